What follows belongs to an exercise in optimizing a design on an open flow for small area; a production flow would make more cautious choices. Where RTL was checked, it was by simulation tests only, not by an equivalence proof against the original. Runs are listed by start time; runs that overlapped did not see each other's results, and the first one shown may already differ from the original design. The series may have gaps, and a smaller design here may also do less where the tests do not look. Function not checked in runs 4, 10 to 12, 15, 17 and 18: the RTL went through the layout flow alone.

--- flow/design.v ---
module bmp280_spi_uart_v2005
#(
  parameter CLK_HZ = 50000,
  parameter BAUD   = 5000,
  parameter SCK_HZ = 12500
)(
  input  wire clk,
  input  wire rst_n,
  output wire spi_csn,
  output wire spi_sck,
  output wire spi_mosi,
  input  wire spi_miso,
  output wire uart_tx
);
  reg [6:0] g;                  
  wire [5:0] t = g[5:0];
  wire eow = (t == 6'd63);
  reg [6:0] pc;
  reg [7:0] j;
  reg first;
  reg [1:0] sp;
  reg [5:0] c;
  reg [1:0] cls; reg [4:0] xs; reg [3:0] ys; reg [1:0] kys; reg [2:0] kms; reg [2:0] msrc;
  reg [2:0] mnx; reg [2:0] kmn; reg [7:0] jsn;
  reg mmul, clr, mdiv, mdve, md10, conv, isT; reg [1:0] subm;
  reg dA, dB, dC, dD, dT, ltsign, lnz, ldsign, nzg, j12;
  reg [7:0] chr; reg [1:0] ctype; reg pre_en, pre_hex; reg [3:0] pre_idx; reg [2:0] spit; reg lastpc;
  reg cbit;
  always @* begin
    cls=2'd1; xs=5'd0; ys=4'd0; kys=2'd0; kms=3'd0; msrc=3'd0; mnx=3'd0; kmn=3'd0; jsn=8'd0;
    mmul=1'b0; clr=1'b0; mdiv=1'b0; mdve=1'b0; md10=1'b0; conv=1'b0; isT=1'b0; subm=2'd0;
    dA=1'b0; dB=1'b0; dC=1'b0; dD=1'b0; dT=1'b0; ltsign=1'b0; lnz=1'b0; ldsign=1'b0; nzg=1'b0; j12=1'b0;
    chr=8'd0; ctype=2'd0; pre_en=1'b0; pre_hex=1'b0; pre_idx=4'd0; spit=3'd0; lastpc=1'b0;
    case (pc)
      7'd0: begin cls=2'd1; jsn=8'd0; end
      7'd1: begin cls=2'd2; jsn=8'd0; chr=8'h42; ctype=2'd0; end
      7'd2: begin cls=2'd2; jsn=8'd0; chr=8'h4d; ctype=2'd0; end
      7'd3: begin cls=2'd2; jsn=8'd0; chr=8'h50; ctype=2'd0; end
      7'd4: begin cls=2'd2; jsn=8'd0; chr=8'h32; ctype=2'd0; end
      7'd5: begin cls=2'd2; jsn=8'd0; chr=8'h38; ctype=2'd0; end
      7'd6: begin cls=2'd2; jsn=8'd0; chr=8'h30; ctype=2'd0; end
      7'd7: begin cls=2'd2; jsn=8'd0; chr=8'h20; ctype=2'd0; end
      7'd8: begin cls=2'd2; jsn=8'd0; chr=8'h53; ctype=2'd0; end
      7'd9: begin cls=2'd2; jsn=8'd0; chr=8'h50; ctype=2'd0; end
      7'd10: begin cls=2'd2; jsn=8'd0; chr=8'h49; ctype=2'd0; end
      7'd11: begin cls=2'd2; jsn=8'd0; chr=8'h20; ctype=2'd0; end
      7'd12: begin cls=2'd2; jsn=8'd0; chr=8'h76; ctype=2'd0; end
      7'd13: begin cls=2'd2; jsn=8'd0; chr=8'h32; ctype=2'd0; end
      7'd14: begin cls=2'd2; jsn=8'd0; chr=8'h30; ctype=2'd0; end
      7'd15: begin cls=2'd2; jsn=8'd0; chr=8'h30; ctype=2'd0; end
      7'd16: begin cls=2'd2; jsn=8'd0; chr=8'h35; ctype=2'd0; end
      7'd17: begin cls=2'd2; jsn=8'd15; chr=8'h0a; ctype=2'd0; end
      7'd18: begin cls=2'd3; jsn=8'd0; spit=3'd0; ys=4'd7; end
      7'd19: begin cls=2'd2; jsn=8'd0; chr=8'h49; ctype=2'd0; end
      7'd20: begin cls=2'd2; jsn=8'd0; chr=8'h44; ctype=2'd0; end
      7'd21: begin cls=2'd2; jsn=8'd0; chr=8'h3d; ctype=2'd0; end
      7'd22: begin cls=2'd2; jsn=8'd0; chr=8'h30; ctype=2'd0; end
      7'd23: begin cls=2'd2; jsn=8'd0; chr=8'h78; ctype=2'd0; pre_en=1'b1; pre_idx=4'd13; pre_hex=1'b1; end
      7'd24: begin cls=2'd2; jsn=8'd0; chr=8'h00; ctype=2'd2; pre_en=1'b1; pre_idx=4'd12; pre_hex=1'b1; end
      7'd25: begin cls=2'd2; jsn=8'd0; chr=8'h00; ctype=2'd2; end
      7'd26: begin cls=2'd2; jsn=8'd15; chr=8'h0a; ctype=2'd0; end
      7'd27: begin cls=2'd3; jsn=8'd6; spit=3'd1; ys=4'd7; end
      7'd28: begin cls=2'd1; jsn=8'd199; end
      7'd29: begin cls=2'd3; jsn=8'd15; spit=3'd2; ys=4'd7; end
      7'd30: begin cls=2'd3; jsn=8'd15; spit=3'd3; ys=4'd7; end
      7'd31: begin cls=2'd3; jsn=8'd75; spit=3'd4; ys=4'd7; end
      7'd32: begin cls=2'd1; jsn=8'd0; end
      7'd33: begin cls=2'd0; jsn=8'd55; xs=5'd0; ys=4'd0; dA=1'b1; dD=1'b1; end
      7'd34: begin cls=2'd3; jsn=8'd0; spit=3'd5; ys=4'd7; end
      7'd35: begin cls=2'd0; jsn=8'd0; xs=5'd6; ys=4'd5; kys=2'd0; subm=2'd1; dB=1'b1; end
      7'd36: begin cls=2'd0; jsn=8'd0; xs=5'd5; ys=4'd5; kys=2'd0; subm=2'd1; dA=1'b1; end
      7'd37: begin cls=2'd0; jsn=8'd15; mnx=3'd3; kmn=3'd0; xs=5'd1; ys=4'd5; kys=2'd0; subm=2'd1; dC=1'b1; end
      7'd38: begin cls=2'd0; jsn=8'd0; xs=5'd0; ys=4'd2; msrc=3'd3; kms=3'd0; mmul=1'b1; subm=2'd1; clr=1'b1; dA=1'b1; end
      7'd39: begin cls=2'd0; jsn=8'd16; mnx=3'd0; xs=5'd6; ys=4'd0; dC=1'b1; end
      7'd40: begin cls=2'd0; jsn=8'd0; xs=5'd0; ys=4'd1; msrc=3'd0; mmul=1'b1; subm=2'd1; clr=1'b1; dA=1'b1; end
      7'd41: begin cls=2'd0; jsn=8'd32; mnx=3'd0; xs=5'd1; ys=4'd0; dB=1'b1; end
      7'd42: begin cls=2'd0; jsn=8'd0; xs=5'd0; ys=4'd5; kys=2'd1; msrc=3'd0; mmul=1'b1; subm=2'd1; clr=1'b1; dA=1'b1; j12=1'b1; end
      7'd43: begin cls=2'd0; jsn=8'd0; xs=5'd8; ys=4'd2; dA=1'b1; end
      7'd44: begin cls=2'd0; jsn=8'd0; xs=5'd16; ys=4'd8; subm=2'd1; dB=1'b1; end
      7'd45: begin cls=2'd0; jsn=8'd0; xs=5'd14; ys=4'd4; dC=1'b1; end
      7'd46: begin cls=2'd0; jsn=8'd0; xs=5'd15; ys=4'd2; dA=1'b1; end
      7'd47: begin cls=2'd0; jsn=8'd32; mnx=3'd0; xs=5'd4; ys=4'd0; dT=1'b1; ltsign=1'b1; end
      7'd48: begin cls=2'd0; jsn=8'd0; xs=5'd0; ys=4'd1; msrc=3'd0; mmul=1'b1; subm=2'd1; clr=1'b1; dA=1'b1; end
      7'd49: begin cls=2'd0; jsn=8'd0; xs=5'd1; ys=4'd0; dC=1'b1; end
      7'd50: begin cls=2'd0; jsn=8'd17; mnx=3'd3; kmn=3'd4; xs=5'd0; ys=4'd5; kys=2'd2; dA=1'b1; end
      7'd51: begin cls=2'd0; jsn=8'd16; mnx=3'd3; kmn=3'd5; xs=5'd0; ys=4'd1; msrc=3'd3; kms=3'd4; mmul=1'b1; subm=2'd1; dA=1'b1; end
      7'd52: begin cls=2'd0; jsn=8'd0; xs=5'd0; ys=4'd2; msrc=3'd3; kms=3'd5; mmul=1'b1; subm=2'd1; dA=1'b1; end
      7'd53: begin cls=2'd0; jsn=8'd0; xs=5'd1; ys=4'd3; dA=1'b1; end
      7'd54: begin cls=2'd0; jsn=8'd12; mnx=3'd4; xs=5'd15; ys=4'd4; subm=2'd1; dD=1'b1; end
      7'd55: begin cls=2'd0; jsn=8'd0; xs=5'd0; ys=4'd3; msrc=3'd4; mmul=1'b1; subm=2'd1; clr=1'b1; dA=1'b1; end
      7'd56: begin cls=2'd0; jsn=8'd15; mnx=3'd3; kmn=3'd3; xs=5'd0; ys=4'd4; subm=2'd2; dD=1'b1; ldsign=1'b1; end
      7'd57: begin cls=2'd0; jsn=8'd0; xs=5'd0; ys=4'd2; msrc=3'd3; kms=3'd3; mmul=1'b1; subm=2'd1; clr=1'b1; dA=1'b1; end
      7'd58: begin cls=2'd0; jsn=8'd15; mnx=3'd3; kmn=3'd2; xs=5'd4; ys=4'd8; dC=1'b1; end
      7'd59: begin cls=2'd0; jsn=8'd0; xs=5'd0; ys=4'd1; msrc=3'd3; kms=3'd2; mmul=1'b1; subm=2'd1; clr=1'b1; dA=1'b1; end
      7'd60: begin cls=2'd0; jsn=8'd16; mnx=3'd3; kmn=3'd1; xs=5'd13; ys=4'd2; dB=1'b1; end
      7'd61: begin cls=2'd0; jsn=8'd0; xs=5'd0; ys=4'd1; msrc=3'd3; kms=3'd1; mmul=1'b1; subm=2'd1; clr=1'b1; dA=1'b1; end
      7'd62: begin cls=2'd0; jsn=8'd63; mnx=3'd2; xs=5'd12; ys=4'd0; dC=1'b1; lnz=1'b1; end
      7'd63: begin cls=2'd0; jsn=8'd0; xs=5'd0; ys=4'd2; msrc=3'd2; mdiv=1'b1; clr=1'b1; dA=1'b1; end
      7'd64: begin cls=2'd0; jsn=8'd0; xs=5'd0; ys=4'd0; mdve=1'b1; dA=1'b1; end
      7'd65: begin cls=2'd0; jsn=8'd0; xs=5'd0; ys=4'd3; subm=2'd3; dD=1'b1; end
      7'd66: begin cls=2'd0; jsn=8'd0; xs=5'd0; ys=4'd3; dA=1'b1; end
      7'd67: begin cls=2'd0; jsn=8'd51; mnx=3'd0; xs=5'd7; ys=4'd0; dB=1'b1; end
      7'd68: begin cls=2'd0; jsn=8'd0; xs=5'd0; ys=4'd1; msrc=3'd0; mmul=1'b1; subm=2'd1; clr=1'b1; dA=1'b1; end
      7'd69: begin cls=2'd0; jsn=8'd15; mnx=3'd3; kmn=3'd7; xs=5'd1; ys=4'd0; dC=1'b1; end
      7'd70: begin cls=2'd0; jsn=8'd0; xs=5'd0; ys=4'd2; msrc=3'd3; kms=3'd7; mmul=1'b1; subm=2'd1; clr=1'b1; dA=1'b1; end
      7'd71: begin cls=2'd0; jsn=8'd0; xs=5'd11; ys=4'd0; dC=1'b1; end
      7'd72: begin cls=2'd0; jsn=8'd0; xs=5'd0; ys=4'd5; kys=2'd3; dA=1'b1; end
      7'd73: begin cls=2'd0; jsn=8'd15; mnx=3'd3; kmn=3'd6; xs=5'd13; ys=4'd0; dB=1'b1; end
      7'd74: begin cls=2'd0; jsn=8'd0; xs=5'd0; ys=4'd3; msrc=3'd3; kms=3'd6; mmul=1'b1; subm=2'd1; clr=1'b1; dA=1'b1; end
      7'd75: begin cls=2'd0; jsn=8'd0; xs=5'd10; ys=4'd2; dA=1'b1; end
      7'd76: begin cls=2'd0; jsn=8'd0; xs=5'd1; ys=4'd3; dA=1'b1; end
      7'd77: begin cls=2'd0; jsn=8'd0; xs=5'd1; ys=4'd1; dA=1'b1; end
      7'd78: begin cls=2'd0; jsn=8'd5; xs=5'd9; ys=4'd0; dA=1'b1; nzg=1'b1; conv=1'b1; end
      7'd79: begin cls=2'd0; jsn=8'd0; xs=5'd3; ys=4'd8; md10=1'b1; subm=2'd1; dA=1'b1; conv=1'b1; end
      7'd80: begin cls=2'd0; jsn=8'd3; xs=5'd0; ys=4'd6; dA=1'b1; conv=1'b1; end
      7'd81: begin cls=2'd0; jsn=8'd0; xs=5'd3; ys=4'd8; md10=1'b1; subm=2'd1; dA=1'b1; conv=1'b1; isT=1'b1; end
      7'd82: begin cls=2'd0; jsn=8'd0; xs=5'd0; ys=4'd0; end
      7'd83: begin cls=2'd2; jsn=8'd0; chr=8'h54; ctype=2'd0; end
      7'd84: begin cls=2'd2; jsn=8'd0; chr=8'h3d; ctype=2'd0; end
      7'd85: begin cls=2'd2; jsn=8'd0; chr=8'h2d; ctype=2'd3; pre_en=1'b1; pre_idx=4'd8; end
      7'd86: begin cls=2'd2; jsn=8'd0; chr=8'h00; ctype=2'd1; pre_en=1'b1; pre_idx=4'd9; end
      7'd87: begin cls=2'd2; jsn=8'd0; chr=8'h00; ctype=2'd1; pre_en=1'b1; pre_idx=4'd10; end
      7'd88: begin cls=2'd2; jsn=8'd0; chr=8'h00; ctype=2'd1; end
      7'd89: begin cls=2'd2; jsn=8'd0; chr=8'h2e; ctype=2'd0; pre_en=1'b1; pre_idx=4'd11; end
      7'd90: begin cls=2'd2; jsn=8'd0; chr=8'h00; ctype=2'd1; end
      7'd91: begin cls=2'd2; jsn=8'd0; chr=8'h20; ctype=2'd0; end
      7'd92: begin cls=2'd2; jsn=8'd0; chr=8'h50; ctype=2'd0; end
      7'd93: begin cls=2'd2; jsn=8'd0; chr=8'h3d; ctype=2'd0; pre_en=1'b1; pre_idx=4'd0; end
      7'd94: begin cls=2'd2; jsn=8'd0; chr=8'h00; ctype=2'd1; pre_en=1'b1; pre_idx=4'd1; end
      7'd95: begin cls=2'd2; jsn=8'd0; chr=8'h00; ctype=2'd1; pre_en=1'b1; pre_idx=4'd2; end
      7'd96: begin cls=2'd2; jsn=8'd0; chr=8'h00; ctype=2'd1; pre_en=1'b1; pre_idx=4'd3; end
      7'd97: begin cls=2'd2; jsn=8'd0; chr=8'h00; ctype=2'd1; pre_en=1'b1; pre_idx=4'd4; end
      7'd98: begin cls=2'd2; jsn=8'd0; chr=8'h00; ctype=2'd1; pre_en=1'b1; pre_idx=4'd5; end
      7'd99: begin cls=2'd2; jsn=8'd0; chr=8'h00; ctype=2'd1; end
      7'd100: begin cls=2'd2; jsn=8'd0; chr=8'h50; ctype=2'd0; end
      7'd101: begin cls=2'd2; jsn=8'd0; chr=8'h0d; ctype=2'd0; end
      7'd102: begin cls=2'd2; jsn=8'd75; chr=8'h0a; ctype=2'd0; lastpc=1'b1; end
      default: ;
    endcase
  end
  always @* begin
    cbit=1'b0;
    case (pc)
      7'd44: cbit = (t==6'd10) | (t==6'd12) | (t==6'd13) | (t==6'd14) | (t==6'd15) | (t==6'd16);
      7'd46: cbit = (t==6'd7);
      7'd54: cbit = (t==6'd51);
      7'd58: cbit = (t==6'd47);
      default: cbit = 1'b0;
    endcase
  end
  reg [63:0] A, B, C, D;
  reg [31:0] TC;
  reg [191:0] KR;               
  reg Aprev, s32, ksY, ksM, mcap, m, cy, q1, q2, c5, rsign, dsign, tsign, nz, z0;
  reg [2:0] r5;
  reg [3:0] dg;
  wire isALU  = (cls == 2'd0);
  wire isCHAR = (cls == 2'd2);
  wire isSPI  = (cls == 2'd3);
  wire raw    = (spit == 3'd5);
  wire bitend = raw ? (c == 6'd62) : (c == 6'd14);
  wire sckhi  = raw ? (c >= 6'd31) : (c >= 6'd7);
  wire sbits  = isSPI & (sp == 2'd1);
  wire sample = sbits & bitend;
  assign spi_csn = ~sbits;
  assign spi_sck = sbits & sckhi;
  reg [7:0] cmdb, datb; reg [4:0] cmdpos;
  always @* begin
    case (spit)
      3'd0: begin cmdb = 8'hD0; datb = 8'h00; cmdpos = 5'd1;  end
      3'd1: begin cmdb = 8'h60; datb = 8'hB6; cmdpos = 5'd1;  end
      3'd2: begin cmdb = 8'h88; datb = 8'h00; cmdpos = 5'd24; end
      3'd3: begin cmdb = 8'h74; datb = 8'h27; cmdpos = 5'd1;  end
      3'd4: begin cmdb = 8'h75; datb = 8'h00; cmdpos = 5'd1;  end
      default: begin cmdb = 8'hF7; datb = 8'h00; cmdpos = 5'd6; end
    endcase
  end
  assign spi_mosi = (j[7:3] == cmdpos) ? cmdb[j[2:0]] : ((j[7:3] == 5'd0) ? datb[j[2:0]] : 1'b0);
  wire calw = sample & ((spit == 3'd0) | (spit == 3'd2)) & ~(j[7] & j[6]);
  wire rawA = sample & raw & (j[7:3] < 5'd3);
  wire rawD = sample & raw & ((j[7:3] == 5'd5) | (j[7:3] == 5'd4) | ((j[7:3] == 5'd3) & j[2]));
  wire start_ok = raw ? (t == 6'd59) : (t[3:0] == 4'd0);
  wire last = (j == (j12 ? 8'd12 : 8'd0));
  always @(posedge clk or negedge rst_n) begin
    if (!rst_n) begin
      g <= 7'd0; pc <= 7'd0; j <= 8'd15; first <= 1'b1; sp <= 2'd0; c <= 6'd0;
    end else begin : seq
      reg adv;
      adv = 1'b0;
      g <= g + 7'd1;
      case (cls)
        2'd0, 2'd1: if (eow) begin if (last) adv = 1'b1; else j <= j - 8'd1; end
        2'd2: if (g == 7'd127) adv = 1'b1;
        default: begin
          case (sp)
            2'd0: if (start_ok) begin sp <= 2'd1; c <= 6'd0; end
            2'd1: if (bitend) begin c <= 6'd0; if (j == 8'd0) sp <= 2'd2; else j <= j - 8'd1; end
                  else c <= c + 6'd1;
            default: if (g == 7'd127) begin sp <= 2'd0; adv = 1'b1; end
          endcase
        end
      endcase
      if (adv) begin
        pc <= lastpc ? 7'd32 : pc + 7'd1;
        j <= jsn; first <= 1'b1;
      end else if (eow) first <= 1'b0;
    end
  end
  wire [11:0] kout;
  genvar gi;
  generate for (gi = 0; gi < 12; gi = gi + 1) begin : kr
    assign kout[gi] = KR[16*gi+15];
    wire we = calw & (j[7:4] == (4'd11 - gi));
    always @(posedge clk) KR[16*gi +: 16] <= {KR[16*gi +: 15], we ? spi_miso : KR[16*gi+15]};
  end endgenerate
  reg kyo, kmo; wire kysg = (kys != 2'd0);
  always @* case (kys) 2'd0: kyo = kout[0]; 2'd1: kyo = kout[2]; 2'd2: kyo = kout[6]; default: kyo = kout[9]; endcase
  wire [2:0] kmsel = last ? kmn : kms;
  always @* case (kmsel)
    3'd0: kmo = kout[1]; 3'd1: kmo = kout[3]; 3'd2: kmo = kout[4]; 3'd3: kmo = kout[5];
    3'd4: kmo = kout[7]; 3'd5: kmo = kout[8]; 3'd6: kmo = kout[10]; default: kmo = kout[11];
  endcase
  wire kmsg = (kmsel != 3'd1);
  wire lo16 = (t[5:4] == 2'b00);
  wire kys_s = lo16 ? kyo : (kysg & ksY);
  wire kms_s = lo16 ? kmo : (kmsg & ksM);
  wire muldiv = mmul | mdiv;
  wire [4:0] xe = muldiv ? ((first & clr) ? 5'd0 : 5'd2) : xs;
  reg xr, xm;
  always @* begin
    case (xe)
      5'd1:  xr = A[63];
      5'd2:  xr = (t == 6'd0) ? (mdiv & m) : Aprev;
      5'd3:  xr = A[62];
      5'd4:  xr = A[55];
      5'd5:  xr = A[53];
      5'd6:  xr = A[52];
      5'd7:  xr = A[50];
      5'd8:  xr = A[49];
      5'd9:  xr = A[47];
      5'd10: xr = A[44];
      5'd11: xr = A[38];
      5'd12: xr = A[30];
      5'd13: xr = A[11];
      5'd14: xr = A[1];
      5'd15: xr = cbit;
      5'd16: xr = (t[5] == 1'b0) ? A[63] : s32;
      default: xr = 1'b0;
    endcase
    case (xe)
      5'd3:  xm = (t == 6'd63);
      5'd4:  xm = (t >= 6'd56);
      5'd7:  xm = (t >= 6'd51);
      5'd9:  xm = t[5] | ~nz;
      5'd10: xm = (t >= 6'd45);
      5'd11: xm = (t >= 6'd39);
      5'd12: xm = (t >= 6'd31);
      5'd13: xm = (t < 6'd12);
      5'd14: xm = (t < 6'd2);
      default: xm = 1'b0;
    endcase
  end
  wire X = xr & ~xm;
  wire dgs = (t == 6'd0) ? dg[1] : (t == 6'd1) ? dg[2] : (t == 6'd2) ? dg[3] : 1'b0;
  reg yr;
  always @* case (ys)
    4'd1: yr = B[63];
    4'd2: yr = C[63];
    4'd3: yr = D[63];
    4'd4: yr = A[63];
    4'd5: yr = kys_s;
    4'd6: yr = ~t[5] & (TC[31] ^ tsign);
    4'd7: yr = spi_miso;
    4'd8: yr = md10 ? dgs : cbit;
    default: yr = 1'b0;
  endcase
  reg sub;
  always @* begin
    if (mmul) sub = first;
    else if (mdiv) sub = first | ~rsign;
    else case (subm) 2'd1: sub = 1'b1; 2'd2: sub = rsign; 2'd3: sub = dsign; default: sub = 1'b0; endcase
  end
  wire yg  = mmul ? (yr & m) : yr;
  wire Y   = yg ^ sub;
  wire cin = (t == 6'd0) ? (sub | ((ys == 4'd6) & tsign)) : cy;
  wire Z   = X ^ Y ^ cin;
  wire q   = Z ^ q2 ^ c5;
  wire W   = md10 ? q : Z;
  wire [2:0] msel = last ? mnx : msrc;
  wire [7:0] jn = last ? jsn : (j - 8'd1);
  reg mbit;
  wire c3125 = (t == 6'd0) | (t == 6'd2) | (t == 6'd4) | (t == 6'd5) | (t == 6'd10) | (t == 6'd11);
  always @* case (msel)
    3'd0: mbit = (isALU & dB) ? W : B[63]; 3'd1: mbit = C[63]; 3'd2: mbit = D[63]; 3'd3: mbit = kms_s; default: mbit = c3125;
  endcase
  wire capt = (t == jn[5:0]);
  wire digst = isALU & md10 & (t[5:2] == {isT, j[2:0]});
  wire qwr   = isALU & ((mdiv & ~first & (t == j[5:0] + 6'd1)) | (mdve & (t == 6'd0)));
  wire weA = (isALU & dA) | rawA;
  wire weB = (isALU & dB) | digst;
  wire weC = isALU & dC;
  wire weD = (isALU & dD) | rawD | qwr;
  wire weT = isALU & dT & ~t[5];
  always @(posedge clk) begin
    A  <= {A[62:0], weA ? W : A[63]};
    B  <= {B[62:0], weB ? (digst ? dg[t[1:0]] : W) : B[63]};
    C  <= {C[62:0], weC ? W : C[63]};
    D  <= {D[62:0], weD ? (qwr ? ~rsign : W) : D[63]};
    TC <= {TC[30:0], weT ? W : TC[31]};
  end
  reg [2:0] r5n; reg [2:0] wt;
  wire [3:0] r5s = {1'b0, r5} + {1'b0, wt};
  always @* begin
    case (t[1:0]) 2'd0: wt = 3'd1; 2'd1: wt = 3'd2; 2'd2: wt = 3'd4; default: wt = 3'd3; endcase
    if (t == 6'd0) r5n = {2'b00, W};
    else if (!W) r5n = r5;
    else r5n = r5s[3:0] >= 4'd5 ? r5s - 4'd5 : r5s[2:0];
  end
  wire [3:0] crt = (r5[0] == z0) ? {1'b0, r5} : ({1'b0, r5} + 4'd5);
  always @(posedge clk) begin
    Aprev <= A[63];
    cy <= (X & Y) | (X & cin) | (Y & cin);
    if (eow) begin q1 <= 1'b0; q2 <= 1'b0; c5 <= 1'b0; end
    else begin q1 <= q; q2 <= q1; c5 <= (q & q2) | (q & c5) | (q2 & c5); end
    if (t == 6'd31) s32 <= A[63];
    if (t == 6'd15) begin ksY <= kyo; ksM <= kmo; end
    if (capt) mcap <= mbit;
    if (eow) m <= (jn[5:0] == 6'd63) ? mbit : mcap;
    if (eow) rsign <= W;
    if (isALU & ldsign & (t == 6'd0)) dsign <= rsign;
    if (isALU & ltsign & (t == 6'd31)) tsign <= W;
    if (isALU & lnz) nz <= (t == 6'd0) ? W : (nz | W);
    r5 <= r5n;
    if (t == 6'd0) z0 <= W;
    if (isALU & conv & eow) dg <= crt;
    else if (isCHAR & pre_en & g[6] & (t[5:2] == pre_idx)) dg <= {pre_hex ? kout[11] : B[63], dg[3:1]};
  end
  reg [2:0] bidx;
  always @* begin
    if (g < 7'd24) bidx = 3'd0;
    else if (g < 7'd35) bidx = 3'd1;
    else if (g < 7'd46) bidx = 3'd2;
    else if (g < 7'd57) bidx = 3'd3;
    else if (g < 7'd68) bidx = 3'd4;
    else if (g < 7'd79) bidx = 3'd5;
    else if (g < 7'd90) bidx = 3'd6;
    else bidx = 3'd7;
  end
  wire hexa = dg[3] & (dg[2] | dg[1]);
  wire [7:0] chv = (ctype == 2'd1 || (ctype == 2'd2 && !hexa)) ? {4'h3, dg} :
                   (ctype == 2'd2) ? {4'h4, dg + 4'd7} : chr;
  wire emit = isCHAR & ~((ctype == 2'd3) & ~tsign);
  wire ustart = (g < 7'd13);
  wire ustop  = (g >= 7'd101);
  assign uart_tx = ~emit | (~ustart & (ustop | chv[bidx]));
endmodule
--- flow/run.sh ---
#!/bin/bash
# synth_recipe.tcl (not shown) runs the flow's synth.tcl, then flattens the netlist and writes it again
# the make line also repeats each setting of config.mk as NAME=value (left out here)
make -C /OpenROAD-flow-scripts/flow DESIGN_CONFIG=/design/flow/config.mk WORK_HOME=/design/flow/orfs CLKGATE_MAP_FILE= SYNTH_SCRIPT=/design/flow/synth_recipe.tcl finish
--- flow/config.mk ---
export PLATFORM = sky130hd
export DESIGN_NAME = bmp280_spi_uart_v2005
export DESIGN_NICKNAME = bmp280_spi_uart_v2005
export VERILOG_FILES = /design/flow/design.v
export SDC_FILE = /design/flow/constraint.sdc
export NUM_CORES = 8
export LEC_CHECK = 0
export ABC_AREA = 1
export CAP_MARGIN = 20
export CORE_MARGIN = 2
export CORE_UTILIZATION = 33
export GPL_TIMING_DRIVEN = 0
export PLACE_DENSITY = 0.5
export SLEW_MARGIN = 20
--- flow/constraint.sdc ---
create_clock -name core_clock -period 1000.0 [get_ports {clk}]
set_input_delay 200.0000 -clock core_clock [delete_from_list [all_inputs] [get_ports {clk}]]
set_output_delay 200.0000 -clock core_clock [all_outputs]
set_load 0.01 [all_outputs]
==> flow_summary_export.csv, run 1 <==
group,metric,value,unit
outcome,status,"aborted with a tool error",
outcome,stop_stage,"1_2_yosys",
outcome,tool.error,"ERROR: TCL interpreter returned an error: Source files actually used in the design:",
logic_synthesis,synth_warnings,1,
==> inputs of run 2 (changes only) <==
--- a/flow/config.mk
+++ b/flow/config.mk
@@ -12,3 +12,4 @@
 export GPL_TIMING_DRIVEN = 0
 export PLACE_DENSITY = 0.5
 export SLEW_MARGIN = 20
+export SYNTH_MEMORY_MAX_BITS = 16384
==> flow_summary_export.csv, run 2 <==
group,metric,value,unit
outcome,status,"complete, no violations",
finish,layout_commonest_cell,"dfxtp_1",
setup_path,critPathMaxStageDelay,0.58,ns
timing,finalSetupViolations,0,
logic_synthesis,synth_cells,1842,
die,dieArea,54800,sq um
global_routing,gr-total-overflow,0,
finish,finalNetCount,1940,
setup_path,crit_cells,18,
timing,fmax,0.00488,GHz
finish,fillerInstances,5223,
finish,largest_register_ffs,192,
logic_synthesis,netlist_area,17500,sq um
cts,cts_resized,0,
setup_path,start_kind,"flip-flop",
global_routing,grt_max_degree,22,
cts,cts_sinks,533,
die,ios,7,
logic_synthesis,synth_largest_area_cell,"dfxtp_1",
detailed_routing,via_per_inst,4.91,
die,rows,84,
detailed_routing,via_count,12900,
setup_path,cp.required,800.00,ns
die,die_h,234,um
setup_path,cpMostUsedCell,"nand2_1",
detailed_routing,wire_per_inst,20.1,um
detailed_routing,dr.pass1.iters,7,
logic_synthesis,synth_warnings,1,
setup_path,crit_start,"pc[1]$_DFFE_PN0N_",
global_routing,grt_antenna_before_repair,1,
logic_synthesis,yosysSeqAreaShare,0.628,
logic_synthesis,synth-edff-count,15,
logic_synthesis,synth_top_area_frac,0.558,
cts,clk_pin_slew,0.06,ns
cts,post_cts_buffers,0,
cts,cts_buffers,50,
die,start_util,0.333,
cts,postCtsHoldBufs,0,
cts,root_buffer,"clkbuf_16",
setup_path,critPathCapture,"uart_tx",
finish,most-common-layout-cells,"487 x dfxtp_1, 353 x nand2_1, 170 x nor2_1",
logic_synthesis,syn_avg_cell_area,9.49,sq um
timing,fin_skew,0.0395,ns
setup_path,crit_type,"flip-flop to output port",
finish,diodes,0,
setup_path,reg2reg_from,"pc[1]$_DFFE_PN0N_",
setup_path,path_cells,"inv_1 -> ha_1 -> nand2_1 -> nor2_1 -> nand2_1 -> o21ai_1 -> nand2_1 -> o21ai_0 -> nand2_1 -> nand2_1 -> nand2_1 -> nand2_1 -> nand2_1 -> nand2_1 -> nand3_1 -> nand2_1 -> nand2_1 -> clkdlybuf4s50_1",
logic_synthesis,synthArstFlopShare,0.0582,
setup_path,crit_slowest_cell,"dfrtp_1",
setup_path,ff2ff_path_depth,29,
die,core-area,52400,sq um
timing,slew-limit-headroom,0.355,
setup_path,crit_buf_inv,2,
detailed_routing,met1Wirelength,23900,um
finish,regMostFlops,"KR",
cts,clock_path_buffers,3,
logic_synthesis,synth_common_cells,"487 x dfxtp_1, 353 x nand2_1, 170 x nor2_1",
worst_hold_path,hold_class,"flip-flop to flip-flop",
logic_synthesis,ys_types,58,
timing,timing.final.crit_period,204.96,ns
cts,h-tree-depth,2,
global_routing,grtUsageTotal,0.195,
timing,rsz0062_at_grt,"no",
flow_run,max_cap_viol_count,0,
timing,tightest_slew,0.961,ns
placement,place_hpwl,39200,um
timing,post-route-period-util,0.205,
detailed_routing,met2_length,23000,um
cts,insertion_delay,0.61,ns
logic_synthesis,synth_seq_cells,533,
detailed_routing,drtAntennaViolNets,0,
setup_path,r2r_setup_slack,993.14,ns
logic_synthesis,dominantRegCellSynth,"dfxtp_1",
setup_path,worstPathArrival,4.96,ns
timing,hold_viol,0,
die,fp.dieW,234,um
placement,gp_congestion,0.975,
global_routing,grt_pass1_wl,78600,um
global_routing,grt_pass1_vias,12400,
detailed_routing,wl_met3,3700,um
setup_path,path_delay_family,"simple AND/OR/NAND/NOR gates",
timing,setup_tns,0,ns
cts,tritoncts,"yes",
detailed_routing,drc_errors,0,
timing,drv_slew,0,
setup_path,cp_max_fo,11,
finish,drive_above_1_share,0.0948,
finish,syn_to_final_growth,15.6,%
placement,port-buffer-count,6,
detailed_routing,wl,52700,um
detailed_routing,drtIter0Drc,1134,
setup_path,worstSetupEndpointType,"output port",
logic_synthesis,synth_fp_nets,1881,
setup_path,worstReg2RegEnd,"m$_DFFE_PP_",
detailed_routing,highest_layer,"met4",
logic_synthesis,synth_area_leaders,"dfxtp_1 56%, nand2_1 7.6%, nand3_1 3.8%",
logic_synthesis,synth_most_common_cell,"dfxtp_1",
[run 2: cells by family (layout without fill, tap and decap cells)]
logic type	after synthesis	after routing	synth area share
XOR/XNOR	36	36	0.0180
buffers and inverters	213	312	0.0495
adder cells (fa/ha/maj)	36	36	0.0266
AO/OA/AOI/OAI	277	277	0.0908
flip-flops	533	533	0.628
multiplexers	2	2	0.00150
AND/OR/NAND/NOR	745	745	0.186
[run 2: layout make-up]
| class | instances | area, sq um | area share |
|---|---|---|---|
| buffer | 44 | 229 | 0.0113 |
| clock buffer | 68 | 1430 | 0.0708 |
| clock inverter | 24 | 360 | 0.0178 |
| inverter | 169 | 637 | 0.0315 |
| multi-input combinational | 1096 | 5640 | 0.279 |
| sequential | 533 | 11000 | 0.543 |
| tap | 688 | 861 | 0.0426 |
| timing repair buffer | 7 | 75.1 | 0.00371 |
[run 2: worst min-delay path by stage]
stage,cells after the start,to,startpoint
after floorplan,0,A[10]$_DFF_P_,A[9]$_DFF_P_
after global placement,0,KR[105]$_DFF_P_,KR[104]$_DFF_P_
after detailed placement,0,KR[133]$_DFF_P_,KR[132]$_DFF_P_
after CTS,0,B[5]$_DFF_P_,B[4]$_DFF_P_
after global routing,0,KR[183]$_DFF_P_,KR[182]$_DFF_P_
final,0,D[58]$_DFF_P_,D[57]$_DFF_P_
[run 2: through the flow]
stage	hold slack (ns)	utilization	setup WS [ns]	std cells	cell area, sq um
2_1_floorplan	0.310	-	797.61	1842	17500
3_3_place_gp	0.310	0.351	795.62	2536	18400
3_5_place_dp	0.312	0.351	795.68	2537	18400
4_1_cts	0.322	0.385	795.04	2629	20200
5_1_grt	0.326	0.385	794.74	2629	20200
6_report	0.312	0.385	795.04	2629	20200
[run 2: worst register-to-register path: cells and delay by family (launching register included)]
family          cells  cell delay (ns)
simple gates       16             2.46
compound gates      5             1.43
fa+ha+maj           2             1.02
buf+inv             4             0.77
flops               1             0.68
xor+xnor            2             0.37
[run 2: metal layers]
layer | GRT usage | vias up
met5 | 0 | -
met4 | 0.0850 | 0
met3 | 0.0401 | 114
met2 | 0.300 | 502
met1 | 0.265 | 6147
li1 | - | 6133
Power of run 2 is not shown: the default activity estimate is doubtful for this run.
==> inputs of run 3 (changes only) <==
==> flow/design.v (replaced) <==
module bmp280_spi_uart_v2005
#(
  parameter CLK_HZ = 50000,
  parameter BAUD   = 5000,
  parameter SCK_HZ = 12500
)(
  input  wire clk,
  input  wire rst_n,
  output wire spi_csn,
  output wire spi_sck,
  output wire spi_mosi,
  input  wire spi_miso,
  output wire uart_tx
);
  reg [6:0] g;                  
  wire [5:0] t = g[5:0];
  wire eow = (t == 6'd63);
  reg [6:0] pc;
  reg [7:0] j;
  reg first;
  reg sp;
  wire [1:0] cls;
  wire [4:0] xs;
  wire [3:0] ys;
  wire [1:0] kys;
  wire [2:0] kms;
  wire [2:0] msrc;
  wire [2:0] mnx;
  wire [2:0] kmn;
  wire [7:0] jsn;
  wire [1:0] jend;
  wire mmul;
  wire fsub;
  wire clr;
  wire mdiv;
  wire mdve;
  wire md10;
  wire conv;
  wire isT;
  wire [1:0] subm;
  wire dA;
  wire dB;
  wire dC;
  wire dD;
  wire dT;
  wire ltsign;
  wire lnz;
  wire ldsign;
  wire nzg;
  wire [7:0] chr;
  wire [1:0] ctype;
  wire pre_en;
  wire pre_hex;
  wire [3:0] pre_idx;
  wire [2:0] spit;
  wire lastpc;
  assign cls[0] = (pc == 7'd0) | (pc == 7'd18) | (pc == 7'd27) | (pc == 7'd28) | (pc == 7'd29) | (pc == 7'd30) | (pc == 7'd31) | (pc == 7'd32) | (pc == 7'd34) | (pc == 7'd104);
  assign cls[1] = (pc == 7'd1) | (pc == 7'd2) | (pc == 7'd3) | (pc == 7'd4) | (pc == 7'd5) | (pc == 7'd6) | (pc == 7'd7) | (pc == 7'd8) | (pc == 7'd9) | (pc == 7'd10) | (pc == 7'd11) | (pc == 7'd12) | (pc == 7'd13) | (pc == 7'd14) | (pc == 7'd15) | (pc == 7'd16) | (pc == 7'd17) | (pc == 7'd18) | (pc == 7'd19) | (pc == 7'd20) | (pc == 7'd21) | (pc == 7'd22) | (pc == 7'd23) | (pc == 7'd24) | (pc == 7'd25) | (pc == 7'd26) | (pc == 7'd27) | (pc == 7'd29) | (pc == 7'd30) | (pc == 7'd31) | (pc == 7'd34) | (pc == 7'd84) | (pc == 7'd85) | (pc == 7'd86) | (pc == 7'd87) | (pc == 7'd88) | (pc == 7'd89) | (pc == 7'd90) | (pc == 7'd91) | (pc == 7'd92) | (pc == 7'd93) | (pc == 7'd94) | (pc == 7'd95) | (pc == 7'd96) | (pc == 7'd97) | (pc == 7'd98) | (pc == 7'd99) | (pc == 7'd100) | (pc == 7'd101) | (pc == 7'd102) | (pc == 7'd103);
  assign xs[0] = (pc == 7'd36) | (pc == 7'd37) | (pc == 7'd41) | (pc == 7'd46) | (pc == 7'd49) | (pc == 7'd53) | (pc == 7'd55) | (pc == 7'd61) | (pc == 7'd68) | (pc == 7'd70) | (pc == 7'd72) | (pc == 7'd74) | (pc == 7'd77) | (pc == 7'd78) | (pc == 7'd79) | (pc == 7'd80) | (pc == 7'd82);
  assign xs[1] = (pc == 7'd39) | (pc == 7'd45) | (pc == 7'd46) | (pc == 7'd55) | (pc == 7'd68) | (pc == 7'd72) | (pc == 7'd76) | (pc == 7'd80) | (pc == 7'd82);
  assign xs[2] = (pc == 7'd35) | (pc == 7'd36) | (pc == 7'd39) | (pc == 7'd45) | (pc == 7'd46) | (pc == 7'd47) | (pc == 7'd55) | (pc == 7'd59) | (pc == 7'd61) | (pc == 7'd63) | (pc == 7'd68) | (pc == 7'd74);
  assign xs[3] = (pc == 7'd43) | (pc == 7'd45) | (pc == 7'd46) | (pc == 7'd55) | (pc == 7'd61) | (pc == 7'd63) | (pc == 7'd72) | (pc == 7'd74) | (pc == 7'd76) | (pc == 7'd79);
  assign xs[4] = (pc == 7'd44);
  assign ys[0] = (pc == 7'd18) | (pc == 7'd27) | (pc == 7'd29) | (pc == 7'd30) | (pc == 7'd31) | (pc == 7'd34) | (pc == 7'd35) | (pc == 7'd36) | (pc == 7'd37) | (pc == 7'd40) | (pc == 7'd42) | (pc == 7'd48) | (pc == 7'd50) | (pc == 7'd51) | (pc == 7'd53) | (pc == 7'd56) | (pc == 7'd60) | (pc == 7'd62) | (pc == 7'd66) | (pc == 7'd67) | (pc == 7'd69) | (pc == 7'd73) | (pc == 7'd75) | (pc == 7'd77) | (pc == 7'd78);
  assign ys[1] = (pc == 7'd18) | (pc == 7'd27) | (pc == 7'd29) | (pc == 7'd30) | (pc == 7'd31) | (pc == 7'd34) | (pc == 7'd38) | (pc == 7'd43) | (pc == 7'd46) | (pc == 7'd52) | (pc == 7'd53) | (pc == 7'd54) | (pc == 7'd56) | (pc == 7'd58) | (pc == 7'd61) | (pc == 7'd64) | (pc == 7'd66) | (pc == 7'd67) | (pc == 7'd71) | (pc == 7'd75) | (pc == 7'd76) | (pc == 7'd77) | (pc == 7'd81);
  assign ys[2] = (pc == 7'd18) | (pc == 7'd27) | (pc == 7'd29) | (pc == 7'd30) | (pc == 7'd31) | (pc == 7'd34) | (pc == 7'd35) | (pc == 7'd36) | (pc == 7'd37) | (pc == 7'd42) | (pc == 7'd45) | (pc == 7'd50) | (pc == 7'd55) | (pc == 7'd57) | (pc == 7'd73) | (pc == 7'd81);
  assign ys[3] = (pc == 7'd44) | (pc == 7'd59) | (pc == 7'd80) | (pc == 7'd82);
  assign kys[0] = (pc == 7'd42) | (pc == 7'd73);
  assign kys[1] = (pc == 7'd50) | (pc == 7'd73);
  assign kms[0] = (pc == 7'd52) | (pc == 7'd54) | (pc == 7'd58) | (pc == 7'd62) | (pc == 7'd71);
  assign kms[1] = (pc == 7'd58) | (pc == 7'd60) | (pc == 7'd71) | (pc == 7'd75);
  assign kms[2] = (pc == 7'd51) | (pc == 7'd52) | (pc == 7'd54) | (pc == 7'd71) | (pc == 7'd75);
  assign msrc[0] = (pc == 7'd38) | (pc == 7'd51) | (pc == 7'd52) | (pc == 7'd54) | (pc == 7'd58) | (pc == 7'd60) | (pc == 7'd62) | (pc == 7'd71) | (pc == 7'd75);
  assign msrc[1] = (pc == 7'd38) | (pc == 7'd51) | (pc == 7'd52) | (pc == 7'd54) | (pc == 7'd58) | (pc == 7'd60) | (pc == 7'd62) | (pc == 7'd64) | (pc == 7'd71) | (pc == 7'd75);
  assign msrc[2] = (pc == 7'd56);
  assign mnx[0] = (pc == 7'd37) | (pc == 7'd50) | (pc == 7'd51) | (pc == 7'd53) | (pc == 7'd57) | (pc == 7'd59) | (pc == 7'd61) | (pc == 7'd70) | (pc == 7'd74);
  assign mnx[1] = (pc == 7'd37) | (pc == 7'd50) | (pc == 7'd51) | (pc == 7'd53) | (pc == 7'd57) | (pc == 7'd59) | (pc == 7'd61) | (pc == 7'd63) | (pc == 7'd70) | (pc == 7'd74);
  assign mnx[2] = (pc == 7'd55);
  assign kmn[0] = (pc == 7'd51) | (pc == 7'd53) | (pc == 7'd57) | (pc == 7'd61) | (pc == 7'd70);
  assign kmn[1] = (pc == 7'd57) | (pc == 7'd59) | (pc == 7'd70) | (pc == 7'd74);
  assign kmn[2] = (pc == 7'd50) | (pc == 7'd51) | (pc == 7'd53) | (pc == 7'd70) | (pc == 7'd74);
  assign jsn[0] = (pc == 7'd17) | (pc == 7'd26) | (pc == 7'd28) | (pc == 7'd29) | (pc == 7'd30) | (pc == 7'd33) | (pc == 7'd37) | (pc == 7'd50) | (pc == 7'd57) | (pc == 7'd59) | (pc == 7'd63) | (pc == 7'd68) | (pc == 7'd70) | (pc == 7'd74) | (pc == 7'd79) | (pc == 7'd81) | (pc == 7'd103);
  assign jsn[1] = (pc == 7'd17) | (pc == 7'd26) | (pc == 7'd27) | (pc == 7'd28) | (pc == 7'd29) | (pc == 7'd30) | (pc == 7'd33) | (pc == 7'd37) | (pc == 7'd53) | (pc == 7'd57) | (pc == 7'd59) | (pc == 7'd63) | (pc == 7'd68) | (pc == 7'd70) | (pc == 7'd74) | (pc == 7'd81) | (pc == 7'd103);
  assign jsn[2] = (pc == 7'd17) | (pc == 7'd26) | (pc == 7'd27) | (pc == 7'd28) | (pc == 7'd29) | (pc == 7'd30) | (pc == 7'd31) | (pc == 7'd33) | (pc == 7'd37) | (pc == 7'd55) | (pc == 7'd57) | (pc == 7'd59) | (pc == 7'd63) | (pc == 7'd70) | (pc == 7'd74) | (pc == 7'd79);
  assign jsn[3] = (pc == 7'd17) | (pc == 7'd26) | (pc == 7'd29) | (pc == 7'd30) | (pc == 7'd31) | (pc == 7'd37) | (pc == 7'd55) | (pc == 7'd57) | (pc == 7'd59) | (pc == 7'd63) | (pc == 7'd70) | (pc == 7'd74) | (pc == 7'd103);
  assign jsn[4] = (pc == 7'd33) | (pc == 7'd39) | (pc == 7'd50) | (pc == 7'd51) | (pc == 7'd61) | (pc == 7'd63) | (pc == 7'd68);
  assign jsn[5] = (pc == 7'd33) | (pc == 7'd41) | (pc == 7'd47) | (pc == 7'd63) | (pc == 7'd68);
  assign jsn[6] = (pc == 7'd28) | (pc == 7'd103);
  assign jsn[7] = (pc == 7'd28);
  assign jend[0] = (pc == 7'd52);
  assign jend[1] = (pc == 7'd42);
  assign mmul = (pc == 7'd38) | (pc == 7'd40) | (pc == 7'd42) | (pc == 7'd48) | (pc == 7'd51) | (pc == 7'd52) | (pc == 7'd54) | (pc == 7'd56) | (pc == 7'd58) | (pc == 7'd60) | (pc == 7'd62) | (pc == 7'd69) | (pc == 7'd71) | (pc == 7'd75);
  assign fsub = (pc == 7'd38) | (pc == 7'd40) | (pc == 7'd42) | (pc == 7'd48) | (pc == 7'd51) | (pc == 7'd52) | (pc == 7'd56) | (pc == 7'd58) | (pc == 7'd60) | (pc == 7'd62) | (pc == 7'd69) | (pc == 7'd71) | (pc == 7'd75);
  assign clr = (pc == 7'd38) | (pc == 7'd40) | (pc == 7'd42) | (pc == 7'd48) | (pc == 7'd56) | (pc == 7'd58) | (pc == 7'd60) | (pc == 7'd62) | (pc == 7'd64) | (pc == 7'd69) | (pc == 7'd71) | (pc == 7'd75);
  assign mdiv = (pc == 7'd64);
  assign mdve = (pc == 7'd65);
  assign md10 = (pc == 7'd80) | (pc == 7'd82);
  assign conv = (pc == 7'd79) | (pc == 7'd80) | (pc == 7'd81) | (pc == 7'd82);
  assign isT = (pc == 7'd82);
  assign subm[0] = (pc == 7'd35) | (pc == 7'd36) | (pc == 7'd37) | (pc == 7'd44) | (pc == 7'd55) | (pc == 7'd66) | (pc == 7'd80) | (pc == 7'd82);
  assign subm[1] = (pc == 7'd57) | (pc == 7'd66);
  assign dA = (pc == 7'd33) | (pc == 7'd36) | (pc == 7'd38) | (pc == 7'd40) | (pc == 7'd42) | (pc == 7'd43) | (pc == 7'd46) | (pc == 7'd48) | (pc == 7'd50) | (pc == 7'd51) | (pc == 7'd52) | (pc == 7'd53) | (pc == 7'd54) | (pc == 7'd56) | (pc == 7'd58) | (pc == 7'd60) | (pc == 7'd62) | (pc == 7'd64) | (pc == 7'd67) | (pc == 7'd69) | (pc == 7'd71) | (pc == 7'd73) | (pc == 7'd75) | (pc == 7'd76) | (pc == 7'd77) | (pc == 7'd78) | (pc == 7'd79) | (pc == 7'd80) | (pc == 7'd81) | (pc == 7'd82);
  assign dB = (pc == 7'd35) | (pc == 7'd41) | (pc == 7'd44) | (pc == 7'd61) | (pc == 7'd68) | (pc == 7'd74);
  assign dC = (pc == 7'd37) | (pc == 7'd39) | (pc == 7'd45) | (pc == 7'd49) | (pc == 7'd59) | (pc == 7'd63) | (pc == 7'd70) | (pc == 7'd72);
  assign dD = (pc == 7'd33) | (pc == 7'd55) | (pc == 7'd57) | (pc == 7'd66);
  assign dT = (pc == 7'd47);
  assign ltsign = (pc == 7'd47);
  assign lnz = (pc == 7'd63);
  assign ldsign = (pc == 7'd57);
  assign nzg = (pc == 7'd79);
  assign chr[0] = (pc == 7'd2) | (pc == 7'd8) | (pc == 7'd10) | (pc == 7'd16) | (pc == 7'd19) | (pc == 7'd21) | (pc == 7'd85) | (pc == 7'd86) | (pc == 7'd94) | (pc == 7'd102);
  assign chr[1] = (pc == 7'd1) | (pc == 7'd4) | (pc == 7'd8) | (pc == 7'd12) | (pc == 7'd13) | (pc == 7'd17) | (pc == 7'd26) | (pc == 7'd90) | (pc == 7'd103);
  assign chr[2] = (pc == 7'd2) | (pc == 7'd12) | (pc == 7'd16) | (pc == 7'd20) | (pc == 7'd21) | (pc == 7'd84) | (pc == 7'd85) | (pc == 7'd86) | (pc == 7'd90) | (pc == 7'd94) | (pc == 7'd102);
  assign chr[3] = (pc == 7'd2) | (pc == 7'd5) | (pc == 7'd10) | (pc == 7'd17) | (pc == 7'd19) | (pc == 7'd21) | (pc == 7'd23) | (pc == 7'd26) | (pc == 7'd85) | (pc == 7'd86) | (pc == 7'd90) | (pc == 7'd94) | (pc == 7'd102) | (pc == 7'd103);
  assign chr[4] = (pc == 7'd3) | (pc == 7'd4) | (pc == 7'd5) | (pc == 7'd6) | (pc == 7'd8) | (pc == 7'd9) | (pc == 7'd12) | (pc == 7'd13) | (pc == 7'd14) | (pc == 7'd15) | (pc == 7'd16) | (pc == 7'd21) | (pc == 7'd22) | (pc == 7'd23) | (pc == 7'd84) | (pc == 7'd85) | (pc == 7'd93) | (pc == 7'd94) | (pc == 7'd101);
  assign chr[5] = (pc == 7'd4) | (pc == 7'd5) | (pc == 7'd6) | (pc == 7'd7) | (pc == 7'd11) | (pc == 7'd12) | (pc == 7'd13) | (pc == 7'd14) | (pc == 7'd15) | (pc == 7'd16) | (pc == 7'd21) | (pc == 7'd22) | (pc == 7'd23) | (pc == 7'd85) | (pc == 7'd86) | (pc == 7'd90) | (pc == 7'd92) | (pc == 7'd94);
  assign chr[6] = (pc == 7'd1) | (pc == 7'd2) | (pc == 7'd3) | (pc == 7'd8) | (pc == 7'd9) | (pc == 7'd10) | (pc == 7'd12) | (pc == 7'd19) | (pc == 7'd20) | (pc == 7'd23) | (pc == 7'd84) | (pc == 7'd93) | (pc == 7'd101);
  assign chr[7] = 1'b0;
  assign ctype[0] = (pc == 7'd86) | (pc == 7'd87) | (pc == 7'd88) | (pc == 7'd89) | (pc == 7'd91) | (pc == 7'd95) | (pc == 7'd96) | (pc == 7'd97) | (pc == 7'd98) | (pc == 7'd99) | (pc == 7'd100);
  assign ctype[1] = (pc == 7'd24) | (pc == 7'd25) | (pc == 7'd86);
  assign pre_en = (pc == 7'd23) | (pc == 7'd24) | (pc == 7'd86) | (pc == 7'd87) | (pc == 7'd88) | (pc == 7'd90) | (pc == 7'd94) | (pc == 7'd95) | (pc == 7'd96) | (pc == 7'd97) | (pc == 7'd98) | (pc == 7'd99);
  assign pre_hex = (pc == 7'd23) | (pc == 7'd24);
  assign pre_idx[0] = (pc == 7'd23) | (pc == 7'd87) | (pc == 7'd90) | (pc == 7'd95) | (pc == 7'd97) | (pc == 7'd99);
  assign pre_idx[1] = (pc == 7'd23) | (pc == 7'd24) | (pc == 7'd88) | (pc == 7'd90) | (pc == 7'd96) | (pc == 7'd97);
  assign pre_idx[2] = (pc == 7'd23) | (pc == 7'd24) | (pc == 7'd98) | (pc == 7'd99);
  assign pre_idx[3] = (pc == 7'd23) | (pc == 7'd24) | (pc == 7'd86) | (pc == 7'd87) | (pc == 7'd88) | (pc == 7'd90);
  assign spit[0] = (pc == 7'd27) | (pc == 7'd30) | (pc == 7'd34);
  assign spit[1] = (pc == 7'd29) | (pc == 7'd30);
  assign spit[2] = (pc == 7'd31) | (pc == 7'd34);
  assign lastpc = (pc == 7'd104);
  wire cbit = ((pc == 7'd44) & ((t == 6'd10) | (t == 6'd12) | (t == 6'd13) | (t == 6'd14) | (t == 6'd15) | (t == 6'd16))) | ((pc == 7'd46) & ((t == 6'd7))) | ((pc == 7'd55) & ((t == 6'd51))) | ((pc == 7'd59) & ((t == 6'd47)));
  reg [63:0] A, B, C, D;
  reg [31:0] TC;
  reg [191:0] KR;               
  reg Aprev, s32, ksY, ksM, mcap, m, cy, q1, q2, c5, rsign, dsign, tsign, nz, z0;
  reg [2:0] r5;
  reg [3:0] dg;
  wire isALU  = (cls == 2'd0);
  wire isCHAR = (cls == 2'd2);
  wire isSPI  = (cls == 2'd3);
  wire raw    = (spit == 3'd5);
  wire bitend = raw ? eow : (t[4:0] == 5'd31);
  wire sbits  = isSPI & ~sp;
  assign spi_csn = ~sbits;
  assign spi_sck = sbits & (raw ? t[5] : t[4]);
  reg [7:0] cmdb, datb; reg [4:0] cmdpos;
  always @* begin
    case (spit)
      3'd0: begin cmdb = 8'hD0; datb = 8'h00; cmdpos = 5'd1;  end
      3'd1: begin cmdb = 8'h60; datb = 8'hB6; cmdpos = 5'd1;  end
      3'd2: begin cmdb = 8'h88; datb = 8'h00; cmdpos = 5'd24; end
      3'd3: begin cmdb = 8'h74; datb = 8'h27; cmdpos = 5'd1;  end
      3'd4: begin cmdb = 8'h75; datb = 8'h00; cmdpos = 5'd1;  end
      default: begin cmdb = 8'hF7; datb = 8'h00; cmdpos = 5'd6; end
    endcase
  end
  assign spi_mosi = (j[7:3] == cmdpos) ? cmdb[j[2:0]] : ((j[7:3] == 5'd0) ? datb[j[2:0]] : 1'b0);
  wire calw = sbits & ((spit == 3'd0) | (spit == 3'd2)) & ~(j[7] & j[6]) & t[4] & (t[3:0] == {~j[3], j[2:0]});
  wire rawt = sbits & raw & (t == j[5:0]);
  wire rawA = rawt & (j[7:3] < 5'd3);
  wire rawD = rawt & ((j[7:3] == 5'd5) | (j[7:3] == 5'd4) | ((j[7:3] == 5'd3) & j[2]));
  wire last = (j == ((jend == 2'd1) ? 8'd3 : (jend == 2'd2) ? 8'd12 : 8'd0));
  always @(posedge clk or negedge rst_n) begin
    if (!rst_n) begin
      g <= 7'd0; pc <= 7'd0; j <= 8'd15; first <= 1'b1; sp <= 1'b0;
    end else begin : seq
      reg adv;
      adv = 1'b0;
      g <= g + 7'd1;
      case (cls)
        2'd0, 2'd1: if (eow) begin if (last) adv = 1'b1; else j <= j - 8'd1; end
        2'd2: if (g == 7'd127) adv = 1'b1;
        default:
          if (!sp) begin
            if (bitend) begin if (j == 8'd0) sp <= 1'b1; else j <= j - 8'd1; end
          end else if (g == 7'd127) begin sp <= 1'b0; adv = 1'b1; end
      endcase
      if (adv) begin
        pc <= lastpc ? 7'd33 : pc + 7'd1;
        j <= jsn; first <= 1'b1;
      end else if (eow) first <= 1'b0;
    end
  end
  wire [11:0] kout;
  genvar gi;
  generate for (gi = 0; gi < 12; gi = gi + 1) begin : kr
    assign kout[gi] = KR[16*gi+15];
    wire we = calw & (j[7:4] == (4'd11 - gi));
    always @(posedge clk) KR[16*gi +: 16] <= {KR[16*gi +: 15], we ? spi_miso : KR[16*gi+15]};
  end endgenerate
  reg kyo, kmo; wire kysg = (kys != 2'd0);
  always @* case (kys) 2'd0: kyo = kout[0]; 2'd1: kyo = kout[2]; 2'd2: kyo = kout[6]; default: kyo = kout[9]; endcase
  wire [2:0] kmsel = last ? kmn : kms;
  always @* case (kmsel)
    3'd0: kmo = kout[1]; 3'd1: kmo = kout[3]; 3'd2: kmo = kout[4]; 3'd3: kmo = kout[5];
    3'd4: kmo = kout[7]; 3'd5: kmo = kout[8]; 3'd6: kmo = kout[10]; default: kmo = kout[11];
  endcase
  wire kmsg = (kmsel != 3'd1);
  wire lo16 = (t[5:4] == 2'b00);
  wire kys_s = lo16 ? kyo : (kysg & ksY);
  wire kms_s = lo16 ? kmo : (kmsg & ksM);
  wire muldiv = mmul | mdiv;
  wire [4:0] xe = muldiv ? ((first & clr) ? 5'd0 : 5'd2) : xs;
  reg xr, xm;
  always @* begin
    case (xe)
      5'd1:  xr = A[63];
      5'd2:  xr = (t == 6'd0) ? (mdiv & m) : Aprev;
      5'd3:  xr = A[62];
      5'd4:  xr = A[55];
      5'd5:  xr = A[56];
      5'd6:  xr = A[52];
      5'd7:  xr = A[50];
      5'd8:  xr = A[49];
      5'd9:  xr = A[47];
      5'd10: xr = A[44];
      5'd11: xr = A[38];
      5'd12: xr = A[30];
      5'd13: xr = A[11];
      5'd14: xr = A[1];
      5'd15: xr = cbit;
      5'd16: xr = (t[5] == 1'b0) ? A[63] : s32;
      default: xr = 1'b0;
    endcase
    case (xe)
      5'd3:  xm = (t == 6'd63);
      5'd4:  xm = (t >= 6'd56);
      5'd7:  xm = (t >= 6'd51);
      5'd9:  xm = t[5] | ~nz;
      5'd10: xm = (t >= 6'd45);
      5'd11: xm = (t >= 6'd39);
      5'd12: xm = (t >= 6'd31);
      5'd13: xm = (t < 6'd12);
      5'd14: xm = (t < 6'd2);
      default: xm = 1'b0;
    endcase
  end
  wire X = xr & ~xm;
  wire dgs = (t == 6'd0) ? dg[1] : (t == 6'd1) ? dg[2] : (t == 6'd2) ? dg[3] : 1'b0;
  reg yr;
  always @* case (ys)
    4'd1: yr = B[63];
    4'd2: yr = C[63];
    4'd3: yr = D[63];
    4'd4: yr = A[63];
    4'd5: yr = kys_s;
    4'd6: yr = ~t[5] & (TC[31] ^ tsign);
    4'd7: yr = spi_miso;
    4'd8: yr = md10 ? dgs : cbit;
    default: yr = 1'b0;
  endcase
  reg sub;
  always @* begin
    if (mmul) sub = first & fsub;
    else if (mdiv) sub = first | ~rsign;
    else case (subm) 2'd1: sub = 1'b1; 2'd2: sub = rsign; 2'd3: sub = dsign; default: sub = 1'b0; endcase
  end
  wire yg  = mmul ? (yr & m) : yr;
  wire Y   = yg ^ sub;
  wire cin = (t == 6'd0) ? (sub | ((ys == 4'd6) & tsign)) : cy;
  wire Z   = X ^ Y ^ cin;
  wire q   = Z ^ q2 ^ c5;
  wire W   = md10 ? q : Z;
  wire [2:0] msel = last ? mnx : msrc;
  wire [7:0] jn = last ? jsn : (j - 8'd1);
  reg mbit;
  wire c3125 = (t == 6'd0) | (t == 6'd2) | (t == 6'd4) | (t == 6'd5) | (t == 6'd10) | (t == 6'd11);
  always @* case (msel)
    3'd0: mbit = (isALU & dB) ? W : B[63]; 3'd1: mbit = C[63]; 3'd2: mbit = D[63]; 3'd3: mbit = kms_s; default: mbit = c3125;
  endcase
  wire capt = (t == jn[5:0]);
  wire digst = isALU & md10 & (t[5:2] == {isT, j[2:0]});
  wire qwr   = isALU & ((mdiv & ~first & (t == j[5:0] + 6'd1)) | (mdve & (t == 6'd0)));
  wire weA = (isALU & dA) | rawA;
  wire weB = (isALU & dB) | digst;
  wire weC = isALU & dC;
  wire weD = (isALU & dD) | rawD | qwr;
  wire weT = isALU & dT & ~t[5];
  always @(posedge clk) begin
    A  <= {A[62:0], weA ? W : A[63]};
    B  <= {B[62:0], weB ? (digst ? dg[t[1:0]] : W) : B[63]};
    C  <= {C[62:0], weC ? W : C[63]};
    D  <= {D[62:0], weD ? (qwr ? ~rsign : W) : D[63]};
    TC <= {TC[30:0], weT ? W : TC[31]};
  end
  reg [2:0] r5n; reg [2:0] wt;
  wire [3:0] r5s = {1'b0, r5} + {1'b0, wt};
  always @* begin
    case (t[1:0]) 2'd0: wt = 3'd1; 2'd1: wt = 3'd2; 2'd2: wt = 3'd4; default: wt = 3'd3; endcase
    if (t == 6'd0) r5n = {2'b00, W};
    else if (!W) r5n = r5;
    else r5n = r5s[3:0] >= 4'd5 ? r5s - 4'd5 : r5s[2:0];
  end
  wire [3:0] crt = (r5[0] == z0) ? {1'b0, r5} : ({1'b0, r5} + 4'd5);
  always @(posedge clk) begin
    Aprev <= A[63];
    cy <= (X & Y) | (X & cin) | (Y & cin);
    if (eow) begin q1 <= 1'b0; q2 <= 1'b0; c5 <= 1'b0; end
    else begin q1 <= q; q2 <= q1; c5 <= (q & q2) | (q & c5) | (q2 & c5); end
    if (t == 6'd31) s32 <= A[63];
    if (t == 6'd15) begin ksY <= kyo; ksM <= kmo; end
    if (capt) mcap <= mbit;
    if (eow) m <= (jn[5:0] == 6'd63) ? mbit : mcap;
    if (eow) rsign <= W;
    if (isALU & ldsign & (t == 6'd0)) dsign <= rsign;
    if (isALU & ltsign & (t == 6'd31)) tsign <= W;
    if (isALU & lnz) nz <= (t == 6'd0) ? W : (nz | W);
    r5 <= r5n;
    if (t == 6'd0) z0 <= W;
    if (isALU & conv & eow) dg <= crt;
    else if (isCHAR & pre_en & g[6] & (t[5:2] == pre_idx)) dg <= {pre_hex ? kout[11] : B[63], dg[3:1]};
  end
  reg [2:0] bidx;
  always @* begin
    if (g < 7'd24) bidx = 3'd0;
    else if (g < 7'd35) bidx = 3'd1;
    else if (g < 7'd46) bidx = 3'd2;
    else if (g < 7'd57) bidx = 3'd3;
    else if (g < 7'd68) bidx = 3'd4;
    else if (g < 7'd79) bidx = 3'd5;
    else if (g < 7'd90) bidx = 3'd6;
    else bidx = 3'd7;
  end
  wire hexa = dg[3] & (dg[2] | dg[1]);
  wire [7:0] chv = (ctype == 2'd1 || (ctype == 2'd2 && !hexa)) ? {4'h3, dg} :
                   (ctype == 2'd2) ? {4'h4, dg + 4'd7} : chr;
  wire emit = isCHAR & ~((ctype == 2'd3) & ~tsign);
  wire ustart = (g < 7'd13);
  wire ustop  = (g >= 7'd101);
  assign uart_tx = ~emit | (~ustart & (ustop | chv[bidx]));
endmodule
==> flow_summary_export.csv, run 3 <==
group,metric,value,unit
detailed_routing,via_per_inst,4.68,
setup_path,cpMostUsedCell,"inv_1",
setup_path,crit_buf_inv,6,
cts,cts_buffers,50,
setup_path,start_kind,"flip-flop",
detailed_routing,via_count,11400,
setup_path,critPathMaxStageDelay,0.66,ns
timing,timing.final.crit_period,204.77,ns
timing,tightest_slew,0.963,ns
logic_synthesis,synth_warnings,1,
setup_path,reg2reg_from,"pc[0]$_DFFE_PN0P_",
detailed_routing,drtAntennaViolNets,0,
finish,layout_commonest_cell,"dfxtp_1",
cts,postCtsHoldBufs,0,
placement,place_hpwl,30800,um
logic_synthesis,synth_top_area_frac,0.591,
logic_synthesis,synth_top_family_by_area,"simple AND/OR/NAND/NOR gates",
setup_path,critPathCapture,"spi_sck",
logic_synthesis,syn_avg_cell_area,9.86,sq um
global_routing,grt_max_degree,18,
die,fp.dieW,228,um
worst_hold_path,hold_class,"flip-flop to flip-flop",
cts,root_buffer,"clkbuf_16",
setup_path,worstPathArrival,4.77,ns
setup_path,crit_type,"flip-flop to output port",
setup_path,path_cells,"inv_1 -> ha_1 -> inv_1 -> nor2_1 -> nor2_2 -> inv_2 -> nand2_2 -> nand2_2 -> nor2_4 -> inv_2 -> nor3_2 -> nand4_2 -> nand2_1 -> nor2_1 -> inv_1 -> a211oi_1 -> clkdlybuf4s50_1",
setup_path,crit_start,"pc[0]$_DFFE_PN0P_",
cts,cts_resized,0,
finish,most-common-layout-cells,"487 x dfxtp_1, 320 x nand2_1, 180 x nor2_1",
global_routing,grt_pass1_wl,64600,um
cts,post_cts_buffers,0,
logic_synthesis,synth-edff-count,15,
logic_synthesis,yosysSeqAreaShare,0.655,
timing,post-route-period-util,0.205,
worst_hold_path,min_from,"KR[189]$_DFF_P_",
logic_synthesis,synth_largest_area_cell,"dfxtp_1",
die,dieArea,51800,sq um
finish,fillerInstances,4896,
logic_synthesis,synth_area_leaders,"dfxtp_1 59%, nand2_1 7.3%, nor2_1 4.1%",
timing,fin_skew,0.0123,ns
setup_path,r2r_setup_slack,993.50,ns
logic_synthesis,dominantRegCellSynth,"dfxtp_1",
logic_synthesis,yosys.area_share.simple,0.189,
logic_synthesis,muxShareOfSynthArea,0,
logic_synthesis,synth_seq_cells,526,
setup_path,path_delay_family,"simple AND/OR/NAND/NOR gates",
die,start_util,0.336,
logic_synthesis,synth_most_common_cell,"dfxtp_1",
finish,diodes,0,
die,rows,81,
setup_path,cp_max_fo,6,
detailed_routing,drtIter0Drc,821,
logic_synthesis,synth_cells,1674,
flow_run,max_cap_viol_count,0,
placement,gp_congestion,0.948,
setup_path,crit_slowest_cell,"nor2_1",
detailed_routing,wl,42300,um
die,ios,7,
logic_synthesis,synth_common_cells,"487 x dfxtp_1, 320 x nand2_1, 180 x nor2_1",
logic_synthesis,synth_compound_area_frac,0.0713,
setup_path,worstSetupEndpointType,"output port",
finish,largest_register_ffs,192,
finish,finalNetCount,1758,
global_routing,grt_antenna_before_repair,1,
logic_synthesis,synth-xor-area-share,0.0196,
setup_path,ff2ff_path_depth,29,
finish,syn_to_final_growth,15.9,%
outcome,status,"complete, no violations",
logic_synthesis,ys_types,66,
cts,clock_path_buffers,3,
setup_path,crit_cells,17,
logic_synthesis,netlist_area,16500,sq um
finish,drive_above_1_share,0.0998,
cts,insertion_delay,0.58,ns
logic_synthesis,synth_fp_nets,1699,
setup_path,worstReg2RegEnd,"B[0]$_DFF_P_",
timing,slew-limit-headroom,0.354,
cts,cts_sinks,526,
timing,rsz0062_at_grt,"no",
timing,fmax,0.00488,GHz
cts,tritoncts,"yes",
placement,port-buffer-count,6,
setup_path,cp.required,800.00,ns
logic_synthesis,synthArstFlopShare,0.0456,
finish,utilization,0.389,
detailed_routing,drc_errors,0,
timing,setup_tns,0,ns
die,core-area,49200,sq um
finish,regMostFlops,"KR",
cts,clk_pin_slew,0.06,ns
global_routing,grt_pass1_vias,11000,
detailed_routing,dr.pass1.iters,5,
die,die_h,228,um
detailed_routing,wire_per_inst,17.3,um
global_routing,gr-total-overflow,0,
timing,finalSetupViolations,0,
logic_synthesis,synth_fa_ha_area_frac,0.0176,
timing,drv_slew,0,
cts,h-tree-depth,2,
timing,hold_viol,0,
global_routing,grtUsageTotal,0.167,
[run 3: cell types whose count changed after synthesis, sizes merged, moves of 9 or more]
cell,before,now
a21oi,65,46
buf,30,17
ha,34,20
nand2,364,331
nand3,139,98
nand4,19,30
nor2,187,198
nor4,3,12
o21ai,139,89
[run 3: cells by family (layout without fill, tap and decap cells)]
family,after synthesis,after routing
buffers and inverters,189,289
flip-flops,526,526
adder cells (fa/ha/maj),22,22
XOR/XNOR,37,37
AND/OR/NAND/NOR,705,705
AO/OA/AOI/OAI,195,195
[run 3: final cells by class]
| class | count | area, sq um | area share |
|---|---|---|---|
| clock inverters | 29 | 337 | 0.0176 |
| multi-input cells | 959 | 4920 | 0.257 |
| clock buffers | 64 | 1370 | 0.0718 |
| plain buffers | 24 | 156 | 0.00818 |
| flip-flops and latches | 526 | 10800 | 0.565 |
| repair buffers | 7 | 82.6 | 0.00432 |
| inverters | 165 | 627 | 0.0328 |
| well taps | 664 | 831 | 0.0434 |
[run 3: routing by layer]
metal | GRT usage | wire (um) | up-vias
met1 | 0.225 | 19700 | 5390
met5 | 0 | 0 | -
li1 | - | - | 5564
met3 | 0.0314 | 2480 | 95
met2 | 0.264 | 18500 | 352
met4 | 0.0681 | 1520 | 0
[run 3: worst min-delay path by stage]
stage                                  to  slack (ns)  cells past startpoint
final                     KR[190]$_DFF_P_        0.32                      0
after global routing         D[1]$_DFF_P_        0.32                      0
after CTS                 KR[190]$_DFF_P_        0.32                      0
after detailed placement    B[14]$_DFF_P_        0.31                      0
after global placement      C[60]$_DFF_P_        0.31                      0
after floorplan             A[10]$_DFF_P_        0.31                      0
[run 3: worst register-to-register path: cells and delay by family (launching register included)]
kind | cells | cell delay, ns
fa+ha+maj | 2 | 0.83
buf+inv | 6 | 1.14
compound gates | 2 | 0.91
xor+xnor | 1 | 0.18
simple gates | 18 | 2.94
flops | 1 | 0.40
[run 3: through the flow]
stage | hold slack (ns) | instance area, sq um | setup WS (ns) | cells
after CTS | 0.316 | 19100 | 795.13 | 2438
after detailed placement | 0.312 | 17400 | 795.81 | 2345
after floorplan | 0.310 | 16500 | 797.56 | 1674
after global routing | 0.322 | 19100 | 794.95 | 2438
after global placement | 0.310 | 17400 | 795.76 | 2344
final | 0.315 | 19100 | 795.23 | 2438
Power of run 3 is not shown: the default activity estimate is doubtful for this run.
==> inputs of run 4 (changes only) <==
--- a/flow/design.v
+++ b/flow/design.v
@@ -17,7 +17,7 @@
   wire eow = (t == 6'd63);
   reg [6:0] pc;
   reg [7:0] j;
-  reg first;
+  reg first, f2;
   reg sp;
   wire [1:0] cls;
   wire [4:0] xs;
@@ -25,9 +25,7 @@
   wire [1:0] kys;
   wire [2:0] kms;
   wire [2:0] msrc;
-  wire [2:0] mnx;
-  wire [2:0] kmn;
-  wire [7:0] jsn;
+  wire [3:0] jc;
   wire [1:0] jend;
   wire mmul;
   wire fsub;
@@ -54,8 +52,8 @@
   wire [3:0] pre_idx;
   wire [2:0] spit;
   wire lastpc;
-  assign cls[0] = (pc == 7'd0) | (pc == 7'd18) | (pc == 7'd27) | (pc == 7'd28) | (pc == 7'd29) | (pc == 7'd30) | (pc == 7'd31) | (pc == 7'd32) | (pc == 7'd34) | (pc == 7'd104);
-  assign cls[1] = (pc == 7'd1) | (pc == 7'd2) | (pc == 7'd3) | (pc == 7'd4) | (pc == 7'd5) | (pc == 7'd6) | (pc == 7'd7) | (pc == 7'd8) | (pc == 7'd9) | (pc == 7'd10) | (pc == 7'd11) | (pc == 7'd12) | (pc == 7'd13) | (pc == 7'd14) | (pc == 7'd15) | (pc == 7'd16) | (pc == 7'd17) | (pc == 7'd18) | (pc == 7'd19) | (pc == 7'd20) | (pc == 7'd21) | (pc == 7'd22) | (pc == 7'd23) | (pc == 7'd24) | (pc == 7'd25) | (pc == 7'd26) | (pc == 7'd27) | (pc == 7'd29) | (pc == 7'd30) | (pc == 7'd31) | (pc == 7'd34) | (pc == 7'd84) | (pc == 7'd85) | (pc == 7'd86) | (pc == 7'd87) | (pc == 7'd88) | (pc == 7'd89) | (pc == 7'd90) | (pc == 7'd91) | (pc == 7'd92) | (pc == 7'd93) | (pc == 7'd94) | (pc == 7'd95) | (pc == 7'd96) | (pc == 7'd97) | (pc == 7'd98) | (pc == 7'd99) | (pc == 7'd100) | (pc == 7'd101) | (pc == 7'd102) | (pc == 7'd103);
+  assign cls[0] = (pc == 7'd0) | (pc == 7'd18) | (pc == 7'd27) | (pc == 7'd28) | (pc == 7'd29) | (pc == 7'd30) | (pc == 7'd31) | (pc == 7'd32) | (pc == 7'd34) | (pc == 7'd103);
+  assign cls[1] = (pc == 7'd1) | (pc == 7'd2) | (pc == 7'd3) | (pc == 7'd4) | (pc == 7'd5) | (pc == 7'd6) | (pc == 7'd7) | (pc == 7'd8) | (pc == 7'd9) | (pc == 7'd10) | (pc == 7'd11) | (pc == 7'd12) | (pc == 7'd13) | (pc == 7'd14) | (pc == 7'd15) | (pc == 7'd16) | (pc == 7'd17) | (pc == 7'd18) | (pc == 7'd19) | (pc == 7'd20) | (pc == 7'd21) | (pc == 7'd22) | (pc == 7'd23) | (pc == 7'd24) | (pc == 7'd25) | (pc == 7'd26) | (pc == 7'd27) | (pc == 7'd29) | (pc == 7'd30) | (pc == 7'd31) | (pc == 7'd34) | (pc == 7'd83) | (pc == 7'd84) | (pc == 7'd85) | (pc == 7'd86) | (pc == 7'd87) | (pc == 7'd88) | (pc == 7'd89) | (pc == 7'd90) | (pc == 7'd91) | (pc == 7'd92) | (pc == 7'd93) | (pc == 7'd94) | (pc == 7'd95) | (pc == 7'd96) | (pc == 7'd97) | (pc == 7'd98) | (pc == 7'd99) | (pc == 7'd100) | (pc == 7'd101) | (pc == 7'd102);
   assign xs[0] = (pc == 7'd36) | (pc == 7'd37) | (pc == 7'd41) | (pc == 7'd46) | (pc == 7'd49) | (pc == 7'd53) | (pc == 7'd55) | (pc == 7'd61) | (pc == 7'd68) | (pc == 7'd70) | (pc == 7'd72) | (pc == 7'd74) | (pc == 7'd77) | (pc == 7'd78) | (pc == 7'd79) | (pc == 7'd80) | (pc == 7'd82);
   assign xs[1] = (pc == 7'd39) | (pc == 7'd45) | (pc == 7'd46) | (pc == 7'd55) | (pc == 7'd68) | (pc == 7'd72) | (pc == 7'd76) | (pc == 7'd80) | (pc == 7'd82);
   assign xs[2] = (pc == 7'd35) | (pc == 7'd36) | (pc == 7'd39) | (pc == 7'd45) | (pc == 7'd46) | (pc == 7'd47) | (pc == 7'd55) | (pc == 7'd59) | (pc == 7'd61) | (pc == 7'd63) | (pc == 7'd68) | (pc == 7'd74);
@@ -73,20 +71,10 @@
   assign msrc[0] = (pc == 7'd38) | (pc == 7'd51) | (pc == 7'd52) | (pc == 7'd54) | (pc == 7'd58) | (pc == 7'd60) | (pc == 7'd62) | (pc == 7'd71) | (pc == 7'd75);
   assign msrc[1] = (pc == 7'd38) | (pc == 7'd51) | (pc == 7'd52) | (pc == 7'd54) | (pc == 7'd58) | (pc == 7'd60) | (pc == 7'd62) | (pc == 7'd64) | (pc == 7'd71) | (pc == 7'd75);
   assign msrc[2] = (pc == 7'd56);
-  assign mnx[0] = (pc == 7'd37) | (pc == 7'd50) | (pc == 7'd51) | (pc == 7'd53) | (pc == 7'd57) | (pc == 7'd59) | (pc == 7'd61) | (pc == 7'd70) | (pc == 7'd74);
-  assign mnx[1] = (pc == 7'd37) | (pc == 7'd50) | (pc == 7'd51) | (pc == 7'd53) | (pc == 7'd57) | (pc == 7'd59) | (pc == 7'd61) | (pc == 7'd63) | (pc == 7'd70) | (pc == 7'd74);
-  assign mnx[2] = (pc == 7'd55);
-  assign kmn[0] = (pc == 7'd51) | (pc == 7'd53) | (pc == 7'd57) | (pc == 7'd61) | (pc == 7'd70);
-  assign kmn[1] = (pc == 7'd57) | (pc == 7'd59) | (pc == 7'd70) | (pc == 7'd74);
-  assign kmn[2] = (pc == 7'd50) | (pc == 7'd51) | (pc == 7'd53) | (pc == 7'd70) | (pc == 7'd74);
-  assign jsn[0] = (pc == 7'd17) | (pc == 7'd26) | (pc == 7'd28) | (pc == 7'd29) | (pc == 7'd30) | (pc == 7'd33) | (pc == 7'd37) | (pc == 7'd50) | (pc == 7'd57) | (pc == 7'd59) | (pc == 7'd63) | (pc == 7'd68) | (pc == 7'd70) | (pc == 7'd74) | (pc == 7'd79) | (pc == 7'd81) | (pc == 7'd103);
-  assign jsn[1] = (pc == 7'd17) | (pc == 7'd26) | (pc == 7'd27) | (pc == 7'd28) | (pc == 7'd29) | (pc == 7'd30) | (pc == 7'd33) | (pc == 7'd37) | (pc == 7'd53) | (pc == 7'd57) | (pc == 7'd59) | (pc == 7'd63) | (pc == 7'd68) | (pc == 7'd70) | (pc == 7'd74) | (pc == 7'd81) | (pc == 7'd103);
-  assign jsn[2] = (pc == 7'd17) | (pc == 7'd26) | (pc == 7'd27) | (pc == 7'd28) | (pc == 7'd29) | (pc == 7'd30) | (pc == 7'd31) | (pc == 7'd33) | (pc == 7'd37) | (pc == 7'd55) | (pc == 7'd57) | (pc == 7'd59) | (pc == 7'd63) | (pc == 7'd70) | (pc == 7'd74) | (pc == 7'd79);
-  assign jsn[3] = (pc == 7'd17) | (pc == 7'd26) | (pc == 7'd29) | (pc == 7'd30) | (pc == 7'd31) | (pc == 7'd37) | (pc == 7'd55) | (pc == 7'd57) | (pc == 7'd59) | (pc == 7'd63) | (pc == 7'd70) | (pc == 7'd74) | (pc == 7'd103);
-  assign jsn[4] = (pc == 7'd33) | (pc == 7'd39) | (pc == 7'd50) | (pc == 7'd51) | (pc == 7'd61) | (pc == 7'd63) | (pc == 7'd68);
-  assign jsn[5] = (pc == 7'd33) | (pc == 7'd41) | (pc == 7'd47) | (pc == 7'd63) | (pc == 7'd68);
-  assign jsn[6] = (pc == 7'd28) | (pc == 7'd103);
-  assign jsn[7] = (pc == 7'd28);
+  assign jc[0] = (pc == 7'd27) | (pc == 7'd28) | (pc == 7'd37) | (pc == 7'd50) | (pc == 7'd53) | (pc == 7'd55) | (pc == 7'd57) | (pc == 7'd59) | (pc == 7'd63) | (pc == 7'd68) | (pc == 7'd70) | (pc == 7'd74) | (pc == 7'd81);
+  assign jc[1] = (pc == 7'd17) | (pc == 7'd26) | (pc == 7'd27) | (pc == 7'd28) | (pc == 7'd29) | (pc == 7'd30) | (pc == 7'd37) | (pc == 7'd41) | (pc == 7'd47) | (pc == 7'd57) | (pc == 7'd59) | (pc == 7'd68) | (pc == 7'd70) | (pc == 7'd74) | (pc == 7'd79) | (pc == 7'd102);
+  assign jc[2] = (pc == 7'd17) | (pc == 7'd26) | (pc == 7'd28) | (pc == 7'd29) | (pc == 7'd30) | (pc == 7'd31) | (pc == 7'd33) | (pc == 7'd37) | (pc == 7'd55) | (pc == 7'd57) | (pc == 7'd59) | (pc == 7'd63) | (pc == 7'd70) | (pc == 7'd74) | (pc == 7'd102);
+  assign jc[3] = (pc == 7'd28) | (pc == 7'd33) | (pc == 7'd39) | (pc == 7'd41) | (pc == 7'd47) | (pc == 7'd50) | (pc == 7'd51) | (pc == 7'd61) | (pc == 7'd63) | (pc == 7'd68) | (pc == 7'd102);
   assign jend[0] = (pc == 7'd52);
   assign jend[1] = (pc == 7'd42);
   assign mmul = (pc == 7'd38) | (pc == 7'd40) | (pc == 7'd42) | (pc == 7'd48) | (pc == 7'd51) | (pc == 7'd52) | (pc == 7'd54) | (pc == 7'd56) | (pc == 7'd58) | (pc == 7'd60) | (pc == 7'd62) | (pc == 7'd69) | (pc == 7'd71) | (pc == 7'd75);
@@ -108,27 +96,47 @@
   assign lnz = (pc == 7'd63);
   assign ldsign = (pc == 7'd57);
   assign nzg = (pc == 7'd79);
-  assign chr[0] = (pc == 7'd2) | (pc == 7'd8) | (pc == 7'd10) | (pc == 7'd16) | (pc == 7'd19) | (pc == 7'd21) | (pc == 7'd85) | (pc == 7'd86) | (pc == 7'd94) | (pc == 7'd102);
-  assign chr[1] = (pc == 7'd1) | (pc == 7'd4) | (pc == 7'd8) | (pc == 7'd12) | (pc == 7'd13) | (pc == 7'd17) | (pc == 7'd26) | (pc == 7'd90) | (pc == 7'd103);
-  assign chr[2] = (pc == 7'd2) | (pc == 7'd12) | (pc == 7'd16) | (pc == 7'd20) | (pc == 7'd21) | (pc == 7'd84) | (pc == 7'd85) | (pc == 7'd86) | (pc == 7'd90) | (pc == 7'd94) | (pc == 7'd102);
-  assign chr[3] = (pc == 7'd2) | (pc == 7'd5) | (pc == 7'd10) | (pc == 7'd17) | (pc == 7'd19) | (pc == 7'd21) | (pc == 7'd23) | (pc == 7'd26) | (pc == 7'd85) | (pc == 7'd86) | (pc == 7'd90) | (pc == 7'd94) | (pc == 7'd102) | (pc == 7'd103);
-  assign chr[4] = (pc == 7'd3) | (pc == 7'd4) | (pc == 7'd5) | (pc == 7'd6) | (pc == 7'd8) | (pc == 7'd9) | (pc == 7'd12) | (pc == 7'd13) | (pc == 7'd14) | (pc == 7'd15) | (pc == 7'd16) | (pc == 7'd21) | (pc == 7'd22) | (pc == 7'd23) | (pc == 7'd84) | (pc == 7'd85) | (pc == 7'd93) | (pc == 7'd94) | (pc == 7'd101);
-  assign chr[5] = (pc == 7'd4) | (pc == 7'd5) | (pc == 7'd6) | (pc == 7'd7) | (pc == 7'd11) | (pc == 7'd12) | (pc == 7'd13) | (pc == 7'd14) | (pc == 7'd15) | (pc == 7'd16) | (pc == 7'd21) | (pc == 7'd22) | (pc == 7'd23) | (pc == 7'd85) | (pc == 7'd86) | (pc == 7'd90) | (pc == 7'd92) | (pc == 7'd94);
-  assign chr[6] = (pc == 7'd1) | (pc == 7'd2) | (pc == 7'd3) | (pc == 7'd8) | (pc == 7'd9) | (pc == 7'd10) | (pc == 7'd12) | (pc == 7'd19) | (pc == 7'd20) | (pc == 7'd23) | (pc == 7'd84) | (pc == 7'd93) | (pc == 7'd101);
+  assign chr[0] = (pc == 7'd2) | (pc == 7'd8) | (pc == 7'd10) | (pc == 7'd16) | (pc == 7'd19) | (pc == 7'd21) | (pc == 7'd84) | (pc == 7'd85) | (pc == 7'd93) | (pc == 7'd101);
+  assign chr[1] = (pc == 7'd1) | (pc == 7'd4) | (pc == 7'd8) | (pc == 7'd12) | (pc == 7'd13) | (pc == 7'd17) | (pc == 7'd26) | (pc == 7'd89) | (pc == 7'd102);
+  assign chr[2] = (pc == 7'd2) | (pc == 7'd12) | (pc == 7'd16) | (pc == 7'd20) | (pc == 7'd21) | (pc == 7'd83) | (pc == 7'd84) | (pc == 7'd85) | (pc == 7'd89) | (pc == 7'd93) | (pc == 7'd101);
+  assign chr[3] = (pc == 7'd2) | (pc == 7'd5) | (pc == 7'd10) | (pc == 7'd17) | (pc == 7'd19) | (pc == 7'd21) | (pc == 7'd23) | (pc == 7'd26) | (pc == 7'd84) | (pc == 7'd85) | (pc == 7'd89) | (pc == 7'd93) | (pc == 7'd101) | (pc == 7'd102);
+  assign chr[4] = (pc == 7'd3) | (pc == 7'd4) | (pc == 7'd5) | (pc == 7'd6) | (pc == 7'd8) | (pc == 7'd9) | (pc == 7'd12) | (pc == 7'd13) | (pc == 7'd14) | (pc == 7'd15) | (pc == 7'd16) | (pc == 7'd21) | (pc == 7'd22) | (pc == 7'd23) | (pc == 7'd83) | (pc == 7'd84) | (pc == 7'd92) | (pc == 7'd93) | (pc == 7'd100);
+  assign chr[5] = (pc == 7'd4) | (pc == 7'd5) | (pc == 7'd6) | (pc == 7'd7) | (pc == 7'd11) | (pc == 7'd12) | (pc == 7'd13) | (pc == 7'd14) | (pc == 7'd15) | (pc == 7'd16) | (pc == 7'd21) | (pc == 7'd22) | (pc == 7'd23) | (pc == 7'd84) | (pc == 7'd85) | (pc == 7'd89) | (pc == 7'd91) | (pc == 7'd93);
+  assign chr[6] = (pc == 7'd1) | (pc == 7'd2) | (pc == 7'd3) | (pc == 7'd8) | (pc == 7'd9) | (pc == 7'd10) | (pc == 7'd12) | (pc == 7'd19) | (pc == 7'd20) | (pc == 7'd23) | (pc == 7'd83) | (pc == 7'd92) | (pc == 7'd100);
   assign chr[7] = 1'b0;
-  assign ctype[0] = (pc == 7'd86) | (pc == 7'd87) | (pc == 7'd88) | (pc == 7'd89) | (pc == 7'd91) | (pc == 7'd95) | (pc == 7'd96) | (pc == 7'd97) | (pc == 7'd98) | (pc == 7'd99) | (pc == 7'd100);
-  assign ctype[1] = (pc == 7'd24) | (pc == 7'd25) | (pc == 7'd86);
-  assign pre_en = (pc == 7'd23) | (pc == 7'd24) | (pc == 7'd86) | (pc == 7'd87) | (pc == 7'd88) | (pc == 7'd90) | (pc == 7'd94) | (pc == 7'd95) | (pc == 7'd96) | (pc == 7'd97) | (pc == 7'd98) | (pc == 7'd99);
+  assign ctype[0] = (pc == 7'd85) | (pc == 7'd86) | (pc == 7'd87) | (pc == 7'd88) | (pc == 7'd90) | (pc == 7'd94) | (pc == 7'd95) | (pc == 7'd96) | (pc == 7'd97) | (pc == 7'd98) | (pc == 7'd99);
+  assign ctype[1] = (pc == 7'd24) | (pc == 7'd25) | (pc == 7'd85);
+  assign pre_en = (pc == 7'd23) | (pc == 7'd24) | (pc == 7'd85) | (pc == 7'd86) | (pc == 7'd87) | (pc == 7'd89) | (pc == 7'd93) | (pc == 7'd94) | (pc == 7'd95) | (pc == 7'd96) | (pc == 7'd97) | (pc == 7'd98);
   assign pre_hex = (pc == 7'd23) | (pc == 7'd24);
-  assign pre_idx[0] = (pc == 7'd23) | (pc == 7'd87) | (pc == 7'd90) | (pc == 7'd95) | (pc == 7'd97) | (pc == 7'd99);
-  assign pre_idx[1] = (pc == 7'd23) | (pc == 7'd24) | (pc == 7'd88) | (pc == 7'd90) | (pc == 7'd96) | (pc == 7'd97);
-  assign pre_idx[2] = (pc == 7'd23) | (pc == 7'd24) | (pc == 7'd98) | (pc == 7'd99);
-  assign pre_idx[3] = (pc == 7'd23) | (pc == 7'd24) | (pc == 7'd86) | (pc == 7'd87) | (pc == 7'd88) | (pc == 7'd90);
+  assign pre_idx[0] = (pc == 7'd23) | (pc == 7'd86) | (pc == 7'd89) | (pc == 7'd94) | (pc == 7'd96) | (pc == 7'd98);
+  assign pre_idx[1] = (pc == 7'd23) | (pc == 7'd24) | (pc == 7'd87) | (pc == 7'd89) | (pc == 7'd95) | (pc == 7'd96);
+  assign pre_idx[2] = (pc == 7'd23) | (pc == 7'd24) | (pc == 7'd97) | (pc == 7'd98);
+  assign pre_idx[3] = (pc == 7'd23) | (pc == 7'd24) | (pc == 7'd85) | (pc == 7'd86) | (pc == 7'd87) | (pc == 7'd89);
   assign spit[0] = (pc == 7'd27) | (pc == 7'd30) | (pc == 7'd34);
   assign spit[1] = (pc == 7'd29) | (pc == 7'd30);
   assign spit[2] = (pc == 7'd31) | (pc == 7'd34);
-  assign lastpc = (pc == 7'd104);
+  assign lastpc = (pc == 7'd103);
   wire cbit = ((pc == 7'd44) & ((t == 6'd10) | (t == 6'd12) | (t == 6'd13) | (t == 6'd14) | (t == 6'd15) | (t == 6'd16))) | ((pc == 7'd46) & ((t == 6'd7))) | ((pc == 7'd55) & ((t == 6'd51))) | ((pc == 7'd59) & ((t == 6'd47)));
+  reg [7:0] jsn;
+  always @* case (jc)
+    4'd0: jsn = 8'd0;
+    4'd1: jsn = 8'd3;
+    4'd2: jsn = 8'd5;
+    4'd3: jsn = 8'd6;
+    4'd4: jsn = 8'd12;
+    4'd5: jsn = 8'd13;
+    4'd6: jsn = 8'd15;
+    4'd7: jsn = 8'd16;
+    4'd8: jsn = 8'd17;
+    4'd9: jsn = 8'd18;
+    4'd10: jsn = 8'd33;
+    4'd11: jsn = 8'd52;
+    4'd12: jsn = 8'd55;
+    4'd13: jsn = 8'd64;
+    4'd14: jsn = 8'd75;
+    4'd15: jsn = 8'd199;
+    default: jsn = 8'd0;
+  endcase
   reg [63:0] A, B, C, D;
   reg [31:0] TC;
   reg [191:0] KR;               
@@ -162,7 +170,7 @@
   wire last = (j == ((jend == 2'd1) ? 8'd3 : (jend == 2'd2) ? 8'd12 : 8'd0));
   always @(posedge clk or negedge rst_n) begin
     if (!rst_n) begin
-      g <= 7'd0; pc <= 7'd0; j <= 8'd15; first <= 1'b1; sp <= 1'b0;
+      g <= 7'd0; pc <= 7'd0; j <= 8'd15; first <= 1'b1; f2 <= 1'b0; sp <= 1'b0;
     end else begin : seq
       reg adv;
       adv = 1'b0;
@@ -177,8 +185,8 @@
       endcase
       if (adv) begin
         pc <= lastpc ? 7'd33 : pc + 7'd1;
-        j <= jsn; first <= 1'b1;
-      end else if (eow) first <= 1'b0;
+        j <= jsn; first <= 1'b1; f2 <= 1'b0;
+      end else if (eow) begin first <= 1'b0; f2 <= first; end
     end
   end
   wire [11:0] kout;
@@ -190,7 +198,7 @@
   end endgenerate
   reg kyo, kmo; wire kysg = (kys != 2'd0);
   always @* case (kys) 2'd0: kyo = kout[0]; 2'd1: kyo = kout[2]; 2'd2: kyo = kout[6]; default: kyo = kout[9]; endcase
-  wire [2:0] kmsel = last ? kmn : kms;
+  wire [2:0] kmsel = kms;
   always @* case (kmsel)
     3'd0: kmo = kout[1]; 3'd1: kmo = kout[3]; 3'd2: kmo = kout[4]; 3'd3: kmo = kout[5];
     3'd4: kmo = kout[7]; 3'd5: kmo = kout[8]; 3'd6: kmo = kout[10]; default: kmo = kout[11];
@@ -200,7 +208,8 @@
   wire kys_s = lo16 ? kyo : (kysg & ksY);
   wire kms_s = lo16 ? kmo : (kmsg & ksM);
   wire muldiv = mmul | mdiv;
-  wire [4:0] xe = muldiv ? ((first & clr) ? 5'd0 : 5'd2) : xs;
+  wire [4:0] xe = muldiv ? ((f2 & clr) ? 5'd0 : 5'd2) : xs;
+  wire setup = muldiv & first;           
   reg xr, xm;
   always @* begin
     case (xe)
@@ -251,8 +260,8 @@
   endcase
   reg sub;
   always @* begin
-    if (mmul) sub = first & fsub;
-    else if (mdiv) sub = first | ~rsign;
+    if (mmul) sub = f2 & fsub;
+    else if (mdiv) sub = f2 | ~rsign;
     else case (subm) 2'd1: sub = 1'b1; 2'd2: sub = rsign; 2'd3: sub = dsign; default: sub = 1'b0; endcase
   end
   wire yg  = mmul ? (yr & m) : yr;
@@ -261,8 +270,8 @@
   wire Z   = X ^ Y ^ cin;
   wire q   = Z ^ q2 ^ c5;
   wire W   = md10 ? q : Z;
-  wire [2:0] msel = last ? mnx : msrc;
-  wire [7:0] jn = last ? jsn : (j - 8'd1);
+  wire [2:0] msel = msrc;
+  wire [7:0] jn = j - 8'd1;
   reg mbit;
   wire c3125 = (t == 6'd0) | (t == 6'd2) | (t == 6'd4) | (t == 6'd5) | (t == 6'd10) | (t == 6'd11);
   always @* case (msel)
@@ -270,8 +279,8 @@
   endcase
   wire capt = (t == jn[5:0]);
   wire digst = isALU & md10 & (t[5:2] == {isT, j[2:0]});
-  wire qwr   = isALU & ((mdiv & ~first & (t == j[5:0] + 6'd1)) | (mdve & (t == 6'd0)));
-  wire weA = (isALU & dA) | rawA;
+  wire qwr   = isALU & ((mdiv & ~first & ~f2 & (t == j[5:0] + 6'd1)) | (mdve & (t == 6'd0)));
+  wire weA = (isALU & dA & ~setup) | rawA;
   wire weB = (isALU & dB) | digst;
   wire weC = isALU & dC;
   wire weD = (isALU & dD) | rawD | qwr;
--- a/flow/config.mk
+++ b/flow/config.mk
@@ -9,6 +9,8 @@
 export CAP_MARGIN = 20
 export CORE_MARGIN = 2
 export CORE_UTILIZATION = 33
+export CTS_BUF_LIST = sky130_fd_sc_hd__clkbuf_4
+export CTS_CLUSTER_SIZE = 20
 export GPL_TIMING_DRIVEN = 0
 export PLACE_DENSITY = 0.5
 export SLEW_MARGIN = 20
==> flow_summary_export.csv, run 4 <==
group,metric,value,unit
global_routing,grt_antenna_before_repair,2,
die,ios,7,
setup_path,start_kind,"flip-flop",
setup_path,cp.required,800.00,ns
timing,fin_skew,0.0933,ns
worst_hold_path,hold-path-cell-count,0,
placement,post-place-ws,796.38,ns
finish,regMostFlops,"KR",
detailed_routing,drtAntennaViolNets,0,
logic_synthesis,synth_seq_cells,527,
setup_path,crit_type,"flip-flop to output port",
cts,tritoncts,"yes",
detailed_routing,drc_errors,0,
die,rows,81,
global_routing,grtUsageTotal,0.177,
worst_hold_path,hold_class,"flip-flop to flip-flop",
die,core-area,49200,sq um
cts,clk_pin_slew,0.06,ns
logic_synthesis,dominantRegCellSynth,"dfxtp_1",
detailed_routing,dr.pass1.iters,7,
logic_synthesis,synth_top_area_frac,0.591,
detailed_routing,wire_per_inst,16.8,um
finish,syn_to_final_growth,16.1,%
global_routing,grt_pass1_wl,67900,um
setup_path,cp_max_fo,8,
cts,h-tree-depth,4,
outcome,status,"complete, no violations",
timing,drv_slew,0,
logic_synthesis,syn_avg_cell_area,9.69,sq um
setup_path,worstPathArrival,4.63,ns
timing,slew-limit-headroom,0.369,
cts,cts_buffers,132,
global_routing,grt_pass1_vias,12100,
timing,setup_tns,0,ns
cts,root_buffer,"clkbuf_4",
setup_path,ff2ff_path_depth,28,
cts,clock_path_buffers,3,
placement,place_hpwl,31500,um
cts,cts_sinks,527,
placement,port-buffer-count,6,
finish,finalNetCount,1874,
cts,postCtsHoldBufs,0,
logic_synthesis,synth_area_leaders,"dfxtp_1 59%, nand2_1 6.9%, nor2_1 5.2%",
timing,fmax,0.00489,GHz
cts,insertion_delay,0.94,ns
finish,most-common-layout-cells,"487 x dfxtp_1, 302 x nand2_1, 230 x nor2_1",
logic_synthesis,synth-edff-count,15,
die,start_util,0.336,
finish,largest_register_ffs,192,
flow_run,max_cap_viol_count,0,
die,dieArea,51800,sq um
logic_synthesis,ys_types,56,
cts,cts_resized,0,
placement,gp_congestion,0.939,
timing,tightest_slew,0.946,ns
timing,rsz0062_at_grt,"no",
timing,finalSetupViolations,0,
cts,post_cts_buffers,0,
finish,ff_latch_area,10800,sq um
finish,utilization,0.390,
die,die_h,228,um
finish,layout_commonest_cell,"dfxtp_1",
timing,post-route-period-util,0.205,
die,fp.dieW,228,um
logic_synthesis,synthArstFlopShare,0.0474,
global_routing,gr-total-overflow,0,
detailed_routing,via_count,12100,
finish,drive_above_1_share,0.137,
logic_synthesis,netlist_area,16500,sq um
finish,multi_input_area,4940,sq um
logic_synthesis,synth_fp_nets,1733,
detailed_routing,drtIter0Drc,862,
logic_synthesis,synth_most_common_cell,"dfxtp_1",
logic_synthesis,synth_warnings,1,
timing,hold_viol,0,
finish,fillerInstances,4991,
detailed_routing,wl,43700,um
logic_synthesis,synth_common_cells,"487 x dfxtp_1, 302 x nand2_1, 230 x nor2_1",
global_routing,grt_max_degree,17,
setup_path,worstSetupEndpointType,"output port",
timing,timing.final.crit_period,204.63,ns
logic_synthesis,synth_largest_area_cell,"dfxtp_1",
detailed_routing,via_per_inst,4.64,
timing,worst_slack,795.37,ns
logic_synthesis,yosysSeqAreaShare,0.657,
logic_synthesis,synth_cells,1702,
==> run 4: changes by cell type after synthesis, sizes merged, moves of 6 or more <==
cell,previous run,this run
nand2,331,307
xor2,31,23
nor2,198,238
nand3,98,123
nand4,30,36
ha,20,26
o21ai,89,81
nor3,23,35
o211ai,12,6
inv,161,146
a21oi,46,56
==> run 4: path summary, 6_finish.rpt <==
kind,startpoint,to,slack (ns)
worst min-delay path,B[58]$_DFF_P_,B[59]$_DFF_P_,0.25
max in group asynchronous,rst_n,g[0]$_DFF_PN0_,800.53
worst max register to register,pc[0]$_DFFE_PN0P_,m$_DFFE_PP_,994.22
min in group asynchronous,rst_n,sp$_DFFE_PN0N_,199.03
worst max-delay path,pc[0]$_DFFE_PN0P_,spi_mosi,795.37
worst min register to register,B[58]$_DFF_P_,B[59]$_DFF_P_,0.25
==> run 4: routing by layer <==
layer | up-vias | global-route usage | routed length (um)
li1 | 5910 | - | -
met1 | 5736 | 0.233 | 20800
met2 | 359 | 0.264 | 18900
met3 | 75 | 0.0472 | 2490
met4 | 0 | 0.100 | 1530
met5 | - | 0 | 0
==> run 4: cell families (layout without fill, tap and decap cells) <==
kind of cell	count (synthesis)	after routing	share of synthesized area
muxes	1	1	0.000683
AOI/OAI and AO/OA	181	181	0.0633
xor gates and xnor gates	29	29	0.0154
other	0	2	0
and+or+nand+nor	755	755	0.198
DFF	527	527	0.657
buffers and inverters	181	415	0.0443
adders and majority gates	28	28	0.0221
==> run 4: final cells by class <==
| type | count | area share |
|---|---|---|
| Clock buffer | 183 | 0.0717 |
| Tap cell | 664 | 0.0434 |
| Antenna cell | 2 | 0.000261 |
| Sequential cell | 527 | 0.566 |
| Timing Repair Buffer | 7 | 0.00431 |
| Inverter | 150 | 0.0294 |
| Buffer | 31 | 0.00875 |
| Multi-Input combinational cell | 994 | 0.258 |
| Clock inverter | 44 | 0.0186 |
==> run 4: stage by stage <==
stage               hold slack [ns]  instance area (sq um)  instances
floorplan                     0.310                  16500       1702
global placement              0.310                  17400       2372
detailed placement            0.312                  17400       2373
CTS                           0.248                  19100       2600
global route                  0.281                  19200       2602
finish                        0.252                  19200       2602
==> run 4: worst max-delay path, stage by stage (launching register included) <==
cell,delay [ns]
dfrtp_1,0.40
inv_1,0.11
ha_1,0.29
nand3_1,0.43
inv_1,0.27
nand2_1,0.23
nand2_1,0.14
nor2_1,0.21
nand2_1,0.18
o31ai_1,0.23
o2111ai_1,0.16
nor2_1,0.14
nand2_1,0.06
o21ai_0,0.23
clkdlybuf4s50_1,0.59
Power of run 4 is not shown: the default activity estimate is doubtful for this run.
==> inputs of run 5 (changes only) <==
--- a/flow/design.v
+++ b/flow/design.v
@@ -40,7 +40,9 @@
   wire dB;
   wire dC;
   wire dD;
-  wire dT;
+  wire whi;
+  wire bsx;
+  wire xinv;
   wire ltsign;
   wire lnz;
   wire ldsign;
@@ -54,48 +56,50 @@
   wire lastpc;
   assign cls[0] = (pc == 7'd0) | (pc == 7'd18) | (pc == 7'd27) | (pc == 7'd28) | (pc == 7'd29) | (pc == 7'd30) | (pc == 7'd31) | (pc == 7'd32) | (pc == 7'd34) | (pc == 7'd103);
   assign cls[1] = (pc == 7'd1) | (pc == 7'd2) | (pc == 7'd3) | (pc == 7'd4) | (pc == 7'd5) | (pc == 7'd6) | (pc == 7'd7) | (pc == 7'd8) | (pc == 7'd9) | (pc == 7'd10) | (pc == 7'd11) | (pc == 7'd12) | (pc == 7'd13) | (pc == 7'd14) | (pc == 7'd15) | (pc == 7'd16) | (pc == 7'd17) | (pc == 7'd18) | (pc == 7'd19) | (pc == 7'd20) | (pc == 7'd21) | (pc == 7'd22) | (pc == 7'd23) | (pc == 7'd24) | (pc == 7'd25) | (pc == 7'd26) | (pc == 7'd27) | (pc == 7'd29) | (pc == 7'd30) | (pc == 7'd31) | (pc == 7'd34) | (pc == 7'd83) | (pc == 7'd84) | (pc == 7'd85) | (pc == 7'd86) | (pc == 7'd87) | (pc == 7'd88) | (pc == 7'd89) | (pc == 7'd90) | (pc == 7'd91) | (pc == 7'd92) | (pc == 7'd93) | (pc == 7'd94) | (pc == 7'd95) | (pc == 7'd96) | (pc == 7'd97) | (pc == 7'd98) | (pc == 7'd99) | (pc == 7'd100) | (pc == 7'd101) | (pc == 7'd102);
-  assign xs[0] = (pc == 7'd36) | (pc == 7'd37) | (pc == 7'd41) | (pc == 7'd46) | (pc == 7'd49) | (pc == 7'd53) | (pc == 7'd55) | (pc == 7'd61) | (pc == 7'd68) | (pc == 7'd70) | (pc == 7'd72) | (pc == 7'd74) | (pc == 7'd77) | (pc == 7'd78) | (pc == 7'd79) | (pc == 7'd80) | (pc == 7'd82);
-  assign xs[1] = (pc == 7'd39) | (pc == 7'd45) | (pc == 7'd46) | (pc == 7'd55) | (pc == 7'd68) | (pc == 7'd72) | (pc == 7'd76) | (pc == 7'd80) | (pc == 7'd82);
-  assign xs[2] = (pc == 7'd35) | (pc == 7'd36) | (pc == 7'd39) | (pc == 7'd45) | (pc == 7'd46) | (pc == 7'd47) | (pc == 7'd55) | (pc == 7'd59) | (pc == 7'd61) | (pc == 7'd63) | (pc == 7'd68) | (pc == 7'd74);
-  assign xs[3] = (pc == 7'd43) | (pc == 7'd45) | (pc == 7'd46) | (pc == 7'd55) | (pc == 7'd61) | (pc == 7'd63) | (pc == 7'd72) | (pc == 7'd74) | (pc == 7'd76) | (pc == 7'd79);
-  assign xs[4] = (pc == 7'd44);
-  assign ys[0] = (pc == 7'd18) | (pc == 7'd27) | (pc == 7'd29) | (pc == 7'd30) | (pc == 7'd31) | (pc == 7'd34) | (pc == 7'd35) | (pc == 7'd36) | (pc == 7'd37) | (pc == 7'd40) | (pc == 7'd42) | (pc == 7'd48) | (pc == 7'd50) | (pc == 7'd51) | (pc == 7'd53) | (pc == 7'd56) | (pc == 7'd60) | (pc == 7'd62) | (pc == 7'd66) | (pc == 7'd67) | (pc == 7'd69) | (pc == 7'd73) | (pc == 7'd75) | (pc == 7'd77) | (pc == 7'd78);
-  assign ys[1] = (pc == 7'd18) | (pc == 7'd27) | (pc == 7'd29) | (pc == 7'd30) | (pc == 7'd31) | (pc == 7'd34) | (pc == 7'd38) | (pc == 7'd43) | (pc == 7'd46) | (pc == 7'd52) | (pc == 7'd53) | (pc == 7'd54) | (pc == 7'd56) | (pc == 7'd58) | (pc == 7'd61) | (pc == 7'd64) | (pc == 7'd66) | (pc == 7'd67) | (pc == 7'd71) | (pc == 7'd75) | (pc == 7'd76) | (pc == 7'd77) | (pc == 7'd81);
-  assign ys[2] = (pc == 7'd18) | (pc == 7'd27) | (pc == 7'd29) | (pc == 7'd30) | (pc == 7'd31) | (pc == 7'd34) | (pc == 7'd35) | (pc == 7'd36) | (pc == 7'd37) | (pc == 7'd42) | (pc == 7'd45) | (pc == 7'd50) | (pc == 7'd55) | (pc == 7'd57) | (pc == 7'd73) | (pc == 7'd81);
-  assign ys[3] = (pc == 7'd44) | (pc == 7'd59) | (pc == 7'd80) | (pc == 7'd82);
-  assign kys[0] = (pc == 7'd42) | (pc == 7'd73);
-  assign kys[1] = (pc == 7'd50) | (pc == 7'd73);
+  assign xs[0] = (pc == 7'd36) | (pc == 7'd37) | (pc == 7'd41) | (pc == 7'd46) | (pc == 7'd47) | (pc == 7'd49) | (pc == 7'd53) | (pc == 7'd55) | (pc == 7'd61) | (pc == 7'd68) | (pc == 7'd70) | (pc == 7'd72) | (pc == 7'd75) | (pc == 7'd76) | (pc == 7'd77) | (pc == 7'd78) | (pc == 7'd81);
+  assign xs[1] = (pc == 7'd39) | (pc == 7'd45) | (pc == 7'd46) | (pc == 7'd55) | (pc == 7'd68) | (pc == 7'd72) | (pc == 7'd74) | (pc == 7'd78) | (pc == 7'd81);
+  assign xs[2] = (pc == 7'd35) | (pc == 7'd36) | (pc == 7'd39) | (pc == 7'd45) | (pc == 7'd46) | (pc == 7'd55) | (pc == 7'd59) | (pc == 7'd61) | (pc == 7'd63) | (pc == 7'd68) | (pc == 7'd80);
+  assign xs[3] = (pc == 7'd43) | (pc == 7'd45) | (pc == 7'd46) | (pc == 7'd55) | (pc == 7'd61) | (pc == 7'd63) | (pc == 7'd72) | (pc == 7'd74) | (pc == 7'd77) | (pc == 7'd80);
+  assign xs[4] = (pc == 7'd44) | (pc == 7'd47);
+  assign ys[0] = (pc == 7'd18) | (pc == 7'd27) | (pc == 7'd29) | (pc == 7'd30) | (pc == 7'd31) | (pc == 7'd34) | (pc == 7'd35) | (pc == 7'd36) | (pc == 7'd37) | (pc == 7'd40) | (pc == 7'd42) | (pc == 7'd48) | (pc == 7'd50) | (pc == 7'd51) | (pc == 7'd53) | (pc == 7'd56) | (pc == 7'd60) | (pc == 7'd66) | (pc == 7'd67) | (pc == 7'd73) | (pc == 7'd75) | (pc == 7'd79);
+  assign ys[1] = (pc == 7'd18) | (pc == 7'd27) | (pc == 7'd29) | (pc == 7'd30) | (pc == 7'd31) | (pc == 7'd34) | (pc == 7'd38) | (pc == 7'd43) | (pc == 7'd46) | (pc == 7'd52) | (pc == 7'd53) | (pc == 7'd54) | (pc == 7'd56) | (pc == 7'd58) | (pc == 7'd61) | (pc == 7'd62) | (pc == 7'd64) | (pc == 7'd66) | (pc == 7'd67) | (pc == 7'd69) | (pc == 7'd71) | (pc == 7'd73) | (pc == 7'd74) | (pc == 7'd75) | (pc == 7'd76);
+  assign ys[2] = (pc == 7'd18) | (pc == 7'd27) | (pc == 7'd29) | (pc == 7'd30) | (pc == 7'd31) | (pc == 7'd34) | (pc == 7'd35) | (pc == 7'd36) | (pc == 7'd37) | (pc == 7'd42) | (pc == 7'd45) | (pc == 7'd50) | (pc == 7'd55) | (pc == 7'd57) | (pc == 7'd76);
+  assign ys[3] = (pc == 7'd44) | (pc == 7'd59) | (pc == 7'd78) | (pc == 7'd81);
+  assign kys[0] = (pc == 7'd42) | (pc == 7'd76);
+  assign kys[1] = (pc == 7'd50) | (pc == 7'd76);
   assign kms[0] = (pc == 7'd52) | (pc == 7'd54) | (pc == 7'd58) | (pc == 7'd62) | (pc == 7'd71);
-  assign kms[1] = (pc == 7'd58) | (pc == 7'd60) | (pc == 7'd71) | (pc == 7'd75);
-  assign kms[2] = (pc == 7'd51) | (pc == 7'd52) | (pc == 7'd54) | (pc == 7'd71) | (pc == 7'd75);
-  assign msrc[0] = (pc == 7'd38) | (pc == 7'd51) | (pc == 7'd52) | (pc == 7'd54) | (pc == 7'd58) | (pc == 7'd60) | (pc == 7'd62) | (pc == 7'd71) | (pc == 7'd75);
-  assign msrc[1] = (pc == 7'd38) | (pc == 7'd51) | (pc == 7'd52) | (pc == 7'd54) | (pc == 7'd58) | (pc == 7'd60) | (pc == 7'd62) | (pc == 7'd64) | (pc == 7'd71) | (pc == 7'd75);
+  assign kms[1] = (pc == 7'd58) | (pc == 7'd60) | (pc == 7'd71) | (pc == 7'd73);
+  assign kms[2] = (pc == 7'd51) | (pc == 7'd52) | (pc == 7'd54) | (pc == 7'd71) | (pc == 7'd73);
+  assign msrc[0] = (pc == 7'd38) | (pc == 7'd51) | (pc == 7'd52) | (pc == 7'd54) | (pc == 7'd58) | (pc == 7'd60) | (pc == 7'd62) | (pc == 7'd69) | (pc == 7'd71) | (pc == 7'd73);
+  assign msrc[1] = (pc == 7'd38) | (pc == 7'd51) | (pc == 7'd52) | (pc == 7'd54) | (pc == 7'd58) | (pc == 7'd60) | (pc == 7'd62) | (pc == 7'd64) | (pc == 7'd71) | (pc == 7'd73);
   assign msrc[2] = (pc == 7'd56);
-  assign jc[0] = (pc == 7'd27) | (pc == 7'd28) | (pc == 7'd37) | (pc == 7'd50) | (pc == 7'd53) | (pc == 7'd55) | (pc == 7'd57) | (pc == 7'd59) | (pc == 7'd63) | (pc == 7'd68) | (pc == 7'd70) | (pc == 7'd74) | (pc == 7'd81);
-  assign jc[1] = (pc == 7'd17) | (pc == 7'd26) | (pc == 7'd27) | (pc == 7'd28) | (pc == 7'd29) | (pc == 7'd30) | (pc == 7'd37) | (pc == 7'd41) | (pc == 7'd47) | (pc == 7'd57) | (pc == 7'd59) | (pc == 7'd68) | (pc == 7'd70) | (pc == 7'd74) | (pc == 7'd79) | (pc == 7'd102);
-  assign jc[2] = (pc == 7'd17) | (pc == 7'd26) | (pc == 7'd28) | (pc == 7'd29) | (pc == 7'd30) | (pc == 7'd31) | (pc == 7'd33) | (pc == 7'd37) | (pc == 7'd55) | (pc == 7'd57) | (pc == 7'd59) | (pc == 7'd63) | (pc == 7'd70) | (pc == 7'd74) | (pc == 7'd102);
+  assign jc[0] = (pc == 7'd27) | (pc == 7'd28) | (pc == 7'd37) | (pc == 7'd50) | (pc == 7'd53) | (pc == 7'd55) | (pc == 7'd57) | (pc == 7'd59) | (pc == 7'd63) | (pc == 7'd68) | (pc == 7'd70) | (pc == 7'd72) | (pc == 7'd80);
+  assign jc[1] = (pc == 7'd17) | (pc == 7'd26) | (pc == 7'd27) | (pc == 7'd28) | (pc == 7'd29) | (pc == 7'd30) | (pc == 7'd37) | (pc == 7'd41) | (pc == 7'd47) | (pc == 7'd57) | (pc == 7'd59) | (pc == 7'd68) | (pc == 7'd70) | (pc == 7'd72) | (pc == 7'd77) | (pc == 7'd102);
+  assign jc[2] = (pc == 7'd17) | (pc == 7'd26) | (pc == 7'd28) | (pc == 7'd29) | (pc == 7'd30) | (pc == 7'd31) | (pc == 7'd33) | (pc == 7'd37) | (pc == 7'd55) | (pc == 7'd57) | (pc == 7'd59) | (pc == 7'd63) | (pc == 7'd70) | (pc == 7'd72) | (pc == 7'd102);
   assign jc[3] = (pc == 7'd28) | (pc == 7'd33) | (pc == 7'd39) | (pc == 7'd41) | (pc == 7'd47) | (pc == 7'd50) | (pc == 7'd51) | (pc == 7'd61) | (pc == 7'd63) | (pc == 7'd68) | (pc == 7'd102);
   assign jend[0] = (pc == 7'd52);
   assign jend[1] = (pc == 7'd42);
-  assign mmul = (pc == 7'd38) | (pc == 7'd40) | (pc == 7'd42) | (pc == 7'd48) | (pc == 7'd51) | (pc == 7'd52) | (pc == 7'd54) | (pc == 7'd56) | (pc == 7'd58) | (pc == 7'd60) | (pc == 7'd62) | (pc == 7'd69) | (pc == 7'd71) | (pc == 7'd75);
-  assign fsub = (pc == 7'd38) | (pc == 7'd40) | (pc == 7'd42) | (pc == 7'd48) | (pc == 7'd51) | (pc == 7'd52) | (pc == 7'd56) | (pc == 7'd58) | (pc == 7'd60) | (pc == 7'd62) | (pc == 7'd69) | (pc == 7'd71) | (pc == 7'd75);
-  assign clr = (pc == 7'd38) | (pc == 7'd40) | (pc == 7'd42) | (pc == 7'd48) | (pc == 7'd56) | (pc == 7'd58) | (pc == 7'd60) | (pc == 7'd62) | (pc == 7'd64) | (pc == 7'd69) | (pc == 7'd71) | (pc == 7'd75);
+  assign mmul = (pc == 7'd38) | (pc == 7'd40) | (pc == 7'd42) | (pc == 7'd48) | (pc == 7'd51) | (pc == 7'd52) | (pc == 7'd54) | (pc == 7'd56) | (pc == 7'd58) | (pc == 7'd60) | (pc == 7'd62) | (pc == 7'd69) | (pc == 7'd71) | (pc == 7'd73);
+  assign fsub = (pc == 7'd38) | (pc == 7'd40) | (pc == 7'd42) | (pc == 7'd48) | (pc == 7'd51) | (pc == 7'd52) | (pc == 7'd56) | (pc == 7'd58) | (pc == 7'd60) | (pc == 7'd62) | (pc == 7'd69) | (pc == 7'd71) | (pc == 7'd73);
+  assign clr = (pc == 7'd38) | (pc == 7'd40) | (pc == 7'd42) | (pc == 7'd48) | (pc == 7'd56) | (pc == 7'd58) | (pc == 7'd60) | (pc == 7'd62) | (pc == 7'd64) | (pc == 7'd69) | (pc == 7'd71) | (pc == 7'd73);
   assign mdiv = (pc == 7'd64);
   assign mdve = (pc == 7'd65);
-  assign md10 = (pc == 7'd80) | (pc == 7'd82);
-  assign conv = (pc == 7'd79) | (pc == 7'd80) | (pc == 7'd81) | (pc == 7'd82);
-  assign isT = (pc == 7'd82);
-  assign subm[0] = (pc == 7'd35) | (pc == 7'd36) | (pc == 7'd37) | (pc == 7'd44) | (pc == 7'd55) | (pc == 7'd66) | (pc == 7'd80) | (pc == 7'd82);
+  assign md10 = (pc == 7'd78) | (pc == 7'd81);
+  assign conv = (pc == 7'd77) | (pc == 7'd78) | (pc == 7'd80) | (pc == 7'd81);
+  assign isT = (pc == 7'd81);
+  assign subm[0] = (pc == 7'd35) | (pc == 7'd36) | (pc == 7'd37) | (pc == 7'd44) | (pc == 7'd55) | (pc == 7'd66) | (pc == 7'd78) | (pc == 7'd81);
   assign subm[1] = (pc == 7'd57) | (pc == 7'd66);
-  assign dA = (pc == 7'd33) | (pc == 7'd36) | (pc == 7'd38) | (pc == 7'd40) | (pc == 7'd42) | (pc == 7'd43) | (pc == 7'd46) | (pc == 7'd48) | (pc == 7'd50) | (pc == 7'd51) | (pc == 7'd52) | (pc == 7'd53) | (pc == 7'd54) | (pc == 7'd56) | (pc == 7'd58) | (pc == 7'd60) | (pc == 7'd62) | (pc == 7'd64) | (pc == 7'd67) | (pc == 7'd69) | (pc == 7'd71) | (pc == 7'd73) | (pc == 7'd75) | (pc == 7'd76) | (pc == 7'd77) | (pc == 7'd78) | (pc == 7'd79) | (pc == 7'd80) | (pc == 7'd81) | (pc == 7'd82);
-  assign dB = (pc == 7'd35) | (pc == 7'd41) | (pc == 7'd44) | (pc == 7'd61) | (pc == 7'd68) | (pc == 7'd74);
-  assign dC = (pc == 7'd37) | (pc == 7'd39) | (pc == 7'd45) | (pc == 7'd49) | (pc == 7'd59) | (pc == 7'd63) | (pc == 7'd70) | (pc == 7'd72);
+  assign dA = (pc == 7'd33) | (pc == 7'd36) | (pc == 7'd38) | (pc == 7'd40) | (pc == 7'd42) | (pc == 7'd43) | (pc == 7'd46) | (pc == 7'd48) | (pc == 7'd50) | (pc == 7'd51) | (pc == 7'd52) | (pc == 7'd53) | (pc == 7'd54) | (pc == 7'd56) | (pc == 7'd58) | (pc == 7'd60) | (pc == 7'd62) | (pc == 7'd64) | (pc == 7'd67) | (pc == 7'd69) | (pc == 7'd71) | (pc == 7'd73) | (pc == 7'd74) | (pc == 7'd75) | (pc == 7'd76) | (pc == 7'd77) | (pc == 7'd78) | (pc == 7'd79) | (pc == 7'd80) | (pc == 7'd81);
+  assign dB = (pc == 7'd35) | (pc == 7'd41) | (pc == 7'd44) | (pc == 7'd47);
+  assign dC = (pc == 7'd37) | (pc == 7'd39) | (pc == 7'd45) | (pc == 7'd49) | (pc == 7'd59) | (pc == 7'd61) | (pc == 7'd63) | (pc == 7'd68) | (pc == 7'd70) | (pc == 7'd72);
   assign dD = (pc == 7'd33) | (pc == 7'd55) | (pc == 7'd57) | (pc == 7'd66);
-  assign dT = (pc == 7'd47);
-  assign ltsign = (pc == 7'd47);
+  assign whi = (pc == 7'd47);
+  assign bsx = (pc == 7'd48) | (pc == 7'd51) | (pc == 7'd60);
+  assign xinv = (pc == 7'd80);
+  assign ltsign = (pc == 7'd46);
   assign lnz = (pc == 7'd63);
   assign ldsign = (pc == 7'd57);
-  assign nzg = (pc == 7'd79);
+  assign nzg = (pc == 7'd77);
   assign chr[0] = (pc == 7'd2) | (pc == 7'd8) | (pc == 7'd10) | (pc == 7'd16) | (pc == 7'd19) | (pc == 7'd21) | (pc == 7'd84) | (pc == 7'd85) | (pc == 7'd93) | (pc == 7'd101);
   assign chr[1] = (pc == 7'd1) | (pc == 7'd4) | (pc == 7'd8) | (pc == 7'd12) | (pc == 7'd13) | (pc == 7'd17) | (pc == 7'd26) | (pc == 7'd89) | (pc == 7'd102);
   assign chr[2] = (pc == 7'd2) | (pc == 7'd12) | (pc == 7'd16) | (pc == 7'd20) | (pc == 7'd21) | (pc == 7'd83) | (pc == 7'd84) | (pc == 7'd85) | (pc == 7'd89) | (pc == 7'd93) | (pc == 7'd101);
@@ -138,9 +142,8 @@
     default: jsn = 8'd0;
   endcase
   reg [63:0] A, B, C, D;
-  reg [31:0] TC;
   reg [191:0] KR;               
-  reg Aprev, s32, ksY, ksM, mcap, m, cy, q1, q2, c5, rsign, dsign, tsign, nz, z0;
+  reg Aprev, s32, b32, ksY, ksM, mcap, m, cy, q1, q2, c5, rsign, dsign, tsign, nz, z0;
   reg [2:0] r5;
   reg [3:0] dg;
   wire isALU  = (cls == 2'd0);
@@ -229,6 +232,7 @@
       5'd14: xr = A[1];
       5'd15: xr = cbit;
       5'd16: xr = (t[5] == 1'b0) ? A[63] : s32;
+      5'd17: xr = A[24];
       default: xr = 1'b0;
     endcase
     case (xe)
@@ -244,16 +248,17 @@
       default: xm = 1'b0;
     endcase
   end
-  wire X = xr & ~xm;
+  wire xiv = xinv & tsign;
+  wire X = (xr ^ xiv) & ~xm;
   wire dgs = (t == 6'd0) ? dg[1] : (t == 6'd1) ? dg[2] : (t == 6'd2) ? dg[3] : 1'b0;
   reg yr;
   always @* case (ys)
-    4'd1: yr = B[63];
+    4'd1: yr = (bsx & (t > 6'd32)) ? b32 : B[63];
     4'd2: yr = C[63];
     4'd3: yr = D[63];
     4'd4: yr = A[63];
     4'd5: yr = kys_s;
-    4'd6: yr = ~t[5] & (TC[31] ^ tsign);
+    4'd6: yr = (t < 6'd12) ? 1'b0 : (t < 6'd28) ? KR[16*9+11] : ksY;
     4'd7: yr = spi_miso;
     4'd8: yr = md10 ? dgs : cbit;
     default: yr = 1'b0;
@@ -266,7 +271,7 @@
   end
   wire yg  = mmul ? (yr & m) : yr;
   wire Y   = yg ^ sub;
-  wire cin = (t == 6'd0) ? (sub | ((ys == 4'd6) & tsign)) : cy;
+  wire cin = (t == 6'd0) ? (sub | xiv) : cy;
   wire Z   = X ^ Y ^ cin;
   wire q   = Z ^ q2 ^ c5;
   wire W   = md10 ? q : Z;
@@ -275,22 +280,20 @@
   reg mbit;
   wire c3125 = (t == 6'd0) | (t == 6'd2) | (t == 6'd4) | (t == 6'd5) | (t == 6'd10) | (t == 6'd11);
   always @* case (msel)
-    3'd0: mbit = (isALU & dB) ? W : B[63]; 3'd1: mbit = C[63]; 3'd2: mbit = D[63]; 3'd3: mbit = kms_s; default: mbit = c3125;
+    3'd0: mbit = B[63]; 3'd1: mbit = C[63]; 3'd2: mbit = D[63]; 3'd3: mbit = kms_s; default: mbit = c3125;
   endcase
   wire capt = (t == jn[5:0]);
   wire digst = isALU & md10 & (t[5:2] == {isT, j[2:0]});
   wire qwr   = isALU & ((mdiv & ~first & ~f2 & (t == j[5:0] + 6'd1)) | (mdve & (t == 6'd0)));
   wire weA = (isALU & dA & ~setup) | rawA;
-  wire weB = (isALU & dB) | digst;
+  wire weB = (isALU & dB & (~whi | (t > 6'd32))) | digst;
   wire weC = isALU & dC;
   wire weD = (isALU & dD) | rawD | qwr;
-  wire weT = isALU & dT & ~t[5];
   always @(posedge clk) begin
     A  <= {A[62:0], weA ? W : A[63]};
     B  <= {B[62:0], weB ? (digst ? dg[t[1:0]] : W) : B[63]};
     C  <= {C[62:0], weC ? W : C[63]};
     D  <= {D[62:0], weD ? (qwr ? ~rsign : W) : D[63]};
-    TC <= {TC[30:0], weT ? W : TC[31]};
   end
   reg [2:0] r5n; reg [2:0] wt;
   wire [3:0] r5s = {1'b0, r5} + {1'b0, wt};
@@ -307,12 +310,13 @@
     if (eow) begin q1 <= 1'b0; q2 <= 1'b0; c5 <= 1'b0; end
     else begin q1 <= q; q2 <= q1; c5 <= (q & q2) | (q & c5) | (q2 & c5); end
     if (t == 6'd31) s32 <= A[63];
+    if (t == 6'd32) b32 <= B[63];
     if (t == 6'd15) begin ksY <= kyo; ksM <= kmo; end
     if (capt) mcap <= mbit;
     if (eow) m <= (jn[5:0] == 6'd63) ? mbit : mcap;
     if (eow) rsign <= W;
     if (isALU & ldsign & (t == 6'd0)) dsign <= rsign;
-    if (isALU & ltsign & (t == 6'd31)) tsign <= W;
+    if (isALU & ltsign & (t == 6'd39)) tsign <= W;
     if (isALU & lnz) nz <= (t == 6'd0) ? W : (nz | W);
     r5 <= r5n;
     if (t == 6'd0) z0 <= W;
==> flow/flow/run.sh (new file) <==
#!/bin/bash
# Standard layout, with clock tree synthesis told not to add dummy loads.
set -euo pipefail
bash standard.sh "CTS_ARGS=-sink_clustering_enable -repair_clock_nets -dont_use_dummy_load" finish > flow_make.log 2>&1
==> flow/standard.sh (new file) <==
#!/bin/bash
# synth_recipe.tcl (not shown) runs the flow's synth.tcl, then flattens the netlist and writes it again
# the make line also repeats each setting of config.mk as NAME=value (left out here)
make -C /OpenROAD-flow-scripts/flow DESIGN_CONFIG=/design/flow/config.mk WORK_HOME=/design/flow/orfs CLKGATE_MAP_FILE= SYNTH_SCRIPT=/design/flow/synth_recipe.tcl "${@:-finish}"
--- a/flow/config.mk
+++ b/flow/config.mk
@@ -9,8 +9,6 @@
 export CAP_MARGIN = 20
 export CORE_MARGIN = 2
 export CORE_UTILIZATION = 33
-export CTS_BUF_LIST = sky130_fd_sc_hd__clkbuf_4
-export CTS_CLUSTER_SIZE = 20
 export GPL_TIMING_DRIVEN = 0
 export PLACE_DENSITY = 0.5
 export SLEW_MARGIN = 20
removed: flow/run.sh
==> flow_summary_export.csv, run 5 <==
group,metric,value,unit
die,ios,7,
placement,gp_congestion,0.960,
logic_synthesis,syn_avg_cell_area,9.92,sq um
setup_path,ff2ff_path_depth,26,
die,rows,81,
logic_synthesis,synthArstFlopShare,0.0504,
cts,root_buffer,"clkbuf_16",
setup_path,start_kind,"flip-flop",
outcome,status,"complete, no violations",
logic_synthesis,synth_fa_ha_area_frac,0.0226,
timing,hold_viol,0,
logic_synthesis,synth_most_common_cell,"dfxtp_1",
setup_path,worstPathArrival,3.92,ns
finish,diodes,0,
logic_synthesis,synth_cells,1629,
logic_synthesis,synth-xor-area-share,0.0190,
timing,rsz0062_at_grt,"no",
die,fp.dieW,225,um
detailed_routing,wl,41200,um
cts,cts_resized,0,
finish,finalNetCount,1716,
setup_path,critPathCapture,"spi_sck",
setup_path,reg2reg_from,"g[1]$_DFF_PN0_",
timing,slew-limit-headroom,0.344,
placement,place_hpwl,31000,um
logic_synthesis,muxShareOfSynthArea,0.00201,
setup_path,crit_type,"flip-flop to output port",
setup_path,cp.required,800.00,ns
setup_path,cp_max_fo,7,
logic_synthesis,synth_top_family_by_area,"simple AND/OR/NAND/NOR gates",
global_routing,grtUsageTotal,0.165,
finish,syn_to_final_growth,12.6,%
finish,regMostFlops,"KR",
logic_synthesis,synth_common_cells,"455 x dfxtp_1, 268 x nand2_1, 168 x nor2_1",
die,core-area,48600,sq um
cts,insertion_delay,0.57,ns
setup_path,r2r_setup_slack,994.46,ns
worst_hold_path,min_from,"KR[82]$_DFF_P_",
logic_synthesis,synth_fp_nets,1660,
cts,h-tree-depth,2,
timing,timing.final.crit_period,203.92,ns
cts,tritoncts,"yes",
timing,post-route-period-util,0.204,
cts,postCtsHoldBufs,0,
detailed_routing,wire_per_inst,17.9,um
timing,fin_skew,0.0517,ns
cts,clk_pin_slew,0.06,ns
timing,tightest_slew,0.974,ns
logic_synthesis,synth_area_leaders,"dfxtp_1 56%, nand2_1 6.2%, nor2_1 3.9%",
global_routing,gr-total-overflow,0,
placement,port-buffer-count,6,
detailed_routing,drc_errors,0,
logic_synthesis,synth-edff-count,16,
finish,most-common-layout-cells,"455 x dfxtp_1, 268 x nand2_1, 168 x nor2_1",
global_routing,grt_max_degree,22,
global_routing,grt_antenna_before_repair,0,
flow_run,max_cap_viol_count,0,
cts,post_cts_buffers,0,
setup_path,worstReg2RegEnd,"C[0]$_DFF_P_",
detailed_routing,met1Wirelength,19600,um
global_routing,grt_pass1_vias,10600,
finish,layout_commonest_cell,"dfxtp_1",
cts,clock_path_buffers,3,
detailed_routing,met2_length,17800,um
logic_synthesis,dominantRegCellSynth,"dfxtp_1",
detailed_routing,drtIter0Drc,842,
die,die_h,225,um
logic_synthesis,netlist_area,16200,sq um
setup_path,worstSetupEndpointType,"output port",
logic_synthesis,synth_warnings,1,
logic_synthesis,synth_compound_area_frac,0.0708,
logic_synthesis,synth_top_area_frac,0.564,
detailed_routing,drtAntennaViolNets,0,
finish,largest_register_ffs,192,
logic_synthesis,yosys.area_share.simple,0.205,
detailed_routing,via_per_inst,4.83,
detailed_routing,wl_met3,2190,um
timing,fmax,0.00490,GHz
detailed_routing,highest_layer,"met4",
cts,cts_sinks,496,
die,dieArea,50800,sq um
global_routing,grt_pass1_wl,63000,um
logic_synthesis,yosysSeqAreaShare,0.632,
logic_synthesis,ys_types,68,
finish,drive_above_1_share,0.110,
detailed_routing,via_count,11100,
detailed_routing,dr.pass1.iters,6,
setup_path,crit_start,"pc[0]$_DFFE_PN0P_",
logic_synthesis,synth_seq_cells,496,
die,start_util,0.332,
timing,setup_tns,0,ns
timing,finalSetupViolations,0,
timing,drv_slew,0,
cts,cts_buffers,47,
worst_hold_path,hold_class,"flip-flop to flip-flop",
logic_synthesis,synth_largest_area_cell,"dfxtp_1",
[run 5: worst min path at each step]
stage | slack, ns | end | cells past startpoint
after global placement | 0.31 | C[26]$_DFF_P_ | 0
after detailed placement | 0.31 | A[11]$_DFF_P_ | 0
after CTS | 0.31 | B[62]$_DFF_P_ | 0
after floorplan | 0.31 | A[10]$_DFF_P_ | 0
final | 0.31 | KR[83]$_DFF_P_ | 0
after global routing | 0.31 | KR[83]$_DFF_P_ | 0
[run 5: worst max-delay path, cell delays in order (launching register included)]
cell and delay, ns:
dfrtp_1 0.39, inv_1 0.15, ha_1 0.32, nand3_2 0.29
nor2_1 0.42, nor2_4 0.14, nand3_1 0.12, nor3_1 0.04
nor3b_2 0.16, nand2_4 0.12, clkinv_4 0.09, nor2_4 0.16
inv_1 0.10, a211oi_1 0.27, clkdlybuf4s50_1 0.60
[run 5: final cells by class]
type,instances,area [sq um]
Fill cell,4919,30500
Sequential cell,496,10200
Multi-Input combinational cell,944,5160
Clock buffer,47,1180
Tap cell,622,778
Inverter,160,611
Buffer,29,176
Timing Repair Buffer,7,75.1
[run 5: per-stage QoR]
stage	utilization	worst slack, ns	instance area [sq um]	instances	hold WS (ns)
floorplan	-	797.77	16200	1629	0.310
global placement	0.349	796.10	17000	2257	0.310
detailed placement	0.350	796.10	17000	2258	0.312
CTS	0.374	795.99	18200	2305	0.308
global route	0.374	795.85	18200	2305	0.309
finish	0.374	796.08	18200	2305	0.306
[run 5: kinds of logic (layout without fill, tap and decap cells)]
group | Yosys count | after routing
simple gates | 691 | 691
flops | 496 | 496
buf+inv | 189 | 243
compound gates | 187 | 187
fa+ha+maj | 28 | 28
mux | 3 | 3
xor+xnor | 35 | 35
[run 5: metal layers]
metal / vias to the layer above / track usage
met5: - / 0
met4: 0 / 0.0722
met3: 89 / 0.0269
met2: 323 / 0.255
met1: 5307 / 0.229
li1: 5410 / -
Power of run 5 is not shown: the default activity estimate is doubtful for this run.
==> inputs of run 6 (changes only) <==
==> flow/run.sh (new file) <==
#!/bin/bash
# synth_recipe.tcl (not shown) runs the flow's synth.tcl, then flattens the netlist and writes it again
# the make line also repeats each setting of config.mk as NAME=value (left out here)
make -C /OpenROAD-flow-scripts/flow DESIGN_CONFIG=/design/flow/config.mk WORK_HOME=/design/flow/orfs CLKGATE_MAP_FILE= SYNTH_SCRIPT=/design/flow/synth_recipe.tcl finish
--- a/flow/config.mk
+++ b/flow/config.mk
@@ -9,6 +9,9 @@
 export CAP_MARGIN = 20
 export CORE_MARGIN = 2
 export CORE_UTILIZATION = 33
+export CTS_BUF_LIST = sky130_fd_sc_hd__clkbuf_8
+export CTS_CLUSTER_DIAMETER = 60
+export CTS_CLUSTER_SIZE = 18
 export GPL_TIMING_DRIVEN = 0
 export PLACE_DENSITY = 0.5
 export SLEW_MARGIN = 20
removed: flow/flow/run.sh
removed: flow/standard.sh
==> flow_summary_export.csv, run 6 <==
group,metric,value,unit
detailed_routing,via_count,11100,
die,rows,81,
timing,fmax,0.00490,GHz
timing,fin_skew,0.0336,ns
logic_synthesis,synth_cells,1629,
logic_synthesis,synth_compound_area_frac,0.0708,
finish,regMostFlops,"KR",
outcome,status,"complete, no violations",
timing,slew-limit-headroom,0.340,
cts,clk_pin_slew,0.08,ns
die,start_util,0.332,
logic_synthesis,synth_most_common_cell,"dfxtp_1",
logic_synthesis,muxShareOfSynthArea,0.00201,
setup_path,worstPathArrival,4.03,ns
global_routing,grtUsageTotal,0.165,
setup_path,worstSetupEndpointType,"output port",
global_routing,grt_max_degree,22,
detailed_routing,dr.pass1.iters,5,
finish,largest_register_ffs,192,
finish,drive_above_1_share,0.111,
logic_synthesis,dominantRegCellSynth,"dfxtp_1",
detailed_routing,drtAntennaViolNets,0,
flow_run,max_cap_viol_count,0,
finish,final_cell_area,17700,sq um
timing,timing.final.crit_period,204.03,ns
global_routing,gr-total-overflow,0,
placement,port-buffer-count,6,
finish,most-common-layout-cells,"455 x dfxtp_1, 268 x nand2_1, 168 x nor2_1",
die,ios,7,
placement,place_hpwl,31000,um
cts,cts_resized,0,
setup_path,start_kind,"flip-flop",
cts,clock_path_buffers,3,
detailed_routing,via_per_inst,4.80,
logic_synthesis,synth_seq_cells,496,
setup_path,crit_type,"flip-flop to output port",
timing,setup_tns,0,ns
logic_synthesis,synthArstFlopShare,0.0504,
logic_synthesis,synth_top_family_by_area,"simple AND/OR/NAND/NOR gates",
cts,h-tree-depth,2,
die,fp.dieW,225,um
logic_synthesis,syn_avg_cell_area,9.92,sq um
die,dieArea,50800,sq um
timing,rsz0062_at_grt,"no",
setup_path,cp.required,800.00,ns
cts,post_cts_buffers,0,
cts,tritoncts,"yes",
logic_synthesis,synth_fp_nets,1660,
finish,finalNetCount,1708,
detailed_routing,wire_per_inst,17.8,um
logic_synthesis,netlist_area,16200,sq um
global_routing,grt_antenna_before_repair,2,
logic_synthesis,synth_area_leaders,"dfxtp_1 56%, nand2_1 6.2%, nor2_1 3.9%",
worst_hold_path,hold_class,"flip-flop to flip-flop",
placement,gp_congestion,0.960,
logic_synthesis,synth_fa_ha_area_frac,0.0226,
detailed_routing,drc_errors,0,
timing,hold_slack,0.306,ns
setup_path,cp_max_fo,7,
logic_synthesis,ys_types,68,
die,core-area,48600,sq um
cts,insertion_delay,0.62,ns
timing,finalSetupViolations,0,
finish,layout_commonest_cell,"dfxtp_1",
logic_synthesis,synth-xor-area-share,0.0190,
timing,tightest_slew,0.980,ns
logic_synthesis,synth-edff-count,16,
die,die_h,225,um
logic_synthesis,yosysSeqAreaShare,0.632,
detailed_routing,drtIter0Drc,953,
logic_synthesis,synth_common_cells,"455 x dfxtp_1, 268 x nand2_1, 168 x nor2_1",
timing,hold_viol,0,
logic_synthesis,synth_largest_area_cell,"dfxtp_1",
cts,cts_sinks,496,
global_routing,grt_pass1_vias,10600,
cts,root_buffer,"clkbuf_8",
cts,cts_buffers,39,
global_routing,grt_pass1_wl,62800,um
logic_synthesis,yosys.area_share.simple,0.205,
timing,drv_slew,0,
finish,utilization,0.364,
detailed_routing,wl,41100,um
finish,syn_to_final_growth,9.58,%
logic_synthesis,synth_top_area_frac,0.564,
cts,postCtsHoldBufs,0,
placement,placed_area,17000,sq um
logic_synthesis,synth_warnings,1,
timing,post-route-period-util,0.204,
run 6: changes by cell type in the layout (fill, tap and decap cells not counted), moves of 2 or more:
| cell | change |
|---|---|
| inv_6 | +2 |
| clkbuf_16 | -47 |
| inv_1 | +7 |
| inv_12 | +2 |
| inv_8 | +3 |
| clkinv_4 | +2 |
| clkbuf_8 | +39 |
run 6: critical path, cell delays in order (launching register included):
cell	delay [ns]
dfrtp_1	0.40
inv_1	0.15
ha_1	0.32
nand3_2	0.29
nor2_1	0.42
nor2_4	0.15
nand3_1	0.12
nor3_1	0.04
nor3b_2	0.16
nand2_4	0.12
clkinv_4	0.09
nor2_4	0.16
inv_1	0.10
a211oi_1	0.28
clkdlybuf4s50_1	0.60
run 6: layer usage:
metal  track usage  vias to the layer above  share of wire
li1              -                     5413              -
met2         0.253                      320           0.43
met4        0.0692                        0          0.036
met1         0.230                     5301           0.48
met3        0.0272                       88          0.053
met5             0                        -              0
run 6: kinds of logic (layout without fill, tap and decap cells):
logic type               Yosys count  after routing
XOR/XNOR                          35             35
other                              0              1
AND/OR/NAND/NOR                  691            691
adder cells (fa/ha/maj)           28             28
AO/OA/AOI/OAI                    187            187
multiplexers                       3              3
flip-flops                       496            496
buffers and inverters            189            253
run 6: final cells by class:
type / instances / area [sq um]
multi-input cells: 944 / 5160
clock inverters: 18 / 151
inverters: 160 / 611
well taps: 622 / 778
clock buffers: 39 / 537
flip-flops and latches: 496 / 10200
plain buffers: 29 / 176
fillers: 4979 / 30900
diodes: 1 / 2.50
repair buffers: 7 / 75.1
run 6: worst paths after layout:
check,start,to,slack [ns],cells past startpoint
max reg2reg,g[1]$_DFF_PN0_,C[0]$_DFF_P_,994.44,26
min,B[59]$_DFF_P_,B[60]$_DFF_P_,0.31,0
max in group asynchronous,rst_n,first$_DFFE_PN1P_,800.35,2
max,pc[0]$_DFFE_PN0P_,spi_sck,795.97,14
min reg2reg,B[59]$_DFF_P_,B[60]$_DFF_P_,0.31,0
min in group asynchronous,rst_n,j[6]$_DFFE_PN0P_,199.19,1
run 6: through the flow:
| stage | worst slack, ns | cells |
|---|---|---|
| floorplan | 797.77 | 1629 |
| global placement | 796.10 | 2257 |
| detailed placement | 796.10 | 2258 |
| CTS | 795.88 | 2315 |
| global route | 795.74 | 2316 |
| finish | 795.97 | 2316 |
Power of run 6 is not shown: the default activity estimate is doubtful for this run.
==> inputs of run 7 (changes only) <==
--- a/flow/config.mk
+++ b/flow/config.mk
@@ -9,9 +9,9 @@
 export CAP_MARGIN = 20
 export CORE_MARGIN = 2
 export CORE_UTILIZATION = 33
-export CTS_BUF_LIST = sky130_fd_sc_hd__clkbuf_8
+export CTS_BUF_LIST = sky130_fd_sc_hd__clkbuf_16
 export CTS_CLUSTER_DIAMETER = 60
-export CTS_CLUSTER_SIZE = 18
+export CTS_CLUSTER_SIZE = 30
 export GPL_TIMING_DRIVEN = 0
 export PLACE_DENSITY = 0.5
 export SLEW_MARGIN = 20
==> flow_summary_export.csv, run 7 <==
group,metric,value,unit
outcome,status,"complete, no violations",
timing,tightest_slew,0.886,ns
flow_run,max_cap_viol_count,0,
setup_path,r2r_setup_slack,994.51,ns
setup_path,critPathCapture,"spi_sck",
setup_path,cp_max_fo,7,
die,rows,81,
timing,worst_slack,796.02,ns
timing,fin_skew,0.0251,ns
logic_synthesis,yosysSeqAreaShare,0.632,
logic_synthesis,synth_fp_nets,1660,
finish,syn_to_final_growth,12.0,%
cts,cts_resized,0,
detailed_routing,wl,40600,um
cts,root_buffer,"clkbuf_16",
logic_synthesis,synth_warnings,1,
cts,clk_pin_slew,0.09,ns
detailed_routing,highest_layer,"met4",
logic_synthesis,synthArstFlopShare,0.0504,
die,ios,7,
die,dieArea,50800,sq um
die,start_util,0.332,
placement,place_hpwl,31000,um
worst_hold_path,hold-path-cell-count,0,
finish,final_cell_area,18100,sq um
logic_synthesis,synth_seq_cells,496,
logic_synthesis,dominantRegCellSynth,"dfxtp_1",
timing,hold_viol,0,
timing,drv_slew,0,
detailed_routing,drtIter0Drc,848,
detailed_routing,dr.pass1.iters,6,
finish,drive_above_1_share,0.110,
placement,port-buffer-count,6,
global_routing,grtUsageTotal,0.162,
finish,multi_input_area,5160,sq um
placement,placed_area,17000,sq um
finish,fillerInstances,4937,
die,core-area,48600,sq um
timing,post-route-period-util,0.204,
cts,h-tree-depth,1,
finish,ff_latch_area,10200,sq um
logic_synthesis,synth_top_area_frac,0.564,
timing,fmax,0.00490,GHz
detailed_routing,met1Wirelength,19200,um
timing,rsz0062_at_grt,"no",
timing,finalSetupViolations,0,
setup_path,cp.required,800.00,ns
setup_path,worstSetupEndpointType,"output port",
finish,layout_commonest_cell,"dfxtp_1",
logic_synthesis,synth_common_cells,"455 x dfxtp_1, 268 x nand2_1, 168 x nor2_1",
global_routing,grt_pass1_wl,62400,um
die,die_h,225,um
global_routing,grt_pass1_vias,10400,
logic_synthesis,syn_avg_cell_area,9.92,sq um
detailed_routing,wl_met3,2460,um
logic_synthesis,ys_types,68,
timing,slew-limit-headroom,0.403,
finish,diodes,0,
logic_synthesis,synth-edff-count,16,
setup_path,crit_type,"flip-flop to output port",
timing,setup_tns,0,ns
cts,cts_buffers,28,
die,fp.dieW,225,um
cts,insertion_delay,0.60,ns
cts,clock_path_buffers,3,
finish,most-common-layout-cells,"455 x dfxtp_1, 268 x nand2_1, 168 x nor2_1",
cts,cts_sinks,496,
cts,post_cts_buffers,0,
setup_path,ff2ff_path_depth,26,
finish,finalNetCount,1697,
logic_synthesis,synth_cells,1629,
placement,post-place-ws,796.10,ns
setup_path,worstPathArrival,3.98,ns
detailed_routing,drtAntennaViolNets,0,
cts,postCtsHoldBufs,0,
logic_synthesis,netlist_area,16200,sq um
global_routing,grt_antenna_before_repair,1,
logic_synthesis,synth_area_leaders,"dfxtp_1 56%, nand2_1 6.2%, nor2_1 3.9%",
detailed_routing,via_count,11100,
placement,gp_congestion,0.960,
finish,regMostFlops,"KR",
setup_path,start_kind,"flip-flop",
cts,tritoncts,"yes",
global_routing,gr-total-overflow,0,
detailed_routing,wire_per_inst,17.6,um
logic_synthesis,synth_largest_area_cell,"dfxtp_1",
global_routing,grt_max_degree,31,
detailed_routing,met2_length,17600,um
timing,hold_slack,0.310,ns
setup_path,worstReg2RegEnd,"C[0]$_DFF_P_",
logic_synthesis,synth_most_common_cell,"dfxtp_1",
finish,largest_register_ffs,192,
timing,timing.final.crit_period,203.98,ns
worst_hold_path,hold_class,"flip-flop to flip-flop",
detailed_routing,via_per_inst,4.81,
setup_path,reg2reg_from,"g[1]$_DFF_PN0_",
setup_path,crit_start,"pc[0]$_DFFE_PN0P_",
detailed_routing,drc_errors,0,
run 7: worst min path at each step:
stage	startpoint	to	slack, ns
2_1_floorplan	A[9]$_DFF_P_	A[10]$_DFF_P_	0.31
3_3_place_gp	C[25]$_DFF_P_	C[26]$_DFF_P_	0.31
3_5_place_dp	A[10]$_DFF_P_	A[11]$_DFF_P_	0.31
4_1_cts	B[59]$_DFF_P_	B[60]$_DFF_P_	0.31
5_1_grt	B[59]$_DFF_P_	B[60]$_DFF_P_	0.32
6_report	B[59]$_DFF_P_	B[60]$_DFF_P_	0.31
run 7: logic make-up (layout without fill, tap and decap cells):
family                     Yosys count  count (layout)  share of synthesized area
and+or+nand+nor                    691             691                      0.205
DFF                                496             496                      0.632
buffers and inverters              189             245                     0.0487
AOI/OAI and AO/OA                  187             187                     0.0708
xor gates and xnor gates            35              35                     0.0190
adders and majority gates           28              28                     0.0226
muxes                                3               3                    0.00201
run 7: per-layer routing:
layer | up-vias | global-route usage
li1 | 5395 | -
met1 | 5277 | 0.230
met2 | 340 | 0.252
met3 | 76 | 0.0252
met4 | 0 | 0.0551
met5 | - | 0
run 7: area by class of cell:
class / count / share of cell area
clock buffer: 28 / 0.0387
sequential: 496 / 0.565
multi-input combinational: 944 / 0.285
inverter: 160 / 0.0337
timing repair buffer: 7 / 0.00415
buffer: 29 / 0.00975
tap: 622 / 0.0430
clock inverter: 21 / 0.0210
run 7: critical path, cell delays in order (launching register included):
cell             delay, ns
dfrtp_1               0.41
inv_1                 0.15
ha_1                  0.31
nand3_2               0.28
nor2_1                0.40
nor2_4                0.15
nand3_1               0.12
nor3_1                0.04
nor3b_2               0.16
nand2_4               0.12
clkinv_4              0.09
nor2_4                0.16
inv_1                 0.10
a211oi_1              0.28
clkdlybuf4s50_1       0.60
run 7: stage by stage:
step,util,cells
global route,0.372,2307
finish,0.372,2307
floorplan,-,1629
detailed placement,0.350,2258
global placement,0.349,2257
CTS,0.372,2307
Power of run 7 is not shown: the default activity estimate is doubtful for this run.
==> inputs of run 8 (changes only) <==
--- a/flow/config.mk
+++ b/flow/config.mk
@@ -6,12 +6,10 @@
 export NUM_CORES = 8
 export LEC_CHECK = 0
 export ABC_AREA = 1
+export ABC_CLOCK_PERIOD_IN_PS = 1000000
 export CAP_MARGIN = 20
 export CORE_MARGIN = 2
 export CORE_UTILIZATION = 33
-export CTS_BUF_LIST = sky130_fd_sc_hd__clkbuf_16
-export CTS_CLUSTER_DIAMETER = 60
-export CTS_CLUSTER_SIZE = 30
 export GPL_TIMING_DRIVEN = 0
 export PLACE_DENSITY = 0.5
 export SLEW_MARGIN = 20
==> flow_summary_export.csv, run 8 <==
group,metric,value,unit
global_routing,grt_antenna_before_repair,0,
die,start_util,0.332,
detailed_routing,wl,41400,um
setup_path,worstPathArrival,4.00,ns
logic_synthesis,dominantRegCellSynth,"dfxtp_1",
logic_synthesis,yosysSeqAreaShare,0.632,
global_routing,grtUsageTotal,0.166,
logic_synthesis,synthArstFlopShare,0.0504,
finish,most-common-layout-cells,"455 x dfxtp_1, 268 x nand2_1, 168 x nor2_1",
die,fp.dieW,225,um
timing,setup_tns,0,ns
die,core-area,48600,sq um
timing,hold_viol,0,
cts,clk_pin_slew,0.06,ns
finish,syn_to_final_growth,14.5,%
cts,clock_path_buffers,3,
logic_synthesis,synth_common_cells,"455 x dfxtp_1, 268 x nand2_1, 168 x nor2_1",
placement,gp_congestion,0.960,
global_routing,grt_max_degree,22,
setup_path,cp.required,800.00,ns
detailed_routing,via_count,11200,
timing,drv_slew,0,
cts,tritoncts,"yes",
timing,tightest_slew,0.990,ns
die,dieArea,50800,sq um
logic_synthesis,synth_largest_area_cell,"dfxtp_1",
finish,layout_commonest_cell,"dfxtp_1",
setup_path,crit_buf_inv,4,
logic_synthesis,synth-edff-count,16,
detailed_routing,dr.pass1.iters,6,
logic_synthesis,ys_types,68,
timing,fin_skew,0.0274,ns
logic_synthesis,synth_top_area_frac,0.564,
timing,slew-limit-headroom,0.333,
setup_path,path_cells,"inv_1 -> ha_1 -> nand3_2 -> nor2_1 -> nor2_4 -> nand3_1 -> nor3_1 -> nor3b_2 -> nand2_4 -> clkinv_4 -> nor2_4 -> inv_1 -> a211oi_1 -> clkdlybuf4s50_1",
setup_path,crit_type,"flip-flop to output port",
finish,regMostFlops,"KR",
die,die_h,225,um
detailed_routing,wire_per_inst,17.7,um
finish,drive_above_1_share,0.121,
cts,postCtsHoldBufs,0,
flow_run,max_cap_viol_count,0,
logic_synthesis,synth_fp_nets,1660,
global_routing,gr-total-overflow,0,
logic_synthesis,synth_warnings,1,
finish,diodes,0,
setup_path,cp_max_fo,7,
finish,largest_register_ffs,192,
timing,post-route-period-util,0.204,
placement,place_hpwl,31000,um
timing,rsz0062_at_grt,"no",
timing,fmax,0.00490,GHz
cts,cts_sinks,496,
die,ios,7,
logic_synthesis,synth_seq_cells,496,
detailed_routing,via_per_inst,4.78,
cts,post_cts_buffers,0,
setup_path,crit_slowest_cell,"clkdlybuf4s50_1",
outcome,status,"complete, no violations",
timing,finalSetupViolations,0,
cts,cts_resized,0,
logic_synthesis,netlist_area,16200,sq um
logic_synthesis,synth_area_leaders,"dfxtp_1 56%, nand2_1 6.2%, nor2_1 3.9%",
cts,cts_buffers,47,
placement,port-buffer-count,6,
cts,insertion_delay,0.58,ns
setup_path,worstSetupEndpointType,"output port",
logic_synthesis,synth_most_common_cell,"dfxtp_1",
cts,h-tree-depth,2,
finish,finalNetCount,1716,
logic_synthesis,synth_cells,1629,
global_routing,grt_pass1_wl,63300,um
setup_path,critPathMaxStageDelay,0.60,ns
timing,timing.final.crit_period,204.00,ns
setup_path,start_kind,"flip-flop",
global_routing,grt_pass1_vias,10700,
detailed_routing,drc_errors,0,
logic_synthesis,syn_avg_cell_area,9.92,sq um
finish,utilization,0.380,
die,rows,81,
detailed_routing,drtAntennaViolNets,0,
detailed_routing,drtIter0Drc,952,
worst_hold_path,hold_class,"flip-flop to flip-flop",
cts,root_buffer,"clkbuf_16",
setup_path,path_delay_family,"simple AND/OR/NAND/NOR gates",
[run 8: changes by cell type in the layout (fill, tap and decap cells not counted), moves of 2 or more]
cell | previous run | this run
clkbuf_1 | 12 | 21
clkbuf_16 | 28 | 48
clkbuf_8 | 0 | 7
clkinv_16 | 6 | 1
clkinv_2 | 1 | 5
clkinvlp_4 | 1 | 3
inv_16 | 3 | 0
inv_8 | 3 | 1
[run 8: through the flow]
step / instance area [sq um] / hold slack [ns] / setup WS (ns) / std cells
floorplan: 16200 / 0.310 / 797.77 / 1629
global placement: 17000 / 0.310 / 796.10 / 2257
detailed placement: 17000 / 0.312 / 796.10 / 2258
CTS: 18500 / 0.308 / 795.94 / 2336
global route: 18500 / 0.321 / 795.80 / 2336
finish: 18500 / 0.302 / 796.00 / 2336
[run 8: path summary, 6_finish.rpt]
kind / startpoint / endpoint / slack, ns / cells past startpoint
worst max-delay path: pc[0]$_DFFE_PN0P_ / spi_sck / 796.00 / 14
worst max register to register: g[1]$_DFF_PN0_ / C[0]$_DFF_P_ / 994.45 / 26
max in group asynchronous: rst_n / first$_DFFE_PN1P_ / 800.30 / 2
worst min-delay path: A[60]$_DFF_P_ / A[61]$_DFF_P_ / 0.30 / 0
worst min register to register: A[60]$_DFF_P_ / A[61]$_DFF_P_ / 0.30 / 0
min in group asynchronous: rst_n / j[4]$_DFFE_PN0P_ / 199.24 / 1
[run 8: per-layer routing]
| layer | track usage | wire length (um) |
|---|---|---|
| met1 | 0.230 | 19800 |
| met2 | 0.255 | 18100 |
| met3 | 0.0271 | 2120 |
| met4 | 0.0728 | 1430 |
| met5 | 0 | 0 |
[run 8: final cells by class]
class	instances	area [sq um]
clock inverter	14	153
buffer	29	176
fill	4902	30100
clock buffer	64	1330
multi-input combinational	944	5160
inverter	160	611
timing repair buffer	7	75.1
tap	622	778
sequential	496	10200
[run 8: logic make-up (layout without fill, tap and decap cells)]
| kind of cell | Yosys count | count (layout) | synth area share |
|---|---|---|---|
| adders and majority gates | 28 | 28 | 0.0226 |
| DFF | 496 | 496 | 0.632 |
| buffers and inverters | 189 | 274 | 0.0487 |
| muxes | 3 | 3 | 0.00201 |
| AOI/OAI and AO/OA | 187 | 187 | 0.0708 |
| xor gates and xnor gates | 35 | 35 | 0.0190 |
| and+or+nand+nor | 691 | 691 | 0.205 |
[run 8: worst register-to-register path, stage by stage (launching register included)]
cell and delay [ns]:
dfrtp_1 0.42, clkbuf_1 0.31, inv_1 0.41, ha_1 0.26, inv_1 0.08, nor2_2 0.41
inv_1 0.33, nand2_1 0.12, o21ai_0 0.09, nand2_1 0.08, nand2_1 0.07, nand2_1 0.06
nand2_1 0.05, clkinv_1 0.04, nand2_1 0.04, nor2_1 0.11, nand3_1 0.08, nand2_1 0.07
nand2_1 0.11, fa_1 0.58, xor2_1 0.18, or2_2 0.29, nand2_1 0.07, nand2_1 0.06
o21ai_2 0.25, inv_1 0.28, mux2i_1 0.51
Power of run 8 is not shown: the default activity estimate is doubtful for this run.
==> inputs of run 9 (changes only) <==
==> flow/flow/run.sh (new file) <==
#!/bin/bash
# Own layout flow:
#  1. the standard synthesis (standard.sh synth), unchanged;
#  2. its combinational logic re-mapped for area with a stronger ABC script
#     (resynth.ys, opt.abc); every register instance is kept as it is, same
#     name and cell;
#  3. the standard layout from that netlist, with clock tree synthesis
#     using clkbuf_8 clusters and no dummy loads.
# Each tool's output goes to a log file of its own in this folder.
set -euo pipefail
W=$PWD
R=$W/orfs/results/$FLOW_PLATFORM/bmp280_spi_uart_v2005/base
L=$W/orfs/logs/$FLOW_PLATFORM/bmp280_spi_uart_v2005/base
bash standard.sh synth > log_1_standard_synth.txt 2>&1
cp "$R/1_2_yosys.v" "$W/synth_standard.v"
LIB=$FLOW_HOME/platforms/$FLOW_PLATFORM/lib/sky130_fd_sc_hd__tt_025C_1v80.lib
DU=$(grep -o -- '-dont_use [A-Za-z0-9_]*' "$L/1_2_yosys.log" | sort -u | tr '\n' ' ')
YOSYS=$FLOW_HOME/../tools/install/yosys/bin/yosys
[ -x "$YOSYS" ] || YOSYS=yosys
sed -e "s|@LIB@|$LIB|g" -e "s|@DU@|$DU|g" -e "s|@IN@|$W/synth_standard.v|g" \
    -e "s|@OUT@|$W/synth_resynth.v|g" -e "s|@ABC@|$W/flow/opt.abc|g" -e "s|@TOP@|$FLOW_TOP|g" \
    flow/resynth.ys > "$W/resynth_run.ys"
"$YOSYS" -s "$W/resynth_run.ys" > log_2_resynth.txt 2>&1
cp "$W/synth_resynth.v" "$R/1_2_yosys.v"
rm -f "$R/1_synth.odb" "$R/1_synth.sdc"
bash standard.sh "CTS_ARGS=-sink_clustering_enable -repair_clock_nets -dont_use_dummy_load -buf_list sky130_fd_sc_hd__clkbuf_8 -sink_clustering_size 18 -sink_clustering_max_diameter 60" finish > log_3_standard_layout.txt 2>&1
==> flow/flow/opt.abc (new file) <==
&get -n
&deepsyn -T 60
&put
dch -f
amap
strash
dch -f
amap
topo
==> flow/flow/resynth.ys (new file) <==
# Re-map the combinational logic of the standard synthesis netlist for area.
# Register cells are kept as hierarchy (not flattened), so every register
# instance keeps its name and cell type.
read_liberty -ignore_miss_func @LIB@
read_verilog @IN@
hierarchy -top @TOP@
setattr -mod -set keep_hierarchy 1 sky130_fd_sc_hd__df* sky130_fd_sc_hd__edf* sky130_fd_sc_hd__sdf* sky130_fd_sc_hd__dl* sky130_fd_sc_hd__conb*
flatten
opt_clean
abc -liberty @LIB@ @DU@ -script @ABC@
opt_clean -purge
splitnets
opt_clean -purge
hilomap -singleton -hicell sky130_fd_sc_hd__conb_1 HI -locell sky130_fd_sc_hd__conb_1 LO
select @TOP@
stat -liberty @LIB@
write_verilog -noattr -nohex -nodec -selected @OUT@
==> flow/standard.sh (new file) <==
#!/bin/bash
# synth_recipe.tcl (not shown) runs the flow's synth.tcl, then flattens the netlist and writes it again
# the make line also repeats each setting of config.mk as NAME=value (left out here)
make -C /OpenROAD-flow-scripts/flow DESIGN_CONFIG=/design/flow/config.mk WORK_HOME=/design/flow/orfs CLKGATE_MAP_FILE= SYNTH_SCRIPT=/design/flow/synth_recipe.tcl "${@:-finish}"
--- a/flow/config.mk
+++ b/flow/config.mk
@@ -6,7 +6,6 @@
 export NUM_CORES = 8
 export LEC_CHECK = 0
 export ABC_AREA = 1
-export ABC_CLOCK_PERIOD_IN_PS = 1000000
 export CAP_MARGIN = 20
 export CORE_MARGIN = 2
 export CORE_UTILIZATION = 33
removed: flow/run.sh
==> flow_summary_export.csv, run 9 <==
group,metric,value,unit
worst_hold_path,hold-path-cell-count,0,
cts,cts_sinks,496,
timing,tightest_slew,1.12,ns
timing,post-route-period-util,0.206,
timing,rsz0062_at_grt,"no",
setup_path,ff2ff_path_depth,25,
finish,largest_register_ffs,192,
setup_path,crit_type,"flip-flop to output port",
finish,finalNetCount,1321,
setup_path,cp_max_fo,16,
outcome,status,"complete, no violations",
finish,regMostFlops,"KR",
placement,placed_area,14800,sq um
finish,utilization,0.364,
global_routing,grt_antenna_before_repair,0,
timing,slew-limit-headroom,0.249,
logic_synthesis,syn_avg_cell_area,11.0,sq um
finish,syn_to_final_growth,9.18,%
die,die_h,210,um
global_routing,grt_pass1_vias,9107,
timing,setup_tns,0,ns
worst_hold_path,hold_class,"flip-flop to flip-flop",
global_routing,grtUsageTotal,0.177,
finish,drive_above_1_share,0.0350,
global_routing,gr-total-overflow,0,
detailed_routing,drtAntennaViolNets,0,
detailed_routing,via_per_inst,4.99,
cts,root_buffer,"clkbuf_8",
global_routing,grt_max_degree,19,
timing,fin_skew,0.0824,ns
logic_synthesis,synth_cells,1271,
cts,insertion_delay,0.60,ns
cts,tritoncts,"yes",
die,core-area,41900,sq um
cts,h-tree-depth,2,
setup_path,crit_slowest_cell,"clkinv_1",
setup_path,critPathMaxStageDelay,0.83,ns
setup_path,path_cells,"clkinv_1 -> nor2_1 -> clkinv_1 -> o21ai_0 -> nor2_1 -> a221o_1 -> a221oi_1 -> a21o_1 -> nand2b_1 -> a31oi_1 -> o21ai_0 -> clkdlybuf4s50_1",
detailed_routing,dr.pass1.iters,6,
worst_hold_path,min_from,"A[0]$_DFF_P_",
timing,fmax,0.00486,GHz
setup_path,worstSetupEndpointType,"output port",
setup_path,r2r_setup_slack,991.72,ns
flow_run,max_cap_viol_count,0,
cts,clock_path_buffers,3,
setup_path,crit_start,"pc[2]$_DFFE_PN0P_",
die,fp.dieW,210,um
die,rows,75,
finish,fillerInstances,4179,
timing,hold_slack,0.275,ns
die,start_util,0.334,
placement,gp_congestion,0.923,
setup_path,start_kind,"flip-flop",
detailed_routing,wl,38200,um
die,ios,7,
detailed_routing,drc_errors,0,
cts,postCtsHoldBufs,0,
finish,most-common-layout-cells,"455 x dfxtp_1, 230 x nor2_1, 120 x clkinv_1",
timing,hold_viol,0,
finish,final_cell_area,15300,sq um
cts,post_cts_buffers,0,
placement,port-buffer-count,6,
timing,timing.final.crit_period,205.81,ns
cts,cts_resized,0,
cts,clk_pin_slew,0.10,ns
logic_synthesis,synth_warnings,1,
placement,place_hpwl,28000,um
logic_synthesis,netlist_area,14000,sq um
detailed_routing,wire_per_inst,20.6,um
setup_path,reg2reg_from,"pc[2]$_DFFE_PN0P_",
cts,cts_buffers,37,
timing,finalSetupViolations,0,
finish,layout_commonest_cell,"dfxtp_1",
detailed_routing,via_count,9256,
setup_path,cp.required,800.00,ns
global_routing,grt_pass1_wl,57500,um
setup_path,worstReg2RegEnd,"r5[1]$_SDFFE_PP0P_",
logic_synthesis,synth_fp_nets,1274,
setup_path,worstPathArrival,5.81,ns
timing,drv_slew,0,
worst_hold_path,min_to,"A[1]$_DFF_P_",
detailed_routing,drtIter0Drc,796,
die,dieArea,44100,sq um
## run 9: worst max path at each step
stage                     cells after the start  slack, ns       to
after CTS                                    12     794.28  uart_tx
final                                        12     794.19  uart_tx
after detailed placement                     12     794.97  uart_tx
after global routing                         18     794.03  uart_tx
after floorplan                              16     797.15  uart_tx
after global placement                       12     794.85  uart_tx
## run 9: layout make-up
type | instances | area, sq um | share of cell area
repair buffers | 8 | 86.3 | 0.00565
clock buffers | 37 | 509 | 0.0333
diodes | 1 | 2.50 | 0.000164
inverters | 120 | 450 | 0.0295
multi-input cells | 655 | 3340 | 0.219
well taps | 539 | 674 | 0.0441
flip-flops and latches | 496 | 10200 | 0.669
## run 9: worst max-delay path: cells and delay by family, from the launching register on
family	cells	cell delay, ns
AO/OA/AOI/OAI	6	1.76
buffers and inverters	3	1.81
flip-flops	1	0.82
AND/OR/NAND/NOR	3	0.83
## run 9: metal layers
metal | vias to the layer above | routed length, um | global-route usage
li1 | 4398 | - | -
met1 | 4502 | 18100 | 0.248
met2 | 278 | 16700 | 0.270
met3 | 78 | 1990 | 0.0280
met4 | 0 | 1450 | 0.0785
met5 | - | 0 | 0
## run 9: stage by stage
stage / worst slack (ns) / cells
floorplan: 797.15 / 1271
global placement: 794.85 / 1816
detailed placement: 794.97 / 1818
CTS: 794.28 / 1855
global route: 794.03 / 1855
finish: 794.19 / 1856
Power of run 9 is not shown: the default activity estimate is doubtful for this run.
==> inputs of run 10 (changes only) <==
==> flow/design.v (replaced) <==
module bmp280_spi_uart_v2005
#(
  parameter CLK_HZ = 50000,
  parameter BAUD   = 5000,
  parameter SCK_HZ = 12500
)(
  input  wire clk,
  input  wire rst_n,
  output wire spi_csn,
  output wire spi_sck,
  output wire spi_mosi,
  input  wire spi_miso,
  output wire uart_tx
);
  reg [6:0] g;                  
  wire [5:0] t = g[5:0];
  wire eow = (t == 6'd63);
  reg [6:0] pc;
  reg [7:0] j;
  reg first, f2;
  reg sp;
  wire [1:0] cls;
  wire [4:0] xs;
  wire [3:0] ys;
  wire [3:0] ki;
  wire [2:0] msrc;
  wire [3:0] jc;
  wire [1:0] jend;
  wire mmul;
  wire fsub;
  wire clr;
  wire mdiv;
  wire mdve;
  wire md10;
  wire conv;
  wire isT;
  wire [1:0] subm;
  wire dA;
  wire dB;
  wire dC;
  wire dD;
  wire whi;
  wire bsx;
  wire xinv;
  wire ltsign;
  wire lnz;
  wire ldsign;
  wire nzg;
  wire [7:0] chr;
  wire [1:0] ctype;
  wire pre_en;
  wire pre_hex;
  wire [3:0] pre_idx;
  wire [2:0] spit;
  wire lastpc;
  assign cls[0] = (pc == 7'd1) | (pc == 7'd19) | (pc == 7'd28) | (pc == 7'd29) | (pc == 7'd30) | (pc == 7'd31) | (pc == 7'd32) | (pc == 7'd33) | (pc == 7'd35) | (pc == 7'd104);
  assign cls[1] = (pc == 7'd0) | (pc == 7'd2) | (pc == 7'd3) | (pc == 7'd4) | (pc == 7'd5) | (pc == 7'd6) | (pc == 7'd7) | (pc == 7'd8) | (pc == 7'd9) | (pc == 7'd10) | (pc == 7'd11) | (pc == 7'd12) | (pc == 7'd13) | (pc == 7'd14) | (pc == 7'd15) | (pc == 7'd16) | (pc == 7'd17) | (pc == 7'd18) | (pc == 7'd19) | (pc == 7'd20) | (pc == 7'd21) | (pc == 7'd22) | (pc == 7'd23) | (pc == 7'd24) | (pc == 7'd25) | (pc == 7'd26) | (pc == 7'd27) | (pc == 7'd28) | (pc == 7'd30) | (pc == 7'd31) | (pc == 7'd32) | (pc == 7'd35) | (pc == 7'd84) | (pc == 7'd85) | (pc == 7'd86) | (pc == 7'd87) | (pc == 7'd88) | (pc == 7'd89) | (pc == 7'd90) | (pc == 7'd91) | (pc == 7'd92) | (pc == 7'd93) | (pc == 7'd94) | (pc == 7'd95) | (pc == 7'd96) | (pc == 7'd97) | (pc == 7'd98) | (pc == 7'd99) | (pc == 7'd100) | (pc == 7'd101) | (pc == 7'd102) | (pc == 7'd103);
  assign xs[0] = (pc == 7'd37) | (pc == 7'd38) | (pc == 7'd42) | (pc == 7'd47) | (pc == 7'd48) | (pc == 7'd50) | (pc == 7'd54) | (pc == 7'd56) | (pc == 7'd62) | (pc == 7'd69) | (pc == 7'd71) | (pc == 7'd73) | (pc == 7'd76) | (pc == 7'd77) | (pc == 7'd78) | (pc == 7'd79) | (pc == 7'd82);
  assign xs[1] = (pc == 7'd40) | (pc == 7'd46) | (pc == 7'd47) | (pc == 7'd56) | (pc == 7'd69) | (pc == 7'd73) | (pc == 7'd75) | (pc == 7'd79) | (pc == 7'd82);
  assign xs[2] = (pc == 7'd36) | (pc == 7'd37) | (pc == 7'd40) | (pc == 7'd46) | (pc == 7'd47) | (pc == 7'd56) | (pc == 7'd60) | (pc == 7'd62) | (pc == 7'd64) | (pc == 7'd69) | (pc == 7'd81);
  assign xs[3] = (pc == 7'd44) | (pc == 7'd46) | (pc == 7'd47) | (pc == 7'd56) | (pc == 7'd62) | (pc == 7'd64) | (pc == 7'd73) | (pc == 7'd75) | (pc == 7'd78) | (pc == 7'd81);
  assign xs[4] = (pc == 7'd45) | (pc == 7'd48);
  assign ys[0] = (pc == 7'd19) | (pc == 7'd28) | (pc == 7'd30) | (pc == 7'd31) | (pc == 7'd32) | (pc == 7'd35) | (pc == 7'd36) | (pc == 7'd37) | (pc == 7'd38) | (pc == 7'd41) | (pc == 7'd43) | (pc == 7'd49) | (pc == 7'd51) | (pc == 7'd52) | (pc == 7'd54) | (pc == 7'd57) | (pc == 7'd61) | (pc == 7'd67) | (pc == 7'd68) | (pc == 7'd74) | (pc == 7'd76) | (pc == 7'd80);
  assign ys[1] = (pc == 7'd19) | (pc == 7'd28) | (pc == 7'd30) | (pc == 7'd31) | (pc == 7'd32) | (pc == 7'd35) | (pc == 7'd39) | (pc == 7'd44) | (pc == 7'd47) | (pc == 7'd53) | (pc == 7'd54) | (pc == 7'd55) | (pc == 7'd57) | (pc == 7'd59) | (pc == 7'd62) | (pc == 7'd63) | (pc == 7'd65) | (pc == 7'd67) | (pc == 7'd68) | (pc == 7'd70) | (pc == 7'd72) | (pc == 7'd74) | (pc == 7'd75) | (pc == 7'd76) | (pc == 7'd77);
  assign ys[2] = (pc == 7'd19) | (pc == 7'd28) | (pc == 7'd30) | (pc == 7'd31) | (pc == 7'd32) | (pc == 7'd35) | (pc == 7'd36) | (pc == 7'd37) | (pc == 7'd38) | (pc == 7'd43) | (pc == 7'd46) | (pc == 7'd51) | (pc == 7'd56) | (pc == 7'd58) | (pc == 7'd77);
  assign ys[3] = (pc == 7'd45) | (pc == 7'd60) | (pc == 7'd79) | (pc == 7'd82);
  assign ki[0] = (pc == 7'd39) | (pc == 7'd52) | (pc == 7'd59) | (pc == 7'd63) | (pc == 7'd72) | (pc == 7'd77);
  assign ki[1] = (pc == 7'd43) | (pc == 7'd51) | (pc == 7'd52) | (pc == 7'd63) | (pc == 7'd72) | (pc == 7'd74);
  assign ki[2] = (pc == 7'd51) | (pc == 7'd52) | (pc == 7'd59) | (pc == 7'd61);
  assign ki[3] = (pc == 7'd53) | (pc == 7'd55) | (pc == 7'd72) | (pc == 7'd74) | (pc == 7'd77);
  assign msrc[0] = (pc == 7'd39) | (pc == 7'd52) | (pc == 7'd53) | (pc == 7'd55) | (pc == 7'd59) | (pc == 7'd61) | (pc == 7'd63) | (pc == 7'd70) | (pc == 7'd72) | (pc == 7'd74);
  assign msrc[1] = (pc == 7'd39) | (pc == 7'd52) | (pc == 7'd53) | (pc == 7'd55) | (pc == 7'd59) | (pc == 7'd61) | (pc == 7'd63) | (pc == 7'd65) | (pc == 7'd72) | (pc == 7'd74);
  assign msrc[2] = (pc == 7'd57);
  assign jc[0] = (pc == 7'd28) | (pc == 7'd29) | (pc == 7'd38) | (pc == 7'd51) | (pc == 7'd54) | (pc == 7'd56) | (pc == 7'd58) | (pc == 7'd60) | (pc == 7'd64) | (pc == 7'd69) | (pc == 7'd71) | (pc == 7'd73) | (pc == 7'd81);
  assign jc[1] = (pc == 7'd0) | (pc == 7'd18) | (pc == 7'd27) | (pc == 7'd28) | (pc == 7'd29) | (pc == 7'd30) | (pc == 7'd31) | (pc == 7'd38) | (pc == 7'd42) | (pc == 7'd48) | (pc == 7'd58) | (pc == 7'd60) | (pc == 7'd69) | (pc == 7'd71) | (pc == 7'd73) | (pc == 7'd78) | (pc == 7'd103);
  assign jc[2] = (pc == 7'd0) | (pc == 7'd18) | (pc == 7'd27) | (pc == 7'd29) | (pc == 7'd30) | (pc == 7'd31) | (pc == 7'd32) | (pc == 7'd34) | (pc == 7'd38) | (pc == 7'd56) | (pc == 7'd58) | (pc == 7'd60) | (pc == 7'd64) | (pc == 7'd71) | (pc == 7'd73) | (pc == 7'd103);
  assign jc[3] = (pc == 7'd29) | (pc == 7'd34) | (pc == 7'd40) | (pc == 7'd42) | (pc == 7'd48) | (pc == 7'd51) | (pc == 7'd52) | (pc == 7'd62) | (pc == 7'd64) | (pc == 7'd69) | (pc == 7'd103);
  assign jend[0] = (pc == 7'd53);
  assign jend[1] = (pc == 7'd43);
  assign mmul = (pc == 7'd39) | (pc == 7'd41) | (pc == 7'd43) | (pc == 7'd49) | (pc == 7'd52) | (pc == 7'd53) | (pc == 7'd55) | (pc == 7'd57) | (pc == 7'd59) | (pc == 7'd61) | (pc == 7'd63) | (pc == 7'd70) | (pc == 7'd72) | (pc == 7'd74);
  assign fsub = (pc == 7'd39) | (pc == 7'd41) | (pc == 7'd43) | (pc == 7'd49) | (pc == 7'd52) | (pc == 7'd53) | (pc == 7'd57) | (pc == 7'd59) | (pc == 7'd61) | (pc == 7'd63) | (pc == 7'd70) | (pc == 7'd72) | (pc == 7'd74);
  assign clr = (pc == 7'd39) | (pc == 7'd41) | (pc == 7'd43) | (pc == 7'd49) | (pc == 7'd57) | (pc == 7'd59) | (pc == 7'd61) | (pc == 7'd63) | (pc == 7'd65) | (pc == 7'd70) | (pc == 7'd72) | (pc == 7'd74);
  assign mdiv = (pc == 7'd65);
  assign mdve = (pc == 7'd66);
  assign md10 = (pc == 7'd79) | (pc == 7'd82);
  assign conv = (pc == 7'd78) | (pc == 7'd79) | (pc == 7'd81) | (pc == 7'd82);
  assign isT = (pc == 7'd82);
  assign subm[0] = (pc == 7'd36) | (pc == 7'd37) | (pc == 7'd38) | (pc == 7'd45) | (pc == 7'd56) | (pc == 7'd67) | (pc == 7'd79) | (pc == 7'd82);
  assign subm[1] = (pc == 7'd58) | (pc == 7'd67);
  assign dA = (pc == 7'd34) | (pc == 7'd37) | (pc == 7'd39) | (pc == 7'd41) | (pc == 7'd43) | (pc == 7'd44) | (pc == 7'd47) | (pc == 7'd49) | (pc == 7'd51) | (pc == 7'd52) | (pc == 7'd53) | (pc == 7'd54) | (pc == 7'd55) | (pc == 7'd57) | (pc == 7'd59) | (pc == 7'd61) | (pc == 7'd63) | (pc == 7'd65) | (pc == 7'd68) | (pc == 7'd70) | (pc == 7'd72) | (pc == 7'd74) | (pc == 7'd75) | (pc == 7'd76) | (pc == 7'd77) | (pc == 7'd78) | (pc == 7'd79) | (pc == 7'd80) | (pc == 7'd81) | (pc == 7'd82);
  assign dB = (pc == 7'd36) | (pc == 7'd42) | (pc == 7'd45) | (pc == 7'd48);
  assign dC = (pc == 7'd38) | (pc == 7'd40) | (pc == 7'd46) | (pc == 7'd50) | (pc == 7'd60) | (pc == 7'd62) | (pc == 7'd64) | (pc == 7'd69) | (pc == 7'd71) | (pc == 7'd73);
  assign dD = (pc == 7'd34) | (pc == 7'd56) | (pc == 7'd58) | (pc == 7'd67);
  assign whi = (pc == 7'd48);
  assign bsx = (pc == 7'd49) | (pc == 7'd52) | (pc == 7'd61);
  assign xinv = (pc == 7'd81);
  assign ltsign = (pc == 7'd47);
  assign lnz = (pc == 7'd64);
  assign ldsign = (pc == 7'd58);
  assign nzg = (pc == 7'd78);
  assign chr[0] = (pc == 7'd3) | (pc == 7'd9) | (pc == 7'd11) | (pc == 7'd17) | (pc == 7'd20) | (pc == 7'd22) | (pc == 7'd85) | (pc == 7'd86) | (pc == 7'd94) | (pc == 7'd102);
  assign chr[1] = (pc == 7'd2) | (pc == 7'd5) | (pc == 7'd9) | (pc == 7'd13) | (pc == 7'd14) | (pc == 7'd18) | (pc == 7'd27) | (pc == 7'd90) | (pc == 7'd103);
  assign chr[2] = (pc == 7'd3) | (pc == 7'd13) | (pc == 7'd17) | (pc == 7'd21) | (pc == 7'd22) | (pc == 7'd84) | (pc == 7'd85) | (pc == 7'd86) | (pc == 7'd90) | (pc == 7'd94) | (pc == 7'd102);
  assign chr[3] = (pc == 7'd3) | (pc == 7'd6) | (pc == 7'd11) | (pc == 7'd18) | (pc == 7'd20) | (pc == 7'd22) | (pc == 7'd24) | (pc == 7'd27) | (pc == 7'd85) | (pc == 7'd86) | (pc == 7'd90) | (pc == 7'd94) | (pc == 7'd102) | (pc == 7'd103);
  assign chr[4] = (pc == 7'd4) | (pc == 7'd5) | (pc == 7'd6) | (pc == 7'd7) | (pc == 7'd9) | (pc == 7'd10) | (pc == 7'd13) | (pc == 7'd14) | (pc == 7'd15) | (pc == 7'd16) | (pc == 7'd17) | (pc == 7'd22) | (pc == 7'd23) | (pc == 7'd24) | (pc == 7'd84) | (pc == 7'd85) | (pc == 7'd93) | (pc == 7'd94) | (pc == 7'd101);
  assign chr[5] = (pc == 7'd5) | (pc == 7'd6) | (pc == 7'd7) | (pc == 7'd8) | (pc == 7'd12) | (pc == 7'd13) | (pc == 7'd14) | (pc == 7'd15) | (pc == 7'd16) | (pc == 7'd17) | (pc == 7'd22) | (pc == 7'd23) | (pc == 7'd24) | (pc == 7'd85) | (pc == 7'd86) | (pc == 7'd90) | (pc == 7'd92) | (pc == 7'd94);
  assign chr[6] = (pc == 7'd2) | (pc == 7'd3) | (pc == 7'd4) | (pc == 7'd9) | (pc == 7'd10) | (pc == 7'd11) | (pc == 7'd13) | (pc == 7'd20) | (pc == 7'd21) | (pc == 7'd24) | (pc == 7'd84) | (pc == 7'd93) | (pc == 7'd101);
  assign chr[7] = 1'b0;
  assign ctype[0] = (pc == 7'd86) | (pc == 7'd87) | (pc == 7'd88) | (pc == 7'd89) | (pc == 7'd91) | (pc == 7'd95) | (pc == 7'd96) | (pc == 7'd97) | (pc == 7'd98) | (pc == 7'd99) | (pc == 7'd100);
  assign ctype[1] = (pc == 7'd25) | (pc == 7'd26) | (pc == 7'd86);
  assign pre_en = (pc == 7'd24) | (pc == 7'd25) | (pc == 7'd86) | (pc == 7'd87) | (pc == 7'd88) | (pc == 7'd90) | (pc == 7'd94) | (pc == 7'd95) | (pc == 7'd96) | (pc == 7'd97) | (pc == 7'd98) | (pc == 7'd99);
  assign pre_hex = (pc == 7'd24) | (pc == 7'd25);
  assign pre_idx[0] = (pc == 7'd24) | (pc == 7'd87) | (pc == 7'd90) | (pc == 7'd95) | (pc == 7'd97) | (pc == 7'd99);
  assign pre_idx[1] = (pc == 7'd24) | (pc == 7'd25) | (pc == 7'd88) | (pc == 7'd90) | (pc == 7'd96) | (pc == 7'd97);
  assign pre_idx[2] = (pc == 7'd24) | (pc == 7'd25) | (pc == 7'd98) | (pc == 7'd99);
  assign pre_idx[3] = (pc == 7'd24) | (pc == 7'd25) | (pc == 7'd86) | (pc == 7'd87) | (pc == 7'd88) | (pc == 7'd90);
  assign spit[0] = (pc == 7'd28) | (pc == 7'd31) | (pc == 7'd35);
  assign spit[1] = (pc == 7'd30) | (pc == 7'd31);
  assign spit[2] = (pc == 7'd32) | (pc == 7'd35);
  assign lastpc = (pc == 7'd104);
  wire cbit = ((pc == 7'd45) & ((t == 6'd10) | (t == 6'd12) | (t == 6'd13) | (t == 6'd14) | (t == 6'd15) | (t == 6'd16))) | ((pc == 7'd47) & ((t == 6'd7))) | ((pc == 7'd56) & ((t == 6'd51))) | ((pc == 7'd60) & ((t == 6'd47)));
  reg [7:0] jsn;
  always @* case (jc)
    4'd0: jsn = 8'd0;
    4'd1: jsn = 8'd3;
    4'd2: jsn = 8'd5;
    4'd3: jsn = 8'd6;
    4'd4: jsn = 8'd12;
    4'd5: jsn = 8'd13;
    4'd6: jsn = 8'd15;
    4'd7: jsn = 8'd16;
    4'd8: jsn = 8'd17;
    4'd9: jsn = 8'd18;
    4'd10: jsn = 8'd33;
    4'd11: jsn = 8'd52;
    4'd12: jsn = 8'd55;
    4'd13: jsn = 8'd64;
    4'd14: jsn = 8'd75;
    4'd15: jsn = 8'd199;
    default: jsn = 8'd0;
  endcase
  reg [63:0] A, B, C, D;
  reg [191:0] KR;               
  reg Aprev, sxf, ks, mcap, m, cy, q1, q2, c5, rsign, dsign, tsign, nz, z0;
  reg [2:0] r5;
  reg [3:0] dg;
  wire isALU  = (cls == 2'd0);
  wire isCHAR = (cls == 2'd2);
  wire isSPI  = (cls == 2'd3);
  wire raw    = (spit == 3'd5);
  wire bitend = raw ? eow : (t[4:0] == 5'd31);
  wire sbits  = isSPI & ~sp;
  assign spi_csn = ~sbits;
  assign spi_sck = sbits & (raw ? t[5] : t[4]);
  reg [7:0] cmdb, datb; reg [4:0] cmdpos;
  always @* begin
    case (spit)
      3'd0: begin cmdb = 8'hD0; datb = 8'h00; cmdpos = 5'd1;  end
      3'd1: begin cmdb = 8'h60; datb = 8'hB6; cmdpos = 5'd1;  end
      3'd2: begin cmdb = 8'h88; datb = 8'h00; cmdpos = 5'd24; end
      3'd3: begin cmdb = 8'h74; datb = 8'h27; cmdpos = 5'd1;  end
      3'd4: begin cmdb = 8'h75; datb = 8'h00; cmdpos = 5'd1;  end
      default: begin cmdb = 8'hF7; datb = 8'h00; cmdpos = 5'd6; end
    endcase
  end
  assign spi_mosi = (j[7:3] == cmdpos) ? cmdb[j[2:0]] : ((j[7:3] == 5'd0) ? datb[j[2:0]] : 1'b0);
  wire calw = sbits & ((spit == 3'd0) | (spit == 3'd2)) & ~(j[7] & j[6]) & t[4] & (t[3:0] == {~j[3], j[2:0]});
  wire rawt = sbits & raw & (t == j[5:0]);
  wire rawA = rawt & (j[7:3] < 5'd3);
  wire rawD = rawt & ((j[7:3] == 5'd5) | (j[7:3] == 5'd4) | ((j[7:3] == 5'd3) & j[2]));
  wire last = (j == ((jend == 2'd1) ? 8'd3 : (jend == 2'd2) ? 8'd12 : 8'd0));
  reg adv;
  always @* begin
    adv = 1'b0;
    case (cls)
      2'd0, 2'd1: adv = eow & last;
      2'd2: adv = (g == 7'd127);
      default: adv = sp & (g == 7'd127);
    endcase
  end
  always @(posedge clk or negedge rst_n) begin
    if (!rst_n) begin
      g <= 7'd0; pc <= 7'd0;
    end else begin
      g <= g + 7'd1;
      if (adv) pc <= lastpc ? 7'd34 : pc + 7'd1;
    end
  end
  always @(posedge clk) begin : seq
      case (cls)
        2'd0, 2'd1: if (eow & ~last) j <= j - 8'd1;
        2'd2: ;
        default:
          if (!sp) begin
            if (bitend) begin if (j == 8'd0) sp <= 1'b1; else j <= j - 8'd1; end
          end
      endcase
      if (adv) begin
        j <= jsn; first <= 1'b1; f2 <= 1'b0; sp <= 1'b0;
      end else if (eow) begin first <= 1'b0; f2 <= first; end
  end
  wire [11:0] kout;
  genvar gi;
  generate for (gi = 0; gi < 12; gi = gi + 1) begin : kr
    assign kout[gi] = KR[16*gi+15];
    wire we = calw & (j[7:4] == (4'd11 - gi));
    always @(posedge clk) KR[16*gi +: 16] <= {KR[16*gi +: 15], we ? spi_miso : KR[16*gi+15]};
  end endgenerate
  wire ko  = kout[ki];
  wire ksg = (ki != 4'd0) & (ki != 4'd3);      
  wire lo16 = (t[5:4] == 2'b00);
  wire kst = lo16 ? ko : (ksg & ks);
  wire muldiv = mmul | mdiv;
  wire [4:0] xe = muldiv ? ((f2 & clr) ? 5'd0 : 5'd2) : xs;
  wire setup = muldiv & first;           
  reg xr, xm;
  always @* begin
    case (xe)
      5'd1:  xr = A[63];
      5'd2:  xr = (t == 6'd0) ? (mdiv & m) : Aprev;
      5'd3:  xr = A[62];
      5'd4:  xr = A[55];
      5'd5:  xr = A[56];
      5'd6:  xr = A[52];
      5'd7:  xr = A[50];
      5'd8:  xr = A[49];
      5'd9:  xr = A[47];
      5'd10: xr = A[44];
      5'd11: xr = A[38];
      5'd12: xr = A[30];
      5'd13: xr = A[11];
      5'd14: xr = A[1];
      5'd15: xr = cbit;
      5'd16: xr = (t[5] == 1'b0) ? A[63] : sxf;
      5'd17: xr = A[24];
      default: xr = 1'b0;
    endcase
    case (xe)
      5'd3:  xm = (t == 6'd63);
      5'd4:  xm = (t >= 6'd56);
      5'd7:  xm = (t >= 6'd51);
      5'd9:  xm = t[5] | ~nz;
      5'd10: xm = (t >= 6'd45);
      5'd11: xm = (t >= 6'd39);
      5'd12: xm = (t >= 6'd31);
      5'd13: xm = (t < 6'd12);
      5'd14: xm = (t < 6'd2);
      default: xm = 1'b0;
    endcase
  end
  wire xiv = xinv & tsign;
  wire X = (xr ^ xiv) & ~xm;
  wire dgs = (t == 6'd0) ? dg[1] : (t == 6'd1) ? dg[2] : (t == 6'd2) ? dg[3] : 1'b0;
  reg yr;
  always @* case (ys)
    4'd1: yr = (bsx & (t > 6'd32)) ? sxf : B[63];
    4'd2: yr = C[63];
    4'd3: yr = D[63];
    4'd4: yr = A[63];
    4'd5: yr = kst;
    4'd6: yr = (t < 6'd12) ? 1'b0 : (t < 6'd28) ? KR[16*9+11] : ks;
    4'd7: yr = spi_miso;
    4'd8: yr = md10 ? dgs : cbit;
    default: yr = 1'b0;
  endcase
  reg sub;
  always @* begin
    if (mmul) sub = f2 & fsub;
    else if (mdiv) sub = f2 | ~rsign;
    else case (subm) 2'd1: sub = 1'b1; 2'd2: sub = rsign; 2'd3: sub = dsign; default: sub = 1'b0; endcase
  end
  wire yg  = mmul ? (yr & m) : yr;
  wire Y   = yg ^ sub;
  wire cin = (t == 6'd0) ? (sub | xiv) : cy;
  wire Z   = X ^ Y ^ cin;
  wire q   = Z ^ q2 ^ c5;
  wire W   = md10 ? q : Z;
  wire [2:0] msel = msrc;
  wire [7:0] jn = j - 8'd1;
  reg mbit;
  wire c3125 = (t == 6'd0) | (t == 6'd2) | (t == 6'd4) | (t == 6'd5) | (t == 6'd10) | (t == 6'd11);
  always @* case (msel)
    3'd0: mbit = B[63]; 3'd1: mbit = C[63]; 3'd2: mbit = D[63]; 3'd3: mbit = kst; default: mbit = c3125;
  endcase
  wire capt = (t == jn[5:0]);
  wire digst = isALU & md10 & (t[5:2] == {isT, j[2:0]});
  wire qwr   = isALU & ((mdiv & ~first & ~f2 & (t == j[5:0] + 6'd1)) | (mdve & (t == 6'd0)));
  wire weA = (isALU & dA & ~setup) | rawA;
  wire weB = (isALU & dB & (~whi | (t > 6'd32))) | digst;
  wire weC = isALU & dC;
  wire weD = (isALU & dD) | rawD | qwr;
  always @(posedge clk) begin
    A  <= {A[62:0], weA ? W : A[63]};
    B  <= {B[62:0], weB ? (digst ? dg[t[1:0]] : W) : B[63]};
    C  <= {C[62:0], weC ? W : C[63]};
    D  <= {D[62:0], weD ? (qwr ? ~rsign : W) : D[63]};
  end
  reg [2:0] r5n; reg [2:0] wt;
  wire [3:0] r5s = {1'b0, r5} + {1'b0, wt};
  always @* begin
    case (t[1:0]) 2'd0: wt = 3'd1; 2'd1: wt = 3'd2; 2'd2: wt = 3'd4; default: wt = 3'd3; endcase
    if (t == 6'd0) r5n = {2'b00, W};
    else if (!W) r5n = r5;
    else r5n = r5s[3:0] >= 4'd5 ? r5s - 4'd5 : r5s[2:0];
  end
  wire [3:0] crt = (r5[0] == z0) ? {1'b0, r5} : ({1'b0, r5} + 4'd5);
  always @(posedge clk) begin
    Aprev <= A[63];
    cy <= (X & Y) | (X & cin) | (Y & cin);
    if (eow) begin q1 <= 1'b0; q2 <= 1'b0; c5 <= 1'b0; end
    else begin q1 <= q; q2 <= q1; c5 <= (q & q2) | (q & c5) | (q2 & c5); end
    if (bsx ? (t == 6'd32) : (t == 6'd31)) sxf <= bsx ? B[63] : A[63];
    if (t == 6'd15) ks <= ko;
    if (capt) mcap <= mbit;
    if (eow) m <= (jn[5:0] == 6'd63) ? mbit : mcap;
    if (eow) rsign <= W;
    if (isALU & ldsign & (t == 6'd0)) dsign <= rsign;
    if (isALU & ltsign & (t == 6'd39)) tsign <= W;
    if (isALU & lnz) nz <= (t == 6'd0) ? W : (nz | W);
    r5 <= r5n;
    if (t == 6'd0) z0 <= W;
    if (isALU & conv & eow) dg <= crt;
    else if (isCHAR & pre_en & g[6] & (t[5:2] == pre_idx)) dg <= {pre_hex ? kout[11] : B[63], dg[3:1]};
  end
  reg [2:0] bidx;
  always @* begin
    if (g < 7'd24) bidx = 3'd0;
    else if (g < 7'd35) bidx = 3'd1;
    else if (g < 7'd46) bidx = 3'd2;
    else if (g < 7'd57) bidx = 3'd3;
    else if (g < 7'd68) bidx = 3'd4;
    else if (g < 7'd79) bidx = 3'd5;
    else if (g < 7'd90) bidx = 3'd6;
    else bidx = 3'd7;
  end
  wire hexa = dg[3] & (dg[2] | dg[1]);
  wire [7:0] chv = (ctype == 2'd1 || (ctype == 2'd2 && !hexa)) ? {4'h3, dg} :
                   (ctype == 2'd2) ? {4'h4, dg + 4'd7} : chr;
  wire emit = isCHAR & ~((ctype == 2'd3) & ~tsign) & (pc != 7'd0);
  wire ustart = (g < 7'd13);
  wire ustop  = (g >= 7'd101);
  assign uart_tx = ~emit | (~ustart & (ustop | chv[bidx]));
endmodule
==> flow_summary_export.csv, run 10 <==
group,metric,value,unit
detailed_routing,wire_per_inst,19.5,um
worst_hold_path,min_from,"KR[60]$_DFF_P_",
detailed_routing,dr.pass1.iters,5,
placement,gp_congestion,0.972,
setup_path,crit_slowest_cell,"nor2_1",
setup_path,ff2ff_path_depth,24,
finish,largest_register_ffs,192,
detailed_routing,drc_errors,0,
finish,drive_above_1_share,0.0322,
placement,dp.cells,1766,
detailed_routing,wl_met3,2530,um
logic_synthesis,synth_fp_nets,1229,
logic_synthesis,synth_warnings,1,
placement,port-buffer-count,6,
setup_path,cp.required,800.00,ns
cts,root_buffer,"clkbuf_8",
logic_synthesis,synth_cells,1226,
global_routing,grt_antenna_before_repair,2,
die,fp.dieW,209,um
cts,cts_resized,0,
setup_path,worstPathArrival,7.51,ns
detailed_routing,drtIter0Drc,818,
setup_path,worstSetupEndpointType,"output port",
die,dieArea,43500,sq um
outcome,status,"complete, no violations",
setup_path,reg2reg_from,"pc[1]$_DFFE_PN0N_",
finish,syn_to_final_growth,9.19,%
finish,most-common-layout-cells,"458 x dfxtp_1, 198 x nor2_1, 115 x clkinv_1",
timing,slew-limit-headroom,0.345,
detailed_routing,via_per_inst,4.94,
setup_path,path_delay_family,"compound AO/OA/AOI/OAI gates",
setup_path,crit_buf_inv,3,
die,start_util,0.336,
die,die_h,209,um
setup_path,cp_max_fo,19,
timing,fmax,0.00482,GHz
die,ios,7,
global_routing,grt_pass1_vias,8560,
global_routing,grt_max_degree,20,
cts,h-tree-depth,2,
setup_path,crit_type,"flip-flop to output port",
finish,finalNetCount,1277,
timing,tightest_slew,0.972,ns
timing,fin_skew,0.0976,ns
global_routing,gr-total-overflow,0,
worst_hold_path,hold-path-cell-count,0,
logic_synthesis,netlist_area,13800,sq um
setup_path,critPathMaxStageDelay,1.02,ns
setup_path,r2r_setup_slack,991.76,ns
logic_synthesis,syn_avg_cell_area,11.3,sq um
die,core-area,41100,sq um
detailed_routing,via_count,8921,
global_routing,grt_pass1_wl,53100,um
setup_path,start_kind,"flip-flop",
setup_path,worstReg2RegEnd,"B[0]$_DFF_P_",
placement,place_hpwl,25500,um
detailed_routing,met2_length,14700,um
cts,post_cts_buffers,0,
timing,setup_tns,0,ns
global_routing,grtUsageTotal,0.163,
worst_hold_path,min_to,"KR[61]$_DFF_P_",
detailed_routing,wl,35300,um
timing,post-route-period-util,0.208,
flow_run,max_cap_viol_count,0,
finish,stdcell_count,1805,
finish,layout_commonest_cell,"dfxtp_1",
setup_path,path_cells,"clkinv_1 -> nor2_1 -> clkinv_1 -> o21ai_0 -> nor2_1 -> a221oi_1 -> a311oi_1 -> o211ai_1 -> nor3_1 -> a32oi_1 -> o22a_1 -> nor3_1 -> nor2_1 -> nor2_1 -> a21o_1 -> nand4_1 -> clkdlybuf4s50_1",
timing,hold_slack,0.259,ns
cts,postCtsHoldBufs,0,
timing,rsz0062_at_grt,"no",
timing,hold_viol,0,
timing,finalSetupViolations,0,
detailed_routing,highest_layer,"met4",
timing,drv_slew,0,
cts,tritoncts,"yes",
detailed_routing,met1Wirelength,16500,um
worst_hold_path,hold_class,"flip-flop to flip-flop",
cts,cts_buffers,38,
timing,timing.final.crit_period,207.51,ns
die,rows,74,
detailed_routing,drtAntennaViolNets,0,
cts,cts_sinks,494,
cts,clock_path_buffers,3,
finish,regMostFlops,"KR",
cts,insertion_delay,0.61,ns
cts,clk_pin_slew,0.10,ns
setup_path,cpMostUsedCell,"nor2_1",
[run 10: layer usage]
metal	vias up	GRT usage
met5	-	0
met4	0	0.0882
met3	90	0.0346
met2	350	0.238
met1	4190	0.226
li1	4291	-
[run 10: layout make-up]
class / count / area, sq um
fillers: 4147 / 26000
well taps: 532 / 666
multi-input cells: 617 / 3220
diodes: 1 / 2.50
clock buffers: 38 / 523
flip-flops and latches: 494 / 10200
inverters: 115 / 432
repair buffers: 8 / 72.6
[run 10: through the flow]
stage / util / setup WS, ns / cell area (sq um)
2_1_floorplan: - / 796.61 / 13800
6_report: 0.367 / 792.49 / 15100
3_3_place_gp: 0.354 / 793.09 / 14500
4_1_cts: 0.367 / 792.72 / 15100
5_1_grt: 0.367 / 792.17 / 15100
3_5_place_dp: 0.354 / 793.42 / 14600
[run 10: worst max-delay path by stage]
stage	start	to	slack, ns	depth (start not counted)
floorplan	pc[0]$_DFFE_PN0N_	uart_tx	796.61	15
global placement	pc[1]$_DFFE_PN0N_	uart_tx	793.09	17
detailed placement	pc[1]$_DFFE_PN0N_	uart_tx	793.42	17
CTS	pc[1]$_DFFE_PN0N_	uart_tx	792.72	17
global route	pc[1]$_DFFE_PN0N_	uart_tx	792.17	17
finish	pc[1]$_DFFE_PN0N_	uart_tx	792.49	17
Power of run 10 is not shown: the default activity estimate is doubtful for this run.
==> inputs of run 11 (changes only) <==
--- a/flow/flow/run.sh
+++ b/flow/flow/run.sh
@@ -23,4 +23,4 @@
 "$YOSYS" -s "$W/resynth_run.ys" > log_2_resynth.txt 2>&1
 cp "$W/synth_resynth.v" "$R/1_2_yosys.v"
 rm -f "$R/1_synth.odb" "$R/1_synth.sdc"
-bash standard.sh "CTS_ARGS=-sink_clustering_enable -repair_clock_nets -dont_use_dummy_load -buf_list sky130_fd_sc_hd__clkbuf_8 -sink_clustering_size 18 -sink_clustering_max_diameter 60" finish > log_3_standard_layout.txt 2>&1
+bash standard.sh "CTS_ARGS=-sink_clustering_enable -repair_clock_nets -dont_use_dummy_load -buf_list sky130_fd_sc_hd__clkbuf_4 -sink_clustering_size 12 -sink_clustering_max_diameter 40" finish > log_3_standard_layout.txt 2>&1
==> flow_summary_export.csv, run 11 <==
group,metric,value,unit
outcome,status,"complete, no violations",
global_routing,grt_antenna_before_repair,3,
setup_path,r2r_setup_slack,991.69,ns
die,ios,7,
logic_synthesis,syn_avg_cell_area,11.3,sq um
cts,post_cts_buffers,0,
die,die_h,209,um
setup_path,path_cells,"clkinv_1 -> nor2_1 -> clkinv_1 -> o21ai_0 -> nor2_1 -> a221oi_1 -> a311oi_1 -> o211ai_1 -> nor3_1 -> a32oi_1 -> o22a_1 -> nor3_1 -> nor2_1 -> nor2_1 -> a21o_1 -> nand4_1 -> clkdlybuf4s50_1",
detailed_routing,via_count,9091,
setup_path,crit_type,"flip-flop to output port",
global_routing,gr-total-overflow,0,
timing,fmax,0.00482,GHz
die,rows,74,
detailed_routing,dr.pass1.iters,5,
timing,fin_skew,0.0847,ns
cts,h-tree-depth,2,
placement,gp_congestion,0.972,
global_routing,grt_max_degree,20,
die,start_util,0.336,
cts,postCtsHoldBufs,0,
setup_path,cpMostUsedCell,"nor2_1",
cts,root_buffer,"clkbuf_4",
finish,syn_to_final_growth,8.52,%
setup_path,cp_max_fo,19,
setup_path,crit_slowest_cell,"nor2_1",
setup_path,cp.required,800.00,ns
timing,slew-limit-headroom,0.322,
cts,cts_resized,0,
flow_run,max_cap_viol_count,0,
setup_path,worstSetupEndpointType,"output port",
finish,largest_register_ffs,192,
die,dieArea,43500,sq um
cts,cts_sinks,494,
finish,layout_commonest_cell,"dfxtp_1",
finish,regMostFlops,"KR",
placement,port-buffer-count,6,
cts,clock_path_buffers,3,
cts,cts_buffers,57,
setup_path,worstReg2RegEnd,"B[0]$_DFF_P_",
timing,finalSetupViolations,0,
worst_hold_path,hold_class,"flip-flop to flip-flop",
setup_path,critPathMaxStageDelay,1.03,ns
finish,drive_above_1_share,0.0465,
timing,rsz0062_at_grt,"no",
setup_path,worstPathArrival,7.67,ns
cts,clk_pin_slew,0.10,ns
timing,drv_slew,0,
timing,timing.final.crit_period,207.67,ns
detailed_routing,drtAntennaViolNets,0,
detailed_routing,wl,35400,um
global_routing,grt_pass1_vias,8676,
setup_path,crit_start,"pc[1]$_DFFE_PN0N_",
logic_synthesis,synth_fp_nets,1229,
timing,setup_tns,0,ns
die,core-area,41100,sq um
global_routing,grtUsageTotal,0.164,
detailed_routing,via_per_inst,4.98,
logic_synthesis,netlist_area,13800,sq um
cts,insertion_delay,0.77,ns
logic_synthesis,synth_warnings,1,
timing,hold_viol,0,
setup_path,ff2ff_path_depth,24,
timing,post-route-period-util,0.208,
die,fp.dieW,209,um
setup_path,critPathCapture,"uart_tx",
detailed_routing,drtIter0Drc,916,
detailed_routing,drc_errors,0,
finish,most-common-layout-cells,"458 x dfxtp_1, 198 x nor2_1, 115 x clkinv_1",
detailed_routing,wire_per_inst,19.4,um
setup_path,start_kind,"flip-flop",
setup_path,reg2reg_from,"pc[1]$_DFFE_PN0N_",
logic_synthesis,synth_cells,1226,
cts,tritoncts,"yes",
timing,tightest_slew,0.991,ns
finish,finalNetCount,1296,
placement,place_hpwl,25500,um
global_routing,grt_pass1_wl,53600,um
==> run 11: critical path, delay by kind of cell (launching register included) <==
family / cells / cell delay (ns)
flops: 1 / 0.82
buf+inv: 3 / 1.98
compound gates: 7 / 2.41
simple gates: 7 / 1.66
==> run 11: final cells by class <==
type,count,area [sq um]
antenna,2,5.00
clock buffer,57,428
multi-input combinational,617,3220
timing repair buffer,8,72.6
inverter,115,432
sequential,494,10200
fill,4178,26100
tap,532,666
==> run 11: worst min path at each step <==
stage                    start              end  slack [ns]  cells after the start
4_1_cts        KR[161]$_DFF_P_  KR[162]$_DFF_P_        0.26                      0
3_3_place_gp   KR[103]$_DFF_P_  KR[104]$_DFF_P_        0.31                      0
2_1_floorplan     A[9]$_DFF_P_    A[10]$_DFF_P_        0.31                      0
6_report       KR[158]$_DFF_P_  KR[159]$_DFF_P_        0.25                      0
3_5_place_dp     B[23]$_DFF_P_    B[24]$_DFF_P_        0.31                      0
5_1_grt          KR[3]$_DFF_P_    KR[4]$_DFF_P_        0.25                      0
==> run 11: stage by stage <==
stage / area (sq um) / std cells / util / hold slack [ns] / setup slack [ns]
floorplan: 13800 / 1226 / - / 0.310 / 796.61
global placement: 14500 / 1764 / 0.354 / 0.310 / 793.09
detailed placement: 14600 / 1766 / 0.354 / 0.312 / 793.42
CTS: 15000 / 1823 / 0.365 / 0.260 / 792.45
global route: 15000 / 1824 / 0.365 / 0.247 / 791.90
finish: 15000 / 1825 / 0.365 / 0.253 / 792.33
==> run 11: layer usage <==
metal	share of wire	track usage
met1	0.47	0.226
met2	0.41	0.239
met3	0.072	0.0383
met4	0.051	0.0901
met5	0	0
Power of run 11 is not shown: the default activity estimate is doubtful for this run.
==> inputs of run 12 (changes only) <==
--- a/flow/flow/run.sh
+++ b/flow/flow/run.sh
@@ -23,4 +23,4 @@
 "$YOSYS" -s "$W/resynth_run.ys" > log_2_resynth.txt 2>&1
 cp "$W/synth_resynth.v" "$R/1_2_yosys.v"
 rm -f "$R/1_synth.odb" "$R/1_synth.sdc"
-bash standard.sh "CTS_ARGS=-sink_clustering_enable -repair_clock_nets -dont_use_dummy_load -buf_list sky130_fd_sc_hd__clkbuf_4 -sink_clustering_size 12 -sink_clustering_max_diameter 40" finish > log_3_standard_layout.txt 2>&1
+bash standard.sh "CTS_ARGS=-sink_clustering_enable -repair_clock_nets -dont_use_dummy_load -buf_list sky130_fd_sc_hd__clkbuf_8 -sink_clustering_size 18 -sink_clustering_max_diameter 60" finish > log_3_standard_layout.txt 2>&1
--- a/flow/config.mk
+++ b/flow/config.mk
@@ -8,8 +8,8 @@
 export ABC_AREA = 1
 export CAP_MARGIN = 20
 export CORE_MARGIN = 2
-export CORE_UTILIZATION = 33
+export CORE_UTILIZATION = 55
 export GPL_TIMING_DRIVEN = 0
-export PLACE_DENSITY = 0.5
+export PLACE_DENSITY = 0.7
 export SLEW_MARGIN = 20
 export SYNTH_MEMORY_MAX_BITS = 16384
==> flow_summary_export.csv, run 12 <==
group,metric,value,unit
outcome,status,"complete, no violations",
timing,post-route-period-util,0.207,
setup_path,critPathMaxStageDelay,0.92,ns
cts,insertion_delay,0.57,ns
timing,timing.final.crit_period,207.40,ns
cts,postCtsHoldBufs,0,
setup_path,crit_type,"flip-flop to output port",
cts,root_buffer,"clkbuf_8",
die,dieArea,26400,sq um
timing,drv_slew,0,
finish,most-common-layout-cells,"458 x dfxtp_1, 198 x nor2_1, 115 x clkinv_1",
cts,cts_buffers,36,
finish,finalNetCount,1273,
detailed_routing,drtAntennaViolNets,0,
global_routing,met1_usage,0.371,
finish,regMostFlops,"KR",
die,ios,7,
timing,tightest_slew,1.11,ns
timing,setup_tns,0,ns
timing,slew-limit-headroom,0.259,
placement,gp_congestion,1.03,
detailed_routing,wire_per_inst,21.3,um
global_routing,grt_antenna_before_repair,1,
worst_hold_path,hold_class,"flip-flop to flip-flop",
logic_synthesis,synth_fp_nets,1229,
die,core-area,24900,sq um
finish,fillerInstances,2034,
finish,drive_above_1_share,0.0300,
finish,multi_input_area,3220,sq um
die,die_h,163,um
worst_hold_path,min_from,"A[13]$_DFF_P_",
detailed_routing,drtIter0Drc,925,
worst_hold_path,min_to,"A[14]$_DFF_P_",
global_routing,grt_max_degree,20,
detailed_routing,dr.pass1.iters,5,
setup_path,reg2reg_from,"pc[0]$_DFFE_PN0N_",
global_routing,met3_usage,0.0489,
setup_path,start_kind,"flip-flop",
detailed_routing,wl,34100,um
logic_synthesis,netlist_area,13800,sq um
cts,post_cts_buffers,0,
timing,hold_slack,0.287,ns
setup_path,path_cells,"clkinv_1 -> nor2_1 -> clkinv_1 -> nor2_1 -> a221oi_1 -> a311oi_1 -> o211ai_1 -> nor3_1 -> a32oi_1 -> o22a_1 -> nor3_1 -> nor2_1 -> nor2_1 -> a21o_1 -> nand4_1 -> clkdlybuf4s50_1",
placement,port-buffer-count,6,
cts,clk_pin_slew,0.10,ns
finish,syn_to_final_growth,7.10,%
cts,h-tree-depth,2,
timing,finalSetupViolations,0,
timing,hold_viol,0,
global_routing,grtUsageTotal,0.262,
timing,fin_skew,0.0957,ns
detailed_routing,drc_errors,0,
setup_path,path_delay_family,"simple AND/OR/NAND/NOR gates",
finish,ff_latch_area,10200,sq um
cts,cts_resized,0,
detailed_routing,via_per_inst,5.64,
global_routing,grt_pass1_vias,8680,
die,rows,58,
placement,dp.cells,1562,
cts,clock_path_buffers,3,
flow_run,max_cap_viol_count,0,
die,fp.dieW,163,um
placement,place_hpwl,24900,um
global_routing,grt_util_met2,0.397,
detailed_routing,via_count,9013,
global_routing,grt_pass1_wl,51800,um
setup_path,worstReg2RegEnd,"tsign$_DFFE_PP_",
logic_synthesis,syn_avg_cell_area,11.3,sq um
timing,fmax,0.00482,GHz
logic_synthesis,synth_warnings,1,
setup_path,ff2ff_path_depth,19,
setup_path,worstPathArrival,7.40,ns
setup_path,r2r_setup_slack,991.92,ns
cts,cts_sinks,494,
setup_path,crit_slowest_cell,"nor2_1",
finish,largest_register_ffs,192,
finish,stdcell_count,1598,
logic_synthesis,synth_cells,1226,
cts,tritoncts,"yes",
die,start_util,0.555,
setup_path,crit_start,"pc[0]$_DFFE_PN0N_",
finish,diodes,0,
setup_path,cp.required,800.00,ns
timing,rsz0062_at_grt,"no",
finish,layout_commonest_cell,"dfxtp_1",
worst_hold_path,hold-path-cell-count,0,
global_routing,grt.busiest_layer,"met2",
setup_path,cp_max_fo,18,
global_routing,gr-total-overflow,0,
setup_path,cpMostUsedCell,"nor2_1",
setup_path,crit_buf_inv,3,
setup_path,worstSetupEndpointType,"output port",
run 12: area by class of cell:
class / count / share of cell area
repair buffers: 6 / 0.00406
clock buffers: 36 / 0.0335
inverters: 115 / 0.0292
well taps: 330 / 0.0279
flip-flops and latches: 494 / 0.688
multi-input cells: 617 / 0.218
run 12: worst max path at each step:
stage | to | cells past startpoint
finish | uart_tx | 16
floorplan | uart_tx | 15
CTS | uart_tx | 16
detailed placement | uart_tx | 16
global route | uart_tx | 16
global placement | uart_tx | 16
run 12: routing by layer:
| metal | part of all wire | up-vias |
|---|---|---|
| li1 | - | 4263 |
| met1 | 0.45 | 4239 |
| met2 | 0.43 | 414 |
| met3 | 0.076 | 95 |
| met4 | 0.042 | 2 |
| met5 | 0.00032 | - |
run 12: per-stage QoR:
stage / instance area, sq um / setup slack [ns] / util
5_1_grt: 14800 / 792.44 / 0.595
4_1_cts: 14800 / 792.88 / 0.595
3_3_place_gp: 14300 / 793.23 / 0.574
2_1_floorplan: 13800 / 796.61 / -
6_report: 14800 / 792.60 / 0.595
3_5_place_dp: 14300 / 793.51 / 0.575
Power of run 12 is not shown: the default activity estimate is doubtful for this run.
==> inputs of run 13 (changes only) <==
--- a/flow/design.v
+++ b/flow/design.v
@@ -48,13 +48,10 @@
   wire nzg;
   wire [7:0] chr;
   wire [1:0] ctype;
-  wire pre_en;
-  wire pre_hex;
-  wire [3:0] pre_idx;
   wire [2:0] spit;
   wire lastpc;
-  assign cls[0] = (pc == 7'd1) | (pc == 7'd19) | (pc == 7'd28) | (pc == 7'd29) | (pc == 7'd30) | (pc == 7'd31) | (pc == 7'd32) | (pc == 7'd33) | (pc == 7'd35) | (pc == 7'd104);
-  assign cls[1] = (pc == 7'd0) | (pc == 7'd2) | (pc == 7'd3) | (pc == 7'd4) | (pc == 7'd5) | (pc == 7'd6) | (pc == 7'd7) | (pc == 7'd8) | (pc == 7'd9) | (pc == 7'd10) | (pc == 7'd11) | (pc == 7'd12) | (pc == 7'd13) | (pc == 7'd14) | (pc == 7'd15) | (pc == 7'd16) | (pc == 7'd17) | (pc == 7'd18) | (pc == 7'd19) | (pc == 7'd20) | (pc == 7'd21) | (pc == 7'd22) | (pc == 7'd23) | (pc == 7'd24) | (pc == 7'd25) | (pc == 7'd26) | (pc == 7'd27) | (pc == 7'd28) | (pc == 7'd30) | (pc == 7'd31) | (pc == 7'd32) | (pc == 7'd35) | (pc == 7'd84) | (pc == 7'd85) | (pc == 7'd86) | (pc == 7'd87) | (pc == 7'd88) | (pc == 7'd89) | (pc == 7'd90) | (pc == 7'd91) | (pc == 7'd92) | (pc == 7'd93) | (pc == 7'd94) | (pc == 7'd95) | (pc == 7'd96) | (pc == 7'd97) | (pc == 7'd98) | (pc == 7'd99) | (pc == 7'd100) | (pc == 7'd101) | (pc == 7'd102) | (pc == 7'd103);
+  assign cls[0] = (pc == 7'd1) | (pc == 7'd19) | (pc == 7'd28) | (pc == 7'd29) | (pc == 7'd30) | (pc == 7'd31) | (pc == 7'd32) | (pc == 7'd33) | (pc == 7'd35) | (pc == 7'd103);
+  assign cls[1] = (pc == 7'd0) | (pc == 7'd2) | (pc == 7'd3) | (pc == 7'd4) | (pc == 7'd5) | (pc == 7'd6) | (pc == 7'd7) | (pc == 7'd8) | (pc == 7'd9) | (pc == 7'd10) | (pc == 7'd11) | (pc == 7'd12) | (pc == 7'd13) | (pc == 7'd14) | (pc == 7'd15) | (pc == 7'd16) | (pc == 7'd17) | (pc == 7'd18) | (pc == 7'd19) | (pc == 7'd20) | (pc == 7'd21) | (pc == 7'd22) | (pc == 7'd23) | (pc == 7'd24) | (pc == 7'd25) | (pc == 7'd26) | (pc == 7'd27) | (pc == 7'd28) | (pc == 7'd30) | (pc == 7'd31) | (pc == 7'd32) | (pc == 7'd35) | (pc == 7'd83) | (pc == 7'd84) | (pc == 7'd85) | (pc == 7'd86) | (pc == 7'd87) | (pc == 7'd88) | (pc == 7'd89) | (pc == 7'd90) | (pc == 7'd91) | (pc == 7'd92) | (pc == 7'd93) | (pc == 7'd94) | (pc == 7'd95) | (pc == 7'd96) | (pc == 7'd97) | (pc == 7'd98) | (pc == 7'd99) | (pc == 7'd100) | (pc == 7'd101) | (pc == 7'd102);
   assign xs[0] = (pc == 7'd37) | (pc == 7'd38) | (pc == 7'd42) | (pc == 7'd47) | (pc == 7'd48) | (pc == 7'd50) | (pc == 7'd54) | (pc == 7'd56) | (pc == 7'd62) | (pc == 7'd69) | (pc == 7'd71) | (pc == 7'd73) | (pc == 7'd76) | (pc == 7'd77) | (pc == 7'd78) | (pc == 7'd79) | (pc == 7'd82);
   assign xs[1] = (pc == 7'd40) | (pc == 7'd46) | (pc == 7'd47) | (pc == 7'd56) | (pc == 7'd69) | (pc == 7'd73) | (pc == 7'd75) | (pc == 7'd79) | (pc == 7'd82);
   assign xs[2] = (pc == 7'd36) | (pc == 7'd37) | (pc == 7'd40) | (pc == 7'd46) | (pc == 7'd47) | (pc == 7'd56) | (pc == 7'd60) | (pc == 7'd62) | (pc == 7'd64) | (pc == 7'd69) | (pc == 7'd81);
@@ -71,10 +68,10 @@
   assign msrc[0] = (pc == 7'd39) | (pc == 7'd52) | (pc == 7'd53) | (pc == 7'd55) | (pc == 7'd59) | (pc == 7'd61) | (pc == 7'd63) | (pc == 7'd70) | (pc == 7'd72) | (pc == 7'd74);
   assign msrc[1] = (pc == 7'd39) | (pc == 7'd52) | (pc == 7'd53) | (pc == 7'd55) | (pc == 7'd59) | (pc == 7'd61) | (pc == 7'd63) | (pc == 7'd65) | (pc == 7'd72) | (pc == 7'd74);
   assign msrc[2] = (pc == 7'd57);
-  assign jc[0] = (pc == 7'd28) | (pc == 7'd29) | (pc == 7'd38) | (pc == 7'd51) | (pc == 7'd54) | (pc == 7'd56) | (pc == 7'd58) | (pc == 7'd60) | (pc == 7'd64) | (pc == 7'd69) | (pc == 7'd71) | (pc == 7'd73) | (pc == 7'd81);
-  assign jc[1] = (pc == 7'd0) | (pc == 7'd18) | (pc == 7'd27) | (pc == 7'd28) | (pc == 7'd29) | (pc == 7'd30) | (pc == 7'd31) | (pc == 7'd38) | (pc == 7'd42) | (pc == 7'd48) | (pc == 7'd58) | (pc == 7'd60) | (pc == 7'd69) | (pc == 7'd71) | (pc == 7'd73) | (pc == 7'd78) | (pc == 7'd103);
-  assign jc[2] = (pc == 7'd0) | (pc == 7'd18) | (pc == 7'd27) | (pc == 7'd29) | (pc == 7'd30) | (pc == 7'd31) | (pc == 7'd32) | (pc == 7'd34) | (pc == 7'd38) | (pc == 7'd56) | (pc == 7'd58) | (pc == 7'd60) | (pc == 7'd64) | (pc == 7'd71) | (pc == 7'd73) | (pc == 7'd103);
-  assign jc[3] = (pc == 7'd29) | (pc == 7'd34) | (pc == 7'd40) | (pc == 7'd42) | (pc == 7'd48) | (pc == 7'd51) | (pc == 7'd52) | (pc == 7'd62) | (pc == 7'd64) | (pc == 7'd69) | (pc == 7'd103);
+  assign jc[0] = (pc == 7'd0) | (pc == 7'd2) | (pc == 7'd3) | (pc == 7'd4) | (pc == 7'd5) | (pc == 7'd6) | (pc == 7'd7) | (pc == 7'd8) | (pc == 7'd9) | (pc == 7'd10) | (pc == 7'd11) | (pc == 7'd12) | (pc == 7'd13) | (pc == 7'd14) | (pc == 7'd15) | (pc == 7'd16) | (pc == 7'd17) | (pc == 7'd18) | (pc == 7'd19) | (pc == 7'd20) | (pc == 7'd21) | (pc == 7'd22) | (pc == 7'd23) | (pc == 7'd24) | (pc == 7'd25) | (pc == 7'd26) | (pc == 7'd27) | (pc == 7'd30) | (pc == 7'd31) | (pc == 7'd34) | (pc == 7'd40) | (pc == 7'd42) | (pc == 7'd48) | (pc == 7'd52) | (pc == 7'd54) | (pc == 7'd62) | (pc == 7'd81) | (pc == 7'd82) | (pc == 7'd83) | (pc == 7'd84) | (pc == 7'd85) | (pc == 7'd86) | (pc == 7'd87) | (pc == 7'd88) | (pc == 7'd89) | (pc == 7'd90) | (pc == 7'd91) | (pc == 7'd92) | (pc == 7'd93) | (pc == 7'd94) | (pc == 7'd95) | (pc == 7'd96) | (pc == 7'd97) | (pc == 7'd98) | (pc == 7'd99) | (pc == 7'd100) | (pc == 7'd101) | (pc == 7'd102);
+  assign jc[1] = (pc == 7'd2) | (pc == 7'd3) | (pc == 7'd4) | (pc == 7'd5) | (pc == 7'd6) | (pc == 7'd7) | (pc == 7'd8) | (pc == 7'd9) | (pc == 7'd10) | (pc == 7'd11) | (pc == 7'd12) | (pc == 7'd13) | (pc == 7'd14) | (pc == 7'd15) | (pc == 7'd16) | (pc == 7'd17) | (pc == 7'd20) | (pc == 7'd21) | (pc == 7'd22) | (pc == 7'd23) | (pc == 7'd24) | (pc == 7'd25) | (pc == 7'd26) | (pc == 7'd29) | (pc == 7'd34) | (pc == 7'd38) | (pc == 7'd40) | (pc == 7'd52) | (pc == 7'd56) | (pc == 7'd58) | (pc == 7'd60) | (pc == 7'd62) | (pc == 7'd69) | (pc == 7'd71) | (pc == 7'd73) | (pc == 7'd78) | (pc == 7'd82) | (pc == 7'd83) | (pc == 7'd84) | (pc == 7'd85) | (pc == 7'd86) | (pc == 7'd87) | (pc == 7'd88) | (pc == 7'd89) | (pc == 7'd90) | (pc == 7'd91) | (pc == 7'd92) | (pc == 7'd93) | (pc == 7'd94) | (pc == 7'd95) | (pc == 7'd96) | (pc == 7'd97) | (pc == 7'd98) | (pc == 7'd99) | (pc == 7'd100) | (pc == 7'd101);
+  assign jc[2] = (pc == 7'd0) | (pc == 7'd2) | (pc == 7'd3) | (pc == 7'd4) | (pc == 7'd5) | (pc == 7'd6) | (pc == 7'd7) | (pc == 7'd8) | (pc == 7'd9) | (pc == 7'd10) | (pc == 7'd11) | (pc == 7'd12) | (pc == 7'd13) | (pc == 7'd14) | (pc == 7'd15) | (pc == 7'd16) | (pc == 7'd17) | (pc == 7'd18) | (pc == 7'd19) | (pc == 7'd20) | (pc == 7'd21) | (pc == 7'd22) | (pc == 7'd23) | (pc == 7'd24) | (pc == 7'd25) | (pc == 7'd26) | (pc == 7'd27) | (pc == 7'd28) | (pc == 7'd29) | (pc == 7'd30) | (pc == 7'd31) | (pc == 7'd32) | (pc == 7'd38) | (pc == 7'd40) | (pc == 7'd52) | (pc == 7'd56) | (pc == 7'd58) | (pc == 7'd60) | (pc == 7'd62) | (pc == 7'd64) | (pc == 7'd71) | (pc == 7'd73) | (pc == 7'd83) | (pc == 7'd84) | (pc == 7'd85) | (pc == 7'd86) | (pc == 7'd87) | (pc == 7'd88) | (pc == 7'd89) | (pc == 7'd90) | (pc == 7'd91) | (pc == 7'd92) | (pc == 7'd93) | (pc == 7'd94) | (pc == 7'd95) | (pc == 7'd96) | (pc == 7'd97) | (pc == 7'd98) | (pc == 7'd99) | (pc == 7'd100) | (pc == 7'd101) | (pc == 7'd102);
+  assign jc[3] = (pc == 7'd2) | (pc == 7'd3) | (pc == 7'd4) | (pc == 7'd5) | (pc == 7'd6) | (pc == 7'd7) | (pc == 7'd8) | (pc == 7'd9) | (pc == 7'd10) | (pc == 7'd11) | (pc == 7'd12) | (pc == 7'd13) | (pc == 7'd14) | (pc == 7'd15) | (pc == 7'd16) | (pc == 7'd17) | (pc == 7'd20) | (pc == 7'd21) | (pc == 7'd22) | (pc == 7'd23) | (pc == 7'd24) | (pc == 7'd25) | (pc == 7'd26) | (pc == 7'd29) | (pc == 7'd34) | (pc == 7'd42) | (pc == 7'd48) | (pc == 7'd51) | (pc == 7'd64) | (pc == 7'd69) | (pc == 7'd83) | (pc == 7'd84) | (pc == 7'd85) | (pc == 7'd86) | (pc == 7'd87) | (pc == 7'd88) | (pc == 7'd89) | (pc == 7'd90) | (pc == 7'd91) | (pc == 7'd92) | (pc == 7'd93) | (pc == 7'd94) | (pc == 7'd95) | (pc == 7'd96) | (pc == 7'd97) | (pc == 7'd98) | (pc == 7'd99) | (pc == 7'd100) | (pc == 7'd101) | (pc == 7'd102);
   assign jend[0] = (pc == 7'd53);
   assign jend[1] = (pc == 7'd43);
   assign mmul = (pc == 7'd39) | (pc == 7'd41) | (pc == 7'd43) | (pc == 7'd49) | (pc == 7'd52) | (pc == 7'd53) | (pc == 7'd55) | (pc == 7'd57) | (pc == 7'd59) | (pc == 7'd61) | (pc == 7'd63) | (pc == 7'd70) | (pc == 7'd72) | (pc == 7'd74);
@@ -98,46 +95,39 @@
   assign lnz = (pc == 7'd64);
   assign ldsign = (pc == 7'd58);
   assign nzg = (pc == 7'd78);
-  assign chr[0] = (pc == 7'd3) | (pc == 7'd9) | (pc == 7'd11) | (pc == 7'd17) | (pc == 7'd20) | (pc == 7'd22) | (pc == 7'd85) | (pc == 7'd86) | (pc == 7'd94) | (pc == 7'd102);
-  assign chr[1] = (pc == 7'd2) | (pc == 7'd5) | (pc == 7'd9) | (pc == 7'd13) | (pc == 7'd14) | (pc == 7'd18) | (pc == 7'd27) | (pc == 7'd90) | (pc == 7'd103);
-  assign chr[2] = (pc == 7'd3) | (pc == 7'd13) | (pc == 7'd17) | (pc == 7'd21) | (pc == 7'd22) | (pc == 7'd84) | (pc == 7'd85) | (pc == 7'd86) | (pc == 7'd90) | (pc == 7'd94) | (pc == 7'd102);
-  assign chr[3] = (pc == 7'd3) | (pc == 7'd6) | (pc == 7'd11) | (pc == 7'd18) | (pc == 7'd20) | (pc == 7'd22) | (pc == 7'd24) | (pc == 7'd27) | (pc == 7'd85) | (pc == 7'd86) | (pc == 7'd90) | (pc == 7'd94) | (pc == 7'd102) | (pc == 7'd103);
-  assign chr[4] = (pc == 7'd4) | (pc == 7'd5) | (pc == 7'd6) | (pc == 7'd7) | (pc == 7'd9) | (pc == 7'd10) | (pc == 7'd13) | (pc == 7'd14) | (pc == 7'd15) | (pc == 7'd16) | (pc == 7'd17) | (pc == 7'd22) | (pc == 7'd23) | (pc == 7'd24) | (pc == 7'd84) | (pc == 7'd85) | (pc == 7'd93) | (pc == 7'd94) | (pc == 7'd101);
-  assign chr[5] = (pc == 7'd5) | (pc == 7'd6) | (pc == 7'd7) | (pc == 7'd8) | (pc == 7'd12) | (pc == 7'd13) | (pc == 7'd14) | (pc == 7'd15) | (pc == 7'd16) | (pc == 7'd17) | (pc == 7'd22) | (pc == 7'd23) | (pc == 7'd24) | (pc == 7'd85) | (pc == 7'd86) | (pc == 7'd90) | (pc == 7'd92) | (pc == 7'd94);
-  assign chr[6] = (pc == 7'd2) | (pc == 7'd3) | (pc == 7'd4) | (pc == 7'd9) | (pc == 7'd10) | (pc == 7'd11) | (pc == 7'd13) | (pc == 7'd20) | (pc == 7'd21) | (pc == 7'd24) | (pc == 7'd84) | (pc == 7'd93) | (pc == 7'd101);
+  assign chr[0] = (pc == 7'd3) | (pc == 7'd9) | (pc == 7'd11) | (pc == 7'd17) | (pc == 7'd20) | (pc == 7'd22) | (pc == 7'd84) | (pc == 7'd85) | (pc == 7'd93) | (pc == 7'd101);
+  assign chr[1] = (pc == 7'd2) | (pc == 7'd5) | (pc == 7'd9) | (pc == 7'd13) | (pc == 7'd14) | (pc == 7'd18) | (pc == 7'd27) | (pc == 7'd89) | (pc == 7'd102);
+  assign chr[2] = (pc == 7'd3) | (pc == 7'd13) | (pc == 7'd17) | (pc == 7'd21) | (pc == 7'd22) | (pc == 7'd83) | (pc == 7'd84) | (pc == 7'd85) | (pc == 7'd89) | (pc == 7'd93) | (pc == 7'd101);
+  assign chr[3] = (pc == 7'd3) | (pc == 7'd6) | (pc == 7'd11) | (pc == 7'd18) | (pc == 7'd20) | (pc == 7'd22) | (pc == 7'd24) | (pc == 7'd27) | (pc == 7'd84) | (pc == 7'd85) | (pc == 7'd89) | (pc == 7'd93) | (pc == 7'd101) | (pc == 7'd102);
+  assign chr[4] = (pc == 7'd4) | (pc == 7'd5) | (pc == 7'd6) | (pc == 7'd7) | (pc == 7'd9) | (pc == 7'd10) | (pc == 7'd13) | (pc == 7'd14) | (pc == 7'd15) | (pc == 7'd16) | (pc == 7'd17) | (pc == 7'd22) | (pc == 7'd23) | (pc == 7'd24) | (pc == 7'd83) | (pc == 7'd84) | (pc == 7'd92) | (pc == 7'd93) | (pc == 7'd100);
+  assign chr[5] = (pc == 7'd5) | (pc == 7'd6) | (pc == 7'd7) | (pc == 7'd8) | (pc == 7'd12) | (pc == 7'd13) | (pc == 7'd14) | (pc == 7'd15) | (pc == 7'd16) | (pc == 7'd17) | (pc == 7'd22) | (pc == 7'd23) | (pc == 7'd24) | (pc == 7'd84) | (pc == 7'd85) | (pc == 7'd89) | (pc == 7'd91) | (pc == 7'd93);
+  assign chr[6] = (pc == 7'd2) | (pc == 7'd3) | (pc == 7'd4) | (pc == 7'd9) | (pc == 7'd10) | (pc == 7'd11) | (pc == 7'd13) | (pc == 7'd20) | (pc == 7'd21) | (pc == 7'd24) | (pc == 7'd83) | (pc == 7'd92) | (pc == 7'd100);
   assign chr[7] = 1'b0;
-  assign ctype[0] = (pc == 7'd86) | (pc == 7'd87) | (pc == 7'd88) | (pc == 7'd89) | (pc == 7'd91) | (pc == 7'd95) | (pc == 7'd96) | (pc == 7'd97) | (pc == 7'd98) | (pc == 7'd99) | (pc == 7'd100);
-  assign ctype[1] = (pc == 7'd25) | (pc == 7'd26) | (pc == 7'd86);
-  assign pre_en = (pc == 7'd24) | (pc == 7'd25) | (pc == 7'd86) | (pc == 7'd87) | (pc == 7'd88) | (pc == 7'd90) | (pc == 7'd94) | (pc == 7'd95) | (pc == 7'd96) | (pc == 7'd97) | (pc == 7'd98) | (pc == 7'd99);
-  assign pre_hex = (pc == 7'd24) | (pc == 7'd25);
-  assign pre_idx[0] = (pc == 7'd24) | (pc == 7'd87) | (pc == 7'd90) | (pc == 7'd95) | (pc == 7'd97) | (pc == 7'd99);
-  assign pre_idx[1] = (pc == 7'd24) | (pc == 7'd25) | (pc == 7'd88) | (pc == 7'd90) | (pc == 7'd96) | (pc == 7'd97);
-  assign pre_idx[2] = (pc == 7'd24) | (pc == 7'd25) | (pc == 7'd98) | (pc == 7'd99);
-  assign pre_idx[3] = (pc == 7'd24) | (pc == 7'd25) | (pc == 7'd86) | (pc == 7'd87) | (pc == 7'd88) | (pc == 7'd90);
+  assign ctype[0] = (pc == 7'd85) | (pc == 7'd86) | (pc == 7'd87) | (pc == 7'd88) | (pc == 7'd90) | (pc == 7'd94) | (pc == 7'd95) | (pc == 7'd96) | (pc == 7'd97) | (pc == 7'd98) | (pc == 7'd99);
+  assign ctype[1] = (pc == 7'd25) | (pc == 7'd26) | (pc == 7'd85);
   assign spit[0] = (pc == 7'd28) | (pc == 7'd31) | (pc == 7'd35);
   assign spit[1] = (pc == 7'd30) | (pc == 7'd31);
   assign spit[2] = (pc == 7'd32) | (pc == 7'd35);
-  assign lastpc = (pc == 7'd104);
+  assign lastpc = (pc == 7'd103);
   wire cbit = ((pc == 7'd45) & ((t == 6'd10) | (t == 6'd12) | (t == 6'd13) | (t == 6'd14) | (t == 6'd15) | (t == 6'd16))) | ((pc == 7'd47) & ((t == 6'd7))) | ((pc == 7'd56) & ((t == 6'd51))) | ((pc == 7'd60) & ((t == 6'd47)));
   reg [7:0] jsn;
   always @* case (jc)
     4'd0: jsn = 8'd0;
     4'd1: jsn = 8'd3;
     4'd2: jsn = 8'd5;
-    4'd3: jsn = 8'd6;
+    4'd3: jsn = 8'd11;
     4'd4: jsn = 8'd12;
-    4'd5: jsn = 8'd13;
-    4'd6: jsn = 8'd15;
-    4'd7: jsn = 8'd16;
-    4'd8: jsn = 8'd17;
-    4'd9: jsn = 8'd18;
-    4'd10: jsn = 8'd33;
-    4'd11: jsn = 8'd52;
-    4'd12: jsn = 8'd55;
-    4'd13: jsn = 8'd64;
-    4'd14: jsn = 8'd75;
-    4'd15: jsn = 8'd199;
-    default: jsn = 8'd0;
+    4'd5: jsn = 8'd15;
+    4'd6: jsn = 8'd16;
+    4'd7: jsn = 8'd17;
+    4'd8: jsn = 8'd18;
+    4'd9: jsn = 8'd33;
+    4'd10: jsn = 8'd52;
+    4'd11: jsn = 8'd55;
+    4'd12: jsn = 8'd64;
+    4'd13: jsn = 8'd75;
+    4'd14: jsn = 8'd199;
+    default: jsn = j;    
   endcase
   reg [63:0] A, B, C, D;
   reg [191:0] KR;               
@@ -189,7 +179,7 @@
   always @(posedge clk) begin : seq
       case (cls)
         2'd0, 2'd1: if (eow & ~last) j <= j - 8'd1;
-        2'd2: ;
+        2'd2: if ((g == 7'd63) & (ctype[1] ^ ctype[0])) j <= j - 8'd1;    
         default:
           if (!sp) begin
             if (bitend) begin if (j == 8'd0) sp <= 1'b1; else j <= j - 8'd1; end
@@ -283,7 +273,7 @@
     3'd0: mbit = B[63]; 3'd1: mbit = C[63]; 3'd2: mbit = D[63]; 3'd3: mbit = kst; default: mbit = c3125;
   endcase
   wire capt = (t == jn[5:0]);
-  wire digst = isALU & md10 & (t[5:2] == {isT, j[2:0]});
+  wire digst = isALU & md10 & (t[5:2] == (isT ? {2'b10, ~j[1:0]} : {1'b0, ~j[2:0]}));
   wire qwr   = isALU & ((mdiv & ~first & ~f2 & (t == j[5:0] + 6'd1)) | (mdve & (t == 6'd0)));
   wire weA = (isALU & dA & ~setup) | rawA;
   wire weB = (isALU & dB & (~whi | (t > 6'd32))) | digst;
@@ -320,7 +310,7 @@
     r5 <= r5n;
     if (t == 6'd0) z0 <= W;
     if (isALU & conv & eow) dg <= crt;
-    else if (isCHAR & pre_en & g[6] & (t[5:2] == pre_idx)) dg <= {pre_hex ? kout[11] : B[63], dg[3:1]};
+    else if (isCHAR & g[6] & (t[5:2] == j[3:0])) dg <= {(j[3:2] == 2'b11) ? kout[11] : B[63], dg[3:1]};
   end
   reg [2:0] bidx;
   always @* begin
--- a/flow/flow/run.sh
+++ b/flow/flow/run.sh
@@ -5,7 +5,7 @@
 #     (resynth.ys, opt.abc); every register instance is kept as it is, same
 #     name and cell;
 #  3. the standard layout from that netlist, with clock tree synthesis
-#     using clkbuf_8 clusters and no dummy loads.
+#     using clkbuf_4 clusters and no dummy loads.
 # Each tool's output goes to a log file of its own in this folder.
 set -euo pipefail
 W=$PWD
@@ -23,4 +23,4 @@
 "$YOSYS" -s "$W/resynth_run.ys" > log_2_resynth.txt 2>&1
 cp "$W/synth_resynth.v" "$R/1_2_yosys.v"
 rm -f "$R/1_synth.odb" "$R/1_synth.sdc"
-bash standard.sh "CTS_ARGS=-sink_clustering_enable -repair_clock_nets -dont_use_dummy_load -buf_list sky130_fd_sc_hd__clkbuf_8 -sink_clustering_size 18 -sink_clustering_max_diameter 60" finish > log_3_standard_layout.txt 2>&1
+bash standard.sh "CTS_ARGS=-sink_clustering_enable -repair_clock_nets -dont_use_dummy_load -buf_list {sky130_fd_sc_hd__clkbuf_4 sky130_fd_sc_hd__clkbuf_8} -sink_clustering_size 16 -sink_clustering_max_diameter 50" finish > log_3_standard_layout.txt 2>&1
==> flow_summary_export.csv, run 13 <==
group,metric,value,unit
placement,dp.cells,1571,
die,core-area,24900,sq um
cts,h-tree-depth,2,
cts,clk_pin_slew,0.08,ns
worst_hold_path,hold_class,"flip-flop to flip-flop",
logic_synthesis,netlist_area,13800,sq um
setup_path,worstReg2RegEnd,"r5[2]$_SDFFE_PP0P_",
setup_path,reg2reg_from,"pc[1]$_DFFE_PN0N_",
cts,clock_path_buffers,3,
die,fp.dieW,163,um
flow_run,max_cap_viol_count,0,
setup_path,start_kind,"flip-flop",
placement,place_hpwl,24400,um
timing,drv_slew,0,
logic_synthesis,synth_fp_nets,1238,
finish,layout_commonest_cell,"dfxtp_1",
finish,diodes,0,
timing,fin_skew,0.0815,ns
outcome,status,"complete, no violations",
detailed_routing,drtIter0Drc,774,
detailed_routing,wire_per_inst,20.9,um
placement,placed_area,14300,sq um
cts,tritoncts,"yes",
detailed_routing,wl,33600,um
setup_path,worstPathArrival,6.86,ns
finish,syn_to_final_growth,7.45,%
setup_path,path_cells,"clkinv_1 -> nor2_1 -> clkinv_1 -> nor2_1 -> clkinv_1 -> nor2_1 -> clkinv_1 -> nor2_1 -> a21o_1 -> a311o_1 -> nand2b_1 -> o22ai_1 -> a2111o_1 -> a31oi_1 -> nor2_1 -> nor2_1 -> a31oi_1 -> o21ai_0 -> a31oi_1 -> nor2_1 -> o31ai_1 -> clkdlybuf4s50_1",
finish,drive_above_1_share,0.0320,
detailed_routing,drc_errors,0,
setup_path,ff2ff_path_depth,24,
timing,slew-limit-headroom,0.307,
cts,insertion_delay,0.58,ns
die,dieArea,26400,sq um
finish,finalNetCount,1286,
timing,rsz0062_at_grt,"no",
timing,post-route-period-util,0.207,
die,rows,58,
cts,root_buffer,"clkbuf_8",
global_routing,grt_pass1_vias,8851,
cts,cts_resized,0,
worst_hold_path,hold-path-cell-count,0,
finish,most-common-layout-cells,"458 x dfxtp_1, 203 x nor2_1, 108 x clkinv_1",
finish,final_cell_area,14900,sq um
timing,timing.final.crit_period,206.86,ns
setup_path,path_delay_family,"buffers and inverters",
cts,cts_buffers,40,
detailed_routing,via_count,9021,
logic_synthesis,synth_warnings,1,
setup_path,cpMostUsedCell,"nor2_1",
timing,finalSetupViolations,0,
cts,post_cts_buffers,0,
detailed_routing,via_per_inst,5.60,
placement,port-buffer-count,6,
finish,largest_register_ffs,192,
setup_path,crit_slowest_cell,"dfrtp_1",
detailed_routing,dr.pass1.iters,5,
die,start_util,0.555,
setup_path,cp.required,800.00,ns
global_routing,grtUsageTotal,0.261,
finish,regMostFlops,"KR",
setup_path,r2r_setup_slack,992.01,ns
timing,fmax,0.00483,GHz
placement,gp_congestion,0.990,
cts,postCtsHoldBufs,0,
setup_path,worstSetupEndpointType,"output port",
logic_synthesis,syn_avg_cell_area,11.2,sq um
global_routing,gr-total-overflow,0,
worst_hold_path,min_to,"A[38]$_DFF_P_",
logic_synthesis,synth_cells,1235,
cts,cts_sinks,494,
timing,hold_viol,0,
die,die_h,163,um
setup_path,crit_buf_inv,5,
setup_path,critPathMaxStageDelay,0.87,ns
global_routing,grt_antenna_before_repair,1,
worst_hold_path,min_from,"A[37]$_DFF_P_",
finish,stdcell_count,1611,
timing,setup_tns,0,ns
setup_path,cp_max_fo,17,
global_routing,grt_max_degree,20,
die,ios,7,
detailed_routing,drtAntennaViolNets,0,
setup_path,crit_type,"flip-flop to output port",
global_routing,grt_pass1_wl,51600,um
timing,tightest_slew,1.03,ns
run 13: cell count changes in the layout (fill, tap and decap cells not counted), sizes merged, moves of 5 or more:
cell,before,now
a211oi,8,2
nor2,198,203
a31oi,11,18
clkinv,115,108
o22a,10,2
a22oi,12,6
o21ai,55,80
run 13: cell type report:
cell class	count	area, sq um
Clock buffer	40	551
Fill cell	2076	10000
Inverter	108	405
Multi-Input combinational cell	633	3240
Sequential cell	494	10200
Tap cell	330	413
Timing Repair Buffer	6	60.1
run 13: through the flow:
step	worst slack (ns)	hold WS (ns)	util
floorplan	796.39	0.310	-
global placement	793.74	0.311	0.574
detailed placement	793.95	0.312	0.574
CTS	793.32	0.273	0.596
global route	792.71	0.270	0.597
finish	793.14	0.278	0.597
run 13: worst max-delay path by stage:
stage,from,endpoint,cells past startpoint
floorplan,pc[1]$_DFFE_PN0N_,uart_tx,21
global placement,pc[1]$_DFFE_PN0N_,uart_tx,22
detailed placement,pc[1]$_DFFE_PN0N_,uart_tx,22
CTS,pc[1]$_DFFE_PN0N_,uart_tx,22
global route,pc[1]$_DFFE_PN0N_,uart_tx,22
finish,pc[1]$_DFFE_PN0N_,uart_tx,22
run 13: worst register-to-register path, stage by stage (launching register included):
cell,delay (ns)
dfrtp_1,0.87
clkinv_1,0.77
nor2_1,0.64
clkinv_1,0.37
o21ai_0,0.38
clkinv_1,0.21
a41o_1,0.29
or2_0,0.29
or3_1,0.42
or2_0,0.25
nor2_1,0.15
nor2_1,0.06
a2111oi_0,0.70
nor2_1,0.12
a21oi_1,0.17
nand2_1,0.06
o21ai_0,0.12
clkinv_1,0.15
nor2b_1,0.18
nor2_1,0.11
a21oi_1,0.51
clkinv_1,0.52
nand2_1,0.24
nand2_1,0.07
a32o_1,0.21
run 13: per-layer routing:
metal / share of wire / wire [um] / up-vias / global-route usage
met5: 0.00030 / 10 / - / 0
met4: 0.045 / 1500 / 2 / 0.115
met3: 0.065 / 2180 / 98 / 0.0469
met2: 0.44 / 14900 / 382 / 0.414
met1: 0.45 / 15000 / 4251 / 0.352
li1: - / - / 4288 / -
Power of run 13 is not shown: the default activity estimate is doubtful for this run.
==> inputs of run 14 (changes only) <==
--- a/flow/flow/run.sh
+++ b/flow/flow/run.sh
@@ -23,4 +23,4 @@
 "$YOSYS" -s "$W/resynth_run.ys" > log_2_resynth.txt 2>&1
 cp "$W/synth_resynth.v" "$R/1_2_yosys.v"
 rm -f "$R/1_synth.odb" "$R/1_synth.sdc"
-bash standard.sh "CTS_ARGS=-sink_clustering_enable -repair_clock_nets -dont_use_dummy_load -buf_list {sky130_fd_sc_hd__clkbuf_4 sky130_fd_sc_hd__clkbuf_8} -sink_clustering_size 16 -sink_clustering_max_diameter 50" finish > log_3_standard_layout.txt 2>&1
+bash standard.sh "CTS_ARGS=-sink_clustering_enable -repair_clock_nets -dont_use_dummy_load -buf_list sky130_fd_sc_hd__clkbuf_4 -sink_clustering_size 10 -sink_clustering_max_diameter 35" finish > log_3_standard_layout.txt 2>&1
==> flow_summary_export.csv, run 14 <==
group,metric,value,unit
finish,largest_register_ffs,192,
cts,insertion_delay,0.71,ns
detailed_routing,wire_per_inst,20.5,um
cts,cts_resized,0,
detailed_routing,met1Wirelength,14700,um
logic_synthesis,netlist_area,13800,sq um
detailed_routing,dr.pass1.iters,5,
global_routing,grtUsageTotal,0.261,
timing,setup_tns,0,ns
finish,syn_to_final_growth,6.74,%
setup_path,start_kind,"flip-flop",
timing,rsz0062_at_grt,"no",
placement,post-place-ws,793.95,ns
setup_path,path_delay_family,"buffers and inverters",
detailed_routing,drtAntennaViolNets,0,
timing,hold_viol,0,
logic_synthesis,synth_fp_nets,1238,
timing,worst_slack,793.03,ns
finish,most-common-layout-cells,"458 x dfxtp_1, 203 x nor2_1, 108 x clkinv_1",
detailed_routing,wl,33500,um
worst_hold_path,hold_class,"flip-flop to flip-flop",
flow_run,max_cap_viol_count,0,
placement,dp.cells,1571,
cts,cts_buffers,59,
die,ios,7,
setup_path,path_cells,"clkinv_1 -> nor2_1 -> clkinv_1 -> nor2_1 -> clkinv_1 -> nor2_1 -> clkinv_1 -> nor2_1 -> a21o_1 -> a311o_1 -> nand2b_1 -> o22ai_1 -> a2111o_1 -> a31oi_1 -> nor2_1 -> nor2_1 -> a31oi_1 -> o21ai_0 -> a31oi_1 -> nor2_1 -> o31ai_1 -> clkdlybuf4s50_1",
die,fp.dieW,163,um
timing,fin_skew,0.0501,ns
cts,tritoncts,"yes",
setup_path,cpMostUsedCell,"nor2_1",
cts,h-tree-depth,2,
setup_path,r2r_setup_slack,992.14,ns
detailed_routing,drc_errors,0,
logic_synthesis,synth_warnings,1,
setup_path,crit_slowest_cell,"dfrtp_1",
setup_path,worstSetupEndpointType,"output port",
outcome,status,"complete, no violations",
setup_path,crit_buf_inv,5,
detailed_routing,via_per_inst,5.58,
die,dieArea,26400,sq um
global_routing,grt_max_degree,20,
setup_path,worstPathArrival,6.98,ns
placement,port-buffer-count,6,
global_routing,grt_pass1_wl,51700,um
timing,fmax,0.00483,GHz
timing,timing.final.crit_period,206.98,ns
detailed_routing,wl_met3,2260,um
finish,layout_commonest_cell,"dfxtp_1",
logic_synthesis,syn_avg_cell_area,11.2,sq um
placement,place_hpwl,24400,um
cts,cts_sinks,494,
detailed_routing,met2_length,14800,um
finish,regMostFlops,"KR",
timing,tightest_slew,1.03,ns
global_routing,gr-total-overflow,0,
timing,post-route-period-util,0.207,
cts,postCtsHoldBufs,0,
die,die_h,163,um
finish,stdcell_count,1634,
finish,finalNetCount,1305,
detailed_routing,highest_layer,"met4",
timing,drv_slew,0,
global_routing,grt_antenna_before_repair,1,
placement,gp_congestion,0.990,
finish,drive_above_1_share,0.0462,
setup_path,cp_max_fo,17,
setup_path,crit_type,"flip-flop to output port",
cts,clock_path_buffers,3,
detailed_routing,via_count,9123,
setup_path,critPathMaxStageDelay,0.87,ns
cts,post_cts_buffers,0,
setup_path,cp.required,800.00,ns
cts,root_buffer,"clkbuf_4",
timing,slew-limit-headroom,0.306,
die,rows,58,
detailed_routing,drtIter0Drc,762,
die,core-area,24900,sq um
logic_synthesis,synth_cells,1235,
timing,finalSetupViolations,0,
global_routing,grt_pass1_vias,9031,
cts,clk_pin_slew,0.09,ns
die,start_util,0.555,
-- run 14: final timing paths --
| path | startpoint | depth (start not counted) | end |
|---|---|---|---|
| setup / recovery | pc[1]$_DFFE_PN0N_ | 22 | uart_tx |
| min in group asynchronous | rst_n | 1 | g[0]$_DFF_PN0_ |
| setup reg to reg | pc[1]$_DFFE_PN0N_ | 24 | r5[2]$_SDFFE_PP0P_ |
| hold reg to reg | A[59]$_DFF_P_ | 0 | A[60]$_DFF_P_ |
| max in group asynchronous | rst_n | 1 | g[1]$_DFF_PN0_ |
| hold / removal | A[59]$_DFF_P_ | 0 | A[60]$_DFF_P_ |
-- run 14: per-layer routing --
metal | track usage | vias to the layer above
met5 | 0 | -
met4 | 0.134 | 0
met3 | 0.0507 | 96
met2 | 0.403 | 389
met1 | 0.351 | 4265
li1 | - | 4373
-- run 14: cell type report --
| type | count | area [sq um] |
|---|---|---|
| Antenna cell | 4 | 10.0 |
| Clock buffer | 59 | 443 |
| Fill cell | 2095 | 10100 |
| Inverter | 108 | 405 |
| Multi-Input combinational cell | 633 | 3240 |
| Sequential cell | 494 | 10200 |
| Tap cell | 330 | 413 |
| Timing Repair Buffer | 6 | 60.1 |
-- run 14: through the flow --
| step | instance area (sq um) | utilization | hold slack [ns] |
|---|---|---|---|
| final | 14800 | 0.593 | 0.291 |
| after global routing | 14800 | 0.593 | 0.278 |
| after CTS | 14700 | 0.592 | 0.285 |
| after detailed placement | 14300 | 0.574 | 0.312 |
| after global placement | 14300 | 0.574 | 0.311 |
| after floorplan | 13800 | - | 0.310 |
Power of run 14 is not shown: the default activity estimate is doubtful for this run.
==> run 15: too many edits to list; what changed since run 14 <==
flow/design.v: 333 -> 341 lines; modules unchanged: 0
  bmp280_spi_uart_v2005: edited, 333 -> 341 lines, shown in part
==> module bmp280_spi_uart_v2005 as of run 15, first 52 of 341 lines <==
module bmp280_spi_uart_v2005
#(
  parameter CLK_HZ = 50000,
  parameter BAUD   = 5000,
  parameter SCK_HZ = 12500
)(
  input  wire clk,
  input  wire rst_n,
  output wire spi_csn,
  output wire spi_sck,
  output wire spi_mosi,
  input  wire spi_miso,
  output wire uart_tx
);
  reg [6:0] g;                  
  wire [5:0] t = g[5:0];
  wire eow = (t == 6'd63);
  reg [6:0] pc;
  reg [7:0] j;
  reg first, f2;
  wire [1:0] cls;
  wire [4:0] xs;
  wire [3:0] ys;
  wire [3:0] ki;
  wire [2:0] msrc;
  wire [4:0] jc;
  wire [1:0] jend;
  wire mmul;
  wire fsub;
  wire clr;
  wire mdiv;
  wire mdve;
  wire md10;
  wire conv;
  wire isT;
  wire [1:0] subm;
  wire dA;
  wire dB;
  wire dC;
  wire dD;
  wire [1:0] bw;
  wire bsx;
  wire tinv;
  wire ltsign;
  wire lnz;
  wire ldsign;
  wire nzg;
  wire [7:0] chr;
  wire [1:0] ctype;
  wire [2:0] spit;
  wire lastpc;
  assign cls[0] = (pc == 7'd1) | (pc == 7'd19) | (pc == 7'd28) | (pc == 7'd29) | (pc == 7'd30) | (pc == 7'd32) | (pc == 7'd34) | (pc == 7'd35) | (pc == 7'd36) | (pc == 7'd104);
==> flow_summary_export.csv, run 15 <==
group,metric,value,unit
die,dieArea,25300,sq um
timing,slew-limit-headroom,0.143,
die,die_h,159,um
finish,largest_register_ffs,192,
detailed_routing,dr.pass1.iters,6,
cts,post_cts_buffers,0,
global_routing,grt_pass1_vias,8838,
setup_path,critPathCapture,"uart_tx",
cts,h-tree-depth,2,
timing,fin_skew,0.0900,ns
cts,clock_path_buffers,3,
timing,worst_slack,793.13,ns
timing,finalSetupViolations,0,
logic_synthesis,syn_avg_cell_area,10.9,sq um
cts,tritoncts,"yes",
global_routing,grt_antenna_before_repair,2,
setup_path,worstReg2RegEnd,"C[0]$_DFF_P_",
outcome,status,"complete, no violations",
placement,post-place-ws,794.29,ns
cts,insertion_delay,0.71,ns
setup_path,cp.required,800.00,ns
setup_path,worstPathArrival,6.87,ns
timing,rsz0062_at_grt,"no",
cts,clk_pin_slew,0.10,ns
cts,cts_sinks,461,
logic_synthesis,synth_fp_nets,1215,
timing,drv_slew,0,
setup_path,r2r_setup_slack,991.72,ns
die,core-area,23500,sq um
die,fp.dieW,159,um
setup_path,start_kind,"flip-flop",
timing,setup_tns,0,ns
global_routing,grt_pass1_wl,52200,um
timing,hold_slack,0.280,ns
logic_synthesis,netlist_area,13200,sq um
flow_run,max_cap_viol_count,0,
timing,tightest_slew,1.28,ns
detailed_routing,via_count,9314,
detailed_routing,wl,34600,um
setup_path,cp_max_fo,15,
placement,port-buffer-count,6,
global_routing,gr-total-overflow,0,
timing,post-route-period-util,0.207,
timing,hold_viol,0,
finish,finalNetCount,1281,
finish,most-common-layout-cells,"425 x dfxtp_1, 204 x nor2_1, 120 x clkinv_1",
logic_synthesis,synth_cells,1212,
finish,regMostFlops,"KR",
die,start_util,0.562,
placement,place_hpwl,25200,um
finish,drive_above_1_share,0.0462,
cts,cts_resized,0,
cts,cts_buffers,58,
detailed_routing,drtAntennaViolNets,0,
detailed_routing,drtIter0Drc,992,
placement,gp_congestion,0.971,
cts,root_buffer,"clkbuf_4",
setup_path,crit_type,"flip-flop to output port",
finish,syn_to_final_growth,6.84,%
setup_path,worstSetupEndpointType,"output port",
timing,fmax,0.00483,GHz
logic_synthesis,synth_warnings,1,
detailed_routing,drc_errors,0,
global_routing,grt_max_degree,25,
setup_path,reg2reg_from,"pc[1]$_DFFE_PN0N_",
worst_hold_path,hold_class,"flip-flop to flip-flop",
die,rows,56,
cts,postCtsHoldBufs,0,
detailed_routing,via_per_inst,5.84,
die,ios,7,
setup_path,ff2ff_path_depth,24,
setup_path,crit_start,"pc[0]$_DFFE_PN0N_",
finish,layout_commonest_cell,"dfxtp_1",
detailed_routing,wire_per_inst,21.7,um
timing,timing.final.crit_period,206.87,ns
global_routing,grtUsageTotal,0.271,
==> run 15: metrics by stage <==
stage                      util  instance area (sq um)  instances
after floorplan               -                  13200       1212
after global placement    0.582                  13700       1537
after detailed placement  0.582                  13700       1537
after CTS                 0.600                  14100       1595
after global routing      0.601                  14100       1596
final                     0.601                  14100       1596
==> run 15: area by class of cell <==
type,count,area [sq um]
diodes,1,2.50
inverters,120,450
well taps,319,399
repair buffers,6,60.1
fillers,1988,9400
flip-flops and latches,461,9520
clock buffers,58,435
multi-input cells,631,3270
==> run 15: worst min path at each step <==
stage,from,end,slack (ns),depth (start not counted)
6_report,B[62]$_DFF_P_,B[63]$_DFF_P_,0.28,0
5_1_grt,D[0]$_DFF_P_,D[1]$_DFF_P_,0.28,0
4_1_cts,KR[22]$_DFF_P_,KR[23]$_DFF_P_,0.28,0
3_5_place_dp,B[29]$_DFF_P_,B[30]$_DFF_P_,0.31,0
3_3_place_gp,A[28]$_DFF_P_,A[29]$_DFF_P_,0.31,0
2_1_floorplan,A[9]$_DFF_P_,A[10]$_DFF_P_,0.31,0
==> run 15: per-layer routing <==
layer	vias to the layer above	share of wire	global-route usage
met4	0	0.043	0.114
met2	510	0.42	0.399
met3	102	0.097	0.0597
met1	4402	0.44	0.390
li1	4300	-	-
met5	-	0	0
==> run 15: worst max-delay path, cell delays in order, from the launching register on <==
cell,delay (ns)
dfrtp_1,0.72
clkinv_1,0.73
nor2_1,0.39
clkinv_1,0.19
nor2_1,0.27
clkinv_1,0.26
o21ai_0,0.19
o21ai_0,0.17
or2_0,0.40
o31ai_1,0.22
a221oi_1,0.33
clkinv_1,0.10
a2111oi_0,0.09
a2111oi_0,0.47
nor3_1,0.12
o311ai_0,0.82
clkdlybuf4s50_1,0.71
Power of run 15 is not shown: the default activity estimate is doubtful for this run.
==> run 16: too many edits to list; what changed since run 15 <==
flow/design.v: 341 -> 341 lines; modules unchanged: 0
  bmp280_spi_uart_v2005: edited, 341 -> 341 lines, shown in part
==> module bmp280_spi_uart_v2005 as of run 16, first 52 of 341 lines <==
module bmp280_spi_uart_v2005
#(
  parameter CLK_HZ = 50000,
  parameter BAUD   = 5000,
  parameter SCK_HZ = 12500
)(
  input  wire clk,
  input  wire rst_n,
  output wire spi_csn,
  output wire spi_sck,
  output wire spi_mosi,
  input  wire spi_miso,
  output wire uart_tx
);
  reg [6:0] g;                  
  wire [5:0] t = g[5:0];
  wire eow = (t == 6'd63);
  reg [6:0] pc;
  reg [7:0] j;
  reg first, f2;
  wire [1:0] cls;
  wire [4:0] xs;
  wire [3:0] ys;
  wire [3:0] ki;
  wire [2:0] msrc;
  wire [4:0] jc;
  wire [1:0] jend;
  wire mmul;
  wire fsub;
  wire clr;
  wire mdiv;
  wire mdve;
  wire md10;
  wire conv;
  wire isT;
  wire [1:0] subm;
  wire dA;
  wire dB;
  wire dC;
  wire dD;
  wire [1:0] bw;
  wire bsx;
  wire tinv;
  wire ltsign;
  wire lnz;
  wire ldsign;
  wire nzg;
  wire [7:0] chr;
  wire [1:0] ctype;
  wire [2:0] spit;
  wire lastpc;
  assign cls[0] = (pc == 7'd1) | (pc == 7'd19) | (pc == 7'd28) | (pc == 7'd29) | (pc == 7'd30) | (pc == 7'd32) | (pc == 7'd34) | (pc == 7'd35) | (pc == 7'd36) | (pc == 7'd108);
==> flow_summary_export.csv, run 16 <==
group,metric,value,unit
die,rows,56,
timing,tightest_slew,1.15,ns
cts,cts_buffers,57,
logic_synthesis,synth_cells,1226,
finish,utilization,0.603,
cts,clock_path_buffers,3,
cts,cts_resized,0,
finish,final_cell_area,14200,sq um
cts,cts_sinks,461,
setup_path,worstPathArrival,7.02,ns
finish,regMostFlops,"KR",
timing,post-route-period-util,0.207,
placement,place_hpwl,25100,um
detailed_routing,drc_errors,0,
global_routing,grt_antenna_before_repair,2,
die,ios,7,
flow_run,max_cap_viol_count,0,
timing,finalSetupViolations,0,
placement,gp_congestion,0.976,
finish,layout_commonest_cell,"dfxtp_1",
timing,fin_skew,0.0970,ns
cts,postCtsHoldBufs,0,
timing,worst_slack,792.98,ns
detailed_routing,drtAntennaViolNets,0,
cts,tritoncts,"yes",
die,start_util,0.565,
detailed_routing,via_per_inst,5.84,
placement,port-buffer-count,6,
timing,hold_viol,0,
global_routing,gr-total-overflow,0,
global_routing,grt_max_degree,22,
timing,fmax,0.00483,GHz
setup_path,worstSetupEndpointType,"output port",
placement,post-place-ws,793.96,ns
worst_hold_path,hold_class,"flip-flop to flip-flop",
setup_path,cpMostUsedCell,"nor2_1",
finish,finalNetCount,1296,
cts,h-tree-depth,2,
logic_synthesis,netlist_area,13300,sq um
setup_path,cp_max_fo,13,
cts,clk_pin_slew,0.09,ns
timing,setup_tns,0,ns
detailed_routing,drtIter0Drc,980,
setup_path,critPathMaxStageDelay,0.60,ns
global_routing,grt_pass1_wl,53100,um
global_routing,grtUsageTotal,0.274,
logic_synthesis,syn_avg_cell_area,10.9,sq um
detailed_routing,via_count,9402,
logic_synthesis,synth_warnings,1,
setup_path,crit_slowest_cell,"clkdlybuf4s50_1",
cts,insertion_delay,0.74,ns
detailed_routing,wl,34500,um
die,fp.dieW,160,um
setup_path,start_kind,"flip-flop",
timing,slew-limit-headroom,0.228,
finish,drive_above_1_share,0.0465,
finish,most-common-layout-cells,"425 x dfxtp_1, 228 x nor2_1, 110 x clkinv_1",
finish,syn_to_final_growth,6.79,%
timing,drv_slew,0,
die,die_h,160,um
placement,placed_area,13800,sq um
detailed_routing,dr.pass1.iters,6,
logic_synthesis,synth_fp_nets,1229,
global_routing,grt_pass1_vias,9159,
detailed_routing,wire_per_inst,21.4,um
die,dieArea,25500,sq um
finish,largest_register_ffs,192,
setup_path,cp.required,800.00,ns
outcome,status,"complete, no violations",
setup_path,crit_type,"flip-flop to output port",
die,core-area,23600,sq um
timing,timing.final.crit_period,207.02,ns
cts,post_cts_buffers,0,
timing,rsz0062_at_grt,"no",
cts,root_buffer,"clkbuf_4",
run 16: cell type report:
type	count	area, sq um
Antenna cell	1	2.50
Clock buffer	57	428
Fill cell	1954	9370
Inverter	110	413
Multi-Input combinational cell	655	3410
Sequential cell	461	9520
Tap cell	319	399
Timing Repair Buffer	8	70.1
run 16: final timing paths:
kind	start	end	slack [ns]	depth (start not counted)
worst max-delay path	pc[4]$_DFFE_PN0N_	uart_tx	792.98	28
worst min-delay path	KR[92]$_DFF_P_	KR[93]$_DFF_P_	0.27	0
worst max register to register	pc[3]$_DFFE_PN0N_	r5[1]$_SDFFE_PP0P_	990.06	29
worst min register to register	KR[92]$_DFF_P_	KR[93]$_DFF_P_	0.27	0
max in group asynchronous	rst_n	g[3]$_DFF_PN0_	799.53	1
min in group asynchronous	rst_n	g[5]$_DFF_PN0_	199.83	1
run 16: worst max-delay path: cells and delay by family (launching register included):
family | cells | cell delay [ns]
AND/OR/NAND/NOR | 14 | 2.80
AO/OA/AOI/OAI | 9 | 1.40
buffers and inverters | 5 | 1.58
flip-flops | 1 | 0.57
run 16: per-layer routing:
metal,share of wire,up-vias,wire (um),track usage
li1,-,4390,-,-
met4,0.050,0,1720,0.138
met2,0.44,470,15100,0.422
met1,0.43,4412,14700,0.362
met3,0.084,130,2910,0.0683
met5,0,-,0,0
run 16: through the flow:
step	cells	hold slack, ns
after floorplan	1226	0.310
after CTS	1610	0.266
after global routing	1611	0.261
after global placement	1551	0.311
after detailed placement	1553	0.312
final	1611	0.274
Power of run 16 is not shown: the default activity estimate is doubtful for this run.
==> inputs of run 17 (changes only) <==
==> flow/design.v: back to that of run 15 <==
==> flow/flow/opt.abc (replaced) <==
&get -n
&deepsyn -T 180
&put
dch -f
amap
strash
dch -f
amap
topo
==> flow_summary_export.csv, run 17 <==
group,metric,value,unit
detailed_routing,met2_length,15000,um
cts,tritoncts,"yes",
global_routing,grt_pass1_wl,52400,um
cts,clk_pin_slew,0.09,ns
setup_path,cp.required,800.00,ns
detailed_routing,via_per_inst,5.80,
outcome,status,"complete, no violations",
detailed_routing,drc_errors,0,
detailed_routing,drtIter0Drc,1019,
setup_path,crit_buf_inv,5,
logic_synthesis,synth_cells,1203,
setup_path,reg2reg_from,"pc[1]$_DFFE_PN0N_",
setup_path,critPathMaxStageDelay,0.88,ns
finish,syn_to_final_growth,6.72,%
finish,most-common-layout-cells,"425 x dfxtp_1, 182 x nor2_1, 124 x clkinv_1",
detailed_routing,dr.pass1.iters,6,
finish,largest_register_ffs,192,
detailed_routing,drtAntennaViolNets,0,
timing,rsz0062_at_grt,"no",
setup_path,start_kind,"flip-flop",
setup_path,cp_max_fo,14,
setup_path,path_cells,"clkinv_1 -> nand2_1 -> nor3_2 -> nor4_1 -> clkinv_1 -> or2_0 -> a211oi_1 -> clkinv_1 -> a31o_1 -> nor2_1 -> clkinv_1 -> nand2_1 -> a2111oi_0 -> o32ai_1 -> clkdlybuf4s50_1",
die,core-area,23500,sq um
setup_path,cpMostUsedCell,"clkinv_1",
die,start_util,0.562,
finish,regMostFlops,"KR",
placement,post-place-ws,793.82,ns
global_routing,gr-total-overflow,0,
detailed_routing,highest_layer,"met4",
setup_path,crit_slowest_cell,"a211oi_1",
global_routing,grt_antenna_before_repair,1,
timing,finalSetupViolations,0,
detailed_routing,wire_per_inst,21.9,um
placement,dp.cells,1528,
flow_run,max_cap_viol_count,0,
finish,layout_commonest_cell,"dfxtp_1",
worst_hold_path,min_to,"A[41]$_DFF_P_",
cts,cts_sinks,461,
die,ios,7,
timing,fin_skew,0.0585,ns
timing,tightest_slew,1.08,ns
die,dieArea,25300,sq um
global_routing,grt_max_degree,21,
logic_synthesis,synth_warnings,1,
die,fp.dieW,159,um
placement,port-buffer-count,6,
cts,postCtsHoldBufs,0,
timing,drv_slew,0,
logic_synthesis,synth_fp_nets,1206,
detailed_routing,wl,34700,um
cts,cts_buffers,56,
setup_path,crit_type,"flip-flop to output port",
setup_path,r2r_setup_slack,990.31,ns
cts,post_cts_buffers,0,
timing,post-route-period-util,0.207,
cts,root_buffer,"clkbuf_4",
global_routing,grt_pass1_vias,8884,
cts,h-tree-depth,2,
timing,setup_tns,0,ns
setup_path,worstSetupEndpointType,"output port",
die,die_h,159,um
finish,drive_above_1_share,0.0451,
global_routing,grtUsageTotal,0.273,
detailed_routing,via_count,9186,
worst_hold_path,hold_class,"flip-flop to flip-flop",
timing,fmax,0.00483,GHz
worst_hold_path,min_from,"A[40]$_DFF_P_",
timing,timing.final.crit_period,207.15,ns
detailed_routing,met1Wirelength,15200,um
finish,finalNetCount,1270,
setup_path,path_delay_family,"buffers and inverters",
die,rows,56,
cts,cts_resized,0,
placement,place_hpwl,25600,um
logic_synthesis,syn_avg_cell_area,11.0,sq um
placement,gp_congestion,1.01,
timing,worst_slack,792.85,ns
timing,hold_viol,0,
cts,clock_path_buffers,3,
timing,slew-limit-headroom,0.274,
setup_path,ff2ff_path_depth,23,
setup_path,worstReg2RegEnd,"D[0]$_DFF_P_",
detailed_routing,wl_met3,2930,um
worst_hold_path,hold-path-cell-count,0,
finish,stdcell_count,1585,
setup_path,worstPathArrival,7.15,ns
logic_synthesis,netlist_area,13200,sq um
cts,insertion_delay,0.71,ns
==> run 17: changes by cell type in the layout (fill, tap and decap cells not counted), moves of 5 or more <==
cell / change
nor2_1: -46
a21oi_1: +26
clkinv_1: +14
o22ai_1: -12
a22oi_1: +9
or4_1: -9
o22a_1: -7
a211oi_1: +6
nand2_1: -5
==> run 17: worst max path at each step <==
stage	start	to	slack, ns	depth (start not counted)
2_1_floorplan	pc[3]$_DFFE_PN0N_	spi_mosi	796.53	14
3_3_place_gp	pc[3]$_DFFE_PN0N_	spi_mosi	793.39	15
3_5_place_dp	pc[3]$_DFFE_PN0N_	spi_mosi	793.82	15
4_1_cts	pc[3]$_DFFE_PN0N_	spi_mosi	793.04	15
5_1_grt	pc[3]$_DFFE_PN0N_	spi_mosi	792.84	15
6_report	pc[3]$_DFFE_PN0N_	spi_mosi	792.85	15
==> run 17: worst reg2reg max path, stage by stage, from the launching register on <==
cell       delay (ns)
dfrtp_1          0.90
clkinv_1         1.00
nor2_1           1.00
a2111oi_1        0.28
nor2_1           0.80
a21oi_1          0.37
a221oi_1         0.27
o21ai_0          0.20
or3_1            0.47
nor3_1           0.27
a31oi_1          0.16
a311oi_1         0.55
a21oi_1          0.13
o21ai_0          0.11
a41oi_1          0.14
a211oi_1         0.23
o21ai_0          0.30
o21ai_0          0.37
nor2_1           0.09
a21oi_1          0.25
nor2_1           0.08
a21oi_1          0.62
clkinv_1         0.46
o21ai_0          0.51
==> run 17: layout make-up <==
cell class	count	area, sq um
clock buffers	56	420
repair buffers	6	60.1
inverters	124	465
well taps	319	399
multi-input cells	618	3260
flip-flops and latches	461	9520
diodes	1	2.50
fillers	1965	9420
==> run 17: through the flow <==
| stage | hold WS [ns] | instance area (sq um) | util |
|---|---|---|---|
| after floorplan | 0.310 | 13200 | - |
| after global placement | 0.310 | 13700 | 0.582 |
| after detailed placement | 0.312 | 13700 | 0.582 |
| after CTS | 0.296 | 14100 | 0.600 |
| after global routing | 0.292 | 14100 | 0.600 |
| final | 0.297 | 14100 | 0.600 |
==> run 17: metal layers <==
metal  global-route usage  vias to the layer above
met1                0.375                     4330
met3               0.0591                      120
met5                    0                        -
met2                0.418                      459
li1                     -                     4277
met4                0.125                        0
Power of run 17 is not shown: the default activity estimate is doubtful for this run.
==> inputs of run 18 (changes only) <==
--- a/flow/flow/run.sh
+++ b/flow/flow/run.sh
@@ -23,4 +23,4 @@
 "$YOSYS" -s "$W/resynth_run.ys" > log_2_resynth.txt 2>&1
 cp "$W/synth_resynth.v" "$R/1_2_yosys.v"
 rm -f "$R/1_synth.odb" "$R/1_synth.sdc"
-bash standard.sh "CTS_ARGS=-sink_clustering_enable -repair_clock_nets -dont_use_dummy_load -buf_list sky130_fd_sc_hd__clkbuf_4 -sink_clustering_size 10 -sink_clustering_max_diameter 35" finish > log_3_standard_layout.txt 2>&1
+bash standard.sh "CTS_ARGS=-sink_clustering_enable -repair_clock_nets -dont_use_dummy_load -buf_list sky130_fd_sc_hd__clkbuf_16 -sink_clustering_size 30 -sink_clustering_max_diameter 60" finish > log_3_standard_layout.txt 2>&1
==> flow_summary_export.csv, run 18 <==
group,metric,value,unit
timing,setup_tns,0,ns
cts,insertion_delay,0.58,ns
setup_path,cp.required,800.00,ns
timing,fmax,0.00483,GHz
finish,most-common-layout-cells,"425 x dfxtp_1, 182 x nor2_1, 124 x clkinv_1",
detailed_routing,highest_layer,"met4",
timing,fin_skew,0.0915,ns
placement,gp_congestion,1.01,
global_routing,grt_max_degree,31,
setup_path,path_delay_family,"buffers and inverters",
detailed_routing,via_count,9064,
detailed_routing,met1Wirelength,15700,um
detailed_routing,dr.pass1.iters,5,
worst_hold_path,hold_class,"flip-flop to flip-flop",
setup_path,crit_type,"flip-flop to output port",
die,die_h,159,um
logic_synthesis,synth_warnings,1,
global_routing,gr-total-overflow,0,
detailed_routing,wl,35700,um
setup_path,critPathMaxStageDelay,0.86,ns
cts,cts_buffers,24,
setup_path,worstSetupEndpointType,"output port",
finish,largest_register_ffs,192,
cts,cts_sinks,461,
die,start_util,0.562,
finish,diodes,0,
finish,drive_above_1_share,0.0203,
cts,root_buffer,"clkbuf_16",
logic_synthesis,synth_cells,1203,
placement,place_hpwl,25600,um
die,rows,56,
global_routing,grt_antenna_before_repair,0,
die,core-area,23500,sq um
cts,post_cts_buffers,0,
cts,postCtsHoldBufs,0,
setup_path,start_kind,"flip-flop",
cts,clk_pin_slew,0.10,ns
die,dieArea,25300,sq um
logic_synthesis,netlist_area,13200,sq um
die,ios,7,
detailed_routing,drc_errors,0,
timing,finalSetupViolations,0,
finish,finalNetCount,1238,
finish,ff_latch_area,9520,sq um
timing,rsz0062_at_grt,"no",
finish,layout_commonest_cell,"dfxtp_1",
timing,tightest_slew,1.05,ns
timing,timing.final.crit_period,206.99,ns
placement,port-buffer-count,6,
global_routing,grt_pass1_vias,8765,
global_routing,grt_pass1_wl,53600,um
detailed_routing,met2_length,15600,um
cts,cts_resized,0,
timing,slew-limit-headroom,0.295,
die,fp.dieW,159,um
detailed_routing,drtIter0Drc,1054,
setup_path,worstPathArrival,6.99,ns
global_routing,grtUsageTotal,0.279,
finish,syn_to_final_growth,8.06,%
detailed_routing,wl_met3,2730,um
flow_run,max_cap_viol_count,0,
timing,drv_slew,0,
setup_path,crit_slowest_cell,"a211oi_1",
timing,post-route-period-util,0.207,
finish,regMostFlops,"KR",
detailed_routing,via_per_inst,5.84,
finish,multi_input_area,3260,sq um
setup_path,path_cells,"clkinv_1 -> nand2_1 -> nor3_2 -> nor4_1 -> clkinv_1 -> or2_0 -> a211oi_1 -> clkinv_1 -> a31o_1 -> nor2_1 -> clkinv_1 -> nand2_1 -> a2111oi_0 -> o32ai_1 -> clkdlybuf4s50_1",
cts,tritoncts,"yes",
outcome,status,"complete, no violations",
setup_path,crit_buf_inv,5,
timing,hold_viol,0,
cts,clock_path_buffers,3,
setup_path,cpMostUsedCell,"clkinv_1",
detailed_routing,wire_per_inst,23.0,um
cts,h-tree-depth,1,
detailed_routing,drtAntennaViolNets,0,
logic_synthesis,synth_fp_nets,1206,
logic_synthesis,syn_avg_cell_area,11.0,sq um
setup_path,cp_max_fo,14,
finish,fillerInstances,1886,
run 18: path summary, 6_finish.rpt:
kind / from / to / slack [ns] / cells after the start
setup / recovery: pc[3]$_DFFE_PN0N_ / spi_mosi / 793.01 / 15
hold / removal: KR[2]$_DFF_P_ / KR[3]$_DFF_P_ / 0.25 / 0
setup reg to reg: pc[1]$_DFFE_PN0N_ / D[0]$_DFF_P_ / 990.30 / 23
hold reg to reg: KR[2]$_DFF_P_ / KR[3]$_DFF_P_ / 0.25 / 0
max in group asynchronous: rst_n / g[0]$_DFF_PN0_ / 799.52 / 1
min in group asynchronous: rst_n / g[2]$_DFF_PN0_ / 199.89 / 1
run 18: final cells by class:
| cell class | count | area share |
|---|---|---|
| Timing Repair Buffer | 6 | 0.00420 |
| Tap cell | 319 | 0.0279 |
| Sequential cell | 461 | 0.666 |
| Clock buffer | 24 | 0.0420 |
| Multi-Input combinational cell | 618 | 0.228 |
| Inverter | 124 | 0.0325 |
run 18: per-layer routing:
layer | global-route usage | up-vias
met5 | 0 | -
met3 | 0.0464 | 96
met4 | 0.114 | 0
met1 | 0.392 | 4339
li1 | - | 4197
met2 | 0.434 | 432
run 18: through the flow:
stage	hold slack (ns)	instances	cell area, sq um	setup WS [ns]	utilization
6_report	0.252	1552	14300	793.01	0.608
5_1_grt	0.253	1552	14300	793.02	0.608
4_1_cts	0.255	1552	14300	793.21	0.608
3_5_place_dp	0.312	1528	13700	793.82	0.582
3_3_place_gp	0.310	1528	13700	793.39	0.582
2_1_floorplan	0.310	1203	13200	796.53	-
run 18: worst register-to-register path, delay by kind of cell (launching register included):
| kind | cells | cell delay, ns |
|---|---|---|
| DFF | 1 | 0.89 |
| buffers and inverters | 2 | 1.48 |
| and+or+nand+nor | 6 | 2.76 |
| AOI/OAI and AO/OA | 15 | 4.49 |
Power of run 18 is not shown: the default activity estimate is doubtful for this run.
==> inputs of run 19 (changes only) <==
--- a/flow/design.v
+++ b/flow/design.v
@@ -23,7 +23,7 @@
   wire [3:0] ys;
   wire [3:0] ki;
   wire [2:0] msrc;
-  wire [4:0] jc;
+  wire [3:0] jc;
   wire [1:0] jend;
   wire mmul;
   wire fsub;
@@ -49,8 +49,8 @@
   wire [1:0] ctype;
   wire [2:0] spit;
   wire lastpc;
-  assign cls[0] = (pc == 7'd1) | (pc == 7'd19) | (pc == 7'd28) | (pc == 7'd29) | (pc == 7'd30) | (pc == 7'd32) | (pc == 7'd34) | (pc == 7'd35) | (pc == 7'd36) | (pc == 7'd104);
-  assign cls[1] = (pc == 7'd0) | (pc == 7'd2) | (pc == 7'd3) | (pc == 7'd4) | (pc == 7'd5) | (pc == 7'd6) | (pc == 7'd7) | (pc == 7'd8) | (pc == 7'd9) | (pc == 7'd10) | (pc == 7'd11) | (pc == 7'd12) | (pc == 7'd13) | (pc == 7'd14) | (pc == 7'd15) | (pc == 7'd16) | (pc == 7'd17) | (pc == 7'd18) | (pc == 7'd19) | (pc == 7'd20) | (pc == 7'd21) | (pc == 7'd22) | (pc == 7'd23) | (pc == 7'd24) | (pc == 7'd25) | (pc == 7'd26) | (pc == 7'd27) | (pc == 7'd28) | (pc == 7'd30) | (pc == 7'd32) | (pc == 7'd34) | (pc == 7'd36) | (pc == 7'd84) | (pc == 7'd85) | (pc == 7'd86) | (pc == 7'd87) | (pc == 7'd88) | (pc == 7'd89) | (pc == 7'd90) | (pc == 7'd91) | (pc == 7'd92) | (pc == 7'd93) | (pc == 7'd94) | (pc == 7'd95) | (pc == 7'd96) | (pc == 7'd97) | (pc == 7'd98) | (pc == 7'd99) | (pc == 7'd100) | (pc == 7'd101) | (pc == 7'd102) | (pc == 7'd103);
+  assign cls[0] = (pc == 7'd1) | (pc == 7'd19) | (pc == 7'd28) | (pc == 7'd29) | (pc == 7'd30) | (pc == 7'd32) | (pc == 7'd34) | (pc == 7'd35) | (pc == 7'd36) | (pc == 7'd105);
+  assign cls[1] = (pc == 7'd0) | (pc == 7'd2) | (pc == 7'd3) | (pc == 7'd4) | (pc == 7'd5) | (pc == 7'd6) | (pc == 7'd7) | (pc == 7'd8) | (pc == 7'd9) | (pc == 7'd10) | (pc == 7'd11) | (pc == 7'd12) | (pc == 7'd13) | (pc == 7'd14) | (pc == 7'd15) | (pc == 7'd16) | (pc == 7'd17) | (pc == 7'd18) | (pc == 7'd19) | (pc == 7'd20) | (pc == 7'd21) | (pc == 7'd22) | (pc == 7'd23) | (pc == 7'd24) | (pc == 7'd25) | (pc == 7'd26) | (pc == 7'd27) | (pc == 7'd28) | (pc == 7'd30) | (pc == 7'd32) | (pc == 7'd34) | (pc == 7'd36) | (pc == 7'd85) | (pc == 7'd86) | (pc == 7'd87) | (pc == 7'd88) | (pc == 7'd89) | (pc == 7'd90) | (pc == 7'd91) | (pc == 7'd92) | (pc == 7'd93) | (pc == 7'd94) | (pc == 7'd95) | (pc == 7'd96) | (pc == 7'd97) | (pc == 7'd98) | (pc == 7'd99) | (pc == 7'd100) | (pc == 7'd101) | (pc == 7'd102) | (pc == 7'd103) | (pc == 7'd104);
   assign xs[0] = (pc == 7'd38) | (pc == 7'd39) | (pc == 7'd43) | (pc == 7'd52) | (pc == 7'd57) | (pc == 7'd59) | (pc == 7'd65) | (pc == 7'd66) | (pc == 7'd68) | (pc == 7'd69) | (pc == 7'd71) | (pc == 7'd73) | (pc == 7'd75) | (pc == 7'd78) | (pc == 7'd79) | (pc == 7'd80) | (pc == 7'd81) | (pc == 7'd83);
   assign xs[1] = (pc == 7'd37) | (pc == 7'd41) | (pc == 7'd47) | (pc == 7'd57) | (pc == 7'd65) | (pc == 7'd66) | (pc == 7'd67) | (pc == 7'd68) | (pc == 7'd71) | (pc == 7'd75) | (pc == 7'd77) | (pc == 7'd81) | (pc == 7'd83);
   assign xs[2] = (pc == 7'd41) | (pc == 7'd50) | (pc == 7'd52) | (pc == 7'd54) | (pc == 7'd57) | (pc == 7'd65) | (pc == 7'd67) | (pc == 7'd68) | (pc == 7'd69) | (pc == 7'd71);
@@ -67,11 +67,10 @@
   assign msrc[0] = (pc == 7'd40) | (pc == 7'd48) | (pc == 7'd51) | (pc == 7'd53) | (pc == 7'd56) | (pc == 7'd62) | (pc == 7'd74) | (pc == 7'd76);
   assign msrc[1] = (pc == 7'd40) | (pc == 7'd48) | (pc == 7'd51) | (pc == 7'd53) | (pc == 7'd56) | (pc == 7'd74) | (pc == 7'd76);
   assign msrc[2] = (pc == 7'd60);
-  assign jc[0] = (pc == 7'd2) | (pc == 7'd3) | (pc == 7'd4) | (pc == 7'd5) | (pc == 7'd6) | (pc == 7'd7) | (pc == 7'd8) | (pc == 7'd9) | (pc == 7'd10) | (pc == 7'd11) | (pc == 7'd12) | (pc == 7'd13) | (pc == 7'd14) | (pc == 7'd15) | (pc == 7'd16) | (pc == 7'd17) | (pc == 7'd20) | (pc == 7'd21) | (pc == 7'd22) | (pc == 7'd23) | (pc == 7'd24) | (pc == 7'd25) | (pc == 7'd26) | (pc == 7'd29) | (pc == 7'd39) | (pc == 7'd43) | (pc == 7'd47) | (pc == 7'd48) | (pc == 7'd50) | (pc == 7'd59) | (pc == 7'd61) | (pc == 7'd71) | (pc == 7'd73) | (pc == 7'd75) | (pc == 7'd82) | (pc == 7'd83) | (pc == 7'd84) | (pc == 7'd85) | (pc == 7'd86) | (pc == 7'd87) | (pc == 7'd88) | (pc == 7'd89) | (pc == 7'd90) | (pc == 7'd91) | (pc == 7'd92) | (pc == 7'd93) | (pc == 7'd94) | (pc == 7'd95) | (pc == 7'd96) | (pc == 7'd97) | (pc == 7'd98) | (pc == 7'd99) | (pc == 7'd100) | (pc == 7'd101) | (pc == 7'd102);
-  assign jc[1] = (pc == 7'd0) | (pc == 7'd2) | (pc == 7'd3) | (pc == 7'd4) | (pc == 7'd5) | (pc == 7'd6) | (pc == 7'd7) | (pc == 7'd8) | (pc == 7'd9) | (pc == 7'd10) | (pc == 7'd11) | (pc == 7'd12) | (pc == 7'd13) | (pc == 7'd14) | (pc == 7'd15) | (pc == 7'd16) | (pc == 7'd17) | (pc == 7'd18) | (pc == 7'd19) | (pc == 7'd20) | (pc == 7'd21) | (pc == 7'd22) | (pc == 7'd23) | (pc == 7'd24) | (pc == 7'd25) | (pc == 7'd26) | (pc == 7'd27) | (pc == 7'd29) | (pc == 7'd31) | (pc == 7'd33) | (pc == 7'd39) | (pc == 7'd47) | (pc == 7'd50) | (pc == 7'd57) | (pc == 7'd71) | (pc == 7'd73) | (pc == 7'd75) | (pc == 7'd80) | (pc == 7'd83) | (pc == 7'd84) | (pc == 7'd85) | (pc == 7'd86) | (pc == 7'd87) | (pc == 7'd88) | (pc == 7'd89) | (pc == 7'd90) | (pc == 7'd91) | (pc == 7'd92) | (pc == 7'd93) | (pc == 7'd94) | (pc == 7'd95) | (pc == 7'd96) | (pc == 7'd97) | (pc == 7'd98) | (pc == 7'd99) | (pc == 7'd100) | (pc == 7'd101) | (pc == 7'd102) | (pc == 7'd103);
-  assign jc[2] = (pc == 7'd0) | (pc == 7'd2) | (pc == 7'd3) | (pc == 7'd4) | (pc == 7'd5) | (pc == 7'd6) | (pc == 7'd7) | (pc == 7'd8) | (pc == 7'd9) | (pc == 7'd10) | (pc == 7'd11) | (pc == 7'd12) | (pc == 7'd13) | (pc == 7'd14) | (pc == 7'd15) | (pc == 7'd16) | (pc == 7'd17) | (pc == 7'd18) | (pc == 7'd19) | (pc == 7'd20) | (pc == 7'd21) | (pc == 7'd22) | (pc == 7'd23) | (pc == 7'd24) | (pc == 7'd25) | (pc == 7'd26) | (pc == 7'd27) | (pc == 7'd28) | (pc == 7'd29) | (pc == 7'd31) | (pc == 7'd33) | (pc == 7'd34) | (pc == 7'd35) | (pc == 7'd39) | (pc == 7'd47) | (pc == 7'd50) | (pc == 7'd59) | (pc == 7'd61) | (pc == 7'd73) | (pc == 7'd75) | (pc == 7'd84) | (pc == 7'd85) | (pc == 7'd86) | (pc == 7'd87) | (pc == 7'd88) | (pc == 7'd89) | (pc == 7'd90) | (pc == 7'd91) | (pc == 7'd92) | (pc == 7'd93) | (pc == 7'd94) | (pc == 7'd95) | (pc == 7'd96) | (pc == 7'd97) | (pc == 7'd98) | (pc == 7'd99) | (pc == 7'd100) | (pc == 7'd101) | (pc == 7'd102) | (pc == 7'd103) | (pc == 7'd104);
-  assign jc[3] = (pc == 7'd2) | (pc == 7'd3) | (pc == 7'd4) | (pc == 7'd5) | (pc == 7'd6) | (pc == 7'd7) | (pc == 7'd8) | (pc == 7'd9) | (pc == 7'd10) | (pc == 7'd11) | (pc == 7'd12) | (pc == 7'd13) | (pc == 7'd14) | (pc == 7'd15) | (pc == 7'd16) | (pc == 7'd17) | (pc == 7'd20) | (pc == 7'd21) | (pc == 7'd22) | (pc == 7'd23) | (pc == 7'd24) | (pc == 7'd25) | (pc == 7'd26) | (pc == 7'd29) | (pc == 7'd35) | (pc == 7'd41) | (pc == 7'd43) | (pc == 7'd48) | (pc == 7'd52) | (pc == 7'd55) | (pc == 7'd57) | (pc == 7'd61) | (pc == 7'd71) | (pc == 7'd84) | (pc == 7'd85) | (pc == 7'd86) | (pc == 7'd87) | (pc == 7'd88) | (pc == 7'd89) | (pc == 7'd90) | (pc == 7'd91) | (pc == 7'd92) | (pc == 7'd93) | (pc == 7'd94) | (pc == 7'd95) | (pc == 7'd96) | (pc == 7'd97) | (pc == 7'd98) | (pc == 7'd99) | (pc == 7'd100) | (pc == 7'd101) | (pc == 7'd102) | (pc == 7'd103) | (pc == 7'd104);
-  assign jc[4] = (pc == 7'd2) | (pc == 7'd3) | (pc == 7'd4) | (pc == 7'd5) | (pc == 7'd6) | (pc == 7'd7) | (pc == 7'd8) | (pc == 7'd9) | (pc == 7'd10) | (pc == 7'd11) | (pc == 7'd12) | (pc == 7'd13) | (pc == 7'd14) | (pc == 7'd15) | (pc == 7'd16) | (pc == 7'd17) | (pc == 7'd20) | (pc == 7'd21) | (pc == 7'd22) | (pc == 7'd23) | (pc == 7'd24) | (pc == 7'd25) | (pc == 7'd26) | (pc == 7'd84) | (pc == 7'd85) | (pc == 7'd86) | (pc == 7'd87) | (pc == 7'd88) | (pc == 7'd89) | (pc == 7'd90) | (pc == 7'd91) | (pc == 7'd92) | (pc == 7'd93) | (pc == 7'd94) | (pc == 7'd95) | (pc == 7'd96) | (pc == 7'd97) | (pc == 7'd98) | (pc == 7'd99) | (pc == 7'd100) | (pc == 7'd101) | (pc == 7'd102);
+  assign jc[0] = (pc == 7'd2) | (pc == 7'd3) | (pc == 7'd4) | (pc == 7'd5) | (pc == 7'd6) | (pc == 7'd7) | (pc == 7'd8) | (pc == 7'd9) | (pc == 7'd10) | (pc == 7'd11) | (pc == 7'd12) | (pc == 7'd13) | (pc == 7'd14) | (pc == 7'd15) | (pc == 7'd16) | (pc == 7'd17) | (pc == 7'd20) | (pc == 7'd21) | (pc == 7'd22) | (pc == 7'd23) | (pc == 7'd24) | (pc == 7'd25) | (pc == 7'd26) | (pc == 7'd29) | (pc == 7'd39) | (pc == 7'd43) | (pc == 7'd47) | (pc == 7'd48) | (pc == 7'd50) | (pc == 7'd59) | (pc == 7'd61) | (pc == 7'd71) | (pc == 7'd73) | (pc == 7'd75) | (pc == 7'd82) | (pc == 7'd84) | (pc == 7'd85) | (pc == 7'd86) | (pc == 7'd87) | (pc == 7'd88) | (pc == 7'd89) | (pc == 7'd90) | (pc == 7'd91) | (pc == 7'd92) | (pc == 7'd93) | (pc == 7'd94) | (pc == 7'd95) | (pc == 7'd96) | (pc == 7'd97) | (pc == 7'd98) | (pc == 7'd99) | (pc == 7'd100) | (pc == 7'd101) | (pc == 7'd102) | (pc == 7'd103);
+  assign jc[1] = (pc == 7'd2) | (pc == 7'd3) | (pc == 7'd4) | (pc == 7'd5) | (pc == 7'd6) | (pc == 7'd7) | (pc == 7'd8) | (pc == 7'd9) | (pc == 7'd10) | (pc == 7'd11) | (pc == 7'd12) | (pc == 7'd13) | (pc == 7'd14) | (pc == 7'd15) | (pc == 7'd16) | (pc == 7'd17) | (pc == 7'd20) | (pc == 7'd21) | (pc == 7'd22) | (pc == 7'd23) | (pc == 7'd24) | (pc == 7'd25) | (pc == 7'd26) | (pc == 7'd35) | (pc == 7'd41) | (pc == 7'd43) | (pc == 7'd48) | (pc == 7'd52) | (pc == 7'd55) | (pc == 7'd61) | (pc == 7'd80) | (pc == 7'd84) | (pc == 7'd85) | (pc == 7'd86) | (pc == 7'd87) | (pc == 7'd88) | (pc == 7'd89) | (pc == 7'd90) | (pc == 7'd91) | (pc == 7'd92) | (pc == 7'd93) | (pc == 7'd94) | (pc == 7'd95) | (pc == 7'd96) | (pc == 7'd97) | (pc == 7'd98) | (pc == 7'd99) | (pc == 7'd100) | (pc == 7'd101) | (pc == 7'd102) | (pc == 7'd103) | (pc == 7'd105);
+  assign jc[2] = (pc == 7'd0) | (pc == 7'd2) | (pc == 7'd3) | (pc == 7'd4) | (pc == 7'd5) | (pc == 7'd6) | (pc == 7'd7) | (pc == 7'd8) | (pc == 7'd9) | (pc == 7'd10) | (pc == 7'd11) | (pc == 7'd12) | (pc == 7'd13) | (pc == 7'd14) | (pc == 7'd15) | (pc == 7'd16) | (pc == 7'd17) | (pc == 7'd18) | (pc == 7'd19) | (pc == 7'd20) | (pc == 7'd21) | (pc == 7'd22) | (pc == 7'd23) | (pc == 7'd24) | (pc == 7'd25) | (pc == 7'd26) | (pc == 7'd27) | (pc == 7'd28) | (pc == 7'd29) | (pc == 7'd31) | (pc == 7'd33) | (pc == 7'd34) | (pc == 7'd39) | (pc == 7'd41) | (pc == 7'd43) | (pc == 7'd47) | (pc == 7'd48) | (pc == 7'd50) | (pc == 7'd52) | (pc == 7'd55) | (pc == 7'd59) | (pc == 7'd73) | (pc == 7'd75) | (pc == 7'd85) | (pc == 7'd86) | (pc == 7'd87) | (pc == 7'd88) | (pc == 7'd89) | (pc == 7'd90) | (pc == 7'd91) | (pc == 7'd92) | (pc == 7'd93) | (pc == 7'd94) | (pc == 7'd95) | (pc == 7'd96) | (pc == 7'd97) | (pc == 7'd98) | (pc == 7'd99) | (pc == 7'd100) | (pc == 7'd101) | (pc == 7'd102) | (pc == 7'd103) | (pc == 7'd104);
+  assign jc[3] = (pc == 7'd2) | (pc == 7'd3) | (pc == 7'd4) | (pc == 7'd5) | (pc == 7'd6) | (pc == 7'd7) | (pc == 7'd8) | (pc == 7'd9) | (pc == 7'd10) | (pc == 7'd11) | (pc == 7'd12) | (pc == 7'd13) | (pc == 7'd14) | (pc == 7'd15) | (pc == 7'd16) | (pc == 7'd17) | (pc == 7'd20) | (pc == 7'd21) | (pc == 7'd22) | (pc == 7'd23) | (pc == 7'd24) | (pc == 7'd25) | (pc == 7'd26) | (pc == 7'd29) | (pc == 7'd35) | (pc == 7'd57) | (pc == 7'd61) | (pc == 7'd71) | (pc == 7'd85) | (pc == 7'd86) | (pc == 7'd87) | (pc == 7'd88) | (pc == 7'd89) | (pc == 7'd90) | (pc == 7'd91) | (pc == 7'd92) | (pc == 7'd93) | (pc == 7'd94) | (pc == 7'd95) | (pc == 7'd96) | (pc == 7'd97) | (pc == 7'd98) | (pc == 7'd99) | (pc == 7'd100) | (pc == 7'd101) | (pc == 7'd102) | (pc == 7'd103) | (pc == 7'd104) | (pc == 7'd105);
   assign jend[0] = 1'b0;
   assign jend[1] = (pc == 7'd44);
   assign mmul = (pc == 7'd40) | (pc == 7'd42) | (pc == 7'd44) | (pc == 7'd48) | (pc == 7'd49) | (pc == 7'd51) | (pc == 7'd53) | (pc == 7'd56) | (pc == 7'd58) | (pc == 7'd60) | (pc == 7'd72) | (pc == 7'd74) | (pc == 7'd76);
@@ -96,39 +95,37 @@
   assign lnz = (pc == 7'd54);
   assign ldsign = (pc == 7'd61);
   assign nzg = (pc == 7'd80);
-  assign chr[0] = (pc == 7'd3) | (pc == 7'd9) | (pc == 7'd11) | (pc == 7'd17) | (pc == 7'd20) | (pc == 7'd22) | (pc == 7'd85) | (pc == 7'd86) | (pc == 7'd94) | (pc == 7'd102);
-  assign chr[1] = (pc == 7'd2) | (pc == 7'd5) | (pc == 7'd9) | (pc == 7'd13) | (pc == 7'd14) | (pc == 7'd18) | (pc == 7'd27) | (pc == 7'd90) | (pc == 7'd103);
-  assign chr[2] = (pc == 7'd3) | (pc == 7'd13) | (pc == 7'd17) | (pc == 7'd21) | (pc == 7'd22) | (pc == 7'd84) | (pc == 7'd85) | (pc == 7'd86) | (pc == 7'd90) | (pc == 7'd94) | (pc == 7'd102);
-  assign chr[3] = (pc == 7'd3) | (pc == 7'd6) | (pc == 7'd11) | (pc == 7'd18) | (pc == 7'd20) | (pc == 7'd22) | (pc == 7'd24) | (pc == 7'd27) | (pc == 7'd85) | (pc == 7'd86) | (pc == 7'd90) | (pc == 7'd94) | (pc == 7'd102) | (pc == 7'd103);
-  assign chr[4] = (pc == 7'd4) | (pc == 7'd5) | (pc == 7'd6) | (pc == 7'd7) | (pc == 7'd9) | (pc == 7'd10) | (pc == 7'd13) | (pc == 7'd14) | (pc == 7'd15) | (pc == 7'd16) | (pc == 7'd17) | (pc == 7'd22) | (pc == 7'd23) | (pc == 7'd24) | (pc == 7'd84) | (pc == 7'd85) | (pc == 7'd93) | (pc == 7'd94) | (pc == 7'd101);
-  assign chr[5] = (pc == 7'd5) | (pc == 7'd6) | (pc == 7'd7) | (pc == 7'd8) | (pc == 7'd12) | (pc == 7'd13) | (pc == 7'd14) | (pc == 7'd15) | (pc == 7'd16) | (pc == 7'd17) | (pc == 7'd22) | (pc == 7'd23) | (pc == 7'd24) | (pc == 7'd85) | (pc == 7'd86) | (pc == 7'd90) | (pc == 7'd92) | (pc == 7'd94);
-  assign chr[6] = (pc == 7'd2) | (pc == 7'd3) | (pc == 7'd4) | (pc == 7'd9) | (pc == 7'd10) | (pc == 7'd11) | (pc == 7'd13) | (pc == 7'd20) | (pc == 7'd21) | (pc == 7'd24) | (pc == 7'd84) | (pc == 7'd93) | (pc == 7'd101);
+  assign chr[0] = (pc == 7'd3) | (pc == 7'd9) | (pc == 7'd11) | (pc == 7'd17) | (pc == 7'd20) | (pc == 7'd22) | (pc == 7'd86) | (pc == 7'd87) | (pc == 7'd95) | (pc == 7'd103);
+  assign chr[1] = (pc == 7'd2) | (pc == 7'd5) | (pc == 7'd9) | (pc == 7'd13) | (pc == 7'd14) | (pc == 7'd18) | (pc == 7'd27) | (pc == 7'd91) | (pc == 7'd104);
+  assign chr[2] = (pc == 7'd3) | (pc == 7'd13) | (pc == 7'd17) | (pc == 7'd21) | (pc == 7'd22) | (pc == 7'd85) | (pc == 7'd86) | (pc == 7'd87) | (pc == 7'd91) | (pc == 7'd95) | (pc == 7'd103);
+  assign chr[3] = (pc == 7'd3) | (pc == 7'd6) | (pc == 7'd11) | (pc == 7'd18) | (pc == 7'd20) | (pc == 7'd22) | (pc == 7'd24) | (pc == 7'd27) | (pc == 7'd86) | (pc == 7'd87) | (pc == 7'd91) | (pc == 7'd95) | (pc == 7'd103) | (pc == 7'd104);
+  assign chr[4] = (pc == 7'd4) | (pc == 7'd5) | (pc == 7'd6) | (pc == 7'd7) | (pc == 7'd9) | (pc == 7'd10) | (pc == 7'd13) | (pc == 7'd14) | (pc == 7'd15) | (pc == 7'd16) | (pc == 7'd17) | (pc == 7'd22) | (pc == 7'd23) | (pc == 7'd24) | (pc == 7'd85) | (pc == 7'd86) | (pc == 7'd94) | (pc == 7'd95) | (pc == 7'd102);
+  assign chr[5] = (pc == 7'd5) | (pc == 7'd6) | (pc == 7'd7) | (pc == 7'd8) | (pc == 7'd12) | (pc == 7'd13) | (pc == 7'd14) | (pc == 7'd15) | (pc == 7'd16) | (pc == 7'd17) | (pc == 7'd22) | (pc == 7'd23) | (pc == 7'd24) | (pc == 7'd86) | (pc == 7'd87) | (pc == 7'd91) | (pc == 7'd93) | (pc == 7'd95);
+  assign chr[6] = (pc == 7'd2) | (pc == 7'd3) | (pc == 7'd4) | (pc == 7'd9) | (pc == 7'd10) | (pc == 7'd11) | (pc == 7'd13) | (pc == 7'd20) | (pc == 7'd21) | (pc == 7'd24) | (pc == 7'd85) | (pc == 7'd94) | (pc == 7'd102);
   assign chr[7] = 1'b0;
-  assign ctype[0] = (pc == 7'd86) | (pc == 7'd87) | (pc == 7'd88) | (pc == 7'd89) | (pc == 7'd91) | (pc == 7'd95) | (pc == 7'd96) | (pc == 7'd97) | (pc == 7'd98) | (pc == 7'd99) | (pc == 7'd100);
-  assign ctype[1] = (pc == 7'd25) | (pc == 7'd26) | (pc == 7'd86);
+  assign ctype[0] = (pc == 7'd87) | (pc == 7'd88) | (pc == 7'd89) | (pc == 7'd90) | (pc == 7'd92) | (pc == 7'd96) | (pc == 7'd97) | (pc == 7'd98) | (pc == 7'd99) | (pc == 7'd100) | (pc == 7'd101);
+  assign ctype[1] = (pc == 7'd25) | (pc == 7'd26) | (pc == 7'd87);
   assign spit[0] = (pc == 7'd28) | (pc == 7'd32) | (pc == 7'd36);
   assign spit[1] = (pc == 7'd30) | (pc == 7'd32);
   assign spit[2] = (pc == 7'd34) | (pc == 7'd36);
-  assign lastpc = (pc == 7'd104);
+  assign lastpc = (pc == 7'd105);
   wire cbit = ((pc == 7'd46) & ((t == 6'd10) | (t == 6'd12) | (t == 6'd13) | (t == 6'd14) | (t == 6'd15) | (t == 6'd16))) | ((pc == 7'd50) & ((t == 6'd47))) | ((pc == 7'd57) & ((t == 6'd16) | (t == 6'd17) | (t == 6'd18) | (t == 6'd19) | (t == 6'd20) | (t == 6'd21) | (t == 6'd22) | (t == 6'd23) | (t == 6'd24) | (t == 6'd25) | (t == 6'd26) | (t == 6'd27) | (t == 6'd28) | (t == 6'd29) | (t == 6'd30) | (t == 6'd31) | (t == 6'd32) | (t == 6'd33) | (t == 6'd34) | (t == 6'd35) | (t == 6'd36) | (t == 6'd37) | (t == 6'd38) | (t == 6'd39) | (t == 6'd40) | (t == 6'd41) | (t == 6'd42) | (t == 6'd43) | (t == 6'd44) | (t == 6'd45) | (t == 6'd46) | (t == 6'd47) | (t == 6'd48) | (t == 6'd49) | (t == 6'd50) | (t == 6'd51) | (t == 6'd52) | (t == 6'd53) | (t == 6'd54) | (t == 6'd55) | (t == 6'd56) | (t == 6'd57) | (t == 6'd58) | (t == 6'd59) | (t == 6'd60) | (t == 6'd61) | (t == 6'd62) | (t == 6'd63))) | ((pc == 7'd65) & ((t == 6'd10) | (t == 6'd12) | (t == 6'd13) | (t == 6'd14) | (t == 6'd15) | (t == 6'd16))) | ((pc == 7'd68) & ((t == 6'd8)));
   reg [7:0] jsn;
   always @* case (jc)
-    5'd0: jsn = 8'd0;
-    5'd1: jsn = 8'd3;
-    5'd2: jsn = 8'd5;
-    5'd3: jsn = 8'd11;
-    5'd4: jsn = 8'd12;
-    5'd5: jsn = 8'd13;
-    5'd6: jsn = 8'd15;
-    5'd7: jsn = 8'd16;
-    5'd8: jsn = 8'd17;
-    5'd9: jsn = 8'd33;
-    5'd10: jsn = 8'd35;
-    5'd11: jsn = 8'd52;
-    5'd12: jsn = 8'd55;
-    5'd13: jsn = 8'd64;
-    5'd14: jsn = 8'd75;
-    5'd15: jsn = 8'd199;
+    4'd0: jsn = 8'd0;
+    4'd1: jsn = 8'd3;
+    4'd2: jsn = 8'd5;
+    4'd3: jsn = 8'd11;
+    4'd4: jsn = 8'd15;
+    4'd5: jsn = 8'd16;
+    4'd6: jsn = 8'd17;
+    4'd7: jsn = 8'd33;
+    4'd8: jsn = 8'd35;
+    4'd9: jsn = 8'd52;
+    4'd10: jsn = 8'd55;
+    4'd11: jsn = 8'd64;
+    4'd12: jsn = 8'd75;
+    4'd13: jsn = 8'd199;
     default: jsn = j;    
   endcase
   reg [63:0] A, B, C;
@@ -275,7 +272,7 @@
   wire [2:0] msel = msrc;
   wire [7:0] jn = j - 8'd1;
   reg mbit;
-  wire c3125 = (t == 6'd0) | (t == 6'd1) | (t == 6'd3) | (t == 6'd6) | (t == 6'd7) | (t == 6'd8) | (t == 6'd9) | (t == 6'd12);
+  wire c3125 = (t == 6'd0) | (t == 6'd1) | (t == 6'd3) | (t == 6'd6) | (t == 6'd7) | (t == 6'd8) | (t == 6'd9) | (t == 6'd12) | (t == 6'd13) | (t == 6'd14) | (t == 6'd15);
   always @* case (msel)
     3'd0: mbit = (bsx & (t > 6'd32)) ? sxf : B[63]; 3'd1: mbit = C[63]; 3'd3: mbit = kst; default: mbit = c3125;
   endcase
--- a/flow/flow/run.sh
+++ b/flow/flow/run.sh
@@ -23,4 +23,4 @@
 "$YOSYS" -s "$W/resynth_run.ys" > log_2_resynth.txt 2>&1
 cp "$W/synth_resynth.v" "$R/1_2_yosys.v"
 rm -f "$R/1_synth.odb" "$R/1_synth.sdc"
-bash standard.sh "CTS_ARGS=-sink_clustering_enable -repair_clock_nets -dont_use_dummy_load -buf_list sky130_fd_sc_hd__clkbuf_16 -sink_clustering_size 30 -sink_clustering_max_diameter 60" finish > log_3_standard_layout.txt 2>&1
+bash standard.sh "CTS_ARGS=-sink_clustering_enable -repair_clock_nets -dont_use_dummy_load -buf_list sky130_fd_sc_hd__clkbuf_4 -sink_clustering_size 10 -sink_clustering_max_diameter 35" finish > log_3_standard_layout.txt 2>&1
==> flow/flow/opt.abc (replaced) <==
&get -n
&deepsyn -T 300
&put
dch -f
amap
strash
dch -f
amap
topo
--- a/flow/flow/resynth.ys
+++ b/flow/flow/resynth.ys
@@ -7,7 +7,7 @@
 setattr -mod -set keep_hierarchy 1 sky130_fd_sc_hd__df* sky130_fd_sc_hd__edf* sky130_fd_sc_hd__sdf* sky130_fd_sc_hd__dl* sky130_fd_sc_hd__conb*
 flatten
 opt_clean
-abc -liberty @LIB@ @DU@ -script @ABC@
+abc -liberty @LIB@ @DU@ -script @ABC@ @TOP@
 opt_clean -purge
 splitnets
 opt_clean -purge
==> flow_summary_export.csv, run 19 <==
group,metric,value,unit
outcome,status,"complete, no violations",
flow_run,max_cap_viol_count,0,
cts,post_cts_buffers,0,
global_routing,grt_pass1_wl,51300,um
timing,tightest_slew,1.06,ns
die,start_util,0.557,
cts,root_buffer,"clkbuf_4",
timing,fmax,0.00482,GHz
logic_synthesis,synth_fp_nets,1166,
timing,drv_slew,0,
timing,rsz0062_at_grt,"no",
placement,place_hpwl,24800,um
timing,slew-limit-headroom,0.292,
setup_path,cp.required,800.00,ns
global_routing,gr-total-overflow,0,
finish,drive_above_1_share,0.0489,
detailed_routing,via_count,8966,
detailed_routing,wire_per_inst,22.1,um
cts,h-tree-depth,2,
global_routing,grtUsageTotal,0.280,
die,ios,7,
finish,multi_input_area,3110,sq um
detailed_routing,drtAntennaViolNets,0,
cts,tritoncts,"yes",
die,die_h,158,um
finish,largest_register_ffs,192,
global_routing,grt_pass1_vias,8575,
cts,cts_buffers,58,
setup_path,worstSetupEndpointType,"output port",
cts,cts_sinks,461,
finish,layout_commonest_cell,"dfxtp_1",
timing,hold_viol,0,
global_routing,grt_max_degree,23,
cts,clock_path_buffers,3,
finish,fillerInstances,1901,
finish,final_cell_area,13900,sq um
placement,port-buffer-count,6,
die,core-area,23300,sq um
worst_hold_path,hold_class,"flip-flop to flip-flop",
logic_synthesis,synth_warnings,1,
finish,regMostFlops,"KR",
setup_path,worstPathArrival,7.34,ns
cts,insertion_delay,0.72,ns
die,dieArea,24900,sq um
detailed_routing,drtIter0Drc,824,
global_routing,grt_antenna_before_repair,2,
logic_synthesis,syn_avg_cell_area,11.2,sq um
placement,placed_area,13500,sq um
timing,timing.final.crit_period,207.34,ns
detailed_routing,drc_errors,0,
finish,utilization,0.596,
setup_path,cp_max_fo,22,
detailed_routing,dr.pass1.iters,5,
cts,cts_resized,0,
cts,clk_pin_slew,0.10,ns
die,rows,56,
finish,syn_to_final_growth,6.99,%
cts,postCtsHoldBufs,0,
placement,gp_congestion,0.996,
timing,finalSetupViolations,0,
finish,finalNetCount,1232,
setup_path,start_kind,"flip-flop",
timing,setup_tns,0,ns
die,fp.dieW,158,um
timing,post-route-period-util,0.207,
timing,fin_skew,0.100,ns
setup_path,crit_type,"flip-flop to output port",
logic_synthesis,synth_cells,1163,
detailed_routing,via_per_inst,5.80,
logic_synthesis,netlist_area,13000,sq um
finish,ff_latch_area,9520,sq um
finish,most-common-layout-cells,"425 x dfxtp_1, 193 x nor2_1, 102 x clkinv_1",
detailed_routing,wl,34200,um
run 19: cell type report:
class | instances | share of cell area
Sequential cell | 461 | 0.684
Multi-Input combinational cell | 600 | 0.224
Clock buffer | 58 | 0.0313
Tap cell | 319 | 0.0287
Inverter | 102 | 0.0275
Timing Repair Buffer | 6 | 0.00432
Antenna cell | 1 | 0.000180
run 19: worst paths after layout:
kind | to | cells after the start | startpoint | slack, ns
min in group asynchronous | g[1]$_DFF_PN0_ | 1 | rst_n | 199.73
setup reg to reg | r5[2]$_SDFFE_PP0P_ | 28 | pc[0]$_DFFE_PN0N_ | 990.29
hold reg to reg | KR[189]$_DFF_P_ | 0 | KR[188]$_DFF_P_ | 0.29
setup / recovery | spi_sck | 15 | pc[0]$_DFFE_PN0N_ | 792.66
hold / removal | KR[189]$_DFF_P_ | 0 | KR[188]$_DFF_P_ | 0.29
max in group asynchronous | pc[6]$_DFFE_PN0N_ | 1 | rst_n | 799.70
run 19: routing by layer:
| metal | routed length (um) | part of all wire | global-route usage | vias up |
|---|---|---|---|---|
| li1 | - | - | - | 4142 |
| met1 | 14400 | 0.42 | 0.379 | 4266 |
| met2 | 15200 | 0.44 | 0.426 | 440 |
| met3 | 2830 | 0.083 | 0.0594 | 118 |
| met4 | 1780 | 0.052 | 0.144 | 0 |
| met5 | 0 | 0 | 0 | - |
run 19: metrics by stage:
stage	setup WS, ns	hold slack [ns]	instances
finish	792.66	0.294	1547
global route	792.41	0.299	1547
CTS	792.96	0.299	1546
detailed placement	793.72	0.312	1488
global placement	793.44	0.310	1488
floorplan	796.55	0.310	1163
run 19: critical path, cell delays in order (launching register included):
cell and delay [ns]:
dfrtp_1 0.97, clkinv_1 0.81, nor2_1 0.35, nor2_1 0.08, nor2_1 0.33, nand2_1 0.31
a211oi_1 0.60, a31oi_1 0.15, o21a_1 0.23, o211ai_1 0.37, and2_0 0.41, a22oi_1 0.23
o31ai_1 0.75, nand3_1 0.22, o21ai_0 0.23, clkdlybuf4s50_1 0.64
Power of run 19 is not shown: the default activity estimate is doubtful for this run.
==> inputs of run 20 (changes only) <==
--- a/flow/flow/run.sh
+++ b/flow/flow/run.sh
@@ -23,4 +23,4 @@
 "$YOSYS" -s "$W/resynth_run.ys" > log_2_resynth.txt 2>&1
 cp "$W/synth_resynth.v" "$R/1_2_yosys.v"
 rm -f "$R/1_synth.odb" "$R/1_synth.sdc"
-bash standard.sh "CTS_ARGS=-sink_clustering_enable -repair_clock_nets -dont_use_dummy_load -buf_list sky130_fd_sc_hd__clkbuf_4 -sink_clustering_size 10 -sink_clustering_max_diameter 35" finish > log_3_standard_layout.txt 2>&1
+bash standard.sh "CTS_ARGS=-sink_clustering_enable -repair_clock_nets -dont_use_dummy_load -buf_list sky130_fd_sc_hd__clkbuf_4 -sink_clustering_size 12 -sink_clustering_max_diameter 30" finish > log_3_standard_layout.txt 2>&1
==> flow/flow/opt.abc (replaced) <==
&get -n
&deepsyn -T 60
&put
dch -f
amap
strash
dch -f
amap
topo
==> flow_summary_export.csv, run 20 <==
group,metric,value,unit
global_routing,grt_pass1_wl,53600,um
logic_synthesis,synth_warnings,1,
finish,regMostFlops,"KR",
detailed_routing,via_count,9227,
setup_path,r2r_setup_slack,990.74,ns
detailed_routing,drtIter0Drc,1030,
setup_path,cp.required,800.00,ns
cts,cts_sinks,461,
global_routing,grtUsageTotal,0.280,
die,die_h,159,um
logic_synthesis,syn_avg_cell_area,11.0,sq um
die,core-area,23500,sq um
global_routing,grt_pass1_vias,9079,
cts,postCtsHoldBufs,0,
timing,hold_viol,0,
timing,timing.final.crit_period,208.25,ns
setup_path,reg2reg_from,"pc[1]$_DFFE_PN0N_",
timing,rsz0062_at_grt,"no",
setup_path,critPathCapture,"uart_tx",
detailed_routing,dr.pass1.iters,6,
cts,cts_buffers,57,
detailed_routing,drc_errors,0,
timing,fin_skew,0.0703,ns
detailed_routing,wl,35200,um
finish,finalNetCount,1272,
setup_path,ff2ff_path_depth,25,
placement,port-buffer-count,6,
placement,gp_congestion,1.03,
finish,most-common-layout-cells,"425 x dfxtp_1, 213 x nor2_1, 102 x clkinv_1",
cts,post_cts_buffers,0,
flow_run,max_cap_viol_count,0,
detailed_routing,via_per_inst,5.81,
setup_path,start_kind,"flip-flop",
timing,finalSetupViolations,0,
setup_path,worstSetupEndpointType,"output port",
timing,fmax,0.00480,GHz
logic_synthesis,netlist_area,13200,sq um
setup_path,crit_type,"flip-flop to output port",
finish,layout_commonest_cell,"dfxtp_1",
finish,stdcell_count,1589,
die,dieArea,25300,sq um
cts,h-tree-depth,2,
global_routing,grt_max_degree,21,
detailed_routing,drtAntennaViolNets,0,
logic_synthesis,synth_cells,1203,
setup_path,crit_start,"pc[1]$_DFFE_PN0N_",
cts,root_buffer,"clkbuf_4",
timing,post-route-period-util,0.208,
finish,drive_above_1_share,0.0481,
cts,clock_path_buffers,3,
timing,tightest_slew,1.19,ns
timing,slew-limit-headroom,0.187,
timing,setup_tns,0,ns
cts,clk_pin_slew,0.08,ns
die,ios,7,
global_routing,gr-total-overflow,0,
finish,largest_register_ffs,192,
cts,cts_resized,0,
finish,syn_to_final_growth,7.00,%
logic_synthesis,synth_fp_nets,1206,
setup_path,cp_max_fo,16,
die,start_util,0.561,
global_routing,grt_antenna_before_repair,3,
setup_path,worstReg2RegEnd,"r5[2]$_SDFFE_PP0P_",
placement,dp.cells,1529,
timing,drv_slew,0,
worst_hold_path,hold_class,"flip-flop to flip-flop",
cts,tritoncts,"yes",
placement,place_hpwl,25500,um
detailed_routing,wire_per_inst,22.2,um
die,fp.dieW,159,um
cts,insertion_delay,0.71,ns
outcome,status,"complete, no violations",
setup_path,worstPathArrival,8.25,ns
die,rows,56,
[run 20: worst min-delay path by stage]
| stage | startpoint | end | slack [ns] | cells past startpoint |
|---|---|---|---|---|
| after global routing | KR[168]$_DFF_P_ | KR[169]$_DFF_P_ | 0.22 | 0 |
| after detailed placement | D[3]$_DFF_P_ | D[4]$_DFF_P_ | 0.31 | 0 |
| after CTS | KR[168]$_DFF_P_ | KR[169]$_DFF_P_ | 0.25 | 0 |
| after floorplan | A[9]$_DFF_P_ | A[10]$_DFF_P_ | 0.31 | 0 |
| after global placement | KR[163]$_DFF_P_ | KR[164]$_DFF_P_ | 0.31 | 0 |
| final | C[9]$_DFF_P_ | C[10]$_DFF_P_ | 0.29 | 0 |
[run 20: layout make-up]
class | instances | area, sq um
inverters | 102 | 383
diodes | 3 | 7.51
flip-flops and latches | 461 | 9520
multi-input cells | 640 | 3310
well taps | 319 | 399
repair buffers | 7 | 75.1
fillers | 1988 | 9420
clock buffers | 57 | 428
[run 20: stage by stage]
stage | instance area, sq um | hold WS [ns] | worst slack (ns) | util
floorplan | 13200 | 0.310 | 796.24 | -
global route | 14100 | 0.219 | 791.70 | 0.600
CTS | 14100 | 0.249 | 792.08 | 0.599
detailed placement | 13700 | 0.312 | 792.79 | 0.581
finish | 14100 | 0.290 | 791.75 | 0.600
global placement | 13700 | 0.310 | 792.21 | 0.580
[run 20: worst max-delay path, stage by stage, from the launching register on]
cell,delay [ns]
dfrtp_1,0.87
clkinv_1,0.81
nor2_1,0.75
clkinv_1,0.47
nor2_1,0.28
clkinv_1,0.24
o21ai_0,0.55
clkinv_1,0.21
nand2_1,0.20
clkinv_1,0.17
nand3_1,0.23
nor2_1,0.15
o21a_1,0.21
nor3_1,0.52
a2111oi_0,0.24
o22ai_1,0.19
nor2_1,0.06
a21oi_1,0.16
a21oi_1,0.07
o21ai_0,0.14
o311ai_0,0.22
o2111ai_1,0.22
clkdlybuf4s50_1,0.62
[run 20: layer usage]
metal / track usage / up-vias / wire length [um] / part of all wire
met5: 0 / - / 21 / 0.00060
met4: 0.123 / 4 / 1460 / 0.041
met3: 0.0684 / 111 / 3230 / 0.092
met2: 0.421 / 475 / 15200 / 0.43
met1: 0.389 / 4344 / 15400 / 0.44
li1: - / 4293 / - / -
Power of run 20 is not shown: the default activity estimate is doubtful for this run.
## Run 21: large edit since run 20, in outline
flow/design.v: 338 -> 338 lines; modules unchanged: 0
  bmp280_spi_uart_v2005: edited, 338 -> 338 lines, shown in part
==> module bmp280_spi_uart_v2005 as of run 21, first 52 of 338 lines <==
module bmp280_spi_uart_v2005
#(
  parameter CLK_HZ = 50000,
  parameter BAUD   = 5000,
  parameter SCK_HZ = 12500
)(
  input  wire clk,
  input  wire rst_n,
  output wire spi_csn,
  output wire spi_sck,
  output wire spi_mosi,
  input  wire spi_miso,
  output wire uart_tx
);
  reg [6:0] g;                  
  wire [5:0] t = g[5:0];
  wire eow = (t == 6'd63);
  reg [6:0] pc;
  reg [7:0] j;
  reg first, f2;
  wire [1:0] cls;
  wire [4:0] xs;
  wire [3:0] ys;
  wire [3:0] ki;
  wire [2:0] msrc;
  wire [3:0] jc;
  wire [1:0] jend;
  wire mmul;
  wire fsub;
  wire clr;
  wire mdiv;
  wire mdve;
  wire md10;
  wire conv;
  wire isT;
  wire [1:0] subm;
  wire dA;
  wire dB;
  wire dC;
  wire dD;
  wire [1:0] bw;
  wire bsx;
  wire tinv;
  wire ltsign;
  wire lnz;
  wire ldsign;
  wire nzg;
  wire [7:0] chr;
  wire [1:0] ctype;
  wire [2:0] spit;
  wire lastpc;
  assign cls[0] = (pc == 7'd2) | (pc == 7'd35) | (pc == 7'd17) | (pc == 7'd34) | (pc == 7'd69) | (pc == 7'd22) | (pc == 7'd89) | (pc == 7'd51) | (pc == 7'd103) | (pc == 7'd115);
--- a/flow/flow/run.sh
+++ b/flow/flow/run.sh
@@ -23,4 +23,4 @@
 "$YOSYS" -s "$W/resynth_run.ys" > log_2_resynth.txt 2>&1
 cp "$W/synth_resynth.v" "$R/1_2_yosys.v"
 rm -f "$R/1_synth.odb" "$R/1_synth.sdc"
-bash standard.sh "CTS_ARGS=-sink_clustering_enable -repair_clock_nets -dont_use_dummy_load -buf_list sky130_fd_sc_hd__clkbuf_4 -sink_clustering_size 12 -sink_clustering_max_diameter 30" finish > log_3_standard_layout.txt 2>&1
+bash standard.sh "CTS_ARGS=-sink_clustering_enable -repair_clock_nets -dont_use_dummy_load -buf_list sky130_fd_sc_hd__clkbuf_4 -sink_clustering_size 10 -sink_clustering_max_diameter 35" finish > log_3_standard_layout.txt 2>&1
==> flow/flow/opt.abc (replaced) <==
&get -n
&deepsyn -T 300
&put
dch -f
amap
strash
dch -f
amap
topo
==> flow_summary_export.csv, run 21 <==
group,metric,value,unit
flow_run,max_cap_viol_count,0,
global_routing,gr-total-overflow,0,
placement,gp_congestion,1.08,
finish,most-common-layout-cells,"425 x dfxtp_1, 182 x nor2_1, 115 x clkinv_1",
die,dieArea,25100,sq um
detailed_routing,dr.pass1.iters,6,
finish,largest_register_ffs,192,
global_routing,grt_antenna_before_repair,2,
cts,clock_path_buffers,3,
finish,regMostFlops,"KR",
finish,layout_commonest_cell,"dfxtp_1",
cts,cts_sinks,461,
detailed_routing,drc_errors,0,
die,rows,56,
setup_path,crit_slowest_cell,"dfstp_2",
global_routing,grt_pass1_vias,8375,
setup_path,worstPathArrival,7.64,ns
finish,drive_above_1_share,0.0498,
detailed_routing,wl,32900,um
die,start_util,0.559,
setup_path,crit_buf_inv,8,
timing,setup_tns,0,ns
cts,insertion_delay,0.71,ns
logic_synthesis,synth_warnings,1,
finish,finalNetCount,1250,
die,die_h,158,um
timing,hold_viol,0,
timing,post-route-period-util,0.208,
timing,finalSetupViolations,0,
global_routing,grtUsageTotal,0.268,
timing,drv_slew,0,
cts,cts_resized,0,
detailed_routing,via_count,9038,
finish,syn_to_final_growth,7.00,%
setup_path,critPathMaxStageDelay,0.76,ns
timing,timing.final.crit_period,207.64,ns
cts,postCtsHoldBufs,0,
setup_path,cp.required,800.00,ns
logic_synthesis,netlist_area,13100,sq um
timing,tightest_slew,0.942,ns
outcome,status,"complete, no violations",
worst_hold_path,hold_class,"flip-flop to flip-flop",
cts,cts_buffers,59,
logic_synthesis,synth_fp_nets,1183,
cts,clk_pin_slew,0.10,ns
finish,fillerInstances,1989,
detailed_routing,drtAntennaViolNets,0,
die,fp.dieW,158,um
cts,h-tree-depth,2,
timing,rsz0062_at_grt,"no",
cts,root_buffer,"clkbuf_4",
timing,fmax,0.00482,GHz
logic_synthesis,syn_avg_cell_area,11.1,sq um
setup_path,worstSetupEndpointType,"output port",
die,ios,7,
placement,place_hpwl,23800,um
setup_path,path_delay_family,"buffers and inverters",
cts,post_cts_buffers,0,
detailed_routing,via_per_inst,5.77,
timing,slew-limit-headroom,0.365,
cts,tritoncts,"yes",
setup_path,start_kind,"flip-flop",
global_routing,grt_max_degree,18,
die,core-area,23500,sq um
logic_synthesis,synth_cells,1180,
global_routing,grt_pass1_wl,49700,um
setup_path,crit_type,"flip-flop to output port",
placement,port-buffer-count,6,
setup_path,cpMostUsedCell,"clkinv_1",
timing,fin_skew,0.0995,ns
setup_path,cp_max_fo,13,
detailed_routing,wire_per_inst,21.0,um
detailed_routing,drtIter0Drc,1018,
run 21: worst reg2reg max path: cells and delay by family, from the launching register on:
family          cells  cell delay, ns
simple gates       17            3.92
buf+inv             8            2.21
flops               1            0.76
compound gates     15            4.48
run 21: path summary, 6_finish.rpt:
| kind | from | end | slack [ns] | depth (start not counted) |
|---|---|---|---|---|
| min in group asynchronous | rst_n | g[5]$_DFF_PN0_ | 199.81 | 1 |
| worst max-delay path | pc[0]$_DFFE_PN1N_ | uart_tx | 792.36 | 26 |
| worst min register to register | B[18]$_DFF_P_ | B[19]$_DFF_P_ | 0.29 | 0 |
| max in group asynchronous | rst_n | g[1]$_DFF_PN0_ | 799.58 | 1 |
| worst max register to register | pc[0]$_DFFE_PN1N_ | r5[2]$_SDFFE_PP0P_ | 988.50 | 40 |
| worst min-delay path | B[18]$_DFF_P_ | B[19]$_DFF_P_ | 0.29 | 0 |
run 21: cell type report:
cell class	instances	area, sq um	area share
sequential	461	9520	0.678
inverter	115	432	0.0307
multi-input combinational	604	3180	0.227
clock buffer	59	443	0.0315
timing repair buffer	6	60.1	0.00428
tap	319	399	0.0284
antenna	2	5.00	0.000356
run 21: metal layers:
layer  vias to the layer above  global-route usage  wire (um)
met5                         -                   0         27
met3                       127              0.0558       3090
li1                       4234                   -          -
met4                         2               0.136       1820
met1                      4208               0.381      14400
met2                       467               0.387      13500
run 21: metrics by stage:
step	setup WS, ns	util	hold WS [ns]	instance area [sq um]	instances
final	792.36	0.598	0.287	14000	1566
after global routing	792.13	0.598	0.304	14000	1566
after CTS	792.73	0.598	0.300	14000	1564
after detailed placement	793.47	0.579	0.312	13600	1505
after global placement	793.36	0.579	0.310	13600	1505
after floorplan	796.16	-	0.310	13100	1180
Power of run 21 is not shown: the default activity estimate is doubtful for this run.
==> inputs of run 22 (changes only) <==
==> flow/design.v: back to that of run 19 <==
==> flow/flow/run.sh (replaced) <==
#!/bin/bash
# Own layout flow:
#  1. the standard synthesis (standard.sh synth), unchanged;
#  2. its combinational logic re-mapped for area with a stronger ABC script
#     (resynth.ys, opt.abc: ABC's &deepsyn, tried with four random seeds in
#     parallel, the smallest result kept); every register instance is kept as
#     it is, same name and cell;
#  3. the standard layout from that netlist, with clock tree synthesis
#     using clkbuf_4 clusters and no dummy loads.
# Each tool's output goes to a log file of its own in this folder.
set -euo pipefail
W=$PWD
R=$W/orfs/results/$FLOW_PLATFORM/bmp280_spi_uart_v2005/base
L=$W/orfs/logs/$FLOW_PLATFORM/bmp280_spi_uart_v2005/base
bash standard.sh synth > log_1_standard_synth.txt 2>&1
cp "$R/1_2_yosys.v" "$W/synth_standard.v"
LIB=$FLOW_HOME/platforms/$FLOW_PLATFORM/lib/sky130_fd_sc_hd__tt_025C_1v80.lib
DU=$(grep -o -- '-dont_use [A-Za-z0-9_]*' "$L/1_2_yosys.log" | sort -u | tr '\n' ' ')
YOSYS=$FLOW_HOME/../tools/install/yosys/bin/yosys
[ -x "$YOSYS" ] || YOSYS=yosys
for s in 0 1 2 3; do
  sed -e "s|@SEED@|$s|g" flow/opt.abc > "$W/opt_$s.abc"
  sed -e "s|@LIB@|$LIB|g" -e "s|@DU@|$DU|g" -e "s|@IN@|$W/synth_standard.v|g" \
      -e "s|@OUT@|$W/synth_resynth_$s.v|g" -e "s|@ABC@|$W/opt_$s.abc|g" -e "s|@TOP@|$FLOW_TOP|g" \
      flow/resynth.ys > "$W/resynth_run_$s.ys"
  "$YOSYS" -s "$W/resynth_run_$s.ys" > "log_2_resynth_$s.txt" 2>&1 &
done
wait
best=""; bestarea=""
for s in 0 1 2 3; do
  a=$(grep 'Chip area' "log_2_resynth_$s.txt" | tail -1 | awk '{print $NF}')
  echo "seed $s area $a" >> log_2_resynth_pick.txt
  if [ -n "$a" ] && [ -s "$W/synth_resynth_$s.v" ]; then
    if [ -z "$best" ] || awk "BEGIN{exit !($a < $bestarea)}"; then best=$s; bestarea=$a; fi
  fi
done
echo "picked seed $best area $bestarea" >> log_2_resynth_pick.txt
cp "$W/synth_resynth_$best.v" "$R/1_2_yosys.v"
rm -f "$R/1_synth.odb" "$R/1_synth.sdc"
bash standard.sh "CTS_ARGS=-sink_clustering_enable -repair_clock_nets -dont_use_dummy_load -buf_list sky130_fd_sc_hd__clkbuf_4 -sink_clustering_size 10 -sink_clustering_max_diameter 35" finish > log_3_standard_layout.txt 2>&1
==> flow/flow/opt.abc (replaced) <==
&get -n
&deepsyn -T 300 -S @SEED@
&put
dch -f
amap
strash
dch -f
amap
topo
==> flow_summary_export.csv, run 22 <==
group,metric,value,unit
timing,fin_skew,0.140,ns
setup_path,critPathMaxStageDelay,1.01,ns
cts,clock_path_buffers,3,
logic_synthesis,synth_warnings,1,
detailed_routing,dr.pass1.iters,8,
setup_path,reg2reg_from,"pc[4]$_DFFE_PN0N_",
setup_path,cp.required,800.00,ns
logic_synthesis,syn_avg_cell_area,11.2,sq um
timing,fmax,0.00483,GHz
cts,h-tree-depth,2,
cts,postCtsHoldBufs,0,
timing,drv_slew,0,
logic_synthesis,synth_fp_nets,1169,
finish,drive_above_1_share,0.0487,
timing,hold_viol,0,
detailed_routing,via_count,9010,
timing,rsz0062_at_grt,"no",
finish,finalNetCount,1236,
cts,clk_pin_slew,0.10,ns
global_routing,grt_pass1_vias,8720,
detailed_routing,wire_per_inst,23.2,um
detailed_routing,drc_errors,0,
placement,place_hpwl,26800,um
timing,post-route-period-util,0.207,
die,start_util,0.557,
timing,setup_tns,0,ns
global_routing,gr-total-overflow,0,
die,fp.dieW,158,um
logic_synthesis,synth_cells,1166,
global_routing,grtUsageTotal,0.295,
detailed_routing,met1Wirelength,15100,um
cts,insertion_delay,0.75,ns
detailed_routing,highest_layer,"met4",
finish,syn_to_final_growth,7.03,%
cts,tritoncts,"yes",
outcome,status,"complete, no violations",
setup_path,cp_max_fo,16,
timing,tightest_slew,1.04,ns
timing,finalSetupViolations,0,
timing,timing.final.crit_period,207.25,ns
setup_path,crit_start,"pc[4]$_DFFE_PN0N_",
die,core-area,23400,sq um
setup_path,path_delay_family,"compound AO/OA/AOI/OAI gates",
detailed_routing,via_per_inst,5.81,
setup_path,path_cells,"clkinv_1 -> o221ai_1 -> clkinv_1 -> o21ai_0 -> clkinv_1 -> a41oi_1 -> o21ai_0 -> nor2_1 -> or2_0 -> o22ai_1 -> nand2_1 -> nand2_1 -> nor2_1 -> clkinv_1 -> nor3_1 -> o21ai_0 -> clkdlybuf4s50_1",
die,ios,7,
cts,post_cts_buffers,0,
detailed_routing,met2_length,16300,um
detailed_routing,wl,36000,um
finish,regMostFlops,"KR",
setup_path,worstSetupEndpointType,"output port",
setup_path,crit_type,"flip-flop to output port",
setup_path,crit_slowest_cell,"o221ai_1",
cts,cts_resized,0,
global_routing,grt_antenna_before_repair,2,
global_routing,grt_pass1_wl,53100,um
detailed_routing,drtIter0Drc,893,
worst_hold_path,min_from,"KR[60]$_DFF_P_",
detailed_routing,drtAntennaViolNets,0,
detailed_routing,wl_met3,3000,um
placement,port-buffer-count,6,
cts,root_buffer,"clkbuf_4",
cts,cts_sinks,461,
setup_path,start_kind,"flip-flop",
finish,layout_commonest_cell,"dfxtp_1",
flow_run,max_cap_viol_count,0,
finish,most-common-layout-cells,"425 x dfxtp_1, 179 x nor2_1, 116 x clkinv_1",
die,rows,56,
finish,largest_register_ffs,192,
placement,gp_congestion,1.08,
timing,slew-limit-headroom,0.307,
global_routing,grt_max_degree,22,
die,die_h,158,um
worst_hold_path,hold_class,"flip-flop to flip-flop",
die,dieArea,24900,sq um
cts,cts_buffers,59,
logic_synthesis,netlist_area,13000,sq um
setup_path,worstPathArrival,7.25,ns
setup_path,crit_buf_inv,5,
setup_path,cpMostUsedCell,"clkinv_1",
[run 22: final timing paths]
path	end	slack [ns]	cells past startpoint
max in group asynchronous	g[1]$_DFF_PN0_	799.61	1
hold reg to reg	KR[61]$_DFF_P_	0.27	0
setup reg to reg	r5[2]$_SDFFE_PP0P_	990.23	30
hold / removal	KR[61]$_DFF_P_	0.27	0
min in group asynchronous	pc[4]$_DFFE_PN0N_	199.72	1
setup / recovery	uart_tx	792.75	17
[run 22: metrics by stage]
stage | utilization | cells | cell area [sq um] | setup slack (ns) | hold slack [ns]
after floorplan | - | 1166 | 13000 | 796.72 | 0.310
after global placement | 0.577 | 1491 | 13500 | 793.65 | 0.310
after detailed placement | 0.577 | 1491 | 13500 | 793.87 | 0.312
after CTS | 0.596 | 1550 | 13900 | 793.02 | 0.274
after global routing | 0.596 | 1551 | 13900 | 792.56 | 0.261
final | 0.596 | 1552 | 14000 | 792.75 | 0.272
[run 22: area by class of cell]
class | instances | area (sq um)
Sequential cell | 461 | 9520
Fill cell | 1963 | 9450
Multi-Input combinational cell | 589 | 3090
Clock buffer | 59 | 443
Inverter | 116 | 435
Tap cell | 319 | 399
Timing Repair Buffer | 6 | 60.1
Antenna cell | 2 | 5.00
[run 22: per-layer routing]
metal,global-route usage,vias to the layer above
li1,-,4160
met1,0.386,4272
met2,0.464,473
met3,0.0695,105
met4,0.142,0
met5,0,-
Power of run 22 is not shown: the default activity estimate is doubtful for this run.
==> inputs of run 23 (changes only) <==
--- a/flow/design.v
+++ b/flow/design.v
@@ -131,7 +131,7 @@
   reg [63:0] A, B, C;
   reg [31:0] D;                 
   reg [191:0] KR;               
-  reg Aprev, sxf, ks, mcap, m, cy, q1, q2, c5, rsign, dsign, tsign, nz, z0;
+  reg Aprev, sxf, ks, mcap, m, cy, c5, rsign, sgn, nz;
   reg [2:0] r5;
   reg [3:0] dg;
   wire isALU  = (cls == 2'd0);
@@ -241,7 +241,7 @@
     endcase
   end
   wire X = xr & ~xm;
-  wire tiv = tinv & tsign;
+  wire tiv = tinv & sgn;
   wire dgs = (t == 6'd0) ? dg[1] : (t == 6'd1) ? dg[2] : (t == 6'd2) ? dg[3] : 1'b0;
   reg yr;
   always @* case (ys)
@@ -261,13 +261,13 @@
   always @* begin
     if (mmul) sub = f2 & fsub;
     else if (mdiv) sub = f2 | ~rsign;
-    else case (subm) 2'd1: sub = 1'b1; 2'd2: sub = rsign; 2'd3: sub = dsign; default: sub = 1'b0; endcase
+    else case (subm) 2'd1: sub = 1'b1; 2'd2: sub = rsign; 2'd3: sub = sgn; default: sub = 1'b0; endcase
   end
   wire yg  = mmul ? (yr & m) : yr;
   wire Y   = yg ^ sub;
   wire cin = (t == 6'd0) ? (sub | tiv) : cy;
   wire Z   = X ^ Y ^ cin;
-  wire q   = Z ^ q2 ^ c5;
+  wire q   = Z ^ A[1] ^ c5;
   wire W   = md10 ? q : Z;
   wire [2:0] msel = msrc;
   wire [7:0] jn = j - 8'd1;
@@ -298,22 +298,20 @@
     else if (!W) r5n = r5;
     else r5n = r5s[3:0] >= 4'd5 ? r5s - 4'd5 : r5s[2:0];
   end
-  wire [3:0] crt = (r5[0] == z0) ? {1'b0, r5} : ({1'b0, r5} + 4'd5);
+  wire [3:0] crt = (r5[0] == A[62]) ? {1'b0, r5} : ({1'b0, r5} + 4'd5);
   always @(posedge clk) begin
     Aprev <= A[63];
     cy <= (X & Y) | (X & cin) | (Y & cin);
-    if (eow) begin q1 <= 1'b0; q2 <= 1'b0; c5 <= 1'b0; end
-    else begin q1 <= q; q2 <= q1; c5 <= (q & q2) | (q & c5) | (q2 & c5); end
+    c5 <= ~eow & ((q & A[1]) | (q & c5) | (A[1] & c5));
     if (bsx ? (t == 6'd32) : (t == 6'd31)) sxf <= bsx ? B[63] : A[63];
     if (t == 6'd15) ks <= ko;
     if (capt) mcap <= mbit;
     if (eow) m <= (jn[5:0] == 6'd63) ? mbit : mcap;
     if (eow) rsign <= W;
-    if (isALU & ldsign & (t == 6'd0)) dsign <= rsign;
-    if (isALU & ltsign & (t == 6'd31)) tsign <= W;
+    if (isALU & ldsign & (t == 6'd0)) sgn <= rsign;
+    else if (isALU & ltsign & (t == 6'd31)) sgn <= W;
     if (isALU & lnz) nz <= (t == 6'd0) ? W : (nz | W);
     r5 <= r5n;
-    if (t == 6'd0) z0 <= W;
     if (isALU & conv & eow) dg <= crt;
     else if (isCHAR & g[6] & (t[5:2] == j[3:0])) dg <= {(j[3:2] == 2'b11) ? kout[11] : B[63], dg[3:1]};
   end
@@ -331,7 +329,7 @@
   wire hexa = dg[3] & (dg[2] | dg[1]);
   wire [7:0] chv = (ctype == 2'd1 || (ctype == 2'd2 && !hexa)) ? {4'h3, dg} :
                    (ctype == 2'd2) ? {4'h4, dg + 4'd7} : chr;
-  wire emit = isCHAR & ~((ctype == 2'd3) & ~tsign) & (pc != 7'd0);
+  wire emit = isCHAR & ~((ctype == 2'd3) & ~sgn) & (pc != 7'd0);
   wire ustart = (g < 7'd13);
   wire ustop  = (g >= 7'd101);
   assign uart_tx = ~emit | (~ustart & (ustop | chv[bidx]));
==> flow_summary_export.csv, run 23 <==
group,metric,value,unit
detailed_routing,drc_errors,0,
finish,regMostFlops,"KR",
finish,multi_input_area,3060,sq um
detailed_routing,drtIter0Drc,1078,
global_routing,grt_pass1_vias,8441,
finish,ff_latch_area,9420,sq um
finish,drive_above_1_share,0.0476,
timing,rsz0062_at_grt,"no",
placement,post-place-ws,793.77,ns
finish,most-common-layout-cells,"423 x dfxtp_1, 174 x nor2_1, 108 x clkinv_1",
cts,tritoncts,"yes",
detailed_routing,wire_per_inst,21.5,um
die,ios,7,
setup_path,worstSetupEndpointType,"output port",
timing,setup_tns,0,ns
finish,fillerInstances,2000,
die,die_h,157,um
timing,hold_viol,0,
placement,port-buffer-count,6,
finish,finalNetCount,1223,
cts,clk_pin_slew,0.09,ns
finish,syn_to_final_growth,6.96,%
setup_path,start_kind,"flip-flop",
logic_synthesis,synth_fp_nets,1157,
timing,fmax,0.00483,GHz
timing,post-route-period-util,0.207,
cts,clock_path_buffers,3,
timing,finalSetupViolations,0,
die,core-area,23300,sq um
timing,drv_slew,0,
global_routing,grt_max_degree,24,
timing,worst_slack,792.75,ns
setup_path,worstPathArrival,7.25,ns
die,start_util,0.554,
setup_path,cp.required,800.00,ns
logic_synthesis,netlist_area,12900,sq um
timing,fin_skew,0.0547,ns
die,dieArea,24700,sq um
cts,cts_sinks,457,
logic_synthesis,synth_warnings,1,
global_routing,grt_antenna_before_repair,2,
die,fp.dieW,157,um
cts,cts_resized,0,
logic_synthesis,syn_avg_cell_area,11.2,sq um
setup_path,cp_max_fo,16,
cts,insertion_delay,0.70,ns
cts,h-tree-depth,2,
cts,root_buffer,"clkbuf_4",
worst_hold_path,hold_class,"flip-flop to flip-flop",
detailed_routing,via_per_inst,5.78,
cts,cts_buffers,58,
detailed_routing,wl,33000,um
global_routing,grtUsageTotal,0.273,
timing,tightest_slew,1.16,ns
logic_synthesis,synth_cells,1154,
global_routing,gr-total-overflow,0,
outcome,status,"complete, no violations",
setup_path,r2r_setup_slack,992.01,ns
setup_path,crit_type,"flip-flop to output port",
flow_run,max_cap_viol_count,0,
placement,gp_congestion,0.970,
cts,post_cts_buffers,0,
timing,hold_slack,0.294,ns
detailed_routing,dr.pass1.iters,6,
timing,timing.final.crit_period,207.25,ns
finish,largest_register_ffs,192,
cts,postCtsHoldBufs,0,
timing,slew-limit-headroom,0.226,
finish,layout_commonest_cell,"dfxtp_1",
global_routing,grt_pass1_wl,49900,um
detailed_routing,drtAntennaViolNets,0,
placement,place_hpwl,24000,um
detailed_routing,via_count,8895,
finish,utilization,0.593,
die,rows,56,
run 23: area by class of cell:
cell class | instances | area share
timing repair buffer | 6 | 0.00436
inverter | 108 | 0.0294
clock buffer | 58 | 0.0316
tap | 319 | 0.0290
antenna | 1 | 0.000182
multi-input combinational | 589 | 0.222
sequential | 457 | 0.683
run 23: final timing paths:
| kind | startpoint | to | cells past startpoint |
|---|---|---|---|
| worst max-delay path | pc[0]$_DFFE_PN0N_ | uart_tx | 18 |
| worst min-delay path | KR[131]$_DFF_P_ | KR[132]$_DFF_P_ | 0 |
| worst max register to register | pc[4]$_DFFE_PN0N_ | r5[2]$_SDFFE_PP0P_ | 30 |
| worst min register to register | KR[131]$_DFF_P_ | KR[132]$_DFF_P_ | 0 |
| max in group asynchronous | rst_n | g[6]$_DFF_PN0_ | 1 |
| min in group asynchronous | rst_n | pc[1]$_DFFE_PN0N_ | 1 |
run 23: routing by layer:
layer  GRT usage  up-vias  share of wire  routed length [um]
li1            -     4122              -                   -
met1       0.379     4198           0.44               14400
met2       0.415      467           0.44               14400
met3      0.0567      106          0.087                2860
met4       0.119        2          0.041                1370
met5           0        -        0.00033                  11
run 23: stage by stage:
step,std cells,area (sq um)
5_1_grt,1538,13800
2_1_floorplan,1154,12900
3_3_place_gp,1479,13300
3_5_place_dp,1479,13300
6_report,1538,13800
4_1_cts,1537,13800
run 23: worst max-delay path: stages (launching register included):
cell             delay [ns]
dfrtp_1                0.84
clkinv_1               0.74
nor2_1                 0.66
nand2_1                0.21
nor3_1                 0.66
a31o_1                 0.27
a31oi_1                0.09
clkinv_1               0.13
o22ai_1                0.09
a221oi_1               0.91
nor2_1                 0.13
a211oi_1               0.55
a2111o_1               0.16
o2111a_1               0.17
a31oi_1                0.07
a21oi_1                0.13
nor3b_1                0.18
nand2_1                0.09
clkdlybuf4s50_1        0.49
Power of run 23 is not shown: the default activity estimate is doubtful for this run.
==> inputs of run 24 (changes only) <==
==> flow/design.v (replaced) <==
module bmp280_spi_uart_v2005
#(
  parameter CLK_HZ = 50000,
  parameter BAUD   = 5000,
  parameter SCK_HZ = 12500
)(
  input  wire clk,
  input  wire rst_n,
  output wire spi_csn,
  output wire spi_sck,
  output wire spi_mosi,
  input  wire spi_miso,
  output wire uart_tx
);
  reg [6:0] g;                  
  wire [5:0] t = g[5:0];
  wire eow = (t == 6'd63);
  reg [6:0] pc;
  reg [7:0] j;
  reg first, f2;
  wire [1:0] cls;
  wire [4:0] xs;
  wire [3:0] ys;
  wire [3:0] ki;
  wire [2:0] msrc;
  wire [3:0] jc;
  wire [1:0] jend;
  wire mmul;
  wire fsub;
  wire clr;
  wire mdiv;
  wire mdve;
  wire md10;
  wire conv;
  wire isT;
  wire [1:0] subm;
  wire dA;
  wire dB;
  wire dC;
  wire dD;
  wire [1:0] bw;
  wire bsx;
  wire tinv;
  wire ltsign;
  wire lnz;
  wire ldsign;
  wire nzg;
  wire [7:0] chr;
  wire [1:0] ctype;
  wire [2:0] spit;
  wire lastpc;
  assign cls[0] = (pc == 7'd1) | (pc == 7'd19) | (pc == 7'd28) | (pc == 7'd29) | (pc == 7'd30) | (pc == 7'd32) | (pc == 7'd34) | (pc == 7'd35) | (pc == 7'd36) | (pc == 7'd103);
  assign cls[1] = (pc == 7'd0) | (pc == 7'd2) | (pc == 7'd3) | (pc == 7'd4) | (pc == 7'd5) | (pc == 7'd6) | (pc == 7'd7) | (pc == 7'd8) | (pc == 7'd9) | (pc == 7'd10) | (pc == 7'd11) | (pc == 7'd12) | (pc == 7'd13) | (pc == 7'd14) | (pc == 7'd15) | (pc == 7'd16) | (pc == 7'd17) | (pc == 7'd18) | (pc == 7'd19) | (pc == 7'd20) | (pc == 7'd21) | (pc == 7'd22) | (pc == 7'd23) | (pc == 7'd24) | (pc == 7'd25) | (pc == 7'd26) | (pc == 7'd27) | (pc == 7'd28) | (pc == 7'd30) | (pc == 7'd32) | (pc == 7'd34) | (pc == 7'd36) | (pc == 7'd83) | (pc == 7'd84) | (pc == 7'd85) | (pc == 7'd86) | (pc == 7'd87) | (pc == 7'd88) | (pc == 7'd89) | (pc == 7'd90) | (pc == 7'd91) | (pc == 7'd92) | (pc == 7'd93) | (pc == 7'd94) | (pc == 7'd95) | (pc == 7'd96) | (pc == 7'd97) | (pc == 7'd98) | (pc == 7'd99) | (pc == 7'd100) | (pc == 7'd101) | (pc == 7'd102);
  assign xs[0] = (pc == 7'd38) | (pc == 7'd39) | (pc == 7'd43) | (pc == 7'd52) | (pc == 7'd57) | (pc == 7'd59) | (pc == 7'd65) | (pc == 7'd66) | (pc == 7'd68) | (pc == 7'd69) | (pc == 7'd71) | (pc == 7'd73) | (pc == 7'd75) | (pc == 7'd78) | (pc == 7'd79) | (pc == 7'd80) | (pc == 7'd82);
  assign xs[1] = (pc == 7'd37) | (pc == 7'd41) | (pc == 7'd47) | (pc == 7'd57) | (pc == 7'd65) | (pc == 7'd66) | (pc == 7'd67) | (pc == 7'd68) | (pc == 7'd71) | (pc == 7'd75) | (pc == 7'd77) | (pc == 7'd80) | (pc == 7'd82);
  assign xs[2] = (pc == 7'd41) | (pc == 7'd50) | (pc == 7'd52) | (pc == 7'd54) | (pc == 7'd57) | (pc == 7'd65) | (pc == 7'd67) | (pc == 7'd68) | (pc == 7'd69) | (pc == 7'd71);
  assign xs[3] = (pc == 7'd45) | (pc == 7'd52) | (pc == 7'd54) | (pc == 7'd57) | (pc == 7'd65) | (pc == 7'd67) | (pc == 7'd68) | (pc == 7'd75) | (pc == 7'd77) | (pc == 7'd79);
  assign xs[4] = (pc == 7'd37) | (pc == 7'd38) | (pc == 7'd46) | (pc == 7'd66);
  assign ys[0] = (pc == 7'd19) | (pc == 7'd28) | (pc == 7'd30) | (pc == 7'd32) | (pc == 7'd34) | (pc == 7'd36) | (pc == 7'd37) | (pc == 7'd38) | (pc == 7'd39) | (pc == 7'd42) | (pc == 7'd44) | (pc == 7'd48) | (pc == 7'd51) | (pc == 7'd55) | (pc == 7'd56) | (pc == 7'd57) | (pc == 7'd59) | (pc == 7'd62) | (pc == 7'd65) | (pc == 7'd68) | (pc == 7'd72) | (pc == 7'd74) | (pc == 7'd77) | (pc == 7'd81);
  assign ys[1] = (pc == 7'd19) | (pc == 7'd28) | (pc == 7'd30) | (pc == 7'd32) | (pc == 7'd34) | (pc == 7'd36) | (pc == 7'd40) | (pc == 7'd45) | (pc == 7'd49) | (pc == 7'd52) | (pc == 7'd53) | (pc == 7'd58) | (pc == 7'd60) | (pc == 7'd62) | (pc == 7'd64) | (pc == 7'd66) | (pc == 7'd70) | (pc == 7'd75) | (pc == 7'd76) | (pc == 7'd78) | (pc == 7'd81);
  assign ys[2] = (pc == 7'd19) | (pc == 7'd28) | (pc == 7'd30) | (pc == 7'd32) | (pc == 7'd34) | (pc == 7'd36) | (pc == 7'd37) | (pc == 7'd38) | (pc == 7'd39) | (pc == 7'd44) | (pc == 7'd55) | (pc == 7'd57) | (pc == 7'd61) | (pc == 7'd67) | (pc == 7'd75);
  assign ys[3] = (pc == 7'd46) | (pc == 7'd50) | (pc == 7'd59) | (pc == 7'd66) | (pc == 7'd80) | (pc == 7'd82);
  assign ki[0] = (pc == 7'd40) | (pc == 7'd48) | (pc == 7'd53) | (pc == 7'd55) | (pc == 7'd74) | (pc == 7'd75);
  assign ki[1] = (pc == 7'd44) | (pc == 7'd53) | (pc == 7'd55) | (pc == 7'd57) | (pc == 7'd74) | (pc == 7'd76);
  assign ki[2] = (pc == 7'd48) | (pc == 7'd51) | (pc == 7'd55) | (pc == 7'd57);
  assign ki[3] = (pc == 7'd56) | (pc == 7'd74) | (pc == 7'd75) | (pc == 7'd76);
  assign msrc[0] = (pc == 7'd40) | (pc == 7'd48) | (pc == 7'd51) | (pc == 7'd53) | (pc == 7'd56) | (pc == 7'd62) | (pc == 7'd74) | (pc == 7'd76);
  assign msrc[1] = (pc == 7'd40) | (pc == 7'd48) | (pc == 7'd51) | (pc == 7'd53) | (pc == 7'd56) | (pc == 7'd74) | (pc == 7'd76);
  assign msrc[2] = (pc == 7'd60);
  assign jc[0] = (pc == 7'd2) | (pc == 7'd3) | (pc == 7'd4) | (pc == 7'd5) | (pc == 7'd6) | (pc == 7'd7) | (pc == 7'd8) | (pc == 7'd9) | (pc == 7'd10) | (pc == 7'd11) | (pc == 7'd12) | (pc == 7'd13) | (pc == 7'd14) | (pc == 7'd15) | (pc == 7'd16) | (pc == 7'd17) | (pc == 7'd20) | (pc == 7'd21) | (pc == 7'd22) | (pc == 7'd23) | (pc == 7'd24) | (pc == 7'd25) | (pc == 7'd26) | (pc == 7'd29) | (pc == 7'd39) | (pc == 7'd43) | (pc == 7'd47) | (pc == 7'd48) | (pc == 7'd50) | (pc == 7'd59) | (pc == 7'd61) | (pc == 7'd71) | (pc == 7'd73) | (pc == 7'd75) | (pc == 7'd81) | (pc == 7'd82) | (pc == 7'd83) | (pc == 7'd84) | (pc == 7'd85) | (pc == 7'd86) | (pc == 7'd87) | (pc == 7'd88) | (pc == 7'd89) | (pc == 7'd90) | (pc == 7'd91) | (pc == 7'd92) | (pc == 7'd93) | (pc == 7'd94) | (pc == 7'd95) | (pc == 7'd96) | (pc == 7'd97) | (pc == 7'd98) | (pc == 7'd99) | (pc == 7'd100) | (pc == 7'd101);
  assign jc[1] = (pc == 7'd2) | (pc == 7'd3) | (pc == 7'd4) | (pc == 7'd5) | (pc == 7'd6) | (pc == 7'd7) | (pc == 7'd8) | (pc == 7'd9) | (pc == 7'd10) | (pc == 7'd11) | (pc == 7'd12) | (pc == 7'd13) | (pc == 7'd14) | (pc == 7'd15) | (pc == 7'd16) | (pc == 7'd17) | (pc == 7'd20) | (pc == 7'd21) | (pc == 7'd22) | (pc == 7'd23) | (pc == 7'd24) | (pc == 7'd25) | (pc == 7'd26) | (pc == 7'd35) | (pc == 7'd41) | (pc == 7'd43) | (pc == 7'd48) | (pc == 7'd52) | (pc == 7'd55) | (pc == 7'd61) | (pc == 7'd79) | (pc == 7'd82) | (pc == 7'd83) | (pc == 7'd84) | (pc == 7'd85) | (pc == 7'd86) | (pc == 7'd87) | (pc == 7'd88) | (pc == 7'd89) | (pc == 7'd90) | (pc == 7'd91) | (pc == 7'd92) | (pc == 7'd93) | (pc == 7'd94) | (pc == 7'd95) | (pc == 7'd96) | (pc == 7'd97) | (pc == 7'd98) | (pc == 7'd99) | (pc == 7'd100) | (pc == 7'd101) | (pc == 7'd103);
  assign jc[2] = (pc == 7'd0) | (pc == 7'd2) | (pc == 7'd3) | (pc == 7'd4) | (pc == 7'd5) | (pc == 7'd6) | (pc == 7'd7) | (pc == 7'd8) | (pc == 7'd9) | (pc == 7'd10) | (pc == 7'd11) | (pc == 7'd12) | (pc == 7'd13) | (pc == 7'd14) | (pc == 7'd15) | (pc == 7'd16) | (pc == 7'd17) | (pc == 7'd18) | (pc == 7'd19) | (pc == 7'd20) | (pc == 7'd21) | (pc == 7'd22) | (pc == 7'd23) | (pc == 7'd24) | (pc == 7'd25) | (pc == 7'd26) | (pc == 7'd27) | (pc == 7'd28) | (pc == 7'd29) | (pc == 7'd31) | (pc == 7'd33) | (pc == 7'd34) | (pc == 7'd39) | (pc == 7'd41) | (pc == 7'd43) | (pc == 7'd47) | (pc == 7'd48) | (pc == 7'd50) | (pc == 7'd52) | (pc == 7'd55) | (pc == 7'd59) | (pc == 7'd73) | (pc == 7'd75) | (pc == 7'd83) | (pc == 7'd84) | (pc == 7'd85) | (pc == 7'd86) | (pc == 7'd87) | (pc == 7'd88) | (pc == 7'd89) | (pc == 7'd90) | (pc == 7'd91) | (pc == 7'd92) | (pc == 7'd93) | (pc == 7'd94) | (pc == 7'd95) | (pc == 7'd96) | (pc == 7'd97) | (pc == 7'd98) | (pc == 7'd99) | (pc == 7'd100) | (pc == 7'd101) | (pc == 7'd102);
  assign jc[3] = (pc == 7'd2) | (pc == 7'd3) | (pc == 7'd4) | (pc == 7'd5) | (pc == 7'd6) | (pc == 7'd7) | (pc == 7'd8) | (pc == 7'd9) | (pc == 7'd10) | (pc == 7'd11) | (pc == 7'd12) | (pc == 7'd13) | (pc == 7'd14) | (pc == 7'd15) | (pc == 7'd16) | (pc == 7'd17) | (pc == 7'd20) | (pc == 7'd21) | (pc == 7'd22) | (pc == 7'd23) | (pc == 7'd24) | (pc == 7'd25) | (pc == 7'd26) | (pc == 7'd29) | (pc == 7'd35) | (pc == 7'd57) | (pc == 7'd61) | (pc == 7'd71) | (pc == 7'd83) | (pc == 7'd84) | (pc == 7'd85) | (pc == 7'd86) | (pc == 7'd87) | (pc == 7'd88) | (pc == 7'd89) | (pc == 7'd90) | (pc == 7'd91) | (pc == 7'd92) | (pc == 7'd93) | (pc == 7'd94) | (pc == 7'd95) | (pc == 7'd96) | (pc == 7'd97) | (pc == 7'd98) | (pc == 7'd99) | (pc == 7'd100) | (pc == 7'd101) | (pc == 7'd102) | (pc == 7'd103);
  assign jend[0] = 1'b0;
  assign jend[1] = (pc == 7'd44);
  assign mmul = (pc == 7'd40) | (pc == 7'd42) | (pc == 7'd44) | (pc == 7'd48) | (pc == 7'd49) | (pc == 7'd51) | (pc == 7'd53) | (pc == 7'd56) | (pc == 7'd58) | (pc == 7'd60) | (pc == 7'd72) | (pc == 7'd74) | (pc == 7'd76);
  assign fsub = (pc == 7'd40) | (pc == 7'd42) | (pc == 7'd44) | (pc == 7'd48) | (pc == 7'd49) | (pc == 7'd51) | (pc == 7'd53) | (pc == 7'd56) | (pc == 7'd58) | (pc == 7'd60) | (pc == 7'd72) | (pc == 7'd74) | (pc == 7'd76);
  assign clr = (pc == 7'd40) | (pc == 7'd42) | (pc == 7'd44) | (pc == 7'd48) | (pc == 7'd49) | (pc == 7'd51) | (pc == 7'd53) | (pc == 7'd60) | (pc == 7'd62) | (pc == 7'd72) | (pc == 7'd74) | (pc == 7'd76);
  assign mdiv = (pc == 7'd62);
  assign mdve = (pc == 7'd63);
  assign md10 = (pc == 7'd80) | (pc == 7'd82);
  assign conv = (pc == 7'd79) | (pc == 7'd80) | (pc == 7'd81) | (pc == 7'd82);
  assign isT = (pc == 7'd82);
  assign subm[0] = (pc == 7'd37) | (pc == 7'd38) | (pc == 7'd39) | (pc == 7'd46) | (pc == 7'd64) | (pc == 7'd80) | (pc == 7'd82);
  assign subm[1] = (pc == 7'd61) | (pc == 7'd64);
  assign dA = (pc == 7'd38) | (pc == 7'd40) | (pc == 7'd42) | (pc == 7'd44) | (pc == 7'd45) | (pc == 7'd48) | (pc == 7'd49) | (pc == 7'd51) | (pc == 7'd53) | (pc == 7'd55) | (pc == 7'd56) | (pc == 7'd57) | (pc == 7'd58) | (pc == 7'd59) | (pc == 7'd60) | (pc == 7'd62) | (pc == 7'd65) | (pc == 7'd66) | (pc == 7'd68) | (pc == 7'd70) | (pc == 7'd72) | (pc == 7'd74) | (pc == 7'd76) | (pc == 7'd77) | (pc == 7'd78) | (pc == 7'd79) | (pc == 7'd80) | (pc == 7'd81) | (pc == 7'd82);
  assign dB = (pc == 7'd37) | (pc == 7'd43) | (pc == 7'd46) | (pc == 7'd47) | (pc == 7'd67) | (pc == 7'd71) | (pc == 7'd73) | (pc == 7'd75);
  assign dC = (pc == 7'd39) | (pc == 7'd41) | (pc == 7'd48) | (pc == 7'd50) | (pc == 7'd52) | (pc == 7'd56) | (pc == 7'd59) | (pc == 7'd61) | (pc == 7'd64);
  assign dD = (pc == 7'd54) | (pc == 7'd69);
  assign bw[0] = (pc == 7'd37) | (pc == 7'd43) | (pc == 7'd46);
  assign bw[1] = (pc == 7'd47);
  assign bsx = (pc == 7'd42) | (pc == 7'd48) | (pc == 7'd49) | (pc == 7'd51) | (pc == 7'd56) | (pc == 7'd58) | (pc == 7'd65);
  assign tinv = (pc == 7'd81);
  assign ltsign = (pc == 7'd69);
  assign lnz = (pc == 7'd54);
  assign ldsign = (pc == 7'd61);
  assign nzg = (pc == 7'd79);
  assign chr[0] = (pc == 7'd3) | (pc == 7'd9) | (pc == 7'd11) | (pc == 7'd17) | (pc == 7'd20) | (pc == 7'd22) | (pc == 7'd84) | (pc == 7'd85) | (pc == 7'd93) | (pc == 7'd101);
  assign chr[1] = (pc == 7'd2) | (pc == 7'd5) | (pc == 7'd9) | (pc == 7'd13) | (pc == 7'd14) | (pc == 7'd18) | (pc == 7'd27) | (pc == 7'd89) | (pc == 7'd102);
  assign chr[2] = (pc == 7'd3) | (pc == 7'd13) | (pc == 7'd17) | (pc == 7'd21) | (pc == 7'd22) | (pc == 7'd83) | (pc == 7'd84) | (pc == 7'd85) | (pc == 7'd89) | (pc == 7'd93) | (pc == 7'd101);
  assign chr[3] = (pc == 7'd3) | (pc == 7'd6) | (pc == 7'd11) | (pc == 7'd18) | (pc == 7'd20) | (pc == 7'd22) | (pc == 7'd24) | (pc == 7'd27) | (pc == 7'd84) | (pc == 7'd85) | (pc == 7'd89) | (pc == 7'd93) | (pc == 7'd101) | (pc == 7'd102);
  assign chr[4] = (pc == 7'd4) | (pc == 7'd5) | (pc == 7'd6) | (pc == 7'd7) | (pc == 7'd9) | (pc == 7'd10) | (pc == 7'd13) | (pc == 7'd14) | (pc == 7'd15) | (pc == 7'd16) | (pc == 7'd17) | (pc == 7'd22) | (pc == 7'd23) | (pc == 7'd24) | (pc == 7'd83) | (pc == 7'd84) | (pc == 7'd92) | (pc == 7'd93) | (pc == 7'd100);
  assign chr[5] = (pc == 7'd5) | (pc == 7'd6) | (pc == 7'd7) | (pc == 7'd8) | (pc == 7'd12) | (pc == 7'd13) | (pc == 7'd14) | (pc == 7'd15) | (pc == 7'd16) | (pc == 7'd17) | (pc == 7'd22) | (pc == 7'd23) | (pc == 7'd24) | (pc == 7'd84) | (pc == 7'd85) | (pc == 7'd89) | (pc == 7'd91) | (pc == 7'd93);
  assign chr[6] = (pc == 7'd2) | (pc == 7'd3) | (pc == 7'd4) | (pc == 7'd9) | (pc == 7'd10) | (pc == 7'd11) | (pc == 7'd13) | (pc == 7'd20) | (pc == 7'd21) | (pc == 7'd24) | (pc == 7'd83) | (pc == 7'd92) | (pc == 7'd100);
  assign chr[7] = 1'b0;
  assign ctype[0] = (pc == 7'd85) | (pc == 7'd86) | (pc == 7'd87) | (pc == 7'd88) | (pc == 7'd90) | (pc == 7'd94) | (pc == 7'd95) | (pc == 7'd96) | (pc == 7'd97) | (pc == 7'd98) | (pc == 7'd99);
  assign ctype[1] = (pc == 7'd25) | (pc == 7'd26) | (pc == 7'd85);
  assign spit[0] = (pc == 7'd28) | (pc == 7'd32) | (pc == 7'd36);
  assign spit[1] = (pc == 7'd30) | (pc == 7'd32);
  assign spit[2] = (pc == 7'd34) | (pc == 7'd36);
  assign lastpc = (pc == 7'd103);
  wire cbit = ((pc == 7'd46) & ((t == 6'd10) | (t == 6'd12) | (t == 6'd13) | (t == 6'd14) | (t == 6'd15) | (t == 6'd16))) | ((pc == 7'd50) & ((t == 6'd47))) | ((pc == 7'd57) & ((t == 6'd16) | (t == 6'd17) | (t == 6'd18) | (t == 6'd19) | (t == 6'd20) | (t == 6'd21) | (t == 6'd22) | (t == 6'd23) | (t == 6'd24) | (t == 6'd25) | (t == 6'd26) | (t == 6'd27) | (t == 6'd28) | (t == 6'd29) | (t == 6'd30) | (t == 6'd31) | (t == 6'd32) | (t == 6'd33) | (t == 6'd34) | (t == 6'd35) | (t == 6'd36) | (t == 6'd37) | (t == 6'd38) | (t == 6'd39) | (t == 6'd40) | (t == 6'd41) | (t == 6'd42) | (t == 6'd43) | (t == 6'd44) | (t == 6'd45) | (t == 6'd46) | (t == 6'd47) | (t == 6'd48) | (t == 6'd49) | (t == 6'd50) | (t == 6'd51) | (t == 6'd52) | (t == 6'd53) | (t == 6'd54) | (t == 6'd55) | (t == 6'd56) | (t == 6'd57) | (t == 6'd58) | (t == 6'd59) | (t == 6'd60) | (t == 6'd61) | (t == 6'd62) | (t == 6'd63))) | ((pc == 7'd65) & ((t == 6'd10) | (t == 6'd12) | (t == 6'd13) | (t == 6'd14) | (t == 6'd15) | (t == 6'd16))) | ((pc == 7'd68) & ((t == 6'd8)));
  reg [7:0] jsn;
  always @* case (jc)
    4'd0: jsn = 8'd0;
    4'd1: jsn = 8'd3;
    4'd2: jsn = 8'd5;
    4'd3: jsn = 8'd11;
    4'd4: jsn = 8'd15;
    4'd5: jsn = 8'd16;
    4'd6: jsn = 8'd17;
    4'd7: jsn = 8'd33;
    4'd8: jsn = 8'd35;
    4'd9: jsn = 8'd52;
    4'd10: jsn = 8'd55;
    4'd11: jsn = 8'd64;
    4'd12: jsn = 8'd75;
    4'd13: jsn = 8'd199;
    default: jsn = j;    
  endcase
  reg [63:0] A, B, C;
  reg [31:0] D;                 
  reg [191:0] KR;               
  reg Aprev, sxf, ks, mcap, m, cy, c5, rsign, sgn, nz;
  reg [2:0] r5;
  reg [3:0] dg;
  wire isALU  = (cls == 2'd0);
  wire isCHAR = (cls == 2'd2);
  wire isSPI  = (cls == 2'd3);
  wire raw    = (spit == 3'd5);
  wire bitend = raw ? eow : (t[4:0] == 5'd31);
  wire sbits  = isSPI;
  assign spi_csn = ~sbits;
  assign spi_sck = sbits & (raw ? t[5] : t[4]);
  reg [7:0] cmdb, datb; reg [4:0] cmdpos;
  always @* begin
    case (spit)
      3'd0: begin cmdb = 8'hD0; datb = 8'h00; cmdpos = 5'd1;  end
      3'd1: begin cmdb = 8'h60; datb = 8'hB6; cmdpos = 5'd1;  end
      3'd2: begin cmdb = 8'h88; datb = 8'h00; cmdpos = 5'd24; end
      3'd3: begin cmdb = 8'h74; datb = 8'h27; cmdpos = 5'd1;  end
      3'd4: begin cmdb = 8'h75; datb = 8'h00; cmdpos = 5'd1;  end
      default: begin cmdb = 8'hF7; datb = 8'h00; cmdpos = 5'd6; end
    endcase
  end
  assign spi_mosi = (j[7:3] == cmdpos) ? cmdb[j[2:0]] : ((j[7:3] == 5'd0) ? datb[j[2:0]] : 1'b0);
  wire calw = sbits & ((spit == 3'd0) | (spit == 3'd2)) & ~(j[7] & j[6]) & t[4] & (t[3:0] == {~j[3], j[2:0]});
  wire rawt = sbits & raw & (t == j[5:0] + 6'd13);
  wire rawA = rawt & (j[7:3] < 5'd3);                          
  wire rawB = rawt & ((j[7:3] == 5'd5) | (j[7:3] == 5'd4) | (j[7:3] == 5'd3));    
  wire last = (j == (jend[1] ? 8'd12 : 8'd0));
  reg adv;
  always @* begin
    adv = 1'b0;
    case (cls)
      2'd0, 2'd1: adv = eow & last;
      2'd2: adv = (g == 7'd127);
      default: adv = bitend & (j == 8'd0);    
    endcase
  end
  always @(posedge clk or negedge rst_n) begin
    if (!rst_n) begin
      g <= 7'd0; pc <= 7'd0;
    end else begin
      g <= g + 7'd1;
      if (adv) pc <= lastpc ? 7'd36 : pc + 7'd1;
    end
  end
  always @(posedge clk) begin : seq
      case (cls)
        2'd0, 2'd1: if (eow & ~last) j <= j - 8'd1;
        2'd2: if ((g == 7'd63) & (ctype[1] ^ ctype[0])) j <= j - 8'd1;    
        default: if (bitend) j <= j - 8'd1;
      endcase
      if (adv) begin
        j <= jsn; first <= 1'b1; f2 <= 1'b0;
      end else if (eow) begin first <= 1'b0; f2 <= first; end
  end
  wire [11:0] kout;
  genvar gi;
  generate for (gi = 0; gi < 12; gi = gi + 1) begin : kr
    assign kout[gi] = KR[16*gi+15];
    wire we = calw & (j[7:4] == (4'd11 - gi));
    always @(posedge clk) KR[16*gi +: 16] <= {KR[16*gi +: 15], we ? spi_miso : KR[16*gi+15]};
  end endgenerate
  wire ko  = kout[ki];
  wire ksg = (ki != 4'd0) & (ki != 4'd3);      
  wire lo16 = (t[5:4] == 2'b00);
  wire kst = lo16 ? ko : (ksg & ks);
  wire muldiv = mmul | mdiv;
  wire [4:0] xe = muldiv ? ((f2 & clr) ? 5'd0 : 5'd2) : xs;
  wire setup = muldiv & first;           
  reg xr, xm;
  always @* begin
    case (xe)
      5'd1:  xr = A[63];
      5'd2:  xr = (t == 6'd0) ? (mdiv & m) : Aprev;
      5'd3:  xr = A[62];
      5'd4:  xr = A[55];
      5'd5:  xr = A[54];
      5'd6:  xr = A[52];
      5'd7:  xr = A[50];
      5'd8:  xr = A[49];
      5'd9:  xr = A[47];
      5'd10: xr = A[44];
      5'd11: xr = A[38];
      5'd12: xr = A[30];
      5'd13: xr = A[11];
      5'd14: xr = A[1];
      5'd15: xr = cbit;
      5'd16: xr = (t[5] == 1'b0) ? A[63] : sxf;
      5'd17: xr = A[43];
      5'd18: xr = A[42];
      5'd19: xr = (t == 6'd0) ? 1'b0 : Aprev;
      default: xr = 1'b0;
    endcase
    case (xe)
      5'd3:  xm = (t == 6'd63);
      5'd4:  xm = (t >= 6'd56);
      5'd7:  xm = (t >= 6'd51);
      5'd9:  xm = t[5] | ~nz;
      5'd10: xm = (t >= 6'd45);
      5'd11: xm = (t >= 6'd39);
      5'd12: xm = (t >= 6'd31);
      5'd13: xm = (t < 6'd12);
      5'd14: xm = (t < 6'd2);
      5'd17: xm = (t >= 6'd17);
      5'd18: xm = (t >= 6'd16);
      5'd19: xm = (t >= 6'd33);
      default: xm = 1'b0;
    endcase
  end
  wire X = xr & ~xm;
  wire tiv = tinv & sgn;
  wire dgs = (t == 6'd0) ? dg[1] : (t == 6'd1) ? dg[2] : (t == 6'd2) ? dg[3] : 1'b0;
  reg yr;
  always @* case (ys)
    4'd1: yr = (bsx & (t > 6'd32)) ? sxf : B[63];
    4'd2: yr = C[63];
    4'd3: yr = ~t[5] & (D[31] ^ tiv);
    4'd4: yr = A[63];
    4'd5: yr = kst;
    4'd6: yr = (t < 6'd12) ? 1'b0 : (t < 6'd28) ? KR[16*9+11] : ks;
    4'd7: yr = spi_miso;
    4'd8: yr = md10 ? dgs : cbit;
    4'd9: yr = (t >= 6'd31) & (t <= 6'd50) & B[53];
    4'd10: yr = (t >= 6'd33) & (t <= 6'd40) & B[63];
    default: yr = 1'b0;
  endcase
  reg sub;
  always @* begin
    if (mmul) sub = f2 & fsub;
    else if (mdiv) sub = f2 | ~rsign;
    else case (subm) 2'd1: sub = 1'b1; 2'd2: sub = rsign; 2'd3: sub = sgn; default: sub = 1'b0; endcase
  end
  wire yg  = mmul ? (yr & m) : yr;
  wire Y   = yg ^ sub;
  wire cin = (t == 6'd0) ? (sub | tiv) : cy;
  wire Z   = X ^ Y ^ cin;
  wire q   = Z ^ A[1] ^ c5;
  wire W   = md10 ? q : Z;
  wire [2:0] msel = msrc;
  wire [7:0] jn = j - 8'd1;
  reg mbit;
  wire c3125 = (t == 6'd0) | (t == 6'd1) | (t == 6'd3) | (t == 6'd6) | (t == 6'd7) | (t == 6'd8) | (t == 6'd9) | (t == 6'd12) | (t == 6'd13) | (t == 6'd14) | (t == 6'd15);
  always @* case (msel)
    3'd0: mbit = (bsx & (t > 6'd32)) ? sxf : B[63]; 3'd1: mbit = C[63]; 3'd3: mbit = kst; default: mbit = c3125;
  endcase
  wire capt = (t == jn[5:0]);
  wire digst = isALU & md10 & (t[5:2] == (isT ? {2'b10, ~j[1:0]} : {1'b0, ~j[2:0]}));
  wire qwr   = isALU & ((mdiv & ~first & ~f2 & (t == j[5:0] + 6'd1)) | (mdve & (t == 6'd0)));
  wire bwin  = (bw == 2'd0) | ((bw == 2'd1) & (t <= 6'd32)) | ((bw == 2'd2) & (t >= 6'd33) & (t <= 6'd40));
  wire weA = (isALU & dA & ~setup) | rawA;
  wire weB = (isALU & dB & bwin) | digst | rawB;
  wire weC = (isALU & dC & ~setup) | qwr;
  wire weD = isALU & dD & ~t[5];
  always @(posedge clk) begin
    A  <= {A[62:0], weA ? W : A[63]};
    B  <= {B[62:0], weB ? (digst ? dg[t[1:0]] : W) : B[63]};
    C  <= {C[62:0], weC ? (qwr ? ~rsign : W) : C[63]};
    D  <= {D[30:0], weD ? W : D[31]};
  end
  reg [2:0] r5n; reg [2:0] wt;
  wire [3:0] r5s = {1'b0, r5} + {1'b0, wt};
  always @* begin
    case (t[1:0]) 2'd0: wt = 3'd1; 2'd1: wt = 3'd2; 2'd2: wt = 3'd4; default: wt = 3'd3; endcase
    if (t == 6'd0) r5n = {2'b00, W};
    else if (!W) r5n = r5;
    else r5n = r5s[3:0] >= 4'd5 ? r5s - 4'd5 : r5s[2:0];
  end
  wire [3:0] crt = (r5[0] == A[62]) ? {1'b0, r5} : ({1'b0, r5} + 4'd5);
  always @(posedge clk) begin
    Aprev <= A[63];
    cy <= (X & Y) | (X & cin) | (Y & cin);
    c5 <= ~eow & ((q & A[1]) | (q & c5) | (A[1] & c5));
    if (bsx ? (t == 6'd32) : (t == 6'd31)) sxf <= bsx ? B[63] : A[63];
    if (t == 6'd15) ks <= ko;
    if (capt) mcap <= mbit;
    if (eow) m <= (jn[5:0] == 6'd63) ? mbit : mcap;
    if (eow) rsign <= W;
    if (isALU & ldsign & (t == 6'd0)) sgn <= rsign;
    else if (isALU & ltsign & (t == 6'd31)) sgn <= W;
    if (isALU & lnz) nz <= (t == 6'd0) ? W : (nz | W);
    r5 <= r5n;
    if (isALU & conv & eow) dg <= crt;
    else if (isCHAR & g[6] & (t[5:2] == j[3:0])) dg <= {(j[3:2] == 2'b11) ? kout[11] : B[63], dg[3:1]};
  end
  reg [2:0] bidx;
  always @* begin
    if (g < 7'd24) bidx = 3'd0;
    else if (g < 7'd35) bidx = 3'd1;
    else if (g < 7'd46) bidx = 3'd2;
    else if (g < 7'd57) bidx = 3'd3;
    else if (g < 7'd68) bidx = 3'd4;
    else if (g < 7'd79) bidx = 3'd5;
    else if (g < 7'd90) bidx = 3'd6;
    else bidx = 3'd7;
  end
  wire hexa = dg[3] & (dg[2] | dg[1]);
  wire [7:0] chv = (ctype == 2'd1 || (ctype == 2'd2 && !hexa)) ? {4'h3, dg} :
                   (ctype == 2'd2) ? {4'h4, dg + 4'd7} : chr;
  wire emit = isCHAR & ~((ctype == 2'd3) & ~sgn) & (pc != 7'd0);
  wire ustart = (g < 7'd13);
  wire ustop  = (g >= 7'd101);
  assign uart_tx = ~emit | (~ustart & (ustop | chv[bidx]));
endmodule
==> flow_summary_export.csv, run 24 <==
group,metric,value,unit
timing,slew-limit-headroom,0.347,
cts,cts_buffers,56,
placement,place_hpwl,25300,um
setup_path,ff2ff_path_depth,31,
setup_path,cpMostUsedCell,"nor2_1",
finish,final_cell_area,13900,sq um
detailed_routing,via_count,9174,
setup_path,cp_max_fo,19,
placement,port-buffer-count,6,
setup_path,cp.required,800.00,ns
setup_path,crit_buf_inv,2,
die,rows,56,
flow_run,max_cap_viol_count,0,
outcome,status,"complete, no violations",
logic_synthesis,synth_warnings,1,
setup_path,crit_type,"flip-flop to output port",
setup_path,crit_cells,15,
detailed_routing,drtAntennaViolNets,0,
setup_path,start_kind,"flip-flop",
worst_hold_path,min_to,"C[2]$_DFF_P_",
detailed_routing,via_per_inst,5.88,
die,dieArea,24900,sq um
finish,fillerInstances,1919,
finish,multi_input_area,3200,sq um
timing,tightest_slew,0.976,ns
cts,h-tree-depth,2,
placement,placed_area,13500,sq um
finish,drive_above_1_share,0.0460,
finish,most-common-layout-cells,"423 x dfxtp_1, 179 x nor2_1, 104 x clkinv_1",
global_routing,grt_antenna_before_repair,1,
finish,utilization,0.595,
timing,drv_slew,0,
setup_path,path_delay_family,"compound AO/OA/AOI/OAI gates",
cts,root_buffer,"clkbuf_4",
cts,insertion_delay,0.73,ns
global_routing,grt_pass1_wl,51800,um
detailed_routing,wire_per_inst,22.2,um
worst_hold_path,hold_class,"flip-flop to flip-flop",
setup_path,critPathMaxStageDelay,0.86,ns
timing,finalSetupViolations,0,
timing,fmax,0.00485,GHz
cts,postCtsHoldBufs,0,
finish,ff_latch_area,9420,sq um
cts,cts_sinks,457,
setup_path,crit_slowest_cell,"dfrtp_1",
die,die_h,158,um
worst_hold_path,min_from,"C[1]$_DFF_P_",
logic_synthesis,syn_avg_cell_area,11.0,sq um
die,core-area,23300,sq um
finish,layout_commonest_cell,"dfxtp_1",
timing,hold_viol,0,
finish,regMostFlops,"KR",
finish,syn_to_final_growth,6.83,%
logic_synthesis,synth_cells,1177,
cts,tritoncts,"yes",
timing,rsz0062_at_grt,"no",
setup_path,worstReg2RegEnd,"r5[2]$_SDFFE_PP0P_",
logic_synthesis,netlist_area,13000,sq um
timing,post-route-period-util,0.206,
setup_path,worstSetupEndpointType,"output port",
die,start_util,0.557,
worst_hold_path,hold-path-cell-count,0,
detailed_routing,drtIter0Drc,1131,
setup_path,reg2reg_from,"pc[1]$_DFFE_PN0N_",
timing,fin_skew,0.114,ns
global_routing,gr-total-overflow,0,
cts,clk_pin_slew,0.10,ns
cts,post_cts_buffers,0,
die,fp.dieW,158,um
timing,setup_tns,0,ns
detailed_routing,dr.pass1.iters,6,
die,ios,7,
global_routing,grt_max_degree,20,
setup_path,path_cells,"clkinv_1 -> nor2_1 -> nand2_1 -> o21ai_0 -> nor2_1 -> o21ai_1 -> a31oi_1 -> nor2_1 -> nor2_1 -> o21a_1 -> o32ai_1 -> o21a_1 -> nor2_1 -> o21ai_0 -> clkdlybuf4s50_1",
cts,cts_resized,0,
cts,clock_path_buffers,3,
detailed_routing,drc_errors,0,
global_routing,grt_pass1_vias,8781,
setup_path,r2r_setup_slack,989.99,ns
placement,gp_congestion,0.981,
global_routing,grtUsageTotal,0.284,
setup_path,worstPathArrival,6.03,ns
finish,finalNetCount,1244,
timing,timing.final.crit_period,206.03,ns
finish,largest_register_ffs,192,
detailed_routing,wl,34500,um
logic_synthesis,synth_fp_nets,1180,
run 24: cell count changes in the layout (fill, tap and decap cells not counted), sizes merged, moves of 3 or more:
cell	change
or3	-3
o31ai	-3
o22a	+10
clkinv	-4
o21a	+5
nor2	+5
nand3	+4
a311oi	+3
a21oi	-8
o211ai	+3
nand2	+19
run 24: cell type report:
type / count / share of cell area
tap: 319 / 0.0287
sequential: 457 / 0.678
clock buffer: 56 / 0.0303
multi-input combinational: 616 / 0.230
antenna: 1 / 0.000180
inverter: 104 / 0.0281
timing repair buffer: 6 / 0.00432
run 24: through the flow:
step | instances | setup WS, ns | hold WS [ns]
floorplan | 1177 | 797.12 | 0.310
global placement | 1502 | 794.56 | 0.310
detailed placement | 1502 | 794.83 | 0.312
CTS | 1558 | 794.11 | 0.306
global route | 1559 | 793.69 | 0.314
finish | 1559 | 793.97 | 0.309
run 24: worst max path at each step:
| stage | from | to | slack (ns) |
|---|---|---|---|
| after CTS | pc[0]$_DFFE_PN0N_ | uart_tx | 794.11 |
| after global routing | pc[0]$_DFFE_PN0N_ | uart_tx | 793.69 |
| after detailed placement | pc[2]$_DFFE_PN0N_ | uart_tx | 794.83 |
| final | pc[0]$_DFFE_PN0N_ | uart_tx | 793.97 |
| after floorplan | pc[2]$_DFFE_PN0N_ | uart_tx | 797.12 |
| after global placement | pc[5]$_DFFE_PN0N_ | uart_tx | 794.56 |
run 24: per-layer routing:
layer,vias up,GRT usage,routed length [um]
li1,4194,-,-
met1,4354,0.390,14900
met2,515,0.429,14900
met3,111,0.0709,3300
met4,0,0.117,1440
met5,-,0,0
run 24: worst reg2reg max path, delay by kind of cell (launching register included):
| family | cells | cell delay (ns) |
|---|---|---|
| AO/OA/AOI/OAI | 14 | 3.94 |
| buffers and inverters | 6 | 2.13 |
| flip-flops | 1 | 0.73 |
| AND/OR/NAND/NOR | 11 | 3.15 |
Power of run 24 is not shown: the default activity estimate is doubtful for this run.
==> inputs of run 25 (changes only) <==
--- a/flow/flow/run.sh
+++ b/flow/flow/run.sh
@@ -2,7 +2,7 @@
 # Own layout flow:
 #  1. the standard synthesis (standard.sh synth), unchanged;
 #  2. its combinational logic re-mapped for area with a stronger ABC script
-#     (resynth.ys, opt.abc: ABC's &deepsyn, tried with four random seeds in
+#     (resynth.ys, opt.abc: ABC's &deepsyn, tried with eight random seeds in
 #     parallel, the smallest result kept); every register instance is kept as
 #     it is, same name and cell;
 #  3. the standard layout from that netlist, with clock tree synthesis
@@ -18,7 +18,7 @@
 DU=$(grep -o -- '-dont_use [A-Za-z0-9_]*' "$L/1_2_yosys.log" | sort -u | tr '\n' ' ')
 YOSYS=$FLOW_HOME/../tools/install/yosys/bin/yosys
 [ -x "$YOSYS" ] || YOSYS=yosys
-for s in 0 1 2 3; do
+for s in 0 1 2 3 4 5 6 7; do
   sed -e "s|@SEED@|$s|g" flow/opt.abc > "$W/opt_$s.abc"
   sed -e "s|@LIB@|$LIB|g" -e "s|@DU@|$DU|g" -e "s|@IN@|$W/synth_standard.v|g" \
       -e "s|@OUT@|$W/synth_resynth_$s.v|g" -e "s|@ABC@|$W/opt_$s.abc|g" -e "s|@TOP@|$FLOW_TOP|g" \
@@ -27,7 +27,7 @@
 done
 wait
 best=""; bestarea=""
-for s in 0 1 2 3; do
+for s in 0 1 2 3 4 5 6 7; do
   a=$(grep 'Chip area' "log_2_resynth_$s.txt" | tail -1 | awk '{print $NF}')
   echo "seed $s area $a" >> log_2_resynth_pick.txt
   if [ -n "$a" ] && [ -s "$W/synth_resynth_$s.v" ]; then
==> flow_summary_export.csv, run 25 <==
group,metric,value,unit
timing,post-route-period-util,0.206,
detailed_routing,drc_errors,0,
die,core-area,23300,sq um
cts,postCtsHoldBufs,0,
setup_path,crit_start,"pc[3]$_DFFE_PN0N_",
die,dieArea,24700,sq um
finish,layout_commonest_cell,"dfxtp_1",
cts,insertion_delay,0.71,ns
placement,dp.cells,1482,
timing,timing.final.crit_period,206.41,ns
timing,rsz0062_at_grt,"no",
timing,tightest_slew,1.19,ns
cts,cts_resized,0,
detailed_routing,wire_per_inst,22.1,um
timing,hold_viol,0,
worst_hold_path,hold_class,"flip-flop to flip-flop",
logic_synthesis,synth_cells,1156,
flow_run,max_cap_viol_count,0,
finish,ff_latch_area,9420,sq um
die,die_h,157,um
die,start_util,0.556,
finish,finalNetCount,1225,
timing,fin_skew,0.0845,ns
cts,cts_buffers,57,
cts,clk_pin_slew,0.09,ns
detailed_routing,drtAntennaViolNets,0,
finish,largest_register_ffs,192,
detailed_routing,via_per_inst,5.79,
cts,h-tree-depth,2,
logic_synthesis,synth_fp_nets,1159,
timing,fmax,0.00484,GHz
setup_path,cp.required,800.00,ns
finish,drive_above_1_share,0.0492,
setup_path,worstSetupEndpointType,"output port",
cts,tritoncts,"yes",
finish,utilization,0.595,
finish,most-common-layout-cells,"423 x dfxtp_1, 180 x nor2_1, 99 x clkinv_1",
detailed_routing,wl,34000,um
logic_synthesis,netlist_area,12900,sq um
placement,gp_congestion,0.988,
global_routing,gr-total-overflow,0,
cts,cts_sinks,457,
placement,port-buffer-count,6,
setup_path,crit_type,"flip-flop to output port",
outcome,status,"complete, no violations",
finish,stdcell_count,1540,
global_routing,grtUsageTotal,0.281,
die,ios,7,
worst_hold_path,min_from,"A[53]$_DFF_P_",
setup_path,start_kind,"flip-flop",
setup_path,reg2reg_from,"pc[1]$_DFFE_PN0N_",
logic_synthesis,synth_warnings,1,
setup_path,worstPathArrival,6.41,ns
timing,slew-limit-headroom,0.200,
cts,clock_path_buffers,3,
timing,finalSetupViolations,0,
global_routing,grt_pass1_vias,8750,
finish,regMostFlops,"KR",
finish,multi_input_area,3150,sq um
logic_synthesis,syn_avg_cell_area,11.2,sq um
placement,place_hpwl,24700,um
timing,setup_tns,0,ns
global_routing,grt_pass1_wl,51000,um
detailed_routing,dr.pass1.iters,6,
global_routing,grt_max_degree,25,
die,fp.dieW,157,um
die,rows,56,
timing,drv_slew,0,
finish,fillerInstances,1910,
setup_path,cp_max_fo,16,
global_routing,grt_antenna_before_repair,2,
detailed_routing,drtIter0Drc,826,
finish,syn_to_final_growth,7.06,%
detailed_routing,via_count,8915,
cts,root_buffer,"clkbuf_4",
timing,hold_slack,0.296,ns
cts,post_cts_buffers,0,
run 25: per-layer routing:
metal	global-route usage	vias up	wire, um
met2	0.422	465	14700
met4	0.147	0	1800
li1	-	4149	-
met3	0.0683	120	2900
met5	0	-	0
met1	0.378	4181	14600
run 25: critical path: stages (launching register included):
cell and delay [ns]:
dfrtp_1 0.81, clkinv_1 0.72, nor2_1 0.48, clkinv_1 0.22
nor3_1 0.78, a311oi_2 0.25, nor2_1 0.39, or2_0 0.19
a311oi_1 0.10, nor4_1 0.31, a211oi_1 0.08, o32ai_1 0.28
a21oi_1 0.10, a31oi_1 0.15, nor3_1 0.09, o21ai_0 0.14
clkdlybuf4s50_1 0.59
run 25: stage by stage:
step | setup slack, ns | area (sq um)
after floorplan | 796.79 | 12900
after global placement | 793.99 | 13400
after detailed placement | 794.13 | 13400
after CTS | 793.34 | 13800
after global routing | 793.26 | 13800
final | 793.59 | 13800
run 25: final timing paths:
| kind | slack [ns] | cells past startpoint | end |
|---|---|---|---|
| min | 0.30 | 0 | A[54]$_DFF_P_ |
| min in group asynchronous | 199.74 | 1 | pc[5]$_DFFE_PN0N_ |
| max reg2reg | 991.08 | 22 | r5[1]$_SDFFE_PP0P_ |
| max | 793.59 | 16 | uart_tx |
| max in group asynchronous | 799.73 | 1 | g[0]$_DFF_PN0_ |
| min reg2reg | 0.30 | 0 | A[54]$_DFF_P_ |
run 25: cell type report:
class | count | share of cell area
Antenna cell | 1 | 0.000181
Clock buffer | 57 | 0.0309
Inverter | 99 | 0.0269
Multi-Input combinational cell | 600 | 0.227
Sequential cell | 457 | 0.681
Tap cell | 319 | 0.0288
Timing Repair Buffer | 7 | 0.00506
Power of run 25 is not shown: the default activity estimate is doubtful for this run.
==> inputs of run 26 (changes only) <==
--- a/flow/flow/run.sh
+++ b/flow/flow/run.sh
@@ -2,8 +2,8 @@
 # Own layout flow:
 #  1. the standard synthesis (standard.sh synth), unchanged;
 #  2. its combinational logic re-mapped for area with a stronger ABC script
-#     (resynth.ys, opt.abc: ABC's &deepsyn, tried with eight random seeds in
-#     parallel, the smallest result kept); every register instance is kept as
+#     (resynth.ys, opt.abc: ABC's &deepsyn, tried with sixteen random seeds,
+#     eight at a time, the smallest result kept); every register instance is kept as
 #     it is, same name and cell;
 #  3. the standard layout from that netlist, with clock tree synthesis
 #     using clkbuf_4 clusters and no dummy loads.
@@ -18,16 +18,18 @@
 DU=$(grep -o -- '-dont_use [A-Za-z0-9_]*' "$L/1_2_yosys.log" | sort -u | tr '\n' ' ')
 YOSYS=$FLOW_HOME/../tools/install/yosys/bin/yosys
 [ -x "$YOSYS" ] || YOSYS=yosys
-for s in 0 1 2 3 4 5 6 7; do
-  sed -e "s|@SEED@|$s|g" flow/opt.abc > "$W/opt_$s.abc"
-  sed -e "s|@LIB@|$LIB|g" -e "s|@DU@|$DU|g" -e "s|@IN@|$W/synth_standard.v|g" \
-      -e "s|@OUT@|$W/synth_resynth_$s.v|g" -e "s|@ABC@|$W/opt_$s.abc|g" -e "s|@TOP@|$FLOW_TOP|g" \
-      flow/resynth.ys > "$W/resynth_run_$s.ys"
-  "$YOSYS" -s "$W/resynth_run_$s.ys" > "log_2_resynth_$s.txt" 2>&1 &
+for batch in "0 1 2 3 4 5 6 7" "8 9 10 11 12 13 14 15"; do
+  for s in $batch; do
+    sed -e "s|@SEED@|$s|g" flow/opt.abc > "$W/opt_$s.abc"
+    sed -e "s|@LIB@|$LIB|g" -e "s|@DU@|$DU|g" -e "s|@IN@|$W/synth_standard.v|g" \
+        -e "s|@OUT@|$W/synth_resynth_$s.v|g" -e "s|@ABC@|$W/opt_$s.abc|g" -e "s|@TOP@|$FLOW_TOP|g" \
+        flow/resynth.ys > "$W/resynth_run_$s.ys"
+    "$YOSYS" -s "$W/resynth_run_$s.ys" > "log_2_resynth_$s.txt" 2>&1 &
+  done
+  wait
 done
-wait
 best=""; bestarea=""
-for s in 0 1 2 3 4 5 6 7; do
+for s in $(seq 0 15); do
   a=$(grep 'Chip area' "log_2_resynth_$s.txt" | tail -1 | awk '{print $NF}')
   echo "seed $s area $a" >> log_2_resynth_pick.txt
   if [ -n "$a" ] && [ -s "$W/synth_resynth_$s.v" ]; then
==> flow_summary_export.csv, run 26 <==
group,metric,value,unit
timing,tightest_slew,1.12,ns
cts,post_cts_buffers,0,
detailed_routing,drc_errors,0,
finish,regMostFlops,"KR",
detailed_routing,dr.pass1.iters,9,
cts,tritoncts,"yes",
cts,postCtsHoldBufs,0,
finish,drive_above_1_share,0.0482,
die,ios,7,
finish,fillerInstances,1895,
finish,finalNetCount,1230,
finish,layout_commonest_cell,"dfxtp_1",
global_routing,grt_antenna_before_repair,1,
logic_synthesis,synth_cells,1162,
timing,fin_skew,0.0923,ns
global_routing,gr-total-overflow,0,
setup_path,start_kind,"flip-flop",
setup_path,crit_slowest_cell,"dfrtp_1",
detailed_routing,wire_per_inst,20.9,um
placement,gp_congestion,1.03,
setup_path,r2r_setup_slack,991.54,ns
cts,h-tree-depth,2,
logic_synthesis,synth_fp_nets,1165,
timing,hold_viol,0,
global_routing,grt_max_degree,26,
timing,slew-limit-headroom,0.255,
timing,fmax,0.00481,GHz
cts,cts_resized,0,
setup_path,critPathMaxStageDelay,1.09,ns
cts,insertion_delay,0.72,ns
timing,post-route-period-util,0.208,
die,dieArea,24800,sq um
cts,cts_sinks,457,
cts,clock_path_buffers,3,
global_routing,grtUsageTotal,0.264,
global_routing,grt_pass1_vias,8318,
cts,clk_pin_slew,0.09,ns
finish,largest_register_ffs,192,
finish,most-common-layout-cells,"423 x dfxtp_1, 196 x nor2_1, 115 x clkinv_1",
cts,cts_buffers,57,
logic_synthesis,netlist_area,13000,sq um
placement,place_hpwl,23300,um
detailed_routing,via_count,8911,
placement,port-buffer-count,6,
setup_path,path_delay_family,"buffers and inverters",
die,fp.dieW,157,um
cts,root_buffer,"clkbuf_4",
setup_path,cp_max_fo,25,
setup_path,worstPathArrival,7.96,ns
timing,timing.final.crit_period,207.96,ns
die,die_h,157,um
setup_path,crit_buf_inv,5,
finish,syn_to_final_growth,6.99,%
worst_hold_path,hold_class,"flip-flop to flip-flop",
timing,rsz0062_at_grt,"no",
flow_run,max_cap_viol_count,0,
logic_synthesis,syn_avg_cell_area,11.2,sq um
detailed_routing,via_per_inst,5.76,
die,core-area,23300,sq um
setup_path,worstSetupEndpointType,"output port",
timing,finalSetupViolations,0,
global_routing,grt_pass1_wl,48200,um
outcome,status,"complete, no violations",
setup_path,cp.required,800.00,ns
timing,drv_slew,0,
die,rows,56,
die,start_util,0.555,
setup_path,path_cells,"clkinv_1 -> nor2_1 -> clkinv_1 -> nor2_1 -> clkinv_1 -> nor2_1 -> nor2_1 -> o21ai_0 -> clkinv_1 -> nor2_1 -> a2111oi_0 -> a211oi_1 -> o32a_1 -> o211ai_1 -> o2111ai_1 -> clkdlybuf4s50_1",
timing,setup_tns,0,ns
logic_synthesis,synth_warnings,1,
setup_path,crit_type,"flip-flop to output port",
detailed_routing,drtAntennaViolNets,0,
detailed_routing,wl,32300,um
detailed_routing,drtIter0Drc,981,
setup_path,cpMostUsedCell,"nor2_1",
==> run 26: path summary, 6_finish.rpt <==
path	from	end	depth (start not counted)
hold / removal	KR[177]$_DFF_P_	KR[178]$_DFF_P_	0
setup reg to reg	pc[1]$_DFFE_PN0N_	r5[1]$_SDFFE_PP0P_	26
hold reg to reg	KR[177]$_DFF_P_	KR[178]$_DFF_P_	0
min in group asynchronous	rst_n	pc[3]$_DFFE_PN0N_	1
setup / recovery	pc[0]$_DFFE_PN0N_	uart_tx	16
max in group asynchronous	rst_n	g[4]$_DFF_PN0_	1
==> run 26: area by class of cell <==
cell class	instances	area, sq um	area share
timing repair buffer	6	60.1	0.00433
inverter	115	432	0.0311
tap	319	399	0.0288
clock buffer	57	428	0.0309
multi-input combinational	590	3120	0.225
antenna	4	10.0	0.000722
sequential	457	9420	0.679
==> run 26: metal layers <==
layer / share of wire / wire [um] / global-route usage / up-vias
met4: 0.041 / 1340 / 0.111 / 0
met1: 0.44 / 14100 / 0.366 / 4169
li1: - / - / - / 4137
met5: 0 / 0 / 0 / -
met3: 0.10 / 3240 / 0.0741 / 105
met2: 0.42 / 13600 / 0.388 / 500
==> run 26: through the flow <==
stage	instance area [sq um]	hold WS (ns)	util	cells	worst slack, ns
2_1_floorplan	13000	0.310	-	1162	796.61
3_3_place_gp	13400	0.310	0.575	1487	793.06
3_5_place_dp	13400	0.312	0.575	1487	793.16
4_1_cts	13900	0.295	0.594	1544	792.36
5_1_grt	13900	0.283	0.594	1547	791.92
6_report	13900	0.298	0.594	1548	792.04
Power of run 26 is not shown: the default activity estimate is doubtful for this run.
==> inputs of run 27 (changes only) <==
==> flow/flow/run.sh (replaced) <==
#!/bin/bash
# Own layout flow:
#  1. the standard synthesis (standard.sh synth), unchanged;
#  2. its combinational logic re-mapped for area with a stronger ABC script
#     (resynth.ys, opt.abc: ABC's &deepsyn, tried with four random seeds in
#     parallel, the smallest result kept); every register instance is kept as
#     it is, same name and cell;
#  3. the standard layout from that netlist, with clock tree synthesis
#     using clkbuf_4 clusters and no dummy loads.
# Each tool's output goes to a log file of its own in this folder.
set -euo pipefail
W=$PWD
R=$W/orfs/results/$FLOW_PLATFORM/bmp280_spi_uart_v2005/base
L=$W/orfs/logs/$FLOW_PLATFORM/bmp280_spi_uart_v2005/base
bash standard.sh synth > log_1_standard_synth.txt 2>&1
cp "$R/1_2_yosys.v" "$W/synth_standard.v"
LIB=$FLOW_HOME/platforms/$FLOW_PLATFORM/lib/sky130_fd_sc_hd__tt_025C_1v80.lib
DU=$(grep -o -- '-dont_use [A-Za-z0-9_]*' "$L/1_2_yosys.log" | sort -u | tr '\n' ' ')
YOSYS=$FLOW_HOME/../tools/install/yosys/bin/yosys
[ -x "$YOSYS" ] || YOSYS=yosys
for s in 0; do
  sed -e "s|@SEED@|$s|g" flow/opt.abc > "$W/opt_$s.abc"
  sed -e "s|@LIB@|$LIB|g" -e "s|@DU@|$DU|g" -e "s|@IN@|$W/synth_standard.v|g" \
      -e "s|@OUT@|$W/synth_resynth_$s.v|g" -e "s|@ABC@|$W/opt_$s.abc|g" -e "s|@TOP@|$FLOW_TOP|g" \
      flow/resynth.ys > "$W/resynth_run_$s.ys"
  "$YOSYS" -s "$W/resynth_run_$s.ys" > "log_2_resynth_$s.txt" 2>&1 &
done
wait
best=""; bestarea=""
for s in 0; do
  a=$(grep 'Chip area' "log_2_resynth_$s.txt" | tail -1 | awk '{print $NF}')
  echo "seed $s area $a" >> log_2_resynth_pick.txt
  if [ -n "$a" ] && [ -s "$W/synth_resynth_$s.v" ]; then
    if [ -z "$best" ] || awk "BEGIN{exit !($a < $bestarea)}"; then best=$s; bestarea=$a; fi
  fi
done
echo "picked seed $best area $bestarea" >> log_2_resynth_pick.txt
cp "$W/synth_resynth_$best.v" "$R/1_2_yosys.v"
rm -f "$R/1_synth.odb" "$R/1_synth.sdc"
bash standard.sh "CTS_ARGS=-sink_clustering_enable -repair_clock_nets -dont_use_dummy_load -buf_list sky130_fd_sc_hd__clkbuf_4 -sink_clustering_size 11 -sink_clustering_max_diameter 40" finish > log_3_standard_layout.txt 2>&1
==> flow/flow/opt.abc (replaced) <==
&get -n
&deepsyn -T 300 -S 0
&put
dch -f
amap
strash
dch -f
amap
topo
==> flow_summary_export.csv, run 27 <==
group,metric,value,unit
timing,fmax,0.00483,GHz
setup_path,start_kind,"flip-flop",
finish,finalNetCount,1250,
detailed_routing,wire_per_inst,22.4,um
worst_hold_path,hold-path-cell-count,0,
die,rows,56,
logic_synthesis,syn_avg_cell_area,11.0,sq um
setup_path,path_cells,"clkinv_1 -> nor2_1 -> clkinv_1 -> nor2_1 -> o21ai_0 -> o21ai_0 -> clkinv_1 -> nor2_1 -> o21ai_0 -> a31oi_1 -> a22oi_1 -> a21oi_1 -> nor2_1 -> a21oi_1 -> o2111ai_1 -> clkdlybuf4s50_1",
finish,regMostFlops,"KR",
timing,setup_tns,0,ns
global_routing,grt_pass1_vias,8738,
placement,gp_congestion,1.04,
finish,drive_above_1_share,0.0442,
timing,slew-limit-headroom,0.301,
timing,rsz0062_at_grt,"no",
global_routing,gr-total-overflow,0,
detailed_routing,dr.pass1.iters,5,
worst_hold_path,hold_class,"flip-flop to flip-flop",
cts,post_cts_buffers,0,
cts,cts_resized,0,
setup_path,worstPathArrival,7.14,ns
detailed_routing,via_count,9130,
logic_synthesis,synth_warnings,1,
setup_path,crit_slowest_cell,"dfrtp_1",
finish,most-common-layout-cells,"423 x dfxtp_1, 171 x nor2_1, 112 x clkinv_1",
die,dieArea,25000,sq um
detailed_routing,drtIter0Drc,1020,
setup_path,cpMostUsedCell,"nor2_1",
cts,cts_sinks,457,
cts,tritoncts,"yes",
cts,clock_path_buffers,3,
setup_path,crit_type,"flip-flop to output port",
flow_run,max_cap_viol_count,0,
die,ios,7,
detailed_routing,drtAntennaViolNets,0,
timing,post-route-period-util,0.207,
timing,hold_viol,0,
global_routing,grt_antenna_before_repair,2,
timing,worst_slack,792.86,ns
cts,root_buffer,"clkbuf_4",
setup_path,cp_max_fo,19,
global_routing,grt_max_degree,21,
detailed_routing,via_per_inst,5.83,
outcome,status,"complete, no violations",
logic_synthesis,synth_fp_nets,1189,
detailed_routing,drc_errors,0,
finish,syn_to_final_growth,6.68,%
detailed_routing,wl,35000,um
finish,utilization,0.595,
die,core-area,23400,sq um
logic_synthesis,synth_cells,1186,
global_routing,grt_pass1_wl,52700,um
placement,place_hpwl,25500,um
timing,drv_slew,0,
placement,post-place-ws,793.91,ns
timing,hold_slack,0.267,ns
setup_path,critPathMaxStageDelay,0.99,ns
die,die_h,158,um
finish,layout_commonest_cell,"dfxtp_1",
cts,clk_pin_slew,0.09,ns
cts,cts_buffers,53,
global_routing,grtUsageTotal,0.287,
cts,postCtsHoldBufs,0,
setup_path,ff2ff_path_depth,32,
setup_path,worstSetupEndpointType,"output port",
timing,finalSetupViolations,0,
logic_synthesis,netlist_area,13100,sq um
die,fp.dieW,158,um
cts,insertion_delay,0.70,ns
timing,fin_skew,0.0950,ns
placement,port-buffer-count,6,
finish,largest_register_ffs,192,
timing,timing.final.crit_period,207.14,ns
cts,h-tree-depth,2,
timing,tightest_slew,1.04,ns
die,start_util,0.558,
setup_path,cp.required,800.00,ns
[run 27: per-layer routing]
layer | part of all wire | wire length, um | vias to the layer above | GRT usage
li1 | - | - | 4226 | -
met4 | 0.046 | 1600 | 0 | 0.130
met5 | 0 | 0 | - | 0
met2 | 0.44 | 15600 | 467 | 0.449
met1 | 0.43 | 15000 | 4315 | 0.389
met3 | 0.079 | 2780 | 122 | 0.0539
[run 27: cell type report]
type | instances | area, sq um
well taps | 319 | 399
repair buffers | 6 | 60.1
flip-flops and latches | 457 | 9420
multi-input cells | 617 | 3230
clock buffers | 53 | 398
diodes | 1 | 2.50
fillers | 2001 | 9470
inverters | 112 | 420
[run 27: worst paths after layout]
path                       slack, ns             end              start
setup / recovery              792.86         uart_tx  pc[1]$_DFFE_PN0N_
hold / removal                  0.27   A[33]$_DFF_P_      A[32]$_DFF_P_
setup reg to reg              989.75    B[0]$_DFF_P_  pc[3]$_DFFE_PN0N_
hold reg to reg                 0.27   A[33]$_DFF_P_      A[32]$_DFF_P_
max in group asynchronous     799.56  g[5]$_DFF_PN0_              rst_n
min in group asynchronous     199.80  g[3]$_DFF_PN0_              rst_n
[run 27: critical path: cells and delay by family, from the launching register on]
family                 cells  cell delay [ns]
flip-flops                 1             0.99
buffers and inverters      4             2.20
AO/OA/AOI/OAI              8             1.57
AND/OR/NAND/NOR            4             1.68
[run 27: stage by stage]
step	std cells	instance area [sq um]
6_report	1565	13900
2_1_floorplan	1186	13100
3_5_place_dp	1511	13500
4_1_cts	1564	13900
3_3_place_gp	1511	13500
5_1_grt	1565	13900
Power of run 27 is not shown: the default activity estimate is doubtful for this run.
==> inputs of run 28 (changes only) <==
--- a/flow/flow/run.sh
+++ b/flow/flow/run.sh
@@ -37,4 +37,4 @@
 echo "picked seed $best area $bestarea" >> log_2_resynth_pick.txt
 cp "$W/synth_resynth_$best.v" "$R/1_2_yosys.v"
 rm -f "$R/1_synth.odb" "$R/1_synth.sdc"
-bash standard.sh "CTS_ARGS=-sink_clustering_enable -repair_clock_nets -dont_use_dummy_load -buf_list sky130_fd_sc_hd__clkbuf_4 -sink_clustering_size 11 -sink_clustering_max_diameter 40" finish > log_3_standard_layout.txt 2>&1
+bash standard.sh "CTS_ARGS=-sink_clustering_enable -repair_clock_nets -dont_use_dummy_load -buf_list sky130_fd_sc_hd__clkbuf_8 -sink_clustering_size 20 -sink_clustering_max_diameter 50" finish > log_3_standard_layout.txt 2>&1
==> flow_summary_export.csv, run 28 <==
group,metric,value,unit
cts,tritoncts,"yes",
setup_path,cpMostUsedCell,"nor2_1",
cts,h-tree-depth,2,
cts,postCtsHoldBufs,0,
die,core-area,23400,sq um
timing,timing.final.crit_period,206.97,ns
placement,port-buffer-count,6,
setup_path,reg2reg_from,"pc[3]$_DFFE_PN0N_",
setup_path,path_cells,"clkinv_1 -> nor2_1 -> clkinv_1 -> nor2_1 -> o21ai_0 -> o21ai_0 -> clkinv_1 -> nor2_1 -> o21ai_0 -> a31oi_1 -> a22oi_1 -> a21oi_1 -> nor2_1 -> a21oi_1 -> o2111ai_1 -> clkdlybuf4s50_1",
die,fp.dieW,158,um
setup_path,cp_max_fo,19,
finish,utilization,0.598,
global_routing,grtUsageTotal,0.285,
detailed_routing,drtIter0Drc,978,
setup_path,start_kind,"flip-flop",
timing,finalSetupViolations,0,
finish,most-common-layout-cells,"423 x dfxtp_1, 171 x nor2_1, 112 x clkinv_1",
setup_path,worstReg2RegEnd,"B[0]$_DFF_P_",
timing,rsz0062_at_grt,"no",
die,rows,56,
placement,post-place-ws,793.91,ns
setup_path,path_delay_family,"buffers and inverters",
logic_synthesis,synth_fp_nets,1189,
setup_path,crit_slowest_cell,"dfrtp_1",
cts,cts_resized,0,
logic_synthesis,netlist_area,13100,sq um
global_routing,gr-total-overflow,0,
timing,hold_viol,0,
setup_path,crit_buf_inv,4,
die,ios,7,
finish,fillerInstances,1984,
setup_path,crit_type,"flip-flop to output port",
finish,drive_above_1_share,0.0294,
timing,fmax,0.00483,GHz
logic_synthesis,synth_cells,1186,
die,dieArea,25000,sq um
die,die_h,158,um
detailed_routing,dr.pass1.iters,7,
global_routing,grt_pass1_vias,8571,
setup_path,worstPathArrival,6.97,ns
worst_hold_path,hold_class,"flip-flop to flip-flop",
placement,place_hpwl,25500,um
global_routing,grt_antenna_before_repair,1,
logic_synthesis,synth_warnings,1,
cts,post_cts_buffers,0,
flow_run,max_cap_viol_count,0,
cts,clock_path_buffers,3,
global_routing,grt_pass1_wl,52300,um
detailed_routing,drc_errors,0,
outcome,status,"complete, no violations",
timing,worst_slack,793.03,ns
die,start_util,0.558,
worst_hold_path,min_from,"D[1]$_DFF_P_",
worst_hold_path,hold-path-cell-count,0,
finish,regMostFlops,"KR",
timing,setup_tns,0,ns
finish,syn_to_final_growth,7.20,%
finish,layout_commonest_cell,"dfxtp_1",
setup_path,ff2ff_path_depth,32,
finish,ff_latch_area,9420,sq um
finish,multi_input_area,3230,sq um
placement,gp_congestion,1.04,
cts,root_buffer,"clkbuf_8",
finish,largest_register_ffs,192,
cts,insertion_delay,0.56,ns
detailed_routing,via_per_inst,5.83,
cts,cts_buffers,34,
timing,hold_slack,0.293,ns
cts,cts_sinks,457,
detailed_routing,wl,34700,um
setup_path,critPathMaxStageDelay,0.98,ns
timing,slew-limit-headroom,0.255,
logic_synthesis,syn_avg_cell_area,11.0,sq um
detailed_routing,drtAntennaViolNets,0,
global_routing,grt_max_degree,21,
finish,finalNetCount,1231,
timing,fin_skew,0.0949,ns
setup_path,worstSetupEndpointType,"output port",
timing,tightest_slew,1.11,ns
finish,diodes,0,
detailed_routing,wire_per_inst,22.5,um
cts,clk_pin_slew,0.10,ns
setup_path,r2r_setup_slack,989.66,ns
setup_path,cp.required,800.00,ns
timing,drv_slew,0,
detailed_routing,via_count,9009,
worst_hold_path,min_to,"D[2]$_DFF_P_",
timing,post-route-period-util,0.207,
## run 28: stage by stage
stage,cells,cell area (sq um)
after detailed placement,1511,13500
final,1545,14000
after global placement,1511,13500
after global routing,1545,14000
after floorplan,1186,13100
after CTS,1545,14000
## run 28: worst max path at each step
| stage | startpoint | to | slack (ns) | cells after the start |
|---|---|---|---|---|
| global placement | pc[1]$_DFFE_PN0N_ | uart_tx | 793.77 | 16 |
| floorplan | pc[1]$_DFFE_PN0N_ | uart_tx | 796.91 | 16 |
| global route | pc[1]$_DFFE_PN0N_ | uart_tx | 793.00 | 16 |
| finish | pc[1]$_DFFE_PN0N_ | uart_tx | 793.03 | 16 |
| detailed placement | pc[1]$_DFFE_PN0N_ | uart_tx | 793.91 | 16 |
| CTS | pc[1]$_DFFE_PN0N_ | uart_tx | 793.30 | 16 |
## run 28: routing by layer
| layer | vias to the layer above | GRT usage | part of all wire |
|---|---|---|---|
| li1 | 4169 | - | - |
| met1 | 4253 | 0.389 | 0.43 |
| met2 | 465 | 0.448 | 0.44 |
| met3 | 122 | 0.0515 | 0.086 |
| met4 | 0 | 0.122 | 0.044 |
| met5 | - | 0 | 0 |
## run 28: layout make-up
cell class	count	share of cell area
clock buffers	34	0.0334
inverters	112	0.0300
multi-input cells	617	0.231
flip-flops and latches	457	0.673
well taps	319	0.0285
repair buffers	6	0.00429
Power of run 28 is not shown: the default activity estimate is doubtful for this run.
==> inputs of run 29 (changes only) <==
==> flow/design.v: back to that of run 23 <==
--- a/flow/flow/run.sh
+++ b/flow/flow/run.sh
@@ -5,8 +5,9 @@
 #     (resynth.ys, opt.abc: ABC's &deepsyn, tried with four random seeds in
 #     parallel, the smallest result kept); every register instance is kept as
 #     it is, same name and cell;
-#  3. the standard layout from that netlist, with clock tree synthesis
-#     using clkbuf_4 clusters and no dummy loads.
+#  3. the standard layout from that netlist, with the ports buffered by
+#     buf_1 cells and clock tree synthesis using clkbuf_4 clusters and no
+#     dummy loads.
 # Each tool's output goes to a log file of its own in this folder.
 set -euo pipefail
 W=$PWD
@@ -18,7 +19,7 @@
 DU=$(grep -o -- '-dont_use [A-Za-z0-9_]*' "$L/1_2_yosys.log" | sort -u | tr '\n' ' ')
 YOSYS=$FLOW_HOME/../tools/install/yosys/bin/yosys
 [ -x "$YOSYS" ] || YOSYS=yosys
-for s in 0; do
+for s in 0 1 2 3; do
   sed -e "s|@SEED@|$s|g" flow/opt.abc > "$W/opt_$s.abc"
   sed -e "s|@LIB@|$LIB|g" -e "s|@DU@|$DU|g" -e "s|@IN@|$W/synth_standard.v|g" \
       -e "s|@OUT@|$W/synth_resynth_$s.v|g" -e "s|@ABC@|$W/opt_$s.abc|g" -e "s|@TOP@|$FLOW_TOP|g" \
@@ -27,7 +28,7 @@
 done
 wait
 best=""; bestarea=""
-for s in 0; do
+for s in 0 1 2 3; do
   a=$(grep 'Chip area' "log_2_resynth_$s.txt" | tail -1 | awk '{print $NF}')
   echo "seed $s area $a" >> log_2_resynth_pick.txt
   if [ -n "$a" ] && [ -s "$W/synth_resynth_$s.v" ]; then
@@ -37,4 +38,4 @@
 echo "picked seed $best area $bestarea" >> log_2_resynth_pick.txt
 cp "$W/synth_resynth_$best.v" "$R/1_2_yosys.v"
 rm -f "$R/1_synth.odb" "$R/1_synth.sdc"
-bash standard.sh "CTS_ARGS=-sink_clustering_enable -repair_clock_nets -dont_use_dummy_load -buf_list sky130_fd_sc_hd__clkbuf_8 -sink_clustering_size 20 -sink_clustering_max_diameter 50" finish > log_3_standard_layout.txt 2>&1
+bash standard.sh "BUFFER_PORTS_ARGS=-buffer_cell sky130_fd_sc_hd__buf_1" "CTS_ARGS=-sink_clustering_enable -repair_clock_nets -dont_use_dummy_load -buf_list sky130_fd_sc_hd__clkbuf_4 -sink_clustering_size 10 -sink_clustering_max_diameter 35" finish > log_3_standard_layout.txt 2>&1
==> flow/flow/opt.abc (replaced) <==
&get -n
&deepsyn -T 300 -S @SEED@
&put
dch -f
amap
strash
dch -f
amap
topo
==> flow_summary_export.csv, run 29 <==
group,metric,value,unit
timing,setup_tns,0,ns
cts,clk_pin_slew,0.10,ns
placement,dp.cells,1481,
global_routing,grtUsageTotal,0.272,
finish,layout_commonest_cell,"dfxtp_1",
finish,drive_above_1_share,0.0500,
setup_path,crit_type,"flip-flop to output port",
flow_run,max_cap_viol_count,0,
placement,port-buffer-count,6,
setup_path,r2r_setup_slack,991.38,ns
placement,place_hpwl,23800,um
logic_synthesis,synth_warnings,1,
cts,tritoncts,"yes",
setup_path,cp.required,800.00,ns
setup_path,ff2ff_path_depth,30,
worst_hold_path,min_from,"KR[190]$_DFF_P_",
timing,post-route-period-util,0.207,
worst_hold_path,hold-path-cell-count,0,
timing,tightest_slew,1.03,ns
detailed_routing,via_count,8864,
finish,utilization,0.592,
logic_synthesis,netlist_area,12900,sq um
cts,post_cts_buffers,0,
timing,fmax,0.00484,GHz
finish,finalNetCount,1226,
timing,hold_viol,0,
detailed_routing,drtIter0Drc,1055,
timing,finalSetupViolations,0,
finish,stdcell_count,1541,
timing,slew-limit-headroom,0.313,
finish,regMostFlops,"KR",
detailed_routing,wire_per_inst,21.4,um
timing,timing.final.crit_period,206.66,ns
detailed_routing,via_per_inst,5.75,
die,rows,56,
detailed_routing,drc_errors,0,
die,start_util,0.554,
worst_hold_path,min_to,"KR[191]$_DFF_P_",
finish,largest_register_ffs,192,
cts,cts_resized,0,
setup_path,reg2reg_from,"pc[4]$_DFFE_PN0N_",
finish,syn_to_final_growth,6.90,%
die,die_h,157,um
global_routing,grt_antenna_before_repair,1,
logic_synthesis,synth_fp_nets,1157,
cts,cts_buffers,59,
cts,root_buffer,"clkbuf_4",
setup_path,worstSetupEndpointType,"output port",
cts,h-tree-depth,2,
die,core-area,23300,sq um
setup_path,worstPathArrival,6.66,ns
die,fp.dieW,157,um
detailed_routing,drtAntennaViolNets,0,
timing,hold_slack,0.258,ns
placement,gp_congestion,0.975,
finish,most-common-layout-cells,"423 x dfxtp_1, 174 x nor2_1, 108 x clkinv_1",
cts,postCtsHoldBufs,0,
cts,clock_path_buffers,3,
timing,drv_slew,0,
global_routing,gr-total-overflow,0,
outcome,status,"complete, no violations",
timing,rsz0062_at_grt,"no",
setup_path,worstReg2RegEnd,"r5[2]$_SDFFE_PP0P_",
die,dieArea,24700,sq um
global_routing,grt_pass1_wl,49700,um
detailed_routing,dr.pass1.iters,7,
global_routing,grt_max_degree,24,
worst_hold_path,hold_class,"flip-flop to flip-flop",
global_routing,grt_pass1_vias,8431,
detailed_routing,wl,33000,um
timing,fin_skew,0.0685,ns
cts,cts_sinks,457,
die,ios,7,
setup_path,start_kind,"flip-flop",
cts,insertion_delay,0.70,ns
setup_path,cp_max_fo,16,
logic_synthesis,synth_cells,1154,
logic_synthesis,syn_avg_cell_area,11.2,sq um
run 29: cell type report:
cell class                 instances  area [sq um]
fill                            1973          9490
sequential                       457          9420
multi-input combinational        589          3060
clock buffer                      59           443
inverter                         108           405
tap                              319           399
timing repair buffer               8          45.0
antenna                            1          2.50
run 29: per-layer routing:
metal	share of wire	global-route usage
met5	0	0
met4	0.037	0.112
met3	0.082	0.0608
met2	0.44	0.413
met1	0.45	0.378
run 29: worst max path at each step:
stage,startpoint,endpoint,slack [ns]
detailed placement,pc[0]$_DFFE_PN0N_,uart_tx,794.21
CTS,pc[3]$_DFFE_PN0N_,uart_tx,793.40
global route,pc[3]$_DFFE_PN0N_,uart_tx,792.86
finish,pc[3]$_DFFE_PN0N_,uart_tx,793.34
global placement,pc[0]$_DFFE_PN0N_,uart_tx,793.97
floorplan,pc[1]$_DFFE_PN0N_,uart_tx,796.44
run 29: critical path, stage by stage, from the launching register on:
cell and delay [ns]:
dfrtp_1 0.87, clkinv_1 0.66, nor2_1 0.60, nand2_1 0.18, nor3_1 0.61, a31o_1 0.24, a31oi_1 0.08, clkinv_1 0.17
o22ai_1 0.10, a221oi_1 0.80, nor2_1 0.12, a211oi_1 0.54, a2111o_1 0.18, o2111a_1 0.19, a31oi_1 0.06, a21oi_1 0.11
nor3b_1 0.19, nand2_1 0.10, buf_1 0.14
run 29: per-stage QoR:
stage | setup WS [ns] | area [sq um]
finish | 793.34 | 13800
global route | 792.86 | 13800
CTS | 793.40 | 13800
detailed placement | 794.21 | 13300
global placement | 793.97 | 13300
floorplan | 796.44 | 12900
Power of run 29 is not shown: the default activity estimate is doubtful for this run.
==> inputs of run 30 (changes only) <==
--- a/flow/flow/run.sh
+++ b/flow/flow/run.sh
@@ -6,7 +6,7 @@
 #     parallel, the smallest result kept); every register instance is kept as
 #     it is, same name and cell;
 #  3. the standard layout from that netlist, with the ports buffered by
-#     buf_1 cells and clock tree synthesis using clkbuf_4 clusters and no
+#     buf_2 cells and clock tree synthesis using clkbuf_4 clusters and no
 #     dummy loads.
 # Each tool's output goes to a log file of its own in this folder.
 set -euo pipefail
@@ -38,4 +38,4 @@
 echo "picked seed $best area $bestarea" >> log_2_resynth_pick.txt
 cp "$W/synth_resynth_$best.v" "$R/1_2_yosys.v"
 rm -f "$R/1_synth.odb" "$R/1_synth.sdc"
-bash standard.sh "BUFFER_PORTS_ARGS=-buffer_cell sky130_fd_sc_hd__buf_1" "CTS_ARGS=-sink_clustering_enable -repair_clock_nets -dont_use_dummy_load -buf_list sky130_fd_sc_hd__clkbuf_4 -sink_clustering_size 10 -sink_clustering_max_diameter 35" finish > log_3_standard_layout.txt 2>&1
+bash standard.sh "BUFFER_PORTS_ARGS=-buffer_cell sky130_fd_sc_hd__buf_2" "CTS_ARGS=-sink_clustering_enable -repair_clock_nets -dont_use_dummy_load -buf_list sky130_fd_sc_hd__clkbuf_4 -sink_clustering_size 10 -sink_clustering_max_diameter 35" finish > log_3_standard_layout.txt 2>&1
==> flow_summary_export.csv, run 30 <==
group,metric,value,unit
outcome,status,"complete, no violations",
cts,clock_path_buffers,3,
setup_path,worstPathArrival,5.92,ns
cts,cts_sinks,457,
cts,cts_buffers,59,
global_routing,grt_pass1_wl,53500,um
die,rows,56,
detailed_routing,wire_per_inst,22.9,um
cts,post_cts_buffers,0,
setup_path,cp_max_fo,18,
setup_path,worstReg2RegEnd,"r5[2]$_SDFFE_PP0P_",
logic_synthesis,netlist_area,13000,sq um
setup_path,path_cells,"clkinv_1 -> nor2_1 -> o21ai_0 -> o22ai_1 -> o21ai_0 -> clkinv_1 -> nor2_1 -> a31oi_1 -> clkinv_1 -> a31oi_1 -> o211a_1 -> buf_2",
timing,slew-limit-headroom,0.257,
detailed_routing,wl,35500,um
detailed_routing,drtIter0Drc,985,
cts,h-tree-depth,2,
timing,timing.final.crit_period,205.91,ns
logic_synthesis,synth_warnings,1,
setup_path,ff2ff_path_depth,38,
global_routing,grt_util_met2,0.471,
setup_path,cpMostUsedCell,"clkinv_1",
placement,place_hpwl,25800,um
timing,hold_viol,0,
logic_synthesis,syn_avg_cell_area,11.1,sq um
placement,port-buffer-count,6,
global_routing,grt_max_degree,19,
finish,regMostFlops,"KR",
global_routing,grtUsageTotal,0.291,
timing,worst_slack,794.09,ns
global_routing,grt.busiest_layer,"met2",
detailed_routing,via_count,9115,
setup_path,start_kind,"flip-flop",
die,start_util,0.557,
cts,root_buffer,"clkbuf_4",
cts,cts_resized,0,
timing,setup_tns,0,ns
worst_hold_path,hold_class,"flip-flop to flip-flop",
die,fp.dieW,158,um
finish,layout_commonest_cell,"dfxtp_1",
global_routing,met1_usage,0.381,
timing,tightest_slew,1.11,ns
cts,clk_pin_slew,0.09,ns
worst_hold_path,min_to,"B[16]$_DFF_P_",
timing,finalSetupViolations,0,
global_routing,grt_antenna_before_repair,1,
setup_path,critPathMaxStageDelay,0.89,ns
die,dieArea,24900,sq um
setup_path,reg2reg_from,"pc[1]$_DFFE_PN0N_",
finish,drive_above_1_share,0.0551,
timing,fin_skew,0.0764,ns
setup_path,r2r_setup_slack,988.66,ns
detailed_routing,via_per_inst,5.87,
placement,post-place-ws,795.05,ns
finish,largest_register_ffs,192,
setup_path,worstSetupEndpointType,"output port",
setup_path,cp.required,800.00,ns
logic_synthesis,synth_cells,1167,
die,core-area,23300,sq um
die,die_h,158,um
setup_path,crit_slowest_cell,"dfrtp_1",
flow_run,max_cap_viol_count,0,
timing,drv_slew,0,
setup_path,crit_type,"flip-flop to output port",
cts,postCtsHoldBufs,0,
finish,most-common-layout-cells,"423 x dfxtp_1, 178 x nor2_1, 114 x clkinv_1",
cts,insertion_delay,0.71,ns
global_routing,gr-total-overflow,0,
timing,post-route-period-util,0.206,
timing,fmax,0.00486,GHz
global_routing,met3_usage,0.0605,
worst_hold_path,min_from,"B[15]$_DFF_P_",
finish,finalNetCount,1239,
detailed_routing,drtAntennaViolNets,0,
placement,gp_congestion,0.998,
finish,syn_to_final_growth,6.91,%
logic_synthesis,synth_fp_nets,1170,
worst_hold_path,hold-path-cell-count,0,
global_routing,grt_pass1_vias,8943,
die,ios,7,
detailed_routing,drc_errors,0,
detailed_routing,dr.pass1.iters,7,
cts,tritoncts,"yes",
timing,rsz0062_at_grt,"no",
run 30: worst max-delay path: cells and delay by family, from the launching register on:
kind                   cells  cell delay (ns)
AO/OA/AOI/OAI              6             1.92
AND/OR/NAND/NOR            2             0.88
buffers and inverters      4             1.54
flip-flops                 1             0.89
run 30: final cells by class:
type	count	area [sq um]
well taps	319	399
diodes	1	2.50
fillers	1836	9430
repair buffers	8	47.5
multi-input cells	596	3170
inverters	114	428
flip-flops and latches	457	9420
clock buffers	59	443
run 30: worst max-delay path by stage:
stage	startpoint	end	cells after the start
after floorplan	pc[1]$_DFFE_PN0N_	uart_tx	14
after global placement	pc[4]$_DFFE_PN0N_	uart_tx	13
after detailed placement	pc[1]$_DFFE_PN0N_	uart_tx	15
after CTS	pc[1]$_DFFE_PN0N_	uart_tx	15
after global routing	pc[1]$_DFFE_PN0N_	uart_tx	15
final	pc[1]$_DFFE_PN0N_	spi_mosi	12
run 30: layer usage:
| layer | up-vias | wire length [um] | part of all wire |
|---|---|---|---|
| li1 | 4191 | - | - |
| met1 | 4250 | 14900 | 0.42 |
| met2 | 544 | 16100 | 0.45 |
| met3 | 130 | 3000 | 0.084 |
| met4 | 0 | 1540 | 0.043 |
| met5 | - | 0 | 0 |
run 30: stage by stage:
stage	cell area, sq um	hold WS (ns)	cells	utilization
final	13900	0.264	1554	0.596
after global routing	13900	0.264	1554	0.596
after CTS	13900	0.264	1553	0.596
after detailed placement	13500	0.312	1494	0.577
after global placement	13400	0.311	1492	0.576
after floorplan	13000	0.310	1167	-
Power of run 30 is not shown: the default activity estimate is doubtful for this run.

==> static timing again, ports no longer ideal <==
The flow's constraints put no driver on any port. The routed layouts listed below were extracted and timed again, unchanged, in two steps. Step 1, drivers: a clkbuf_16 drives clk and a buf_2 each remaining input, both assumed. Step 2 adds t to the input delays and takes it off the output delays; t is the mean of the earliest and latest rising clock arrival at the registers after step 1. Input paths then give back, and output paths get back, about the clock's delay inside the block. Slacks: ideal / step 1 / step 2; pairs: ideal / step 1.
run	shift t [ns]	slack for setup (ns)	worst setup path after step 2
run 2	0.644	795.044 / 794.989 / 795.633	register to output
run 3	0.629	795.232 / 795.179 / 795.766	input to register
run 4	0.947	795.373 / 795.324 / 796.271	register to output
run 5	0.595	796.077 / 796.023 / 796.407	input to register
run 6	0.652	795.973 / 795.923 / 796.441	input to register
run 7	0.643	796.024 / 795.969 / 796.430	input to register
run 8	0.621	796.002 / 795.948 / 796.403	input to register
run 9	0.613	794.194 / 794.145 / 794.757	register to output
run 10	0.610	792.486 / 792.441 / 793.051	register to output
run 11	0.773	792.329 / 792.284 / 793.058	register to output
run 12	0.567	792.599 / 792.554 / 793.121	register to output
run 13	0.585	793.139 / 793.095 / 793.680	register to output
run 14	0.726	793.025 / 792.979 / 793.705	register to output
run 15	0.710	793.131 / 793.090 / 793.800	register to output
run 16	0.735	792.976 / 792.930 / 793.665	register to output
run 17	0.724	792.851 / 792.810 / 793.535	register to output
run 18	0.578	793.008 / 792.959 / 793.537	register to output
run 19	0.715	792.657 / 792.615 / 793.330	register to output
run 20	0.718	791.750 / 791.706 / 792.424	register to output
run 21	0.698	792.359 / 792.317 / 793.015	register to output
run 22	0.719	792.752 / 792.710 / 793.429	register to output
run 23	0.708	792.747 / 792.707 / 793.414	register to output
run 24	0.718	793.974 / 793.934 / 794.652	register to output
run 25	0.715	793.592 / 793.550 / 794.264	register to output
run 26	0.720	792.036 / 791.992 / 792.711	register to output
run 27	0.693	792.864 / 792.822 / 793.514	register to output
run 28	0.562	793.029 / 792.982 / 793.544	register to output
run 29	0.694	793.343 / 793.303 / 793.997	register to output
run 30	0.718	794.085 / 794.038 / 794.756	register to output
After both steps setup and hold are still met in every run listed.
